This is an optimization exercise on Yosys and OpenROAD, whose aim is a short achievable clock period and few clock cycles, not a production implementation.
Where RTL was checked, it was by simulation tests only, not by an equivalence proof against the original.
The runs stand in the order in which they began. Some may have run side by side, so a run need not build on the results above it, and the first need not be the original design.
Not every run is shown, and edits may drop behaviour that the tests do not exercise.
No functional check of the RTL was part of runs 2, 4 to 6, 8 to 12, 14, 15, 19 and 20.
No activity file was given, so power comes from the tool's default toggle rates.

==> flow/design.v <==
module MUX #(
    parameter WIDTH = 32
) (
    output wire [WIDTH-1:0] out, 
    input  wire [WIDTH-1:0] in1, in2,
    input  wire             sel
);
assign out = (sel) ? in1 : in2;
endmodule
module MUX4X1 #(
    parameter WIDTH = 32
) (
    output reg  [WIDTH-1:0] out, 
    input  wire [WIDTH-1:0] in1, in2, in3,
    input  wire [1:0]       sel
);
always @(*)
    begin
        case (sel)
            2'b00   : out = in1;
            2'b01   : out = in2;
            2'b10   : out = in3;
            default : out = {(WIDTH){1'b0}};
        endcase
    end
endmodule
module PC_Adder #(
    parameter WIDTH = 32
) (
    output wire  [WIDTH-1:0] pcNewValue,
    input  wire  [WIDTH-1:0] pcCurentValue
);
assign pcNewValue = pcCurentValue + 4; 
endmodule
module pcBranch #(
    parameter WIDTH = 32
) (
    output wire [WIDTH-1:0] pcBranch, 
    input  wire [WIDTH-1:0] shiftedSignImm,
    input  wire [WIDTH-1:0] pcPlusFour
);
assign pcBranch = shiftedSignImm + pcPlusFour; 
endmodule
module equality #(
    parameter WIDTH  = 32   
) ( 
    input     wire  [WIDTH-1:0]            in1, in2,
    output    wire                         equalD
);
assign equalD   =   (in1 == in2);
endmodule
module shiftLeftTwice #(
    parameter WIDTHOut = 32,
    parameter WIDTHIn  = 32
) (
    output wire [WIDTHOut-1:0] out, 
    input  wire [WIDTHIn-1:0] in
);
assign out = in << 2; 
endmodule
module signExtend #(
    parameter OUTPUT_WIDTH = 32,
    parameter INPUT_WIDTH  = 16
) (
    output wire [OUTPUT_WIDTH-1:0] dataOut,
    input  wire [INPUT_WIDTH-1:0]  dataIn
);
assign dataOut = {{(OUTPUT_WIDTH-INPUT_WIDTH) {dataIn[INPUT_WIDTH-1]}}, dataIn};
endmodule
module ALU #(
    parameter DATA_WIDTH = 32,
    parameter OP_WIDTH   = 2
) (
    output reg   [DATA_WIDTH-1:0]  aluOut, 
    input  wire  [OP_WIDTH-1:0]    aluFunc,
    input  wire  [DATA_WIDTH-1:0]  A, B
);
localparam ADD   =  2'b00;
localparam SUB   =  2'b01;
localparam MUL   =  2'b10;
localparam SLT   =  2'b11;
always @ (*)
    begin 
        case (aluFunc)
            ADD: aluOut = A + B; 
            SUB: aluOut = A - B;
            MUL: aluOut = A * B;
            SLT: aluOut = (A < B) ? {{(DATA_WIDTH - 1){1'b0}}, 1'b1} :  {(DATA_WIDTH){1'b0}};  
            default: aluOut = {(DATA_WIDTH){1'b0}};
        endcase
    end
endmodule
module ALU_Decoder (
    input   wire    [1:0]      aluOp,
    input   wire    [5:0]      func,
    output  reg     [1:0]      aluController
);
localparam   add = 6'b10_0000,
             sub = 6'b10_0010,
             slt = 6'b10_1010,
             mul = 6'b01_1100;
always @(*)
    begin
        case (aluOp)
            2'b00   :    aluController = 2'b00;
            2'b01   :    aluController = 2'b01;
            2'b10   :    begin
                            case (func)
                                add     :   aluController = 2'b00;
                                sub     :   aluController = 2'b01;
                                slt     :   aluController = 2'b11;
                                mul     :   aluController = 2'b10;
                                default :   aluController = 2'b00;
                            endcase
                         end 
            default :   aluController = 2'b00;
        endcase
    end
endmodule
module Main_Decoder (
    input    wire     [5:0]     opCode,
    output   reg      [1:0]     aluOp,
    output   reg                memWrite, regWrite, regDest, aluSrc, memtoReg, branch, jump
);
reg     [8:0]     flags;  
localparam loadWord        = 6'b10_0011,
           storeWord       = 6'b10_1011,
           rType           = 6'b00_0000,
           addImmediate    = 6'b00_1000,
           branchIfEqual   = 6'b00_0100,
           jump_inst       = 6'b00_0010; 
always @(*)
    begin
        {jump, aluOp, memWrite, regWrite, regDest, aluSrc, memtoReg, branch} = flags;
    end
always @(*)
    begin
        case (opCode)
            loadWord      : flags = 9'b0_0001_0110;
            storeWord     : flags = 9'b0_0010_0110;
            rType         : flags = 9'b0_1001_1000;
            addImmediate  : flags = 9'b0_0001_0100;
            branchIfEqual : flags = 9'b0_0100_0001;
            jump_inst     : flags = 9'b1_0000_0000;
            default       : flags = 9'b0_0000_0000;
        endcase
    end
endmodule 
module Controller (
    input    wire    [5:0]      opCode, func,
    input    wire               equalD,
    output   wire               memWrite, regWrite, regDest, aluSrc, memtoReg, jump, pcSrcD, clearD, branch,
    output   wire    [1:0]      aluController
);
wire      [1:0]     aluOp;
assign pcSrcD = branch & equalD;
assign clearD = pcSrcD | jump;
Main_Decoder U1_MD1 (
    .opCode(opCode),
    .aluOp(aluOp),
    .memWrite(memWrite),
    .regWrite(regWrite),
    .regDest(regDest),
    .aluSrc(aluSrc),
    .memtoReg(memtoReg),
    .jump(jump),
    .branch(branch)
);
ALU_Decoder  U2_ALUD (
    .aluOp(aluOp),
    .func(func),
    .aluController(aluController)
);
endmodule
module Hazard_Unit (
    input     wire                  regWriteW, regWriteM, memToRegM, regWriteE, memToRegE, jumpD, branchD,
    input     wire      [4:0]       writeRegE, writeRegM, writeRegW, rsE, rsD, rtE, rtD,
    output    wire                  stallD, stallF, flushE,
    output    wire                  forwardAD, forwardBD,
    output    reg       [1:0]       forwardAE, forwardBE
);
wire  lwStall;
wire  branshStall;
assign  lwStall      = (((rsD == rtE) | (rtD == rtE)) & memToRegE);
assign  branshStall  = ((branchD & regWriteE & ((writeRegE == rsD) | (writeRegE == rtD))) | (branchD & memToRegM & ((writeRegM == rsD) | (writeRegM == rtD))));
assign  stallF       = (lwStall | branshStall);
assign  stallD       = (lwStall | branshStall);
assign  flushE       = (lwStall | branshStall | jumpD);
assign  forwardAD    = ((rsD != 0) & (rsD == writeRegM) & regWriteM);
assign  forwardBD    = ((rtD != 0) & (rtD == writeRegM) & regWriteM);
always @(*)
    begin
        if ((rsE != 0) & (rsE == writeRegM) & regWriteM)
                forwardAE = 2'b10;
        else if ((rsE != 0) & (rsE == writeRegW) & regWriteW)
                forwardAE = 2'b01;
        else
                forwardAE = 2'b00;
    end
always @(*)
    begin
        if ((rtE != 0) & (rtE == writeRegM) & regWriteM)
                forwardBE = 2'b10;
        else if ((rtE != 0) & (rtE == writeRegW) & regWriteW)
                forwardBE = 2'b01;
        else
                forwardBE = 2'b00;
    end
endmodule
module Program_Counter #(
    parameter WIDTH = 32
) (
    output reg  [WIDTH-1:0] pcNew, 
    input  wire [WIDTH-1:0] pcOld,
    input  wire             clk,
    input  wire             reset,
    input  wire             enable
);
always @ (posedge clk or negedge reset)
    begin 
        if (!reset)
            begin 
                pcNew <= { (WIDTH) {1'b0} };
            end
        else if(!enable)
            begin
                pcNew <= pcOld; 
            end  
    end 
endmodule
module Register_File #(
    parameter WIDTH  = 32,   
    parameter DEPTH  = 32   
) ( 
    output wire  [WIDTH-1:0]            readData1, readData2,
    input  wire  [WIDTH-1:0]            writeData,
    input  wire  [$clog2 (DEPTH)-1:0]   readAddr1, readAddr2, writeAddr,
    input  wire                         writeEnable, 
    input  wire                         clk, 
    input  wire                         reset
);
reg [WIDTH-1:0] MEM [0:DEPTH-1];
integer i;
always @ (negedge clk or negedge reset)
    begin
        if (!reset)
            begin 
                for (i=0; i<DEPTH; i=i+1)
                    begin
                        MEM [i] <= { (WIDTH) {1'b0} };
                    end
            end
        else if (writeEnable) 
            begin
                MEM[writeAddr] <= writeData;
            end
    end 
assign readData1 = MEM[readAddr1];
assign readData2 = MEM[readAddr2];
endmodule
module Decode_Register (
    input     wire        [31:0]       rd, pcPlus4F,
    input     wire                     clk, en, clear, rst,
    output    reg         [31:0]       instrD, pcPlus4D
);
always @(posedge clk or negedge rst)
        begin
            if(!rst)
                begin
                    instrD   <=    32'b0;
                    pcPlus4D <=    32'b0;
                end
            else if (clear & !en)
                begin
                    instrD   <=    32'b0;
                    pcPlus4D <=    32'b0;
                end
            else if(!en)
                begin
                    instrD   <=    rd;
                    pcPlus4D <=    pcPlus4F;
                end
        end
endmodule 
module Execute_Register (
    output reg              regWriteE, 
    output reg              memToRegE,
    output reg              memWriteE,
    output reg    [1:0]     aluControlE,
    output reg              aluSrcE,
    output reg              regDstE,
    output reg    [31:0]    rd1E,
    output reg    [31:0]    rd2E,
    output reg    [4:0]     rsE, 
    output reg    [4:0]     rtE, 
    output reg    [4:0]     rdE,
    output reg    [31:0]    signImmE, 
    input  wire             regWriteD,
    input  wire             memToRegD,
    input  wire             memWriteD,
    input  wire   [1:0]     aluControlD,
    input  wire             aluSrcD,
    input  wire             regDstD,
    input  wire   [31:0]    rd1D,
    input  wire   [31:0]    rd2D,
    input  wire   [4:0]     rsD, 
    input  wire   [4:0]     rtD, 
    input  wire   [4:0]     rdD,
    input  wire   [31:0]    signImmD, 
    input  wire             clk, 
    input  wire             reset, 
    input  wire             clear
);
always @ (posedge clk or negedge reset)
    begin 
        if (!reset)
            begin
                regWriteE   <=  1'b0;
                memToRegE   <=  1'b0;
                memWriteE   <=  1'b0;
                aluControlE <=  2'b0;
                aluSrcE     <=  1'b0;
                regDstE     <=  1'b0;
                rd1E        <=  32'b0;
                rd2E        <=  32'b0;
                rsE         <=  5'b0;
                rtE         <=  5'b0;
                rdE         <=  5'b0;
                signImmE    <=  32'b0;
            end
        else if (clear)
            begin
                regWriteE   <=  1'b0;
                memToRegE   <=  1'b0;
                memWriteE   <=  1'b0;
                aluControlE <=  2'b0;
                aluSrcE     <=  1'b0;
                regDstE     <=  1'b0;
                rd1E        <=  32'b0;
                rd2E        <=  32'b0;
                rsE         <=  5'b0;
                rtE         <=  5'b0;
                rdE         <=  5'b0;
                signImmE    <=  32'b0;
            end
        else
            begin
                regWriteE   <=  regWriteD;
                memToRegE   <=  memToRegD;
                memWriteE   <=  memWriteD;
                aluControlE <=  aluControlD;
                aluSrcE     <=  aluSrcD;
                regDstE     <=  regDstD;
                rd1E        <=  rd1D;
                rd2E        <=  rd2D;
                rsE         <=  rsD;
                rtE         <=  rtD;
                rdE         <=  rdD;
                signImmE    <=  signImmD;
            end  
    end
endmodule
module Memory_Register (
    input     wire             regWriteE, memToRegE, memWriteE,
    input     wire   [31:0]    aluOutE, writeDataE,
    input     wire   [4:0]     writeRegE,
    input     wire             clk, rst,
    output    reg              regWriteM, memToRegM, memWriteM,
    output    reg    [31:0]    aluOutM, writeDataM,
    output    reg    [4:0]     writeRegM
);
always @(posedge clk or negedge rst)
    begin
        if (!rst)
            begin
                regWriteM    <=    1'b0; 
                memToRegM    <=    1'b0;
                memWriteM    <=    1'b0;
                aluOutM      <=    32'b0; 
                writeDataM   <=    32'b0;
                writeRegM    <=    5'b0;
            end
        else
            begin
                regWriteM    <=   regWriteE; 
                memToRegM    <=   memToRegE;
                memWriteM    <=   memWriteE;
                aluOutM      <=   aluOutE; 
                writeDataM   <=   writeDataE;
                writeRegM    <=   writeRegE;
            end
    end
endmodule 
module WriteBack_Register (
    input    wire            regWriteM, memToRegM,
    input    wire   [31:0]   readDataM, aluOutM,
    input    wire   [4:0]    writeRegM,
    input    wire            clk, rst,
    output   reg             regWriteW, memToRegW,
    output   reg    [31:0]   readDataW, aluOutW,
    output   reg    [4:0]    writeRegW
);
always @(posedge clk or negedge rst)
    begin
        if(!rst)
            begin
                regWriteW      <=      1'b0;
                memToRegW      <=      1'b0;
                readDataW      <=      32'b0;
                aluOutW        <=      32'b0;
                writeRegW      <=      5'b0;
            end
        else
            begin
                regWriteW      <=      regWriteM;
                memToRegW      <=      memToRegM;
                readDataW      <=      readDataM;
                aluOutW        <=      aluOutM;
                writeRegW      <=      writeRegM;
            end
    end
endmodule
module fetchSatge (
    input  wire [31:0] instrIn,
    output wire [31:0] rd, 
    output wire [31:0] pcPlus4F,
    input  wire [31:0] pcF 
);
PC_Adder #(32) pcAdderInstance 
(
    .pcNewValue     (pcPlus4F), 
    .pcCurentValue  (pcF)
);
assign rd = instrIn;
endmodule
module decodeStage (
    input    wire           regWriteW,
    input    wire   [31:0]  instrD, resultW, aluOutM, pcPlus4D,
    input    wire   [4:0]   writeRegW,
    input    wire           forwardAD, forwardBD,
    input    wire           clk, rst,
    output   wire   [5:0]   opCode, func,
    output   wire   [31:0]  rd1D, rd2D, signImmD,
    output   wire   [31:0]  pcBrancD, pcJumpD,
    output   wire   [4:0]   rsD, rtD, rdE,
    output   wire           equalD
);
wire    [31:0]  signImmDTimes4;
wire    [31:0]  equalDIn1, equalDIn2;
assign  opCode    =   instrD[31:26];
assign  func      =   instrD[5:0];
assign  rsD       =   instrD[25:21];
assign  rtD       =   instrD[20:16];
assign  rdE       =   instrD[15:11];
signExtend #(32,16) U1_signExtend (
    .dataOut(signImmD),
    .dataIn(instrD[15:0])
);
shiftLeftTwice #(32) U2_shiftLeftTwice (
    .out(signImmDTimes4),
    .in(signImmD)
);
pcBranch #(32)  U3_pcBranch (
    .pcBranch(pcBrancD),
    .shiftedSignImm(signImmDTimes4),
    .pcPlusFour(pcPlus4D)
);
shiftLeftTwice #(32, 26) U4_shiftLeftTwice (
    .out(pcJumpD),
    .in(instrD[25:0])
);
Register_File #(32,32) U5_Register_File (
    .readData1(rd1D),
    .readData2(rd2D),
    .writeData(resultW),
    .readAddr1(instrD[25:21]),
    .readAddr2(instrD[20:16]),
    .writeAddr(writeRegW),
    .writeEnable(regWriteW),
    .clk(clk),
    .reset(rst)
);
MUX #(32)  U6_MUX (
    .out(equalDIn1),
    .in1(aluOutM),
    .in2(rd1D),
    .sel(forwardAD)
);
MUX #(32)  U7_MUX (
    .out(equalDIn2),
    .in1(aluOutM),
    .in2(rd2D),
    .sel(forwardBD)
);
equality #(32)  U8_equality (
    .in1(equalDIn1),
    .in2(equalDIn2),
    .equalD(equalD)
);
endmodule
module executeStage (
    input     wire              regDstE, aluSrcE,
    input     wire  [1:0]       aluControlE,
    input     wire  [31:0]      rd1D, rd2D,
    input     wire  [4:0]       rsE, rtE, rdE,
    input     wire  [31:0]      signImmE,
    input     wire  [31:0]      aluOutMOut, resultW,
    input     wire  [1:0]       forwardAE, forwardBE,
    output    wire  [4:0]       rsEHazardUnit, rtEHazardUnit,
    output    wire  [4:0]       writeRegE,
    output    wire  [31:0]      writeDataE, aluOutE
);
wire   [31:0]   srcAE, srcBE;
assign rsEHazardUnit = rsE;
assign rtEHazardUnit = rtE;
MUX #(5) U1_MUX (
    .out(writeRegE),
    .in1(rdE),
    .in2(rtE),
    .sel(regDstE)
);
MUX4X1 #(32) U2_MUX (
    .out(srcAE),
    .in1(rd1D),
    .in2(resultW),
    .in3(aluOutMOut),
    .sel(forwardAE)
);
MUX4X1 #(32) U3_MUX (
    .out(writeDataE),
    .in1(rd2D),
    .in2(resultW),
    .in3(aluOutMOut),
    .sel(forwardBE)
);
MUX #(32) U4_MUX (
    .out(srcBE),
    .in1(signImmE),
    .in2(writeDataE),
    .sel(aluSrcE)
);
ALU #(32,2) U5_ALU (
    .aluOut(aluOutE),
    .aluFunc(aluControlE),
    .A(srcAE),
    .B(srcBE)
);
endmodule
module memStage (
    output wire  [4:0]   writeRegMOut,
    output wire  [31:0]  aluOutMOut, 
    output wire  [31:0]  readDataM,
    output wire  [31:0]  aluOutM, 
    output wire  [4:0]   writeRegM,
    output wire  [31:0]  dmem_addr,
    output wire  [31:0]  dmem_wdata,
    output wire          dmem_we,
    input  wire  [31:0]  dmem_rdata,
    input  wire  [4:0]   writeRegMIn, 
    input  wire  [31:0]  aluOutMIn, 
    input  wire  [31:0]  writeDataM, 
    input  wire          memWriteM, 
    input  wire          clk, 
    input  wire          reset 
);
assign writeRegM    = writeRegMIn;
assign writeRegMOut = writeRegMIn; 
assign aluOutM      = aluOutMIn; 
assign aluOutMOut   = aluOutMIn; 
assign dmem_addr    = aluOutMIn;
assign dmem_wdata   = writeDataM;
assign dmem_we      = memWriteM;
assign readDataM    = dmem_rdata;
endmodule
module writeBackStage (
    output wire   [31:0]   resultW, 
    output wire   [4:0]    writeRegWOut,
    input  wire            memToRegW, 
    input  wire   [31:0]   readDataW,
    input  wire   [31:0]   aluOutW,
    input  wire   [4:0]    writeRegWIn    
);
assign writeRegWOut = writeRegWIn; 
MUX #(32) MUX_instance
(
    .out (resultW), 
    .in1 (readDataW), 
    .in2 (aluOutW), 
    .sel (memToRegW)
);
endmodule
module Datapath (
    input      wire               clearD, jump, pcSrcD, 
    input      wire               memWrite, regWrite, regDest, aluSrc, memtoReg, 
    input      wire    [1:0]      aluController,
    input      wire               stallD, stallF, flushE,
    input      wire               forwardAD, forwardBD,
    input      wire    [1:0]      forwardAE, forwardBE,
    input      wire               clk, rst,
    output     wire    [5:0]      opCode, func,
    output     wire               equalD,
    output     wire               regWriteM, memToRegM, regWriteE, memToRegE, regWriteW,
    output     wire    [4:0]      writeRegE, writeRegMOut, writeRegW, rsEHazardUnit, rsD, rtEHazardUnit, rtD,
    output     wire    [31:0]     imem_addr,
    input      wire    [31:0]     imem_rdata,
    output     wire    [31:0]     dmem_addr,
    output     wire    [31:0]     dmem_wdata,
    output     wire               dmem_we,
    input      wire    [31:0]     dmem_rdata
);
wire    [31:0]   pcMux1Out, pcOld, pcPlus4F, pcPlus4D, pcBranchD, pcJumpD;
wire    [31:0]   pcF, rd;
wire    [31:0]   instrD, resultW, aluOutMOut, aluOutMIn, aluOutM, writeDataM;
wire    [4:0]    writeRegWIn, writeRegMIn, writeRegM, rdD;
wire    [31:0]   rd1D, rd2D, signImmD, signImmE;
wire             memWriteE, aluSrcE, regDstE;
wire    [1:0]    aluControlE;
wire    [31:0]   rd1E, rd2E, writeDataE, aluOutE;
wire    [4:0]    rdE, rsE, rtE;
wire             memToRegW, memWriteM;
wire    [31:0]   readDataM, readDataW, aluOutW;
MUX #(32) U1_MUX (
    .out(pcMux1Out),
    .in1(pcBranchD),
    .in2(pcPlus4F),
    .sel(pcSrcD)
);
MUX #(32) U2_MUX (
    .out(pcOld),
    .in1(pcJumpD),
    .in2(pcMux1Out),
    .sel(jump)
);
Program_Counter #(32)  U3_Program_Counter (
    .pcNew(pcF),
    .pcOld(pcOld),
    .clk(clk),
    .reset(rst),
    .enable(stallF)
);
assign imem_addr = pcF;
fetchSatge U4_fetchSatge (
    .instrIn(imem_rdata),
    .rd(rd),
    .pcPlus4F(pcPlus4F),
    .pcF(pcF)
);
Decode_Register U5_Decode_Register(
    .rd(rd),
    .pcPlus4F(pcPlus4F),
    .clk(clk),
    .rst(rst),
    .en(stallD),
    .clear(clearD),
    .instrD(instrD),
    .pcPlus4D(pcPlus4D)
);
decodeStage U6_decodeStage (
    .regWriteW(regWriteW),
    .instrD(instrD),
    .resultW(resultW),
    .aluOutM(aluOutMOut),
    .pcPlus4D(pcPlus4D),
    .writeRegW(writeRegW),
    .forwardAD(forwardAD),
    .forwardBD(forwardBD),
    .clk(clk),
    .rst(rst),
    .opCode(opCode),
    .func(func),
    .rd1D(rd1D),
    .rd2D(rd2D),
    .signImmD(signImmD),
    .pcBrancD(pcBranchD),
    .pcJumpD(pcJumpD),
    .rsD(rsD),
    .rtD(rtD),
    .rdE(rdD),
    .equalD(equalD)
);
Execute_Register U7_Execute_Register (
    .regWriteE(regWriteE),
    .memToRegE(memToRegE),
    .memWriteE(memWriteE),
    .aluControlE(aluControlE),
    .aluSrcE(aluSrcE),
    .regDstE(regDstE),
    .rd1E(rd1E),
    .rd2E(rd2E),
    .rsE(rsE),
    .rtE(rtE),
    .rdE(rdE),
    .signImmE(signImmE),
    .regWriteD(regWrite),
    .memToRegD(memtoReg),
    .memWriteD(memWrite),
    .aluControlD(aluController),
    .aluSrcD(aluSrc),
    .regDstD(regDest),
    .rd1D(rd1D),
    .rd2D(rd2D),
    .rsD(rsD),
    .rtD(rtD),
    .rdD(rdD),
    .signImmD(signImmD),
    .clk(clk),
    .reset(rst),
    .clear(flushE)
);
executeStage U8_executeStage (
    .regDstE(regDstE),
    .aluSrcE(aluSrcE),
    .aluControlE(aluControlE),
    .rd1D(rd1E),
    .rd2D(rd2E),
    .rsE(rsE),
    .rtE(rtE),
    .rdE(rdE),
    .signImmE(signImmE),
    .aluOutMOut(aluOutMOut),
    .resultW(resultW),
    .forwardAE(forwardAE),
    .forwardBE(forwardBE),
    .rsEHazardUnit(rsEHazardUnit),
    .rtEHazardUnit(rtEHazardUnit),
    .writeRegE(writeRegE),
    .writeDataE(writeDataE),
    .aluOutE(aluOutE)
);
Memory_Register U9_Memory_Register (
    .regWriteE(regWriteE),
    .memToRegE(memToRegE),
    .memWriteE(memWriteE),
    .aluOutE(aluOutE),
    .writeRegE(writeRegE),
    .writeDataE(writeDataE),
    .clk(clk),
    .rst(rst),
    .regWriteM(regWriteM),
    .memToRegM(memToRegM),
    .memWriteM(memWriteM),
    .aluOutM(aluOutMIn),
    .writeDataM(writeDataM),
    .writeRegM(writeRegMIn)
);
memStage U10_memStage (
    .writeRegMOut(writeRegMOut),
    .aluOutMOut(aluOutMOut),
    .readDataM(readDataM),
    .aluOutM(aluOutM),
    .writeRegM(writeRegM),
    .dmem_addr(dmem_addr),
    .dmem_wdata(dmem_wdata),
    .dmem_we(dmem_we),
    .dmem_rdata(dmem_rdata),
    .writeRegMIn(writeRegMIn),
    .aluOutMIn(aluOutMIn),
    .writeDataM(writeDataM),
    .memWriteM(memWriteM),
    .clk(clk),
    .reset(rst)
);
WriteBack_Register U11_WriteBack_Register (
    .regWriteM(regWriteM),
    .memToRegM(memToRegM),
    .readDataM(readDataM),
    .aluOutM(aluOutM),
    .writeRegM(writeRegM),
    .clk(clk),
    .rst(rst),
    .regWriteW(regWriteW),
    .memToRegW(memToRegW),
    .readDataW(readDataW),
    .aluOutW(aluOutW),
    .writeRegW(writeRegWIn)
);
writeBackStage U12_writeBackStage (
    .resultW(resultW),
    .writeRegWOut(writeRegW),
    .memToRegW(memToRegW),
    .readDataW(readDataW),
    .aluOutW(aluOutW),
    .writeRegWIn(writeRegWIn)
);
endmodule
module MIPSProcessor (
    input    wire               clk, rst,
    output   wire    [31:0]     imem_addr,
    input    wire    [31:0]     imem_rdata,
    output   wire    [31:0]     dmem_addr,
    output   wire    [31:0]     dmem_wdata,
    output   wire               dmem_we,
    input    wire    [31:0]     dmem_rdata
);
wire               clearD, jump, pcSrcD, branch;
wire               memWrite, regWrite, regDest, aluSrc, memtoReg;
wire    [1:0]      aluController;
wire               stallD, stallF, flushE;
wire               forwardAD, forwardBD;
wire    [1:0]      forwardAE, forwardBE;
wire    [5:0]      opCode, func;
wire               equalD;
wire               regWriteM, memToRegM, regWriteE, memToRegE, regWriteW;
wire    [4:0]      writeRegE, writeRegMOut, writeRegW, rsE, rsD, rtE, rtD;
Datapath U1_Datapath (
    .clearD(clearD),
    .jump(jump),
    .pcSrcD(pcSrcD),
    .memWrite(memWrite), 
    .regWrite(regWrite), 
    .regDest(regDest), 
    .aluSrc(aluSrc), 
    .memtoReg(memtoReg),
    .aluController(aluController),
    .stallD(stallD), 
    .stallF(stallF), 
    .flushE(flushE),
    .forwardAD(forwardAD), 
    .forwardBD(forwardBD),
    .forwardAE(forwardAE), 
    .forwardBE(forwardBE),
    .clk(clk), 
    .rst(rst),
    .opCode(opCode), 
    .func(func),
    .equalD(equalD),
    .regWriteM(regWriteM), 
    .memToRegM(memToRegM), 
    .regWriteE(regWriteE), 
    .memToRegE(memToRegE),
    .writeRegE(writeRegE), 
    .regWriteW(regWriteW),
    .writeRegMOut(writeRegMOut), 
    .writeRegW(writeRegW), 
    .rsEHazardUnit(rsE), 
    .rsD(rsD), 
    .rtEHazardUnit(rtE), 
    .rtD(rtD),
    .imem_addr(imem_addr),
    .imem_rdata(imem_rdata),
    .dmem_addr(dmem_addr),
    .dmem_wdata(dmem_wdata),
    .dmem_we(dmem_we),
    .dmem_rdata(dmem_rdata)
);
Controller U2_Controller (
    .opCode(opCode), 
    .func(func),
    .equalD(equalD),
    .clearD(clearD),
    .jump(jump),
    .pcSrcD(pcSrcD),
    .memWrite(memWrite), 
    .regWrite(regWrite), 
    .regDest(regDest), 
    .aluSrc(aluSrc), 
    .memtoReg(memtoReg),
    .aluController(aluController),
    .branch(branch)
);
Hazard_Unit U3_Hazard_Unit (
    .regWriteW(regWriteW),
    .regWriteM(regWriteM), 
    .memToRegM(memToRegM), 
    .regWriteE(regWriteE), 
    .memToRegE(memToRegE),
    .writeRegE(writeRegE),
    .jumpD(jump), 
    .branchD(branch),
    .writeRegM(writeRegMOut), 
    .writeRegW(writeRegW), 
    .rsE(rsE), 
    .rsD(rsD), 
    .rtE(rtE), 
    .rtD(rtD),
    .stallD(stallD), 
    .stallF(stallF), 
    .flushE(flushE),
    .forwardAD(forwardAD), 
    .forwardBD(forwardBD),
    .forwardAE(forwardAE), 
    .forwardBE(forwardBE)
);
endmodule
==> flow/run.sh <==
#!/bin/bash
# synth_recipe.tcl (not shown) runs the flow's synth.tcl, then flattens the netlist and writes it again
# the make line also repeats each setting of config.mk as NAME=value (left out here)
make -C /OpenROAD-flow-scripts/flow DESIGN_CONFIG=/design/flow/config.mk WORK_HOME=/design/flow/orfs CLKGATE_MAP_FILE= SYNTH_SCRIPT=/design/flow/synth_recipe.tcl finish
==> flow/config.mk <==
export PLATFORM = sky130hd
export DESIGN_NAME = MIPSProcessor
export DESIGN_NICKNAME = MIPSProcessor
export VERILOG_FILES = /design/flow/design.v
export SDC_FILE = /design/flow/constraint.sdc
export NUM_CORES = 8
export LEC_CHECK = 0
export CAP_MARGIN = 20
export CORE_MARGIN = 2
export CORE_UTILIZATION = 40
export SLEW_MARGIN = 20
==> flow/constraint.sdc <==
create_clock -name core_clock -period 12.0 [get_ports {clk}]
set_input_delay 2.4000 -clock core_clock [delete_from_list [all_inputs] [get_ports {clk}]]
set_output_delay 2.4000 -clock core_clock [all_outputs]
set_load 0.01 [all_outputs]
==> results of run 1 <==
-- through the flow --
step / hold WS, ns / utilization (%)
floorplan: 0.3312 / -
finish: 0.3862 / 45.43
detailed placement: 0.3740 / 42.84
global route: 0.4109 / 45.35
global placement: 0.3806 / 42.81
CTS: 0.3879 / 45.28
-- cells in the mapped netlist (48+ instances only) --
cell	instances	area [sq um]
sky130_fd_sc_hd__a2111oi_0	101	884.6
sky130_fd_sc_hd__a21o_1	48	360.4
sky130_fd_sc_hd__a21oi_1	743	3719
sky130_fd_sc_hd__a22o_1	96	840.8
sky130_fd_sc_hd__a22oi_1	346	2597
sky130_fd_sc_hd__and2_1	76	475.5
sky130_fd_sc_hd__and3_1	367	2296
sky130_fd_sc_hd__buf_2	141	705.7
sky130_fd_sc_hd__clkbuf_1	585	2196
sky130_fd_sc_hd__dfrtn_1	1024	25620
sky130_fd_sc_hd__dfrtp_1	336	8408
sky130_fd_sc_hd__fa_1	411	8228
sky130_fd_sc_hd__ha_1	218	2728
sky130_fd_sc_hd__inv_1	550	2064
sky130_fd_sc_hd__mux2i_1	86	860.8
sky130_fd_sc_hd__nand2_1	998	3746
sky130_fd_sc_hd__nand3_1	526	2633
sky130_fd_sc_hd__nand4_1	226	1414
sky130_fd_sc_hd__nor2_1	1138	4272
sky130_fd_sc_hd__nor3_1	102	510.5
sky130_fd_sc_hd__nor4_1	62	387.9
sky130_fd_sc_hd__o21ai_0	645	3228
sky130_fd_sc_hd__xnor2_1	157	1375
sky130_fd_sc_hd__xor2_1	66	578.1
-- sequential cells by signal (all words and copies together) (netlist names), 2 cells and up --
signal / flops
U1_Datapath.U7_Execute_Register.aluControlE: 2
U1_Datapath.U11_WriteBack_Register.writeRegW: 5
U1_Datapath.U11_WriteBack_Register.aluOutW: 32
U1_Datapath.U5_Decode_Register.instrD: 32
U1_Datapath.U3_Program_Counter.pcNew: 32
U1_Datapath.U7_Execute_Register.rdE: 4
U1_Datapath.U9_Memory_Register.writeDataM: 32
U1_Datapath.U11_WriteBack_Register.readDataW: 32
U1_Datapath.U5_Decode_Register.pcPlus4D: 32
U1_Datapath.U9_Memory_Register.writeRegM: 5
U1_Datapath.U7_Execute_Register.rtE: 5
U1_Datapath.U6_decodeStage.U5_Register_File.MEM: 1024
U1_Datapath.U7_Execute_Register.rd2E: 32
U1_Datapath.U7_Execute_Register.rsE: 5
U1_Datapath.U9_Memory_Register.aluOutM: 32
U1_Datapath.U7_Execute_Register.rd1E: 32
U1_Datapath.U7_Execute_Register.signImmE: 12
-- cell type report --
class | count | share of cell area [%]
Inverter | 568 | 2.157
Clock inverter | 65 | 0.9139
Clock buffer | 209 | 4.466
Sequential cell | 1360 | 34.45
Tap cell | 2854 | 3.613
Timing Repair Buffer | 534 | 4.743
Multi-Input combinational cell | 7226 | 49.46
Antenna cell | 78 | 0.1975
-- how the worst max path moves through the flow --
stage	endpoint	slack (ns)	cells after the start
after global routing	U1_Datapath.U9_Memory_Register.aluOutM[30]	0.76	36
after detailed placement	U1_Datapath.U3_Program_Counter.pcNew[17]	1.16	14
after floorplan	U1_Datapath.U3_Program_Counter.pcNew[29]	2.31	16
final	U1_Datapath.U3_Program_Counter.pcNew[29]	1.02	13
after global placement	U1_Datapath.U3_Program_Counter.pcNew[29]	1.21	13
after CTS	U1_Datapath.U3_Program_Counter.pcNew[17]	1.22	14
-- power by group through the flow --
stage          registers [mW]  logic (mW)  clock network, mW
2_1_floorplan            5.28        1.59                  0
3_3_place_gp             5.47        2.85                  0
3_5_place_dp             5.47        2.88                  0
4_1_cts                  5.40        2.90               5.09
5_1_grt                  5.44        3.15               5.28
6_report                 5.42        3.05               5.12
-- metal layers --
| metal | up-vias | wire length, um | global-route usage, % |
|---|---|---|---|
| li1 | 34600 | - | - |
| met1 | 43210 | 167100 | 50.51 |
| met2 | 8086 | 184900 | 56.35 |
| met3 | 2357 | 71670 | 18.12 |
| met4 | 32 | 42370 | 29.09 |
| met5 | - | 560 | 1.233 |
-- logic make-up (layout without fill, tap and decap cells) --
kind of cell | Yosys count | count (layout) | synth area share (%)
AND/OR/NAND/NOR | 3798 | 3798 | 20.59
multiplexers | 117 | 117 | 1.393
buffers and inverters | 1394 | 1376 | 6.670
XOR/XNOR | 224 | 224 | 2.253
AO/OA/AOI/OAI | 2458 | 2458 | 17.78
flip-flops | 1360 | 1360 | 38.82
other | 0 | 78 | 0
adder cells (fa/ha/maj) | 629 | 629 | 12.50
==> out/metrics.cfg, run 1 <==
[sta]
maxSlewViolCount = 0
setup_violations = 0
pin_slew_with_the_least_headroom_to_its_limit_ns = 1.416
setup-tns-final_ns = 0
slew_margin_rel_pct = 5.413
clock_skew_ns = 0.1271
grt_setup_unrepaired = false
report.final.hold_viol_count = 0
worst_slack_ns = 1.024

[route]
totalWireLength_um = 466500
route.detailed.drc = 0
drtIter0Drc = 15770
postRouteAntennaNets = 0
dr_total_vias = 88280
drt_pre_antenna_iters = 17
detail_routed_net_length_per_standard_cell_um = 36.18
post_drt_via_cell_ratio = 6.847

[setup_path]
critical_path.endpoint_type = register
crit_family = simple AND/OR/NAND/NOR gates
ff2ff_setup_slack_ns = 1.02
cp_slowest_stage_delay_ns = 0.73
ff2ff_path_depth = 13
crit_path_cell_trace = and3_1, a2111oi_0, nand4_1, nor4_2, nor2_1, xor2_1, o21ai_0, a21oi_1, or4_1, or3_4, or2_1, a31o_1, o2bb2ai_1
critPathBufInv = 0
crit_fanout = 18
timing.setup.critical_path_class = register to register
worstSetupStartpointType = register
slowest_stage = sky130_fd_sc_hd__nor4_2
critical_path_arrival_ns = 11.64
regToRegEndpoint = U1_Datapath.U3_Program_Counter.pcNew[29]
cp.required_ns = 12.66

[placement]
placement.cell_area_sq_um = 93220
gp_congestion = 1.035
dp_cells = 12540
post-place-ws_ns = 1.162
portBuffers = 162
dp.final_hpwl_um = 310000

[min_path]
min_delay_path_depth = 0
hold_crit_start = U1_Datapath.U7_Execute_Register.regWriteE
min_delay_worst_endpoint = U1_Datapath.U9_Memory_Register.regWriteM
worst_hold_path_type = register to register

[finish]
finish.cell_count_without_fillers = 12890
leading_cell_type_in_the_layout_fill_and_taps_excluded = sky130_fd_sc_hd__nor2_1
final_cell_mix = sky130_fd_sc_hd__nor2_1, sky130_fd_sc_hd__dfrtn_1, sky130_fd_sc_hd__nand2_1, sky130_fd_sc_hd__a21oi_1, sky130_fd_sc_hd__o21ai_0
area_growth_syn_to_layout_pct = 12.74
multiInputGateArea_sq_um = 48890
final_net_count = 10540
final.fill_count = 20840
register_area_sq_um = 34060
post_route_cells_drive_above_1_share_pct = 8.924
final_area_sq_um = 98850

[power]
power_switching_mw = 4.727
share_comb_of_total_power_pct = 22.4
p_per_area_nw_per_um2 = 137.5
clock_power_share_pct = 37.7
relative_contribution_of_sequential_cells_to_total_power_pct = 39.9
power.switching_fraction_pct = 34.78
total_power_mw = 13.59
p_int_mw = 8.864
leakagePower_nw = 44.88
max-vdd-ir-drop_v = 0.0001575

[synthesis]
synth_cells = 9980
syn_area_sq_um = 87680
async_flop_share_pct = 100.0
count_of_warnings_emitted_by_yosys = 12
mean_instance_size_in_the_synthesized_netlist_sq_um = 8.785
synth.distinct_cells = 102
postSynth.topFlopCell = sky130_fd_sc_hd__dfrtn_1
fraction_of_the_yosys_area_taken_by_sequential_cells_pct = 38.82
syn_nets = 10680
synth-edff-count = 0
yosys_register_bits = 1360

[die]
boundaryPins = 163
core.rowCount = 171
die_width_um = 472.2
die_area_sq_um = 222900
initial_utilization_pct = 40.29
core_area_sq_um = 217600
die_h_um = 472.2

[clock_network]
postCtsResizedCells = 0
cts.repair_timing.setup_buffer_count = 0
ctsHoldBuffers = 0
htree_levels = 4
cts_num_sinks = 1360
cts.reportedPaths.clkPinSlew_ns = 0.06
tritoncts = yes
numCtsBuffers = 151
cts.path.max_buffers = 3
clock_latency_ns = 0.86
clockRootBuffer = sky130_fd_sc_hd__clkbuf_16

[grt]
first_global_vias = 83110
grt_first_pass_wirelength_um = 647000
initial_antenna_violation_count = 58
grt.total_usage_pct = 40.89
gr_overflow_total = 0
grt_max_degree = 138

[run_status]
outcome = timing/DRC/antenna clean

[job]
max_cap_violations = 0

Testbench counts, summed over its fixed seeds: cycles 41,405.
==> inputs of run 2 (changes only) <==
==> flow/design.v (replaced) <==
module mul_stage1 (
    input  wire [31:0] a, b,
    output wire [99:0] rows
);
    wire neg0 = b[1];
    wire one0 = b[0] ^ 1'b0;
    wire two0 = (b[1] & ~b[0] & ~1'b0) | (~b[1] & b[0] & 1'b0);
    wire pp0_0 = ((one0 & a[0]) | (two0 & 1'b0)) ^ neg0;
    wire pp0_1 = ((one0 & a[1]) | (two0 & a[0])) ^ neg0;
    wire pp0_2 = ((one0 & a[2]) | (two0 & a[1])) ^ neg0;
    wire pp0_3 = ((one0 & a[3]) | (two0 & a[2])) ^ neg0;
    wire pp0_4 = ((one0 & a[4]) | (two0 & a[3])) ^ neg0;
    wire pp0_5 = ((one0 & a[5]) | (two0 & a[4])) ^ neg0;
    wire pp0_6 = ((one0 & a[6]) | (two0 & a[5])) ^ neg0;
    wire pp0_7 = ((one0 & a[7]) | (two0 & a[6])) ^ neg0;
    wire pp0_8 = ((one0 & a[8]) | (two0 & a[7])) ^ neg0;
    wire pp0_9 = ((one0 & a[9]) | (two0 & a[8])) ^ neg0;
    wire pp0_10 = ((one0 & a[10]) | (two0 & a[9])) ^ neg0;
    wire pp0_11 = ((one0 & a[11]) | (two0 & a[10])) ^ neg0;
    wire pp0_12 = ((one0 & a[12]) | (two0 & a[11])) ^ neg0;
    wire pp0_13 = ((one0 & a[13]) | (two0 & a[12])) ^ neg0;
    wire pp0_14 = ((one0 & a[14]) | (two0 & a[13])) ^ neg0;
    wire pp0_15 = ((one0 & a[15]) | (two0 & a[14])) ^ neg0;
    wire pp0_16 = ((one0 & a[16]) | (two0 & a[15])) ^ neg0;
    wire pp0_17 = ((one0 & a[17]) | (two0 & a[16])) ^ neg0;
    wire pp0_18 = ((one0 & a[18]) | (two0 & a[17])) ^ neg0;
    wire pp0_19 = ((one0 & a[19]) | (two0 & a[18])) ^ neg0;
    wire pp0_20 = ((one0 & a[20]) | (two0 & a[19])) ^ neg0;
    wire pp0_21 = ((one0 & a[21]) | (two0 & a[20])) ^ neg0;
    wire pp0_22 = ((one0 & a[22]) | (two0 & a[21])) ^ neg0;
    wire pp0_23 = ((one0 & a[23]) | (two0 & a[22])) ^ neg0;
    wire pp0_24 = ((one0 & a[24]) | (two0 & a[23])) ^ neg0;
    wire pp0_25 = ((one0 & a[25]) | (two0 & a[24])) ^ neg0;
    wire pp0_26 = ((one0 & a[26]) | (two0 & a[25])) ^ neg0;
    wire pp0_27 = ((one0 & a[27]) | (two0 & a[26])) ^ neg0;
    wire pp0_28 = ((one0 & a[28]) | (two0 & a[27])) ^ neg0;
    wire pp0_29 = ((one0 & a[29]) | (two0 & a[28])) ^ neg0;
    wire pp0_30 = ((one0 & a[30]) | (two0 & a[29])) ^ neg0;
    wire pp0_31 = ((one0 & a[31]) | (two0 & a[30])) ^ neg0;
    wire neg1 = b[3];
    wire one1 = b[2] ^ b[1];
    wire two1 = (b[3] & ~b[2] & ~b[1]) | (~b[3] & b[2] & b[1]);
    wire pp1_0 = ((one1 & a[0]) | (two1 & 1'b0)) ^ neg1;
    wire pp1_1 = ((one1 & a[1]) | (two1 & a[0])) ^ neg1;
    wire pp1_2 = ((one1 & a[2]) | (two1 & a[1])) ^ neg1;
    wire pp1_3 = ((one1 & a[3]) | (two1 & a[2])) ^ neg1;
    wire pp1_4 = ((one1 & a[4]) | (two1 & a[3])) ^ neg1;
    wire pp1_5 = ((one1 & a[5]) | (two1 & a[4])) ^ neg1;
    wire pp1_6 = ((one1 & a[6]) | (two1 & a[5])) ^ neg1;
    wire pp1_7 = ((one1 & a[7]) | (two1 & a[6])) ^ neg1;
    wire pp1_8 = ((one1 & a[8]) | (two1 & a[7])) ^ neg1;
    wire pp1_9 = ((one1 & a[9]) | (two1 & a[8])) ^ neg1;
    wire pp1_10 = ((one1 & a[10]) | (two1 & a[9])) ^ neg1;
    wire pp1_11 = ((one1 & a[11]) | (two1 & a[10])) ^ neg1;
    wire pp1_12 = ((one1 & a[12]) | (two1 & a[11])) ^ neg1;
    wire pp1_13 = ((one1 & a[13]) | (two1 & a[12])) ^ neg1;
    wire pp1_14 = ((one1 & a[14]) | (two1 & a[13])) ^ neg1;
    wire pp1_15 = ((one1 & a[15]) | (two1 & a[14])) ^ neg1;
    wire pp1_16 = ((one1 & a[16]) | (two1 & a[15])) ^ neg1;
    wire pp1_17 = ((one1 & a[17]) | (two1 & a[16])) ^ neg1;
    wire pp1_18 = ((one1 & a[18]) | (two1 & a[17])) ^ neg1;
    wire pp1_19 = ((one1 & a[19]) | (two1 & a[18])) ^ neg1;
    wire pp1_20 = ((one1 & a[20]) | (two1 & a[19])) ^ neg1;
    wire pp1_21 = ((one1 & a[21]) | (two1 & a[20])) ^ neg1;
    wire pp1_22 = ((one1 & a[22]) | (two1 & a[21])) ^ neg1;
    wire pp1_23 = ((one1 & a[23]) | (two1 & a[22])) ^ neg1;
    wire pp1_24 = ((one1 & a[24]) | (two1 & a[23])) ^ neg1;
    wire pp1_25 = ((one1 & a[25]) | (two1 & a[24])) ^ neg1;
    wire pp1_26 = ((one1 & a[26]) | (two1 & a[25])) ^ neg1;
    wire pp1_27 = ((one1 & a[27]) | (two1 & a[26])) ^ neg1;
    wire pp1_28 = ((one1 & a[28]) | (two1 & a[27])) ^ neg1;
    wire pp1_29 = ((one1 & a[29]) | (two1 & a[28])) ^ neg1;
    wire neg2 = b[5];
    wire one2 = b[4] ^ b[3];
    wire two2 = (b[5] & ~b[4] & ~b[3]) | (~b[5] & b[4] & b[3]);
    wire pp2_0 = ((one2 & a[0]) | (two2 & 1'b0)) ^ neg2;
    wire pp2_1 = ((one2 & a[1]) | (two2 & a[0])) ^ neg2;
    wire pp2_2 = ((one2 & a[2]) | (two2 & a[1])) ^ neg2;
    wire pp2_3 = ((one2 & a[3]) | (two2 & a[2])) ^ neg2;
    wire pp2_4 = ((one2 & a[4]) | (two2 & a[3])) ^ neg2;
    wire pp2_5 = ((one2 & a[5]) | (two2 & a[4])) ^ neg2;
    wire pp2_6 = ((one2 & a[6]) | (two2 & a[5])) ^ neg2;
    wire pp2_7 = ((one2 & a[7]) | (two2 & a[6])) ^ neg2;
    wire pp2_8 = ((one2 & a[8]) | (two2 & a[7])) ^ neg2;
    wire pp2_9 = ((one2 & a[9]) | (two2 & a[8])) ^ neg2;
    wire pp2_10 = ((one2 & a[10]) | (two2 & a[9])) ^ neg2;
    wire pp2_11 = ((one2 & a[11]) | (two2 & a[10])) ^ neg2;
    wire pp2_12 = ((one2 & a[12]) | (two2 & a[11])) ^ neg2;
    wire pp2_13 = ((one2 & a[13]) | (two2 & a[12])) ^ neg2;
    wire pp2_14 = ((one2 & a[14]) | (two2 & a[13])) ^ neg2;
    wire pp2_15 = ((one2 & a[15]) | (two2 & a[14])) ^ neg2;
    wire pp2_16 = ((one2 & a[16]) | (two2 & a[15])) ^ neg2;
    wire pp2_17 = ((one2 & a[17]) | (two2 & a[16])) ^ neg2;
    wire pp2_18 = ((one2 & a[18]) | (two2 & a[17])) ^ neg2;
    wire pp2_19 = ((one2 & a[19]) | (two2 & a[18])) ^ neg2;
    wire pp2_20 = ((one2 & a[20]) | (two2 & a[19])) ^ neg2;
    wire pp2_21 = ((one2 & a[21]) | (two2 & a[20])) ^ neg2;
    wire pp2_22 = ((one2 & a[22]) | (two2 & a[21])) ^ neg2;
    wire pp2_23 = ((one2 & a[23]) | (two2 & a[22])) ^ neg2;
    wire pp2_24 = ((one2 & a[24]) | (two2 & a[23])) ^ neg2;
    wire pp2_25 = ((one2 & a[25]) | (two2 & a[24])) ^ neg2;
    wire pp2_26 = ((one2 & a[26]) | (two2 & a[25])) ^ neg2;
    wire pp2_27 = ((one2 & a[27]) | (two2 & a[26])) ^ neg2;
    wire neg3 = b[7];
    wire one3 = b[6] ^ b[5];
    wire two3 = (b[7] & ~b[6] & ~b[5]) | (~b[7] & b[6] & b[5]);
    wire pp3_0 = ((one3 & a[0]) | (two3 & 1'b0)) ^ neg3;
    wire pp3_1 = ((one3 & a[1]) | (two3 & a[0])) ^ neg3;
    wire pp3_2 = ((one3 & a[2]) | (two3 & a[1])) ^ neg3;
    wire pp3_3 = ((one3 & a[3]) | (two3 & a[2])) ^ neg3;
    wire pp3_4 = ((one3 & a[4]) | (two3 & a[3])) ^ neg3;
    wire pp3_5 = ((one3 & a[5]) | (two3 & a[4])) ^ neg3;
    wire pp3_6 = ((one3 & a[6]) | (two3 & a[5])) ^ neg3;
    wire pp3_7 = ((one3 & a[7]) | (two3 & a[6])) ^ neg3;
    wire pp3_8 = ((one3 & a[8]) | (two3 & a[7])) ^ neg3;
    wire pp3_9 = ((one3 & a[9]) | (two3 & a[8])) ^ neg3;
    wire pp3_10 = ((one3 & a[10]) | (two3 & a[9])) ^ neg3;
    wire pp3_11 = ((one3 & a[11]) | (two3 & a[10])) ^ neg3;
    wire pp3_12 = ((one3 & a[12]) | (two3 & a[11])) ^ neg3;
    wire pp3_13 = ((one3 & a[13]) | (two3 & a[12])) ^ neg3;
    wire pp3_14 = ((one3 & a[14]) | (two3 & a[13])) ^ neg3;
    wire pp3_15 = ((one3 & a[15]) | (two3 & a[14])) ^ neg3;
    wire pp3_16 = ((one3 & a[16]) | (two3 & a[15])) ^ neg3;
    wire pp3_17 = ((one3 & a[17]) | (two3 & a[16])) ^ neg3;
    wire pp3_18 = ((one3 & a[18]) | (two3 & a[17])) ^ neg3;
    wire pp3_19 = ((one3 & a[19]) | (two3 & a[18])) ^ neg3;
    wire pp3_20 = ((one3 & a[20]) | (two3 & a[19])) ^ neg3;
    wire pp3_21 = ((one3 & a[21]) | (two3 & a[20])) ^ neg3;
    wire pp3_22 = ((one3 & a[22]) | (two3 & a[21])) ^ neg3;
    wire pp3_23 = ((one3 & a[23]) | (two3 & a[22])) ^ neg3;
    wire pp3_24 = ((one3 & a[24]) | (two3 & a[23])) ^ neg3;
    wire pp3_25 = ((one3 & a[25]) | (two3 & a[24])) ^ neg3;
    wire neg4 = b[9];
    wire one4 = b[8] ^ b[7];
    wire two4 = (b[9] & ~b[8] & ~b[7]) | (~b[9] & b[8] & b[7]);
    wire pp4_0 = ((one4 & a[0]) | (two4 & 1'b0)) ^ neg4;
    wire pp4_1 = ((one4 & a[1]) | (two4 & a[0])) ^ neg4;
    wire pp4_2 = ((one4 & a[2]) | (two4 & a[1])) ^ neg4;
    wire pp4_3 = ((one4 & a[3]) | (two4 & a[2])) ^ neg4;
    wire pp4_4 = ((one4 & a[4]) | (two4 & a[3])) ^ neg4;
    wire pp4_5 = ((one4 & a[5]) | (two4 & a[4])) ^ neg4;
    wire pp4_6 = ((one4 & a[6]) | (two4 & a[5])) ^ neg4;
    wire pp4_7 = ((one4 & a[7]) | (two4 & a[6])) ^ neg4;
    wire pp4_8 = ((one4 & a[8]) | (two4 & a[7])) ^ neg4;
    wire pp4_9 = ((one4 & a[9]) | (two4 & a[8])) ^ neg4;
    wire pp4_10 = ((one4 & a[10]) | (two4 & a[9])) ^ neg4;
    wire pp4_11 = ((one4 & a[11]) | (two4 & a[10])) ^ neg4;
    wire pp4_12 = ((one4 & a[12]) | (two4 & a[11])) ^ neg4;
    wire pp4_13 = ((one4 & a[13]) | (two4 & a[12])) ^ neg4;
    wire pp4_14 = ((one4 & a[14]) | (two4 & a[13])) ^ neg4;
    wire pp4_15 = ((one4 & a[15]) | (two4 & a[14])) ^ neg4;
    wire pp4_16 = ((one4 & a[16]) | (two4 & a[15])) ^ neg4;
    wire pp4_17 = ((one4 & a[17]) | (two4 & a[16])) ^ neg4;
    wire pp4_18 = ((one4 & a[18]) | (two4 & a[17])) ^ neg4;
    wire pp4_19 = ((one4 & a[19]) | (two4 & a[18])) ^ neg4;
    wire pp4_20 = ((one4 & a[20]) | (two4 & a[19])) ^ neg4;
    wire pp4_21 = ((one4 & a[21]) | (two4 & a[20])) ^ neg4;
    wire pp4_22 = ((one4 & a[22]) | (two4 & a[21])) ^ neg4;
    wire pp4_23 = ((one4 & a[23]) | (two4 & a[22])) ^ neg4;
    wire neg5 = b[11];
    wire one5 = b[10] ^ b[9];
    wire two5 = (b[11] & ~b[10] & ~b[9]) | (~b[11] & b[10] & b[9]);
    wire pp5_0 = ((one5 & a[0]) | (two5 & 1'b0)) ^ neg5;
    wire pp5_1 = ((one5 & a[1]) | (two5 & a[0])) ^ neg5;
    wire pp5_2 = ((one5 & a[2]) | (two5 & a[1])) ^ neg5;
    wire pp5_3 = ((one5 & a[3]) | (two5 & a[2])) ^ neg5;
    wire pp5_4 = ((one5 & a[4]) | (two5 & a[3])) ^ neg5;
    wire pp5_5 = ((one5 & a[5]) | (two5 & a[4])) ^ neg5;
    wire pp5_6 = ((one5 & a[6]) | (two5 & a[5])) ^ neg5;
    wire pp5_7 = ((one5 & a[7]) | (two5 & a[6])) ^ neg5;
    wire pp5_8 = ((one5 & a[8]) | (two5 & a[7])) ^ neg5;
    wire pp5_9 = ((one5 & a[9]) | (two5 & a[8])) ^ neg5;
    wire pp5_10 = ((one5 & a[10]) | (two5 & a[9])) ^ neg5;
    wire pp5_11 = ((one5 & a[11]) | (two5 & a[10])) ^ neg5;
    wire pp5_12 = ((one5 & a[12]) | (two5 & a[11])) ^ neg5;
    wire pp5_13 = ((one5 & a[13]) | (two5 & a[12])) ^ neg5;
    wire pp5_14 = ((one5 & a[14]) | (two5 & a[13])) ^ neg5;
    wire pp5_15 = ((one5 & a[15]) | (two5 & a[14])) ^ neg5;
    wire pp5_16 = ((one5 & a[16]) | (two5 & a[15])) ^ neg5;
    wire pp5_17 = ((one5 & a[17]) | (two5 & a[16])) ^ neg5;
    wire pp5_18 = ((one5 & a[18]) | (two5 & a[17])) ^ neg5;
    wire pp5_19 = ((one5 & a[19]) | (two5 & a[18])) ^ neg5;
    wire pp5_20 = ((one5 & a[20]) | (two5 & a[19])) ^ neg5;
    wire pp5_21 = ((one5 & a[21]) | (two5 & a[20])) ^ neg5;
    wire neg6 = b[13];
    wire one6 = b[12] ^ b[11];
    wire two6 = (b[13] & ~b[12] & ~b[11]) | (~b[13] & b[12] & b[11]);
    wire pp6_0 = ((one6 & a[0]) | (two6 & 1'b0)) ^ neg6;
    wire pp6_1 = ((one6 & a[1]) | (two6 & a[0])) ^ neg6;
    wire pp6_2 = ((one6 & a[2]) | (two6 & a[1])) ^ neg6;
    wire pp6_3 = ((one6 & a[3]) | (two6 & a[2])) ^ neg6;
    wire pp6_4 = ((one6 & a[4]) | (two6 & a[3])) ^ neg6;
    wire pp6_5 = ((one6 & a[5]) | (two6 & a[4])) ^ neg6;
    wire pp6_6 = ((one6 & a[6]) | (two6 & a[5])) ^ neg6;
    wire pp6_7 = ((one6 & a[7]) | (two6 & a[6])) ^ neg6;
    wire pp6_8 = ((one6 & a[8]) | (two6 & a[7])) ^ neg6;
    wire pp6_9 = ((one6 & a[9]) | (two6 & a[8])) ^ neg6;
    wire pp6_10 = ((one6 & a[10]) | (two6 & a[9])) ^ neg6;
    wire pp6_11 = ((one6 & a[11]) | (two6 & a[10])) ^ neg6;
    wire pp6_12 = ((one6 & a[12]) | (two6 & a[11])) ^ neg6;
    wire pp6_13 = ((one6 & a[13]) | (two6 & a[12])) ^ neg6;
    wire pp6_14 = ((one6 & a[14]) | (two6 & a[13])) ^ neg6;
    wire pp6_15 = ((one6 & a[15]) | (two6 & a[14])) ^ neg6;
    wire pp6_16 = ((one6 & a[16]) | (two6 & a[15])) ^ neg6;
    wire pp6_17 = ((one6 & a[17]) | (two6 & a[16])) ^ neg6;
    wire pp6_18 = ((one6 & a[18]) | (two6 & a[17])) ^ neg6;
    wire pp6_19 = ((one6 & a[19]) | (two6 & a[18])) ^ neg6;
    wire neg7 = b[15];
    wire one7 = b[14] ^ b[13];
    wire two7 = (b[15] & ~b[14] & ~b[13]) | (~b[15] & b[14] & b[13]);
    wire pp7_0 = ((one7 & a[0]) | (two7 & 1'b0)) ^ neg7;
    wire pp7_1 = ((one7 & a[1]) | (two7 & a[0])) ^ neg7;
    wire pp7_2 = ((one7 & a[2]) | (two7 & a[1])) ^ neg7;
    wire pp7_3 = ((one7 & a[3]) | (two7 & a[2])) ^ neg7;
    wire pp7_4 = ((one7 & a[4]) | (two7 & a[3])) ^ neg7;
    wire pp7_5 = ((one7 & a[5]) | (two7 & a[4])) ^ neg7;
    wire pp7_6 = ((one7 & a[6]) | (two7 & a[5])) ^ neg7;
    wire pp7_7 = ((one7 & a[7]) | (two7 & a[6])) ^ neg7;
    wire pp7_8 = ((one7 & a[8]) | (two7 & a[7])) ^ neg7;
    wire pp7_9 = ((one7 & a[9]) | (two7 & a[8])) ^ neg7;
    wire pp7_10 = ((one7 & a[10]) | (two7 & a[9])) ^ neg7;
    wire pp7_11 = ((one7 & a[11]) | (two7 & a[10])) ^ neg7;
    wire pp7_12 = ((one7 & a[12]) | (two7 & a[11])) ^ neg7;
    wire pp7_13 = ((one7 & a[13]) | (two7 & a[12])) ^ neg7;
    wire pp7_14 = ((one7 & a[14]) | (two7 & a[13])) ^ neg7;
    wire pp7_15 = ((one7 & a[15]) | (two7 & a[14])) ^ neg7;
    wire pp7_16 = ((one7 & a[16]) | (two7 & a[15])) ^ neg7;
    wire pp7_17 = ((one7 & a[17]) | (two7 & a[16])) ^ neg7;
    wire neg8 = b[17];
    wire one8 = b[16] ^ b[15];
    wire two8 = (b[17] & ~b[16] & ~b[15]) | (~b[17] & b[16] & b[15]);
    wire pp8_0 = ((one8 & a[0]) | (two8 & 1'b0)) ^ neg8;
    wire pp8_1 = ((one8 & a[1]) | (two8 & a[0])) ^ neg8;
    wire pp8_2 = ((one8 & a[2]) | (two8 & a[1])) ^ neg8;
    wire pp8_3 = ((one8 & a[3]) | (two8 & a[2])) ^ neg8;
    wire pp8_4 = ((one8 & a[4]) | (two8 & a[3])) ^ neg8;
    wire pp8_5 = ((one8 & a[5]) | (two8 & a[4])) ^ neg8;
    wire pp8_6 = ((one8 & a[6]) | (two8 & a[5])) ^ neg8;
    wire pp8_7 = ((one8 & a[7]) | (two8 & a[6])) ^ neg8;
    wire pp8_8 = ((one8 & a[8]) | (two8 & a[7])) ^ neg8;
    wire pp8_9 = ((one8 & a[9]) | (two8 & a[8])) ^ neg8;
    wire pp8_10 = ((one8 & a[10]) | (two8 & a[9])) ^ neg8;
    wire pp8_11 = ((one8 & a[11]) | (two8 & a[10])) ^ neg8;
    wire pp8_12 = ((one8 & a[12]) | (two8 & a[11])) ^ neg8;
    wire pp8_13 = ((one8 & a[13]) | (two8 & a[12])) ^ neg8;
    wire pp8_14 = ((one8 & a[14]) | (two8 & a[13])) ^ neg8;
    wire pp8_15 = ((one8 & a[15]) | (two8 & a[14])) ^ neg8;
    wire neg9 = b[19];
    wire one9 = b[18] ^ b[17];
    wire two9 = (b[19] & ~b[18] & ~b[17]) | (~b[19] & b[18] & b[17]);
    wire pp9_0 = ((one9 & a[0]) | (two9 & 1'b0)) ^ neg9;
    wire pp9_1 = ((one9 & a[1]) | (two9 & a[0])) ^ neg9;
    wire pp9_2 = ((one9 & a[2]) | (two9 & a[1])) ^ neg9;
    wire pp9_3 = ((one9 & a[3]) | (two9 & a[2])) ^ neg9;
    wire pp9_4 = ((one9 & a[4]) | (two9 & a[3])) ^ neg9;
    wire pp9_5 = ((one9 & a[5]) | (two9 & a[4])) ^ neg9;
    wire pp9_6 = ((one9 & a[6]) | (two9 & a[5])) ^ neg9;
    wire pp9_7 = ((one9 & a[7]) | (two9 & a[6])) ^ neg9;
    wire pp9_8 = ((one9 & a[8]) | (two9 & a[7])) ^ neg9;
    wire pp9_9 = ((one9 & a[9]) | (two9 & a[8])) ^ neg9;
    wire pp9_10 = ((one9 & a[10]) | (two9 & a[9])) ^ neg9;
    wire pp9_11 = ((one9 & a[11]) | (two9 & a[10])) ^ neg9;
    wire pp9_12 = ((one9 & a[12]) | (two9 & a[11])) ^ neg9;
    wire pp9_13 = ((one9 & a[13]) | (two9 & a[12])) ^ neg9;
    wire neg10 = b[21];
    wire one10 = b[20] ^ b[19];
    wire two10 = (b[21] & ~b[20] & ~b[19]) | (~b[21] & b[20] & b[19]);
    wire pp10_0 = ((one10 & a[0]) | (two10 & 1'b0)) ^ neg10;
    wire pp10_1 = ((one10 & a[1]) | (two10 & a[0])) ^ neg10;
    wire pp10_2 = ((one10 & a[2]) | (two10 & a[1])) ^ neg10;
    wire pp10_3 = ((one10 & a[3]) | (two10 & a[2])) ^ neg10;
    wire pp10_4 = ((one10 & a[4]) | (two10 & a[3])) ^ neg10;
    wire pp10_5 = ((one10 & a[5]) | (two10 & a[4])) ^ neg10;
    wire pp10_6 = ((one10 & a[6]) | (two10 & a[5])) ^ neg10;
    wire pp10_7 = ((one10 & a[7]) | (two10 & a[6])) ^ neg10;
    wire pp10_8 = ((one10 & a[8]) | (two10 & a[7])) ^ neg10;
    wire pp10_9 = ((one10 & a[9]) | (two10 & a[8])) ^ neg10;
    wire pp10_10 = ((one10 & a[10]) | (two10 & a[9])) ^ neg10;
    wire pp10_11 = ((one10 & a[11]) | (two10 & a[10])) ^ neg10;
    wire neg11 = b[23];
    wire one11 = b[22] ^ b[21];
    wire two11 = (b[23] & ~b[22] & ~b[21]) | (~b[23] & b[22] & b[21]);
    wire pp11_0 = ((one11 & a[0]) | (two11 & 1'b0)) ^ neg11;
    wire pp11_1 = ((one11 & a[1]) | (two11 & a[0])) ^ neg11;
    wire pp11_2 = ((one11 & a[2]) | (two11 & a[1])) ^ neg11;
    wire pp11_3 = ((one11 & a[3]) | (two11 & a[2])) ^ neg11;
    wire pp11_4 = ((one11 & a[4]) | (two11 & a[3])) ^ neg11;
    wire pp11_5 = ((one11 & a[5]) | (two11 & a[4])) ^ neg11;
    wire pp11_6 = ((one11 & a[6]) | (two11 & a[5])) ^ neg11;
    wire pp11_7 = ((one11 & a[7]) | (two11 & a[6])) ^ neg11;
    wire pp11_8 = ((one11 & a[8]) | (two11 & a[7])) ^ neg11;
    wire pp11_9 = ((one11 & a[9]) | (two11 & a[8])) ^ neg11;
    wire neg12 = b[25];
    wire one12 = b[24] ^ b[23];
    wire two12 = (b[25] & ~b[24] & ~b[23]) | (~b[25] & b[24] & b[23]);
    wire pp12_0 = ((one12 & a[0]) | (two12 & 1'b0)) ^ neg12;
    wire pp12_1 = ((one12 & a[1]) | (two12 & a[0])) ^ neg12;
    wire pp12_2 = ((one12 & a[2]) | (two12 & a[1])) ^ neg12;
    wire pp12_3 = ((one12 & a[3]) | (two12 & a[2])) ^ neg12;
    wire pp12_4 = ((one12 & a[4]) | (two12 & a[3])) ^ neg12;
    wire pp12_5 = ((one12 & a[5]) | (two12 & a[4])) ^ neg12;
    wire pp12_6 = ((one12 & a[6]) | (two12 & a[5])) ^ neg12;
    wire pp12_7 = ((one12 & a[7]) | (two12 & a[6])) ^ neg12;
    wire neg13 = b[27];
    wire one13 = b[26] ^ b[25];
    wire two13 = (b[27] & ~b[26] & ~b[25]) | (~b[27] & b[26] & b[25]);
    wire pp13_0 = ((one13 & a[0]) | (two13 & 1'b0)) ^ neg13;
    wire pp13_1 = ((one13 & a[1]) | (two13 & a[0])) ^ neg13;
    wire pp13_2 = ((one13 & a[2]) | (two13 & a[1])) ^ neg13;
    wire pp13_3 = ((one13 & a[3]) | (two13 & a[2])) ^ neg13;
    wire pp13_4 = ((one13 & a[4]) | (two13 & a[3])) ^ neg13;
    wire pp13_5 = ((one13 & a[5]) | (two13 & a[4])) ^ neg13;
    wire neg14 = b[29];
    wire one14 = b[28] ^ b[27];
    wire two14 = (b[29] & ~b[28] & ~b[27]) | (~b[29] & b[28] & b[27]);
    wire pp14_0 = ((one14 & a[0]) | (two14 & 1'b0)) ^ neg14;
    wire pp14_1 = ((one14 & a[1]) | (two14 & a[0])) ^ neg14;
    wire pp14_2 = ((one14 & a[2]) | (two14 & a[1])) ^ neg14;
    wire pp14_3 = ((one14 & a[3]) | (two14 & a[2])) ^ neg14;
    wire neg15 = b[31];
    wire one15 = b[30] ^ b[29];
    wire two15 = (b[31] & ~b[30] & ~b[29]) | (~b[31] & b[30] & b[29]);
    wire pp15_0 = ((one15 & a[0]) | (two15 & 1'b0)) ^ neg15;
    wire pp15_1 = ((one15 & a[1]) | (two15 & a[0])) ^ neg15;
    wire s1_0 = pp0_2 ^ pp1_0 ^ neg1;
    wire s1_1 = (pp0_2 & pp1_0) | (pp0_2 & neg1) | (pp1_0 & neg1);
    wire s1_2 = pp0_4 ^ pp1_2 ^ pp2_0;
    wire s1_3 = (pp0_4 & pp1_2) | (pp0_4 & pp2_0) | (pp1_2 & pp2_0);
    wire s1_4 = pp0_5 ^ pp1_3 ^ pp2_1;
    wire s1_5 = (pp0_5 & pp1_3) | (pp0_5 & pp2_1) | (pp1_3 & pp2_1);
    wire s1_6 = pp0_6 ^ pp1_4 ^ pp2_2;
    wire s1_7 = (pp0_6 & pp1_4) | (pp0_6 & pp2_2) | (pp1_4 & pp2_2);
    wire s1_8 = pp3_0 ^ neg3;
    wire s1_9 = pp3_0 & neg3;
    wire s1_10 = pp0_7 ^ pp1_5 ^ pp2_3;
    wire s1_11 = (pp0_7 & pp1_5) | (pp0_7 & pp2_3) | (pp1_5 & pp2_3);
    wire s1_12 = pp0_8 ^ pp1_6 ^ pp2_4;
    wire s1_13 = (pp0_8 & pp1_6) | (pp0_8 & pp2_4) | (pp1_6 & pp2_4);
    wire s1_14 = pp3_2 ^ pp4_0 ^ neg4;
    wire s1_15 = (pp3_2 & pp4_0) | (pp3_2 & neg4) | (pp4_0 & neg4);
    wire s1_16 = pp0_9 ^ pp1_7 ^ pp2_5;
    wire s1_17 = (pp0_9 & pp1_7) | (pp0_9 & pp2_5) | (pp1_7 & pp2_5);
    wire s1_18 = pp3_3 ^ pp4_1;
    wire s1_19 = pp3_3 & pp4_1;
    wire s1_20 = pp0_10 ^ pp1_8 ^ pp2_6;
    wire s1_21 = (pp0_10 & pp1_8) | (pp0_10 & pp2_6) | (pp1_8 & pp2_6);
    wire s1_22 = pp3_4 ^ pp4_2 ^ pp5_0;
    wire s1_23 = (pp3_4 & pp4_2) | (pp3_4 & pp5_0) | (pp4_2 & pp5_0);
    wire s1_24 = pp0_11 ^ pp1_9 ^ pp2_7;
    wire s1_25 = (pp0_11 & pp1_9) | (pp0_11 & pp2_7) | (pp1_9 & pp2_7);
    wire s1_26 = pp3_5 ^ pp4_3 ^ pp5_1;
    wire s1_27 = (pp3_5 & pp4_3) | (pp3_5 & pp5_1) | (pp4_3 & pp5_1);
    wire s1_28 = pp0_12 ^ pp1_10 ^ pp2_8;
    wire s1_29 = (pp0_12 & pp1_10) | (pp0_12 & pp2_8) | (pp1_10 & pp2_8);
    wire s1_30 = pp3_6 ^ pp4_4 ^ pp5_2;
    wire s1_31 = (pp3_6 & pp4_4) | (pp3_6 & pp5_2) | (pp4_4 & pp5_2);
    wire s1_32 = pp6_0 ^ neg6;
    wire s1_33 = pp6_0 & neg6;
    wire s1_34 = pp0_13 ^ pp1_11 ^ pp2_9;
    wire s1_35 = (pp0_13 & pp1_11) | (pp0_13 & pp2_9) | (pp1_11 & pp2_9);
    wire s1_36 = pp3_7 ^ pp4_5 ^ pp5_3;
    wire s1_37 = (pp3_7 & pp4_5) | (pp3_7 & pp5_3) | (pp4_5 & pp5_3);
    wire s1_38 = pp0_14 ^ pp1_12 ^ pp2_10;
    wire s1_39 = (pp0_14 & pp1_12) | (pp0_14 & pp2_10) | (pp1_12 & pp2_10);
    wire s1_40 = pp3_8 ^ pp4_6 ^ pp5_4;
    wire s1_41 = (pp3_8 & pp4_6) | (pp3_8 & pp5_4) | (pp4_6 & pp5_4);
    wire s1_42 = pp6_2 ^ pp7_0 ^ neg7;
    wire s1_43 = (pp6_2 & pp7_0) | (pp6_2 & neg7) | (pp7_0 & neg7);
    wire s1_44 = pp0_15 ^ pp1_13 ^ pp2_11;
    wire s1_45 = (pp0_15 & pp1_13) | (pp0_15 & pp2_11) | (pp1_13 & pp2_11);
    wire s1_46 = pp3_9 ^ pp4_7 ^ pp5_5;
    wire s1_47 = (pp3_9 & pp4_7) | (pp3_9 & pp5_5) | (pp4_7 & pp5_5);
    wire s1_48 = pp6_3 ^ pp7_1;
    wire s1_49 = pp6_3 & pp7_1;
    wire s1_50 = pp0_16 ^ pp1_14 ^ pp2_12;
    wire s1_51 = (pp0_16 & pp1_14) | (pp0_16 & pp2_12) | (pp1_14 & pp2_12);
    wire s1_52 = pp3_10 ^ pp4_8 ^ pp5_6;
    wire s1_53 = (pp3_10 & pp4_8) | (pp3_10 & pp5_6) | (pp4_8 & pp5_6);
    wire s1_54 = pp6_4 ^ pp7_2 ^ pp8_0;
    wire s1_55 = (pp6_4 & pp7_2) | (pp6_4 & pp8_0) | (pp7_2 & pp8_0);
    wire s1_56 = pp0_17 ^ pp1_15 ^ pp2_13;
    wire s1_57 = (pp0_17 & pp1_15) | (pp0_17 & pp2_13) | (pp1_15 & pp2_13);
    wire s1_58 = pp3_11 ^ pp4_9 ^ pp5_7;
    wire s1_59 = (pp3_11 & pp4_9) | (pp3_11 & pp5_7) | (pp4_9 & pp5_7);
    wire s1_60 = pp6_5 ^ pp7_3 ^ pp8_1;
    wire s1_61 = (pp6_5 & pp7_3) | (pp6_5 & pp8_1) | (pp7_3 & pp8_1);
    wire s1_62 = pp0_18 ^ pp1_16 ^ pp2_14;
    wire s1_63 = (pp0_18 & pp1_16) | (pp0_18 & pp2_14) | (pp1_16 & pp2_14);
    wire s1_64 = pp3_12 ^ pp4_10 ^ pp5_8;
    wire s1_65 = (pp3_12 & pp4_10) | (pp3_12 & pp5_8) | (pp4_10 & pp5_8);
    wire s1_66 = pp6_6 ^ pp7_4 ^ pp8_2;
    wire s1_67 = (pp6_6 & pp7_4) | (pp6_6 & pp8_2) | (pp7_4 & pp8_2);
    wire s1_68 = pp9_0 ^ neg9;
    wire s1_69 = pp9_0 & neg9;
    wire s1_70 = pp0_19 ^ pp1_17 ^ pp2_15;
    wire s1_71 = (pp0_19 & pp1_17) | (pp0_19 & pp2_15) | (pp1_17 & pp2_15);
    wire s1_72 = pp3_13 ^ pp4_11 ^ pp5_9;
    wire s1_73 = (pp3_13 & pp4_11) | (pp3_13 & pp5_9) | (pp4_11 & pp5_9);
    wire s1_74 = pp6_7 ^ pp7_5 ^ pp8_3;
    wire s1_75 = (pp6_7 & pp7_5) | (pp6_7 & pp8_3) | (pp7_5 & pp8_3);
    wire s1_76 = pp0_20 ^ pp1_18 ^ pp2_16;
    wire s1_77 = (pp0_20 & pp1_18) | (pp0_20 & pp2_16) | (pp1_18 & pp2_16);
    wire s1_78 = pp3_14 ^ pp4_12 ^ pp5_10;
    wire s1_79 = (pp3_14 & pp4_12) | (pp3_14 & pp5_10) | (pp4_12 & pp5_10);
    wire s1_80 = pp6_8 ^ pp7_6 ^ pp8_4;
    wire s1_81 = (pp6_8 & pp7_6) | (pp6_8 & pp8_4) | (pp7_6 & pp8_4);
    wire s1_82 = pp9_2 ^ pp10_0 ^ neg10;
    wire s1_83 = (pp9_2 & pp10_0) | (pp9_2 & neg10) | (pp10_0 & neg10);
    wire s1_84 = pp0_21 ^ pp1_19 ^ pp2_17;
    wire s1_85 = (pp0_21 & pp1_19) | (pp0_21 & pp2_17) | (pp1_19 & pp2_17);
    wire s1_86 = pp3_15 ^ pp4_13 ^ pp5_11;
    wire s1_87 = (pp3_15 & pp4_13) | (pp3_15 & pp5_11) | (pp4_13 & pp5_11);
    wire s1_88 = pp6_9 ^ pp7_7 ^ pp8_5;
    wire s1_89 = (pp6_9 & pp7_7) | (pp6_9 & pp8_5) | (pp7_7 & pp8_5);
    wire s1_90 = pp9_3 ^ pp10_1;
    wire s1_91 = pp9_3 & pp10_1;
    wire s1_92 = pp0_22 ^ pp1_20 ^ pp2_18;
    wire s1_93 = (pp0_22 & pp1_20) | (pp0_22 & pp2_18) | (pp1_20 & pp2_18);
    wire s1_94 = pp3_16 ^ pp4_14 ^ pp5_12;
    wire s1_95 = (pp3_16 & pp4_14) | (pp3_16 & pp5_12) | (pp4_14 & pp5_12);
    wire s1_96 = pp6_10 ^ pp7_8 ^ pp8_6;
    wire s1_97 = (pp6_10 & pp7_8) | (pp6_10 & pp8_6) | (pp7_8 & pp8_6);
    wire s1_98 = pp9_4 ^ pp10_2 ^ pp11_0;
    wire s1_99 = (pp9_4 & pp10_2) | (pp9_4 & pp11_0) | (pp10_2 & pp11_0);
    wire s1_100 = pp0_23 ^ pp1_21 ^ pp2_19;
    wire s1_101 = (pp0_23 & pp1_21) | (pp0_23 & pp2_19) | (pp1_21 & pp2_19);
    wire s1_102 = pp3_17 ^ pp4_15 ^ pp5_13;
    wire s1_103 = (pp3_17 & pp4_15) | (pp3_17 & pp5_13) | (pp4_15 & pp5_13);
    wire s1_104 = pp6_11 ^ pp7_9 ^ pp8_7;
    wire s1_105 = (pp6_11 & pp7_9) | (pp6_11 & pp8_7) | (pp7_9 & pp8_7);
    wire s1_106 = pp9_5 ^ pp10_3 ^ pp11_1;
    wire s1_107 = (pp9_5 & pp10_3) | (pp9_5 & pp11_1) | (pp10_3 & pp11_1);
    wire s1_108 = pp0_24 ^ pp1_22 ^ pp2_20;
    wire s1_109 = (pp0_24 & pp1_22) | (pp0_24 & pp2_20) | (pp1_22 & pp2_20);
    wire s1_110 = pp3_18 ^ pp4_16 ^ pp5_14;
    wire s1_111 = (pp3_18 & pp4_16) | (pp3_18 & pp5_14) | (pp4_16 & pp5_14);
    wire s1_112 = pp6_12 ^ pp7_10 ^ pp8_8;
    wire s1_113 = (pp6_12 & pp7_10) | (pp6_12 & pp8_8) | (pp7_10 & pp8_8);
    wire s1_114 = pp9_6 ^ pp10_4 ^ pp11_2;
    wire s1_115 = (pp9_6 & pp10_4) | (pp9_6 & pp11_2) | (pp10_4 & pp11_2);
    wire s1_116 = pp12_0 ^ neg12;
    wire s1_117 = pp12_0 & neg12;
    wire s1_118 = pp0_25 ^ pp1_23 ^ pp2_21;
    wire s1_119 = (pp0_25 & pp1_23) | (pp0_25 & pp2_21) | (pp1_23 & pp2_21);
    wire s1_120 = pp3_19 ^ pp4_17 ^ pp5_15;
    wire s1_121 = (pp3_19 & pp4_17) | (pp3_19 & pp5_15) | (pp4_17 & pp5_15);
    wire s1_122 = pp6_13 ^ pp7_11 ^ pp8_9;
    wire s1_123 = (pp6_13 & pp7_11) | (pp6_13 & pp8_9) | (pp7_11 & pp8_9);
    wire s1_124 = pp9_7 ^ pp10_5 ^ pp11_3;
    wire s1_125 = (pp9_7 & pp10_5) | (pp9_7 & pp11_3) | (pp10_5 & pp11_3);
    wire s1_126 = pp0_26 ^ pp1_24 ^ pp2_22;
    wire s1_127 = (pp0_26 & pp1_24) | (pp0_26 & pp2_22) | (pp1_24 & pp2_22);
    wire s1_128 = pp3_20 ^ pp4_18 ^ pp5_16;
    wire s1_129 = (pp3_20 & pp4_18) | (pp3_20 & pp5_16) | (pp4_18 & pp5_16);
    wire s1_130 = pp6_14 ^ pp7_12 ^ pp8_10;
    wire s1_131 = (pp6_14 & pp7_12) | (pp6_14 & pp8_10) | (pp7_12 & pp8_10);
    wire s1_132 = pp9_8 ^ pp10_6 ^ pp11_4;
    wire s1_133 = (pp9_8 & pp10_6) | (pp9_8 & pp11_4) | (pp10_6 & pp11_4);
    wire s1_134 = pp12_2 ^ pp13_0 ^ neg13;
    wire s1_135 = (pp12_2 & pp13_0) | (pp12_2 & neg13) | (pp13_0 & neg13);
    wire s1_136 = pp0_27 ^ pp1_25 ^ pp2_23;
    wire s1_137 = (pp0_27 & pp1_25) | (pp0_27 & pp2_23) | (pp1_25 & pp2_23);
    wire s1_138 = pp3_21 ^ pp4_19 ^ pp5_17;
    wire s1_139 = (pp3_21 & pp4_19) | (pp3_21 & pp5_17) | (pp4_19 & pp5_17);
    wire s1_140 = pp6_15 ^ pp7_13 ^ pp8_11;
    wire s1_141 = (pp6_15 & pp7_13) | (pp6_15 & pp8_11) | (pp7_13 & pp8_11);
    wire s1_142 = pp9_9 ^ pp10_7 ^ pp11_5;
    wire s1_143 = (pp9_9 & pp10_7) | (pp9_9 & pp11_5) | (pp10_7 & pp11_5);
    wire s1_144 = pp12_3 ^ pp13_1;
    wire s1_145 = pp12_3 & pp13_1;
    wire s1_146 = pp0_28 ^ pp1_26 ^ pp2_24;
    wire s1_147 = (pp0_28 & pp1_26) | (pp0_28 & pp2_24) | (pp1_26 & pp2_24);
    wire s1_148 = pp3_22 ^ pp4_20 ^ pp5_18;
    wire s1_149 = (pp3_22 & pp4_20) | (pp3_22 & pp5_18) | (pp4_20 & pp5_18);
    wire s1_150 = pp6_16 ^ pp7_14 ^ pp8_12;
    wire s1_151 = (pp6_16 & pp7_14) | (pp6_16 & pp8_12) | (pp7_14 & pp8_12);
    wire s1_152 = pp9_10 ^ pp10_8 ^ pp11_6;
    wire s1_153 = (pp9_10 & pp10_8) | (pp9_10 & pp11_6) | (pp10_8 & pp11_6);
    wire s1_154 = pp12_4 ^ pp13_2 ^ pp14_0;
    wire s1_155 = (pp12_4 & pp13_2) | (pp12_4 & pp14_0) | (pp13_2 & pp14_0);
    wire s1_156 = pp0_29 ^ pp1_27 ^ pp2_25;
    wire s1_157 = (pp0_29 & pp1_27) | (pp0_29 & pp2_25) | (pp1_27 & pp2_25);
    wire s1_158 = pp3_23 ^ pp4_21 ^ pp5_19;
    wire s1_159 = (pp3_23 & pp4_21) | (pp3_23 & pp5_19) | (pp4_21 & pp5_19);
    wire s1_160 = pp6_17 ^ pp7_15 ^ pp8_13;
    wire s1_161 = (pp6_17 & pp7_15) | (pp6_17 & pp8_13) | (pp7_15 & pp8_13);
    wire s1_162 = pp9_11 ^ pp10_9 ^ pp11_7;
    wire s1_163 = (pp9_11 & pp10_9) | (pp9_11 & pp11_7) | (pp10_9 & pp11_7);
    wire s1_164 = pp12_5 ^ pp13_3 ^ pp14_1;
    wire s1_165 = (pp12_5 & pp13_3) | (pp12_5 & pp14_1) | (pp13_3 & pp14_1);
    wire s1_166 = pp0_30 ^ pp1_28 ^ pp2_26;
    wire s1_167 = (pp0_30 & pp1_28) | (pp0_30 & pp2_26) | (pp1_28 & pp2_26);
    wire s1_168 = pp3_24 ^ pp4_22 ^ pp5_20;
    wire s1_169 = (pp3_24 & pp4_22) | (pp3_24 & pp5_20) | (pp4_22 & pp5_20);
    wire s1_170 = pp6_18 ^ pp7_16 ^ pp8_14;
    wire s1_171 = (pp6_18 & pp7_16) | (pp6_18 & pp8_14) | (pp7_16 & pp8_14);
    wire s1_172 = pp9_12 ^ pp10_10 ^ pp11_8;
    wire s1_173 = (pp9_12 & pp10_10) | (pp9_12 & pp11_8) | (pp10_10 & pp11_8);
    wire s1_174 = pp12_6 ^ pp13_4 ^ pp14_2;
    wire s1_175 = (pp12_6 & pp13_4) | (pp12_6 & pp14_2) | (pp13_4 & pp14_2);
    wire s1_176 = pp15_0 ^ neg15;
    wire s1_177 = pp15_0 & neg15;
    wire s1_178 = pp0_31 ^ pp1_29 ^ pp2_27;
    wire s1_179 = pp3_25 ^ pp4_23 ^ pp5_21;
    wire s1_180 = pp6_19 ^ pp7_17 ^ pp8_15;
    wire s1_181 = pp9_13 ^ pp10_11 ^ pp11_9;
    wire s1_182 = pp12_7 ^ pp13_5 ^ pp14_3;
    wire s1_183 = s1_1 ^ pp0_3 ^ pp1_1;
    wire s1_184 = (s1_1 & pp0_3) | (s1_1 & pp1_1) | (pp0_3 & pp1_1);
    wire s1_185 = s1_5 ^ s1_6 ^ s1_8;
    wire s1_186 = (s1_5 & s1_6) | (s1_5 & s1_8) | (s1_6 & s1_8);
    wire s1_187 = s1_7 ^ s1_9 ^ s1_10;
    wire s1_188 = (s1_7 & s1_9) | (s1_7 & s1_10) | (s1_9 & s1_10);
    wire s1_189 = s1_11 ^ s1_12 ^ s1_14;
    wire s1_190 = (s1_11 & s1_12) | (s1_11 & s1_14) | (s1_12 & s1_14);
    wire s1_191 = s1_13 ^ s1_15 ^ s1_16;
    wire s1_192 = (s1_13 & s1_15) | (s1_13 & s1_16) | (s1_15 & s1_16);
    wire s1_193 = s1_17 ^ s1_19 ^ s1_20;
    wire s1_194 = (s1_17 & s1_19) | (s1_17 & s1_20) | (s1_19 & s1_20);
    wire s1_195 = s1_22 ^ neg5;
    wire s1_196 = s1_22 & neg5;
    wire s1_197 = s1_21 ^ s1_23 ^ s1_24;
    wire s1_198 = (s1_21 & s1_23) | (s1_21 & s1_24) | (s1_23 & s1_24);
    wire s1_199 = s1_25 ^ s1_27 ^ s1_28;
    wire s1_200 = (s1_25 & s1_27) | (s1_25 & s1_28) | (s1_27 & s1_28);
    wire s1_201 = s1_30 ^ s1_32;
    wire s1_202 = s1_30 & s1_32;
    wire s1_203 = s1_29 ^ s1_31 ^ s1_33;
    wire s1_204 = (s1_29 & s1_31) | (s1_29 & s1_33) | (s1_31 & s1_33);
    wire s1_205 = s1_34 ^ s1_36 ^ pp6_1;
    wire s1_206 = (s1_34 & s1_36) | (s1_34 & pp6_1) | (s1_36 & pp6_1);
    wire s1_207 = s1_35 ^ s1_37 ^ s1_38;
    wire s1_208 = (s1_35 & s1_37) | (s1_35 & s1_38) | (s1_37 & s1_38);
    wire s1_209 = s1_40 ^ s1_42;
    wire s1_210 = s1_40 & s1_42;
    wire s1_211 = s1_39 ^ s1_41 ^ s1_43;
    wire s1_212 = (s1_39 & s1_41) | (s1_39 & s1_43) | (s1_41 & s1_43);
    wire s1_213 = s1_44 ^ s1_46 ^ s1_48;
    wire s1_214 = (s1_44 & s1_46) | (s1_44 & s1_48) | (s1_46 & s1_48);
    wire s1_215 = s1_45 ^ s1_47 ^ s1_49;
    wire s1_216 = (s1_45 & s1_47) | (s1_45 & s1_49) | (s1_47 & s1_49);
    wire s1_217 = s1_50 ^ s1_52 ^ s1_54;
    wire s1_218 = (s1_50 & s1_52) | (s1_50 & s1_54) | (s1_52 & s1_54);
    wire s1_219 = s1_51 ^ s1_53 ^ s1_55;
    wire s1_220 = (s1_51 & s1_53) | (s1_51 & s1_55) | (s1_53 & s1_55);
    wire s1_221 = s1_56 ^ s1_58 ^ s1_60;
    wire s1_222 = (s1_56 & s1_58) | (s1_56 & s1_60) | (s1_58 & s1_60);
    wire s1_223 = s1_57 ^ s1_59 ^ s1_61;
    wire s1_224 = (s1_57 & s1_59) | (s1_57 & s1_61) | (s1_59 & s1_61);
    wire s1_225 = s1_62 ^ s1_64 ^ s1_66;
    wire s1_226 = (s1_62 & s1_64) | (s1_62 & s1_66) | (s1_64 & s1_66);
    wire s1_227 = s1_63 ^ s1_65 ^ s1_67;
    wire s1_228 = (s1_63 & s1_65) | (s1_63 & s1_67) | (s1_65 & s1_67);
    wire s1_229 = s1_69 ^ s1_70 ^ s1_72;
    wire s1_230 = (s1_69 & s1_70) | (s1_69 & s1_72) | (s1_70 & s1_72);
    wire s1_231 = s1_74 ^ pp9_1;
    wire s1_232 = s1_74 & pp9_1;
    wire s1_233 = s1_71 ^ s1_73 ^ s1_75;
    wire s1_234 = (s1_71 & s1_73) | (s1_71 & s1_75) | (s1_73 & s1_75);
    wire s1_235 = s1_76 ^ s1_78 ^ s1_80;
    wire s1_236 = (s1_76 & s1_78) | (s1_76 & s1_80) | (s1_78 & s1_80);
    wire s1_237 = s1_77 ^ s1_79 ^ s1_81;
    wire s1_238 = (s1_77 & s1_79) | (s1_77 & s1_81) | (s1_79 & s1_81);
    wire s1_239 = s1_83 ^ s1_84 ^ s1_86;
    wire s1_240 = (s1_83 & s1_84) | (s1_83 & s1_86) | (s1_84 & s1_86);
    wire s1_241 = s1_88 ^ s1_90;
    wire s1_242 = s1_88 & s1_90;
    wire s1_243 = s1_85 ^ s1_87 ^ s1_89;
    wire s1_244 = (s1_85 & s1_87) | (s1_85 & s1_89) | (s1_87 & s1_89);
    wire s1_245 = s1_91 ^ s1_92 ^ s1_94;
    wire s1_246 = (s1_91 & s1_92) | (s1_91 & s1_94) | (s1_92 & s1_94);
    wire s1_247 = s1_96 ^ s1_98 ^ neg11;
    wire s1_248 = (s1_96 & s1_98) | (s1_96 & neg11) | (s1_98 & neg11);
    wire s1_249 = s1_93 ^ s1_95 ^ s1_97;
    wire s1_250 = (s1_93 & s1_95) | (s1_93 & s1_97) | (s1_95 & s1_97);
    wire s1_251 = s1_99 ^ s1_100 ^ s1_102;
    wire s1_252 = (s1_99 & s1_100) | (s1_99 & s1_102) | (s1_100 & s1_102);
    wire s1_253 = s1_104 ^ s1_106;
    wire s1_254 = s1_104 & s1_106;
    wire s1_255 = s1_101 ^ s1_103 ^ s1_105;
    wire s1_256 = (s1_101 & s1_103) | (s1_101 & s1_105) | (s1_103 & s1_105);
    wire s1_257 = s1_107 ^ s1_108 ^ s1_110;
    wire s1_258 = (s1_107 & s1_108) | (s1_107 & s1_110) | (s1_108 & s1_110);
    wire s1_259 = s1_112 ^ s1_114 ^ s1_116;
    wire s1_260 = (s1_112 & s1_114) | (s1_112 & s1_116) | (s1_114 & s1_116);
    wire s1_261 = s1_109 ^ s1_111 ^ s1_113;
    wire s1_262 = (s1_109 & s1_111) | (s1_109 & s1_113) | (s1_111 & s1_113);
    wire s1_263 = s1_115 ^ s1_117 ^ s1_118;
    wire s1_264 = (s1_115 & s1_117) | (s1_115 & s1_118) | (s1_117 & s1_118);
    wire s1_265 = s1_120 ^ s1_122 ^ s1_124;
    wire s1_266 = (s1_120 & s1_122) | (s1_120 & s1_124) | (s1_122 & s1_124);
    wire s1_267 = s1_119 ^ s1_121 ^ s1_123;
    wire s1_268 = (s1_119 & s1_121) | (s1_119 & s1_123) | (s1_121 & s1_123);
    wire s1_269 = s1_125 ^ s1_126 ^ s1_128;
    wire s1_270 = (s1_125 & s1_126) | (s1_125 & s1_128) | (s1_126 & s1_128);
    wire s1_271 = s1_130 ^ s1_132 ^ s1_134;
    wire s1_272 = (s1_130 & s1_132) | (s1_130 & s1_134) | (s1_132 & s1_134);
    wire s1_273 = s1_127 ^ s1_129 ^ s1_131;
    wire s1_274 = (s1_127 & s1_129) | (s1_127 & s1_131) | (s1_129 & s1_131);
    wire s1_275 = s1_133 ^ s1_135 ^ s1_136;
    wire s1_276 = (s1_133 & s1_135) | (s1_133 & s1_136) | (s1_135 & s1_136);
    wire s1_277 = s1_138 ^ s1_140 ^ s1_142;
    wire s1_278 = (s1_138 & s1_140) | (s1_138 & s1_142) | (s1_140 & s1_142);
    wire s1_279 = s1_137 ^ s1_139 ^ s1_141;
    wire s1_280 = (s1_137 & s1_139) | (s1_137 & s1_141) | (s1_139 & s1_141);
    wire s1_281 = s1_143 ^ s1_145 ^ s1_146;
    wire s1_282 = (s1_143 & s1_145) | (s1_143 & s1_146) | (s1_145 & s1_146);
    wire s1_283 = s1_148 ^ s1_150 ^ s1_152;
    wire s1_284 = (s1_148 & s1_150) | (s1_148 & s1_152) | (s1_150 & s1_152);
    wire s1_285 = s1_154 ^ neg14;
    wire s1_286 = s1_154 & neg14;
    wire s1_287 = s1_147 ^ s1_149 ^ s1_151;
    wire s1_288 = (s1_147 & s1_149) | (s1_147 & s1_151) | (s1_149 & s1_151);
    wire s1_289 = s1_153 ^ s1_155 ^ s1_156;
    wire s1_290 = (s1_153 & s1_155) | (s1_153 & s1_156) | (s1_155 & s1_156);
    wire s1_291 = s1_158 ^ s1_160 ^ s1_162;
    wire s1_292 = (s1_158 & s1_160) | (s1_158 & s1_162) | (s1_160 & s1_162);
    wire s1_293 = s1_157 ^ s1_159 ^ s1_161;
    wire s1_294 = (s1_157 & s1_159) | (s1_157 & s1_161) | (s1_159 & s1_161);
    wire s1_295 = s1_163 ^ s1_165 ^ s1_166;
    wire s1_296 = (s1_163 & s1_165) | (s1_163 & s1_166) | (s1_165 & s1_166);
    wire s1_297 = s1_168 ^ s1_170 ^ s1_172;
    wire s1_298 = (s1_168 & s1_170) | (s1_168 & s1_172) | (s1_170 & s1_172);
    wire s1_299 = s1_174 ^ s1_176;
    wire s1_300 = s1_174 & s1_176;
    wire s1_301 = s1_167 ^ s1_169 ^ s1_171;
    wire s1_302 = s1_173 ^ s1_175 ^ s1_177;
    wire s1_303 = s1_178 ^ s1_179 ^ s1_180;
    wire s1_304 = s1_181 ^ s1_182 ^ pp15_1;
    wire s1_305 = s1_184 ^ s1_2 ^ neg2;
    wire s1_306 = (s1_184 & s1_2) | (s1_184 & neg2) | (s1_2 & neg2);
    wire s1_307 = s1_186 ^ s1_187 ^ pp3_1;
    wire s1_308 = (s1_186 & s1_187) | (s1_186 & pp3_1) | (s1_187 & pp3_1);
    wire s1_309 = s1_190 ^ s1_191 ^ s1_18;
    wire s1_310 = (s1_190 & s1_191) | (s1_190 & s1_18) | (s1_191 & s1_18);
    wire s1_311 = s1_192 ^ s1_193 ^ s1_195;
    wire s1_312 = (s1_192 & s1_193) | (s1_192 & s1_195) | (s1_193 & s1_195);
    wire s1_313 = s1_194 ^ s1_196 ^ s1_197;
    wire s1_314 = (s1_194 & s1_196) | (s1_194 & s1_197) | (s1_196 & s1_197);
    wire s1_315 = s1_198 ^ s1_199 ^ s1_201;
    wire s1_316 = (s1_198 & s1_199) | (s1_198 & s1_201) | (s1_199 & s1_201);
    wire s1_317 = s1_200 ^ s1_202 ^ s1_203;
    wire s1_318 = (s1_200 & s1_202) | (s1_200 & s1_203) | (s1_202 & s1_203);
    wire s1_319 = s1_204 ^ s1_206 ^ s1_207;
    wire s1_320 = (s1_204 & s1_206) | (s1_204 & s1_207) | (s1_206 & s1_207);
    wire s1_321 = s1_208 ^ s1_210 ^ s1_211;
    wire s1_322 = (s1_208 & s1_210) | (s1_208 & s1_211) | (s1_210 & s1_211);
    wire s1_323 = s1_212 ^ s1_214 ^ s1_215;
    wire s1_324 = (s1_212 & s1_214) | (s1_212 & s1_215) | (s1_214 & s1_215);
    wire s1_325 = s1_217 ^ neg8;
    wire s1_326 = s1_217 & neg8;
    wire s1_327 = s1_216 ^ s1_218 ^ s1_219;
    wire s1_328 = (s1_216 & s1_218) | (s1_216 & s1_219) | (s1_218 & s1_219);
    wire s1_329 = s1_220 ^ s1_222 ^ s1_223;
    wire s1_330 = (s1_220 & s1_222) | (s1_220 & s1_223) | (s1_222 & s1_223);
    wire s1_331 = s1_225 ^ s1_68;
    wire s1_332 = s1_225 & s1_68;
    wire s1_333 = s1_224 ^ s1_226 ^ s1_227;
    wire s1_334 = (s1_224 & s1_226) | (s1_224 & s1_227) | (s1_226 & s1_227);
    wire s1_335 = s1_229 ^ s1_231;
    wire s1_336 = s1_229 & s1_231;
    wire s1_337 = s1_228 ^ s1_230 ^ s1_232;
    wire s1_338 = (s1_228 & s1_230) | (s1_228 & s1_232) | (s1_230 & s1_232);
    wire s1_339 = s1_233 ^ s1_235 ^ s1_82;
    wire s1_340 = (s1_233 & s1_235) | (s1_233 & s1_82) | (s1_235 & s1_82);
    wire s1_341 = s1_234 ^ s1_236 ^ s1_237;
    wire s1_342 = (s1_234 & s1_236) | (s1_234 & s1_237) | (s1_236 & s1_237);
    wire s1_343 = s1_239 ^ s1_241;
    wire s1_344 = s1_239 & s1_241;
    wire s1_345 = s1_238 ^ s1_240 ^ s1_242;
    wire s1_346 = (s1_238 & s1_240) | (s1_238 & s1_242) | (s1_240 & s1_242);
    wire s1_347 = s1_243 ^ s1_245 ^ s1_247;
    wire s1_348 = (s1_243 & s1_245) | (s1_243 & s1_247) | (s1_245 & s1_247);
    wire s1_349 = s1_244 ^ s1_246 ^ s1_248;
    wire s1_350 = (s1_244 & s1_246) | (s1_244 & s1_248) | (s1_246 & s1_248);
    wire s1_351 = s1_249 ^ s1_251 ^ s1_253;
    wire s1_352 = (s1_249 & s1_251) | (s1_249 & s1_253) | (s1_251 & s1_253);
    wire s1_353 = s1_250 ^ s1_252 ^ s1_254;
    wire s1_354 = (s1_250 & s1_252) | (s1_250 & s1_254) | (s1_252 & s1_254);
    wire s1_355 = s1_255 ^ s1_257 ^ s1_259;
    wire s1_356 = (s1_255 & s1_257) | (s1_255 & s1_259) | (s1_257 & s1_259);
    wire s1_357 = s1_256 ^ s1_258 ^ s1_260;
    wire s1_358 = (s1_256 & s1_258) | (s1_256 & s1_260) | (s1_258 & s1_260);
    wire s1_359 = s1_261 ^ s1_263 ^ s1_265;
    wire s1_360 = (s1_261 & s1_263) | (s1_261 & s1_265) | (s1_263 & s1_265);
    wire s1_361 = s1_262 ^ s1_264 ^ s1_266;
    wire s1_362 = (s1_262 & s1_264) | (s1_262 & s1_266) | (s1_264 & s1_266);
    wire s1_363 = s1_267 ^ s1_269 ^ s1_271;
    wire s1_364 = (s1_267 & s1_269) | (s1_267 & s1_271) | (s1_269 & s1_271);
    wire s1_365 = s1_268 ^ s1_270 ^ s1_272;
    wire s1_366 = (s1_268 & s1_270) | (s1_268 & s1_272) | (s1_270 & s1_272);
    wire s1_367 = s1_273 ^ s1_275 ^ s1_277;
    wire s1_368 = (s1_273 & s1_275) | (s1_273 & s1_277) | (s1_275 & s1_277);
    wire s1_369 = s1_274 ^ s1_276 ^ s1_278;
    wire s1_370 = (s1_274 & s1_276) | (s1_274 & s1_278) | (s1_276 & s1_278);
    wire s1_371 = s1_279 ^ s1_281 ^ s1_283;
    wire s1_372 = (s1_279 & s1_281) | (s1_279 & s1_283) | (s1_281 & s1_283);
    wire s1_373 = s1_280 ^ s1_282 ^ s1_284;
    wire s1_374 = (s1_280 & s1_282) | (s1_280 & s1_284) | (s1_282 & s1_284);
    wire s1_375 = s1_286 ^ s1_287 ^ s1_289;
    wire s1_376 = (s1_286 & s1_287) | (s1_286 & s1_289) | (s1_287 & s1_289);
    wire s1_377 = s1_291 ^ s1_164;
    wire s1_378 = s1_291 & s1_164;
    wire s1_379 = s1_288 ^ s1_290 ^ s1_292;
    wire s1_380 = (s1_288 & s1_290) | (s1_288 & s1_292) | (s1_290 & s1_292);
    wire s1_381 = s1_293 ^ s1_295 ^ s1_297;
    wire s1_382 = (s1_293 & s1_295) | (s1_293 & s1_297) | (s1_295 & s1_297);
    wire s1_383 = s1_294 ^ s1_296 ^ s1_298;
    wire s1_384 = s1_300 ^ s1_301 ^ s1_302;
    wire s1_385 = s1_303 ^ s1_304;
    assign rows[0] = pp0_0;
    assign rows[1] = neg0;
    assign rows[2] = pp0_1;
    assign rows[3] = s1_0;
    assign rows[4] = s1_183;
    assign rows[5] = s1_305;
    assign rows[6] = s1_306;
    assign rows[7] = s1_3;
    assign rows[8] = s1_4;
    assign rows[9] = s1_185;
    assign rows[10] = s1_307;
    assign rows[11] = s1_308;
    assign rows[12] = s1_188;
    assign rows[13] = s1_189;
    assign rows[14] = s1_309;
    assign rows[15] = s1_310;
    assign rows[16] = s1_311;
    assign rows[17] = s1_312;
    assign rows[18] = s1_313;
    assign rows[19] = s1_26;
    assign rows[20] = s1_314;
    assign rows[21] = s1_315;
    assign rows[22] = s1_316;
    assign rows[23] = s1_317;
    assign rows[24] = s1_205;
    assign rows[25] = s1_318;
    assign rows[26] = s1_319;
    assign rows[27] = s1_209;
    assign rows[28] = s1_320;
    assign rows[29] = s1_321;
    assign rows[30] = s1_213;
    assign rows[31] = s1_322;
    assign rows[32] = s1_323;
    assign rows[33] = s1_325;
    assign rows[34] = s1_324;
    assign rows[35] = s1_326;
    assign rows[36] = s1_327;
    assign rows[37] = s1_221;
    assign rows[38] = s1_328;
    assign rows[39] = s1_329;
    assign rows[40] = s1_331;
    assign rows[41] = s1_330;
    assign rows[42] = s1_332;
    assign rows[43] = s1_333;
    assign rows[44] = s1_335;
    assign rows[45] = s1_334;
    assign rows[46] = s1_336;
    assign rows[47] = s1_337;
    assign rows[48] = s1_339;
    assign rows[49] = s1_338;
    assign rows[50] = s1_340;
    assign rows[51] = s1_341;
    assign rows[52] = s1_343;
    assign rows[53] = s1_342;
    assign rows[54] = s1_344;
    assign rows[55] = s1_345;
    assign rows[56] = s1_347;
    assign rows[57] = s1_346;
    assign rows[58] = s1_348;
    assign rows[59] = s1_349;
    assign rows[60] = s1_351;
    assign rows[61] = s1_350;
    assign rows[62] = s1_352;
    assign rows[63] = s1_353;
    assign rows[64] = s1_355;
    assign rows[65] = s1_354;
    assign rows[66] = s1_356;
    assign rows[67] = s1_357;
    assign rows[68] = s1_359;
    assign rows[69] = pp12_1;
    assign rows[70] = s1_358;
    assign rows[71] = s1_360;
    assign rows[72] = s1_361;
    assign rows[73] = s1_363;
    assign rows[74] = s1_362;
    assign rows[75] = s1_364;
    assign rows[76] = s1_365;
    assign rows[77] = s1_367;
    assign rows[78] = s1_144;
    assign rows[79] = s1_366;
    assign rows[80] = s1_368;
    assign rows[81] = s1_369;
    assign rows[82] = s1_371;
    assign rows[83] = s1_285;
    assign rows[84] = s1_370;
    assign rows[85] = s1_372;
    assign rows[86] = s1_373;
    assign rows[87] = s1_375;
    assign rows[88] = s1_377;
    assign rows[89] = s1_374;
    assign rows[90] = s1_376;
    assign rows[91] = s1_378;
    assign rows[92] = s1_379;
    assign rows[93] = s1_381;
    assign rows[94] = s1_299;
    assign rows[95] = s1_380;
    assign rows[96] = s1_382;
    assign rows[97] = s1_383;
    assign rows[98] = s1_384;
    assign rows[99] = s1_385;
endmodule
module mul_stage2 (
    input  wire [99:0] rows,
    output wire [31:0] p
);
    wire s2_0 = rows[6] ^ rows[7] ^ rows[8];
    wire s2_1 = (rows[6] & rows[7]) | (rows[6] & rows[8]) | (rows[7] & rows[8]);
    wire s2_2 = rows[11] ^ rows[12] ^ rows[13];
    wire s2_3 = (rows[11] & rows[12]) | (rows[11] & rows[13]) | (rows[12] & rows[13]);
    wire s2_4 = rows[17] ^ rows[18] ^ rows[19];
    wire s2_5 = (rows[17] & rows[18]) | (rows[17] & rows[19]) | (rows[18] & rows[19]);
    wire s2_6 = rows[22] ^ rows[23] ^ rows[24];
    wire s2_7 = (rows[22] & rows[23]) | (rows[22] & rows[24]) | (rows[23] & rows[24]);
    wire s2_8 = rows[25] ^ rows[26] ^ rows[27];
    wire s2_9 = (rows[25] & rows[26]) | (rows[25] & rows[27]) | (rows[26] & rows[27]);
    wire s2_10 = rows[28] ^ rows[29] ^ rows[30];
    wire s2_11 = (rows[28] & rows[29]) | (rows[28] & rows[30]) | (rows[29] & rows[30]);
    wire s2_12 = rows[31] ^ rows[32] ^ rows[33];
    wire s2_13 = (rows[31] & rows[32]) | (rows[31] & rows[33]) | (rows[32] & rows[33]);
    wire s2_14 = rows[34] ^ rows[35] ^ rows[36];
    wire s2_15 = (rows[34] & rows[35]) | (rows[34] & rows[36]) | (rows[35] & rows[36]);
    wire s2_16 = rows[38] ^ rows[39] ^ rows[40];
    wire s2_17 = (rows[38] & rows[39]) | (rows[38] & rows[40]) | (rows[39] & rows[40]);
    wire s2_18 = rows[41] ^ rows[42] ^ rows[43];
    wire s2_19 = (rows[41] & rows[42]) | (rows[41] & rows[43]) | (rows[42] & rows[43]);
    wire s2_20 = rows[45] ^ rows[46] ^ rows[47];
    wire s2_21 = (rows[45] & rows[46]) | (rows[45] & rows[47]) | (rows[46] & rows[47]);
    wire s2_22 = rows[49] ^ rows[50] ^ rows[51];
    wire s2_23 = (rows[49] & rows[50]) | (rows[49] & rows[51]) | (rows[50] & rows[51]);
    wire s2_24 = rows[53] ^ rows[54] ^ rows[55];
    wire s2_25 = (rows[53] & rows[54]) | (rows[53] & rows[55]) | (rows[54] & rows[55]);
    wire s2_26 = rows[57] ^ rows[58] ^ rows[59];
    wire s2_27 = (rows[57] & rows[58]) | (rows[57] & rows[59]) | (rows[58] & rows[59]);
    wire s2_28 = rows[61] ^ rows[62] ^ rows[63];
    wire s2_29 = (rows[61] & rows[62]) | (rows[61] & rows[63]) | (rows[62] & rows[63]);
    wire s2_30 = rows[65] ^ rows[66] ^ rows[67];
    wire s2_31 = (rows[65] & rows[66]) | (rows[65] & rows[67]) | (rows[66] & rows[67]);
    wire s2_32 = rows[68] ^ rows[69];
    wire s2_33 = rows[68] & rows[69];
    wire s2_34 = rows[70] ^ rows[71] ^ rows[72];
    wire s2_35 = (rows[70] & rows[71]) | (rows[70] & rows[72]) | (rows[71] & rows[72]);
    wire s2_36 = rows[74] ^ rows[75] ^ rows[76];
    wire s2_37 = (rows[74] & rows[75]) | (rows[74] & rows[76]) | (rows[75] & rows[76]);
    wire s2_38 = rows[77] ^ rows[78];
    wire s2_39 = rows[77] & rows[78];
    wire s2_40 = rows[79] ^ rows[80] ^ rows[81];
    wire s2_41 = (rows[79] & rows[80]) | (rows[79] & rows[81]) | (rows[80] & rows[81]);
    wire s2_42 = rows[82] ^ rows[83];
    wire s2_43 = rows[82] & rows[83];
    wire s2_44 = rows[84] ^ rows[85] ^ rows[86];
    wire s2_45 = (rows[84] & rows[85]) | (rows[84] & rows[86]) | (rows[85] & rows[86]);
    wire s2_46 = rows[87] ^ rows[88];
    wire s2_47 = rows[87] & rows[88];
    wire s2_48 = rows[89] ^ rows[90] ^ rows[91];
    wire s2_49 = (rows[89] & rows[90]) | (rows[89] & rows[91]) | (rows[90] & rows[91]);
    wire s2_50 = rows[92] ^ rows[93] ^ rows[94];
    wire s2_51 = (rows[92] & rows[93]) | (rows[92] & rows[94]) | (rows[93] & rows[94]);
    wire s2_52 = rows[95] ^ rows[96] ^ rows[97];
    wire s2_53 = rows[98] ^ rows[99];
    wire s2_54 = s2_5 ^ rows[20] ^ rows[21];
    wire s2_55 = (s2_5 & rows[20]) | (s2_5 & rows[21]) | (rows[20] & rows[21]);
    wire s2_56 = s2_13 ^ s2_14 ^ rows[37];
    wire s2_57 = (s2_13 & s2_14) | (s2_13 & rows[37]) | (s2_14 & rows[37]);
    wire s2_58 = s2_17 ^ s2_18 ^ rows[44];
    wire s2_59 = (s2_17 & s2_18) | (s2_17 & rows[44]) | (s2_18 & rows[44]);
    wire s2_60 = s2_19 ^ s2_20 ^ rows[48];
    wire s2_61 = (s2_19 & s2_20) | (s2_19 & rows[48]) | (s2_20 & rows[48]);
    wire s2_62 = s2_21 ^ s2_22 ^ rows[52];
    wire s2_63 = (s2_21 & s2_22) | (s2_21 & rows[52]) | (s2_22 & rows[52]);
    wire s2_64 = s2_23 ^ s2_24 ^ rows[56];
    wire s2_65 = (s2_23 & s2_24) | (s2_23 & rows[56]) | (s2_24 & rows[56]);
    wire s2_66 = s2_25 ^ s2_26 ^ rows[60];
    wire s2_67 = (s2_25 & s2_26) | (s2_25 & rows[60]) | (s2_26 & rows[60]);
    wire s2_68 = s2_27 ^ s2_28 ^ rows[64];
    wire s2_69 = (s2_27 & s2_28) | (s2_27 & rows[64]) | (s2_28 & rows[64]);
    wire s2_70 = s2_29 ^ s2_30 ^ s2_32;
    wire s2_71 = (s2_29 & s2_30) | (s2_29 & s2_32) | (s2_30 & s2_32);
    wire s2_72 = s2_31 ^ s2_33 ^ s2_34;
    wire s2_73 = (s2_31 & s2_33) | (s2_31 & s2_34) | (s2_33 & s2_34);
    wire s2_74 = s2_35 ^ s2_36 ^ s2_38;
    wire s2_75 = (s2_35 & s2_36) | (s2_35 & s2_38) | (s2_36 & s2_38);
    wire s2_76 = s2_37 ^ s2_39 ^ s2_40;
    wire s2_77 = (s2_37 & s2_39) | (s2_37 & s2_40) | (s2_39 & s2_40);
    wire s2_78 = s2_41 ^ s2_43 ^ s2_44;
    wire s2_79 = (s2_41 & s2_43) | (s2_41 & s2_44) | (s2_43 & s2_44);
    wire s2_80 = s2_45 ^ s2_47 ^ s2_48;
    wire s2_81 = (s2_45 & s2_47) | (s2_45 & s2_48) | (s2_47 & s2_48);
    wire s2_82 = s2_49 ^ s2_51 ^ s2_52;
    wire s2_83 = s2_57 ^ s2_15 ^ s2_16;
    wire s2_84 = (s2_57 & s2_15) | (s2_57 & s2_16) | (s2_15 & s2_16);
    wire s2_85 = s2_71 ^ s2_72 ^ rows[73];
    wire s2_86 = (s2_71 & s2_72) | (s2_71 & rows[73]) | (s2_72 & rows[73]);
    wire s2_87 = s2_75 ^ s2_76 ^ s2_42;
    wire s2_88 = (s2_75 & s2_76) | (s2_75 & s2_42) | (s2_76 & s2_42);
    wire s2_89 = s2_77 ^ s2_78 ^ s2_46;
    wire s2_90 = (s2_77 & s2_78) | (s2_77 & s2_46) | (s2_78 & s2_46);
    wire s2_91 = s2_79 ^ s2_80 ^ s2_50;
    wire s2_92 = (s2_79 & s2_80) | (s2_79 & s2_50) | (s2_80 & s2_50);
    wire s2_93 = s2_81 ^ s2_82 ^ s2_53;
    wire s2_94 = s2_86 ^ s2_73 ^ s2_74;
    wire s2_95 = (s2_86 & s2_73) | (s2_86 & s2_74) | (s2_73 & s2_74);
    wire [31:0] x = {s2_92, s2_90, s2_88, s2_95, s2_94, s2_85, s2_69, s2_67, s2_65, s2_63, s2_61, s2_59, s2_84, s2_83, s2_56, s2_11, s2_9, s2_7, s2_55, s2_54, s2_4, rows[15], s2_3, s2_2, rows[10], s2_1, s2_0, rows[5], rows[4], rows[3], rows[2], rows[0]};
    wire [31:0] y = {s2_93, s2_91, s2_89, s2_87, 1'b0, 1'b0, s2_70, s2_68, s2_66, s2_64, s2_62, s2_60, s2_58, 1'b0, 1'b0, s2_12, s2_10, s2_8, s2_6, 1'b0, 1'b0, rows[16], rows[14], 1'b0, 1'b0, rows[9], 1'b0, 1'b0, 1'b0, 1'b0, 1'b0, rows[1]};
    assign p = x + y;
endmodule
module MIPSProcessor (
    input    wire               clk, rst,
    output   wire    [31:0]     imem_addr,
    input    wire    [31:0]     imem_rdata,
    output   wire    [31:0]     dmem_addr,
    output   wire    [31:0]     dmem_wdata,
    output   wire               dmem_we,
    input    wire    [31:0]     dmem_rdata
);
localparam MULW = 100;
localparam OP_R    = 6'b000000,
           OP_ADDI = 6'b001000,
           OP_LW   = 6'b100011,
           OP_SW   = 6'b101011,
           OP_BEQ  = 6'b000100,
           OP_J    = 6'b000010;
reg  [31:0] pcF;
reg         vD;
reg  [31:0] irD;
reg  [31:0] pc4D;
reg         wenE, ldE, mulE, swE, brE;
reg  [4:0]  dstE;
reg  [1:0]  aluE;                
reg  [31:0] opAE, opBE, sdE, tgtE;
reg         fAME, fAWE, fBME, fBWE, fSME, fSWE;
reg         wenM, ldM, mulM, weM;
reg  [4:0]  dstM;
reg  [31:0] resM, sdM;
reg         wenW;
reg  [4:0]  dstW;
reg  [31:0] resW;
reg  [31:0] rf [0:31];
reg  [31:0] rfv;
wire        stallD, redirD, redirE;
wire [31:0] instF = imem_rdata;
wire        jF    = (instF[31:26] == OP_J);
wire [31:0] pc4F  = pcF + 32'd4;
assign imem_addr = pcF;
wire [5:0]  opD  = irD[31:26];
wire [5:0]  fnD  = irD[5:0];
wire [4:0]  rsD  = irD[25:21];
wire [4:0]  rtD  = irD[20:16];
wire [4:0]  rdD  = irD[15:11];
wire [31:0] immD = {{16{irD[15]}}, irD[15:0]};
wire isR   = (opD == OP_R);
wire isAdi = (opD == OP_ADDI);
wire isLw  = (opD == OP_LW);
wire isSw  = (opD == OP_SW);
wire isBeq = (opD == OP_BEQ);
wire [4:0] dstD  = isR ? rdD : rtD;
wire       wenD  = vD & (isR | isAdi | isLw) & (dstD != 5'd0);
wire       useRs = vD & (isR | isAdi | isLw | isSw | isBeq) & (rsD != 5'd0);
wire       useRt = vD & (isR | isSw | isBeq) & (rtD != 5'd0);
wire       useImm = isAdi | isLw | isSw;
wire       beqSame = isBeq & (rsD == rtD);
wire       mulD  = isR & (fnD == 6'b011100);
wire [1:0] aluD  = (isR & (fnD == 6'b100010)) ? 2'd1 :
                   (isR & (fnD == 6'b101010)) ? 2'd2 : 2'd0;
wire [31:0] tgtD = pc4D + {immD[29:0], 2'b00};
wire hazE = wenE & (ldE | mulE);
assign stallD = hazE & ((useRs & (rsD == dstE)) | (useRt & (rtD == dstE)));
assign redirD = vD & beqSame & ~redirE;
wire aME = useRs & wenE & (rsD == dstE);
wire aWE = useRs & wenM & (rsD == dstM) & ~aME;
wire bME = useRt & wenE & (rtD == dstE);
wire bWE = useRt & wenM & (rtD == dstM) & ~bME;
wire [31:0] rfA = (wenW & (dstW == rsD)) ? resW : (rf[rsD] & {32{rfv[rsD]}});
wire [31:0] rfB = (wenW & (dstW == rtD)) ? resW : (rf[rtD] & {32{rfv[rtD]}});
wire [31:0] A  = fAME ? resM : fAWE ? resW : opAE;
wire [31:0] B  = fBME ? resM : fBWE ? resW : opBE;
wire [31:0] SD = fSME ? resM : fSWE ? resW : sdE;
wire [31:0] sumE  = A + B;
wire [32:0] difE  = {1'b0, A} - {1'b0, B};
wire [31:0] aluOut = (aluE == 2'd1) ? difE[31:0] :
                     (aluE == 2'd2) ? {31'd0, difE[32]} : sumE;
assign redirE = brE & (A == SD);
wire [MULW-1:0] mulRowsE;
mul_stage1 U_mul1 (.a(A), .b(B), .rows(mulRowsE));
reg  [MULW-1:0] mulRowsM;
wire [31:0] mulP;
mul_stage2 U_mul2 (.rows(mulRowsM), .p(mulP));
assign dmem_addr  = resM;
assign dmem_wdata = sdM;
assign dmem_we    = weM;
wire [31:0] resMnext = ldM ? dmem_rdata : mulM ? mulP : resM;
always @(posedge clk or negedge rst) begin
    if (!rst) begin
        pcF <= 32'd0;
    end else if (redirE) begin
        pcF <= tgtE;
    end else if (redirD) begin
        pcF <= tgtD;
    end else if (!stallD) begin
        pcF <= jF ? {4'b0000, instF[25:0], 2'b00} : pc4F;
    end
end
always @(posedge clk or negedge rst) begin
    if (!rst) begin
        vD <= 1'b0;
    end else if (redirE | redirD) begin
        vD <= 1'b0;
    end else if (!stallD) begin
        vD <= ~jF;
    end
end
always @(posedge clk) begin
    if (!stallD) begin
        irD  <= instF;
        pc4D <= pc4F;
    end
end
wire killE = stallD | redirE | ~vD;
always @(posedge clk or negedge rst) begin
    if (!rst) begin
        wenE <= 1'b0; ldE <= 1'b0; mulE <= 1'b0; swE <= 1'b0; brE <= 1'b0;
    end else if (killE) begin
        wenE <= 1'b0; ldE <= 1'b0; mulE <= 1'b0; swE <= 1'b0; brE <= 1'b0;
    end else begin
        wenE <= wenD;
        ldE  <= isLw;
        mulE <= mulD & wenD;
        swE  <= isSw;
        brE  <= isBeq & ~beqSame;
    end
end
always @(posedge clk) begin
    dstE <= dstD;
    aluE <= aluD;
    opAE <= rfA;
    opBE <= useImm ? immD : rfB;
    sdE  <= rfB;
    tgtE <= tgtD;
    fAME <= aME;
    fAWE <= aWE;
    fBME <= bME & ~useImm;
    fBWE <= bWE & ~useImm;
    fSME <= bME;
    fSWE <= bWE;
end
always @(posedge clk or negedge rst) begin
    if (!rst) begin
        wenM <= 1'b0; ldM <= 1'b0; mulM <= 1'b0; weM <= 1'b0;
    end else begin
        wenM <= wenE;
        ldM  <= ldE;
        mulM <= mulE;
        weM  <= swE;
    end
end
always @(posedge clk) begin
    dstM     <= dstE;
    resM     <= aluOut;
    sdM      <= SD;
    mulRowsM <= mulRowsE;
end
always @(posedge clk or negedge rst) begin
    if (!rst) begin
        wenW <= 1'b0;
    end else begin
        wenW <= wenM;
    end
end
always @(posedge clk) begin
    dstW <= dstM;
    resW <= resMnext;
end
always @(posedge clk) begin
    if (wenW) rf[dstW] <= resW;
end
always @(posedge clk or negedge rst) begin
    if (!rst) begin
        rfv <= 32'd0;
    end else if (wenW) begin
        rfv[dstW] <= 1'b1;
    end
end
endmodule
--- a/flow/config.mk
+++ b/flow/config.mk
@@ -5,7 +5,9 @@
 export SDC_FILE = /design/flow/constraint.sdc
 export NUM_CORES = 8
 export LEC_CHECK = 0
+export ABC_CLOCK_PERIOD_IN_PS = 3000
 export CAP_MARGIN = 20
 export CORE_MARGIN = 2
 export CORE_UTILIZATION = 40
+export SETUP_SLACK_MARGIN = 5
 export SLEW_MARGIN = 20
==> out/metrics.cfg, run 2 <==
[synthesis]
synth_top_cell_area_share_pct = 38.68
async_flop_share_pct = 4.934
syn_nets = 6754
syn_area_sq_um = 84470
synth_cells = 6341
synth_top_cells_by_area = sky130_fd_sc_hd__edfxtp_1, sky130_fd_sc_hd__mux4_2, sky130_fd_sc_hd__dfxtp_1, sky130_fd_sc_hd__fa_1, sky130_fd_sc_hd__o21ai_0
synth-edff-count = 1088
synth.distinct_cells = 99
count_of_warnings_emitted_by_yosys = 1
most_common_cell_in_the_netlist = sky130_fd_sc_hd__edfxtp_1
fraction_of_the_yosys_area_taken_by_sequential_cells_pct = 49.36
yosys_register_bits = 1520
synth_top_cell_by_area = sky130_fd_sc_hd__edfxtp_1
ys_top_cells_by_count = sky130_fd_sc_hd__edfxtp_1, sky130_fd_sc_hd__mux4_2, sky130_fd_sc_hd__o21ai_0
postSynth.topFlopCell = sky130_fd_sc_hd__edfxtp_1
mean_instance_size_in_the_synthesized_netlist_sq_um = 13.32

[clock_network]
cts_num_sinks = 1520
cts.repair_timing.setup_buffer_count = 0
numCtsBuffers = 163
postCtsResizedCells = 0
tritoncts = yes
cts.path.max_buffers = 3
ctsHoldBuffers = 0
cts.reportedPaths.clkPinSlew_ns = 0.07
htree_levels = 4
clock_latency_ns = 0.84
clockRootBuffer = sky130_fd_sc_hd__clkbuf_16

[route]
post_drt_via_cell_ratio = 6.385
dr_total_vias = 59120
route.detailed.drc = 0
drtIter0Drc = 8745
detail_routed_net_length_per_standard_cell_um = 32.59
totalWireLength_um = 301800
drt_pre_antenna_iters = 9
postRouteAntennaNets = 0

[finish]
leading_cell_type_in_the_layout_fill_and_taps_excluded = sky130_fd_sc_hd__edfxtp_1
area_growth_syn_to_layout_pct = 11.84
biggestRegsByFlops = rf: 1024 flops, mulRowsM: 100 flops
final_net_count = 6728
post_route_cells_drive_above_1_share_pct = 19.59
regMostFlops = rf
final_cell_mix = sky130_fd_sc_hd__edfxtp_1, sky130_fd_sc_hd__mux4_2, sky130_fd_sc_hd__o21ai_0, sky130_fd_sc_hd__nand2_1, sky130_fd_sc_hd__a21oi_1
largest_register_ff_count = 1024

[sta]
clock_skew_ns = 0.04373
finalHoldWorstSlack_ns = 0.3678
setup_violations = 0
setup-tns-final_ns = 0
timing.fmax_mhz = 163.2
layout_worst_path_cycle_share_pct = 51.05
min_period_ns = 6.126
grt_setup_unrepaired = false
report.final.hold_viol_count = 0
slew_margin_rel_pct = 15.04
pin_slew_with_the_least_headroom_to_its_limit_ns = 1.264
maxSlewViolCount = 0

[min_path]
min_delay_path_depth = 0
min_delay_worst_endpoint = weM
hold_crit_start = swE
worst_hold_path_type = register to register

[setup_path]
timing.setup.critical_path_class = register to register
critical_path.reg2reg.startpoint = fBWE
worstSetupStartpointType = register
ff2ff_setup_slack_ns = 5.87
critical_path_arrival_ns = 6.83
ff2ff_path_depth = 17
regToRegEndpoint = resM[0]
critical_path.endpoint_type = register
cp.required_ns = 12.70
crit_fanout = 32

[power]
power.switching_fraction_pct = 31.21
max-vdd-ir-drop_v = 0.0001183
leakagePower_nw = 33.10
share_comb_of_total_power_pct = 23.6
power_switching_mw = 4.641
clock_power_share_pct = 33.7
relative_contribution_of_sequential_cells_to_total_power_pct = 42.8
p_per_area_nw_per_um2 = 157.4
p_int_mw = 10.23

[run_status]
outcome = timing/DRC/antenna clean

[grt]
gr_overflow_total = 0
grt_first_pass_wirelength_um = 430200
first_global_vias = 58140
grt_max_degree = 120
grt.total_usage_pct = 27.63
initial_antenna_violation_count = 4

[placement]
portBuffers = 162
gp_congestion = 0.9811
dp.final_hpwl_um = 192700

[die]
die_area_sq_um = 214900
die_h_um = 463.5
core_area_sq_um = 209800
die_width_um = 463.5
core.rowCount = 168
initial_utilization_pct = 40.27
boundaryPins = 163

[job]
max_cap_violations = 0

## run 2: cell count changes in the layout (fill, tap and decap cells not counted), moves of 340 or more
cell,delta
sky130_fd_sc_hd__a21oi_1,-377
sky130_fd_sc_hd__and3_1,-348
sky130_fd_sc_hd__dfrtn_1,-1024
sky130_fd_sc_hd__dfxtp_1,+340
sky130_fd_sc_hd__edfxtp_1,+1088
sky130_fd_sc_hd__mux4_2,+659
sky130_fd_sc_hd__nand2_1,-600
sky130_fd_sc_hd__nand3_1,-476
sky130_fd_sc_hd__nor2_1,-810
## run 2: how the worst max path moves through the flow
stage,slack (ns),startpoint,end
6_report,5.87,fBWE,resM[0]
5_1_grt,5.57,fBWE,resM[26]
4_1_cts,6.08,fBWE,resM[0]
3_5_place_dp,6.13,fBWE,resM[0]
3_3_place_gp,6.14,fBWE,resM[0]
2_1_floorplan,7.61,resW[2],resM[29]
## run 2: through the flow
stage / utilization (%) / instances / power, mW / instance area, sq um / worst slack (ns)
2_1_floorplan: - / 6341 / 8.549 / 84470 / 7.613
5_1_grt: 45.03 / 9257 / 15.46 / 94470 / 5.566
4_1_cts: 45.00 / 9252 / 14.89 / 94410 / 6.075
6_report: 45.03 / 9260 / 14.87 / 94470 / 5.874
3_3_place_gp: 42.48 / 8950 / 9.853 / 89110 / 6.144
3_5_place_dp: 42.48 / 8951 / 9.890 / 89120 / 6.133
## run 2: layout make-up
| class | count | area (sq um) |
|---|---|---|
| fill | 18670 | 115300 |
| sequential | 1520 | 41740 |
| multi-input combinational | 3995 | 39740 |
| clock buffer | 220 | 4466 |
| tap | 2805 | 3510 |
| timing repair buffer | 349 | 3112 |
| inverter | 286 | 1081 |
| clock inverter | 81 | 819.5 |
| antenna | 4 | 10.01 |
## run 2: metal layers
metal	vias up	wire (um)	global-route usage, %
met5	-	13	0
met4	2	18110	13.88
met2	3824	134300	41.64
met3	752	32680	6.642
met1	30130	116600	37.29
li1	24410	-	-
## run 2: worst max-delay path, stage by stage, from the launching register on
cell and delay, ns:
sky130_fd_sc_hd__dfxtp_2 0.31, sky130_fd_sc_hd__buf_4 0.50, sky130_fd_sc_hd__mux2i_1 0.27, sky130_fd_sc_hd__o21a_1 0.72, sky130_fd_sc_hd__inv_1 0.61, sky130_fd_sc_hd__buf_4 0.42
sky130_fd_sc_hd__ha_1 0.28, sky130_fd_sc_hd__fa_1 0.44, sky130_fd_sc_hd__nor2b_1 0.12, sky130_fd_sc_hd__o21a_1 0.13, sky130_fd_sc_hd__o21ai_0 0.11, sky130_fd_sc_hd__o2bb2ai_1 0.24
sky130_fd_sc_hd__o21ai_2 0.39, sky130_fd_sc_hd__a31oi_2 0.21, sky130_fd_sc_hd__a21oi_1 0.46, sky130_fd_sc_hd__a221o_1 0.27, sky130_fd_sc_hd__a2111oi_0 0.09, sky130_fd_sc_hd__or3_1 0.39
## run 2: cells by family after synthesis
logic type / after synthesis / share of synthesized area [%]
AOI/OAI and AO/OA: 1500 / 11.18
xor gates and xnor gates: 271 / 2.828
adders and majority gates: 348 / 6.974
buffers and inverters: 826 / 3.937
DFF: 1520 / 49.36
muxes: 915 / 20.70
and+or+nand+nor: 961 / 5.024
## run 2: power by group through the flow
stage	clock [mW]	sequential, mW	combinational (mW)
after floorplan	0	6.42	2.13
after global placement	0	6.46	3.40
after detailed placement	0	6.46	3.43
after CTS	5.08	6.36	3.45
after global routing	5.30	6.39	3.78
final	5.01	6.36	3.51
==> inputs of run 3 (changes only) <==
--- a/flow/design.v
+++ b/flow/design.v
@@ -2,326 +2,359 @@
     input  wire [31:0] a, b,
     output wire [99:0] rows
 );
-    wire neg0 = b[1];
-    wire one0 = b[0] ^ 1'b0;
-    wire two0 = (b[1] & ~b[0] & ~1'b0) | (~b[1] & b[0] & 1'b0);
-    wire pp0_0 = ((one0 & a[0]) | (two0 & 1'b0)) ^ neg0;
-    wire pp0_1 = ((one0 & a[1]) | (two0 & a[0])) ^ neg0;
-    wire pp0_2 = ((one0 & a[2]) | (two0 & a[1])) ^ neg0;
-    wire pp0_3 = ((one0 & a[3]) | (two0 & a[2])) ^ neg0;
-    wire pp0_4 = ((one0 & a[4]) | (two0 & a[3])) ^ neg0;
-    wire pp0_5 = ((one0 & a[5]) | (two0 & a[4])) ^ neg0;
-    wire pp0_6 = ((one0 & a[6]) | (two0 & a[5])) ^ neg0;
-    wire pp0_7 = ((one0 & a[7]) | (two0 & a[6])) ^ neg0;
-    wire pp0_8 = ((one0 & a[8]) | (two0 & a[7])) ^ neg0;
-    wire pp0_9 = ((one0 & a[9]) | (two0 & a[8])) ^ neg0;
-    wire pp0_10 = ((one0 & a[10]) | (two0 & a[9])) ^ neg0;
-    wire pp0_11 = ((one0 & a[11]) | (two0 & a[10])) ^ neg0;
-    wire pp0_12 = ((one0 & a[12]) | (two0 & a[11])) ^ neg0;
-    wire pp0_13 = ((one0 & a[13]) | (two0 & a[12])) ^ neg0;
-    wire pp0_14 = ((one0 & a[14]) | (two0 & a[13])) ^ neg0;
-    wire pp0_15 = ((one0 & a[15]) | (two0 & a[14])) ^ neg0;
-    wire pp0_16 = ((one0 & a[16]) | (two0 & a[15])) ^ neg0;
-    wire pp0_17 = ((one0 & a[17]) | (two0 & a[16])) ^ neg0;
-    wire pp0_18 = ((one0 & a[18]) | (two0 & a[17])) ^ neg0;
-    wire pp0_19 = ((one0 & a[19]) | (two0 & a[18])) ^ neg0;
-    wire pp0_20 = ((one0 & a[20]) | (two0 & a[19])) ^ neg0;
-    wire pp0_21 = ((one0 & a[21]) | (two0 & a[20])) ^ neg0;
-    wire pp0_22 = ((one0 & a[22]) | (two0 & a[21])) ^ neg0;
-    wire pp0_23 = ((one0 & a[23]) | (two0 & a[22])) ^ neg0;
-    wire pp0_24 = ((one0 & a[24]) | (two0 & a[23])) ^ neg0;
-    wire pp0_25 = ((one0 & a[25]) | (two0 & a[24])) ^ neg0;
-    wire pp0_26 = ((one0 & a[26]) | (two0 & a[25])) ^ neg0;
-    wire pp0_27 = ((one0 & a[27]) | (two0 & a[26])) ^ neg0;
-    wire pp0_28 = ((one0 & a[28]) | (two0 & a[27])) ^ neg0;
-    wire pp0_29 = ((one0 & a[29]) | (two0 & a[28])) ^ neg0;
-    wire pp0_30 = ((one0 & a[30]) | (two0 & a[29])) ^ neg0;
-    wire pp0_31 = ((one0 & a[31]) | (two0 & a[30])) ^ neg0;
-    wire neg1 = b[3];
-    wire one1 = b[2] ^ b[1];
-    wire two1 = (b[3] & ~b[2] & ~b[1]) | (~b[3] & b[2] & b[1]);
-    wire pp1_0 = ((one1 & a[0]) | (two1 & 1'b0)) ^ neg1;
-    wire pp1_1 = ((one1 & a[1]) | (two1 & a[0])) ^ neg1;
-    wire pp1_2 = ((one1 & a[2]) | (two1 & a[1])) ^ neg1;
-    wire pp1_3 = ((one1 & a[3]) | (two1 & a[2])) ^ neg1;
-    wire pp1_4 = ((one1 & a[4]) | (two1 & a[3])) ^ neg1;
-    wire pp1_5 = ((one1 & a[5]) | (two1 & a[4])) ^ neg1;
-    wire pp1_6 = ((one1 & a[6]) | (two1 & a[5])) ^ neg1;
-    wire pp1_7 = ((one1 & a[7]) | (two1 & a[6])) ^ neg1;
-    wire pp1_8 = ((one1 & a[8]) | (two1 & a[7])) ^ neg1;
-    wire pp1_9 = ((one1 & a[9]) | (two1 & a[8])) ^ neg1;
-    wire pp1_10 = ((one1 & a[10]) | (two1 & a[9])) ^ neg1;
-    wire pp1_11 = ((one1 & a[11]) | (two1 & a[10])) ^ neg1;
-    wire pp1_12 = ((one1 & a[12]) | (two1 & a[11])) ^ neg1;
-    wire pp1_13 = ((one1 & a[13]) | (two1 & a[12])) ^ neg1;
-    wire pp1_14 = ((one1 & a[14]) | (two1 & a[13])) ^ neg1;
-    wire pp1_15 = ((one1 & a[15]) | (two1 & a[14])) ^ neg1;
-    wire pp1_16 = ((one1 & a[16]) | (two1 & a[15])) ^ neg1;
-    wire pp1_17 = ((one1 & a[17]) | (two1 & a[16])) ^ neg1;
-    wire pp1_18 = ((one1 & a[18]) | (two1 & a[17])) ^ neg1;
-    wire pp1_19 = ((one1 & a[19]) | (two1 & a[18])) ^ neg1;
-    wire pp1_20 = ((one1 & a[20]) | (two1 & a[19])) ^ neg1;
-    wire pp1_21 = ((one1 & a[21]) | (two1 & a[20])) ^ neg1;
-    wire pp1_22 = ((one1 & a[22]) | (two1 & a[21])) ^ neg1;
-    wire pp1_23 = ((one1 & a[23]) | (two1 & a[22])) ^ neg1;
-    wire pp1_24 = ((one1 & a[24]) | (two1 & a[23])) ^ neg1;
-    wire pp1_25 = ((one1 & a[25]) | (two1 & a[24])) ^ neg1;
-    wire pp1_26 = ((one1 & a[26]) | (two1 & a[25])) ^ neg1;
-    wire pp1_27 = ((one1 & a[27]) | (two1 & a[26])) ^ neg1;
-    wire pp1_28 = ((one1 & a[28]) | (two1 & a[27])) ^ neg1;
-    wire pp1_29 = ((one1 & a[29]) | (two1 & a[28])) ^ neg1;
-    wire neg2 = b[5];
-    wire one2 = b[4] ^ b[3];
-    wire two2 = (b[5] & ~b[4] & ~b[3]) | (~b[5] & b[4] & b[3]);
-    wire pp2_0 = ((one2 & a[0]) | (two2 & 1'b0)) ^ neg2;
-    wire pp2_1 = ((one2 & a[1]) | (two2 & a[0])) ^ neg2;
-    wire pp2_2 = ((one2 & a[2]) | (two2 & a[1])) ^ neg2;
-    wire pp2_3 = ((one2 & a[3]) | (two2 & a[2])) ^ neg2;
-    wire pp2_4 = ((one2 & a[4]) | (two2 & a[3])) ^ neg2;
-    wire pp2_5 = ((one2 & a[5]) | (two2 & a[4])) ^ neg2;
-    wire pp2_6 = ((one2 & a[6]) | (two2 & a[5])) ^ neg2;
-    wire pp2_7 = ((one2 & a[7]) | (two2 & a[6])) ^ neg2;
-    wire pp2_8 = ((one2 & a[8]) | (two2 & a[7])) ^ neg2;
-    wire pp2_9 = ((one2 & a[9]) | (two2 & a[8])) ^ neg2;
-    wire pp2_10 = ((one2 & a[10]) | (two2 & a[9])) ^ neg2;
-    wire pp2_11 = ((one2 & a[11]) | (two2 & a[10])) ^ neg2;
-    wire pp2_12 = ((one2 & a[12]) | (two2 & a[11])) ^ neg2;
-    wire pp2_13 = ((one2 & a[13]) | (two2 & a[12])) ^ neg2;
-    wire pp2_14 = ((one2 & a[14]) | (two2 & a[13])) ^ neg2;
-    wire pp2_15 = ((one2 & a[15]) | (two2 & a[14])) ^ neg2;
-    wire pp2_16 = ((one2 & a[16]) | (two2 & a[15])) ^ neg2;
-    wire pp2_17 = ((one2 & a[17]) | (two2 & a[16])) ^ neg2;
-    wire pp2_18 = ((one2 & a[18]) | (two2 & a[17])) ^ neg2;
-    wire pp2_19 = ((one2 & a[19]) | (two2 & a[18])) ^ neg2;
-    wire pp2_20 = ((one2 & a[20]) | (two2 & a[19])) ^ neg2;
-    wire pp2_21 = ((one2 & a[21]) | (two2 & a[20])) ^ neg2;
-    wire pp2_22 = ((one2 & a[22]) | (two2 & a[21])) ^ neg2;
-    wire pp2_23 = ((one2 & a[23]) | (two2 & a[22])) ^ neg2;
-    wire pp2_24 = ((one2 & a[24]) | (two2 & a[23])) ^ neg2;
-    wire pp2_25 = ((one2 & a[25]) | (two2 & a[24])) ^ neg2;
-    wire pp2_26 = ((one2 & a[26]) | (two2 & a[25])) ^ neg2;
-    wire pp2_27 = ((one2 & a[27]) | (two2 & a[26])) ^ neg2;
-    wire neg3 = b[7];
-    wire one3 = b[6] ^ b[5];
-    wire two3 = (b[7] & ~b[6] & ~b[5]) | (~b[7] & b[6] & b[5]);
-    wire pp3_0 = ((one3 & a[0]) | (two3 & 1'b0)) ^ neg3;
-    wire pp3_1 = ((one3 & a[1]) | (two3 & a[0])) ^ neg3;
-    wire pp3_2 = ((one3 & a[2]) | (two3 & a[1])) ^ neg3;
-    wire pp3_3 = ((one3 & a[3]) | (two3 & a[2])) ^ neg3;
-    wire pp3_4 = ((one3 & a[4]) | (two3 & a[3])) ^ neg3;
-    wire pp3_5 = ((one3 & a[5]) | (two3 & a[4])) ^ neg3;
-    wire pp3_6 = ((one3 & a[6]) | (two3 & a[5])) ^ neg3;
-    wire pp3_7 = ((one3 & a[7]) | (two3 & a[6])) ^ neg3;
-    wire pp3_8 = ((one3 & a[8]) | (two3 & a[7])) ^ neg3;
-    wire pp3_9 = ((one3 & a[9]) | (two3 & a[8])) ^ neg3;
-    wire pp3_10 = ((one3 & a[10]) | (two3 & a[9])) ^ neg3;
-    wire pp3_11 = ((one3 & a[11]) | (two3 & a[10])) ^ neg3;
-    wire pp3_12 = ((one3 & a[12]) | (two3 & a[11])) ^ neg3;
-    wire pp3_13 = ((one3 & a[13]) | (two3 & a[12])) ^ neg3;
-    wire pp3_14 = ((one3 & a[14]) | (two3 & a[13])) ^ neg3;
-    wire pp3_15 = ((one3 & a[15]) | (two3 & a[14])) ^ neg3;
-    wire pp3_16 = ((one3 & a[16]) | (two3 & a[15])) ^ neg3;
-    wire pp3_17 = ((one3 & a[17]) | (two3 & a[16])) ^ neg3;
-    wire pp3_18 = ((one3 & a[18]) | (two3 & a[17])) ^ neg3;
-    wire pp3_19 = ((one3 & a[19]) | (two3 & a[18])) ^ neg3;
-    wire pp3_20 = ((one3 & a[20]) | (two3 & a[19])) ^ neg3;
-    wire pp3_21 = ((one3 & a[21]) | (two3 & a[20])) ^ neg3;
-    wire pp3_22 = ((one3 & a[22]) | (two3 & a[21])) ^ neg3;
-    wire pp3_23 = ((one3 & a[23]) | (two3 & a[22])) ^ neg3;
-    wire pp3_24 = ((one3 & a[24]) | (two3 & a[23])) ^ neg3;
-    wire pp3_25 = ((one3 & a[25]) | (two3 & a[24])) ^ neg3;
-    wire neg4 = b[9];
-    wire one4 = b[8] ^ b[7];
-    wire two4 = (b[9] & ~b[8] & ~b[7]) | (~b[9] & b[8] & b[7]);
-    wire pp4_0 = ((one4 & a[0]) | (two4 & 1'b0)) ^ neg4;
-    wire pp4_1 = ((one4 & a[1]) | (two4 & a[0])) ^ neg4;
-    wire pp4_2 = ((one4 & a[2]) | (two4 & a[1])) ^ neg4;
-    wire pp4_3 = ((one4 & a[3]) | (two4 & a[2])) ^ neg4;
-    wire pp4_4 = ((one4 & a[4]) | (two4 & a[3])) ^ neg4;
-    wire pp4_5 = ((one4 & a[5]) | (two4 & a[4])) ^ neg4;
-    wire pp4_6 = ((one4 & a[6]) | (two4 & a[5])) ^ neg4;
-    wire pp4_7 = ((one4 & a[7]) | (two4 & a[6])) ^ neg4;
-    wire pp4_8 = ((one4 & a[8]) | (two4 & a[7])) ^ neg4;
-    wire pp4_9 = ((one4 & a[9]) | (two4 & a[8])) ^ neg4;
-    wire pp4_10 = ((one4 & a[10]) | (two4 & a[9])) ^ neg4;
-    wire pp4_11 = ((one4 & a[11]) | (two4 & a[10])) ^ neg4;
-    wire pp4_12 = ((one4 & a[12]) | (two4 & a[11])) ^ neg4;
-    wire pp4_13 = ((one4 & a[13]) | (two4 & a[12])) ^ neg4;
-    wire pp4_14 = ((one4 & a[14]) | (two4 & a[13])) ^ neg4;
-    wire pp4_15 = ((one4 & a[15]) | (two4 & a[14])) ^ neg4;
-    wire pp4_16 = ((one4 & a[16]) | (two4 & a[15])) ^ neg4;
-    wire pp4_17 = ((one4 & a[17]) | (two4 & a[16])) ^ neg4;
-    wire pp4_18 = ((one4 & a[18]) | (two4 & a[17])) ^ neg4;
-    wire pp4_19 = ((one4 & a[19]) | (two4 & a[18])) ^ neg4;
-    wire pp4_20 = ((one4 & a[20]) | (two4 & a[19])) ^ neg4;
-    wire pp4_21 = ((one4 & a[21]) | (two4 & a[20])) ^ neg4;
-    wire pp4_22 = ((one4 & a[22]) | (two4 & a[21])) ^ neg4;
-    wire pp4_23 = ((one4 & a[23]) | (two4 & a[22])) ^ neg4;
-    wire neg5 = b[11];
-    wire one5 = b[10] ^ b[9];
-    wire two5 = (b[11] & ~b[10] & ~b[9]) | (~b[11] & b[10] & b[9]);
-    wire pp5_0 = ((one5 & a[0]) | (two5 & 1'b0)) ^ neg5;
-    wire pp5_1 = ((one5 & a[1]) | (two5 & a[0])) ^ neg5;
-    wire pp5_2 = ((one5 & a[2]) | (two5 & a[1])) ^ neg5;
-    wire pp5_3 = ((one5 & a[3]) | (two5 & a[2])) ^ neg5;
-    wire pp5_4 = ((one5 & a[4]) | (two5 & a[3])) ^ neg5;
-    wire pp5_5 = ((one5 & a[5]) | (two5 & a[4])) ^ neg5;
-    wire pp5_6 = ((one5 & a[6]) | (two5 & a[5])) ^ neg5;
-    wire pp5_7 = ((one5 & a[7]) | (two5 & a[6])) ^ neg5;
-    wire pp5_8 = ((one5 & a[8]) | (two5 & a[7])) ^ neg5;
-    wire pp5_9 = ((one5 & a[9]) | (two5 & a[8])) ^ neg5;
-    wire pp5_10 = ((one5 & a[10]) | (two5 & a[9])) ^ neg5;
-    wire pp5_11 = ((one5 & a[11]) | (two5 & a[10])) ^ neg5;
-    wire pp5_12 = ((one5 & a[12]) | (two5 & a[11])) ^ neg5;
-    wire pp5_13 = ((one5 & a[13]) | (two5 & a[12])) ^ neg5;
-    wire pp5_14 = ((one5 & a[14]) | (two5 & a[13])) ^ neg5;
-    wire pp5_15 = ((one5 & a[15]) | (two5 & a[14])) ^ neg5;
-    wire pp5_16 = ((one5 & a[16]) | (two5 & a[15])) ^ neg5;
-    wire pp5_17 = ((one5 & a[17]) | (two5 & a[16])) ^ neg5;
-    wire pp5_18 = ((one5 & a[18]) | (two5 & a[17])) ^ neg5;
-    wire pp5_19 = ((one5 & a[19]) | (two5 & a[18])) ^ neg5;
-    wire pp5_20 = ((one5 & a[20]) | (two5 & a[19])) ^ neg5;
-    wire pp5_21 = ((one5 & a[21]) | (two5 & a[20])) ^ neg5;
-    wire neg6 = b[13];
-    wire one6 = b[12] ^ b[11];
-    wire two6 = (b[13] & ~b[12] & ~b[11]) | (~b[13] & b[12] & b[11]);
-    wire pp6_0 = ((one6 & a[0]) | (two6 & 1'b0)) ^ neg6;
-    wire pp6_1 = ((one6 & a[1]) | (two6 & a[0])) ^ neg6;
-    wire pp6_2 = ((one6 & a[2]) | (two6 & a[1])) ^ neg6;
-    wire pp6_3 = ((one6 & a[3]) | (two6 & a[2])) ^ neg6;
-    wire pp6_4 = ((one6 & a[4]) | (two6 & a[3])) ^ neg6;
-    wire pp6_5 = ((one6 & a[5]) | (two6 & a[4])) ^ neg6;
-    wire pp6_6 = ((one6 & a[6]) | (two6 & a[5])) ^ neg6;
-    wire pp6_7 = ((one6 & a[7]) | (two6 & a[6])) ^ neg6;
-    wire pp6_8 = ((one6 & a[8]) | (two6 & a[7])) ^ neg6;
-    wire pp6_9 = ((one6 & a[9]) | (two6 & a[8])) ^ neg6;
-    wire pp6_10 = ((one6 & a[10]) | (two6 & a[9])) ^ neg6;
-    wire pp6_11 = ((one6 & a[11]) | (two6 & a[10])) ^ neg6;
-    wire pp6_12 = ((one6 & a[12]) | (two6 & a[11])) ^ neg6;
-    wire pp6_13 = ((one6 & a[13]) | (two6 & a[12])) ^ neg6;
-    wire pp6_14 = ((one6 & a[14]) | (two6 & a[13])) ^ neg6;
-    wire pp6_15 = ((one6 & a[15]) | (two6 & a[14])) ^ neg6;
-    wire pp6_16 = ((one6 & a[16]) | (two6 & a[15])) ^ neg6;
-    wire pp6_17 = ((one6 & a[17]) | (two6 & a[16])) ^ neg6;
-    wire pp6_18 = ((one6 & a[18]) | (two6 & a[17])) ^ neg6;
-    wire pp6_19 = ((one6 & a[19]) | (two6 & a[18])) ^ neg6;
-    wire neg7 = b[15];
-    wire one7 = b[14] ^ b[13];
-    wire two7 = (b[15] & ~b[14] & ~b[13]) | (~b[15] & b[14] & b[13]);
-    wire pp7_0 = ((one7 & a[0]) | (two7 & 1'b0)) ^ neg7;
-    wire pp7_1 = ((one7 & a[1]) | (two7 & a[0])) ^ neg7;
-    wire pp7_2 = ((one7 & a[2]) | (two7 & a[1])) ^ neg7;
-    wire pp7_3 = ((one7 & a[3]) | (two7 & a[2])) ^ neg7;
-    wire pp7_4 = ((one7 & a[4]) | (two7 & a[3])) ^ neg7;
-    wire pp7_5 = ((one7 & a[5]) | (two7 & a[4])) ^ neg7;
-    wire pp7_6 = ((one7 & a[6]) | (two7 & a[5])) ^ neg7;
-    wire pp7_7 = ((one7 & a[7]) | (two7 & a[6])) ^ neg7;
-    wire pp7_8 = ((one7 & a[8]) | (two7 & a[7])) ^ neg7;
-    wire pp7_9 = ((one7 & a[9]) | (two7 & a[8])) ^ neg7;
-    wire pp7_10 = ((one7 & a[10]) | (two7 & a[9])) ^ neg7;
-    wire pp7_11 = ((one7 & a[11]) | (two7 & a[10])) ^ neg7;
-    wire pp7_12 = ((one7 & a[12]) | (two7 & a[11])) ^ neg7;
-    wire pp7_13 = ((one7 & a[13]) | (two7 & a[12])) ^ neg7;
-    wire pp7_14 = ((one7 & a[14]) | (two7 & a[13])) ^ neg7;
-    wire pp7_15 = ((one7 & a[15]) | (two7 & a[14])) ^ neg7;
-    wire pp7_16 = ((one7 & a[16]) | (two7 & a[15])) ^ neg7;
-    wire pp7_17 = ((one7 & a[17]) | (two7 & a[16])) ^ neg7;
-    wire neg8 = b[17];
-    wire one8 = b[16] ^ b[15];
-    wire two8 = (b[17] & ~b[16] & ~b[15]) | (~b[17] & b[16] & b[15]);
-    wire pp8_0 = ((one8 & a[0]) | (two8 & 1'b0)) ^ neg8;
-    wire pp8_1 = ((one8 & a[1]) | (two8 & a[0])) ^ neg8;
-    wire pp8_2 = ((one8 & a[2]) | (two8 & a[1])) ^ neg8;
-    wire pp8_3 = ((one8 & a[3]) | (two8 & a[2])) ^ neg8;
-    wire pp8_4 = ((one8 & a[4]) | (two8 & a[3])) ^ neg8;
-    wire pp8_5 = ((one8 & a[5]) | (two8 & a[4])) ^ neg8;
-    wire pp8_6 = ((one8 & a[6]) | (two8 & a[5])) ^ neg8;
-    wire pp8_7 = ((one8 & a[7]) | (two8 & a[6])) ^ neg8;
-    wire pp8_8 = ((one8 & a[8]) | (two8 & a[7])) ^ neg8;
-    wire pp8_9 = ((one8 & a[9]) | (two8 & a[8])) ^ neg8;
-    wire pp8_10 = ((one8 & a[10]) | (two8 & a[9])) ^ neg8;
-    wire pp8_11 = ((one8 & a[11]) | (two8 & a[10])) ^ neg8;
-    wire pp8_12 = ((one8 & a[12]) | (two8 & a[11])) ^ neg8;
-    wire pp8_13 = ((one8 & a[13]) | (two8 & a[12])) ^ neg8;
-    wire pp8_14 = ((one8 & a[14]) | (two8 & a[13])) ^ neg8;
-    wire pp8_15 = ((one8 & a[15]) | (two8 & a[14])) ^ neg8;
-    wire neg9 = b[19];
-    wire one9 = b[18] ^ b[17];
-    wire two9 = (b[19] & ~b[18] & ~b[17]) | (~b[19] & b[18] & b[17]);
-    wire pp9_0 = ((one9 & a[0]) | (two9 & 1'b0)) ^ neg9;
-    wire pp9_1 = ((one9 & a[1]) | (two9 & a[0])) ^ neg9;
-    wire pp9_2 = ((one9 & a[2]) | (two9 & a[1])) ^ neg9;
-    wire pp9_3 = ((one9 & a[3]) | (two9 & a[2])) ^ neg9;
-    wire pp9_4 = ((one9 & a[4]) | (two9 & a[3])) ^ neg9;
-    wire pp9_5 = ((one9 & a[5]) | (two9 & a[4])) ^ neg9;
-    wire pp9_6 = ((one9 & a[6]) | (two9 & a[5])) ^ neg9;
-    wire pp9_7 = ((one9 & a[7]) | (two9 & a[6])) ^ neg9;
-    wire pp9_8 = ((one9 & a[8]) | (two9 & a[7])) ^ neg9;
-    wire pp9_9 = ((one9 & a[9]) | (two9 & a[8])) ^ neg9;
-    wire pp9_10 = ((one9 & a[10]) | (two9 & a[9])) ^ neg9;
-    wire pp9_11 = ((one9 & a[11]) | (two9 & a[10])) ^ neg9;
-    wire pp9_12 = ((one9 & a[12]) | (two9 & a[11])) ^ neg9;
-    wire pp9_13 = ((one9 & a[13]) | (two9 & a[12])) ^ neg9;
-    wire neg10 = b[21];
-    wire one10 = b[20] ^ b[19];
-    wire two10 = (b[21] & ~b[20] & ~b[19]) | (~b[21] & b[20] & b[19]);
-    wire pp10_0 = ((one10 & a[0]) | (two10 & 1'b0)) ^ neg10;
-    wire pp10_1 = ((one10 & a[1]) | (two10 & a[0])) ^ neg10;
-    wire pp10_2 = ((one10 & a[2]) | (two10 & a[1])) ^ neg10;
-    wire pp10_3 = ((one10 & a[3]) | (two10 & a[2])) ^ neg10;
-    wire pp10_4 = ((one10 & a[4]) | (two10 & a[3])) ^ neg10;
-    wire pp10_5 = ((one10 & a[5]) | (two10 & a[4])) ^ neg10;
-    wire pp10_6 = ((one10 & a[6]) | (two10 & a[5])) ^ neg10;
-    wire pp10_7 = ((one10 & a[7]) | (two10 & a[6])) ^ neg10;
-    wire pp10_8 = ((one10 & a[8]) | (two10 & a[7])) ^ neg10;
-    wire pp10_9 = ((one10 & a[9]) | (two10 & a[8])) ^ neg10;
-    wire pp10_10 = ((one10 & a[10]) | (two10 & a[9])) ^ neg10;
-    wire pp10_11 = ((one10 & a[11]) | (two10 & a[10])) ^ neg10;
-    wire neg11 = b[23];
-    wire one11 = b[22] ^ b[21];
-    wire two11 = (b[23] & ~b[22] & ~b[21]) | (~b[23] & b[22] & b[21]);
-    wire pp11_0 = ((one11 & a[0]) | (two11 & 1'b0)) ^ neg11;
-    wire pp11_1 = ((one11 & a[1]) | (two11 & a[0])) ^ neg11;
-    wire pp11_2 = ((one11 & a[2]) | (two11 & a[1])) ^ neg11;
-    wire pp11_3 = ((one11 & a[3]) | (two11 & a[2])) ^ neg11;
-    wire pp11_4 = ((one11 & a[4]) | (two11 & a[3])) ^ neg11;
-    wire pp11_5 = ((one11 & a[5]) | (two11 & a[4])) ^ neg11;
-    wire pp11_6 = ((one11 & a[6]) | (two11 & a[5])) ^ neg11;
-    wire pp11_7 = ((one11 & a[7]) | (two11 & a[6])) ^ neg11;
-    wire pp11_8 = ((one11 & a[8]) | (two11 & a[7])) ^ neg11;
-    wire pp11_9 = ((one11 & a[9]) | (two11 & a[8])) ^ neg11;
-    wire neg12 = b[25];
-    wire one12 = b[24] ^ b[23];
-    wire two12 = (b[25] & ~b[24] & ~b[23]) | (~b[25] & b[24] & b[23]);
-    wire pp12_0 = ((one12 & a[0]) | (two12 & 1'b0)) ^ neg12;
-    wire pp12_1 = ((one12 & a[1]) | (two12 & a[0])) ^ neg12;
-    wire pp12_2 = ((one12 & a[2]) | (two12 & a[1])) ^ neg12;
-    wire pp12_3 = ((one12 & a[3]) | (two12 & a[2])) ^ neg12;
-    wire pp12_4 = ((one12 & a[4]) | (two12 & a[3])) ^ neg12;
-    wire pp12_5 = ((one12 & a[5]) | (two12 & a[4])) ^ neg12;
-    wire pp12_6 = ((one12 & a[6]) | (two12 & a[5])) ^ neg12;
-    wire pp12_7 = ((one12 & a[7]) | (two12 & a[6])) ^ neg12;
-    wire neg13 = b[27];
-    wire one13 = b[26] ^ b[25];
-    wire two13 = (b[27] & ~b[26] & ~b[25]) | (~b[27] & b[26] & b[25]);
-    wire pp13_0 = ((one13 & a[0]) | (two13 & 1'b0)) ^ neg13;
-    wire pp13_1 = ((one13 & a[1]) | (two13 & a[0])) ^ neg13;
-    wire pp13_2 = ((one13 & a[2]) | (two13 & a[1])) ^ neg13;
-    wire pp13_3 = ((one13 & a[3]) | (two13 & a[2])) ^ neg13;
-    wire pp13_4 = ((one13 & a[4]) | (two13 & a[3])) ^ neg13;
-    wire pp13_5 = ((one13 & a[5]) | (two13 & a[4])) ^ neg13;
-    wire neg14 = b[29];
-    wire one14 = b[28] ^ b[27];
-    wire two14 = (b[29] & ~b[28] & ~b[27]) | (~b[29] & b[28] & b[27]);
-    wire pp14_0 = ((one14 & a[0]) | (two14 & 1'b0)) ^ neg14;
-    wire pp14_1 = ((one14 & a[1]) | (two14 & a[0])) ^ neg14;
-    wire pp14_2 = ((one14 & a[2]) | (two14 & a[1])) ^ neg14;
-    wire pp14_3 = ((one14 & a[3]) | (two14 & a[2])) ^ neg14;
-    wire neg15 = b[31];
-    wire one15 = b[30] ^ b[29];
-    wire two15 = (b[31] & ~b[30] & ~b[29]) | (~b[31] & b[30] & b[29]);
-    wire pp15_0 = ((one15 & a[0]) | (two15 & 1'b0)) ^ neg15;
-    wire pp15_1 = ((one15 & a[1]) | (two15 & a[0])) ^ neg15;
+    wire [31:0] an = ~a;
+    wire p1_0 = ~b[1] & (b[0] ^ 1'b0);
+    wire n1_0 =  b[1] & (b[0] ^ 1'b0);
+    wire p2_0 = ~b[1] &  b[0] &  1'b0;
+    wire n2_0 =  b[1] & ~b[0] & ~1'b0;
+    wire neg0 = n1_0 | n2_0;
+    wire pp0_0 = (p1_0 & a[0]) | (n1_0 & an[0]) | n2_0;
+    wire pp0_1 = (p1_0 & a[1]) | (n1_0 & an[1]) | (p2_0 & a[0]) | (n2_0 & an[0]);
+    wire pp0_2 = (p1_0 & a[2]) | (n1_0 & an[2]) | (p2_0 & a[1]) | (n2_0 & an[1]);
+    wire pp0_3 = (p1_0 & a[3]) | (n1_0 & an[3]) | (p2_0 & a[2]) | (n2_0 & an[2]);
+    wire pp0_4 = (p1_0 & a[4]) | (n1_0 & an[4]) | (p2_0 & a[3]) | (n2_0 & an[3]);
+    wire pp0_5 = (p1_0 & a[5]) | (n1_0 & an[5]) | (p2_0 & a[4]) | (n2_0 & an[4]);
+    wire pp0_6 = (p1_0 & a[6]) | (n1_0 & an[6]) | (p2_0 & a[5]) | (n2_0 & an[5]);
+    wire pp0_7 = (p1_0 & a[7]) | (n1_0 & an[7]) | (p2_0 & a[6]) | (n2_0 & an[6]);
+    wire pp0_8 = (p1_0 & a[8]) | (n1_0 & an[8]) | (p2_0 & a[7]) | (n2_0 & an[7]);
+    wire pp0_9 = (p1_0 & a[9]) | (n1_0 & an[9]) | (p2_0 & a[8]) | (n2_0 & an[8]);
+    wire pp0_10 = (p1_0 & a[10]) | (n1_0 & an[10]) | (p2_0 & a[9]) | (n2_0 & an[9]);
+    wire pp0_11 = (p1_0 & a[11]) | (n1_0 & an[11]) | (p2_0 & a[10]) | (n2_0 & an[10]);
+    wire pp0_12 = (p1_0 & a[12]) | (n1_0 & an[12]) | (p2_0 & a[11]) | (n2_0 & an[11]);
+    wire pp0_13 = (p1_0 & a[13]) | (n1_0 & an[13]) | (p2_0 & a[12]) | (n2_0 & an[12]);
+    wire pp0_14 = (p1_0 & a[14]) | (n1_0 & an[14]) | (p2_0 & a[13]) | (n2_0 & an[13]);
+    wire pp0_15 = (p1_0 & a[15]) | (n1_0 & an[15]) | (p2_0 & a[14]) | (n2_0 & an[14]);
+    wire pp0_16 = (p1_0 & a[16]) | (n1_0 & an[16]) | (p2_0 & a[15]) | (n2_0 & an[15]);
+    wire pp0_17 = (p1_0 & a[17]) | (n1_0 & an[17]) | (p2_0 & a[16]) | (n2_0 & an[16]);
+    wire pp0_18 = (p1_0 & a[18]) | (n1_0 & an[18]) | (p2_0 & a[17]) | (n2_0 & an[17]);
+    wire pp0_19 = (p1_0 & a[19]) | (n1_0 & an[19]) | (p2_0 & a[18]) | (n2_0 & an[18]);
+    wire pp0_20 = (p1_0 & a[20]) | (n1_0 & an[20]) | (p2_0 & a[19]) | (n2_0 & an[19]);
+    wire pp0_21 = (p1_0 & a[21]) | (n1_0 & an[21]) | (p2_0 & a[20]) | (n2_0 & an[20]);
+    wire pp0_22 = (p1_0 & a[22]) | (n1_0 & an[22]) | (p2_0 & a[21]) | (n2_0 & an[21]);
+    wire pp0_23 = (p1_0 & a[23]) | (n1_0 & an[23]) | (p2_0 & a[22]) | (n2_0 & an[22]);
+    wire pp0_24 = (p1_0 & a[24]) | (n1_0 & an[24]) | (p2_0 & a[23]) | (n2_0 & an[23]);
+    wire pp0_25 = (p1_0 & a[25]) | (n1_0 & an[25]) | (p2_0 & a[24]) | (n2_0 & an[24]);
+    wire pp0_26 = (p1_0 & a[26]) | (n1_0 & an[26]) | (p2_0 & a[25]) | (n2_0 & an[25]);
+    wire pp0_27 = (p1_0 & a[27]) | (n1_0 & an[27]) | (p2_0 & a[26]) | (n2_0 & an[26]);
+    wire pp0_28 = (p1_0 & a[28]) | (n1_0 & an[28]) | (p2_0 & a[27]) | (n2_0 & an[27]);
+    wire pp0_29 = (p1_0 & a[29]) | (n1_0 & an[29]) | (p2_0 & a[28]) | (n2_0 & an[28]);
+    wire pp0_30 = (p1_0 & a[30]) | (n1_0 & an[30]) | (p2_0 & a[29]) | (n2_0 & an[29]);
+    wire pp0_31 = (p1_0 & a[31]) | (n1_0 & an[31]) | (p2_0 & a[30]) | (n2_0 & an[30]);
+    wire p1_1 = ~b[3] & (b[2] ^ b[1]);
+    wire n1_1 =  b[3] & (b[2] ^ b[1]);
+    wire p2_1 = ~b[3] &  b[2] &  b[1];
+    wire n2_1 =  b[3] & ~b[2] & ~b[1];
+    wire neg1 = n1_1 | n2_1;
+    wire pp1_0 = (p1_1 & a[0]) | (n1_1 & an[0]) | n2_1;
+    wire pp1_1 = (p1_1 & a[1]) | (n1_1 & an[1]) | (p2_1 & a[0]) | (n2_1 & an[0]);
+    wire pp1_2 = (p1_1 & a[2]) | (n1_1 & an[2]) | (p2_1 & a[1]) | (n2_1 & an[1]);
+    wire pp1_3 = (p1_1 & a[3]) | (n1_1 & an[3]) | (p2_1 & a[2]) | (n2_1 & an[2]);
+    wire pp1_4 = (p1_1 & a[4]) | (n1_1 & an[4]) | (p2_1 & a[3]) | (n2_1 & an[3]);
+    wire pp1_5 = (p1_1 & a[5]) | (n1_1 & an[5]) | (p2_1 & a[4]) | (n2_1 & an[4]);
+    wire pp1_6 = (p1_1 & a[6]) | (n1_1 & an[6]) | (p2_1 & a[5]) | (n2_1 & an[5]);
+    wire pp1_7 = (p1_1 & a[7]) | (n1_1 & an[7]) | (p2_1 & a[6]) | (n2_1 & an[6]);
+    wire pp1_8 = (p1_1 & a[8]) | (n1_1 & an[8]) | (p2_1 & a[7]) | (n2_1 & an[7]);
+    wire pp1_9 = (p1_1 & a[9]) | (n1_1 & an[9]) | (p2_1 & a[8]) | (n2_1 & an[8]);
+    wire pp1_10 = (p1_1 & a[10]) | (n1_1 & an[10]) | (p2_1 & a[9]) | (n2_1 & an[9]);
+    wire pp1_11 = (p1_1 & a[11]) | (n1_1 & an[11]) | (p2_1 & a[10]) | (n2_1 & an[10]);
+    wire pp1_12 = (p1_1 & a[12]) | (n1_1 & an[12]) | (p2_1 & a[11]) | (n2_1 & an[11]);
+    wire pp1_13 = (p1_1 & a[13]) | (n1_1 & an[13]) | (p2_1 & a[12]) | (n2_1 & an[12]);
+    wire pp1_14 = (p1_1 & a[14]) | (n1_1 & an[14]) | (p2_1 & a[13]) | (n2_1 & an[13]);
+    wire pp1_15 = (p1_1 & a[15]) | (n1_1 & an[15]) | (p2_1 & a[14]) | (n2_1 & an[14]);
+    wire pp1_16 = (p1_1 & a[16]) | (n1_1 & an[16]) | (p2_1 & a[15]) | (n2_1 & an[15]);
+    wire pp1_17 = (p1_1 & a[17]) | (n1_1 & an[17]) | (p2_1 & a[16]) | (n2_1 & an[16]);
+    wire pp1_18 = (p1_1 & a[18]) | (n1_1 & an[18]) | (p2_1 & a[17]) | (n2_1 & an[17]);
+    wire pp1_19 = (p1_1 & a[19]) | (n1_1 & an[19]) | (p2_1 & a[18]) | (n2_1 & an[18]);
+    wire pp1_20 = (p1_1 & a[20]) | (n1_1 & an[20]) | (p2_1 & a[19]) | (n2_1 & an[19]);
+    wire pp1_21 = (p1_1 & a[21]) | (n1_1 & an[21]) | (p2_1 & a[20]) | (n2_1 & an[20]);
+    wire pp1_22 = (p1_1 & a[22]) | (n1_1 & an[22]) | (p2_1 & a[21]) | (n2_1 & an[21]);
+    wire pp1_23 = (p1_1 & a[23]) | (n1_1 & an[23]) | (p2_1 & a[22]) | (n2_1 & an[22]);
+    wire pp1_24 = (p1_1 & a[24]) | (n1_1 & an[24]) | (p2_1 & a[23]) | (n2_1 & an[23]);
+    wire pp1_25 = (p1_1 & a[25]) | (n1_1 & an[25]) | (p2_1 & a[24]) | (n2_1 & an[24]);
+    wire pp1_26 = (p1_1 & a[26]) | (n1_1 & an[26]) | (p2_1 & a[25]) | (n2_1 & an[25]);
+    wire pp1_27 = (p1_1 & a[27]) | (n1_1 & an[27]) | (p2_1 & a[26]) | (n2_1 & an[26]);
+    wire pp1_28 = (p1_1 & a[28]) | (n1_1 & an[28]) | (p2_1 & a[27]) | (n2_1 & an[27]);
+    wire pp1_29 = (p1_1 & a[29]) | (n1_1 & an[29]) | (p2_1 & a[28]) | (n2_1 & an[28]);
+    wire p1_2 = ~b[5] & (b[4] ^ b[3]);
+    wire n1_2 =  b[5] & (b[4] ^ b[3]);
+    wire p2_2 = ~b[5] &  b[4] &  b[3];
+    wire n2_2 =  b[5] & ~b[4] & ~b[3];
+    wire neg2 = n1_2 | n2_2;
+    wire pp2_0 = (p1_2 & a[0]) | (n1_2 & an[0]) | n2_2;
+    wire pp2_1 = (p1_2 & a[1]) | (n1_2 & an[1]) | (p2_2 & a[0]) | (n2_2 & an[0]);
+    wire pp2_2 = (p1_2 & a[2]) | (n1_2 & an[2]) | (p2_2 & a[1]) | (n2_2 & an[1]);
+    wire pp2_3 = (p1_2 & a[3]) | (n1_2 & an[3]) | (p2_2 & a[2]) | (n2_2 & an[2]);
+    wire pp2_4 = (p1_2 & a[4]) | (n1_2 & an[4]) | (p2_2 & a[3]) | (n2_2 & an[3]);
+    wire pp2_5 = (p1_2 & a[5]) | (n1_2 & an[5]) | (p2_2 & a[4]) | (n2_2 & an[4]);
+    wire pp2_6 = (p1_2 & a[6]) | (n1_2 & an[6]) | (p2_2 & a[5]) | (n2_2 & an[5]);
+    wire pp2_7 = (p1_2 & a[7]) | (n1_2 & an[7]) | (p2_2 & a[6]) | (n2_2 & an[6]);
+    wire pp2_8 = (p1_2 & a[8]) | (n1_2 & an[8]) | (p2_2 & a[7]) | (n2_2 & an[7]);
+    wire pp2_9 = (p1_2 & a[9]) | (n1_2 & an[9]) | (p2_2 & a[8]) | (n2_2 & an[8]);
+    wire pp2_10 = (p1_2 & a[10]) | (n1_2 & an[10]) | (p2_2 & a[9]) | (n2_2 & an[9]);
+    wire pp2_11 = (p1_2 & a[11]) | (n1_2 & an[11]) | (p2_2 & a[10]) | (n2_2 & an[10]);
+    wire pp2_12 = (p1_2 & a[12]) | (n1_2 & an[12]) | (p2_2 & a[11]) | (n2_2 & an[11]);
+    wire pp2_13 = (p1_2 & a[13]) | (n1_2 & an[13]) | (p2_2 & a[12]) | (n2_2 & an[12]);
+    wire pp2_14 = (p1_2 & a[14]) | (n1_2 & an[14]) | (p2_2 & a[13]) | (n2_2 & an[13]);
+    wire pp2_15 = (p1_2 & a[15]) | (n1_2 & an[15]) | (p2_2 & a[14]) | (n2_2 & an[14]);
+    wire pp2_16 = (p1_2 & a[16]) | (n1_2 & an[16]) | (p2_2 & a[15]) | (n2_2 & an[15]);
+    wire pp2_17 = (p1_2 & a[17]) | (n1_2 & an[17]) | (p2_2 & a[16]) | (n2_2 & an[16]);
+    wire pp2_18 = (p1_2 & a[18]) | (n1_2 & an[18]) | (p2_2 & a[17]) | (n2_2 & an[17]);
+    wire pp2_19 = (p1_2 & a[19]) | (n1_2 & an[19]) | (p2_2 & a[18]) | (n2_2 & an[18]);
+    wire pp2_20 = (p1_2 & a[20]) | (n1_2 & an[20]) | (p2_2 & a[19]) | (n2_2 & an[19]);
+    wire pp2_21 = (p1_2 & a[21]) | (n1_2 & an[21]) | (p2_2 & a[20]) | (n2_2 & an[20]);
+    wire pp2_22 = (p1_2 & a[22]) | (n1_2 & an[22]) | (p2_2 & a[21]) | (n2_2 & an[21]);
+    wire pp2_23 = (p1_2 & a[23]) | (n1_2 & an[23]) | (p2_2 & a[22]) | (n2_2 & an[22]);
+    wire pp2_24 = (p1_2 & a[24]) | (n1_2 & an[24]) | (p2_2 & a[23]) | (n2_2 & an[23]);
+    wire pp2_25 = (p1_2 & a[25]) | (n1_2 & an[25]) | (p2_2 & a[24]) | (n2_2 & an[24]);
+    wire pp2_26 = (p1_2 & a[26]) | (n1_2 & an[26]) | (p2_2 & a[25]) | (n2_2 & an[25]);
+    wire pp2_27 = (p1_2 & a[27]) | (n1_2 & an[27]) | (p2_2 & a[26]) | (n2_2 & an[26]);
+    wire p1_3 = ~b[7] & (b[6] ^ b[5]);
+    wire n1_3 =  b[7] & (b[6] ^ b[5]);
+    wire p2_3 = ~b[7] &  b[6] &  b[5];
+    wire n2_3 =  b[7] & ~b[6] & ~b[5];
+    wire neg3 = n1_3 | n2_3;
+    wire pp3_0 = (p1_3 & a[0]) | (n1_3 & an[0]) | n2_3;
+    wire pp3_1 = (p1_3 & a[1]) | (n1_3 & an[1]) | (p2_3 & a[0]) | (n2_3 & an[0]);
+    wire pp3_2 = (p1_3 & a[2]) | (n1_3 & an[2]) | (p2_3 & a[1]) | (n2_3 & an[1]);
+    wire pp3_3 = (p1_3 & a[3]) | (n1_3 & an[3]) | (p2_3 & a[2]) | (n2_3 & an[2]);
+    wire pp3_4 = (p1_3 & a[4]) | (n1_3 & an[4]) | (p2_3 & a[3]) | (n2_3 & an[3]);
+    wire pp3_5 = (p1_3 & a[5]) | (n1_3 & an[5]) | (p2_3 & a[4]) | (n2_3 & an[4]);
+    wire pp3_6 = (p1_3 & a[6]) | (n1_3 & an[6]) | (p2_3 & a[5]) | (n2_3 & an[5]);
+    wire pp3_7 = (p1_3 & a[7]) | (n1_3 & an[7]) | (p2_3 & a[6]) | (n2_3 & an[6]);
+    wire pp3_8 = (p1_3 & a[8]) | (n1_3 & an[8]) | (p2_3 & a[7]) | (n2_3 & an[7]);
+    wire pp3_9 = (p1_3 & a[9]) | (n1_3 & an[9]) | (p2_3 & a[8]) | (n2_3 & an[8]);
+    wire pp3_10 = (p1_3 & a[10]) | (n1_3 & an[10]) | (p2_3 & a[9]) | (n2_3 & an[9]);
+    wire pp3_11 = (p1_3 & a[11]) | (n1_3 & an[11]) | (p2_3 & a[10]) | (n2_3 & an[10]);
+    wire pp3_12 = (p1_3 & a[12]) | (n1_3 & an[12]) | (p2_3 & a[11]) | (n2_3 & an[11]);
+    wire pp3_13 = (p1_3 & a[13]) | (n1_3 & an[13]) | (p2_3 & a[12]) | (n2_3 & an[12]);
+    wire pp3_14 = (p1_3 & a[14]) | (n1_3 & an[14]) | (p2_3 & a[13]) | (n2_3 & an[13]);
+    wire pp3_15 = (p1_3 & a[15]) | (n1_3 & an[15]) | (p2_3 & a[14]) | (n2_3 & an[14]);
+    wire pp3_16 = (p1_3 & a[16]) | (n1_3 & an[16]) | (p2_3 & a[15]) | (n2_3 & an[15]);
+    wire pp3_17 = (p1_3 & a[17]) | (n1_3 & an[17]) | (p2_3 & a[16]) | (n2_3 & an[16]);
+    wire pp3_18 = (p1_3 & a[18]) | (n1_3 & an[18]) | (p2_3 & a[17]) | (n2_3 & an[17]);
+    wire pp3_19 = (p1_3 & a[19]) | (n1_3 & an[19]) | (p2_3 & a[18]) | (n2_3 & an[18]);
+    wire pp3_20 = (p1_3 & a[20]) | (n1_3 & an[20]) | (p2_3 & a[19]) | (n2_3 & an[19]);
+    wire pp3_21 = (p1_3 & a[21]) | (n1_3 & an[21]) | (p2_3 & a[20]) | (n2_3 & an[20]);
+    wire pp3_22 = (p1_3 & a[22]) | (n1_3 & an[22]) | (p2_3 & a[21]) | (n2_3 & an[21]);
+    wire pp3_23 = (p1_3 & a[23]) | (n1_3 & an[23]) | (p2_3 & a[22]) | (n2_3 & an[22]);
+    wire pp3_24 = (p1_3 & a[24]) | (n1_3 & an[24]) | (p2_3 & a[23]) | (n2_3 & an[23]);
+    wire pp3_25 = (p1_3 & a[25]) | (n1_3 & an[25]) | (p2_3 & a[24]) | (n2_3 & an[24]);
+    wire p1_4 = ~b[9] & (b[8] ^ b[7]);
+    wire n1_4 =  b[9] & (b[8] ^ b[7]);
+    wire p2_4 = ~b[9] &  b[8] &  b[7];
+    wire n2_4 =  b[9] & ~b[8] & ~b[7];
+    wire neg4 = n1_4 | n2_4;
+    wire pp4_0 = (p1_4 & a[0]) | (n1_4 & an[0]) | n2_4;
+    wire pp4_1 = (p1_4 & a[1]) | (n1_4 & an[1]) | (p2_4 & a[0]) | (n2_4 & an[0]);
+    wire pp4_2 = (p1_4 & a[2]) | (n1_4 & an[2]) | (p2_4 & a[1]) | (n2_4 & an[1]);
+    wire pp4_3 = (p1_4 & a[3]) | (n1_4 & an[3]) | (p2_4 & a[2]) | (n2_4 & an[2]);
+    wire pp4_4 = (p1_4 & a[4]) | (n1_4 & an[4]) | (p2_4 & a[3]) | (n2_4 & an[3]);
+    wire pp4_5 = (p1_4 & a[5]) | (n1_4 & an[5]) | (p2_4 & a[4]) | (n2_4 & an[4]);
+    wire pp4_6 = (p1_4 & a[6]) | (n1_4 & an[6]) | (p2_4 & a[5]) | (n2_4 & an[5]);
+    wire pp4_7 = (p1_4 & a[7]) | (n1_4 & an[7]) | (p2_4 & a[6]) | (n2_4 & an[6]);
+    wire pp4_8 = (p1_4 & a[8]) | (n1_4 & an[8]) | (p2_4 & a[7]) | (n2_4 & an[7]);
+    wire pp4_9 = (p1_4 & a[9]) | (n1_4 & an[9]) | (p2_4 & a[8]) | (n2_4 & an[8]);
+    wire pp4_10 = (p1_4 & a[10]) | (n1_4 & an[10]) | (p2_4 & a[9]) | (n2_4 & an[9]);
+    wire pp4_11 = (p1_4 & a[11]) | (n1_4 & an[11]) | (p2_4 & a[10]) | (n2_4 & an[10]);
+    wire pp4_12 = (p1_4 & a[12]) | (n1_4 & an[12]) | (p2_4 & a[11]) | (n2_4 & an[11]);
+    wire pp4_13 = (p1_4 & a[13]) | (n1_4 & an[13]) | (p2_4 & a[12]) | (n2_4 & an[12]);
+    wire pp4_14 = (p1_4 & a[14]) | (n1_4 & an[14]) | (p2_4 & a[13]) | (n2_4 & an[13]);
+    wire pp4_15 = (p1_4 & a[15]) | (n1_4 & an[15]) | (p2_4 & a[14]) | (n2_4 & an[14]);
+    wire pp4_16 = (p1_4 & a[16]) | (n1_4 & an[16]) | (p2_4 & a[15]) | (n2_4 & an[15]);
+    wire pp4_17 = (p1_4 & a[17]) | (n1_4 & an[17]) | (p2_4 & a[16]) | (n2_4 & an[16]);
+    wire pp4_18 = (p1_4 & a[18]) | (n1_4 & an[18]) | (p2_4 & a[17]) | (n2_4 & an[17]);
+    wire pp4_19 = (p1_4 & a[19]) | (n1_4 & an[19]) | (p2_4 & a[18]) | (n2_4 & an[18]);
+    wire pp4_20 = (p1_4 & a[20]) | (n1_4 & an[20]) | (p2_4 & a[19]) | (n2_4 & an[19]);
+    wire pp4_21 = (p1_4 & a[21]) | (n1_4 & an[21]) | (p2_4 & a[20]) | (n2_4 & an[20]);
+    wire pp4_22 = (p1_4 & a[22]) | (n1_4 & an[22]) | (p2_4 & a[21]) | (n2_4 & an[21]);
+    wire pp4_23 = (p1_4 & a[23]) | (n1_4 & an[23]) | (p2_4 & a[22]) | (n2_4 & an[22]);
+    wire p1_5 = ~b[11] & (b[10] ^ b[9]);
+    wire n1_5 =  b[11] & (b[10] ^ b[9]);
+    wire p2_5 = ~b[11] &  b[10] &  b[9];
+    wire n2_5 =  b[11] & ~b[10] & ~b[9];
+    wire neg5 = n1_5 | n2_5;
+    wire pp5_0 = (p1_5 & a[0]) | (n1_5 & an[0]) | n2_5;
+    wire pp5_1 = (p1_5 & a[1]) | (n1_5 & an[1]) | (p2_5 & a[0]) | (n2_5 & an[0]);
+    wire pp5_2 = (p1_5 & a[2]) | (n1_5 & an[2]) | (p2_5 & a[1]) | (n2_5 & an[1]);
+    wire pp5_3 = (p1_5 & a[3]) | (n1_5 & an[3]) | (p2_5 & a[2]) | (n2_5 & an[2]);
+    wire pp5_4 = (p1_5 & a[4]) | (n1_5 & an[4]) | (p2_5 & a[3]) | (n2_5 & an[3]);
+    wire pp5_5 = (p1_5 & a[5]) | (n1_5 & an[5]) | (p2_5 & a[4]) | (n2_5 & an[4]);
+    wire pp5_6 = (p1_5 & a[6]) | (n1_5 & an[6]) | (p2_5 & a[5]) | (n2_5 & an[5]);
+    wire pp5_7 = (p1_5 & a[7]) | (n1_5 & an[7]) | (p2_5 & a[6]) | (n2_5 & an[6]);
+    wire pp5_8 = (p1_5 & a[8]) | (n1_5 & an[8]) | (p2_5 & a[7]) | (n2_5 & an[7]);
+    wire pp5_9 = (p1_5 & a[9]) | (n1_5 & an[9]) | (p2_5 & a[8]) | (n2_5 & an[8]);
+    wire pp5_10 = (p1_5 & a[10]) | (n1_5 & an[10]) | (p2_5 & a[9]) | (n2_5 & an[9]);
+    wire pp5_11 = (p1_5 & a[11]) | (n1_5 & an[11]) | (p2_5 & a[10]) | (n2_5 & an[10]);
+    wire pp5_12 = (p1_5 & a[12]) | (n1_5 & an[12]) | (p2_5 & a[11]) | (n2_5 & an[11]);
+    wire pp5_13 = (p1_5 & a[13]) | (n1_5 & an[13]) | (p2_5 & a[12]) | (n2_5 & an[12]);
+    wire pp5_14 = (p1_5 & a[14]) | (n1_5 & an[14]) | (p2_5 & a[13]) | (n2_5 & an[13]);
+    wire pp5_15 = (p1_5 & a[15]) | (n1_5 & an[15]) | (p2_5 & a[14]) | (n2_5 & an[14]);
+    wire pp5_16 = (p1_5 & a[16]) | (n1_5 & an[16]) | (p2_5 & a[15]) | (n2_5 & an[15]);
+    wire pp5_17 = (p1_5 & a[17]) | (n1_5 & an[17]) | (p2_5 & a[16]) | (n2_5 & an[16]);
+    wire pp5_18 = (p1_5 & a[18]) | (n1_5 & an[18]) | (p2_5 & a[17]) | (n2_5 & an[17]);
+    wire pp5_19 = (p1_5 & a[19]) | (n1_5 & an[19]) | (p2_5 & a[18]) | (n2_5 & an[18]);
+    wire pp5_20 = (p1_5 & a[20]) | (n1_5 & an[20]) | (p2_5 & a[19]) | (n2_5 & an[19]);
+    wire pp5_21 = (p1_5 & a[21]) | (n1_5 & an[21]) | (p2_5 & a[20]) | (n2_5 & an[20]);
+    wire p1_6 = ~b[13] & (b[12] ^ b[11]);
+    wire n1_6 =  b[13] & (b[12] ^ b[11]);
+    wire p2_6 = ~b[13] &  b[12] &  b[11];
+    wire n2_6 =  b[13] & ~b[12] & ~b[11];
+    wire neg6 = n1_6 | n2_6;
+    wire pp6_0 = (p1_6 & a[0]) | (n1_6 & an[0]) | n2_6;
+    wire pp6_1 = (p1_6 & a[1]) | (n1_6 & an[1]) | (p2_6 & a[0]) | (n2_6 & an[0]);
+    wire pp6_2 = (p1_6 & a[2]) | (n1_6 & an[2]) | (p2_6 & a[1]) | (n2_6 & an[1]);
+    wire pp6_3 = (p1_6 & a[3]) | (n1_6 & an[3]) | (p2_6 & a[2]) | (n2_6 & an[2]);
+    wire pp6_4 = (p1_6 & a[4]) | (n1_6 & an[4]) | (p2_6 & a[3]) | (n2_6 & an[3]);
+    wire pp6_5 = (p1_6 & a[5]) | (n1_6 & an[5]) | (p2_6 & a[4]) | (n2_6 & an[4]);
+    wire pp6_6 = (p1_6 & a[6]) | (n1_6 & an[6]) | (p2_6 & a[5]) | (n2_6 & an[5]);
+    wire pp6_7 = (p1_6 & a[7]) | (n1_6 & an[7]) | (p2_6 & a[6]) | (n2_6 & an[6]);
+    wire pp6_8 = (p1_6 & a[8]) | (n1_6 & an[8]) | (p2_6 & a[7]) | (n2_6 & an[7]);
+    wire pp6_9 = (p1_6 & a[9]) | (n1_6 & an[9]) | (p2_6 & a[8]) | (n2_6 & an[8]);
+    wire pp6_10 = (p1_6 & a[10]) | (n1_6 & an[10]) | (p2_6 & a[9]) | (n2_6 & an[9]);
+    wire pp6_11 = (p1_6 & a[11]) | (n1_6 & an[11]) | (p2_6 & a[10]) | (n2_6 & an[10]);
+    wire pp6_12 = (p1_6 & a[12]) | (n1_6 & an[12]) | (p2_6 & a[11]) | (n2_6 & an[11]);
+    wire pp6_13 = (p1_6 & a[13]) | (n1_6 & an[13]) | (p2_6 & a[12]) | (n2_6 & an[12]);
+    wire pp6_14 = (p1_6 & a[14]) | (n1_6 & an[14]) | (p2_6 & a[13]) | (n2_6 & an[13]);
+    wire pp6_15 = (p1_6 & a[15]) | (n1_6 & an[15]) | (p2_6 & a[14]) | (n2_6 & an[14]);
+    wire pp6_16 = (p1_6 & a[16]) | (n1_6 & an[16]) | (p2_6 & a[15]) | (n2_6 & an[15]);
+    wire pp6_17 = (p1_6 & a[17]) | (n1_6 & an[17]) | (p2_6 & a[16]) | (n2_6 & an[16]);
+    wire pp6_18 = (p1_6 & a[18]) | (n1_6 & an[18]) | (p2_6 & a[17]) | (n2_6 & an[17]);
+    wire pp6_19 = (p1_6 & a[19]) | (n1_6 & an[19]) | (p2_6 & a[18]) | (n2_6 & an[18]);
+    wire p1_7 = ~b[15] & (b[14] ^ b[13]);
+    wire n1_7 =  b[15] & (b[14] ^ b[13]);
+    wire p2_7 = ~b[15] &  b[14] &  b[13];
+    wire n2_7 =  b[15] & ~b[14] & ~b[13];
+    wire neg7 = n1_7 | n2_7;
+    wire pp7_0 = (p1_7 & a[0]) | (n1_7 & an[0]) | n2_7;
+    wire pp7_1 = (p1_7 & a[1]) | (n1_7 & an[1]) | (p2_7 & a[0]) | (n2_7 & an[0]);
+    wire pp7_2 = (p1_7 & a[2]) | (n1_7 & an[2]) | (p2_7 & a[1]) | (n2_7 & an[1]);
+    wire pp7_3 = (p1_7 & a[3]) | (n1_7 & an[3]) | (p2_7 & a[2]) | (n2_7 & an[2]);
+    wire pp7_4 = (p1_7 & a[4]) | (n1_7 & an[4]) | (p2_7 & a[3]) | (n2_7 & an[3]);
+    wire pp7_5 = (p1_7 & a[5]) | (n1_7 & an[5]) | (p2_7 & a[4]) | (n2_7 & an[4]);
+    wire pp7_6 = (p1_7 & a[6]) | (n1_7 & an[6]) | (p2_7 & a[5]) | (n2_7 & an[5]);
+    wire pp7_7 = (p1_7 & a[7]) | (n1_7 & an[7]) | (p2_7 & a[6]) | (n2_7 & an[6]);
+    wire pp7_8 = (p1_7 & a[8]) | (n1_7 & an[8]) | (p2_7 & a[7]) | (n2_7 & an[7]);
+    wire pp7_9 = (p1_7 & a[9]) | (n1_7 & an[9]) | (p2_7 & a[8]) | (n2_7 & an[8]);
+    wire pp7_10 = (p1_7 & a[10]) | (n1_7 & an[10]) | (p2_7 & a[9]) | (n2_7 & an[9]);
+    wire pp7_11 = (p1_7 & a[11]) | (n1_7 & an[11]) | (p2_7 & a[10]) | (n2_7 & an[10]);
+    wire pp7_12 = (p1_7 & a[12]) | (n1_7 & an[12]) | (p2_7 & a[11]) | (n2_7 & an[11]);
+    wire pp7_13 = (p1_7 & a[13]) | (n1_7 & an[13]) | (p2_7 & a[12]) | (n2_7 & an[12]);
+    wire pp7_14 = (p1_7 & a[14]) | (n1_7 & an[14]) | (p2_7 & a[13]) | (n2_7 & an[13]);
+    wire pp7_15 = (p1_7 & a[15]) | (n1_7 & an[15]) | (p2_7 & a[14]) | (n2_7 & an[14]);
+    wire pp7_16 = (p1_7 & a[16]) | (n1_7 & an[16]) | (p2_7 & a[15]) | (n2_7 & an[15]);
+    wire pp7_17 = (p1_7 & a[17]) | (n1_7 & an[17]) | (p2_7 & a[16]) | (n2_7 & an[16]);
+    wire p1_8 = ~b[17] & (b[16] ^ b[15]);
+    wire n1_8 =  b[17] & (b[16] ^ b[15]);
+    wire p2_8 = ~b[17] &  b[16] &  b[15];
+    wire n2_8 =  b[17] & ~b[16] & ~b[15];
+    wire neg8 = n1_8 | n2_8;
+    wire pp8_0 = (p1_8 & a[0]) | (n1_8 & an[0]) | n2_8;
+    wire pp8_1 = (p1_8 & a[1]) | (n1_8 & an[1]) | (p2_8 & a[0]) | (n2_8 & an[0]);
+    wire pp8_2 = (p1_8 & a[2]) | (n1_8 & an[2]) | (p2_8 & a[1]) | (n2_8 & an[1]);
+    wire pp8_3 = (p1_8 & a[3]) | (n1_8 & an[3]) | (p2_8 & a[2]) | (n2_8 & an[2]);
+    wire pp8_4 = (p1_8 & a[4]) | (n1_8 & an[4]) | (p2_8 & a[3]) | (n2_8 & an[3]);
+    wire pp8_5 = (p1_8 & a[5]) | (n1_8 & an[5]) | (p2_8 & a[4]) | (n2_8 & an[4]);
+    wire pp8_6 = (p1_8 & a[6]) | (n1_8 & an[6]) | (p2_8 & a[5]) | (n2_8 & an[5]);
+    wire pp8_7 = (p1_8 & a[7]) | (n1_8 & an[7]) | (p2_8 & a[6]) | (n2_8 & an[6]);
+    wire pp8_8 = (p1_8 & a[8]) | (n1_8 & an[8]) | (p2_8 & a[7]) | (n2_8 & an[7]);
+    wire pp8_9 = (p1_8 & a[9]) | (n1_8 & an[9]) | (p2_8 & a[8]) | (n2_8 & an[8]);
+    wire pp8_10 = (p1_8 & a[10]) | (n1_8 & an[10]) | (p2_8 & a[9]) | (n2_8 & an[9]);
+    wire pp8_11 = (p1_8 & a[11]) | (n1_8 & an[11]) | (p2_8 & a[10]) | (n2_8 & an[10]);
+    wire pp8_12 = (p1_8 & a[12]) | (n1_8 & an[12]) | (p2_8 & a[11]) | (n2_8 & an[11]);
+    wire pp8_13 = (p1_8 & a[13]) | (n1_8 & an[13]) | (p2_8 & a[12]) | (n2_8 & an[12]);
+    wire pp8_14 = (p1_8 & a[14]) | (n1_8 & an[14]) | (p2_8 & a[13]) | (n2_8 & an[13]);
+    wire pp8_15 = (p1_8 & a[15]) | (n1_8 & an[15]) | (p2_8 & a[14]) | (n2_8 & an[14]);
+    wire p1_9 = ~b[19] & (b[18] ^ b[17]);
+    wire n1_9 =  b[19] & (b[18] ^ b[17]);
+    wire p2_9 = ~b[19] &  b[18] &  b[17];
+    wire n2_9 =  b[19] & ~b[18] & ~b[17];
+    wire neg9 = n1_9 | n2_9;
+    wire pp9_0 = (p1_9 & a[0]) | (n1_9 & an[0]) | n2_9;
+    wire pp9_1 = (p1_9 & a[1]) | (n1_9 & an[1]) | (p2_9 & a[0]) | (n2_9 & an[0]);
+    wire pp9_2 = (p1_9 & a[2]) | (n1_9 & an[2]) | (p2_9 & a[1]) | (n2_9 & an[1]);
+    wire pp9_3 = (p1_9 & a[3]) | (n1_9 & an[3]) | (p2_9 & a[2]) | (n2_9 & an[2]);
+    wire pp9_4 = (p1_9 & a[4]) | (n1_9 & an[4]) | (p2_9 & a[3]) | (n2_9 & an[3]);
+    wire pp9_5 = (p1_9 & a[5]) | (n1_9 & an[5]) | (p2_9 & a[4]) | (n2_9 & an[4]);
+    wire pp9_6 = (p1_9 & a[6]) | (n1_9 & an[6]) | (p2_9 & a[5]) | (n2_9 & an[5]);
+    wire pp9_7 = (p1_9 & a[7]) | (n1_9 & an[7]) | (p2_9 & a[6]) | (n2_9 & an[6]);
+    wire pp9_8 = (p1_9 & a[8]) | (n1_9 & an[8]) | (p2_9 & a[7]) | (n2_9 & an[7]);
+    wire pp9_9 = (p1_9 & a[9]) | (n1_9 & an[9]) | (p2_9 & a[8]) | (n2_9 & an[8]);
+    wire pp9_10 = (p1_9 & a[10]) | (n1_9 & an[10]) | (p2_9 & a[9]) | (n2_9 & an[9]);
+    wire pp9_11 = (p1_9 & a[11]) | (n1_9 & an[11]) | (p2_9 & a[10]) | (n2_9 & an[10]);
+    wire pp9_12 = (p1_9 & a[12]) | (n1_9 & an[12]) | (p2_9 & a[11]) | (n2_9 & an[11]);
+    wire pp9_13 = (p1_9 & a[13]) | (n1_9 & an[13]) | (p2_9 & a[12]) | (n2_9 & an[12]);
+    wire p1_10 = ~b[21] & (b[20] ^ b[19]);
+    wire n1_10 =  b[21] & (b[20] ^ b[19]);
+    wire p2_10 = ~b[21] &  b[20] &  b[19];
+    wire n2_10 =  b[21] & ~b[20] & ~b[19];
+    wire neg10 = n1_10 | n2_10;
+    wire pp10_0 = (p1_10 & a[0]) | (n1_10 & an[0]) | n2_10;
+    wire pp10_1 = (p1_10 & a[1]) | (n1_10 & an[1]) | (p2_10 & a[0]) | (n2_10 & an[0]);
+    wire pp10_2 = (p1_10 & a[2]) | (n1_10 & an[2]) | (p2_10 & a[1]) | (n2_10 & an[1]);
+    wire pp10_3 = (p1_10 & a[3]) | (n1_10 & an[3]) | (p2_10 & a[2]) | (n2_10 & an[2]);
+    wire pp10_4 = (p1_10 & a[4]) | (n1_10 & an[4]) | (p2_10 & a[3]) | (n2_10 & an[3]);
+    wire pp10_5 = (p1_10 & a[5]) | (n1_10 & an[5]) | (p2_10 & a[4]) | (n2_10 & an[4]);
+    wire pp10_6 = (p1_10 & a[6]) | (n1_10 & an[6]) | (p2_10 & a[5]) | (n2_10 & an[5]);
+    wire pp10_7 = (p1_10 & a[7]) | (n1_10 & an[7]) | (p2_10 & a[6]) | (n2_10 & an[6]);
+    wire pp10_8 = (p1_10 & a[8]) | (n1_10 & an[8]) | (p2_10 & a[7]) | (n2_10 & an[7]);
+    wire pp10_9 = (p1_10 & a[9]) | (n1_10 & an[9]) | (p2_10 & a[8]) | (n2_10 & an[8]);
+    wire pp10_10 = (p1_10 & a[10]) | (n1_10 & an[10]) | (p2_10 & a[9]) | (n2_10 & an[9]);
+    wire pp10_11 = (p1_10 & a[11]) | (n1_10 & an[11]) | (p2_10 & a[10]) | (n2_10 & an[10]);
+    wire p1_11 = ~b[23] & (b[22] ^ b[21]);
+    wire n1_11 =  b[23] & (b[22] ^ b[21]);
+    wire p2_11 = ~b[23] &  b[22] &  b[21];
+    wire n2_11 =  b[23] & ~b[22] & ~b[21];
+    wire neg11 = n1_11 | n2_11;
+    wire pp11_0 = (p1_11 & a[0]) | (n1_11 & an[0]) | n2_11;
+    wire pp11_1 = (p1_11 & a[1]) | (n1_11 & an[1]) | (p2_11 & a[0]) | (n2_11 & an[0]);
+    wire pp11_2 = (p1_11 & a[2]) | (n1_11 & an[2]) | (p2_11 & a[1]) | (n2_11 & an[1]);
+    wire pp11_3 = (p1_11 & a[3]) | (n1_11 & an[3]) | (p2_11 & a[2]) | (n2_11 & an[2]);
+    wire pp11_4 = (p1_11 & a[4]) | (n1_11 & an[4]) | (p2_11 & a[3]) | (n2_11 & an[3]);
+    wire pp11_5 = (p1_11 & a[5]) | (n1_11 & an[5]) | (p2_11 & a[4]) | (n2_11 & an[4]);
+    wire pp11_6 = (p1_11 & a[6]) | (n1_11 & an[6]) | (p2_11 & a[5]) | (n2_11 & an[5]);
+    wire pp11_7 = (p1_11 & a[7]) | (n1_11 & an[7]) | (p2_11 & a[6]) | (n2_11 & an[6]);
+    wire pp11_8 = (p1_11 & a[8]) | (n1_11 & an[8]) | (p2_11 & a[7]) | (n2_11 & an[7]);
+    wire pp11_9 = (p1_11 & a[9]) | (n1_11 & an[9]) | (p2_11 & a[8]) | (n2_11 & an[8]);
+    wire p1_12 = ~b[25] & (b[24] ^ b[23]);
+    wire n1_12 =  b[25] & (b[24] ^ b[23]);
+    wire p2_12 = ~b[25] &  b[24] &  b[23];
+    wire n2_12 =  b[25] & ~b[24] & ~b[23];
+    wire neg12 = n1_12 | n2_12;
+    wire pp12_0 = (p1_12 & a[0]) | (n1_12 & an[0]) | n2_12;
+    wire pp12_1 = (p1_12 & a[1]) | (n1_12 & an[1]) | (p2_12 & a[0]) | (n2_12 & an[0]);
+    wire pp12_2 = (p1_12 & a[2]) | (n1_12 & an[2]) | (p2_12 & a[1]) | (n2_12 & an[1]);
+    wire pp12_3 = (p1_12 & a[3]) | (n1_12 & an[3]) | (p2_12 & a[2]) | (n2_12 & an[2]);
+    wire pp12_4 = (p1_12 & a[4]) | (n1_12 & an[4]) | (p2_12 & a[3]) | (n2_12 & an[3]);
+    wire pp12_5 = (p1_12 & a[5]) | (n1_12 & an[5]) | (p2_12 & a[4]) | (n2_12 & an[4]);
+    wire pp12_6 = (p1_12 & a[6]) | (n1_12 & an[6]) | (p2_12 & a[5]) | (n2_12 & an[5]);
+    wire pp12_7 = (p1_12 & a[7]) | (n1_12 & an[7]) | (p2_12 & a[6]) | (n2_12 & an[6]);
+    wire p1_13 = ~b[27] & (b[26] ^ b[25]);
+    wire n1_13 =  b[27] & (b[26] ^ b[25]);
+    wire p2_13 = ~b[27] &  b[26] &  b[25];
+    wire n2_13 =  b[27] & ~b[26] & ~b[25];
+    wire neg13 = n1_13 | n2_13;
+    wire pp13_0 = (p1_13 & a[0]) | (n1_13 & an[0]) | n2_13;
+    wire pp13_1 = (p1_13 & a[1]) | (n1_13 & an[1]) | (p2_13 & a[0]) | (n2_13 & an[0]);
+    wire pp13_2 = (p1_13 & a[2]) | (n1_13 & an[2]) | (p2_13 & a[1]) | (n2_13 & an[1]);
+    wire pp13_3 = (p1_13 & a[3]) | (n1_13 & an[3]) | (p2_13 & a[2]) | (n2_13 & an[2]);
+    wire pp13_4 = (p1_13 & a[4]) | (n1_13 & an[4]) | (p2_13 & a[3]) | (n2_13 & an[3]);
+    wire pp13_5 = (p1_13 & a[5]) | (n1_13 & an[5]) | (p2_13 & a[4]) | (n2_13 & an[4]);
+    wire p1_14 = ~b[29] & (b[28] ^ b[27]);
+    wire n1_14 =  b[29] & (b[28] ^ b[27]);
+    wire p2_14 = ~b[29] &  b[28] &  b[27];
+    wire n2_14 =  b[29] & ~b[28] & ~b[27];
+    wire neg14 = n1_14 | n2_14;
+    wire pp14_0 = (p1_14 & a[0]) | (n1_14 & an[0]) | n2_14;
+    wire pp14_1 = (p1_14 & a[1]) | (n1_14 & an[1]) | (p2_14 & a[0]) | (n2_14 & an[0]);
+    wire pp14_2 = (p1_14 & a[2]) | (n1_14 & an[2]) | (p2_14 & a[1]) | (n2_14 & an[1]);
+    wire pp14_3 = (p1_14 & a[3]) | (n1_14 & an[3]) | (p2_14 & a[2]) | (n2_14 & an[2]);
+    wire p1_15 = ~b[31] & (b[30] ^ b[29]);
+    wire n1_15 =  b[31] & (b[30] ^ b[29]);
+    wire p2_15 = ~b[31] &  b[30] &  b[29];
+    wire n2_15 =  b[31] & ~b[30] & ~b[29];
+    wire neg15 = n1_15 | n2_15;
+    wire pp15_0 = (p1_15 & a[0]) | (n1_15 & an[0]) | n2_15;
+    wire pp15_1 = (p1_15 & a[1]) | (n1_15 & an[1]) | (p2_15 & a[0]) | (n2_15 & an[0]);
     wire s1_0 = pp0_2 ^ pp1_0 ^ neg1;
     wire s1_1 = (pp0_2 & pp1_0) | (pp0_2 & neg1) | (pp1_0 & neg1);
     wire s1_2 = pp0_4 ^ pp1_2 ^ pp2_0;
@@ -933,14 +966,16 @@
 reg         vD;
 reg  [31:0] irD;
 reg  [31:0] pc4D;
-reg         wenE, ldE, mulE, swE, brE;
+reg         wenE, ldE, eldE, mulE, swE, brE;
 reg  [4:0]  dstE;
 reg  [1:0]  aluE;                
 reg  [31:0] opAE, opBE, sdE, tgtE;
-reg         fAME, fAWE, fBME, fBWE, fSME, fSWE;
+reg         fAME, fAWE, fBME, fBWE, fSME, fSWE, fSXE;
+reg  [31:0] mAE, mBE;
+reg         mfAME, mfAWE, mfBME, mfBWE;
 reg         wenM, ldM, mulM, weM;
 reg  [4:0]  dstM;
-reg  [31:0] resM, sdM;
+reg  [31:0] resM, sdM, addrM;
 reg         wenW;
 reg  [4:0]  dstW;
 reg  [31:0] resW;
@@ -950,6 +985,10 @@
 wire [31:0] instF = imem_rdata;
 wire        jF    = (instF[31:26] == OP_J);
 wire [31:0] pc4F  = pcF + 32'd4;
+wire [8:0]  btLo  = {1'b0, pc4F[9:2]} + {1'b0, instF[7:0]};
+wire        bsF   = (instF[31:26] == OP_BEQ) & (instF[25:21] == instF[20:16]) &
+                    (instF[15:8] == 8'd0) & ~btLo[8];
+wire [31:0] btF   = {pc4F[31:10], btLo[7:0], pc4F[1:0]};
 assign imem_addr = pcF;
 wire [5:0]  opD  = irD[31:26];
 wire [5:0]  fnD  = irD[5:0];
@@ -972,8 +1011,12 @@
 wire [1:0] aluD  = (isR & (fnD == 6'b100010)) ? 2'd1 :
                    (isR & (fnD == 6'b101010)) ? 2'd2 : 2'd0;
 wire [31:0] tgtD = pc4D + {immD[29:0], 2'b00};
-wire hazE = wenE & (ldE | mulE);
-assign stallD = hazE & ((useRs & (rsD == dstE)) | (useRt & (rtD == dstE)));
+wire memE = ldE | swE;
+wire eldD = isLw & (rsD == 5'd0) & ~memE;
+wire hazE   = wenE & (ldE | mulE);
+wire rsHit  = useRs & (rsD == dstE);
+wire rtHit  = useRt & (rtD == dstE);
+assign stallD = hazE & (rsHit | (rtHit & ~isSw));
 assign redirD = vD & beqSame & ~redirE;
 wire aME = useRs & wenE & (rsD == dstE);
 wire aWE = useRs & wenM & (rsD == dstM) & ~aME;
@@ -984,21 +1027,24 @@
 wire [31:0] A  = fAME ? resM : fAWE ? resW : opAE;
 wire [31:0] B  = fBME ? resM : fBWE ? resW : opBE;
 wire [31:0] SD = fSME ? resM : fSWE ? resW : sdE;
+wire [31:0] MA = mfAME ? resM : mfAWE ? resW : mAE;
+wire [31:0] MB = mfBME ? resM : mfBWE ? resW : mBE;
 wire [31:0] sumE  = A + B;
 wire [32:0] difE  = {1'b0, A} - {1'b0, B};
-wire [31:0] aluOut = (aluE == 2'd1) ? difE[31:0] :
+wire [31:0] aluOut = eldE          ? dmem_rdata :
+                     (aluE == 2'd1) ? difE[31:0] :
                      (aluE == 2'd2) ? {31'd0, difE[32]} : sumE;
 assign redirE = brE & (A == SD);
 wire [MULW-1:0] mulRowsE;
-mul_stage1 U_mul1 (.a(A), .b(B), .rows(mulRowsE));
+mul_stage1 U_mul1 (.a(MA), .b(MB), .rows(mulRowsE));
 reg  [MULW-1:0] mulRowsM;
 wire [31:0] mulP;
 mul_stage2 U_mul2 (.rows(mulRowsM), .p(mulP));
-assign dmem_addr  = resM;
+assign dmem_addr  = addrM;
 assign dmem_wdata = sdM;
 assign dmem_we    = weM;
-wire [31:0] resMnext = ldM ? dmem_rdata : mulM ? mulP : resM;
-always @(posedge clk or negedge rst) begin
+wire [31:0] resMnext = mulM ? mulP : ldM ? dmem_rdata : resM;
+always @(posedge clk) begin
     if (!rst) begin
         pcF <= 32'd0;
     end else if (redirE) begin
@@ -1006,7 +1052,8 @@
     end else if (redirD) begin
         pcF <= tgtD;
     end else if (!stallD) begin
-        pcF <= jF ? {4'b0000, instF[25:0], 2'b00} : pc4F;
+        pcF <= jF  ? {4'b0000, instF[25:0], 2'b00} :
+               bsF ? btF : pc4F;
     end
 end
 always @(posedge clk or negedge rst) begin
@@ -1015,7 +1062,7 @@
     end else if (redirE | redirD) begin
         vD <= 1'b0;
     end else if (!stallD) begin
-        vD <= ~jF;
+        vD <= ~(jF | bsF);
     end
 end
 always @(posedge clk) begin
@@ -1027,12 +1074,15 @@
 wire killE = stallD | redirE | ~vD;
 always @(posedge clk or negedge rst) begin
     if (!rst) begin
-        wenE <= 1'b0; ldE <= 1'b0; mulE <= 1'b0; swE <= 1'b0; brE <= 1'b0;
+        wenE <= 1'b0; ldE <= 1'b0; eldE <= 1'b0; mulE <= 1'b0;
+        swE <= 1'b0; brE <= 1'b0;
     end else if (killE) begin
-        wenE <= 1'b0; ldE <= 1'b0; mulE <= 1'b0; swE <= 1'b0; brE <= 1'b0;
+        wenE <= 1'b0; ldE <= 1'b0; eldE <= 1'b0; mulE <= 1'b0;
+        swE <= 1'b0; brE <= 1'b0;
     end else begin
         wenE <= wenD;
-        ldE  <= isLw;
+        ldE  <= isLw & ~eldD;
+        eldE <= eldD;
         mulE <= mulD & wenD;
         swE  <= isSw;
         brE  <= isBeq & ~beqSame;
@@ -1051,6 +1101,15 @@
     fBWE <= bWE & ~useImm;
     fSME <= bME;
     fSWE <= bWE;
+    fSXE <= hazE & rtHit & isSw;
+end
+always @(posedge clk) begin
+    mAE   <= rfA & {32{mulD}};
+    mBE   <= rfB & {32{mulD}};
+    mfAME <= aME & mulD;
+    mfAWE <= aWE & mulD;
+    mfBME <= bME & mulD;
+    mfBWE <= bWE & mulD;
 end
 always @(posedge clk or negedge rst) begin
     if (!rst) begin
@@ -1065,7 +1124,8 @@
 always @(posedge clk) begin
     dstM     <= dstE;
     resM     <= aluOut;
-    sdM      <= SD;
+    sdM      <= fSXE ? resMnext : SD;
+    addrM    <= (vD & eldD) ? immD : sumE;
     mulRowsM <= mulRowsE;
 end
 always @(posedge clk or negedge rst) begin
==> flow/flow/run.sh (new file) <==
#!/bin/bash
# The standard layout, with timing repair aiming past the 12 ns clock:
# repair_timing treats any path with less than SETUP_SLACK_MARGIN of slack
# as failing, so it keeps sizing and buffering the longest paths.
set -euo pipefail
bash standard.sh SETUP_SLACK_MARGIN=8.3 finish > standard_flow.log 2>&1
==> flow/standard.sh (new file) <==
#!/bin/bash
# synth_recipe.tcl (not shown) runs the flow's synth.tcl, then flattens the netlist and writes it again
# the make line also repeats each setting of config.mk as NAME=value (left out here)
make -C /OpenROAD-flow-scripts/flow DESIGN_CONFIG=/design/flow/config.mk WORK_HOME=/design/flow/orfs CLKGATE_MAP_FILE= SYNTH_SCRIPT=/design/flow/synth_recipe.tcl "${@:-finish}"
--- a/flow/config.mk
+++ b/flow/config.mk
@@ -7,7 +7,12 @@
 export LEC_CHECK = 0
 export ABC_CLOCK_PERIOD_IN_PS = 3000
 export CAP_MARGIN = 20
+export CELL_PAD_IN_SITES_DETAIL_PLACEMENT = 1
+export CELL_PAD_IN_SITES_GLOBAL_PLACEMENT = 1
 export CORE_MARGIN = 2
-export CORE_UTILIZATION = 40
+export CORE_UTILIZATION = 50
+export CTS_BUF_LIST = sky130_fd_sc_hd__clkbuf_16
+export CTS_CLUSTER_DIAMETER = 100
+export CTS_CLUSTER_SIZE = 25
 export SETUP_SLACK_MARGIN = 5
 export SLEW_MARGIN = 20
removed: flow/run.sh
==> out/metrics.cfg, run 3 <==
[finish]
leading_cell_type_in_the_layout_fill_and_taps_excluded = sky130_fd_sc_hd__edfxtp_1
final_net_count = 7608
regMostFlops = rf
area_growth_syn_to_layout_pct = 20.26
final.fill_count = 16580
biggestRegsByFlops = rf: 1024 flops, mulRowsM: 100 flops
final_cell_mix = sky130_fd_sc_hd__edfxtp_1, sky130_fd_sc_hd__mux4_2, sky130_fd_sc_hd__nor2_1, sky130_fd_sc_hd__dfxtp_1, sky130_fd_sc_hd__buf_4
largest_register_ff_count = 1024
post_route_cells_drive_above_1_share_pct = 34.27

[sta]
setup-tns-final_ns = 0
report.final.hold_viol_count = 0
min_period_ns = 4.134
maxSlewViolCount = 0
slew_margin_rel_pct = 18.00
pin_slew_with_the_least_headroom_to_its_limit_ns = 1.217
layout_worst_path_cycle_share_pct = 34.45
clock_skew_ns = 0.04299
timing.fmax_mhz = 241.9
setup_violations = 0
grt_setup_unrepaired = true

[grt]
gr_overflow_total = 0
grt.total_usage_pct = 37.28
first_global_vias = 65160
initial_antenna_violation_count = 9
grt_first_pass_wirelength_um = 481300
grt_max_degree = 75

[setup_path]
crit_family = adder cells
worstSetupStartpointType = register
critPathMostFrequentCell = sky130_fd_sc_hd__fa_2
crit_fanout = 13
cp.required_ns = 12.72
critical_path_arrival_ns = 4.85
critical_path.endpoint_type = register
critical_path.reg2reg.startpoint = mfBWE
regToRegEndpoint = mulRowsM[26]
crit_path_cell_trace = buf_12, buf_6, buf_6, mux2i_4, o21a_4, buf_4, buf_4, bufbuf_16, xnor2_1, a21oi_1, fa_2, inv_1, fa_2, inv_2, fa_2
timing.setup.critical_path_class = register to register
slowest_stage = sky130_fd_sc_hd__a21oi_1
ff2ff_path_depth = 15
critPathBufInv = 8
cp_slowest_stage_delay_ns = 0.56
ff2ff_setup_slack_ns = 7.87

[synthesis]
yosys_register_bits = 1622
postSynth.topFlopCell = sky130_fd_sc_hd__edfxtp_1
synth_xor_area_share_pct = 5.061
synth-adder-area-share_pct = 6.859
syn_nets = 7171
synth-compound-area-share_pct = 8.350
synth_top_cells_by_area = sky130_fd_sc_hd__edfxtp_1, sky130_fd_sc_hd__mux4_2, sky130_fd_sc_hd__dfxtp_1, sky130_fd_sc_hd__fa_1, sky130_fd_sc_hd__xnor2_1
synth_top_cell_area_share_pct = 36.73
most_common_cell_in_the_netlist = sky130_fd_sc_hd__edfxtp_1
fraction_of_the_yosys_area_taken_by_sequential_cells_pct = 49.00
async_flop_share_pct = 2.713
ys_top_cells_by_count = sky130_fd_sc_hd__edfxtp_1, sky130_fd_sc_hd__mux4_2, sky130_fd_sc_hd__nor2_1
synth-edff-count = 1088
mean_instance_size_in_the_synthesized_netlist_sq_um = 13.19
synth.distinct_cells = 88
count_of_warnings_emitted_by_yosys = 1
syn_area_sq_um = 88950
synth_mux_area_share_pct = 20.65
basic_gate_share_of_the_synthesized_area_counting_and_or_nand_and_nor_cells_pct = 6.545
synth_top_family_by_area = multiplexers
synth_cells = 6744
synth_top_cell_by_area = sky130_fd_sc_hd__edfxtp_1

[route]
drtIter0Drc = 7850
post_drt_via_cell_ratio = 6.794
postRouteAntennaNets = 0
totalWireLength_um = 356000
dr_total_vias = 65100
route.detailed.drc = 0
detail_routed_net_length_per_standard_cell_um = 37.15
drt_pre_antenna_iters = 8

[placement]
portBuffers = 162
dp.final_hpwl_um = 204500
gp_congestion = 0.9573

[clock_network]
numCtsBuffers = 80
clock_latency_ns = 0.80
clockRootBuffer = sky130_fd_sc_hd__clkbuf_16
cts_num_sinks = 1622
tritoncts = yes
cts.path.max_buffers = 3
cts.reportedPaths.clkPinSlew_ns = 0.11
htree_levels = 3

[min_path]
hold_crit_start = dstM[2]
min_delay_path_depth = 0
worst_hold_path_type = register to register
min_delay_worst_endpoint = dstW[2]

[die]
core_area_sq_um = 176500
initial_utilization_pct = 50.39
die_h_um = 425.8
boundaryPins = 163
die_area_sq_um = 181300
core.rowCount = 154
die_width_um = 425.8

[run_status]
outcome = timing/DRC/antenna clean

[power]
p_int_mw = 8.178
p_per_area_nw_per_um2 = 105.9
total_power_mw = 11.33
share_comb_of_total_power_pct = 15.0
clock_power_share_pct = 28.8
leakagePower_nw = 38.46
relative_contribution_of_sequential_cells_to_total_power_pct = 56.2
power.switching_fraction_pct = 27.83
power_switching_mw = 3.153
max-vdd-ir-drop_v = 0.0001676

[job]
max_cap_violations = 0

## run 3: cell count changes after synthesis, sizes merged, moves of 42 or more
cell,change
a21oi,-52
dfxtp,+133
mux2i,+61
nor2,+197
nor2b,+64
nor3,+42
o21ai,-203
o221ai,-121
o22ai,-60
xnor2,+107
xor2,+136
## run 3: power by group through the flow
stage	combinational (mW)	clock (mW)	sequential, mW
after floorplan	0.859	0	6.43
after global placement	1.37	0	6.52
after detailed placement	1.38	0	6.52
after CTS	1.60	3.31	6.36
after global routing	1.77	3.48	6.37
final	1.69	3.27	6.37
## run 3: what timing repair did
action / 4_1_cts / 5_1_grt
gates resized for setup: 1277 / 491
pin swaps: 163 / 238
endpoints found under the setup margin: 528 / 164
gates cloned: 39 / 16
hold buffers: 0 / 0
buffers inserted: 271 / 192
## run 3: area by class of cell
cell class / instances / area [sq um] / area share [%]
antenna: 6 / 15.01 / 0.01404
clock buffer: 81 / 2027 / 1.895
clock inverter: 56 / 445.4 / 0.4164
inverter: 300 / 1160 / 1.084
multi-input combinational: 4327 / 47050 / 43.98
sequential: 1622 / 43850 / 41.00
tap: 2340 / 2928 / 2.737
timing repair buffer: 849 / 9483 / 8.865
timing repair inverter: 1 / 7.507 / 0.007018
## run 3: logic make-up after synthesis
group,count (synthesis)
xor gates and xnor gates,514
adders and majority gates,361
DFF,1622
muxes,998
buffers and inverters,805
AOI/OAI and AO/OA,1135
and+or+nand+nor,1309
## run 3: worst max path at each step
stage | start | to | slack (ns) | cells past startpoint
floorplan | imem_rdata[0] | pcF[3] | 7.71 | 11
global placement | mfBWE | mulRowsM[93] | 6.48 | 11
detailed placement | mfBWE | mulRowsM[36] | 6.34 | 11
CTS | mulRowsM[36] | sdM[29] | 8.16 | 14
global route | mfBWE | mulRowsM[26] | 7.79 | 15
finish | mfBWE | mulRowsM[26] | 7.87 | 15
## run 3: stage by stage
stage	hold WS, ns	utilization, %	cells	area (sq um)	worst slack, ns
floorplan	0.3479	-	6744	89350	7.714
global placement	0.3495	53.06	8921	93650	6.479
detailed placement	0.3571	53.06	8921	93650	6.340
CTS	0.3827	58.20	9368	102700	8.157
global route	0.3986	60.60	9576	107000	7.789
finish	0.3873	60.60	9582	107000	7.866
## run 3: per-layer routing
layer	share of wire (%)	GRT usage (%)	vias up
li1	-	-	26160
met5	0.013	0	-
met4	6.9	19.33	6
met3	8.2	4.961	1053
met1	38	49.61	34220
met2	47	60.11	3664
## run 3: worst reg2reg max path, stage by stage, from the launching register on
cell and delay, ns:
sky130_fd_sc_hd__dfxtp_4 0.39, sky130_fd_sc_hd__buf_12 0.12, sky130_fd_sc_hd__buf_6 0.10, sky130_fd_sc_hd__buf_6 0.09, sky130_fd_sc_hd__mux2i_4 0.35, sky130_fd_sc_hd__o21a_4 0.19
sky130_fd_sc_hd__buf_4 0.10, sky130_fd_sc_hd__buf_4 0.20, sky130_fd_sc_hd__bufbuf_16 0.35, sky130_fd_sc_hd__xnor2_1 0.10, sky130_fd_sc_hd__a21oi_1 0.56, sky130_fd_sc_hd__fa_2 0.34
sky130_fd_sc_hd__inv_1 0.06, sky130_fd_sc_hd__fa_2 0.56, sky130_fd_sc_hd__inv_2 0.04, sky130_fd_sc_hd__fa_2 0.52
Testbench counts for the RTL of run 3, summed over its fixed seeds: cycles 37,333.
==> run 4: too many edits to list; what changed since run 3 <==
flow/design.v: 1152 -> 1200 lines; modules unchanged: 0
  mul_stage1: edited, 844 -> 778 lines, shown in part
  mul_stage2: edited, 104 -> 220 lines, not shown
  MIPSProcessor: edited, 204 -> 202 lines, not shown
==> module mul_stage1 as of run 4, first 28 of 778 lines <==
module mul_stage1 (
    input  wire [31:0] a, b,
    output wire [166:0] rows
);
    wire [31:0] an = ~a;
    wire p1_0 = ~b[1] & (b[0] ^ 1'b0);
    wire n1_0 =  b[1] & (b[0] ^ 1'b0);
    wire p2_0 = ~b[1] &  b[0] &  1'b0;
    wire n2_0 =  b[1] & ~b[0] & ~1'b0;
    wire neg0 = n1_0 | n2_0;
    wire pp0_0 = (p1_0 & a[0]) | (n1_0 & an[0]) | n2_0;
    wire pp0_1 = (p1_0 & a[1]) | (n1_0 & an[1]) | (p2_0 & a[0]) | (n2_0 & an[0]);
    wire pp0_2 = (p1_0 & a[2]) | (n1_0 & an[2]) | (p2_0 & a[1]) | (n2_0 & an[1]);
    wire pp0_3 = (p1_0 & a[3]) | (n1_0 & an[3]) | (p2_0 & a[2]) | (n2_0 & an[2]);
    wire pp0_4 = (p1_0 & a[4]) | (n1_0 & an[4]) | (p2_0 & a[3]) | (n2_0 & an[3]);
    wire pp0_5 = (p1_0 & a[5]) | (n1_0 & an[5]) | (p2_0 & a[4]) | (n2_0 & an[4]);
    wire pp0_6 = (p1_0 & a[6]) | (n1_0 & an[6]) | (p2_0 & a[5]) | (n2_0 & an[5]);
    wire pp0_7 = (p1_0 & a[7]) | (n1_0 & an[7]) | (p2_0 & a[6]) | (n2_0 & an[6]);
    wire pp0_8 = (p1_0 & a[8]) | (n1_0 & an[8]) | (p2_0 & a[7]) | (n2_0 & an[7]);
    wire pp0_9 = (p1_0 & a[9]) | (n1_0 & an[9]) | (p2_0 & a[8]) | (n2_0 & an[8]);
    wire pp0_10 = (p1_0 & a[10]) | (n1_0 & an[10]) | (p2_0 & a[9]) | (n2_0 & an[9]);
    wire pp0_11 = (p1_0 & a[11]) | (n1_0 & an[11]) | (p2_0 & a[10]) | (n2_0 & an[10]);
    wire pp0_12 = (p1_0 & a[12]) | (n1_0 & an[12]) | (p2_0 & a[11]) | (n2_0 & an[11]);
    wire pp0_13 = (p1_0 & a[13]) | (n1_0 & an[13]) | (p2_0 & a[12]) | (n2_0 & an[12]);
    wire pp0_14 = (p1_0 & a[14]) | (n1_0 & an[14]) | (p2_0 & a[13]) | (n2_0 & an[13]);
    wire pp0_15 = (p1_0 & a[15]) | (n1_0 & an[15]) | (p2_0 & a[14]) | (n2_0 & an[14]);
    wire pp0_16 = (p1_0 & a[16]) | (n1_0 & an[16]) | (p2_0 & a[15]) | (n2_0 & an[15]);
    wire pp0_17 = (p1_0 & a[17]) | (n1_0 & an[17]) | (p2_0 & a[16]) | (n2_0 & an[16]);
==> flow/flow/run.sh (replaced) <==
#!/bin/bash
# The standard layout, with two changes:
# - timing repair aims past the 12 ns clock: repair_timing treats any path
#   with less than SETUP_SLACK_MARGIN of slack as failing, so it keeps
#   sizing and buffering the longest paths;
# - no full/half adder cells (ADDER_MAP_FILE empty): the multiplier's
#   carry-save tree is mapped to plain gates, which are faster here.
# Registers are untouched: synthesis is otherwise the standard flow's own.
set -euo pipefail
bash standard.sh SETUP_SLACK_MARGIN=8.3 ADDER_MAP_FILE= finish > standard_flow.log 2>&1
--- a/flow/config.mk
+++ b/flow/config.mk
@@ -5,7 +5,7 @@
 export SDC_FILE = /design/flow/constraint.sdc
 export NUM_CORES = 8
 export LEC_CHECK = 0
-export ABC_CLOCK_PERIOD_IN_PS = 3000
+export ABC_CLOCK_PERIOD_IN_PS = 1000
 export CAP_MARGIN = 20
 export CELL_PAD_IN_SITES_DETAIL_PLACEMENT = 1
 export CELL_PAD_IN_SITES_GLOBAL_PLACEMENT = 1
==> out/metrics.cfg, run 4 <==
[die]
core.rowCount = 157
die_area_sq_um = 186800
core_area_sq_um = 182700
boundaryPins = 163
initial_utilization_pct = 50.19
die_width_um = 432.3
die_h_um = 432.3

[synthesis]
yosys_register_bits = 1684
syn_area_sq_um = 91700
mean_instance_size_in_the_synthesized_netlist_sq_um = 13.02
async_flop_share_pct = 2.613
synth.distinct_cells = 114
postSynth.topFlopCell = sky130_fd_sc_hd__edfxtp_1
count_of_warnings_emitted_by_yosys = 1
synth_cells = 7041
synth_top_cell_area_share_pct = 35.63
syn_nets = 7107
synth_top_cells_by_area = sky130_fd_sc_hd__edfxtp_1, sky130_fd_sc_hd__mux4_2, sky130_fd_sc_hd__dfxtp_1, sky130_fd_sc_hd__xnor2_1, sky130_fd_sc_hd__xor2_1
fraction_of_the_yosys_area_taken_by_sequential_cells_pct = 48.88
ys_top_cells_by_count = sky130_fd_sc_hd__edfxtp_1, sky130_fd_sc_hd__mux4_2, sky130_fd_sc_hd__nor2_1
synth_top_cell_by_area = sky130_fd_sc_hd__edfxtp_1
most_common_cell_in_the_netlist = sky130_fd_sc_hd__edfxtp_1
synth-edff-count = 1088

[setup_path]
critPathMostFrequentCell = sky130_fd_sc_hd__xor3_2
ff2ff_path_depth = 13
critical_path.endpoint_type = register
worstSetupStartpointType = register
cp_slowest_stage_delay_ns = 0.56
cp_num_cells = 13
crit_fanout = 5
timing.setup.critical_path_class = register to register
regToRegEndpoint = resW[31]
crit_family = simple AND/OR/NAND/NOR gates
crit_path_cell_trace = maj3_2, xor3_2, xor3_2, xor2_2, nand4b_1, or3_4, nand2b_4, a21oi_4, nor3_4, or4b_4, a311oi_2, a311o_2, clkinvlp_4
cp.required_ns = 12.60
slowest_stage = sky130_fd_sc_hd__or4b_4
critical_path_arrival_ns = 5.32
critical_path.reg2reg.startpoint = mulRowsM[68]
critPathBufInv = 1
ff2ff_setup_slack_ns = 7.28

[power]
leakagePower_nw = 36.55
p_int_mw = 8.419
p_per_area_nw_per_um2 = 107.8
power.switching_fraction_pct = 27.34
max-vdd-ir-drop_v = 0.0001569
power_switching_mw = 3.168
share_comb_of_total_power_pct = 13.7
total_power_mw = 11.59
relative_contribution_of_sequential_cells_to_total_power_pct = 57.0
clock_power_share_pct = 29.3

[route]
postRouteAntennaNets = 0
drt_pre_antenna_iters = 6
drtIter0Drc = 6876
dr_total_vias = 66580
detail_routed_net_length_per_standard_cell_um = 35.40
totalWireLength_um = 348200
post_drt_via_cell_ratio = 6.768
route.detailed.drc = 0

[clock_network]
cts.path.max_buffers = 3
cts.reportedPaths.clkPinSlew_ns = 0.11
clock_latency_ns = 0.80
htree_levels = 3
ctsHoldBuffers = 0
clockRootBuffer = sky130_fd_sc_hd__clkbuf_16
cts_num_sinks = 1684
tritoncts = yes
numCtsBuffers = 82

[placement]
portBuffers = 162
dp.final_hpwl_um = 219400
gp_congestion = 0.9239

[finish]
final_net_count = 7450
leading_cell_type_in_the_layout_fill_and_taps_excluded = sky130_fd_sc_hd__edfxtp_1
area_growth_syn_to_layout_pct = 17.20
post_route_cells_drive_above_1_share_pct = 33.10
largest_register_ff_count = 1024
biggestRegsByFlops = rf: 1024 flops, mulRowsM: 167 flops
regMostFlops = rf
final_cell_mix = sky130_fd_sc_hd__edfxtp_1, sky130_fd_sc_hd__mux4_2, sky130_fd_sc_hd__xnor2_1, sky130_fd_sc_hd__nor2_1, sky130_fd_sc_hd__dfxtp_1
final_core_utilization_pct = 58.83

[min_path]
hold_crit_start = pc4D[1]
min_delay_path_depth = 0
min_delay_worst_endpoint = tgtE[1]
worst_hold_path_type = register to register

[grt]
first_global_vias = 66340
grt_first_pass_wirelength_um = 485000
grt_max_degree = 107
initial_antenna_violation_count = 16
grt.total_usage_pct = 36.14
gr_overflow_total = 0

[sta]
pin_slew_with_the_least_headroom_to_its_limit_ns = 1.271
report.final.hold_viol_count = 0
min_period_ns = 4.721
setup-tns-final_ns = 0
grt_setup_unrepaired = true
layout_worst_path_cycle_share_pct = 39.34
clock_skew_ns = 0.05303
maxSlewViolCount = 0
slew_margin_rel_pct = 15.24
setup_violations = 0
timing.fmax_mhz = 211.8

[job]
max_cap_violations = 0

[run_status]
outcome = timing/DRC/antenna clean

[run 4: routing by layer]
metal	part of all wire, %	routed length, um	vias to the layer above	global-route usage, %
met5	0.026	90	-	0
met4	6.1	21120	14	17.81
met3	7.4	25660	789	5.232
met2	49	170400	3022	60.97
met1	38	131000	35110	45.67
li1	-	-	27640	-
[run 4: per-stage QoR]
stage,instance area (sq um),setup WS (ns),hold WS (ns),cells
global route,107500,7.185,0.3942,9837
floorplan,92020,6.891,0.3476,7041
global placement,96750,5.794,0.3549,9263
detailed placement,96810,5.836,0.3654,9269
CTS,104200,7.438,0.3806,9676
finish,107500,7.279,0.3717,9837
[run 4: area by class of cell]
type,instances,area (sq um)
multi-input combinational,4696,48650
antenna,1,2.502
timing repair buffer,780,7567
tap,2385,2984
clock buffer,83,2077
timing repair inverter,1,7.507
clock inverter,68,538.0
inverter,139,565.5
sequential,1684,45080
fill,17380,75220
[run 4: cells by family after synthesis]
family	Yosys count	synth area share, %
simple gates	1332	6.790
flops	1684	48.88
buf+inv	663	2.797
mux	1004	20.18
compound gates	1194	9.199
xor+xnor	940	9.696
fa+ha+maj	224	2.456
[run 4: power by group through the flow]
stage | clock, mW | combinational [mW] | sequential [mW]
after floorplan | 0 | 0.853 | 6.58
after global placement | 0 | 1.26 | 6.72
after detailed placement | 0 | 1.27 | 6.73
after CTS | 3.43 | 1.45 | 6.59
after global routing | 3.60 | 1.66 | 6.61
final | 3.40 | 1.59 | 6.60
[run 4: worst max path at each step]
stage / end / from
2_1_floorplan: pcF[2] / imem_rdata[0]
3_3_place_gp: pcF[4] / imem_rdata[0]
3_5_place_dp: pcF[4] / imem_rdata[0]
4_1_cts: resW[31] / mulRowsM[67]
5_1_grt: resW[31] / mulRowsM[66]
6_report: resW[31] / mulRowsM[68]
[run 4: timing repair]
action                     in CTS  in global routing
setup endpoints to repair     558                291
resized for setup            1098                421
setup buffers                 244                150
pin swaps                     168                224
gates cloned                   12                  8
==> inputs of run 5 (changes only) <==
--- a/flow/config.mk
+++ b/flow/config.mk
@@ -5,7 +5,7 @@
 export SDC_FILE = /design/flow/constraint.sdc
 export NUM_CORES = 8
 export LEC_CHECK = 0
-export ABC_CLOCK_PERIOD_IN_PS = 1000
+export ABC_CLOCK_PERIOD_IN_PS = 2000
 export CAP_MARGIN = 20
 export CELL_PAD_IN_SITES_DETAIL_PLACEMENT = 1
 export CELL_PAD_IN_SITES_GLOBAL_PLACEMENT = 1
==> out/metrics.cfg, run 5 <==
[synthesis]
mean_instance_size_in_the_synthesized_netlist_sq_um = 13.02
async_flop_share_pct = 2.613
syn_area_sq_um = 91700
synth-edff-count = 1088
fraction_of_the_yosys_area_taken_by_sequential_cells_pct = 48.88
postSynth.topFlopCell = sky130_fd_sc_hd__edfxtp_1
synth_cells = 7041
synth_top_cell_area_share_pct = 35.63
synth.distinct_cells = 114
most_common_cell_in_the_netlist = sky130_fd_sc_hd__edfxtp_1
count_of_warnings_emitted_by_yosys = 1
synth_top_cells_by_area = sky130_fd_sc_hd__edfxtp_1, sky130_fd_sc_hd__mux4_2, sky130_fd_sc_hd__dfxtp_1, sky130_fd_sc_hd__xnor2_1, sky130_fd_sc_hd__xor2_1
ys_top_cells_by_count = sky130_fd_sc_hd__edfxtp_1, sky130_fd_sc_hd__mux4_2, sky130_fd_sc_hd__nor2_1
synth_top_cell_by_area = sky130_fd_sc_hd__edfxtp_1
syn_nets = 7107
yosys_register_bits = 1684

[finish]
final_net_count = 7450
register_area_sq_um = 45080
final_core_utilization_pct = 58.83
largest_register_ff_count = 1024
biggestRegsByFlops = rf: 1024 flops, mulRowsM: 167 flops
final_cell_mix = sky130_fd_sc_hd__edfxtp_1, sky130_fd_sc_hd__mux4_2, sky130_fd_sc_hd__xnor2_1, sky130_fd_sc_hd__nor2_1, sky130_fd_sc_hd__dfxtp_1
area_growth_syn_to_layout_pct = 17.20
leading_cell_type_in_the_layout_fill_and_taps_excluded = sky130_fd_sc_hd__edfxtp_1
final.fill_count = 17380
post_route_cells_drive_above_1_share_pct = 33.10
regMostFlops = rf
multiInputGateArea_sq_um = 48650

[die]
die_width_um = 432.3
die_area_sq_um = 186800
boundaryPins = 163
core.rowCount = 157
core_area_sq_um = 182700
initial_utilization_pct = 50.19
die_h_um = 432.3

[route]
totalWireLength_um = 348200
post_drt_via_cell_ratio = 6.768
route.detailed.drc = 0
postRouteAntennaNets = 0
drt_pre_antenna_iters = 6
detail_routed_net_length_per_standard_cell_um = 35.40
dr_total_vias = 66580
drtIter0Drc = 6876

[min_path]
worst_hold_path_type = register to register
hold_crit_start = pc4D[1]
min_delay_worst_endpoint = tgtE[1]
min_delay_path_depth = 0

[setup_path]
cp.required_ns = 12.60
ff2ff_setup_slack_ns = 7.28
ff2ff_path_depth = 13
crit_fanout = 5
critical_path.endpoint_type = register
worstSetupStartpointType = register
timing.setup.critical_path_class = register to register
critical_path.reg2reg.startpoint = mulRowsM[68]
regToRegEndpoint = resW[31]
critical_path_arrival_ns = 5.32

[job]
max_cap_violations = 0

[run_status]
outcome = timing/DRC/antenna clean

[grt]
grt.total_usage_pct = 36.14
grt_first_pass_wirelength_um = 485000
initial_antenna_violation_count = 16
first_global_vias = 66340
gr_overflow_total = 0
grt_max_degree = 107

[clock_network]
numCtsBuffers = 82
htree_levels = 3
cts_num_sinks = 1684
clock_latency_ns = 0.80
cts.reportedPaths.clkPinSlew_ns = 0.11
cts.path.max_buffers = 3
tritoncts = yes
clockRootBuffer = sky130_fd_sc_hd__clkbuf_16

[power]
leakagePower_nw = 36.55
p_per_area_nw_per_um2 = 107.8
max-vdd-ir-drop_v = 0.0001569

[placement]
dp.final_hpwl_um = 219400
gp_congestion = 0.9239
portBuffers = 162

[sta]
maxSlewViolCount = 0
layout_worst_path_cycle_share_pct = 39.34
setup_violations = 0
min_period_ns = 4.721
pin_slew_with_the_least_headroom_to_its_limit_ns = 1.271
slew_margin_rel_pct = 15.24
setup-tns-final_ns = 0
grt_setup_unrepaired = true
clock_skew_ns = 0.05303
timing.fmax_mhz = 211.8
report.final.hold_viol_count = 0

-- run 5: how the worst max path moves through the flow --
stage                              from        to
final                      mulRowsM[68]  resW[31]
after global routing       mulRowsM[66]  resW[31]
after CTS                  mulRowsM[67]  resW[31]
after detailed placement  imem_rdata[0]    pcF[4]
after global placement    imem_rdata[0]    pcF[4]
after floorplan           imem_rdata[0]    pcF[2]
-- run 5: cell families (layout without fill, tap and decap cells) --
family / count (synthesis) / in the layout / share of synthesized area [%]
buffers and inverters: 663 / 1071 / 2.797
and+or+nand+nor: 1332 / 1333 / 6.790
adders and majority gates: 224 / 224 / 2.456
other: 0 / 1 / 0
xor gates and xnor gates: 940 / 941 / 9.696
DFF: 1684 / 1684 / 48.88
muxes: 1004 / 1004 / 20.18
AOI/OAI and AO/OA: 1194 / 1194 / 9.199
-- run 5: area by class of cell --
type                            instances  share of cell area [%]
Multi-Input combinational cell       4696                   45.27
Sequential cell                      1684                   41.95
Timing Repair Buffer                  780                   7.041
Tap cell                             2385                   2.777
Clock buffer                           83                   1.933
Inverter                              139                  0.5262
Clock inverter                         68                  0.5006
Timing Repair inverter                  1                0.006986
Antenna cell                            1                0.002329
-- run 5: per-layer routing --
layer | part of all wire [%] | vias to the layer above | wire length [um] | GRT usage, %
li1 | - | 27640 | - | -
met5 | 0.026 | - | 90 | 0
met1 | 38 | 35110 | 131000 | 45.67
met4 | 6.1 | 14 | 21120 | 17.81
met2 | 49 | 3022 | 170400 | 60.97
met3 | 7.4 | 789 | 25660 | 5.232
-- run 5: repair_timing --
action | CTS | global route
gates resized for setup | 1098 | 421
gates cloned | 12 | 8
pin swaps | 168 | 224
hold buffers | 0 | 0
setup endpoints to repair | 558 | 291
setup buffers | 244 | 150
-- run 5: where the power goes --
part | internal [mW] | switching, mW | leakage [nW] | total (mW)
Combinational | 0.736 | 0.853 | 19.7 | 1.59
Clock | 1.35 | 2.05 | 1.43 | 3.40
Sequential | 6.33 | 0.268 | 15.4 | 6.60
-- run 5: per-stage QoR --
| stage | setup slack [ns] | std cells | hold slack (ns) | power [mW] | cell area (sq um) |
|---|---|---|---|---|---|
| after floorplan | 6.891 | 7041 | 0.3476 | 7.432 | 92020 |
| after global placement | 5.794 | 9263 | 0.3549 | 7.978 | 96750 |
| after detailed placement | 5.836 | 9269 | 0.3654 | 8.002 | 96810 |
| after CTS | 7.438 | 9676 | 0.3806 | 11.47 | 104200 |
| after global routing | 7.185 | 9837 | 0.3942 | 11.87 | 107500 |
| final | 7.279 | 9837 | 0.3717 | 11.59 | 107500 |
-- run 5: worst max-delay path: stages (launching register included) --
cell	delay [ns]
sky130_fd_sc_hd__dfxtp_1	0.35
sky130_fd_sc_hd__maj3_2	0.33
sky130_fd_sc_hd__xor3_2	0.42
sky130_fd_sc_hd__xor3_2	0.54
sky130_fd_sc_hd__xor2_2	0.28
sky130_fd_sc_hd__nand4b_1	0.19
sky130_fd_sc_hd__or3_4	0.44
sky130_fd_sc_hd__nand2b_4	0.17
sky130_fd_sc_hd__a21oi_4	0.28
sky130_fd_sc_hd__nor3_4	0.10
sky130_fd_sc_hd__or4b_4	0.56
sky130_fd_sc_hd__a311oi_2	0.25
sky130_fd_sc_hd__a311o_2	0.29
sky130_fd_sc_hd__clkinvlp_4	0.31
==> inputs of run 6 (changes only) <==
==> flow/flow/run.sh (replaced) <==
#!/bin/bash
# The standard layout, with timing repair aiming past the 12 ns clock:
# repair_timing treats any path with less than SETUP_SLACK_MARGIN of slack
# as failing, so it keeps sizing and buffering the longest paths.
set -euo pipefail
bash standard.sh SETUP_SLACK_MARGIN=8.3 finish > standard_flow.log 2>&1
--- a/flow/config.mk
+++ b/flow/config.mk
@@ -5,7 +5,7 @@
 export SDC_FILE = /design/flow/constraint.sdc
 export NUM_CORES = 8
 export LEC_CHECK = 0
-export ABC_CLOCK_PERIOD_IN_PS = 2000
+export ABC_CLOCK_PERIOD_IN_PS = 3000
 export CAP_MARGIN = 20
 export CELL_PAD_IN_SITES_DETAIL_PLACEMENT = 1
 export CELL_PAD_IN_SITES_GLOBAL_PLACEMENT = 1
==> out/metrics.cfg, run 6 <==
[run_status]
outcome = timing/DRC/antenna clean

[finish]
biggestRegsByFlops = rf: 1024 flops, mulRowsM: 167 flops
final_net_count = 7362
final.fill_count = 16800
area_growth_syn_to_layout_pct = 16.53
largest_register_ff_count = 1024
final_cell_mix = sky130_fd_sc_hd__edfxtp_1, sky130_fd_sc_hd__mux4_2, sky130_fd_sc_hd__dfxtp_1, sky130_fd_sc_hd__buf_4, sky130_fd_sc_hd__inv_1
post_route_cells_drive_above_1_share_pct = 32.42
multiInputGateArea_sq_um = 45850
register_area_sq_um = 45090
final_area_sq_um = 105000
regMostFlops = rf
leading_cell_type_in_the_layout_fill_and_taps_excluded = sky130_fd_sc_hd__edfxtp_1

[sta]
pin_slew_with_the_least_headroom_to_its_limit_ns = 1.200
finalHoldWorstSlack_ns = 0.3831
slew_margin_rel_pct = 19.17
maxSlewViolCount = 0
grt_setup_unrepaired = true
report.final.hold_viol_count = 0
layout_worst_path_cycle_share_pct = 37.92
timing.fmax_mhz = 219.8
min_period_ns = 4.550
setup_violations = 0
clock_skew_ns = 0.05328
setup-tns-final_ns = 0
worst_slack_ns = 7.450

[synthesis]
mean_instance_size_in_the_synthesized_netlist_sq_um = 13.56
synth_cells = 6645
synth.distinct_cells = 97
synth_xor_area_share_pct = 4.735
fraction_of_the_yosys_area_taken_by_sequential_cells_pct = 49.76
synth_top_cell_by_area = sky130_fd_sc_hd__edfxtp_1
synth-compound-area-share_pct = 9.385
basic_gate_share_of_the_synthesized_area_counting_and_or_nand_and_nor_cells_pct = 5.077
postSynth.topFlopCell = sky130_fd_sc_hd__edfxtp_1
synth-adder-area-share_pct = 6.736
synth_top_cells_by_area = sky130_fd_sc_hd__edfxtp_1, sky130_fd_sc_hd__mux4_2, sky130_fd_sc_hd__dfxtp_1, sky130_fd_sc_hd__fa_1, sky130_fd_sc_hd__xnor2_1
syn_area_sq_um = 90080
async_flop_share_pct = 2.613
ys_top_cells_by_count = sky130_fd_sc_hd__edfxtp_1, sky130_fd_sc_hd__mux4_2, sky130_fd_sc_hd__dfxtp_1
synth_top_cell_area_share_pct = 36.27
synth_top_family_by_area = multiplexers
count_of_warnings_emitted_by_yosys = 1
synth_mux_area_share_pct = 20.37
synth-edff-count = 1088
yosys_register_bits = 1684
most_common_cell_in_the_netlist = sky130_fd_sc_hd__edfxtp_1
syn_nets = 7076

[setup_path]
crit_fanout = 10
cp.required_ns = 12.64
crit_path_cell_trace = inv_1, fa_1, fa_1, inv_1, fa_2, ha_4, a21o_1, a21o_1, a21o_1, a31oi_1, o21ai_1, or3_1, a31oi_2, a21oi_4, buf_4, a21oi_4
ff2ff_path_depth = 16
critPathMostFrequentCell = sky130_fd_sc_hd__a21o_1
worstSetupStartpointType = register
critical_path_arrival_ns = 5.19
timing.setup.critical_path_class = register to register
cp_slowest_stage_delay_ns = 0.58
critical_path.endpoint_type = register
critical_path.reg2reg.startpoint = mulRowsM[121]
ff2ff_setup_slack_ns = 7.45
critPathBufInv = 3
slowest_stage = sky130_fd_sc_hd__fa_2
crit_family = adder cells
regToRegEndpoint = sdM[31]

[route]
drt_pre_antenna_iters = 5
totalWireLength_um = 346800
detail_routed_net_length_per_standard_cell_um = 37.06
route.detailed.drc = 0
drtIter0Drc = 6647
post_drt_via_cell_ratio = 6.756
postRouteAntennaNets = 0
dr_total_vias = 63220

[clock_network]
cts.path.max_buffers = 3
tritoncts = yes
clock_latency_ns = 0.79
ctsHoldBuffers = 0
cts_num_sinks = 1684
cts.reportedPaths.clkPinSlew_ns = 0.10
htree_levels = 3
clockRootBuffer = sky130_fd_sc_hd__clkbuf_16
numCtsBuffers = 82

[placement]
post-place-ws_ns = 6.682
gp_congestion = 0.9239
placement.cell_area_sq_um = 95080
dp.final_hpwl_um = 215700
portBuffers = 162

[power]
leakagePower_nw = 37.96
max-vdd-ir-drop_v = 0.0001505
p_per_area_nw_per_um2 = 111.3
total_power_mw = 11.68

[min_path]
hold_crit_start = pc4D[1]
min_delay_path_depth = 0
min_delay_worst_endpoint = tgtE[1]
worst_hold_path_type = register to register

[grt]
grt_max_degree = 77
grt.total_usage_pct = 36.92
first_global_vias = 65060
gr_overflow_total = 0
initial_antenna_violation_count = 10
grt_first_pass_wirelength_um = 486700

[die]
core.rowCount = 155
initial_utilization_pct = 50.38
core_area_sq_um = 178800
die_width_um = 428.5
boundaryPins = 163
die_h_um = 428.5
die_area_sq_um = 183600

[job]
max_cap_violations = 0

[run 6: layout make-up]
type / instances / share of cell area, %
Antenna cell: 6 / 0.01430
Clock buffer: 84 / 2.002
Tap cell: 2355 / 2.807
Multi-Input combinational cell: 4084 / 43.68
Clock inverter: 65 / 0.4172
Timing Repair Buffer: 713 / 6.779
Sequential cell: 1684 / 42.95
Inverter: 366 / 1.349
[run 6: worst register-to-register path: cells and delay by family (launching register included)]
kind,cells,cell delay (ns)
AOI/OAI and AO/OA,8,1.59
adders and majority gates,4,1.86
DFF,1,0.33
buffers and inverters,3,0.30
and+or+nand+nor,1,0.37
[run 6: cell families after synthesis]
kind of cell / count (synthesis)
compound gates: 1242
xor+xnor: 487
fa+ha+maj: 365
buf+inv: 880
flops: 1684
mux: 991
simple gates: 996
[run 6: stage by stage]
stage          util, %  cells
3_3_place_gp     53.16   8837
3_5_place_dp     53.17   8837
2_1_floorplan        -   6645
6_report         58.71   9357
4_1_cts          57.12   9201
5_1_grt          58.70   9353
[run 6: per-layer routing]
metal  GRT usage [%]  vias to the layer above  wire (um)
li1                -                    25800          -
met1           46.86                    33550     129800
met2           60.20                     2994     167200
met3           6.792                      868      27730
met4           20.21                        6      22080
met5               0                        -         34
[run 6: power by group]
group | switching [mW] | internal [mW] | leakage (nW)
sequential | 0.291 | 6.36 | 15.3
combinational | 0.909 | 0.761 | 21.3
clock | 2.02 | 1.34 | 1.39
total | 3.22 | 8.47 | 38.0
[run 6: worst max-delay path by stage]
stage                              start        to  slack (ns)  cells after the start
after floorplan            imem_rdata[0]    pcF[5]        7.58                     12
final                      mulRowsM[121]   sdM[31]        7.45                     16
after CTS                   mulRowsM[24]  opBE[31]        7.47                     15
after global routing       mulRowsM[121]   sdM[31]        7.35                     16
after global placement    imem_rdata[16]    pcF[2]        6.60                     10
after detailed placement  imem_rdata[16]    pcF[3]        6.68                      9
[run 6: repair_timing]
| item | CTS | global route |
|---|---|---|
| buffers inserted | 195 | 141 |
| gates resized for setup | 1078 | 360 |
| endpoints found under the setup margin | 569 | 273 |
| pin swaps | 128 | 154 |
| gates cloned | 20 | 9 |
--- run 7: outline of the changes from run 6 ---
flow/design.v: 1200 -> 1150 lines; modules unchanged: 0
  mul_stage1: edited, 778 -> 844 lines, shown in part
  mul_stage2: edited, 220 -> 104 lines, not shown
  MIPSProcessor: edited, 202 -> 202 lines
==> module mul_stage1 as of run 7, first 28 of 844 lines <==
module mul_stage1 (
    input  wire [31:0] a, b,
    output wire [99:0] rows
);
    wire [31:0] an = ~a;
    wire p1_0 = ~b[1] & (b[0] ^ 1'b0);
    wire n1_0 =  b[1] & (b[0] ^ 1'b0);
    wire p2_0 = ~b[1] &  b[0] &  1'b0;
    wire n2_0 =  b[1] & ~b[0] & ~1'b0;
    wire neg0 = n1_0 | n2_0;
    wire pp0_0 = (p1_0 & a[0]) | (n1_0 & an[0]) | n2_0;
    wire pp0_1 = (p1_0 & a[1]) | (n1_0 & an[1]) | (p2_0 & a[0]) | (n2_0 & an[0]);
    wire pp0_2 = (p1_0 & a[2]) | (n1_0 & an[2]) | (p2_0 & a[1]) | (n2_0 & an[1]);
    wire pp0_3 = (p1_0 & a[3]) | (n1_0 & an[3]) | (p2_0 & a[2]) | (n2_0 & an[2]);
    wire pp0_4 = (p1_0 & a[4]) | (n1_0 & an[4]) | (p2_0 & a[3]) | (n2_0 & an[3]);
    wire pp0_5 = (p1_0 & a[5]) | (n1_0 & an[5]) | (p2_0 & a[4]) | (n2_0 & an[4]);
    wire pp0_6 = (p1_0 & a[6]) | (n1_0 & an[6]) | (p2_0 & a[5]) | (n2_0 & an[5]);
    wire pp0_7 = (p1_0 & a[7]) | (n1_0 & an[7]) | (p2_0 & a[6]) | (n2_0 & an[6]);
    wire pp0_8 = (p1_0 & a[8]) | (n1_0 & an[8]) | (p2_0 & a[7]) | (n2_0 & an[7]);
    wire pp0_9 = (p1_0 & a[9]) | (n1_0 & an[9]) | (p2_0 & a[8]) | (n2_0 & an[8]);
    wire pp0_10 = (p1_0 & a[10]) | (n1_0 & an[10]) | (p2_0 & a[9]) | (n2_0 & an[9]);
    wire pp0_11 = (p1_0 & a[11]) | (n1_0 & an[11]) | (p2_0 & a[10]) | (n2_0 & an[10]);
    wire pp0_12 = (p1_0 & a[12]) | (n1_0 & an[12]) | (p2_0 & a[11]) | (n2_0 & an[11]);
    wire pp0_13 = (p1_0 & a[13]) | (n1_0 & an[13]) | (p2_0 & a[12]) | (n2_0 & an[12]);
    wire pp0_14 = (p1_0 & a[14]) | (n1_0 & an[14]) | (p2_0 & a[13]) | (n2_0 & an[13]);
    wire pp0_15 = (p1_0 & a[15]) | (n1_0 & an[15]) | (p2_0 & a[14]) | (n2_0 & an[14]);
    wire pp0_16 = (p1_0 & a[16]) | (n1_0 & an[16]) | (p2_0 & a[15]) | (n2_0 & an[15]);
    wire pp0_17 = (p1_0 & a[17]) | (n1_0 & an[17]) | (p2_0 & a[16]) | (n2_0 & an[16]);
==> module MIPSProcessor, changes in run 7 <==
@@ -7,7 +7,7 @@
     output   wire               dmem_we,
     input    wire    [31:0]     dmem_rdata
 );
-localparam MULW = 167;
+localparam MULW = 100;
 localparam OP_R    = 6'b000000,
            OP_ADDI = 6'b001000,
            OP_LW   = 6'b100011,
==> out/metrics.cfg, run 7 <==
[grt]
grt_max_degree = 68
gr_overflow_total = 0
initial_antenna_violation_count = 9
grt.total_usage_pct = 35.85
grt_first_pass_wirelength_um = 465700
first_global_vias = 63130

[setup_path]
cp.required_ns = 12.62
slowest_stage = sky130_fd_sc_hd__fa_2
crit_fanout = 3
critical_path_arrival_ns = 4.51
critical_path.endpoint_type = register
crit_path_cell_trace = inv_2, fa_1, fa_1, fa_2, fa_2, nor2_4, and3_4, a21boi_4, or3_4, a31oi_4, inv_2, a21oi_4, o21ai_1
cp_slowest_stage_delay_ns = 0.62
critPathBufInv = 2
worstSetupStartpointType = register
timing.setup.critical_path_class = register to register
crit_family = adder cells

[route]
drt_pre_antenna_iters = 7
route.detailed.drc = 0
postRouteAntennaNets = 0
detail_routed_net_length_per_standard_cell_um = 36.04
dr_total_vias = 62950
drtIter0Drc = 7277
totalWireLength_um = 335300
post_drt_via_cell_ratio = 6.765

[synthesis]
postSynth.topFlopCell = sky130_fd_sc_hd__edfxtp_1
count_of_warnings_emitted_by_yosys = 1
mean_instance_size_in_the_synthesized_netlist_sq_um = 13.38
synth_top_cell_area_share_pct = 36.82
async_flop_share_pct = 2.721
synth_top_cells_by_area = sky130_fd_sc_hd__edfxtp_1, sky130_fd_sc_hd__mux4_2, sky130_fd_sc_hd__dfxtp_1, sky130_fd_sc_hd__fa_1, sky130_fd_sc_hd__xnor2_1
fraction_of_the_yosys_area_taken_by_sequential_cells_pct = 49.00
ys_top_cells_by_count = sky130_fd_sc_hd__edfxtp_1, sky130_fd_sc_hd__mux4_2, sky130_fd_sc_hd__dfxtp_1
most_common_cell_in_the_netlist = sky130_fd_sc_hd__edfxtp_1
synth-edff-count = 1088
syn_area_sq_um = 88730
synth.distinct_cells = 95
yosys_register_bits = 1617
synth_top_cell_by_area = sky130_fd_sc_hd__edfxtp_1
synth_cells = 6631
syn_nets = 7058

[power]
p_per_area_nw_per_um2 = 108.0
leakagePower_nw = 37.11
total_power_mw = 11.16
max-vdd-ir-drop_v = 0.0001821

[sta]
slew_margin_rel_pct = 23.63
pin_slew_with_the_least_headroom_to_its_limit_ns = 1.144
maxSlewViolCount = 0
grt_setup_unrepaired = true
setup_violations = 0
min_period_ns = 3.897
timing.fmax_mhz = 256.6
setup-tns-final_ns = 0
finalHoldWorstSlack_ns = 0.3840
report.final.hold_viol_count = 0
clock_skew_ns = 0.06041
worst_slack_ns = 8.103
layout_worst_path_cycle_share_pct = 32.47

[placement]
post-place-ws_ns = 6.449
placement.cell_area_sq_um = 93350
gp_congestion = 0.9199
portBuffers = 162
dp.final_hpwl_um = 204600
dp_cells = 8810

[finish]
final_area_sq_um = 103300
final_core_utilization_pct = 58.60
post_route_cells_drive_above_1_share_pct = 31.05
leading_cell_type_in_the_layout_fill_and_taps_excluded = sky130_fd_sc_hd__edfxtp_1
largest_register_ff_count = 1024
regMostFlops = rf
final.fill_count = 16730
biggestRegsByFlops = rf: 1024 flops, mulRowsM: 100 flops
final_cell_mix = sky130_fd_sc_hd__edfxtp_1, sky130_fd_sc_hd__mux4_2, sky130_fd_sc_hd__nor2_1, sky130_fd_sc_hd__dfxtp_1, sky130_fd_sc_hd__buf_4
finish.cell_count_without_fillers = 9305
area_growth_syn_to_layout_pct = 16.44
final_net_count = 7335

[die]
core_area_sq_um = 176300
die_width_um = 425.3
boundaryPins = 163
initial_utilization_pct = 50.33
die_h_um = 425.3
core.rowCount = 154
die_area_sq_um = 180900

[clock_network]
tritoncts = yes
numCtsBuffers = 79
cts.reportedPaths.clkPinSlew_ns = 0.11
clock_latency_ns = 0.77
ctsHoldBuffers = 0
clockRootBuffer = sky130_fd_sc_hd__clkbuf_16
htree_levels = 3
cts.path.max_buffers = 3
cts_num_sinks = 1617

[run_status]
outcome = timing/DRC/antenna clean

[job]
max_cap_violations = 0

[min_path]
worst_hold_path_type = register to register

==> run 7: cell count changes in the layout (fill, tap and decap cells not counted), moves of 30 or more <==
cell                       change
sky130_fd_sc_hd__a22oi_1      -30
sky130_fd_sc_hd__dfxtp_1      -55
sky130_fd_sc_hd__inv_1        -33
sky130_fd_sc_hd__mux2_2       -45
sky130_fd_sc_hd__mux2i_1      +61
sky130_fd_sc_hd__nor2_1      +155
sky130_fd_sc_hd__o221ai_1     -44
==> run 7: path summary, 6_finish.rpt <==
path | start | endpoint | slack (ns) | cells after the start
max in group asynchronous | rst | ldM | 9.24 | 2
max reg2reg | mulRowsM[72] | opBE[30] | 8.10 | 13
max | mulRowsM[72] | opBE[30] | 8.10 | 13
min reg2reg | pc4D[0] | tgtE[0] | 0.38 | 0
min | pc4D[0] | tgtE[0] | 0.38 | 0
min in group asynchronous | rst | vD | 1.57 | 1
==> run 7: final cells by class <==
type | instances | area, sq um | area share [%]
Clock inverter | 54 | 341.6 | 0.3306
Inverter | 328 | 1252 | 1.212
Clock buffer | 81 | 2027 | 1.962
Antenna cell | 3 | 7.507 | 0.007266
Sequential cell | 1617 | 43730 | 42.32
Tap cell | 2340 | 2928 | 2.834
Timing Repair Buffer | 689 | 7226 | 6.994
Multi-Input combinational cell | 4193 | 45810 | 44.34
==> run 7: cells by family after synthesis <==
group,Yosys count,synth area share [%]
multiplexers,993,20.61
adder cells (fa/ha/maj),361,6.875
XOR/XNOR,499,4.925
buffers and inverters,826,3.752
AND/OR/NAND/NOR,1123,5.639
AO/OA/AOI/OAI,1212,9.192
flip-flops,1617,49.00
==> run 7: report_power, final <==
part,switching (mW),total (mW),internal (mW)
Clock,1.92,3.18,1.27
Combinational,0.891,1.58,0.685
Sequential,0.264,6.40,6.14
Total,3.07,11.2,8.09
==> run 7: what timing repair did <==
item | CTS | global route
gates cloned | 20 | 22
pin swaps | 100 | 174
resized for setup | 1079 | 430
buffers inserted | 158 | 157
setup endpoints to repair | 581 | 254
==> run 7: layer usage <==
layer,GRT usage (%),part of all wire [%]
met5,0,0.0039
met4,13.66,4.7
met3,5.420,8.6
met2,57.30,47
met1,49.76,40
Testbench counts for the RTL of run 7, summed over its fixed seeds: cycles 37,333.
==> inputs of run 8 (changes only) <==
--- a/flow/design.v
+++ b/flow/design.v
@@ -1095,7 +1095,7 @@
     dstE <= dstD;
     aluE <= aluD;
     opAE <= opA;
-    opBE <= useImm ? immD : opB;
+    opBE <= (bWE & ~useImm) ? resMnext : (useImm ? immD : rfB);
     sdE  <= opB;
     tgtE <= tgtD;
     fAME <= aME;
@@ -1104,8 +1104,8 @@
     fSXE <= hazE & rtHit & isSw;
 end
 always @(posedge clk) begin
-    mAE   <= opA & {32{mulD}};
-    mBE   <= opB & {32{mulD}};
+    mAE   <= (aWE & mulD) ? resMnext : (rfA & {32{mulD}});
+    mBE   <= (bWE & mulD) ? resMnext : (rfB & {32{mulD}});
     mfAME <= aME & mulD;
     mfBME <= bME & mulD;
 end
==> out/metrics.cfg, run 8 <==
[run_status]
outcome = timing/DRC/antenna clean

[grt]
grt_max_degree = 68
gr_overflow_total = 0
initial_antenna_violation_count = 17
grt_first_pass_wirelength_um = 492600
grt.total_usage_pct = 38.60
first_global_vias = 64310

[synthesis]
postSynth.topFlopCell = sky130_fd_sc_hd__edfxtp_1
most_common_cell_in_the_netlist = sky130_fd_sc_hd__edfxtp_1
synth_top_cell_by_area = sky130_fd_sc_hd__edfxtp_1
fraction_of_the_yosys_area_taken_by_sequential_cells_pct = 49.15
synth.distinct_cells = 95
synth_cells = 6598
syn_area_sq_um = 88460
syn_nets = 7025
ys_top_cells_by_count = sky130_fd_sc_hd__edfxtp_1, sky130_fd_sc_hd__mux4_2, sky130_fd_sc_hd__dfxtp_1
count_of_warnings_emitted_by_yosys = 1
async_flop_share_pct = 2.721
synth_top_cells_by_area = sky130_fd_sc_hd__edfxtp_1, sky130_fd_sc_hd__mux4_2, sky130_fd_sc_hd__dfxtp_1, sky130_fd_sc_hd__fa_1, sky130_fd_sc_hd__xnor2_1
synth_top_cell_area_share_pct = 36.93
mean_instance_size_in_the_synthesized_netlist_sq_um = 13.41
yosys_register_bits = 1617
synth-edff-count = 1088

[die]
boundaryPins = 163
die_area_sq_um = 180300
die_width_um = 424.6
core.rowCount = 154
initial_utilization_pct = 50.28
die_h_um = 424.6
core_area_sq_um = 175900

[finish]
leading_cell_type_in_the_layout_fill_and_taps_excluded = sky130_fd_sc_hd__edfxtp_1
final_area_sq_um = 105100
largest_register_ff_count = 1024
regMostFlops = rf
area_growth_syn_to_layout_pct = 18.84
final_cell_mix = sky130_fd_sc_hd__edfxtp_1, sky130_fd_sc_hd__mux4_2, sky130_fd_sc_hd__dfxtp_1, sky130_fd_sc_hd__nor2_1, sky130_fd_sc_hd__buf_4
biggestRegsByFlops = rf: 1024 flops, mulRowsM: 100 flops
final_net_count = 7401
post_route_cells_drive_above_1_share_pct = 32.56

[clock_network]
clock_latency_ns = 0.80
cts.path.max_buffers = 3
tritoncts = yes
clockRootBuffer = sky130_fd_sc_hd__clkbuf_16
numCtsBuffers = 80
htree_levels = 3
cts_num_sinks = 1617
cts.reportedPaths.clkPinSlew_ns = 0.11
ctsHoldBuffers = 0

[setup_path]
crit_path_cell_trace = fa_1, fa_2, fa_2, ha_4, and4_1, a221o_1, a311o_1, o31ai_2, mux2i_2, a311oi_4, buf_12, a21oi_4, buf_12, nor2_4
crit_fanout = 4
critical_path_arrival_ns = 4.80
critPathBufInv = 2
critical_path.endpoint_type = register
worstSetupStartpointType = register
crit_family = adder cells
cp.required_ns = 12.62
timing.setup.critical_path_class = register to register
cp_slowest_stage_delay_ns = 0.50
slowest_stage = sky130_fd_sc_hd__fa_1

[route]
dr_total_vias = 65530
post_drt_via_cell_ratio = 6.981
postRouteAntennaNets = 0
drt_pre_antenna_iters = 7
detail_routed_net_length_per_standard_cell_um = 38.87
drtIter0Drc = 9023
totalWireLength_um = 364900
route.detailed.drc = 0

[power]
p_per_area_nw_per_um2 = 107.6
max-vdd-ir-drop_v = 0.0001111
leakagePower_nw = 38.21
total_power_mw = 11.31

[sta]
timing.fmax_mhz = 239.4
setup_violations = 0
report.final.hold_viol_count = 0
min_period_ns = 4.177
pin_slew_with_the_least_headroom_to_its_limit_ns = 1.133
setup-tns-final_ns = 0
slew_margin_rel_pct = 24.35
maxSlewViolCount = 0
clock_skew_ns = 0.06150
layout_worst_path_cycle_share_pct = 34.81
grt_setup_unrepaired = true

[placement]
dp.final_hpwl_um = 215600
portBuffers = 162
gp_congestion = 0.9259
placement.cell_area_sq_um = 93420

[job]
max_cap_violations = 0

[min_path]
worst_hold_path_type = register to register

==> run 8: changes by cell type after synthesis, sizes merged, moves of 8 or more <==
cell / delta
buf: +15
a21oi: +30
nor4: +12
or2: +9
clkbuf: -23
nor2b: +8
nor2: -35
xor2: -11
and3: -13
o21ai: -12
or3: +8
==> run 8: cell families (layout without fill, tap and decap cells) <==
| logic type | after synthesis | in the layout | synth area share (%) |
|---|---|---|---|
| AO/OA/AOI/OAI | 1212 | 1212 | 9.154 |
| multiplexers | 986 | 986 | 20.58 |
| buffers and inverters | 823 | 1252 | 3.669 |
| other | 0 | 16 | 0 |
| adder cells (fa/ha/maj) | 361 | 361 | 6.897 |
| AND/OR/NAND/NOR | 1110 | 1114 | 5.703 |
| flip-flops | 1617 | 1617 | 49.15 |
| XOR/XNOR | 489 | 489 | 4.842 |
==> run 8: final timing paths <==
kind	cells past startpoint	startpoint	endpoint	slack [ns]
worst max-delay path	14	mulRowsM[34]	mBE[30]	7.82
worst min register to register	0	pc4D[0]	tgtE[0]	0.38
worst max register to register	14	mulRowsM[34]	mBE[30]	7.82
min in group asynchronous	2	rst	vD	1.72
worst min-delay path	0	pc4D[0]	tgtE[0]	0.38
max in group asynchronous	2	rst	eldE	9.76
==> run 8: worst register-to-register path: cells and delay by family, from the launching register on <==
| kind | cells | cell delay (ns) |
|---|---|---|
| multiplexers | 1 | 0.32 |
| flip-flops | 1 | 0.33 |
| AND/OR/NAND/NOR | 2 | 0.19 |
| AO/OA/AOI/OAI | 5 | 1.27 |
| adder cells (fa/ha/maj) | 4 | 1.52 |
| buffers and inverters | 2 | 0.38 |
==> run 8: area by class of cell <==
cell class	instances	area, sq um
fillers	16480	70800
inverters	333	1279
clock inverters	57	417.9
well taps	2340	2928
clock buffers	82	2052
repair inverters	2	15.01
diodes	16	40.04
repair buffers	778	8707
multi-input cells	4162	45980
flip-flops and latches	1617	43710
==> run 8: power breakdown <==
group          internal, mW  switching, mW  total [mW]
Combinational         0.705          0.919        1.62
Clock                  1.30           1.99        3.29
Sequential             6.13          0.268        6.40
==> run 8: through the flow <==
step / cells / worst slack, ns / utilization [%] / hold slack, ns
3_3_place_gp: 8800 / 6.498 / 53.07 / 0.3599
3_5_place_dp: 8802 / 6.501 / 53.10 / 0.3661
5_1_grt: 9372 / 7.768 / 59.74 / 0.4001
4_1_cts: 9202 / 7.955 / 57.59 / 0.3841
6_report: 9387 / 7.823 / 59.76 / 0.3826
2_1_floorplan: 6598 / 7.359 / - / 0.3479
==> run 8: repair_timing <==
item,4_1_cts,5_1_grt
pin swaps,114,186
hold endpoints to repair,0,0
cloned,37,25
setup endpoints to repair,460,262
resized for setup,1058,476
setup buffers,224,143
==> run 8: per-layer routing <==
layer	track usage [%]	wire length, um	vias to the layer above
met5	0	272	-
met4	16.09	19530	24
met3	8.709	41020	875
met2	58.25	162800	4101
met1	54.12	141200	34680
li1	-	-	25850
==> inputs of run 9 (changes only) <==
--- a/flow/design.v
+++ b/flow/design.v
@@ -846,104 +846,98 @@
     input  wire [99:0] rows,
     output wire [31:0] p
 );
-    wire s2_0 = rows[6] ^ rows[7] ^ rows[8];
-    wire s2_1 = (rows[6] & rows[7]) | (rows[6] & rows[8]) | (rows[7] & rows[8]);
-    wire s2_2 = rows[11] ^ rows[12] ^ rows[13];
-    wire s2_3 = (rows[11] & rows[12]) | (rows[11] & rows[13]) | (rows[12] & rows[13]);
-    wire s2_4 = rows[17] ^ rows[18] ^ rows[19];
-    wire s2_5 = (rows[17] & rows[18]) | (rows[17] & rows[19]) | (rows[18] & rows[19]);
-    wire s2_6 = rows[22] ^ rows[23] ^ rows[24];
-    wire s2_7 = (rows[22] & rows[23]) | (rows[22] & rows[24]) | (rows[23] & rows[24]);
-    wire s2_8 = rows[25] ^ rows[26] ^ rows[27];
-    wire s2_9 = (rows[25] & rows[26]) | (rows[25] & rows[27]) | (rows[26] & rows[27]);
-    wire s2_10 = rows[28] ^ rows[29] ^ rows[30];
-    wire s2_11 = (rows[28] & rows[29]) | (rows[28] & rows[30]) | (rows[29] & rows[30]);
-    wire s2_12 = rows[31] ^ rows[32] ^ rows[33];
-    wire s2_13 = (rows[31] & rows[32]) | (rows[31] & rows[33]) | (rows[32] & rows[33]);
-    wire s2_14 = rows[34] ^ rows[35] ^ rows[36];
-    wire s2_15 = (rows[34] & rows[35]) | (rows[34] & rows[36]) | (rows[35] & rows[36]);
-    wire s2_16 = rows[38] ^ rows[39] ^ rows[40];
-    wire s2_17 = (rows[38] & rows[39]) | (rows[38] & rows[40]) | (rows[39] & rows[40]);
-    wire s2_18 = rows[41] ^ rows[42] ^ rows[43];
-    wire s2_19 = (rows[41] & rows[42]) | (rows[41] & rows[43]) | (rows[42] & rows[43]);
-    wire s2_20 = rows[45] ^ rows[46] ^ rows[47];
-    wire s2_21 = (rows[45] & rows[46]) | (rows[45] & rows[47]) | (rows[46] & rows[47]);
-    wire s2_22 = rows[49] ^ rows[50] ^ rows[51];
-    wire s2_23 = (rows[49] & rows[50]) | (rows[49] & rows[51]) | (rows[50] & rows[51]);
-    wire s2_24 = rows[53] ^ rows[54] ^ rows[55];
-    wire s2_25 = (rows[53] & rows[54]) | (rows[53] & rows[55]) | (rows[54] & rows[55]);
-    wire s2_26 = rows[57] ^ rows[58] ^ rows[59];
-    wire s2_27 = (rows[57] & rows[58]) | (rows[57] & rows[59]) | (rows[58] & rows[59]);
-    wire s2_28 = rows[61] ^ rows[62] ^ rows[63];
-    wire s2_29 = (rows[61] & rows[62]) | (rows[61] & rows[63]) | (rows[62] & rows[63]);
-    wire s2_30 = rows[65] ^ rows[66] ^ rows[67];
-    wire s2_31 = (rows[65] & rows[66]) | (rows[65] & rows[67]) | (rows[66] & rows[67]);
-    wire s2_32 = rows[68] ^ rows[69];
-    wire s2_33 = rows[68] & rows[69];
-    wire s2_34 = rows[70] ^ rows[71] ^ rows[72];
-    wire s2_35 = (rows[70] & rows[71]) | (rows[70] & rows[72]) | (rows[71] & rows[72]);
-    wire s2_36 = rows[74] ^ rows[75] ^ rows[76];
-    wire s2_37 = (rows[74] & rows[75]) | (rows[74] & rows[76]) | (rows[75] & rows[76]);
-    wire s2_38 = rows[77] ^ rows[78];
-    wire s2_39 = rows[77] & rows[78];
-    wire s2_40 = rows[79] ^ rows[80] ^ rows[81];
-    wire s2_41 = (rows[79] & rows[80]) | (rows[79] & rows[81]) | (rows[80] & rows[81]);
-    wire s2_42 = rows[82] ^ rows[83];
-    wire s2_43 = rows[82] & rows[83];
-    wire s2_44 = rows[84] ^ rows[85] ^ rows[86];
-    wire s2_45 = (rows[84] & rows[85]) | (rows[84] & rows[86]) | (rows[85] & rows[86]);
-    wire s2_46 = rows[87] ^ rows[88];
-    wire s2_47 = rows[87] & rows[88];
-    wire s2_48 = rows[89] ^ rows[90] ^ rows[91];
-    wire s2_49 = (rows[89] & rows[90]) | (rows[89] & rows[91]) | (rows[90] & rows[91]);
-    wire s2_50 = rows[92] ^ rows[93] ^ rows[94];
-    wire s2_51 = (rows[92] & rows[93]) | (rows[92] & rows[94]) | (rows[93] & rows[94]);
-    wire s2_52 = rows[95] ^ rows[96] ^ rows[97];
-    wire s2_53 = rows[98] ^ rows[99];
-    wire s2_54 = s2_5 ^ rows[20] ^ rows[21];
-    wire s2_55 = (s2_5 & rows[20]) | (s2_5 & rows[21]) | (rows[20] & rows[21]);
-    wire s2_56 = s2_13 ^ s2_14 ^ rows[37];
-    wire s2_57 = (s2_13 & s2_14) | (s2_13 & rows[37]) | (s2_14 & rows[37]);
-    wire s2_58 = s2_17 ^ s2_18 ^ rows[44];
-    wire s2_59 = (s2_17 & s2_18) | (s2_17 & rows[44]) | (s2_18 & rows[44]);
-    wire s2_60 = s2_19 ^ s2_20 ^ rows[48];
-    wire s2_61 = (s2_19 & s2_20) | (s2_19 & rows[48]) | (s2_20 & rows[48]);
-    wire s2_62 = s2_21 ^ s2_22 ^ rows[52];
-    wire s2_63 = (s2_21 & s2_22) | (s2_21 & rows[52]) | (s2_22 & rows[52]);
-    wire s2_64 = s2_23 ^ s2_24 ^ rows[56];
-    wire s2_65 = (s2_23 & s2_24) | (s2_23 & rows[56]) | (s2_24 & rows[56]);
-    wire s2_66 = s2_25 ^ s2_26 ^ rows[60];
-    wire s2_67 = (s2_25 & s2_26) | (s2_25 & rows[60]) | (s2_26 & rows[60]);
-    wire s2_68 = s2_27 ^ s2_28 ^ rows[64];
-    wire s2_69 = (s2_27 & s2_28) | (s2_27 & rows[64]) | (s2_28 & rows[64]);
-    wire s2_70 = s2_29 ^ s2_30 ^ s2_32;
-    wire s2_71 = (s2_29 & s2_30) | (s2_29 & s2_32) | (s2_30 & s2_32);
-    wire s2_72 = s2_31 ^ s2_33 ^ s2_34;
-    wire s2_73 = (s2_31 & s2_33) | (s2_31 & s2_34) | (s2_33 & s2_34);
-    wire s2_74 = s2_35 ^ s2_36 ^ s2_38;
-    wire s2_75 = (s2_35 & s2_36) | (s2_35 & s2_38) | (s2_36 & s2_38);
-    wire s2_76 = s2_37 ^ s2_39 ^ s2_40;
-    wire s2_77 = (s2_37 & s2_39) | (s2_37 & s2_40) | (s2_39 & s2_40);
-    wire s2_78 = s2_41 ^ s2_43 ^ s2_44;
-    wire s2_79 = (s2_41 & s2_43) | (s2_41 & s2_44) | (s2_43 & s2_44);
-    wire s2_80 = s2_45 ^ s2_47 ^ s2_48;
-    wire s2_81 = (s2_45 & s2_47) | (s2_45 & s2_48) | (s2_47 & s2_48);
-    wire s2_82 = s2_49 ^ s2_51 ^ s2_52;
-    wire s2_83 = s2_57 ^ s2_15 ^ s2_16;
-    wire s2_84 = (s2_57 & s2_15) | (s2_57 & s2_16) | (s2_15 & s2_16);
-    wire s2_85 = s2_71 ^ s2_72 ^ rows[73];
-    wire s2_86 = (s2_71 & s2_72) | (s2_71 & rows[73]) | (s2_72 & rows[73]);
-    wire s2_87 = s2_75 ^ s2_76 ^ s2_42;
-    wire s2_88 = (s2_75 & s2_76) | (s2_75 & s2_42) | (s2_76 & s2_42);
-    wire s2_89 = s2_77 ^ s2_78 ^ s2_46;
-    wire s2_90 = (s2_77 & s2_78) | (s2_77 & s2_46) | (s2_78 & s2_46);
-    wire s2_91 = s2_79 ^ s2_80 ^ s2_50;
-    wire s2_92 = (s2_79 & s2_80) | (s2_79 & s2_50) | (s2_80 & s2_50);
-    wire s2_93 = s2_81 ^ s2_82 ^ s2_53;
-    wire s2_94 = s2_86 ^ s2_73 ^ s2_74;
-    wire s2_95 = (s2_86 & s2_73) | (s2_86 & s2_74) | (s2_73 & s2_74);
-    wire [31:0] x = {s2_92, s2_90, s2_88, s2_95, s2_94, s2_85, s2_69, s2_67, s2_65, s2_63, s2_61, s2_59, s2_84, s2_83, s2_56, s2_11, s2_9, s2_7, s2_55, s2_54, s2_4, rows[15], s2_3, s2_2, rows[10], s2_1, s2_0, rows[5], rows[4], rows[3], rows[2], rows[0]};
-    wire [31:0] y = {s2_93, s2_91, s2_89, s2_87, 1'b0, 1'b0, s2_70, s2_68, s2_66, s2_64, s2_62, s2_60, s2_58, 1'b0, 1'b0, s2_12, s2_10, s2_8, s2_6, 1'b0, 1'b0, rows[16], rows[14], 1'b0, 1'b0, rows[9], 1'b0, 1'b0, 1'b0, 1'b0, 1'b0, rows[1]};
+    wire s2_0 = rows[65] ^ rows[66];
+    wire s2_1 = rows[65] & rows[66];
+    wire s2_2 = rows[70] ^ rows[71];
+    wire s2_3 = rows[70] & rows[71];
+    wire s2_4 = rows[74] ^ rows[75] ^ rows[76];
+    wire s2_5 = (rows[74] & rows[75]) | (rows[74] & rows[76]) | (rows[75] & rows[76]);
+    wire s2_6 = rows[79] ^ rows[80] ^ rows[81];
+    wire s2_7 = (rows[79] & rows[80]) | (rows[79] & rows[81]) | (rows[80] & rows[81]);
+    wire s2_8 = rows[84] ^ rows[85] ^ rows[86];
+    wire s2_9 = (rows[84] & rows[85]) | (rows[84] & rows[86]) | (rows[85] & rows[86]);
+    wire s2_10 = rows[89] ^ rows[90] ^ rows[91];
+    wire s2_11 = (rows[89] & rows[90]) | (rows[89] & rows[91]) | (rows[90] & rows[91]);
+    wire s2_12 = rows[92] ^ rows[93];
+    wire s2_13 = rows[92] & rows[93];
+    wire s2_14 = rows[95] ^ rows[96] ^ rows[97];
+    wire s2_15 = rows[98] ^ rows[99];
+    wire s2_16 = rows[34] ^ rows[35];
+    wire s2_17 = rows[34] & rows[35];
+    wire s2_18 = rows[38] ^ rows[39];
+    wire s2_19 = rows[38] & rows[39];
+    wire s2_20 = rows[41] ^ rows[42] ^ rows[43];
+    wire s2_21 = (rows[41] & rows[42]) | (rows[41] & rows[43]) | (rows[42] & rows[43]);
+    wire s2_22 = rows[45] ^ rows[46] ^ rows[47];
+    wire s2_23 = (rows[45] & rows[46]) | (rows[45] & rows[47]) | (rows[46] & rows[47]);
+    wire s2_24 = rows[49] ^ rows[50] ^ rows[51];
+    wire s2_25 = (rows[49] & rows[50]) | (rows[49] & rows[51]) | (rows[50] & rows[51]);
+    wire s2_26 = rows[53] ^ rows[54] ^ rows[55];
+    wire s2_27 = (rows[53] & rows[54]) | (rows[53] & rows[55]) | (rows[54] & rows[55]);
+    wire s2_28 = rows[57] ^ rows[58] ^ rows[59];
+    wire s2_29 = (rows[57] & rows[58]) | (rows[57] & rows[59]) | (rows[58] & rows[59]);
+    wire s2_30 = rows[61] ^ rows[62] ^ rows[63];
+    wire s2_31 = (rows[61] & rows[62]) | (rows[61] & rows[63]) | (rows[62] & rows[63]);
+    wire s2_32 = s2_0 ^ rows[67] ^ rows[68];
+    wire s2_33 = (s2_0 & rows[67]) | (s2_0 & rows[68]) | (rows[67] & rows[68]);
+    wire s2_34 = s2_1 ^ s2_2 ^ rows[72];
+    wire s2_35 = (s2_1 & s2_2) | (s2_1 & rows[72]) | (s2_2 & rows[72]);
+    wire s2_36 = s2_3 ^ s2_4 ^ rows[77];
+    wire s2_37 = (s2_3 & s2_4) | (s2_3 & rows[77]) | (s2_4 & rows[77]);
+    wire s2_38 = s2_5 ^ s2_6 ^ rows[82];
+    wire s2_39 = (s2_5 & s2_6) | (s2_5 & rows[82]) | (s2_6 & rows[82]);
+    wire s2_40 = s2_7 ^ s2_8 ^ rows[87];
+    wire s2_41 = (s2_7 & s2_8) | (s2_7 & rows[87]) | (s2_8 & rows[87]);
+    wire s2_42 = s2_9 ^ s2_10 ^ s2_12;
+    wire s2_43 = (s2_9 & s2_10) | (s2_9 & s2_12) | (s2_10 & s2_12);
+    wire s2_44 = s2_11 ^ s2_13 ^ s2_14;
+    wire s2_45 = rows[6] ^ rows[7];
+    wire s2_46 = rows[6] & rows[7];
+    wire s2_47 = rows[11] ^ rows[12];
+    wire s2_48 = rows[11] & rows[12];
+    wire s2_49 = rows[17] ^ rows[18];
+    wire s2_50 = rows[17] & rows[18];
+    wire s2_51 = rows[20] ^ rows[21];
+    wire s2_52 = rows[20] & rows[21];
+    wire s2_53 = rows[22] ^ rows[23] ^ rows[24];
+    wire s2_54 = (rows[22] & rows[23]) | (rows[22] & rows[24]) | (rows[23] & rows[24]);
+    wire s2_55 = rows[25] ^ rows[26] ^ rows[27];
+    wire s2_56 = (rows[25] & rows[26]) | (rows[25] & rows[27]) | (rows[26] & rows[27]);
+    wire s2_57 = rows[28] ^ rows[29] ^ rows[30];
+    wire s2_58 = (rows[28] & rows[29]) | (rows[28] & rows[30]) | (rows[29] & rows[30]);
+    wire s2_59 = rows[31] ^ rows[32] ^ rows[33];
+    wire s2_60 = (rows[31] & rows[32]) | (rows[31] & rows[33]) | (rows[32] & rows[33]);
+    wire s2_61 = s2_16 ^ rows[36] ^ rows[37];
+    wire s2_62 = (s2_16 & rows[36]) | (s2_16 & rows[37]) | (rows[36] & rows[37]);
+    wire s2_63 = s2_17 ^ s2_18 ^ rows[40];
+    wire s2_64 = (s2_17 & s2_18) | (s2_17 & rows[40]) | (s2_18 & rows[40]);
+    wire s2_65 = s2_19 ^ s2_20 ^ rows[44];
+    wire s2_66 = (s2_19 & s2_20) | (s2_19 & rows[44]) | (s2_20 & rows[44]);
+    wire s2_67 = s2_21 ^ s2_22 ^ rows[48];
+    wire s2_68 = (s2_21 & s2_22) | (s2_21 & rows[48]) | (s2_22 & rows[48]);
+    wire s2_69 = s2_23 ^ s2_24 ^ rows[52];
+    wire s2_70 = (s2_23 & s2_24) | (s2_23 & rows[52]) | (s2_24 & rows[52]);
+    wire s2_71 = s2_25 ^ s2_26 ^ rows[56];
+    wire s2_72 = (s2_25 & s2_26) | (s2_25 & rows[56]) | (s2_26 & rows[56]);
+    wire s2_73 = s2_27 ^ s2_28 ^ rows[60];
+    wire s2_74 = (s2_27 & s2_28) | (s2_27 & rows[60]) | (s2_28 & rows[60]);
+    wire s2_75 = s2_29 ^ s2_30 ^ rows[64];
+    wire s2_76 = (s2_29 & s2_30) | (s2_29 & rows[64]) | (s2_30 & rows[64]);
+    wire s2_77 = s2_31 ^ s2_32 ^ rows[69];
+    wire s2_78 = (s2_31 & s2_32) | (s2_31 & rows[69]) | (s2_32 & rows[69]);
+    wire s2_79 = s2_33 ^ s2_34 ^ rows[73];
+    wire s2_80 = (s2_33 & s2_34) | (s2_33 & rows[73]) | (s2_34 & rows[73]);
+    wire s2_81 = s2_35 ^ s2_36 ^ rows[78];
+    wire s2_82 = (s2_35 & s2_36) | (s2_35 & rows[78]) | (s2_36 & rows[78]);
+    wire s2_83 = s2_37 ^ s2_38 ^ rows[83];
+    wire s2_84 = (s2_37 & s2_38) | (s2_37 & rows[83]) | (s2_38 & rows[83]);
+    wire s2_85 = s2_39 ^ s2_40 ^ rows[88];
+    wire s2_86 = (s2_39 & s2_40) | (s2_39 & rows[88]) | (s2_40 & rows[88]);
+    wire s2_87 = s2_41 ^ s2_42 ^ rows[94];
+    wire s2_88 = (s2_41 & s2_42) | (s2_41 & rows[94]) | (s2_42 & rows[94]);
+    wire s2_89 = s2_43 ^ s2_44 ^ s2_15;
+    wire [31:0] x = {s2_88, s2_86, s2_84, s2_82, s2_80, s2_78, s2_76, s2_74, s2_72, s2_70, s2_68, s2_66, s2_64, s2_62, s2_60, s2_58, s2_56, s2_54, s2_52, s2_50, s2_49, rows[15], s2_48, s2_47, rows[10], s2_46, s2_45, rows[5], rows[4], rows[3], rows[2], rows[0]};
+    wire [31:0] y = {s2_89, s2_87, s2_85, s2_83, s2_81, s2_79, s2_77, s2_75, s2_73, s2_71, s2_69, s2_67, s2_65, s2_63, s2_61, s2_59, s2_57, s2_55, s2_53, s2_51, rows[19], rows[16], rows[14], rows[13], 1'b0, rows[9], rows[8], 1'b0, 1'b0, 1'b0, 1'b0, rows[1]};
     assign p = x + y;
 endmodule
 module MIPSProcessor (
@@ -1095,7 +1089,7 @@
     dstE <= dstD;
     aluE <= aluD;
     opAE <= opA;
-    opBE <= (bWE & ~useImm) ? resMnext : (useImm ? immD : rfB);
+    opBE <= useImm ? immD : opB;
     sdE  <= opB;
     tgtE <= tgtD;
     fAME <= aME;
@@ -1104,8 +1098,8 @@
     fSXE <= hazE & rtHit & isSw;
 end
 always @(posedge clk) begin
-    mAE   <= (aWE & mulD) ? resMnext : (rfA & {32{mulD}});
-    mBE   <= (bWE & mulD) ? resMnext : (rfB & {32{mulD}});
+    mAE   <= opA & {32{mulD}};
+    mBE   <= opB & {32{mulD}};
     mfAME <= aME & mulD;
     mfBME <= bME & mulD;
 end
==> out/metrics.cfg, run 9 <==
[synthesis]
count_of_warnings_emitted_by_yosys = 1
postSynth.topFlopCell = sky130_fd_sc_hd__edfxtp_1
syn_nets = 6942
synth.distinct_cells = 88
ys_top_cells_by_count = sky130_fd_sc_hd__edfxtp_1, sky130_fd_sc_hd__mux4_2, sky130_fd_sc_hd__dfxtp_1
mean_instance_size_in_the_synthesized_netlist_sq_um = 13.54
yosys_register_bits = 1617
async_flop_share_pct = 2.721
syn_area_sq_um = 88160
most_common_cell_in_the_netlist = sky130_fd_sc_hd__edfxtp_1
synth_top_cells_by_area = sky130_fd_sc_hd__edfxtp_1, sky130_fd_sc_hd__mux4_2, sky130_fd_sc_hd__dfxtp_1, sky130_fd_sc_hd__fa_1, sky130_fd_sc_hd__xnor2_1
synth_top_cell_area_share_pct = 37.06
synth-edff-count = 1088
fraction_of_the_yosys_area_taken_by_sequential_cells_pct = 49.32
synth_top_cell_by_area = sky130_fd_sc_hd__edfxtp_1
synth_cells = 6510

[route]
drtIter0Drc = 7678
route.detailed.drc = 0
dr_total_vias = 63940
postRouteAntennaNets = 0
post_drt_via_cell_ratio = 6.834
totalWireLength_um = 355000
detail_routed_net_length_per_standard_cell_um = 37.95
drt_pre_antenna_iters = 8

[sta]
pin_slew_with_the_least_headroom_to_its_limit_ns = 1.175
report.final.hold_viol_count = 0
slew_margin_rel_pct = 21.17
layout_worst_path_cycle_share_pct = 34.62
timing.fmax_mhz = 240.7
setup-tns-final_ns = 0
maxSlewViolCount = 0
min_period_ns = 4.154
grt_setup_unrepaired = true
worst_slack_ns = 7.846
clock_skew_ns = 0.04626
setup_violations = 0

[clock_network]
cts_num_sinks = 1617
clock_latency_ns = 0.80
cts.reportedPaths.clkPinSlew_ns = 0.11
clockRootBuffer = sky130_fd_sc_hd__clkbuf_16
numCtsBuffers = 80
htree_levels = 3
ctsHoldBuffers = 0
tritoncts = yes
cts.path.max_buffers = 3

[setup_path]
crit_family = compound AO/OA/AOI/OAI gates
crit_path_cell_trace = clkdlybuf4s50_1, xnor2_1, nand4_1, a311oi_4, buf_6, buf_12, o21ai_1, a21oi_1, a22o_1, nand2_1, a21oi_1
regToRegEndpoint = mAE[26]
critical_path.reg2reg.startpoint = mulRowsM[43]
timing.setup.critical_path_class = input pin to register
slowest_stage = sky130_fd_sc_hd__clkdlybuf4s50_1
critPathMostFrequentCell = sky130_fd_sc_hd__a21oi_1
critical_path.endpoint_type = register
cp_slowest_stage_delay_ns = 0.53
ff2ff_setup_slack_ns = 7.99
ff2ff_path_depth = 16
critPathBufInv = 3
worstSetupStartpointType = input pin
cp.required_ns = 12.71
crit_fanout = 7
critical_path_arrival_ns = 4.87

[power]
p_per_area_nw_per_um2 = 106.8
power_switching_mw = 3.196
p_int_mw = 8.163
clock_power_share_pct = 28.8
share_comb_of_total_power_pct = 14.1
leakagePower_nw = 38.41
power.switching_fraction_pct = 28.14
relative_contribution_of_sequential_cells_to_total_power_pct = 57.2
max-vdd-ir-drop_v = 0.0001201

[finish]
biggestRegsByFlops = rf: 1024 flops, mulRowsM: 100 flops
area_growth_syn_to_layout_pct = 20.64
regMostFlops = rf
final_cell_mix = sky130_fd_sc_hd__edfxtp_1, sky130_fd_sc_hd__mux4_2, sky130_fd_sc_hd__buf_4, sky130_fd_sc_hd__dfxtp_1, sky130_fd_sc_hd__inv_1
post_route_cells_drive_above_1_share_pct = 36.08
final_net_count = 7378
largest_register_ff_count = 1024
final.fill_count = 16300
final_area_sq_um = 106400
leading_cell_type_in_the_layout_fill_and_taps_excluded = sky130_fd_sc_hd__edfxtp_1

[grt]
first_global_vias = 63970
grt_max_degree = 82
grt.total_usage_pct = 37.64
initial_antenna_violation_count = 19
gr_overflow_total = 0
grt_first_pass_wirelength_um = 481600

[min_path]
hold_crit_start = swE
min_delay_worst_endpoint = weM
worst_hold_path_type = register to register
min_delay_path_depth = 0

[placement]
gp_congestion = 0.9109
dp.final_hpwl_um = 212500
post-place-ws_ns = 6.153
placement.cell_area_sq_um = 93140
portBuffers = 162

[die]
boundaryPins = 163
die_h_um = 423.9
core_area_sq_um = 175700
die_width_um = 423.9
initial_utilization_pct = 50.17
core.rowCount = 154
die_area_sq_um = 179700

[run_status]
outcome = timing/DRC/antenna clean

[job]
max_cap_violations = 0

-- run 9: cell types whose count changed after synthesis, sizes merged, moves of 13 or more --
cell	delta
inv	+31
clkbuf	+84
mux2	+87
buf	-78
nand2	-41
a211oi	-46
mux2i	-67
ha	+13
a221oi	+34
nor2	-101
nor4	-19
a21oi	+24
-- run 9: cell families after synthesis --
kind of cell	synth area share, %
DFF	49.32
AOI/OAI and AO/OA	9.158
muxes	20.99
and+or+nand+nor	4.956
buffers and inverters	3.715
xor gates and xnor gates	4.937
adders and majority gates	6.923
-- run 9: power groups by stage --
| stage | clock [mW] | combinational [mW] | sequential, mW |
|---|---|---|---|
| final | 3.27 | 1.60 | 6.49 |
| after detailed placement | 0 | 1.29 | 6.61 |
| after global placement | 0 | 1.28 | 6.60 |
| after global routing | 3.47 | 1.66 | 6.51 |
| after floorplan | 0 | 0.809 | 6.43 |
| after CTS | 3.29 | 1.46 | 6.47 |
-- run 9: repair_timing --
| action | 4_1_cts | 5_1_grt |
|---|---|---|
| pin swaps | 148 | 254 |
| buffers inserted | 250 | 202 |
| gates cloned | 30 | 17 |
| endpoints found under the setup margin | 554 | 292 |
| hold endpoints to repair | 0 | 0 |
| resized for setup | 1178 | 584 |
-- run 9: cell type report --
class / instances / area (sq um) / area share [%]
clock inverter: 68 / 474.2 / 0.4458
multi-input combinational: 4036 / 46550 / 43.77
timing repair buffer: 846 / 9244 / 8.691
tap: 2340 / 2928 / 2.753
sequential: 1617 / 43730 / 41.11
inverter: 365 / 1401 / 1.318
antenna: 3 / 7.507 / 0.007058
clock buffer: 81 / 2027 / 1.906
-- run 9: worst max-delay path by stage --
| stage | end | start | cells after the start | slack, ns |
|---|---|---|---|---|
| after floorplan | pcF[7] | imem_rdata[0] | 13 | 7.38 |
| after CTS | mAE[26] | mulRowsM[43] | 16 | 8.01 |
| after global routing | pcF[6] | imem_rdata[0] | 14 | 7.77 |
| final | pcF[6] | imem_rdata[19] | 11 | 7.85 |
| after detailed placement | pcF[7] | imem_rdata[0] | 14 | 6.15 |
| after global placement | pcF[7] | imem_rdata[0] | 14 | 6.10 |
-- run 9: worst register-to-register path, delay by kind of cell (launching register included) --
family	cells	cell delay (ns)
xor+xnor	1	0.23
mux	1	0.36
simple gates	5	0.85
buf+inv	2	0.09
fa+ha+maj	3	1.20
flops	1	0.34
compound gates	4	0.84
-- run 9: per-layer routing --
| layer | GRT usage, % | wire, um |
|---|---|---|
| met1 | 48.93 | 132100 |
| met2 | 61.21 | 166900 |
| met3 | 7.151 | 31990 |
| met4 | 17.70 | 23870 |
| met5 | 0 | 157 |
-- run 9: per-stage QoR --
| stage | util (%) | total power, mW | cells | hold WS [ns] |
|---|---|---|---|---|
| after CTS | 57.89 | 11.22 | 9134 | 0.3922 |
| after floorplan | - | 7.238 | 6510 | 0.3486 |
| final | 60.53 | 11.36 | 9356 | 0.3914 |
| after global routing | 60.52 | 11.63 | 9353 | 0.3986 |
| after detailed placement | 53.00 | 7.905 | 8705 | 0.3650 |
| after global placement | 52.99 | 7.888 | 8704 | 0.3576 |
==> inputs of run 10 (changes only) <==
--- a/flow/design.v
+++ b/flow/design.v
@@ -1041,16 +1041,14 @@
 assign dmem_wdata = sdM;
 assign dmem_we    = weM;
 assign resMnext = mulM ? mulP : ldM ? dmem_rdata : resM;
+wire [31:0] pcSlow = redirE ? tgtE : redirD ? tgtD : stallD ? pcF : pc4F;
+wire        useF   = (jF | bsF) & ~redirE & ~redirD & ~stallD;
+wire [31:0] tgtF   = jF ? {4'b0000, instF[25:0], 2'b00} : btF;
 always @(posedge clk) begin
     if (!rst) begin
         pcF <= 32'd0;
-    end else if (redirE) begin
-        pcF <= tgtE;
-    end else if (redirD) begin
-        pcF <= tgtD;
-    end else if (!stallD) begin
-        pcF <= jF  ? {4'b0000, instF[25:0], 2'b00} :
-               bsF ? btF : pc4F;
+    end else begin
+        pcF <= useF ? tgtF : pcSlow;
     end
 end
 always @(posedge clk or negedge rst) begin
==> out/metrics.cfg, run 10 <==
[power]
share_comb_of_total_power_pct = 14.9
relative_contribution_of_sequential_cells_to_total_power_pct = 56.4
clock_power_share_pct = 28.7
p_int_mw = 8.218
leakagePower_nw = 38.25
p_per_area_nw_per_um2 = 108.7
max-vdd-ir-drop_v = 0.0001630
power_switching_mw = 3.201
power.switching_fraction_pct = 28.03

[finish]
final_cell_mix = sky130_fd_sc_hd__edfxtp_1, sky130_fd_sc_hd__mux4_2, sky130_fd_sc_hd__dfxtp_1, sky130_fd_sc_hd__inv_1, sky130_fd_sc_hd__buf_4
area_growth_syn_to_layout_pct = 18.25
leading_cell_type_in_the_layout_fill_and_taps_excluded = sky130_fd_sc_hd__edfxtp_1
multiInputGateArea_sq_um = 46210
post_route_cells_drive_above_1_share_pct = 33.72
final_net_count = 7329
finish.cell_count_without_fillers = 9308
largest_register_ff_count = 1024
final.fill_count = 16440
register_area_sq_um = 43720
biggestRegsByFlops = rf: 1024 flops, mulRowsM: 100 flops
regMostFlops = rf

[clock_network]
cts.reportedPaths.clkPinSlew_ns = 0.10
numCtsBuffers = 80
cts.path.max_buffers = 3
tritoncts = yes
clockRootBuffer = sky130_fd_sc_hd__clkbuf_16
htree_levels = 3
clock_latency_ns = 0.79
cts_num_sinks = 1617

[setup_path]
timing.setup.critical_path_class = input pin to register
crit_family = simple AND/OR/NAND/NOR gates
critical_path_arrival_ns = 4.93
slowest_stage = sky130_fd_sc_hd__clkdlybuf4s50_1
crit_path_cell_trace = clkdlybuf4s50_1, xnor2_1, nand3b_1, nor4_4, a21boi_4, or3_4, buf_12, nor2_8, buf_12, buf_12, o211ai_1, a31oi_1
critical_path.reg2reg.startpoint = mulRowsM[76]
critPathBufInv = 4
ff2ff_setup_slack_ns = 8.08
critical_path.endpoint_type = register
crit_fanout = 5
regToRegEndpoint = sdM[31]
cp.required_ns = 12.69
critPathMostFrequentCell = sky130_fd_sc_hd__buf_12
worstSetupStartpointType = input pin
cp_slowest_stage_delay_ns = 0.51
ff2ff_path_depth = 14

[synthesis]
syn_area_sq_um = 88830
fraction_of_the_yosys_area_taken_by_sequential_cells_pct = 48.95
yosys_register_bits = 1617
postSynth.topFlopCell = sky130_fd_sc_hd__edfxtp_1
ys_top_cells_by_count = sky130_fd_sc_hd__edfxtp_1, sky130_fd_sc_hd__mux4_2, sky130_fd_sc_hd__dfxtp_1
synth_top_cell_by_area = sky130_fd_sc_hd__edfxtp_1
synth_top_cell_area_share_pct = 36.78
synth_top_cells_by_area = sky130_fd_sc_hd__edfxtp_1, sky130_fd_sc_hd__mux4_2, sky130_fd_sc_hd__dfxtp_1, sky130_fd_sc_hd__fa_1, sky130_fd_sc_hd__xnor2_1
synth-edff-count = 1088
count_of_warnings_emitted_by_yosys = 1
syn_nets = 6982
synth.distinct_cells = 97
mean_instance_size_in_the_synthesized_netlist_sq_um = 13.56
synth_cells = 6550
async_flop_share_pct = 2.721
most_common_cell_in_the_netlist = sky130_fd_sc_hd__edfxtp_1

[sta]
min_period_ns = 4.238
clock_skew_ns = 0.07884
report.final.hold_viol_count = 0
maxSlewViolCount = 0
grt_setup_unrepaired = true
timing.fmax_mhz = 236.0
pin_slew_with_the_least_headroom_to_its_limit_ns = 1.246
setup_violations = 0
slew_margin_rel_pct = 16.82
layout_worst_path_cycle_share_pct = 35.32
setup-tns-final_ns = 0

[grt]
initial_antenna_violation_count = 14
gr_overflow_total = 0
first_global_vias = 63480
grt.total_usage_pct = 37.15
grt_max_degree = 68
grt_first_pass_wirelength_um = 478400

[die]
die_width_um = 425.5
core.rowCount = 154
die_area_sq_um = 181000
core_area_sq_um = 176300
initial_utilization_pct = 50.38
die_h_um = 425.5
boundaryPins = 163

[placement]
gp_congestion = 0.9098
dp.final_hpwl_um = 210400
portBuffers = 162
dp_cells = 8752

[min_path]
hold_crit_start = pc4D[0]
min_delay_path_depth = 0
min_delay_worst_endpoint = tgtE[0]
worst_hold_path_type = register to register

[route]
postRouteAntennaNets = 0
drtIter0Drc = 7344
route.detailed.drc = 0
drt_pre_antenna_iters = 6
detail_routed_net_length_per_standard_cell_um = 37.26
post_drt_via_cell_ratio = 6.801
totalWireLength_um = 346800
dr_total_vias = 63310

[run_status]
outcome = timing/DRC/antenna clean

[job]
max_cap_violations = 0

-- run 10: changes by cell type in the layout (fill, tap and decap cells not counted), sizes merged, moves of 17 or more --
cell / change
buf: -92
a21oi: -34
xor2: +33
nand2: -25
o22ai: -24
a31oi: +19
xnor2: -19
o21ai: +18
nor2: +17
o221ai: -17
-- run 10: logic make-up (layout without fill, tap and decap cells) --
logic type / count (synthesis) / in the layout / share of synthesized area (%)
flops: 1617 / 1617 / 48.95
compound gates: 1210 / 1211 / 9.149
mux: 1007 / 1008 / 20.89
simple gates: 977 / 981 / 5.215
buf+inv: 862 / 1270 / 3.890
xor+xnor: 511 / 511 / 5.038
fa+ha+maj: 366 / 366 / 6.871
other cells: 0 / 4 / 0
-- run 10: final cells by class --
class	count	area share [%]
Inverter	368	1.334
Clock inverter	67	0.4348
Tap cell	2340	2.787
Antenna cell	4	0.009530
Multi-Input combinational cell	4077	44.00
Timing Repair Buffer	753	7.861
Sequential cell	1617	41.62
Clock buffer	82	1.954
-- run 10: routing by layer --
layer / routed length [um] / GRT usage [%] / part of all wire (%)
met5: 49 / 0 / 0.014
met4: 21450 / 17.20 / 6.2
met3: 28710 / 6.706 / 8.3
met2: 165900 / 60.96 / 48
met1: 130700 / 48.12 / 38
-- run 10: worst max path at each step --
stage                         from      end  slack [ns]  cells past startpoint
finish              imem_rdata[16]  pcF[17]        7.76                     12
global route        imem_rdata[10]  pcF[17]        7.70                     12
CTS                  imem_rdata[0]  pcF[17]        7.90                     14
detailed placement   imem_rdata[0]  pcF[26]        6.15                     12
global placement     imem_rdata[0]  pcF[26]        6.21                     12
floorplan            imem_rdata[0]  pcF[15]        7.33                     13
-- run 10: power by group through the flow --
| stage | Sequential, mW | Clock [mW] | Combinational, mW |
|---|---|---|---|
| global route | 6.45 | 3.49 | 1.78 |
| CTS | 6.42 | 3.31 | 1.56 |
| global placement | 6.55 | 0 | 1.41 |
| floorplan | 6.40 | 0 | 0.923 |
| detailed placement | 6.56 | 0 | 1.42 |
| finish | 6.44 | 3.28 | 1.70 |
-- run 10: metrics by stage --
stage | hold slack, ns | power, mW | area, sq um | setup WS (ns) | util [%]
finish | 0.3835 | 11.42 | 105000 | 7.762 | 59.58
CTS | 0.3826 | 11.30 | 101600 | 7.899 | 57.65
global route | 0.3939 | 11.72 | 105000 | 7.697 | 59.57
global placement | 0.3540 | 7.959 | 93610 | 6.206 | 53.09
detailed placement | 0.3602 | 7.980 | 93660 | 6.148 | 53.12
floorplan | 0.3479 | 7.325 | 89060 | 7.334 | -
-- run 10: timing repair --
action / in CTS / in global routing
hold buffers: 0 / 0
setup buffers: 206 / 147
gates resized for setup: 1113 / 456
endpoints found under the setup margin: 463 / 231
gates cloned: 34 / 16
pin swaps: 157 / 222
==> inputs of run 11 (changes only) <==
--- a/flow/design.v
+++ b/flow/design.v
@@ -846,98 +846,104 @@
     input  wire [99:0] rows,
     output wire [31:0] p
 );
-    wire s2_0 = rows[65] ^ rows[66];
-    wire s2_1 = rows[65] & rows[66];
-    wire s2_2 = rows[70] ^ rows[71];
-    wire s2_3 = rows[70] & rows[71];
-    wire s2_4 = rows[74] ^ rows[75] ^ rows[76];
-    wire s2_5 = (rows[74] & rows[75]) | (rows[74] & rows[76]) | (rows[75] & rows[76]);
-    wire s2_6 = rows[79] ^ rows[80] ^ rows[81];
-    wire s2_7 = (rows[79] & rows[80]) | (rows[79] & rows[81]) | (rows[80] & rows[81]);
-    wire s2_8 = rows[84] ^ rows[85] ^ rows[86];
-    wire s2_9 = (rows[84] & rows[85]) | (rows[84] & rows[86]) | (rows[85] & rows[86]);
-    wire s2_10 = rows[89] ^ rows[90] ^ rows[91];
-    wire s2_11 = (rows[89] & rows[90]) | (rows[89] & rows[91]) | (rows[90] & rows[91]);
-    wire s2_12 = rows[92] ^ rows[93];
-    wire s2_13 = rows[92] & rows[93];
-    wire s2_14 = rows[95] ^ rows[96] ^ rows[97];
-    wire s2_15 = rows[98] ^ rows[99];
-    wire s2_16 = rows[34] ^ rows[35];
-    wire s2_17 = rows[34] & rows[35];
-    wire s2_18 = rows[38] ^ rows[39];
-    wire s2_19 = rows[38] & rows[39];
-    wire s2_20 = rows[41] ^ rows[42] ^ rows[43];
-    wire s2_21 = (rows[41] & rows[42]) | (rows[41] & rows[43]) | (rows[42] & rows[43]);
-    wire s2_22 = rows[45] ^ rows[46] ^ rows[47];
-    wire s2_23 = (rows[45] & rows[46]) | (rows[45] & rows[47]) | (rows[46] & rows[47]);
-    wire s2_24 = rows[49] ^ rows[50] ^ rows[51];
-    wire s2_25 = (rows[49] & rows[50]) | (rows[49] & rows[51]) | (rows[50] & rows[51]);
-    wire s2_26 = rows[53] ^ rows[54] ^ rows[55];
-    wire s2_27 = (rows[53] & rows[54]) | (rows[53] & rows[55]) | (rows[54] & rows[55]);
-    wire s2_28 = rows[57] ^ rows[58] ^ rows[59];
-    wire s2_29 = (rows[57] & rows[58]) | (rows[57] & rows[59]) | (rows[58] & rows[59]);
-    wire s2_30 = rows[61] ^ rows[62] ^ rows[63];
-    wire s2_31 = (rows[61] & rows[62]) | (rows[61] & rows[63]) | (rows[62] & rows[63]);
-    wire s2_32 = s2_0 ^ rows[67] ^ rows[68];
-    wire s2_33 = (s2_0 & rows[67]) | (s2_0 & rows[68]) | (rows[67] & rows[68]);
-    wire s2_34 = s2_1 ^ s2_2 ^ rows[72];
-    wire s2_35 = (s2_1 & s2_2) | (s2_1 & rows[72]) | (s2_2 & rows[72]);
-    wire s2_36 = s2_3 ^ s2_4 ^ rows[77];
-    wire s2_37 = (s2_3 & s2_4) | (s2_3 & rows[77]) | (s2_4 & rows[77]);
-    wire s2_38 = s2_5 ^ s2_6 ^ rows[82];
-    wire s2_39 = (s2_5 & s2_6) | (s2_5 & rows[82]) | (s2_6 & rows[82]);
-    wire s2_40 = s2_7 ^ s2_8 ^ rows[87];
-    wire s2_41 = (s2_7 & s2_8) | (s2_7 & rows[87]) | (s2_8 & rows[87]);
-    wire s2_42 = s2_9 ^ s2_10 ^ s2_12;
-    wire s2_43 = (s2_9 & s2_10) | (s2_9 & s2_12) | (s2_10 & s2_12);
-    wire s2_44 = s2_11 ^ s2_13 ^ s2_14;
-    wire s2_45 = rows[6] ^ rows[7];
-    wire s2_46 = rows[6] & rows[7];
-    wire s2_47 = rows[11] ^ rows[12];
-    wire s2_48 = rows[11] & rows[12];
-    wire s2_49 = rows[17] ^ rows[18];
-    wire s2_50 = rows[17] & rows[18];
-    wire s2_51 = rows[20] ^ rows[21];
-    wire s2_52 = rows[20] & rows[21];
-    wire s2_53 = rows[22] ^ rows[23] ^ rows[24];
-    wire s2_54 = (rows[22] & rows[23]) | (rows[22] & rows[24]) | (rows[23] & rows[24]);
-    wire s2_55 = rows[25] ^ rows[26] ^ rows[27];
-    wire s2_56 = (rows[25] & rows[26]) | (rows[25] & rows[27]) | (rows[26] & rows[27]);
-    wire s2_57 = rows[28] ^ rows[29] ^ rows[30];
-    wire s2_58 = (rows[28] & rows[29]) | (rows[28] & rows[30]) | (rows[29] & rows[30]);
-    wire s2_59 = rows[31] ^ rows[32] ^ rows[33];
-    wire s2_60 = (rows[31] & rows[32]) | (rows[31] & rows[33]) | (rows[32] & rows[33]);
-    wire s2_61 = s2_16 ^ rows[36] ^ rows[37];
-    wire s2_62 = (s2_16 & rows[36]) | (s2_16 & rows[37]) | (rows[36] & rows[37]);
-    wire s2_63 = s2_17 ^ s2_18 ^ rows[40];
-    wire s2_64 = (s2_17 & s2_18) | (s2_17 & rows[40]) | (s2_18 & rows[40]);
-    wire s2_65 = s2_19 ^ s2_20 ^ rows[44];
-    wire s2_66 = (s2_19 & s2_20) | (s2_19 & rows[44]) | (s2_20 & rows[44]);
-    wire s2_67 = s2_21 ^ s2_22 ^ rows[48];
-    wire s2_68 = (s2_21 & s2_22) | (s2_21 & rows[48]) | (s2_22 & rows[48]);
-    wire s2_69 = s2_23 ^ s2_24 ^ rows[52];
-    wire s2_70 = (s2_23 & s2_24) | (s2_23 & rows[52]) | (s2_24 & rows[52]);
-    wire s2_71 = s2_25 ^ s2_26 ^ rows[56];
-    wire s2_72 = (s2_25 & s2_26) | (s2_25 & rows[56]) | (s2_26 & rows[56]);
-    wire s2_73 = s2_27 ^ s2_28 ^ rows[60];
-    wire s2_74 = (s2_27 & s2_28) | (s2_27 & rows[60]) | (s2_28 & rows[60]);
-    wire s2_75 = s2_29 ^ s2_30 ^ rows[64];
-    wire s2_76 = (s2_29 & s2_30) | (s2_29 & rows[64]) | (s2_30 & rows[64]);
-    wire s2_77 = s2_31 ^ s2_32 ^ rows[69];
-    wire s2_78 = (s2_31 & s2_32) | (s2_31 & rows[69]) | (s2_32 & rows[69]);
-    wire s2_79 = s2_33 ^ s2_34 ^ rows[73];
-    wire s2_80 = (s2_33 & s2_34) | (s2_33 & rows[73]) | (s2_34 & rows[73]);
-    wire s2_81 = s2_35 ^ s2_36 ^ rows[78];
-    wire s2_82 = (s2_35 & s2_36) | (s2_35 & rows[78]) | (s2_36 & rows[78]);
-    wire s2_83 = s2_37 ^ s2_38 ^ rows[83];
-    wire s2_84 = (s2_37 & s2_38) | (s2_37 & rows[83]) | (s2_38 & rows[83]);
-    wire s2_85 = s2_39 ^ s2_40 ^ rows[88];
-    wire s2_86 = (s2_39 & s2_40) | (s2_39 & rows[88]) | (s2_40 & rows[88]);
-    wire s2_87 = s2_41 ^ s2_42 ^ rows[94];
-    wire s2_88 = (s2_41 & s2_42) | (s2_41 & rows[94]) | (s2_42 & rows[94]);
-    wire s2_89 = s2_43 ^ s2_44 ^ s2_15;
-    wire [31:0] x = {s2_88, s2_86, s2_84, s2_82, s2_80, s2_78, s2_76, s2_74, s2_72, s2_70, s2_68, s2_66, s2_64, s2_62, s2_60, s2_58, s2_56, s2_54, s2_52, s2_50, s2_49, rows[15], s2_48, s2_47, rows[10], s2_46, s2_45, rows[5], rows[4], rows[3], rows[2], rows[0]};
-    wire [31:0] y = {s2_89, s2_87, s2_85, s2_83, s2_81, s2_79, s2_77, s2_75, s2_73, s2_71, s2_69, s2_67, s2_65, s2_63, s2_61, s2_59, s2_57, s2_55, s2_53, s2_51, rows[19], rows[16], rows[14], rows[13], 1'b0, rows[9], rows[8], 1'b0, 1'b0, 1'b0, 1'b0, rows[1]};
+    wire s2_0 = rows[6] ^ rows[7] ^ rows[8];
+    wire s2_1 = (rows[6] & rows[7]) | (rows[6] & rows[8]) | (rows[7] & rows[8]);
+    wire s2_2 = rows[11] ^ rows[12] ^ rows[13];
+    wire s2_3 = (rows[11] & rows[12]) | (rows[11] & rows[13]) | (rows[12] & rows[13]);
+    wire s2_4 = rows[17] ^ rows[18] ^ rows[19];
+    wire s2_5 = (rows[17] & rows[18]) | (rows[17] & rows[19]) | (rows[18] & rows[19]);
+    wire s2_6 = rows[22] ^ rows[23] ^ rows[24];
+    wire s2_7 = (rows[22] & rows[23]) | (rows[22] & rows[24]) | (rows[23] & rows[24]);
+    wire s2_8 = rows[25] ^ rows[26] ^ rows[27];
+    wire s2_9 = (rows[25] & rows[26]) | (rows[25] & rows[27]) | (rows[26] & rows[27]);
+    wire s2_10 = rows[28] ^ rows[29] ^ rows[30];
+    wire s2_11 = (rows[28] & rows[29]) | (rows[28] & rows[30]) | (rows[29] & rows[30]);
+    wire s2_12 = rows[31] ^ rows[32] ^ rows[33];
+    wire s2_13 = (rows[31] & rows[32]) | (rows[31] & rows[33]) | (rows[32] & rows[33]);
+    wire s2_14 = rows[34] ^ rows[35] ^ rows[36];
+    wire s2_15 = (rows[34] & rows[35]) | (rows[34] & rows[36]) | (rows[35] & rows[36]);
+    wire s2_16 = rows[38] ^ rows[39] ^ rows[40];
+    wire s2_17 = (rows[38] & rows[39]) | (rows[38] & rows[40]) | (rows[39] & rows[40]);
+    wire s2_18 = rows[41] ^ rows[42] ^ rows[43];
+    wire s2_19 = (rows[41] & rows[42]) | (rows[41] & rows[43]) | (rows[42] & rows[43]);
+    wire s2_20 = rows[45] ^ rows[46] ^ rows[47];
+    wire s2_21 = (rows[45] & rows[46]) | (rows[45] & rows[47]) | (rows[46] & rows[47]);
+    wire s2_22 = rows[49] ^ rows[50] ^ rows[51];
+    wire s2_23 = (rows[49] & rows[50]) | (rows[49] & rows[51]) | (rows[50] & rows[51]);
+    wire s2_24 = rows[53] ^ rows[54] ^ rows[55];
+    wire s2_25 = (rows[53] & rows[54]) | (rows[53] & rows[55]) | (rows[54] & rows[55]);
+    wire s2_26 = rows[57] ^ rows[58] ^ rows[59];
+    wire s2_27 = (rows[57] & rows[58]) | (rows[57] & rows[59]) | (rows[58] & rows[59]);
+    wire s2_28 = rows[61] ^ rows[62] ^ rows[63];
+    wire s2_29 = (rows[61] & rows[62]) | (rows[61] & rows[63]) | (rows[62] & rows[63]);
+    wire s2_30 = rows[65] ^ rows[66] ^ rows[67];
+    wire s2_31 = (rows[65] & rows[66]) | (rows[65] & rows[67]) | (rows[66] & rows[67]);
+    wire s2_32 = rows[68] ^ rows[69];
+    wire s2_33 = rows[68] & rows[69];
+    wire s2_34 = rows[70] ^ rows[71] ^ rows[72];
+    wire s2_35 = (rows[70] & rows[71]) | (rows[70] & rows[72]) | (rows[71] & rows[72]);
+    wire s2_36 = rows[74] ^ rows[75] ^ rows[76];
+    wire s2_37 = (rows[74] & rows[75]) | (rows[74] & rows[76]) | (rows[75] & rows[76]);
+    wire s2_38 = rows[77] ^ rows[78];
+    wire s2_39 = rows[77] & rows[78];
+    wire s2_40 = rows[79] ^ rows[80] ^ rows[81];
+    wire s2_41 = (rows[79] & rows[80]) | (rows[79] & rows[81]) | (rows[80] & rows[81]);
+    wire s2_42 = rows[82] ^ rows[83];
+    wire s2_43 = rows[82] & rows[83];
+    wire s2_44 = rows[84] ^ rows[85] ^ rows[86];
+    wire s2_45 = (rows[84] & rows[85]) | (rows[84] & rows[86]) | (rows[85] & rows[86]);
+    wire s2_46 = rows[87] ^ rows[88];
+    wire s2_47 = rows[87] & rows[88];
+    wire s2_48 = rows[89] ^ rows[90] ^ rows[91];
+    wire s2_49 = (rows[89] & rows[90]) | (rows[89] & rows[91]) | (rows[90] & rows[91]);
+    wire s2_50 = rows[92] ^ rows[93] ^ rows[94];
+    wire s2_51 = (rows[92] & rows[93]) | (rows[92] & rows[94]) | (rows[93] & rows[94]);
+    wire s2_52 = rows[95] ^ rows[96] ^ rows[97];
+    wire s2_53 = rows[98] ^ rows[99];
+    wire s2_54 = s2_5 ^ rows[20] ^ rows[21];
+    wire s2_55 = (s2_5 & rows[20]) | (s2_5 & rows[21]) | (rows[20] & rows[21]);
+    wire s2_56 = s2_13 ^ s2_14 ^ rows[37];
+    wire s2_57 = (s2_13 & s2_14) | (s2_13 & rows[37]) | (s2_14 & rows[37]);
+    wire s2_58 = s2_17 ^ s2_18 ^ rows[44];
+    wire s2_59 = (s2_17 & s2_18) | (s2_17 & rows[44]) | (s2_18 & rows[44]);
+    wire s2_60 = s2_19 ^ s2_20 ^ rows[48];
+    wire s2_61 = (s2_19 & s2_20) | (s2_19 & rows[48]) | (s2_20 & rows[48]);
+    wire s2_62 = s2_21 ^ s2_22 ^ rows[52];
+    wire s2_63 = (s2_21 & s2_22) | (s2_21 & rows[52]) | (s2_22 & rows[52]);
+    wire s2_64 = s2_23 ^ s2_24 ^ rows[56];
+    wire s2_65 = (s2_23 & s2_24) | (s2_23 & rows[56]) | (s2_24 & rows[56]);
+    wire s2_66 = s2_25 ^ s2_26 ^ rows[60];
+    wire s2_67 = (s2_25 & s2_26) | (s2_25 & rows[60]) | (s2_26 & rows[60]);
+    wire s2_68 = s2_27 ^ s2_28 ^ rows[64];
+    wire s2_69 = (s2_27 & s2_28) | (s2_27 & rows[64]) | (s2_28 & rows[64]);
+    wire s2_70 = s2_29 ^ s2_30 ^ s2_32;
+    wire s2_71 = (s2_29 & s2_30) | (s2_29 & s2_32) | (s2_30 & s2_32);
+    wire s2_72 = s2_31 ^ s2_33 ^ s2_34;
+    wire s2_73 = (s2_31 & s2_33) | (s2_31 & s2_34) | (s2_33 & s2_34);
+    wire s2_74 = s2_35 ^ s2_36 ^ s2_38;
+    wire s2_75 = (s2_35 & s2_36) | (s2_35 & s2_38) | (s2_36 & s2_38);
+    wire s2_76 = s2_37 ^ s2_39 ^ s2_40;
+    wire s2_77 = (s2_37 & s2_39) | (s2_37 & s2_40) | (s2_39 & s2_40);
+    wire s2_78 = s2_41 ^ s2_43 ^ s2_44;
+    wire s2_79 = (s2_41 & s2_43) | (s2_41 & s2_44) | (s2_43 & s2_44);
+    wire s2_80 = s2_45 ^ s2_47 ^ s2_48;
+    wire s2_81 = (s2_45 & s2_47) | (s2_45 & s2_48) | (s2_47 & s2_48);
+    wire s2_82 = s2_49 ^ s2_51 ^ s2_52;
+    wire s2_83 = s2_57 ^ s2_15 ^ s2_16;
+    wire s2_84 = (s2_57 & s2_15) | (s2_57 & s2_16) | (s2_15 & s2_16);
+    wire s2_85 = s2_71 ^ s2_72 ^ rows[73];
+    wire s2_86 = (s2_71 & s2_72) | (s2_71 & rows[73]) | (s2_72 & rows[73]);
+    wire s2_87 = s2_75 ^ s2_76 ^ s2_42;
+    wire s2_88 = (s2_75 & s2_76) | (s2_75 & s2_42) | (s2_76 & s2_42);
+    wire s2_89 = s2_77 ^ s2_78 ^ s2_46;
+    wire s2_90 = (s2_77 & s2_78) | (s2_77 & s2_46) | (s2_78 & s2_46);
+    wire s2_91 = s2_79 ^ s2_80 ^ s2_50;
+    wire s2_92 = (s2_79 & s2_80) | (s2_79 & s2_50) | (s2_80 & s2_50);
+    wire s2_93 = s2_81 ^ s2_82 ^ s2_53;
+    wire s2_94 = s2_86 ^ s2_73 ^ s2_74;
+    wire s2_95 = (s2_86 & s2_73) | (s2_86 & s2_74) | (s2_73 & s2_74);
+    wire [31:0] x = {s2_92, s2_90, s2_88, s2_95, s2_94, s2_85, s2_69, s2_67, s2_65, s2_63, s2_61, s2_59, s2_84, s2_83, s2_56, s2_11, s2_9, s2_7, s2_55, s2_54, s2_4, rows[15], s2_3, s2_2, rows[10], s2_1, s2_0, rows[5], rows[4], rows[3], rows[2], rows[0]};
+    wire [31:0] y = {s2_93, s2_91, s2_89, s2_87, 1'b0, 1'b0, s2_70, s2_68, s2_66, s2_64, s2_62, s2_60, s2_58, 1'b0, 1'b0, s2_12, s2_10, s2_8, s2_6, 1'b0, 1'b0, rows[16], rows[14], 1'b0, 1'b0, rows[9], 1'b0, 1'b0, 1'b0, 1'b0, 1'b0, rows[1]};
     assign p = x + y;
 endmodule
 module MIPSProcessor (
@@ -979,10 +985,11 @@
 wire [31:0] instF = imem_rdata;
 wire        jF    = (instF[31:26] == OP_J);
 wire [31:0] pc4F  = pcF + 32'd4;
-wire [8:0]  btLo  = {1'b0, pc4F[9:2]} + {1'b0, instF[7:0]};
+wire [4:0]  btLo  = {1'b0, pc4F[5:2]} + {1'b0, instF[3:0]};
+wire [25:0] btHiP = pc4F[31:6] + 26'd1;
 wire        bsF   = (instF[31:26] == OP_BEQ) & (instF[25:21] == instF[20:16]) &
-                    (instF[15:8] == 8'd0) & ~btLo[8];
-wire [31:0] btF   = {pc4F[31:10], btLo[7:0], pc4F[1:0]};
+                    (instF[15:4] == 12'd0);
+wire [31:0] btF   = {(btLo[4] ? btHiP : pc4F[31:6]), btLo[3:0], pc4F[1:0]};
 assign imem_addr = pcF;
 wire [31:0] resMnext;
 wire [5:0]  opD  = irD[31:26];
@@ -1041,14 +1048,16 @@
 assign dmem_wdata = sdM;
 assign dmem_we    = weM;
 assign resMnext = mulM ? mulP : ldM ? dmem_rdata : resM;
-wire [31:0] pcSlow = redirE ? tgtE : redirD ? tgtD : stallD ? pcF : pc4F;
-wire        useF   = (jF | bsF) & ~redirE & ~redirD & ~stallD;
-wire [31:0] tgtF   = jF ? {4'b0000, instF[25:0], 2'b00} : btF;
 always @(posedge clk) begin
     if (!rst) begin
         pcF <= 32'd0;
-    end else begin
-        pcF <= useF ? tgtF : pcSlow;
+    end else if (redirE) begin
+        pcF <= tgtE;
+    end else if (redirD) begin
+        pcF <= tgtD;
+    end else if (!stallD) begin
+        pcF <= jF  ? {4'b0000, instF[25:0], 2'b00} :
+               bsF ? btF : pc4F;
     end
 end
 always @(posedge clk or negedge rst) begin
==> out/metrics.cfg, run 11 <==
[run_status]
outcome = timing/DRC/antenna clean

[synthesis]
synth_top_cells_by_area = sky130_fd_sc_hd__edfxtp_1, sky130_fd_sc_hd__mux4_2, sky130_fd_sc_hd__dfxtp_1, sky130_fd_sc_hd__fa_1, sky130_fd_sc_hd__xnor2_1
async_flop_share_pct = 2.721
ys_top_cells_by_count = sky130_fd_sc_hd__edfxtp_1, sky130_fd_sc_hd__mux4_2, sky130_fd_sc_hd__dfxtp_1
syn_area_sq_um = 88760
postSynth.topFlopCell = sky130_fd_sc_hd__edfxtp_1
synth.distinct_cells = 103
synth_top_cell_area_share_pct = 36.81
synth_cells = 6564
synth_top_cell_by_area = sky130_fd_sc_hd__edfxtp_1
count_of_warnings_emitted_by_yosys = 1
yosys_register_bits = 1617
synth-edff-count = 1088
mean_instance_size_in_the_synthesized_netlist_sq_um = 13.52
syn_nets = 6988
most_common_cell_in_the_netlist = sky130_fd_sc_hd__edfxtp_1
fraction_of_the_yosys_area_taken_by_sequential_cells_pct = 48.99

[clock_network]
numCtsBuffers = 81
ctsHoldBuffers = 0
htree_levels = 3
cts.path.max_buffers = 3
clockRootBuffer = sky130_fd_sc_hd__clkbuf_16
tritoncts = yes
clock_latency_ns = 0.79
cts_num_sinks = 1617
cts.reportedPaths.clkPinSlew_ns = 0.10

[setup_path]
crit_fanout = 4
critical_path.endpoint_type = register
worstSetupStartpointType = input pin
timing.setup.critical_path_class = input pin to register
cp.required_ns = 12.71
critical_path_arrival_ns = 4.82

[finish]
leading_cell_type_in_the_layout_fill_and_taps_excluded = sky130_fd_sc_hd__edfxtp_1
final_cell_mix = sky130_fd_sc_hd__edfxtp_1, sky130_fd_sc_hd__mux4_2, sky130_fd_sc_hd__dfxtp_1, sky130_fd_sc_hd__buf_4, sky130_fd_sc_hd__inv_1
regMostFlops = rf
biggestRegsByFlops = rf: 1024 flops, mulRowsM: 100 flops
final_net_count = 7387
final_area_sq_um = 105700
largest_register_ff_count = 1024
area_growth_syn_to_layout_pct = 19.07
post_route_cells_drive_above_1_share_pct = 34.63

[route]
drt_pre_antenna_iters = 6
detail_routed_net_length_per_standard_cell_um = 38.21
post_drt_via_cell_ratio = 6.915
drtIter0Drc = 7963
totalWireLength_um = 358300
postRouteAntennaNets = 0
dr_total_vias = 64850
route.detailed.drc = 0

[sta]
finalHoldWorstSlack_ns = 0.3895
layout_worst_path_cycle_share_pct = 34.25
clock_skew_ns = 0.04178
min_period_ns = 4.110
setup_violations = 0
timing.fmax_mhz = 243.3
slew_margin_rel_pct = 17.74
setup-tns-final_ns = 0
maxSlewViolCount = 0
report.final.hold_viol_count = 0
pin_slew_with_the_least_headroom_to_its_limit_ns = 1.229
grt_setup_unrepaired = true

[placement]
dp.final_hpwl_um = 210100
portBuffers = 162
placement.cell_area_sq_um = 93740
gp_congestion = 0.9399

[job]
max_cap_violations = 0

[grt]
initial_antenna_violation_count = 17
grt_first_pass_wirelength_um = 478300
gr_overflow_total = 0
grt.total_usage_pct = 37.08
first_global_vias = 64170
grt_max_degree = 102

[die]
boundaryPins = 163
die_area_sq_um = 180900
die_h_um = 425.3
core.rowCount = 154
die_width_um = 425.3
core_area_sq_um = 176300
initial_utilization_pct = 50.34

[power]
max-vdd-ir-drop_v = 0.0001239
leakagePower_nw = 38.23
p_per_area_nw_per_um2 = 108.8
total_power_mw = 11.50

[min_path]
worst_hold_path_type = register to register

==> run 11: cell types whose count changed in the layout (fill, tap and decap cells not counted), sizes merged, moves of 44 or more <==
cell   change
xor2      -47
nand2     +69
inv       -58
buf       +44
o22ai     +48
xnor2     +48
==> run 11: critical path: stages <==
cell and delay [ns]:
sky130_fd_sc_hd__buf_8 0.10, sky130_fd_sc_hd__nor4b_4 0.32, sky130_fd_sc_hd__nand4_1 0.22, sky130_fd_sc_hd__nor4_4 0.30, sky130_fd_sc_hd__buf_4 0.19, sky130_fd_sc_hd__and3_4 0.21
sky130_fd_sc_hd__nand4_4 0.16, sky130_fd_sc_hd__buf_4 0.22, sky130_fd_sc_hd__buf_6 0.11, sky130_fd_sc_hd__nor2b_1 0.13, sky130_fd_sc_hd__xnor2_1 0.09, sky130_fd_sc_hd__nor2_1 0.12
sky130_fd_sc_hd__a21oi_1 0.05, sky130_fd_sc_hd__a211oi_1 0.20
==> run 11: cell families (layout without fill, tap and decap cells) <==
logic type	count (synthesis)	count (layout)	synth area share (%)
adders and majority gates	358	358	6.831
muxes	991	991	20.73
buffers and inverters	823	1273	3.714
DFF	1617	1617	48.99
other	0	14	0
xor gates and xnor gates	510	512	5.058
and+or+nand+nor	1060	1067	5.632
AOI/OAI and AO/OA	1205	1205	9.047
==> run 11: metal layers <==
metal  part of all wire (%)  global-route usage [%]  routed length, um  vias to the layer above
li1                       -                       -                  -                    25850
met3                    9.5                   6.635              34150                     1185
met4                    7.1                   18.83              25440                       10
met1                     37                   48.29             133100                    33870
met5                  0.019                       0                 69                        -
met2                     46                   59.83             165500                     3927
==> run 11: cell type report <==
cell class	count	area, sq um
repair inverters	1	7.507
clock inverters	59	489.2
multi-input cells	4133	46410
clock buffers	84	2102
flip-flops and latches	1617	43690
fillers	16470	70620
repair buffers	800	8775
inverters	329	1256
diodes	14	35.03
well taps	2340	2928
==> run 11: worst paths after layout <==
check | start | end | slack [ns] | cells after the start
setup / recovery | imem_rdata[10] | pcF[20] | 7.89 | 14
setup reg to reg | mulRowsM[89] | opBE[31] | 7.91 | 12
hold reg to reg | pc4D[1] | tgtE[1] | 0.39 | 0
max in group asynchronous | rst | rfv[0] | 9.28 | 2
min in group asynchronous | rst | wenE | 1.66 | 1
hold / removal | pc4D[1] | tgtE[1] | 0.39 | 0
==> run 11: power by group <==
part / internal (mW) / switching, mW
Sequential: 6.15 / 0.279
Clock: 1.35 / 1.99
Combinational: 0.754 / 0.971
==> run 11: timing repair <==
action                     4_1_cts  5_1_grt
cloned                          29       30
resized for setup             1124      487
setup endpoints to repair      438      224
pin swaps                      153      246
setup buffers                  226      170
==> run 11: metrics by stage <==
step | utilization (%) | instances | setup WS, ns
after floorplan | - | 6564 | 7.396
after global placement | 53.08 | 8760 | 6.155
after detailed placement | 53.17 | 8765 | 6.032
after CTS | 57.65 | 9163 | 7.991
after global routing | 59.93 | 9364 | 7.817
final | 59.95 | 9377 | 7.890
==> inputs of run 12 (changes only) <==
--- a/flow/design.v
+++ b/flow/design.v
@@ -1048,16 +1048,14 @@
 assign dmem_wdata = sdM;
 assign dmem_we    = weM;
 assign resMnext = mulM ? mulP : ldM ? dmem_rdata : resM;
+wire [31:0] pcSlow = redirE ? tgtE : redirD ? tgtD : stallD ? pcF : pc4F;
+wire        useF   = (jF | bsF) & ~redirE & ~redirD & ~stallD;
+wire [31:0] tgtF   = jF ? {4'b0000, instF[25:0], 2'b00} : btF;
 always @(posedge clk) begin
     if (!rst) begin
         pcF <= 32'd0;
-    end else if (redirE) begin
-        pcF <= tgtE;
-    end else if (redirD) begin
-        pcF <= tgtD;
-    end else if (!stallD) begin
-        pcF <= jF  ? {4'b0000, instF[25:0], 2'b00} :
-               bsF ? btF : pc4F;
+    end else begin
+        pcF <= useF ? tgtF : pcSlow;
     end
 end
 always @(posedge clk or negedge rst) begin
==> out/metrics.cfg, run 12 <==
[synthesis]
postSynth.topFlopCell = sky130_fd_sc_hd__edfxtp_1
synth_top_cells_by_area = sky130_fd_sc_hd__edfxtp_1, sky130_fd_sc_hd__mux4_2, sky130_fd_sc_hd__dfxtp_1, sky130_fd_sc_hd__fa_1, sky130_fd_sc_hd__xnor2_1
syn_area_sq_um = 89150
yosys_register_bits = 1617
most_common_cell_in_the_netlist = sky130_fd_sc_hd__edfxtp_1
synth_top_cell_area_share_pct = 36.65
async_flop_share_pct = 2.721
mean_instance_size_in_the_synthesized_netlist_sq_um = 13.31
synth-edff-count = 1088
fraction_of_the_yosys_area_taken_by_sequential_cells_pct = 48.77
synth_cells = 6698
synth.distinct_cells = 101
syn_nets = 7122
count_of_warnings_emitted_by_yosys = 1
synth_top_cell_by_area = sky130_fd_sc_hd__edfxtp_1
ys_top_cells_by_count = sky130_fd_sc_hd__edfxtp_1, sky130_fd_sc_hd__mux4_2, sky130_fd_sc_hd__dfxtp_1

[finish]
leading_cell_type_in_the_layout_fill_and_taps_excluded = sky130_fd_sc_hd__edfxtp_1
post_route_cells_drive_above_1_share_pct = 32.89
largest_register_ff_count = 1024
final_net_count = 7482
regMostFlops = rf
biggestRegsByFlops = rf: 1024 flops, mulRowsM: 100 flops
final_cell_mix = sky130_fd_sc_hd__edfxtp_1, sky130_fd_sc_hd__mux4_2, sky130_fd_sc_hd__buf_4, sky130_fd_sc_hd__dfxtp_1, sky130_fd_sc_hd__nor2_1
area_growth_syn_to_layout_pct = 18.79
finish.cell_count_without_fillers = 9457

[die]
die_width_um = 426.3
die_h_um = 426.3
core.rowCount = 154
die_area_sq_um = 181700
initial_utilization_pct = 50.46
core_area_sq_um = 176700
boundaryPins = 163

[sta]
report.final.hold_viol_count = 0
maxSlewViolCount = 0
clock_skew_ns = 0.05370
min_period_ns = 4.239
setup-tns-final_ns = 0
pin_slew_with_the_least_headroom_to_its_limit_ns = 1.204
grt_setup_unrepaired = true
timing.fmax_mhz = 235.9
setup_violations = 0
layout_worst_path_cycle_share_pct = 35.33
slew_margin_rel_pct = 19.60

[power]
leakagePower_nw = 38.39
p_per_area_nw_per_um2 = 108.8
max-vdd-ir-drop_v = 0.0001476

[setup_path]
cp_slowest_stage_delay_ns = 0.52
crit_family = simple AND/OR/NAND/NOR gates
timing.setup.critical_path_class = input pin to register
ff2ff_setup_slack_ns = 7.98
ff2ff_path_depth = 15
regToRegEndpoint = opBE[31]
slowest_stage = sky130_fd_sc_hd__or4_4
critical_path.reg2reg.startpoint = mulRowsM[72]
critPathBufInv = 2
critical_path.endpoint_type = register
critical_path_arrival_ns = 4.94
cp.required_ns = 12.71
worstSetupStartpointType = input pin
crit_fanout = 5
crit_path_cell_trace = buf_8, ha_4, fa_2, a21o_1, a21o_4, buf_6, o211ai_1, or4_4, nor3_4, nand3_2, xor2_1, nor2_1, a211oi_1, o32ai_1

[clock_network]
tritoncts = yes
cts_num_sinks = 1617
clockRootBuffer = sky130_fd_sc_hd__clkbuf_16
htree_levels = 3
ctsHoldBuffers = 0
clock_latency_ns = 0.80
cts.path.max_buffers = 3
numCtsBuffers = 81
cts.reportedPaths.clkPinSlew_ns = 0.10

[grt]
first_global_vias = 65220
gr_overflow_total = 0
grt.total_usage_pct = 37.35
grt_first_pass_wirelength_um = 483900
initial_antenna_violation_count = 11
grt_max_degree = 78

[route]
postRouteAntennaNets = 0
post_drt_via_cell_ratio = 6.795
dr_total_vias = 64260
drt_pre_antenna_iters = 6
detail_routed_net_length_per_standard_cell_um = 37.30
drtIter0Drc = 7739
totalWireLength_um = 352800
route.detailed.drc = 0

[min_path]
min_delay_worst_endpoint = tgtE[0]
hold_crit_start = pc4D[0]
worst_hold_path_type = register to register
min_delay_path_depth = 0

[run_status]
outcome = timing/DRC/antenna clean

[placement]
portBuffers = 162
dp.final_hpwl_um = 215400
dp_cells = 8873
gp_congestion = 0.9442

[job]
max_cap_violations = 0

## run 12: cell types whose count changed in the layout (fill, tap and decap cells not counted), sizes merged, moves of 18 or more
| cell | change |
|---|---|
| nor2 | +60 |
| mux2 | -46 |
| mux2i | +45 |
| xor2 | +31 |
| and3 | -22 |
| a211oi | +21 |
| o221ai | -20 |
| a221o | -18 |
## run 12: through the flow
stage                     worst slack [ns]  util [%]  hold slack [ns]  cell area, sq um  power [mW]
after floorplan                      7.190         -           0.3479             89550       7.334
after global placement               6.235     53.21           0.3530             94010       7.966
after detailed placement             6.218     53.21           0.3588             94020       7.986
after CTS                            7.758     57.71           0.3833            102000       11.35
after global routing                 7.677     59.93           0.3949            105900       11.82
final                                7.761     59.94           0.3860            105900       11.52
## run 12: worst max path at each step
stage                       start  slack [ns]  cells past startpoint  endpoint
finish              imem_rdata[0]        7.76                     14   pcF[24]
global route        imem_rdata[0]        7.68                     14   pcF[24]
CTS                 imem_rdata[0]        7.76                     13   pcF[25]
detailed placement  imem_rdata[0]        6.22                     13   pcF[25]
global placement    imem_rdata[0]        6.23                     13   pcF[25]
floorplan           imem_rdata[0]        7.19                     13   pcF[25]
## run 12: cell type report
class,instances,area [sq um]
diodes,3,7.507
clock buffers,81,2027
clock inverters,58,535.5
fillers,16620,70790
inverters,333,1266
multi-input cells,4243,46800
flip-flops and latches,1617,43720
well taps,2340,2928
repair buffers,782,8621
## run 12: layer usage
metal / vias up / wire length [um] / share of wire, % / GRT usage [%]
li1: 26080 / - / - / -
met1: 33570 / 132000 / 37 / 48.51
met2: 3522 / 163300 / 46 / 59.44
met3: 1081 / 30960 / 8.8 / 6.905
met4: 12 / 26450 / 7.5 / 20.70
met5: - / 94 / 0.027 / 0
## run 12: power by group
part	internal, mW	leakage [nW]	switching, mW
Clock	1.34	1.36	2.00
Sequential	6.14	14.8	0.260
Combinational	0.776	22.3	1.00
## run 12: cells by family after synthesis
group           Yosys count  share of synthesized area [%]
fa+ha+maj               358                          6.801
compound gates         1224                          9.047
simple gates           1131                          5.861
mux                     990                          20.55
buf+inv                 847                          3.749
flops                  1617                          48.77
xor+xnor                531                          5.225
## run 12: worst reg2reg max path, stage by stage (launching register included)
cell	delay, ns
sky130_fd_sc_hd__dfxtp_2	0.33
sky130_fd_sc_hd__inv_2	0.03
sky130_fd_sc_hd__fa_1	0.54
sky130_fd_sc_hd__fa_1	0.43
sky130_fd_sc_hd__fa_2	0.37
sky130_fd_sc_hd__fa_2	0.64
sky130_fd_sc_hd__nor2_4	0.07
sky130_fd_sc_hd__and2_4	0.18
sky130_fd_sc_hd__o21ai_4	0.15
sky130_fd_sc_hd__a31oi_4	0.06
sky130_fd_sc_hd__a21o_1	0.24
sky130_fd_sc_hd__a21oi_4	0.21
sky130_fd_sc_hd__xnor2_2	0.14
sky130_fd_sc_hd__buf_6	0.16
sky130_fd_sc_hd__a31o_4	0.22
sky130_fd_sc_hd__o21ai_1	0.08
## run 12: timing repair
| action | CTS | global route |
|---|---|---|
| setup buffers | 201 | 192 |
| hold endpoints to repair | 0 | 0 |
| resized for setup | 1148 | 471 |
| pin swaps | 123 | 209 |
| endpoints found under the setup margin | 474 | 328 |
| cloned | 31 | 18 |
==> inputs of run 13 (changes only) <==
--- a/flow/design.v
+++ b/flow/design.v
@@ -981,15 +981,14 @@
 reg  [31:0] resW;
 reg  [31:0] rf [0:31];
 reg  [31:0] rfv;
-wire        stallD, redirD, redirE;
+wire        stallD, redirE;
 wire [31:0] instF = imem_rdata;
 wire        jF    = (instF[31:26] == OP_J);
 wire [31:0] pc4F  = pcF + 32'd4;
-wire [4:0]  btLo  = {1'b0, pc4F[5:2]} + {1'b0, instF[3:0]};
-wire [25:0] btHiP = pc4F[31:6] + 26'd1;
+wire [8:0]  btLo  = {1'b0, pc4F[9:2]} + {1'b0, instF[7:0]};
 wire        bsF   = (instF[31:26] == OP_BEQ) & (instF[25:21] == instF[20:16]) &
-                    (instF[15:4] == 12'd0);
-wire [31:0] btF   = {(btLo[4] ? btHiP : pc4F[31:6]), btLo[3:0], pc4F[1:0]};
+                    (instF[15:8] == 8'd0) & ~btLo[8];
+wire [31:0] btF   = {pc4F[31:10], btLo[7:0], pc4F[1:0]};
 assign imem_addr = pcF;
 wire [31:0] resMnext;
 wire [5:0]  opD  = irD[31:26];
@@ -1008,18 +1007,19 @@
 wire       useRs = vD & (isR | isAdi | isLw | isSw | isBeq) & (rsD != 5'd0);
 wire       useRt = vD & (isR | isSw | isBeq) & (rtD != 5'd0);
 wire       useImm = isAdi | isLw | isSw;
-wire       beqSame = isBeq & (rsD == rtD);
 wire       mulD  = isR & (fnD == 6'b011100);
 wire [1:0] aluD  = (isR & (fnD == 6'b100010)) ? 2'd1 :
                    (isR & (fnD == 6'b101010)) ? 2'd2 : 2'd0;
 wire [31:0] tgtD = pc4D + {immD[29:0], 2'b00};
 wire memE = ldE | swE;
 wire eldD = isLw & (rsD == 5'd0) & ~memE;
+wire esD  = vD & isSw & (rsD == 5'd0) & ~memE &
+            ~(useRt & ((wenE & (rtD == dstE)) | (wenM & (rtD == dstM))));
+wire esGo = esD & ~redirE;
 wire hazE   = wenE & (ldE | mulE);
 wire rsHit  = useRs & (rsD == dstE);
 wire rtHit  = useRt & (rtD == dstE);
 assign stallD = hazE & (rsHit | (rtHit & ~isSw));
-assign redirD = vD & beqSame & ~redirE;
 wire aME = useRs & wenE & (rsD == dstE);
 wire aWE = useRs & wenM & (rsD == dstM) & ~aME;
 wire bME = useRt & wenE & (rtD == dstE);
@@ -1048,20 +1048,20 @@
 assign dmem_wdata = sdM;
 assign dmem_we    = weM;
 assign resMnext = mulM ? mulP : ldM ? dmem_rdata : resM;
-wire [31:0] pcSlow = redirE ? tgtE : redirD ? tgtD : stallD ? pcF : pc4F;
-wire        useF   = (jF | bsF) & ~redirE & ~redirD & ~stallD;
-wire [31:0] tgtF   = jF ? {4'b0000, instF[25:0], 2'b00} : btF;
 always @(posedge clk) begin
     if (!rst) begin
         pcF <= 32'd0;
-    end else begin
-        pcF <= useF ? tgtF : pcSlow;
+    end else if (redirE) begin
+        pcF <= tgtE;
+    end else if (!stallD) begin
+        pcF <= jF  ? {4'b0000, instF[25:0], 2'b00} :
+               bsF ? btF : pc4F;
     end
 end
 always @(posedge clk or negedge rst) begin
     if (!rst) begin
         vD <= 1'b0;
-    end else if (redirE | redirD) begin
+    end else if (redirE) begin
         vD <= 1'b0;
     end else if (!stallD) begin
         vD <= ~(jF | bsF);
@@ -1086,8 +1086,8 @@
         ldE  <= isLw & ~eldD;
         eldE <= eldD;
         mulE <= mulD & wenD;
-        swE  <= isSw;
-        brE  <= isBeq & ~beqSame;
+        swE  <= isSw & ~esD;
+        brE  <= isBeq;
     end
 end
 always @(posedge clk) begin
@@ -1115,14 +1115,14 @@
         wenM <= wenE;
         ldM  <= ldE;
         mulM <= mulE;
-        weM  <= swE;
+        weM  <= swE | esGo;
     end
 end
 always @(posedge clk) begin
     dstM     <= dstE;
     resM     <= aluOut;
-    sdM      <= fSXE ? resMnext : SD;
-    addrM    <= (vD & eldD) ? immD : sumE;
+    sdM      <= esD ? rfB : fSXE ? resMnext : SD;
+    addrM    <= ((vD & eldD) | esD) ? immD : sumE;
     mulRowsM <= mulRowsE;
 end
 always @(posedge clk or negedge rst) begin
==> out/metrics.cfg, run 13 <==
[route]
post_drt_via_cell_ratio = 6.743
totalWireLength_um = 342500
route.detailed.drc = 0
detail_routed_net_length_per_standard_cell_um = 36.31
drtIter0Drc = 7368
dr_total_vias = 63600
postRouteAntennaNets = 0
drt_pre_antenna_iters = 6

[finish]
regMostFlops = rf
area_growth_syn_to_layout_pct = 16.61
final_net_count = 7457
final_cell_mix = sky130_fd_sc_hd__edfxtp_1, sky130_fd_sc_hd__mux4_2, sky130_fd_sc_hd__buf_4, sky130_fd_sc_hd__dfxtp_1, sky130_fd_sc_hd__nor2_1
largest_register_ff_count = 1024
final.fill_count = 16740
leading_cell_type_in_the_layout_fill_and_taps_excluded = sky130_fd_sc_hd__edfxtp_1
post_route_cells_drive_above_1_share_pct = 29.91
biggestRegsByFlops = rf: 1024 flops, mulRowsM: 100 flops
final_core_utilization_pct = 58.82

[setup_path]
critical_path.endpoint_type = register
ff2ff_path_depth = 15
timing.setup.critical_path_class = input pin to register
ff2ff_setup_slack_ns = 8.08
worstSetupStartpointType = input pin
regToRegEndpoint = opBE[29]
critical_path_arrival_ns = 4.66
crit_fanout = 3
cp.required_ns = 12.64
critical_path.reg2reg.startpoint = mulRowsM[70]
crit_path_start = dmem_rdata[30]
endpoint = mAE[30]

[die]
die_h_um = 426.2
die_width_um = 426.2
core_area_sq_um = 176700
boundaryPins = 163
initial_utilization_pct = 50.44
die_area_sq_um = 181600
core.rowCount = 154

[power]
p_int_mw = 8.150
max-vdd-ir-drop_v = 0.0001669
relative_contribution_of_sequential_cells_to_total_power_pct = 56.3
power_switching_mw = 3.175
total_power_mw = 11.32
leakagePower_nw = 38.04
p_per_area_nw_per_um2 = 109.0
share_comb_of_total_power_pct = 14.9
power.switching_fraction_pct = 28.03
clock_power_share_pct = 28.8

[sta]
setup_violations = 0
setup-tns-final_ns = 0
timing.fmax_mhz = 248.8
min_period_ns = 4.019
layout_worst_path_cycle_share_pct = 33.50
slew_margin_rel_pct = 23.67
pin_slew_with_the_least_headroom_to_its_limit_ns = 1.145
maxSlewViolCount = 0
grt_setup_unrepaired = true
clock_skew_ns = 0.04436
report.final.hold_viol_count = 0

[synthesis]
syn_nets = 7175
synth_mux_area_share_pct = 20.66
synth-adder-area-share_pct = 6.846
count_of_warnings_emitted_by_yosys = 1
synth_top_cell_area_share_pct = 36.66
synth-edff-count = 1088
synth_xor_area_share_pct = 4.756
postSynth.topFlopCell = sky130_fd_sc_hd__edfxtp_1
most_common_cell_in_the_netlist = sky130_fd_sc_hd__edfxtp_1
async_flop_share_pct = 2.721
ys_top_cells_by_count = sky130_fd_sc_hd__edfxtp_1, sky130_fd_sc_hd__mux4_2, sky130_fd_sc_hd__dfxtp_1
fraction_of_the_yosys_area_taken_by_sequential_cells_pct = 48.79
synth_top_cell_by_area = sky130_fd_sc_hd__edfxtp_1
syn_area_sq_um = 89120
synth_cells = 6748
synth_top_cells_by_area = sky130_fd_sc_hd__edfxtp_1, sky130_fd_sc_hd__mux4_2, sky130_fd_sc_hd__dfxtp_1, sky130_fd_sc_hd__fa_1, sky130_fd_sc_hd__mux2i_1
synth_top_family_by_area = multiplexers
basic_gate_share_of_the_synthesized_area_counting_and_or_nand_and_nor_cells_pct = 5.780
mean_instance_size_in_the_synthesized_netlist_sq_um = 13.21
synth.distinct_cells = 85
yosys_register_bits = 1617
synth-compound-area-share_pct = 9.312

[grt]
grt_first_pass_wirelength_um = 472400
first_global_vias = 63520
grt_max_degree = 97
grt.total_usage_pct = 36.33
gr_overflow_total = 0
initial_antenna_violation_count = 8

[clock_network]
tritoncts = yes
cts.path.max_buffers = 3
clock_latency_ns = 0.79
clockRootBuffer = sky130_fd_sc_hd__clkbuf_16
cts.reportedPaths.clkPinSlew_ns = 0.11
numCtsBuffers = 79
htree_levels = 3
cts_num_sinks = 1617

[run_status]
outcome = timing/DRC/antenna clean

[placement]
portBuffers = 162
dp.final_hpwl_um = 216000
gp_congestion = 0.9290

[min_path]
worst_hold_path_type = register to register

[job]
max_cap_violations = 0

run 13: changes by cell type after synthesis, sizes merged, moves of 15 or more:
cell    previous run  this run
a211oi            52        75
nor2             420       437
nor2b             70        98
buf              165       194
nand4             40        18
xnor2            344       308
mux4             660       629
o21ai            229       204
a22oi             25        50
a21o              62        79
clkbuf           349       329
and2              21         6
mux2i            220       306
run 13: cell type report:
type                       instances  area (sq um)  share of cell area [%]
sequential                      1617         43710                   42.06
antenna                            5         12.51                 0.01204
inverter                         331          1267                   1.220
tap                             2340          2928                   2.817
clock inverter                    57         442.9                  0.4262
timing repair buffer             718          7510                   7.226
clock buffer                      81          2027                   1.950
multi-input combinational       4283         46030                   44.29
run 13: kinds of logic (layout without fill, tap and decap cells):
kind of cell             count (synthesis)  in the layout
buffers and inverters                  854           1187
adder cells (fa/ha/maj)                361            361
other                                    0              5
AO/OA/AOI/OAI                         1257           1257
XOR/XNOR                               484            484
flip-flops                            1617           1617
multiplexers                          1040           1040
AND/OR/NAND/NOR                       1135           1141
run 13: timing repair:
item                                   4_1_cts  5_1_grt
hold buffers                                 0        0
gates resized for setup                   1055      377
buffers inserted                           140      192
setup endpoints to repair                  520      242
cloned                                      16       26
endpoints found under the hold margin        0        0
pin swaps                                   90      128
run 13: stage by stage:
stage                     setup WS (ns)  cell area, sq um  hold slack, ns  std cells
final                             7.981            103900          0.3603       9432
after global routing              8.025            103900          0.3786       9428
after CTS                         8.077            100100          0.3571       9209
after detailed placement          6.850             93720          0.3285       8915
after global placement            6.818             93710          0.3234       8915
after floorplan                   7.667             89280          0.3233       6748
run 13: worst min-delay path by stage:
stage,end,from,depth (start not counted),slack [ns]
floorplan,tgtE[0],pc4D[0],0,0.32
global placement,tgtE[0],pc4D[0],0,0.32
detailed placement,tgtE[0],pc4D[0],0,0.33
CTS,tgtE[0],pc4D[0],0,0.36
global route,tgtE[0],pc4D[0],0,0.38
finish,tgtE[0],pc4D[0],0,0.36
run 13: worst max-delay path, stage by stage:
cell and delay [ns]:
sky130_fd_sc_hd__clkdlybuf4s50_1 0.57, sky130_fd_sc_hd__mux2i_1 0.76, sky130_fd_sc_hd__nor2_1 0.17, sky130_fd_sc_hd__a31oi_4 0.35, sky130_fd_sc_hd__buf_6 0.15, sky130_fd_sc_hd__a21oi_2 0.06
sky130_fd_sc_hd__nor2b_2 0.19
run 13: layer usage:
metal / vias to the layer above / global-route usage, % / wire length [um]
li1: 26080 / - / -
met1: 33540 / 48.47 / 132000
met2: 3140 / 59.12 / 162800
met3: 843 / 5.417 / 26730
met4: 0 / 16.43 / 21020
met5: - / 0 / 0
run 13: power groups by stage:
| stage | Sequential (mW) | Combinational, mW | Clock (mW) |
|---|---|---|---|
| 6_report | 6.38 | 1.69 | 3.26 |
| 5_1_grt | 6.39 | 1.76 | 3.47 |
| 4_1_cts | 6.37 | 1.55 | 3.30 |
| 3_5_place_dp | 6.51 | 1.43 | 0 |
| 3_3_place_gp | 6.50 | 1.41 | 0 |
| 2_1_floorplan | 6.39 | 0.885 | 0 |
Testbench counts for the RTL of run 13, summed over its fixed seeds: cycles 37,178.
==> inputs of run 14 (changes only) <==
--- a/flow/design.v
+++ b/flow/design.v
@@ -1048,14 +1048,14 @@
 assign dmem_wdata = sdM;
 assign dmem_we    = weM;
 assign resMnext = mulM ? mulP : ldM ? dmem_rdata : resM;
+wire [31:0] pcSlow = redirE ? tgtE : stallD ? pcF : pc4F;
+wire        useF   = (jF | bsF) & ~redirE & ~stallD;
+wire [31:0] tgtF   = jF ? {4'b0000, instF[25:0], 2'b00} : btF;
 always @(posedge clk) begin
     if (!rst) begin
         pcF <= 32'd0;
-    end else if (redirE) begin
-        pcF <= tgtE;
-    end else if (!stallD) begin
-        pcF <= jF  ? {4'b0000, instF[25:0], 2'b00} :
-               bsF ? btF : pc4F;
+    end else begin
+        pcF <= useF ? tgtF : pcSlow;
     end
 end
 always @(posedge clk or negedge rst) begin
==> out/metrics.cfg, run 14 <==
[finish]
final_core_utilization_pct = 59.54
final.fill_count = 16560
biggestRegsByFlops = rf: 1024 flops, mulRowsM: 100 flops
area_growth_syn_to_layout_pct = 18.62
largest_register_ff_count = 1024
final_cell_mix = sky130_fd_sc_hd__edfxtp_1, sky130_fd_sc_hd__mux4_2, sky130_fd_sc_hd__nor2_1, sky130_fd_sc_hd__buf_4, sky130_fd_sc_hd__dfxtp_1
regMostFlops = rf
post_route_cells_drive_above_1_share_pct = 32.15
final_net_count = 7441
leading_cell_type_in_the_layout_fill_and_taps_excluded = sky130_fd_sc_hd__edfxtp_1

[setup_path]
worstSetupStartpointType = input pin
ff2ff_path_depth = 16
crit_fanout = 3
cp.required_ns = 12.65
critical_path_arrival_ns = 5.15
timing.setup.critical_path_class = input pin to register
critical_path.endpoint_type = register
critical_path.reg2reg.startpoint = mulRowsM[72]
regToRegEndpoint = opBE[30]
ff2ff_setup_slack_ns = 7.83

[die]
initial_utilization_pct = 50.20
die_area_sq_um = 179800
core.rowCount = 154
boundaryPins = 163
die_h_um = 424.0
core_area_sq_um = 175700
die_width_um = 424.0

[sta]
grt_setup_unrepaired = true
slew_margin_rel_pct = -5.982
min_period_ns = 4.494
clock_skew_ns = 0.03893
worst_slack_ns = 7.506
layout_worst_path_cycle_share_pct = 37.45
pin_slew_with_the_least_headroom_to_its_limit_ns = 1.580
timing.fmax_mhz = 222.5
setup_violations = 0
maxSlewViolCount = 2
report.final.hold_viol_count = 0
setup-tns-final_ns = 0

[run_status]
outcome = complete, but fails checks
check.faults = max-capacitance violations, max-slew violations

[synthesis]
synth_cells = 6645
mean_instance_size_in_the_synthesized_netlist_sq_um = 13.28
synth_top_cells_by_area = sky130_fd_sc_hd__edfxtp_1, sky130_fd_sc_hd__mux4_2, sky130_fd_sc_hd__dfxtp_1, sky130_fd_sc_hd__fa_1, sky130_fd_sc_hd__xnor2_1
synth-edff-count = 1088
syn_area_sq_um = 88210
fraction_of_the_yosys_area_taken_by_sequential_cells_pct = 49.29
synth_top_cell_area_share_pct = 37.04
postSynth.topFlopCell = sky130_fd_sc_hd__edfxtp_1
syn_nets = 7072
ys_top_cells_by_count = sky130_fd_sc_hd__edfxtp_1, sky130_fd_sc_hd__mux4_2, sky130_fd_sc_hd__nor2_1
synth_top_cell_by_area = sky130_fd_sc_hd__edfxtp_1
async_flop_share_pct = 2.721
count_of_warnings_emitted_by_yosys = 1
most_common_cell_in_the_netlist = sky130_fd_sc_hd__edfxtp_1
synth.distinct_cells = 97
yosys_register_bits = 1617

[route]
post_drt_via_cell_ratio = 6.772
drtIter0Drc = 7627
dr_total_vias = 63700
totalWireLength_um = 349300
postRouteAntennaNets = 0
detail_routed_net_length_per_standard_cell_um = 37.14
drt_pre_antenna_iters = 8
route.detailed.drc = 0

[grt]
initial_antenna_violation_count = 14
grt.total_usage_pct = 36.93
gr_overflow_total = 0
first_global_vias = 63380
grt_max_degree = 62
grt_first_pass_wirelength_um = 473700

[clock_network]
ctsHoldBuffers = 0
clock_latency_ns = 0.77
cts_num_sinks = 1617
numCtsBuffers = 79
cts.path.max_buffers = 3
htree_levels = 3
clockRootBuffer = sky130_fd_sc_hd__clkbuf_16
cts.reportedPaths.clkPinSlew_ns = 0.10
tritoncts = yes

[placement]
portBuffers = 162
dp.final_hpwl_um = 214000
post-place-ws_ns = 6.454
gp_congestion = 0.9219

[min_path]
hold_crit_start = pc4D[1]
worst_hold_path_type = register to register
min_delay_path_depth = 0
min_delay_worst_endpoint = tgtE[1]

[power]
p_per_area_nw_per_um2 = 108.6
total_power_mw = 11.36
leakagePower_nw = 38.35
max-vdd-ir-drop_v = 0.0001724

[job]
max_cap_violations = 1

## run 14: cell types whose count changed in the layout (fill, tap and decap cells not counted), moves of 26 or more
| cell | delta |
|---|---|
| sky130_fd_sc_hd__a21oi_1 | -35 |
| sky130_fd_sc_hd__and2_1 | +38 |
| sky130_fd_sc_hd__buf_6 | +35 |
| sky130_fd_sc_hd__nand2_1 | +30 |
| sky130_fd_sc_hd__o22ai_1 | -31 |
| sky130_fd_sc_hd__mux2i_1 | -32 |
| sky130_fd_sc_hd__nor2_1 | +49 |
| sky130_fd_sc_hd__inv_1 | -26 |
| sky130_fd_sc_hd__nor2b_1 | -51 |
## run 14: layer usage
layer | routed length, um | GRT usage [%] | part of all wire [%]
met2 | 162100 | 59.17 | 46
met5 | 39 | 0 | 0.011
met1 | 131700 | 48.85 | 38
met3 | 31060 | 5.839 | 8.9
met4 | 24330 | 19.02 | 7.0
## run 14: worst max path at each step
| stage | startpoint | endpoint |
|---|---|---|
| final | dmem_rdata[29] | opBE[29] |
| after global routing | dmem_rdata[29] | opBE[29] |
| after CTS | mulRowsM[72] | opBE[30] |
| after detailed placement | imem_rdata[0] | pcF[5] |
| after global placement | imem_rdata[17] | pcF[5] |
| after floorplan | imem_rdata[0] | pcF[4] |
## run 14: kinds of logic (layout without fill, tap and decap cells)
| family | Yosys count | in the layout | synth area share [%] |
|---|---|---|---|
| compound gates | 1139 | 1139 | 8.489 |
| xor+xnor | 502 | 502 | 4.984 |
| fa+ha+maj | 361 | 361 | 6.916 |
| buf+inv | 816 | 1224 | 3.783 |
| flops | 1617 | 1617 | 49.29 |
| mux | 991 | 992 | 20.33 |
| other cells | 0 | 3 | 0 |
| simple gates | 1219 | 1228 | 6.210 |
## run 14: what timing repair did
| item | 4_1_cts | 5_1_grt |
|---|---|---|
| endpoints found under the hold margin | 0 | 0 |
| endpoints found under the setup margin | 516 | 273 |
| resized for setup | 1094 | 496 |
| gates cloned | 38 | 22 |
| buffers inserted | 189 | 169 |
| pin swaps | 120 | 200 |
## run 14: layout make-up
type	count	area [sq um]	share of cell area, %
timing repair buffer	771	8504	8.128
inverter	323	1229	1.174
tap	2340	2928	2.798
multi-input combinational	4222	45850	43.81
clock buffer	81	2027	1.937
antenna	3	7.507	0.007175
sequential	1617	43730	41.80
clock inverter	49	360.3	0.3444
## run 14: critical path, stage by stage
cell                              delay [ns]
sky130_fd_sc_hd__clkdlybuf4s50_1        0.53
sky130_fd_sc_hd__a211oi_1               1.32
sky130_fd_sc_hd__a21oi_1                0.23
sky130_fd_sc_hd__buf_4                  0.28
sky130_fd_sc_hd__buf_6                  0.13
sky130_fd_sc_hd__o21ai_4                0.15
sky130_fd_sc_hd__o21ai_1                0.10
## run 14: stage by stage
step                      hold slack (ns)  cell area [sq um]  cells
after CTS                          0.3572             100500   9211
after global placement             0.3249              92990   8853
after floorplan                    0.3233              88430   6645
after global routing               0.3596             104600   9403
after detailed placement           0.3390              93020   8854
final                              0.3551             104600   9406
## run 14: power breakdown
group / internal [mW] / switching (mW) / leakage, nW
logic: 0.739 / 1.03 / 22.3
clock network: 1.30 / 1.91 / 1.28
registers: 6.15 / 0.237 / 14.8
==> inputs of run 15 (changes only) <==
--- a/flow/design.v
+++ b/flow/design.v
@@ -846,104 +846,98 @@
     input  wire [99:0] rows,
     output wire [31:0] p
 );
-    wire s2_0 = rows[6] ^ rows[7] ^ rows[8];
-    wire s2_1 = (rows[6] & rows[7]) | (rows[6] & rows[8]) | (rows[7] & rows[8]);
-    wire s2_2 = rows[11] ^ rows[12] ^ rows[13];
-    wire s2_3 = (rows[11] & rows[12]) | (rows[11] & rows[13]) | (rows[12] & rows[13]);
-    wire s2_4 = rows[17] ^ rows[18] ^ rows[19];
-    wire s2_5 = (rows[17] & rows[18]) | (rows[17] & rows[19]) | (rows[18] & rows[19]);
-    wire s2_6 = rows[22] ^ rows[23] ^ rows[24];
-    wire s2_7 = (rows[22] & rows[23]) | (rows[22] & rows[24]) | (rows[23] & rows[24]);
-    wire s2_8 = rows[25] ^ rows[26] ^ rows[27];
-    wire s2_9 = (rows[25] & rows[26]) | (rows[25] & rows[27]) | (rows[26] & rows[27]);
-    wire s2_10 = rows[28] ^ rows[29] ^ rows[30];
-    wire s2_11 = (rows[28] & rows[29]) | (rows[28] & rows[30]) | (rows[29] & rows[30]);
-    wire s2_12 = rows[31] ^ rows[32] ^ rows[33];
-    wire s2_13 = (rows[31] & rows[32]) | (rows[31] & rows[33]) | (rows[32] & rows[33]);
-    wire s2_14 = rows[34] ^ rows[35] ^ rows[36];
-    wire s2_15 = (rows[34] & rows[35]) | (rows[34] & rows[36]) | (rows[35] & rows[36]);
-    wire s2_16 = rows[38] ^ rows[39] ^ rows[40];
-    wire s2_17 = (rows[38] & rows[39]) | (rows[38] & rows[40]) | (rows[39] & rows[40]);
-    wire s2_18 = rows[41] ^ rows[42] ^ rows[43];
-    wire s2_19 = (rows[41] & rows[42]) | (rows[41] & rows[43]) | (rows[42] & rows[43]);
-    wire s2_20 = rows[45] ^ rows[46] ^ rows[47];
-    wire s2_21 = (rows[45] & rows[46]) | (rows[45] & rows[47]) | (rows[46] & rows[47]);
-    wire s2_22 = rows[49] ^ rows[50] ^ rows[51];
-    wire s2_23 = (rows[49] & rows[50]) | (rows[49] & rows[51]) | (rows[50] & rows[51]);
-    wire s2_24 = rows[53] ^ rows[54] ^ rows[55];
-    wire s2_25 = (rows[53] & rows[54]) | (rows[53] & rows[55]) | (rows[54] & rows[55]);
-    wire s2_26 = rows[57] ^ rows[58] ^ rows[59];
-    wire s2_27 = (rows[57] & rows[58]) | (rows[57] & rows[59]) | (rows[58] & rows[59]);
-    wire s2_28 = rows[61] ^ rows[62] ^ rows[63];
-    wire s2_29 = (rows[61] & rows[62]) | (rows[61] & rows[63]) | (rows[62] & rows[63]);
-    wire s2_30 = rows[65] ^ rows[66] ^ rows[67];
-    wire s2_31 = (rows[65] & rows[66]) | (rows[65] & rows[67]) | (rows[66] & rows[67]);
-    wire s2_32 = rows[68] ^ rows[69];
-    wire s2_33 = rows[68] & rows[69];
-    wire s2_34 = rows[70] ^ rows[71] ^ rows[72];
-    wire s2_35 = (rows[70] & rows[71]) | (rows[70] & rows[72]) | (rows[71] & rows[72]);
-    wire s2_36 = rows[74] ^ rows[75] ^ rows[76];
-    wire s2_37 = (rows[74] & rows[75]) | (rows[74] & rows[76]) | (rows[75] & rows[76]);
-    wire s2_38 = rows[77] ^ rows[78];
-    wire s2_39 = rows[77] & rows[78];
-    wire s2_40 = rows[79] ^ rows[80] ^ rows[81];
-    wire s2_41 = (rows[79] & rows[80]) | (rows[79] & rows[81]) | (rows[80] & rows[81]);
-    wire s2_42 = rows[82] ^ rows[83];
-    wire s2_43 = rows[82] & rows[83];
-    wire s2_44 = rows[84] ^ rows[85] ^ rows[86];
-    wire s2_45 = (rows[84] & rows[85]) | (rows[84] & rows[86]) | (rows[85] & rows[86]);
-    wire s2_46 = rows[87] ^ rows[88];
-    wire s2_47 = rows[87] & rows[88];
-    wire s2_48 = rows[89] ^ rows[90] ^ rows[91];
-    wire s2_49 = (rows[89] & rows[90]) | (rows[89] & rows[91]) | (rows[90] & rows[91]);
-    wire s2_50 = rows[92] ^ rows[93] ^ rows[94];
-    wire s2_51 = (rows[92] & rows[93]) | (rows[92] & rows[94]) | (rows[93] & rows[94]);
-    wire s2_52 = rows[95] ^ rows[96] ^ rows[97];
-    wire s2_53 = rows[98] ^ rows[99];
-    wire s2_54 = s2_5 ^ rows[20] ^ rows[21];
-    wire s2_55 = (s2_5 & rows[20]) | (s2_5 & rows[21]) | (rows[20] & rows[21]);
-    wire s2_56 = s2_13 ^ s2_14 ^ rows[37];
-    wire s2_57 = (s2_13 & s2_14) | (s2_13 & rows[37]) | (s2_14 & rows[37]);
-    wire s2_58 = s2_17 ^ s2_18 ^ rows[44];
-    wire s2_59 = (s2_17 & s2_18) | (s2_17 & rows[44]) | (s2_18 & rows[44]);
-    wire s2_60 = s2_19 ^ s2_20 ^ rows[48];
-    wire s2_61 = (s2_19 & s2_20) | (s2_19 & rows[48]) | (s2_20 & rows[48]);
-    wire s2_62 = s2_21 ^ s2_22 ^ rows[52];
-    wire s2_63 = (s2_21 & s2_22) | (s2_21 & rows[52]) | (s2_22 & rows[52]);
-    wire s2_64 = s2_23 ^ s2_24 ^ rows[56];
-    wire s2_65 = (s2_23 & s2_24) | (s2_23 & rows[56]) | (s2_24 & rows[56]);
-    wire s2_66 = s2_25 ^ s2_26 ^ rows[60];
-    wire s2_67 = (s2_25 & s2_26) | (s2_25 & rows[60]) | (s2_26 & rows[60]);
-    wire s2_68 = s2_27 ^ s2_28 ^ rows[64];
-    wire s2_69 = (s2_27 & s2_28) | (s2_27 & rows[64]) | (s2_28 & rows[64]);
-    wire s2_70 = s2_29 ^ s2_30 ^ s2_32;
-    wire s2_71 = (s2_29 & s2_30) | (s2_29 & s2_32) | (s2_30 & s2_32);
-    wire s2_72 = s2_31 ^ s2_33 ^ s2_34;
-    wire s2_73 = (s2_31 & s2_33) | (s2_31 & s2_34) | (s2_33 & s2_34);
-    wire s2_74 = s2_35 ^ s2_36 ^ s2_38;
-    wire s2_75 = (s2_35 & s2_36) | (s2_35 & s2_38) | (s2_36 & s2_38);
-    wire s2_76 = s2_37 ^ s2_39 ^ s2_40;
-    wire s2_77 = (s2_37 & s2_39) | (s2_37 & s2_40) | (s2_39 & s2_40);
-    wire s2_78 = s2_41 ^ s2_43 ^ s2_44;
-    wire s2_79 = (s2_41 & s2_43) | (s2_41 & s2_44) | (s2_43 & s2_44);
-    wire s2_80 = s2_45 ^ s2_47 ^ s2_48;
-    wire s2_81 = (s2_45 & s2_47) | (s2_45 & s2_48) | (s2_47 & s2_48);
-    wire s2_82 = s2_49 ^ s2_51 ^ s2_52;
-    wire s2_83 = s2_57 ^ s2_15 ^ s2_16;
-    wire s2_84 = (s2_57 & s2_15) | (s2_57 & s2_16) | (s2_15 & s2_16);
-    wire s2_85 = s2_71 ^ s2_72 ^ rows[73];
-    wire s2_86 = (s2_71 & s2_72) | (s2_71 & rows[73]) | (s2_72 & rows[73]);
-    wire s2_87 = s2_75 ^ s2_76 ^ s2_42;
-    wire s2_88 = (s2_75 & s2_76) | (s2_75 & s2_42) | (s2_76 & s2_42);
-    wire s2_89 = s2_77 ^ s2_78 ^ s2_46;
-    wire s2_90 = (s2_77 & s2_78) | (s2_77 & s2_46) | (s2_78 & s2_46);
-    wire s2_91 = s2_79 ^ s2_80 ^ s2_50;
-    wire s2_92 = (s2_79 & s2_80) | (s2_79 & s2_50) | (s2_80 & s2_50);
-    wire s2_93 = s2_81 ^ s2_82 ^ s2_53;
-    wire s2_94 = s2_86 ^ s2_73 ^ s2_74;
-    wire s2_95 = (s2_86 & s2_73) | (s2_86 & s2_74) | (s2_73 & s2_74);
-    wire [31:0] x = {s2_92, s2_90, s2_88, s2_95, s2_94, s2_85, s2_69, s2_67, s2_65, s2_63, s2_61, s2_59, s2_84, s2_83, s2_56, s2_11, s2_9, s2_7, s2_55, s2_54, s2_4, rows[15], s2_3, s2_2, rows[10], s2_1, s2_0, rows[5], rows[4], rows[3], rows[2], rows[0]};
-    wire [31:0] y = {s2_93, s2_91, s2_89, s2_87, 1'b0, 1'b0, s2_70, s2_68, s2_66, s2_64, s2_62, s2_60, s2_58, 1'b0, 1'b0, s2_12, s2_10, s2_8, s2_6, 1'b0, 1'b0, rows[16], rows[14], 1'b0, 1'b0, rows[9], 1'b0, 1'b0, 1'b0, 1'b0, 1'b0, rows[1]};
+    wire s2_0 = rows[65] ^ rows[66];
+    wire s2_1 = rows[65] & rows[66];
+    wire s2_2 = rows[70] ^ rows[71];
+    wire s2_3 = rows[70] & rows[71];
+    wire s2_4 = rows[74] ^ rows[75] ^ rows[76];
+    wire s2_5 = (rows[74] & rows[75]) | (rows[74] & rows[76]) | (rows[75] & rows[76]);
+    wire s2_6 = rows[79] ^ rows[80] ^ rows[81];
+    wire s2_7 = (rows[79] & rows[80]) | (rows[79] & rows[81]) | (rows[80] & rows[81]);
+    wire s2_8 = rows[84] ^ rows[85] ^ rows[86];
+    wire s2_9 = (rows[84] & rows[85]) | (rows[84] & rows[86]) | (rows[85] & rows[86]);
+    wire s2_10 = rows[89] ^ rows[90] ^ rows[91];
+    wire s2_11 = (rows[89] & rows[90]) | (rows[89] & rows[91]) | (rows[90] & rows[91]);
+    wire s2_12 = rows[92] ^ rows[93];
+    wire s2_13 = rows[92] & rows[93];
+    wire s2_14 = rows[95] ^ rows[96] ^ rows[97];
+    wire s2_15 = rows[98] ^ rows[99];
+    wire s2_16 = rows[34] ^ rows[35];
+    wire s2_17 = rows[34] & rows[35];
+    wire s2_18 = rows[38] ^ rows[39];
+    wire s2_19 = rows[38] & rows[39];
+    wire s2_20 = rows[41] ^ rows[42] ^ rows[43];
+    wire s2_21 = (rows[41] & rows[42]) | (rows[41] & rows[43]) | (rows[42] & rows[43]);
+    wire s2_22 = rows[45] ^ rows[46] ^ rows[47];
+    wire s2_23 = (rows[45] & rows[46]) | (rows[45] & rows[47]) | (rows[46] & rows[47]);
+    wire s2_24 = rows[49] ^ rows[50] ^ rows[51];
+    wire s2_25 = (rows[49] & rows[50]) | (rows[49] & rows[51]) | (rows[50] & rows[51]);
+    wire s2_26 = rows[53] ^ rows[54] ^ rows[55];
+    wire s2_27 = (rows[53] & rows[54]) | (rows[53] & rows[55]) | (rows[54] & rows[55]);
+    wire s2_28 = rows[57] ^ rows[58] ^ rows[59];
+    wire s2_29 = (rows[57] & rows[58]) | (rows[57] & rows[59]) | (rows[58] & rows[59]);
+    wire s2_30 = rows[61] ^ rows[62] ^ rows[63];
+    wire s2_31 = (rows[61] & rows[62]) | (rows[61] & rows[63]) | (rows[62] & rows[63]);
+    wire s2_32 = s2_0 ^ rows[67] ^ rows[68];
+    wire s2_33 = (s2_0 & rows[67]) | (s2_0 & rows[68]) | (rows[67] & rows[68]);
+    wire s2_34 = s2_1 ^ s2_2 ^ rows[72];
+    wire s2_35 = (s2_1 & s2_2) | (s2_1 & rows[72]) | (s2_2 & rows[72]);
+    wire s2_36 = s2_3 ^ s2_4 ^ rows[77];
+    wire s2_37 = (s2_3 & s2_4) | (s2_3 & rows[77]) | (s2_4 & rows[77]);
+    wire s2_38 = s2_5 ^ s2_6 ^ rows[82];
+    wire s2_39 = (s2_5 & s2_6) | (s2_5 & rows[82]) | (s2_6 & rows[82]);
+    wire s2_40 = s2_7 ^ s2_8 ^ rows[87];
+    wire s2_41 = (s2_7 & s2_8) | (s2_7 & rows[87]) | (s2_8 & rows[87]);
+    wire s2_42 = s2_9 ^ s2_10 ^ s2_12;
+    wire s2_43 = (s2_9 & s2_10) | (s2_9 & s2_12) | (s2_10 & s2_12);
+    wire s2_44 = s2_11 ^ s2_13 ^ s2_14;
+    wire s2_45 = rows[6] ^ rows[7];
+    wire s2_46 = rows[6] & rows[7];
+    wire s2_47 = rows[11] ^ rows[12];
+    wire s2_48 = rows[11] & rows[12];
+    wire s2_49 = rows[17] ^ rows[18];
+    wire s2_50 = rows[17] & rows[18];
+    wire s2_51 = rows[20] ^ rows[21];
+    wire s2_52 = rows[20] & rows[21];
+    wire s2_53 = rows[22] ^ rows[23] ^ rows[24];
+    wire s2_54 = (rows[22] & rows[23]) | (rows[22] & rows[24]) | (rows[23] & rows[24]);
+    wire s2_55 = rows[25] ^ rows[26] ^ rows[27];
+    wire s2_56 = (rows[25] & rows[26]) | (rows[25] & rows[27]) | (rows[26] & rows[27]);
+    wire s2_57 = rows[28] ^ rows[29] ^ rows[30];
+    wire s2_58 = (rows[28] & rows[29]) | (rows[28] & rows[30]) | (rows[29] & rows[30]);
+    wire s2_59 = rows[31] ^ rows[32] ^ rows[33];
+    wire s2_60 = (rows[31] & rows[32]) | (rows[31] & rows[33]) | (rows[32] & rows[33]);
+    wire s2_61 = s2_16 ^ rows[36] ^ rows[37];
+    wire s2_62 = (s2_16 & rows[36]) | (s2_16 & rows[37]) | (rows[36] & rows[37]);
+    wire s2_63 = s2_17 ^ s2_18 ^ rows[40];
+    wire s2_64 = (s2_17 & s2_18) | (s2_17 & rows[40]) | (s2_18 & rows[40]);
+    wire s2_65 = s2_19 ^ s2_20 ^ rows[44];
+    wire s2_66 = (s2_19 & s2_20) | (s2_19 & rows[44]) | (s2_20 & rows[44]);
+    wire s2_67 = s2_21 ^ s2_22 ^ rows[48];
+    wire s2_68 = (s2_21 & s2_22) | (s2_21 & rows[48]) | (s2_22 & rows[48]);
+    wire s2_69 = s2_23 ^ s2_24 ^ rows[52];
+    wire s2_70 = (s2_23 & s2_24) | (s2_23 & rows[52]) | (s2_24 & rows[52]);
+    wire s2_71 = s2_25 ^ s2_26 ^ rows[56];
+    wire s2_72 = (s2_25 & s2_26) | (s2_25 & rows[56]) | (s2_26 & rows[56]);
+    wire s2_73 = s2_27 ^ s2_28 ^ rows[60];
+    wire s2_74 = (s2_27 & s2_28) | (s2_27 & rows[60]) | (s2_28 & rows[60]);
+    wire s2_75 = s2_29 ^ s2_30 ^ rows[64];
+    wire s2_76 = (s2_29 & s2_30) | (s2_29 & rows[64]) | (s2_30 & rows[64]);
+    wire s2_77 = s2_31 ^ s2_32 ^ rows[69];
+    wire s2_78 = (s2_31 & s2_32) | (s2_31 & rows[69]) | (s2_32 & rows[69]);
+    wire s2_79 = s2_33 ^ s2_34 ^ rows[73];
+    wire s2_80 = (s2_33 & s2_34) | (s2_33 & rows[73]) | (s2_34 & rows[73]);
+    wire s2_81 = s2_35 ^ s2_36 ^ rows[78];
+    wire s2_82 = (s2_35 & s2_36) | (s2_35 & rows[78]) | (s2_36 & rows[78]);
+    wire s2_83 = s2_37 ^ s2_38 ^ rows[83];
+    wire s2_84 = (s2_37 & s2_38) | (s2_37 & rows[83]) | (s2_38 & rows[83]);
+    wire s2_85 = s2_39 ^ s2_40 ^ rows[88];
+    wire s2_86 = (s2_39 & s2_40) | (s2_39 & rows[88]) | (s2_40 & rows[88]);
+    wire s2_87 = s2_41 ^ s2_42 ^ rows[94];
+    wire s2_88 = (s2_41 & s2_42) | (s2_41 & rows[94]) | (s2_42 & rows[94]);
+    wire s2_89 = s2_43 ^ s2_44 ^ s2_15;
+    wire [31:0] x = {s2_88, s2_86, s2_84, s2_82, s2_80, s2_78, s2_76, s2_74, s2_72, s2_70, s2_68, s2_66, s2_64, s2_62, s2_60, s2_58, s2_56, s2_54, s2_52, s2_50, s2_49, rows[15], s2_48, s2_47, rows[10], s2_46, s2_45, rows[5], rows[4], rows[3], rows[2], rows[0]};
+    wire [31:0] y = {s2_89, s2_87, s2_85, s2_83, s2_81, s2_79, s2_77, s2_75, s2_73, s2_71, s2_69, s2_67, s2_65, s2_63, s2_61, s2_59, s2_57, s2_55, s2_53, s2_51, rows[19], rows[16], rows[14], rows[13], 1'b0, rows[9], rows[8], 1'b0, 1'b0, 1'b0, 1'b0, rows[1]};
     assign p = x + y;
 endmodule
 module MIPSProcessor (
@@ -1048,14 +1042,14 @@
 assign dmem_wdata = sdM;
 assign dmem_we    = weM;
 assign resMnext = mulM ? mulP : ldM ? dmem_rdata : resM;
-wire [31:0] pcSlow = redirE ? tgtE : stallD ? pcF : pc4F;
-wire        useF   = (jF | bsF) & ~redirE & ~stallD;
-wire [31:0] tgtF   = jF ? {4'b0000, instF[25:0], 2'b00} : btF;
 always @(posedge clk) begin
     if (!rst) begin
         pcF <= 32'd0;
-    end else begin
-        pcF <= useF ? tgtF : pcSlow;
+    end else if (redirE) begin
+        pcF <= tgtE;
+    end else if (!stallD) begin
+        pcF <= jF  ? {4'b0000, instF[25:0], 2'b00} :
+               bsF ? btF : pc4F;
     end
 end
 always @(posedge clk or negedge rst) begin
==> out/metrics.cfg, run 15 <==
[run_status]
outcome = timing/DRC/antenna clean

[sta]
slew_margin_rel_pct = 24.98
timing.fmax_mhz = 231.7
layout_worst_path_cycle_share_pct = 35.97
clock_skew_ns = 0.05178
report.final.hold_viol_count = 0
pin_slew_with_the_least_headroom_to_its_limit_ns = 1.124
worst_slack_ns = 7.684
grt_setup_unrepaired = true
min_period_ns = 4.316
setup_violations = 0
setup-tns-final_ns = 0
maxSlewViolCount = 0

[synthesis]
synth_top_cell_by_area = sky130_fd_sc_hd__edfxtp_1
synth_top_cell_area_share_pct = 36.54
mean_instance_size_in_the_synthesized_netlist_sq_um = 13.13
synth_top_cells_by_area = sky130_fd_sc_hd__edfxtp_1, sky130_fd_sc_hd__mux4_2, sky130_fd_sc_hd__dfxtp_1, sky130_fd_sc_hd__fa_1, sky130_fd_sc_hd__mux2i_1
synth_cells = 6810
postSynth.topFlopCell = sky130_fd_sc_hd__edfxtp_1
syn_nets = 7242
synth.distinct_cells = 102
most_common_cell_in_the_netlist = sky130_fd_sc_hd__edfxtp_1
synth-edff-count = 1088
fraction_of_the_yosys_area_taken_by_sequential_cells_pct = 48.63
yosys_register_bits = 1617
async_flop_share_pct = 2.721
count_of_warnings_emitted_by_yosys = 1
ys_top_cells_by_count = sky130_fd_sc_hd__edfxtp_1, sky130_fd_sc_hd__mux4_2, sky130_fd_sc_hd__dfxtp_1
syn_area_sq_um = 89420

[die]
core.rowCount = 155
die_width_um = 426.9
die_h_um = 426.9
core_area_sq_um = 178000
initial_utilization_pct = 50.22
boundaryPins = 163
die_area_sq_um = 182200

[route]
totalWireLength_um = 350200
post_drt_via_cell_ratio = 6.777
wire_length_the_detailed_router_placed_on_met1_um = 131400
postRouteAntennaNets = 0
met2WireLength_um = 164200
route.met3.wl_um = 30310
dr_total_vias = 64830
detail_routed_net_length_per_standard_cell_um = 36.61
drtIter0Drc = 7742
top_layer = met5
route.detailed.drc = 0
drt_pre_antenna_iters = 8

[finish]
largest_register_ff_count = 1024
final_area_sq_um = 105300
finish.cell_count_without_fillers = 9565
final_cell_mix = sky130_fd_sc_hd__edfxtp_1, sky130_fd_sc_hd__mux4_2, sky130_fd_sc_hd__inv_1, sky130_fd_sc_hd__buf_4, sky130_fd_sc_hd__dfxtp_1
register_area_sq_um = 43720
area_growth_syn_to_layout_pct = 17.78
biggestRegsByFlops = rf: 1024 flops, mulRowsM: 100 flops
final.fill_count = 16810
final_net_count = 7579
post_route_cells_drive_above_1_share_pct = 31.37
leading_cell_type_in_the_layout_fill_and_taps_excluded = sky130_fd_sc_hd__edfxtp_1
multiInputGateArea_sq_um = 46470
regMostFlops = rf
final_core_utilization_pct = 59.15

[grt]
first_global_vias = 64890
grt_first_pass_wirelength_um = 482600
gr_overflow_total = 0
initial_antenna_violation_count = 23
grt.total_usage_pct = 37.16
grt_max_degree = 83

[setup_path]
ff2ff_setup_slack_ns = 7.68
critical_path_arrival_ns = 4.96
worstSetupStartpointType = register
cp.required_ns = 12.65
timing.setup.critical_path_class = register to register
critical_path.endpoint_type = register
regToRegEndpoint = opBE[30]
critical_path.reg2reg.startpoint = mulRowsM[81]
crit_fanout = 4
ff2ff_path_depth = 15

[clock_network]
ctsHoldBuffers = 0
clockRootBuffer = sky130_fd_sc_hd__clkbuf_16
cts.reportedPaths.clkPinSlew_ns = 0.11
cts.path.max_buffers = 3
tritoncts = yes
clock_latency_ns = 0.79
numCtsBuffers = 80
cts_num_sinks = 1617
htree_levels = 3

[power]
share_comb_of_total_power_pct = 15.2
p_per_area_nw_per_um2 = 108.4
max-vdd-ir-drop_v = 0.0001248
leakagePower_nw = 38.61
relative_contribution_of_sequential_cells_to_total_power_pct = 56.1
power.switching_fraction_pct = 28.47
clock_power_share_pct = 28.7
power_switching_mw = 3.252
p_int_mw = 8.169

[min_path]
min_delay_worst_endpoint = tgtE[0]
hold_crit_start = pc4D[0]
min_delay_path_depth = 0
worst_hold_path_type = register to register

[placement]
placement.cell_area_sq_um = 94160
portBuffers = 162
dp.final_hpwl_um = 213400
gp_congestion = 0.9407
post-place-ws_ns = 6.585
dp_cells = 8999

[job]
max_cap_violations = 0

-- run 15: cell count changes in the layout (fill, tap and decap cells not counted), sizes merged, moves of 32 or more --
cell and change:
a21oi +42, and2 -39, inv +80, mux2 +32, nor2b +45, o21ai +39
nor2 -100
-- run 15: cells by family after synthesis --
group	Yosys count	synth area share (%)
buf+inv	913	4.082
xor+xnor	482	4.721
simple gates	1139	5.864
mux	1026	20.50
compound gates	1267	9.382
flops	1617	48.63
fa+ha+maj	366	6.826
-- run 15: per-layer routing --
| layer | vias up | track usage (%) |
|---|---|---|
| met1 | 34110 | 48.02 |
| li1 | 26380 | - |
| met2 | 3376 | 59.75 |
| met5 | - | 0 |
| met4 | 22 | 19.78 |
| met3 | 938 | 6.930 |
-- run 15: timing repair --
action                                 in CTS  in global routing
gates cloned                               28                 16
endpoints found under the hold margin       0                  0
setup endpoints to repair                 527                254
buffers inserted                          219                158
pin swaps                                 124                181
gates resized for setup                  1129                435
-- run 15: worst max path at each step --
stage	slack [ns]	startpoint	cells past startpoint	endpoint
finish	7.68	mulRowsM[81]	15	opBE[30]
global route	7.66	mulRowsM[81]	15	opBE[30]
detailed placement	6.58	imem_rdata[0]	11	pcF[9]
floorplan	7.62	imem_rdata[0]	12	pcF[8]
CTS	7.83	mulRowsM[76]	16	mBE[30]
global placement	6.54	mfBME	11	mulRowsM[87]
-- run 15: metrics by stage --
| step | power [mW] | hold WS (ns) |
|---|---|---|
| after floorplan | 7.336 | 0.3233 |
| after global placement | 7.994 | 0.3257 |
| after detailed placement | 8.011 | 0.3357 |
| after CTS | 11.32 | 0.3560 |
| after global routing | 11.70 | 0.3652 |
| final | 11.42 | 0.3524 |
-- run 15: worst max-delay path: stages (launching register included) --
cell,delay (ns)
sky130_fd_sc_hd__dfxtp_2,0.33
sky130_fd_sc_hd__inv_2,0.03
sky130_fd_sc_hd__fa_1,0.56
sky130_fd_sc_hd__fa_1,0.47
sky130_fd_sc_hd__fa_2,0.73
sky130_fd_sc_hd__inv_2,0.10
sky130_fd_sc_hd__ha_4,0.24
sky130_fd_sc_hd__buf_4,0.13
sky130_fd_sc_hd__nand4_1,0.14
sky130_fd_sc_hd__nor3_2,0.09
sky130_fd_sc_hd__or4_4,0.52
sky130_fd_sc_hd__a31oi_4,0.34
sky130_fd_sc_hd__inv_4,0.09
sky130_fd_sc_hd__mux2i_4,0.20
sky130_fd_sc_hd__buf_12,0.16
sky130_fd_sc_hd__o21ai_1,0.05
-- run 15: cell type report --
cell class              instances  share of cell area, %
well taps                    2355                  2.798
clock buffers                  80                  1.901
repair buffers                763                  7.751
diodes                          6                0.01426
clock inverters                59                 0.4717
multi-input cells            4291                  44.12
flip-flops and latches       1617                  41.51
inverters                     394                  1.427
-- run 15: power by group through the flow --
stage | logic (mW) | registers [mW] | clock network (mW)
2_1_floorplan | 0.929 | 6.41 | 0
3_3_place_gp | 1.47 | 6.52 | 0
3_5_place_dp | 1.48 | 6.53 | 0
5_1_grt | 1.82 | 6.42 | 3.46
6_report | 1.74 | 6.41 | 3.28
4_1_cts | 1.62 | 6.40 | 3.31
==> inputs of run 16 (changes only) <==
==> flow/design.v: back to that of run 13 <==
--- a/flow/config.mk
+++ b/flow/config.mk
@@ -10,7 +10,7 @@
 export CELL_PAD_IN_SITES_DETAIL_PLACEMENT = 1
 export CELL_PAD_IN_SITES_GLOBAL_PLACEMENT = 1
 export CORE_MARGIN = 2
-export CORE_UTILIZATION = 50
+export CORE_UTILIZATION = 60
 export CTS_BUF_LIST = sky130_fd_sc_hd__clkbuf_16
 export CTS_CLUSTER_DIAMETER = 100
 export CTS_CLUSTER_SIZE = 25
==> out/metrics.cfg, run 16 <==
[run_status]
outcome = timing/DRC/antenna clean

[synthesis]
syn_area_sq_um = 89120
synth_top_cell_by_area = sky130_fd_sc_hd__edfxtp_1
most_common_cell_in_the_netlist = sky130_fd_sc_hd__edfxtp_1
ys_top_cells_by_count = sky130_fd_sc_hd__edfxtp_1, sky130_fd_sc_hd__mux4_2, sky130_fd_sc_hd__dfxtp_1
synth.distinct_cells = 85
synth-edff-count = 1088
mean_instance_size_in_the_synthesized_netlist_sq_um = 13.21
synth_cells = 6748
yosys_register_bits = 1617
async_flop_share_pct = 2.721
fraction_of_the_yosys_area_taken_by_sequential_cells_pct = 48.79
postSynth.topFlopCell = sky130_fd_sc_hd__edfxtp_1
count_of_warnings_emitted_by_yosys = 1
synth_top_cells_by_area = sky130_fd_sc_hd__edfxtp_1, sky130_fd_sc_hd__mux4_2, sky130_fd_sc_hd__dfxtp_1, sky130_fd_sc_hd__fa_1, sky130_fd_sc_hd__mux2i_1
syn_nets = 7175
synth_top_cell_area_share_pct = 36.66

[sta]
layout_worst_path_cycle_share_pct = 32.81
slew_margin_rel_pct = 22.05
clock_skew_ns = 0.05806
min_period_ns = 3.937
report.final.hold_viol_count = 0
grt_setup_unrepaired = true
maxSlewViolCount = 0
setup_violations = 0
timing.fmax_mhz = 254.0
pin_slew_with_the_least_headroom_to_its_limit_ns = 1.168
setup-tns-final_ns = 0
finalHoldWorstSlack_ns = 0.3503

[clock_network]
clockRootBuffer = sky130_fd_sc_hd__clkbuf_16
htree_levels = 3
clock_latency_ns = 0.78
cts_num_sinks = 1617
cts.reportedPaths.clkPinSlew_ns = 0.11
cts.path.max_buffers = 3
ctsHoldBuffers = 0
numCtsBuffers = 77
tritoncts = yes

[grt]
grt_max_degree = 82
first_global_vias = 67150
gr_overflow_total = 0
initial_antenna_violation_count = 17
grt_first_pass_wirelength_um = 475100
grt.total_usage_pct = 43.55

[power]
leakagePower_nw = 37.70
p_per_area_nw_per_um2 = 108.9
max-vdd-ir-drop_v = 0.0001619

[route]
route.detailed.drc = 0
detail_routed_net_length_per_standard_cell_um = 39.70
totalWireLength_um = 356100
dr_total_vias = 67660
drtIter0Drc = 9613
drt_pre_antenna_iters = 10
postRouteAntennaNets = 0
post_drt_via_cell_ratio = 7.544

[setup_path]
worstSetupStartpointType = register
cp.required_ns = 12.67
crit_fanout = 4
critical_path_arrival_ns = 4.60
timing.setup.critical_path_class = register to register
critical_path.endpoint_type = register

[die]
initial_utilization_pct = 60.35
die_area_sq_um = 151600
boundaryPins = 163
core_area_sq_um = 147700
die_width_um = 389.4
core.rowCount = 141
die_h_um = 389.4

[finish]
final_cell_mix = sky130_fd_sc_hd__edfxtp_1, sky130_fd_sc_hd__mux4_2, sky130_fd_sc_hd__dfxtp_1, sky130_fd_sc_hd__nor2_1, sky130_fd_sc_hd__buf_4
final.fill_count = 13240
post_route_cells_drive_above_1_share_pct = 29.70
biggestRegsByFlops = rf: 1024 flops, mulRowsM: 100 flops
final_net_count = 7420
area_growth_syn_to_layout_pct = 15.26
leading_cell_type_in_the_layout_fill_and_taps_excluded = sky130_fd_sc_hd__edfxtp_1
regMostFlops = rf
largest_register_ff_count = 1024

[placement]
portBuffers = 162
dp.final_hpwl_um = 206000
gp_congestion = 0.9726

[job]
max_cap_violations = 0

[min_path]
worst_hold_path_type = register to register

run 16: worst paths after layout:
kind	startpoint	to	slack (ns)	cells after the start
worst min-delay path	pc4D[0]	tgtE[0]	0.35	0
min in group asynchronous	rst	weM	1.79	2
max in group asynchronous	rst	rfv[16]	9.66	2
worst max register to register	mulRowsM[72]	opBE[29]	8.06	14
worst max-delay path	mulRowsM[72]	opBE[29]	8.06	14
worst min register to register	pc4D[0]	tgtE[0]	0.35	0
run 16: layer usage:
| layer | GRT usage (%) | vias to the layer above | share of wire, % |
|---|---|---|---|
| met5 | 0 | - | 0.042 |
| met4 | 25.18 | 20 | 8.9 |
| met3 | 9.439 | 1732 | 12 |
| met2 | 68.98 | 5487 | 45 |
| met1 | 55.91 | 34470 | 33 |
| li1 | - | 25960 | - |
run 16: what timing repair did:
item / in CTS / in global routing
hold endpoints to repair: 0 / 0
setup endpoints to repair: 531 / 250
pin swaps: 83 / 148
resized for setup: 1000 / 421
setup buffers: 150 / 167
cloned: 21 / 22
run 16: cell type report:
cell class	instances	area [sq um]	share of cell area [%]
Antenna cell	2	5.005	0.004872
Clock buffer	78	1952	1.900
Clock inverter	45	362.8	0.3532
Inverter	331	1270	1.236
Multi-Input combinational cell	4286	46050	44.83
Sequential cell	1617	43700	42.54
Tap cell	1930	2415	2.351
Timing Repair Buffer	680	6969	6.785
run 16: cells by family after synthesis:
group,synth area share (%)
muxes,20.66
xor gates and xnor gates,4.756
and+or+nand+nor,5.780
AOI/OAI and AO/OA,9.312
buffers and inverters,3.854
adders and majority gates,6.846
DFF,48.79
run 16: per-stage QoR:
step	util [%]	instances	total power, mW	area (sq um)	worst slack [ns]
finish	69.56	8969	11.19	102700	8.063
global route	69.56	8967	11.40	102700	7.985
CTS	67.15	8778	10.98	99150	8.174
detailed placement	63.04	8484	7.894	93090	6.520
global placement	63.01	8483	7.849	93050	6.553
floorplan	-	6748	7.276	89280	7.667
run 16: power by group:
group / leakage, nW / total [mW] / internal [mW] / switching (mW)
logic: 21.7 / 1.65 / 0.698 / 0.951
registers: 14.8 / 6.41 / 6.14 / 0.274
clock network: 1.23 / 3.13 / 1.22 / 1.90
total: 37.7 / 11.2 / 8.06 / 3.13
run 16: critical path: stages (launching register included):
cell	delay [ns]
sky130_fd_sc_hd__dfxtp_2	0.34
sky130_fd_sc_hd__inv_2	0.04
sky130_fd_sc_hd__fa_1	0.56
sky130_fd_sc_hd__fa_1	0.44
sky130_fd_sc_hd__fa_2	0.39
sky130_fd_sc_hd__fa_2	0.47
sky130_fd_sc_hd__nor2_4	0.18
sky130_fd_sc_hd__nand2_8	0.10
sky130_fd_sc_hd__o21bai_4	0.17
sky130_fd_sc_hd__inv_2	0.09
sky130_fd_sc_hd__o31ai_4	0.07
sky130_fd_sc_hd__xor2_2	0.26
sky130_fd_sc_hd__a21oi_4	0.14
sky130_fd_sc_hd__mux2_4	0.41
sky130_fd_sc_hd__o21ai_1	0.16
Testbench counts for the RTL of run 16, summed over its fixed seeds: cycles 37,178.
==> inputs of run 17 (changes only) <==
--- a/flow/config.mk
+++ b/flow/config.mk
@@ -10,7 +10,7 @@
 export CELL_PAD_IN_SITES_DETAIL_PLACEMENT = 1
 export CELL_PAD_IN_SITES_GLOBAL_PLACEMENT = 1
 export CORE_MARGIN = 2
-export CORE_UTILIZATION = 60
+export CORE_UTILIZATION = 55
 export CTS_BUF_LIST = sky130_fd_sc_hd__clkbuf_16
 export CTS_CLUSTER_DIAMETER = 100
 export CTS_CLUSTER_SIZE = 25
==> out/metrics.cfg, run 17 <==
[power]
power_switching_mw = 3.146
p_per_area_nw_per_um2 = 108.6
clock_power_share_pct = 28.4
p_int_mw = 8.099
max-vdd-ir-drop_v = 0.0001752
leakagePower_nw = 37.86
power.switching_fraction_pct = 27.98
share_comb_of_total_power_pct = 14.7
relative_contribution_of_sequential_cells_to_total_power_pct = 56.9

[sta]
setup-tns-final_ns = 0
slew_margin_rel_pct = 25.19
grt_setup_unrepaired = true
pin_slew_with_the_least_headroom_to_its_limit_ns = 1.113
min_period_ns = 3.867
report.final.hold_viol_count = 0
clock_skew_ns = 0.06949
layout_worst_path_cycle_share_pct = 32.22
maxSlewViolCount = 0
setup_violations = 0
timing.fmax_mhz = 258.6

[finish]
final.fill_count = 14950
post_route_cells_drive_above_1_share_pct = 30.42
final_net_count = 7434
largest_register_ff_count = 1024
final_area_sq_um = 103500
biggestRegsByFlops = rf: 1024 flops, mulRowsM: 100 flops
finish.cell_count_without_fillers = 9229
leading_cell_type_in_the_layout_fill_and_taps_excluded = sky130_fd_sc_hd__edfxtp_1
area_growth_syn_to_layout_pct = 16.14
final_cell_mix = sky130_fd_sc_hd__edfxtp_1, sky130_fd_sc_hd__mux4_2, sky130_fd_sc_hd__dfxtp_1, sky130_fd_sc_hd__buf_4, sky130_fd_sc_hd__nor2_1
regMostFlops = rf

[synthesis]
fraction_of_the_yosys_area_taken_by_sequential_cells_pct = 48.79
synth_top_family_by_area = multiplexers
synth_top_cell_area_share_pct = 36.66
synth-edff-count = 1088
async_flop_share_pct = 2.721
yosys_register_bits = 1617
syn_area_sq_um = 89120
synth_cells = 6748
most_common_cell_in_the_netlist = sky130_fd_sc_hd__edfxtp_1
synth-adder-area-share_pct = 6.846
synth_mux_area_share_pct = 20.66
synth_top_cell_by_area = sky130_fd_sc_hd__edfxtp_1
mean_instance_size_in_the_synthesized_netlist_sq_um = 13.21
ys_top_cells_by_count = sky130_fd_sc_hd__edfxtp_1, sky130_fd_sc_hd__mux4_2, sky130_fd_sc_hd__dfxtp_1
synth_xor_area_share_pct = 4.756
synth.distinct_cells = 85
postSynth.topFlopCell = sky130_fd_sc_hd__edfxtp_1
count_of_warnings_emitted_by_yosys = 1
basic_gate_share_of_the_synthesized_area_counting_and_or_nand_and_nor_cells_pct = 5.780
synth-compound-area-share_pct = 9.312
syn_nets = 7175
synth_top_cells_by_area = sky130_fd_sc_hd__edfxtp_1, sky130_fd_sc_hd__mux4_2, sky130_fd_sc_hd__dfxtp_1, sky130_fd_sc_hd__fa_1, sky130_fd_sc_hd__mux2i_1

[grt]
first_global_vias = 65310
grt_max_degree = 84
grt.total_usage_pct = 40.16
gr_overflow_total = 0
initial_antenna_violation_count = 19
grt_first_pass_wirelength_um = 473300

[setup_path]
critPathMostFrequentCell = sky130_fd_sc_hd__fa_1
critical_path.endpoint_type = register
cp_slowest_stage_delay_ns = 0.52
slowest_stage = sky130_fd_sc_hd__fa_1
crit_fanout = 7
timing.setup.critical_path_class = register to register
worstSetupStartpointType = register
cp.required_ns = 12.60
crit_path_cell_trace = buf_12, buf_8, mux2i_4, buf_6, buf_6, nand2_4, nor2_4, buf_12, buf_16, a22oi_1, o21ai_0, fa_1, fa_1, fa_1
crit_family = adder cells
critical_path_arrival_ns = 4.46
critPathBufInv = 6

[route]
route.detailed.drc = 0
drt_pre_antenna_iters = 6
detail_routed_net_length_per_standard_cell_um = 37.60
dr_total_vias = 65490
post_drt_via_cell_ratio = 7.096
postRouteAntennaNets = 0
totalWireLength_um = 347000
drtIter0Drc = 8269

[placement]
dp.final_hpwl_um = 207600
placement.cell_area_sq_um = 93470
dp_cells = 8723
portBuffers = 162
gp_congestion = 0.9455

[clock_network]
cts.reportedPaths.clkPinSlew_ns = 0.11
clock_latency_ns = 0.79
tritoncts = yes
cts_num_sinks = 1617
numCtsBuffers = 79
cts.path.max_buffers = 3
htree_levels = 3
ctsHoldBuffers = 0
clockRootBuffer = sky130_fd_sc_hd__clkbuf_16

[min_path]
worst_hold_path_type = register to register

[die]
die_h_um = 406.5
die_width_um = 406.5
core.rowCount = 147
core_area_sq_um = 160800
boundaryPins = 163
die_area_sq_um = 165300
initial_utilization_pct = 55.44

[job]
max_cap_violations = 0

[run_status]
outcome = timing/DRC/antenna clean

==> run 17: area by class of cell <==
cell class              instances  area, sq um  area share (%)
diodes                          9        22.52         0.02176
clock buffers                  79         1977           1.910
clock inverters                55        446.7          0.4315
inverters                     331         1260           1.217
multi-input cells            4282        46150           44.59
flip-flops and latches       1617        43710           42.23
well taps                    2160         2703           2.611
repair buffers                696         7236           6.991
==> run 17: worst paths after layout <==
kind                       slack, ns      endpoint  depth (start not counted)    start
min                             0.35       tgtE[1]                          0  pc4D[1]
max in group asynchronous       9.69          mulM                          2      rst
min in group asynchronous       1.78          eldE                          2      rst
max                             8.13  mulRowsM[26]                         14    mfBME
max reg2reg                     8.13  mulRowsM[26]                         14    mfBME
min reg2reg                     0.35       tgtE[1]                          0  pc4D[1]
==> run 17: power by group through the flow <==
stage / combinational [mW] / sequential (mW) / clock, mW
floorplan: 0.885 / 6.39 / 0
detailed placement: 1.39 / 6.52 / 0
global placement: 1.37 / 6.51 / 0
CTS: 1.51 / 6.39 / 3.20
finish: 1.66 / 6.40 / 3.19
global route: 1.74 / 6.41 / 3.37
==> run 17: timing repair <==
item                                   in CTS  in global routing
gates cloned                               24                 25
buffers inserted                          160                153
setup endpoints to repair                 524                265
pin swaps                                  86                172
resized for setup                         990                431
endpoints found under the hold margin       0                  0
==> run 17: stage by stage <==
| step | util, % | hold WS (ns) | setup slack, ns | power, mW |
|---|---|---|---|---|
| floorplan | - | 0.3233 | 7.667 | 7.276 |
| global placement | 58.14 | 0.3243 | 6.877 | 7.879 |
| detailed placement | 58.15 | 0.3383 | 6.823 | 7.910 |
| CTS | 62.15 | 0.3589 | 8.161 | 11.10 |
| global route | 64.38 | 0.3709 | 8.117 | 11.51 |
| finish | 64.39 | 0.3537 | 8.133 | 11.25 |
==> run 17: layer usage <==
metal,global-route usage [%],share of wire [%],vias to the layer above
li1,-,-,26040
met1,51.99,36,33810
met2,64.10,46,4321
met3,8.152,11,1301
met4,21.49,7.4,14
met5,0,0.031,-
==> run 17: kinds of logic after synthesis <==
family,Yosys count
multiplexers,1040
buffers and inverters,854
flip-flops,1617
AND/OR/NAND/NOR,1135
AO/OA/AOI/OAI,1257
adder cells (fa/ha/maj),361
XOR/XNOR,484
==> inputs of run 18 (changes only) <==
--- a/flow/config.mk
+++ b/flow/config.mk
@@ -7,8 +7,8 @@
 export LEC_CHECK = 0
 export ABC_CLOCK_PERIOD_IN_PS = 3000
 export CAP_MARGIN = 20
-export CELL_PAD_IN_SITES_DETAIL_PLACEMENT = 1
-export CELL_PAD_IN_SITES_GLOBAL_PLACEMENT = 1
+export CELL_PAD_IN_SITES_DETAIL_PLACEMENT = 0
+export CELL_PAD_IN_SITES_GLOBAL_PLACEMENT = 0
 export CORE_MARGIN = 2
 export CORE_UTILIZATION = 55
 export CTS_BUF_LIST = sky130_fd_sc_hd__clkbuf_16
==> out/metrics.cfg, run 18 <==
[sta]
min_period_ns = 3.881
report.final.hold_viol_count = 0
timing.fmax_mhz = 257.7
maxSlewViolCount = 0
setup-tns-final_ns = 0
setup_violations = 0
layout_worst_path_cycle_share_pct = 32.34
pin_slew_with_the_least_headroom_to_its_limit_ns = 1.117
grt_setup_unrepaired = true
clock_skew_ns = 0.05145
slew_margin_rel_pct = 25.46

[setup_path]
regToRegEndpoint = opBE[28]
endpoint = opBE[28]
critical_path.endpoint_type = register
ff2ff_path_depth = 12
critical_path_arrival_ns = 4.41
ff2ff_setup_slack_ns = 8.12
cp.required_ns = 12.53
worstSetupStartpointType = register
crit_path_start = mulRowsM[71]
crit_fanout = 3
critical_path.reg2reg.startpoint = mulRowsM[71]
timing.setup.critical_path_class = register to register

[finish]
register_area_sq_um = 43700
leading_cell_type_in_the_layout_fill_and_taps_excluded = sky130_fd_sc_hd__edfxtp_1
final.fill_count = 12310
biggestRegsByFlops = rf: 1024 flops, mulRowsM: 100 flops
largest_register_ff_count = 1024
finish.cell_count_without_fillers = 9138
regMostFlops = rf
area_growth_syn_to_layout_pct = 13.91
multiInputGateArea_sq_um = 45280
post_route_cells_drive_above_1_share_pct = 27.52
final_cell_mix = sky130_fd_sc_hd__edfxtp_1, sky130_fd_sc_hd__mux4_2, sky130_fd_sc_hd__dfxtp_1, sky130_fd_sc_hd__nor2_1, sky130_fd_sc_hd__inv_1
final_net_count = 7349

[synthesis]
synth_xor_area_share_pct = 4.756
yosys_register_bits = 1617
synth_top_family_by_area = multiplexers
synth-compound-area-share_pct = 9.312
synth_top_cell_area_share_pct = 36.66
ys_top_cells_by_count = sky130_fd_sc_hd__edfxtp_1, sky130_fd_sc_hd__mux4_2, sky130_fd_sc_hd__dfxtp_1
syn_area_sq_um = 89120
fraction_of_the_yosys_area_taken_by_sequential_cells_pct = 48.79
syn_nets = 7175
mean_instance_size_in_the_synthesized_netlist_sq_um = 13.21
synth.distinct_cells = 85
async_flop_share_pct = 2.721
basic_gate_share_of_the_synthesized_area_counting_and_or_nand_and_nor_cells_pct = 5.780
synth-edff-count = 1088
count_of_warnings_emitted_by_yosys = 1
synth-adder-area-share_pct = 6.846
most_common_cell_in_the_netlist = sky130_fd_sc_hd__edfxtp_1
synth_mux_area_share_pct = 20.66
synth_cells = 6748
synth_top_cell_by_area = sky130_fd_sc_hd__edfxtp_1
synth_top_cells_by_area = sky130_fd_sc_hd__edfxtp_1, sky130_fd_sc_hd__mux4_2, sky130_fd_sc_hd__dfxtp_1, sky130_fd_sc_hd__fa_1, sky130_fd_sc_hd__mux2i_1
postSynth.topFlopCell = sky130_fd_sc_hd__edfxtp_1

[placement]
dp.final_hpwl_um = 196500
dp_cells = 8722
gp_congestion = 0.9798
portBuffers = 162

[route]
top_layer = met5
drtIter0Drc = 8373
dr_total_vias = 62470
post_drt_via_cell_ratio = 6.836
route.detailed.drc = 0
detail_routed_net_length_per_standard_cell_um = 34.59
wire_length_the_detailed_router_placed_on_met1_um = 119700
drt_pre_antenna_iters = 6
postRouteAntennaNets = 0
totalWireLength_um = 316100
met2WireLength_um = 146100
route.met3.wl_um = 31490

[clock_network]
numCtsBuffers = 78
htree_levels = 3
ctsHoldBuffers = 0
cts_num_sinks = 1617
clock_latency_ns = 0.74
cts.reportedPaths.clkPinSlew_ns = 0.11
tritoncts = yes
clockRootBuffer = sky130_fd_sc_hd__clkbuf_16
cts.path.max_buffers = 3

[power]
leakagePower_nw = 37.22
p_per_area_nw_per_um2 = 109.9
total_power_mw = 11.16
max-vdd-ir-drop_v = 0.0001548

[die]
die_h_um = 406.5
die_area_sq_um = 165300
initial_utilization_pct = 55.44
boundaryPins = 163
die_width_um = 406.5
core_area_sq_um = 160800
core.rowCount = 147

[grt]
gr_overflow_total = 0
first_global_vias = 60100
grt_first_pass_wirelength_um = 438500
grt_max_degree = 85
grt.total_usage_pct = 37.32
initial_antenna_violation_count = 10

[min_path]
worst_hold_path_type = register to register

[run_status]
outcome = timing/DRC/antenna clean

[job]
max_cap_violations = 0

==> run 18: worst min path at each step <==
stage            start       to  cells after the start
6_report       pc4D[1]  tgtE[1]                      0
4_1_cts        pc4D[1]  tgtE[1]                      0
2_1_floorplan  pc4D[0]  tgtE[0]                      0
3_5_place_dp   pc4D[0]  tgtE[0]                      0
3_3_place_gp   pc4D[0]  tgtE[0]                      0
5_1_grt        pc4D[1]  tgtE[1]                      0
==> run 18: logic make-up after synthesis <==
logic type | count (synthesis)
AO/OA/AOI/OAI | 1257
XOR/XNOR | 484
adder cells (fa/ha/maj) | 361
buffers and inverters | 854
flip-flops | 1617
multiplexers | 1040
AND/OR/NAND/NOR | 1135
==> run 18: timing repair <==
item / CTS / global route
pin swaps: 83 / 98
setup buffers: 132 / 111
resized for setup: 928 / 240
cloned: 20 / 17
setup endpoints to repair: 519 / 234
==> run 18: power by group <==
part	internal, mW	leakage, nW	switching, mW
clock	1.28	1.30	1.88
sequential	6.14	14.8	0.249
combinational	0.698	21.1	0.912
total	8.11	37.2	3.04
==> run 18: worst max-delay path, cell delays in order (launching register included) <==
cell and delay (ns):
sky130_fd_sc_hd__dfxtp_1 0.32, sky130_fd_sc_hd__inv_2 0.04, sky130_fd_sc_hd__fa_2 0.59, sky130_fd_sc_hd__fa_1 0.45
sky130_fd_sc_hd__fa_2 0.38, sky130_fd_sc_hd__fa_2 0.66, sky130_fd_sc_hd__nor2_4 0.07, sky130_fd_sc_hd__buf_4 0.14
sky130_fd_sc_hd__nand3b_1 0.06, sky130_fd_sc_hd__o21ai_0 0.10, sky130_fd_sc_hd__o31a_2 0.41, sky130_fd_sc_hd__mux2i_4 0.26
sky130_fd_sc_hd__o21ai_0 0.20
==> run 18: area by class of cell <==
| class | count | area share (%) |
|---|---|---|
| flip-flops and latches | 1617 | 43.05 |
| clock inverters | 54 | 0.3389 |
| multi-input cells | 4283 | 44.61 |
| repair buffers | 611 | 6.091 |
| diodes | 1 | 0.002465 |
| well taps | 2160 | 2.662 |
| clock buffers | 81 | 1.997 |
| inverters | 331 | 1.257 |
==> run 18: layer usage <==
metal	track usage (%)	up-vias
li1	-	25840
met1	50.58	31980
met2	58.39	3801
met3	6.948	840
met4	18.10	6
met5	0	-
==> run 18: per-stage QoR <==
stage	util (%)	area [sq um]	setup WS (ns)	hold slack, ns
detailed placement	58.14	93460	6.871	0.3400
CTS	61.72	99220	8.152	0.3590
floorplan	-	89280	7.667	0.3233
global route	63.15	101500	8.074	0.3734
finish	63.15	101500	8.119	0.3532
global placement	58.13	93450	6.882	0.3244
==> inputs of run 19 (changes only) <==
--- a/flow/design.v
+++ b/flow/design.v
@@ -981,7 +981,7 @@
 reg  [31:0] resW;
 reg  [31:0] rf [0:31];
 reg  [31:0] rfv;
-wire        stallD, redirE;
+wire        stallD, redirD, redirE;
 wire [31:0] instF = imem_rdata;
 wire        jF    = (instF[31:26] == OP_J);
 wire [31:0] pc4F  = pcF + 32'd4;
@@ -1024,8 +1024,12 @@
 wire aWE = useRs & wenM & (rsD == dstM) & ~aME;
 wire bME = useRt & wenE & (rtD == dstE);
 wire bWE = useRt & wenM & (rtD == dstM) & ~bME;
+wire rfOnlyD = ~((useRs & ((wenE & (rsD == dstE)) | (wenM & (rsD == dstM)))) |
+                 (useRt & ((wenE & (rtD == dstE)) | (wenM & (rtD == dstM)))));
 wire [31:0] rfA = (wenW & (dstW == rsD)) ? resW : (rf[rsD] & {32{rfv[rsD]}});
 wire [31:0] rfB = (wenW & (dstW == rtD)) ? resW : (rf[rtD] & {32{rfv[rtD]}});
+wire brD    = vD & isBeq & rfOnlyD;
+assign redirD = brD & (rfA == rfB) & ~redirE;
 wire [31:0] opA = aWE ? resMnext : rfA;
 wire [31:0] opB = bWE ? resMnext : rfB;
 wire [31:0] A  = fAME ? resM : opAE;
@@ -1053,6 +1057,8 @@
         pcF <= 32'd0;
     end else if (redirE) begin
         pcF <= tgtE;
+    end else if (redirD) begin
+        pcF <= tgtD;
     end else if (!stallD) begin
         pcF <= jF  ? {4'b0000, instF[25:0], 2'b00} :
                bsF ? btF : pc4F;
@@ -1061,7 +1067,7 @@
 always @(posedge clk or negedge rst) begin
     if (!rst) begin
         vD <= 1'b0;
-    end else if (redirE) begin
+    end else if (redirE | redirD) begin
         vD <= 1'b0;
     end else if (!stallD) begin
         vD <= ~(jF | bsF);
@@ -1087,7 +1093,7 @@
         eldE <= eldD;
         mulE <= mulD & wenD;
         swE  <= isSw & ~esD;
-        brE  <= isBeq;
+        brE  <= isBeq & ~rfOnlyD;
     end
 end
 always @(posedge clk) begin
--- a/flow/config.mk
+++ b/flow/config.mk
@@ -10,7 +10,7 @@
 export CELL_PAD_IN_SITES_DETAIL_PLACEMENT = 0
 export CELL_PAD_IN_SITES_GLOBAL_PLACEMENT = 0
 export CORE_MARGIN = 2
-export CORE_UTILIZATION = 55
+export CORE_UTILIZATION = 50
 export CTS_BUF_LIST = sky130_fd_sc_hd__clkbuf_16
 export CTS_CLUSTER_DIAMETER = 100
 export CTS_CLUSTER_SIZE = 25
==> out/metrics.cfg, run 19 <==
[run_status]
outcome = timing/DRC/antenna clean

[power]
leakagePower_nw = 38.81
p_per_area_nw_per_um2 = 107.0
max-vdd-ir-drop_v = 0.0001060
total_power_mw = 11.29

[placement]
gp_congestion = 0.9468
post-place-ws_ns = 5.469
dp.final_hpwl_um = 196600
portBuffers = 162

[setup_path]
crit_fanout = 16
crit_path_cell_trace = buf_12, buf_6, mux4_2, mux2i_1, mux4_2, buf_4, or2_4, o31ai_4, xnor2_1, nand4_1, nor4_4, nand4_4, buf_12, buf_12, buf_12, a31o_4, a21oi_2
worstSetupStartpointType = register
cp_num_cells = 17
cp_slowest_stage_delay_ns = 0.57
critPathMostFrequentCell = sky130_fd_sc_hd__buf_12
ff2ff_path_depth = 17
critPathBufInv = 6
critical_path_arrival_ns = 5.24
critical_path.endpoint_type = register
slowest_stage = sky130_fd_sc_hd__nor4_4
crit_family = simple AND/OR/NAND/NOR gates
cp.required_ns = 12.67
timing.setup.critical_path_class = register to register

[synthesis]
synth.distinct_cells = 88
async_flop_share_pct = 2.721
synth_top_cells_by_area = sky130_fd_sc_hd__edfxtp_1, sky130_fd_sc_hd__mux4_2, sky130_fd_sc_hd__dfxtp_1, sky130_fd_sc_hd__fa_1, sky130_fd_sc_hd__mux2i_1
syn_nets = 7045
synth_top_family_by_area = multiplexers
synth-compound-area-share_pct = 8.345
yosys_register_bits = 1617
most_common_cell_in_the_netlist = sky130_fd_sc_hd__edfxtp_1
basic_gate_share_of_the_synthesized_area_counting_and_or_nand_and_nor_cells_pct = 5.665
ys_top_cells_by_count = sky130_fd_sc_hd__edfxtp_1, sky130_fd_sc_hd__mux4_2, sky130_fd_sc_hd__dfxtp_1
synth_cells = 6618
count_of_warnings_emitted_by_yosys = 1
synth_top_cell_by_area = sky130_fd_sc_hd__edfxtp_1
mean_instance_size_in_the_synthesized_netlist_sq_um = 13.32
synth-adder-area-share_pct = 6.920
synth_top_cell_area_share_pct = 37.06
syn_area_sq_um = 88160
synth-edff-count = 1088
fraction_of_the_yosys_area_taken_by_sequential_cells_pct = 49.32
synth_mux_area_share_pct = 20.99
postSynth.topFlopCell = sky130_fd_sc_hd__edfxtp_1
synth_xor_area_share_pct = 5.136

[sta]
finalHoldWorstSlack_ns = 0.3823
min_period_ns = 4.570
setup-tns-final_ns = 0
worst_slack_ns = 7.430
slew_margin_rel_pct = 22.70
pin_slew_with_the_least_headroom_to_its_limit_ns = 1.158
maxSlewViolCount = 0
clock_skew_ns = 0.04286
timing.fmax_mhz = 218.8
grt_setup_unrepaired = true
layout_worst_path_cycle_share_pct = 38.09
setup_violations = 0
report.final.hold_viol_count = 0

[clock_network]
numCtsBuffers = 78
htree_levels = 3
tritoncts = yes
clockRootBuffer = sky130_fd_sc_hd__clkbuf_16
clock_latency_ns = 0.76
cts_num_sinks = 1617
cts.reportedPaths.clkPinSlew_ns = 0.11
ctsHoldBuffers = 0
cts.path.max_buffers = 3

[finish]
regMostFlops = rf
area_growth_syn_to_layout_pct = 19.72
largest_register_ff_count = 1024
post_route_cells_drive_above_1_share_pct = 33.66
leading_cell_type_in_the_layout_fill_and_taps_excluded = sky130_fd_sc_hd__edfxtp_1
final_cell_mix = sky130_fd_sc_hd__edfxtp_1, sky130_fd_sc_hd__mux4_2, sky130_fd_sc_hd__dfxtp_1, sky130_fd_sc_hd__buf_4, sky130_fd_sc_hd__nand2_1
final_net_count = 7444
biggestRegsByFlops = rf: 1024 flops, mulRowsM: 100 flops

[die]
die_area_sq_um = 179700
core.rowCount = 154
boundaryPins = 163
die_h_um = 423.9
die_width_um = 423.9
core_area_sq_um = 175700
initial_utilization_pct = 50.17

[grt]
grt.total_usage_pct = 36.41
first_global_vias = 61200
grt_first_pass_wirelength_um = 463500
initial_antenna_violation_count = 10
grt_max_degree = 81
gr_overflow_total = 0

[job]
max_cap_violations = 0

[route]
post_drt_via_cell_ratio = 6.819
postRouteAntennaNets = 0
drtIter0Drc = 9608
detail_routed_net_length_per_standard_cell_um = 35.80
dr_total_vias = 64210
drt_pre_antenna_iters = 5
totalWireLength_um = 337100
route.detailed.drc = 0

[min_path]
min_delay_path_depth = 0
worst_hold_path_type = register to register

## run 19: cell count changes after synthesis, moves of 30 or more
cell / change
sky130_fd_sc_hd__nor2b_1: -30
sky130_fd_sc_hd__a211oi_1: -39
sky130_fd_sc_hd__a21oi_1: -47
sky130_fd_sc_hd__nand2_1: +34
sky130_fd_sc_hd__buf_2: -47
sky130_fd_sc_hd__o21ai_0: +89
## run 19: what timing repair did
item                                    in CTS  in global routing
resized for setup                         1137                523
pin swaps                                  167                234
endpoints found under the setup margin     529                326
buffers inserted                           274                141
gates cloned                                50                 13
## run 19: where the power goes
part | leakage [nW] | total (mW) | switching, mW | internal, mW
clock network | 1.28 | 3.12 | 1.88 | 1.24
registers | 14.8 | 6.41 | 0.259 | 6.15
logic | 22.8 | 1.76 | 0.966 | 0.798
total | 38.8 | 11.3 | 3.10 | 8.19
## run 19: path summary, 6_finish.rpt
path | start | end | slack [ns]
setup / recovery | irD[16] | pcF[9] | 7.43
hold / removal | pc4D[1] | tgtE[1] | 0.38
setup reg to reg | irD[16] | pcF[9] | 7.43
hold reg to reg | pc4D[1] | tgtE[1] | 0.38
max in group asynchronous | rst | mulM | 9.74
min in group asynchronous | rst | vD | 1.71
## run 19: cells by family (layout without fill, tap and decap cells)
logic type | count (synthesis) | after routing
simple gates | 1115 | 1120
mux | 1058 | 1061
fa+ha+maj | 361 | 361
other cells | 0 | 4
compound gates | 1147 | 1147
buf+inv | 803 | 1250
flops | 1617 | 1617
xor+xnor | 517 | 517
## run 19: final cells by class
| class | count | area [sq um] |
|---|---|---|
| antenna | 4 | 10.01 |
| timing repair buffer | 794 | 9076 |
| clock buffer | 80 | 2002 |
| inverter | 320 | 1241 |
| fill | 13600 | 70180 |
| sequential | 1617 | 43690 |
| multi-input combinational | 4206 | 46280 |
| clock inverter | 56 | 310.3 |
| tap | 2340 | 2928 |
## run 19: metrics by stage
step / utilization (%) / std cells / area (sq um)
finish: 60.06 / 9417 / 105500
global route: 60.06 / 9413 / 105500
CTS: 57.93 / 9258 / 101800
detailed placement: 52.84 / 8798 / 92860
global placement: 52.83 / 8796 / 92830
floorplan: - / 6618 / 88470
## run 19: metal layers
metal	GRT usage [%]	part of all wire, %
met1	48.22	37
met4	18.00	6.8
met5	0.4032	0.048
met3	7.803	11
met2	57.07	46
==> inputs of run 20 (changes only) <==
--- a/flow/design.v
+++ b/flow/design.v
@@ -981,7 +981,7 @@
 reg  [31:0] resW;
 reg  [31:0] rf [0:31];
 reg  [31:0] rfv;
-wire        stallD, redirD, redirE;
+wire        stallD, redirE;
 wire [31:0] instF = imem_rdata;
 wire        jF    = (instF[31:26] == OP_J);
 wire [31:0] pc4F  = pcF + 32'd4;
@@ -1012,7 +1012,8 @@
                    (isR & (fnD == 6'b101010)) ? 2'd2 : 2'd0;
 wire [31:0] tgtD = pc4D + {immD[29:0], 2'b00};
 wire memE = ldE | swE;
-wire eldD = isLw & (rsD == 5'd0) & ~memE;
+wire rsRF = ~(useRs & ((wenE & (rsD == dstE)) | (wenM & (rsD == dstM))));
+wire eldD = isLw & rsRF & ~memE;
 wire esD  = vD & isSw & (rsD == 5'd0) & ~memE &
             ~(useRt & ((wenE & (rtD == dstE)) | (wenM & (rtD == dstM))));
 wire esGo = esD & ~redirE;
@@ -1024,12 +1025,9 @@
 wire aWE = useRs & wenM & (rsD == dstM) & ~aME;
 wire bME = useRt & wenE & (rtD == dstE);
 wire bWE = useRt & wenM & (rtD == dstM) & ~bME;
-wire rfOnlyD = ~((useRs & ((wenE & (rsD == dstE)) | (wenM & (rsD == dstM)))) |
-                 (useRt & ((wenE & (rtD == dstE)) | (wenM & (rtD == dstM)))));
 wire [31:0] rfA = (wenW & (dstW == rsD)) ? resW : (rf[rsD] & {32{rfv[rsD]}});
 wire [31:0] rfB = (wenW & (dstW == rtD)) ? resW : (rf[rtD] & {32{rfv[rtD]}});
-wire brD    = vD & isBeq & rfOnlyD;
-assign redirD = brD & (rfA == rfB) & ~redirE;
+wire [31:0] eaD = rfA + immD;
 wire [31:0] opA = aWE ? resMnext : rfA;
 wire [31:0] opB = bWE ? resMnext : rfB;
 wire [31:0] A  = fAME ? resM : opAE;
@@ -1057,8 +1055,6 @@
         pcF <= 32'd0;
     end else if (redirE) begin
         pcF <= tgtE;
-    end else if (redirD) begin
-        pcF <= tgtD;
     end else if (!stallD) begin
         pcF <= jF  ? {4'b0000, instF[25:0], 2'b00} :
                bsF ? btF : pc4F;
@@ -1067,7 +1063,7 @@
 always @(posedge clk or negedge rst) begin
     if (!rst) begin
         vD <= 1'b0;
-    end else if (redirE | redirD) begin
+    end else if (redirE) begin
         vD <= 1'b0;
     end else if (!stallD) begin
         vD <= ~(jF | bsF);
@@ -1093,7 +1089,7 @@
         eldE <= eldD;
         mulE <= mulD & wenD;
         swE  <= isSw & ~esD;
-        brE  <= isBeq & ~rfOnlyD;
+        brE  <= isBeq;
     end
 end
 always @(posedge clk) begin
@@ -1128,7 +1124,7 @@
     dstM     <= dstE;
     resM     <= aluOut;
     sdM      <= esD ? rfB : fSXE ? resMnext : SD;
-    addrM    <= ((vD & eldD) | esD) ? immD : sumE;
+    addrM    <= (vD & eldD) ? eaD : esD ? immD : sumE;
     mulRowsM <= mulRowsE;
 end
 always @(posedge clk or negedge rst) begin
==> out/metrics.cfg, run 20 <==
[run_status]
outcome = timing/DRC/antenna clean

[min_path]
min_delay_path_depth = 0
min_delay_worst_endpoint = tgtE[1]
hold_crit_start = pc4D[1]
worst_hold_path_type = register to register

[synthesis]
syn_area_sq_um = 89380
fraction_of_the_yosys_area_taken_by_sequential_cells_pct = 48.65
synth_xor_area_share_pct = 5.056
synth_top_family_by_area = multiplexers
count_of_warnings_emitted_by_yosys = 1
synth_mux_area_share_pct = 20.85
synth-edff-count = 1088
async_flop_share_pct = 2.721
most_common_cell_in_the_netlist = sky130_fd_sc_hd__edfxtp_1
synth_cells = 6719
synth_top_cells_by_area = sky130_fd_sc_hd__edfxtp_1, sky130_fd_sc_hd__mux4_2, sky130_fd_sc_hd__dfxtp_1, sky130_fd_sc_hd__fa_1, sky130_fd_sc_hd__xnor2_1
mean_instance_size_in_the_synthesized_netlist_sq_um = 13.30
basic_gate_share_of_the_synthesized_area_counting_and_or_nand_and_nor_cells_pct = 5.965
syn_nets = 7178
synth-adder-area-share_pct = 7.282
synth.distinct_cells = 93
synth_top_cell_area_share_pct = 36.55
synth_top_cell_by_area = sky130_fd_sc_hd__edfxtp_1
yosys_register_bits = 1617
synth-compound-area-share_pct = 8.563
ys_top_cells_by_count = sky130_fd_sc_hd__edfxtp_1, sky130_fd_sc_hd__mux4_2, sky130_fd_sc_hd__dfxtp_1
postSynth.topFlopCell = sky130_fd_sc_hd__edfxtp_1

[clock_network]
clockRootBuffer = sky130_fd_sc_hd__clkbuf_16
ctsHoldBuffers = 0
cts_num_sinks = 1617
cts.reportedPaths.clkPinSlew_ns = 0.10
numCtsBuffers = 80
htree_levels = 3
cts.path.max_buffers = 3
clock_latency_ns = 0.79
tritoncts = yes

[grt]
grt_first_pass_wirelength_um = 454400
gr_overflow_total = 0
first_global_vias = 61670
grt.total_usage_pct = 35.13
grt_max_degree = 74
initial_antenna_violation_count = 13

[finish]
biggestRegsByFlops = rf: 1024 flops, mulRowsM: 100 flops
largest_register_ff_count = 1024
final_net_count = 7584
leading_cell_type_in_the_layout_fill_and_taps_excluded = sky130_fd_sc_hd__edfxtp_1
post_route_cells_drive_above_1_share_pct = 35.09
final_cell_mix = sky130_fd_sc_hd__edfxtp_1, sky130_fd_sc_hd__mux4_2, sky130_fd_sc_hd__dfxtp_1, sky130_fd_sc_hd__nor2_1, sky130_fd_sc_hd__buf_4
area_growth_syn_to_layout_pct = 20.68
finish.cell_count_without_fillers = 9537
regMostFlops = rf

[power]
total_power_mw = 11.40
leakagePower_nw = 39.44
max-vdd-ir-drop_v = 0.0001354
p_per_area_nw_per_um2 = 105.7

[die]
die_width_um = 426.8
initial_utilization_pct = 50.20
boundaryPins = 163
die_h_um = 426.8
core_area_sq_um = 178000
die_area_sq_um = 182200
core.rowCount = 155

[sta]
pin_slew_with_the_least_headroom_to_its_limit_ns = 1.333
clock_skew_ns = 0.07112
maxSlewViolCount = 0
min_period_ns = 4.870
grt_setup_unrepaired = true
setup-tns-final_ns = 0
setup_violations = 0
timing.fmax_mhz = 205.3
report.final.hold_viol_count = 0
layout_worst_path_cycle_share_pct = 40.59
slew_margin_rel_pct = 11.05

[route]
totalWireLength_um = 329600
route.detailed.drc = 0
post_drt_via_cell_ratio = 6.667
dr_total_vias = 63580
drt_pre_antenna_iters = 8
drtIter0Drc = 8773
postRouteAntennaNets = 0
detail_routed_net_length_per_standard_cell_um = 34.56

[setup_path]
critical_path_arrival_ns = 5.57
crit_path_cell_trace = buf_12, buf_4, buf_16, mux4_2, mux4_2, mux2i_4, o21ai_4, ha_4, a211oi_4, o211ai_1, a221oi_4, o211ai_1, buf_4, o21ba_4, o21a_4, a31oi_1, a2bb2oi_1, o311ai_2, nor3_2
crit_fanout = 6
regToRegEndpoint = addrM[31]
slowest_stage = sky130_fd_sc_hd__mux4_2
crit_family = compound AO/OA/AOI/OAI gates
cp.required_ns = 12.70
critical_path.endpoint_type = register
ff2ff_setup_slack_ns = 7.13
critPathBufInv = 4
timing.setup.critical_path_class = register to register
cp_slowest_stage_delay_ns = 0.54
ff2ff_path_depth = 19
worstSetupStartpointType = register

[placement]
dp.final_hpwl_um = 195300
portBuffers = 162
dp_cells = 8918
gp_congestion = 0.9725

[job]
max_cap_violations = 0

## run 20: routing by layer
layer / up-vias / GRT usage [%] / part of all wire (%)
li1: 26180 / - / -
met1: 32770 / 47.40 / 38
met2: 3716 / 55.40 / 46
met3: 912 / 6.991 / 9.8
met4: 4 / 15.48 / 6.0
met5: - / 0 / 0.0079
## run 20: cell families (layout without fill, tap and decap cells)
kind of cell             count (synthesis)  after routing
flip-flops                            1617           1617
multiplexers                          1021           1022
buffers and inverters                  807           1250
AO/OA/AOI/OAI                         1193           1194
adder cells (fa/ha/maj)                393            393
other                                    0             10
AND/OR/NAND/NOR                       1172           1179
XOR/XNOR                               516            517
## run 20: cell type report
class	count	area (sq um)
Inverter	328	1236
Clock buffer	80	2002
Sequential cell	1617	43780
Multi-Input combinational cell	4305	48130
Antenna cell	10	25.02
Fill cell	13570	70170
Clock inverter	49	415.4
Tap cell	2355	2947
Timing Repair Buffer	793	9329
## run 20: what timing repair did
| action | 4_1_cts | 5_1_grt |
|---|---|---|
| gates cloned | 52 | 16 |
| setup buffers | 252 | 160 |
| pin swaps | 182 | 222 |
| gates resized for setup | 1362 | 545 |
| setup endpoints to repair | 509 | 349 |
## run 20: per-stage QoR
stage / utilization [%] / cell area (sq um) / setup WS (ns) / hold slack, ns
final: 60.59 / 107900 / 7.130 / 0.3518
after global placement: 52.82 / 94050 / 5.377 / 0.3257
after CTS: 58.34 / 103900 / 7.180 / 0.3539
after detailed placement: 52.83 / 94050 / 5.376 / 0.3301
after floorplan: - / 89910 / 7.601 / 0.3233
after global routing: 60.58 / 107900 / 7.041 / 0.3665
## run 20: power by group
| part | internal, mW | switching (mW) | leakage, nW | total [mW] |
|---|---|---|---|---|
| Sequential | 6.15 | 0.265 | 14.8 | 6.41 |
| Combinational | 0.815 | 0.980 | 23.4 | 1.80 |
| Clock | 1.28 | 1.92 | 1.27 | 3.20 |
## run 20: how the worst max path moves through the flow
stage                     cells past startpoint         to  slack, ns     startpoint
final                                        19  addrM[31]       7.13       register
after global routing                         20  addrM[29]       7.04       register
after CTS                                    19  addrM[31]       7.18       register
after detailed placement                     17  addrM[31]       5.38       register
after global placement                       17  addrM[31]       5.38       register
after floorplan                              11     pcF[9]       7.60  imem_rdata[0]
==> inputs of run 21 (changes only) <==
--- a/flow/design.v
+++ b/flow/design.v
@@ -1012,8 +1012,7 @@
                    (isR & (fnD == 6'b101010)) ? 2'd2 : 2'd0;
 wire [31:0] tgtD = pc4D + {immD[29:0], 2'b00};
 wire memE = ldE | swE;
-wire rsRF = ~(useRs & ((wenE & (rsD == dstE)) | (wenM & (rsD == dstM))));
-wire eldD = isLw & rsRF & ~memE;
+wire eldD = isLw & (rsD == 5'd0) & ~memE;
 wire esD  = vD & isSw & (rsD == 5'd0) & ~memE &
             ~(useRt & ((wenE & (rtD == dstE)) | (wenM & (rtD == dstM))));
 wire esGo = esD & ~redirE;
@@ -1027,7 +1026,6 @@
 wire bWE = useRt & wenM & (rtD == dstM) & ~bME;
 wire [31:0] rfA = (wenW & (dstW == rsD)) ? resW : (rf[rsD] & {32{rfv[rsD]}});
 wire [31:0] rfB = (wenW & (dstW == rtD)) ? resW : (rf[rtD] & {32{rfv[rtD]}});
-wire [31:0] eaD = rfA + immD;
 wire [31:0] opA = aWE ? resMnext : rfA;
 wire [31:0] opB = bWE ? resMnext : rfB;
 wire [31:0] A  = fAME ? resM : opAE;
@@ -1124,7 +1122,7 @@
     dstM     <= dstE;
     resM     <= aluOut;
     sdM      <= esD ? rfB : fSXE ? resMnext : SD;
-    addrM    <= (vD & eldD) ? eaD : esD ? immD : sumE;
+    addrM    <= ((vD & eldD) | esD) ? immD : sumE;
     mulRowsM <= mulRowsE;
 end
 always @(posedge clk or negedge rst) begin
==> flow/flow/run.sh (replaced) <==
#!/bin/bash
# The standard layout, with timing repair aiming past the 12 ns clock:
# repair_timing treats any path with less than SETUP_SLACK_MARGIN of slack
# as failing, so it keeps sizing and buffering the longest paths.
set -euo pipefail
bash standard.sh SETUP_SLACK_MARGIN=8.6 finish > standard_flow.log 2>&1
==> out/metrics.cfg, run 21 <==
[clock_network]
tritoncts = yes
htree_levels = 3
clock_latency_ns = 0.77
ctsHoldBuffers = 0
cts_num_sinks = 1617
clockRootBuffer = sky130_fd_sc_hd__clkbuf_16
cts.reportedPaths.clkPinSlew_ns = 0.11
numCtsBuffers = 78
cts.path.max_buffers = 3

[route]
detail_routed_net_length_per_standard_cell_um = 34.91
totalWireLength_um = 333900
drt_pre_antenna_iters = 12
wire_length_the_detailed_router_placed_on_met1_um = 122000
post_drt_via_cell_ratio = 6.816
postRouteAntennaNets = 0
top_layer = met5
dr_total_vias = 65190
met2WireLength_um = 153600
route.met3.wl_um = 36580
drtIter0Drc = 8975
route.detailed.drc = 0

[synthesis]
count_of_warnings_emitted_by_yosys = 1
mean_instance_size_in_the_synthesized_netlist_sq_um = 13.21
synth_cells = 6748
postSynth.topFlopCell = sky130_fd_sc_hd__edfxtp_1
syn_nets = 7175
async_flop_share_pct = 2.721
synth_top_cells_by_area = sky130_fd_sc_hd__edfxtp_1, sky130_fd_sc_hd__mux4_2, sky130_fd_sc_hd__dfxtp_1, sky130_fd_sc_hd__fa_1, sky130_fd_sc_hd__mux2i_1
most_common_cell_in_the_netlist = sky130_fd_sc_hd__edfxtp_1
yosys_register_bits = 1617
synth-edff-count = 1088
synth_top_cell_by_area = sky130_fd_sc_hd__edfxtp_1
synth_top_cell_area_share_pct = 36.66
synth.distinct_cells = 85
fraction_of_the_yosys_area_taken_by_sequential_cells_pct = 48.79
ys_top_cells_by_count = sky130_fd_sc_hd__edfxtp_1, sky130_fd_sc_hd__mux4_2, sky130_fd_sc_hd__dfxtp_1
syn_area_sq_um = 89120

[grt]
grt_first_pass_wirelength_um = 458600
grt_max_degree = 83
initial_antenna_violation_count = 19
first_global_vias = 63070
grt.total_usage_pct = 35.22
gr_overflow_total = 0

[finish]
largest_register_ff_count = 1024
regMostFlops = rf
register_area_sq_um = 43780
multiInputGateArea_sq_um = 48770
area_growth_syn_to_layout_pct = 22.84
final_core_utilization_pct = 61.96
leading_cell_type_in_the_layout_fill_and_taps_excluded = sky130_fd_sc_hd__edfxtp_1
final_net_count = 7609
post_route_cells_drive_above_1_share_pct = 37.81
final_cell_mix = sky130_fd_sc_hd__edfxtp_1, sky130_fd_sc_hd__mux4_2, sky130_fd_sc_hd__buf_4, sky130_fd_sc_hd__nor2_1, sky130_fd_sc_hd__dfxtp_1
final.fill_count = 13020
biggestRegsByFlops = rf: 1024 flops, mulRowsM: 100 flops

[die]
boundaryPins = 163
core_area_sq_um = 176700
initial_utilization_pct = 50.44
core.rowCount = 154
die_area_sq_um = 181600
die_width_um = 426.2
die_h_um = 426.2

[sta]
pin_slew_with_the_least_headroom_to_its_limit_ns = 1.179
slew_margin_rel_pct = 21.39
grt_setup_unrepaired = true
layout_worst_path_cycle_share_pct = 34.16
report.final.hold_viol_count = 0
maxSlewViolCount = 0
min_period_ns = 4.099
timing.fmax_mhz = 243.9
worst_slack_ns = 7.901
clock_skew_ns = 0.03986
setup_violations = 0
setup-tns-final_ns = 0

[power]
p_per_area_nw_per_um2 = 102.9
leakagePower_nw = 39.52
max-vdd-ir-drop_v = 0.0001249

[setup_path]
slowest_stage = sky130_fd_sc_hd__fa_2
crit_family = adder cells
crit_fanout = 3
cp_slowest_stage_delay_ns = 0.58
worstSetupStartpointType = register
cp.required_ns = 12.69
critical_path.endpoint_type = register
crit_path_cell_trace = inv_2, fa_1, fa_1, fa_2, fa_2, nor2_4, nand2_4, buf_6, nor2_2, nand2_1, o21a_1, nand2_1, o211ai_1, buf_4, mux2_4, o21ai_1
critPathBufInv = 3
timing.setup.critical_path_class = register to register
critical_path_arrival_ns = 4.79

[job]
max_cap_violations = 0

[min_path]
worst_hold_path_type = register to register

[run_status]
outcome = timing/DRC/antenna clean

[placement]
portBuffers = 162
dp.final_hpwl_um = 189000
gp_congestion = 0.9323
post-place-ws_ns = 6.763

==> run 21: cell count changes in the layout (fill, tap and decap cells not counted), moves of 26 or more <==
| cell | before | now |
|---|---|---|
| sky130_fd_sc_hd__mux4_2 | 656 | 629 |
| sky130_fd_sc_hd__ha_1 | 129 | 93 |
| sky130_fd_sc_hd__fa_1 | 154 | 109 |
| sky130_fd_sc_hd__nor2b_1 | 67 | 94 |
| sky130_fd_sc_hd__o21ai_1 | 65 | 39 |
| sky130_fd_sc_hd__o21ai_0 | 182 | 130 |
| sky130_fd_sc_hd__inv_1 | 307 | 256 |
| sky130_fd_sc_hd__nand2_1 | 332 | 302 |
| sky130_fd_sc_hd__mux2i_1 | 156 | 200 |
| sky130_fd_sc_hd__inv_2 | 46 | 82 |
| sky130_fd_sc_hd__dfxtp_2 | 50 | 89 |
| sky130_fd_sc_hd__buf_6 | 156 | 189 |
| sky130_fd_sc_hd__buf_4 | 339 | 370 |
| sky130_fd_sc_hd__fa_2 | 58 | 102 |
==> run 21: final cells by class <==
| class | count | area share, % |
|---|---|---|
| multi-input cells | 4292 | 44.54 |
| flip-flops and latches | 1617 | 39.99 |
| repair buffers | 860 | 9.498 |
| well taps | 2340 | 2.674 |
| clock buffers | 79 | 1.806 |
| inverters | 331 | 1.201 |
| clock inverters | 37 | 0.2549 |
| repair inverters | 2 | 0.01943 |
| diodes | 7 | 0.01600 |
==> run 21: routing by layer <==
metal | global-route usage, % | up-vias
met2 | 55.70 | 4203
met3 | 8.600 | 1175
li1 | - | 26410
met5 | 0 | -
met1 | 45.53 | 33400
met4 | 17.48 | 10
==> run 21: repair_timing <==
action                                  4_1_cts  5_1_grt
cloned                                       60       16
buffers inserted                            369      115
endpoints found under the setup margin      587      488
gates resized for setup                    1766      472
pin swaps                                   264      246
==> run 21: cell families after synthesis <==
kind of cell / Yosys count / share of synthesized area [%]
adder cells (fa/ha/maj): 361 / 6.846
AND/OR/NAND/NOR: 1135 / 5.780
buffers and inverters: 854 / 3.854
AO/OA/AOI/OAI: 1257 / 9.312
XOR/XNOR: 484 / 4.756
flip-flops: 1617 / 48.79
multiplexers: 1040 / 20.66
==> run 21: power by group <==
| group | internal, mW | switching (mW) | total (mW) |
|---|---|---|---|
| Clock | 1.23 | 1.89 | 3.12 |
| Sequential | 6.14 | 0.296 | 6.43 |
| Combinational | 0.796 | 0.916 | 1.71 |
==> run 21: path summary, 6_finish.rpt <==
path	startpoint	to	slack (ns)	cells after the start
worst max-delay path	mulRowsM[70]	opBE[31]	7.90	16
worst min-delay path	pc4D[0]	tgtE[0]	0.36	0
worst max register to register	mulRowsM[70]	opBE[31]	7.90	16
worst min register to register	pc4D[0]	tgtE[0]	0.36	0
max in group asynchronous	rst	rfv[4]	9.71	2
min in group asynchronous	rst	vD	1.72	2
==> run 21: through the flow <==
step	hold WS, ns	power (mW)	instances	instance area [sq um]
6_report	0.3553	11.26	9565	109500
5_1_grt	0.3636	11.56	9563	109500
4_1_cts	0.3569	11.12	9427	106000
3_5_place_dp	0.3390	7.857	8882	93690
3_3_place_gp	0.3295	7.845	8882	93680
2_1_floorplan	0.3233	7.286	6748	89970
Testbench counts for the RTL of run 21, summed over its fixed seeds: cycles 37,178.
==> inputs of run 22 (changes only) <==
==> flow/flow/run.sh (replaced) <==
#!/bin/bash
# The standard layout, with timing repair aiming past the 12 ns clock:
# repair_timing treats any path with less than SETUP_SLACK_MARGIN of slack
# as failing, so it keeps sizing and buffering the longest paths.
set -euo pipefail
bash standard.sh SETUP_SLACK_MARGIN=8.3 finish > standard_flow.log 2>&1
==> out/metrics.cfg, run 22 <==
[run_status]
outcome = timing/DRC/antenna clean

[sta]
layout_worst_path_cycle_share_pct = 31.90
maxSlewViolCount = 0
slew_margin_rel_pct = 19.38
min_period_ns = 3.828
setup_violations = 0
setup-tns-final_ns = 0
report.final.hold_viol_count = 0
timing.fmax_mhz = 261.3
pin_slew_with_the_least_headroom_to_its_limit_ns = 1.199
grt_setup_unrepaired = true
clock_skew_ns = 0.03976

[synthesis]
synth_top_cells_by_area = sky130_fd_sc_hd__edfxtp_1, sky130_fd_sc_hd__mux4_2, sky130_fd_sc_hd__dfxtp_1, sky130_fd_sc_hd__fa_1, sky130_fd_sc_hd__mux2i_1
postSynth.topFlopCell = sky130_fd_sc_hd__edfxtp_1
ys_top_cells_by_count = sky130_fd_sc_hd__edfxtp_1, sky130_fd_sc_hd__mux4_2, sky130_fd_sc_hd__dfxtp_1
async_flop_share_pct = 2.721
synth_top_cell_by_area = sky130_fd_sc_hd__edfxtp_1
fraction_of_the_yosys_area_taken_by_sequential_cells_pct = 48.79
yosys_register_bits = 1617
syn_nets = 7175
count_of_warnings_emitted_by_yosys = 1
synth_cells = 6748
synth_top_cell_area_share_pct = 36.66
most_common_cell_in_the_netlist = sky130_fd_sc_hd__edfxtp_1
synth-edff-count = 1088
mean_instance_size_in_the_synthesized_netlist_sq_um = 13.21
synth.distinct_cells = 85
syn_area_sq_um = 89120

[finish]
multiInputGateArea_sq_um = 45370
area_growth_syn_to_layout_pct = 14.53
post_route_cells_drive_above_1_share_pct = 27.77
final_cell_mix = sky130_fd_sc_hd__edfxtp_1, sky130_fd_sc_hd__mux4_2, sky130_fd_sc_hd__nor2_1, sky130_fd_sc_hd__dfxtp_1, sky130_fd_sc_hd__inv_1
leading_cell_type_in_the_layout_fill_and_taps_excluded = sky130_fd_sc_hd__edfxtp_1
final_area_sq_um = 102100
largest_register_ff_count = 1024
finish.cell_count_without_fillers = 9310
final_net_count = 7344
register_area_sq_um = 43750
regMostFlops = rf
biggestRegsByFlops = rf: 1024 flops, mulRowsM: 100 flops
final.fill_count = 13920
final_core_utilization_pct = 57.77

[clock_network]
cts.path.max_buffers = 3
tritoncts = yes
htree_levels = 3
clockRootBuffer = sky130_fd_sc_hd__clkbuf_16
numCtsBuffers = 79
clock_latency_ns = 0.75
cts_num_sinks = 1617
ctsHoldBuffers = 0
cts.reportedPaths.clkPinSlew_ns = 0.10

[die]
core_area_sq_um = 176700
initial_utilization_pct = 50.44
die_h_um = 426.2
die_width_um = 426.2
core.rowCount = 154
die_area_sq_um = 181600
boundaryPins = 163

[power]
total_power_mw = 11.05
max-vdd-ir-drop_v = 0.0001346
leakagePower_nw = 37.21
p_per_area_nw_per_um2 = 108.3

[route]
dr_total_vias = 62080
totalWireLength_um = 307900
drt_pre_antenna_iters = 6
drtIter0Drc = 8160
detail_routed_net_length_per_standard_cell_um = 33.08
postRouteAntennaNets = 0
post_drt_via_cell_ratio = 6.668
route.detailed.drc = 0

[setup_path]
worstSetupStartpointType = input pin
slowest_stage = sky130_fd_sc_hd__clkdlybuf4s50_1
crit_path_cell_trace = clkdlybuf4s50_1, a211oi_1, a311oi_1, o211ai_1, buf_4, mux2_4, o21ai_2
cp.required_ns = 12.65
critical_path.reg2reg.startpoint = mulRowsM[89]
crit_path_start = dmem_rdata[31]
critical_path_arrival_ns = 4.48
timing.setup.critical_path_class = input pin to register
regToRegEndpoint = opBE[31]
crit_fanout = 3
critical_path.endpoint_type = register
ff2ff_setup_slack_ns = 8.20
ff2ff_path_depth = 13
cp_slowest_stage_delay_ns = 0.64

[min_path]
worst_hold_path_type = register to register
hold_crit_start = pc4D[0]
min_delay_worst_endpoint = tgtE[0]
min_delay_path_depth = 0

[grt]
grt_max_degree = 77
initial_antenna_violation_count = 11
grt_first_pass_wirelength_um = 432300
grt.total_usage_pct = 33.09
first_global_vias = 59470
gr_overflow_total = 0

[job]
max_cap_violations = 0

[placement]
placement.cell_area_sq_um = 93570
dp_cells = 8890
portBuffers = 162
gp_congestion = 0.9575
dp.final_hpwl_um = 191100

run 22: cells by family after synthesis:
group | after synthesis | synth area share [%]
fa+ha+maj | 361 | 6.846
flops | 1617 | 48.79
compound gates | 1257 | 9.312
buf+inv | 854 | 3.854
mux | 1040 | 20.66
xor+xnor | 484 | 4.756
simple gates | 1135 | 5.780
run 22: power by group:
group          leakage (nW)  internal [mW]  switching, mW
combinational          21.2          0.663          0.820
clock                  1.26           1.27           1.88
sequential             14.8           6.14          0.289
run 22: area by class of cell:
class / count / area share, %
Timing Repair inverter: 1 / 0.007355
Clock inverter: 48 / 0.3481
Sequential cell: 1617 / 42.86
Multi-Input combinational cell: 4284 / 44.45
Antenna cell: 6 / 0.01471
Inverter: 331 / 1.234
Tap cell: 2340 / 2.868
Clock buffer: 80 / 1.961
Timing Repair Buffer: 603 / 6.252
run 22: how the worst max path moves through the flow:
stage                    end  slack (ns)  depth (start not counted)
global route        opBE[31]        8.07                         13
detailed placement  opBE[20]        6.73                          8
global placement    opBE[20]        6.74                          8
floorplan             pcF[8]        7.67                         11
finish              opBE[31]        8.17                          7
CTS                 opBE[29]        8.15                         14
run 22: layer usage:
layer	track usage, %	share of wire [%]
met4	14.49	5.7
met3	5.417	9.6
met5	0	0.0042
met2	52.13	46
met1	45.58	39
run 22: per-stage QoR:
step	hold slack, ns	worst slack, ns
finish	0.3639	8.172
global route	0.3707	8.069
CTS	0.3663	8.152
detailed placement	0.3340	6.732
global placement	0.3258	6.738
floorplan	0.3233	7.667
run 22: critical path, delay by kind of cell:
family                 cells  cell delay, ns
buffers and inverters      2            0.83
AO/OA/AOI/OAI              4            0.93
multiplexers               1            0.32
run 22: timing repair:
action / in CTS / in global routing
gates cloned: 18 / 16
resized for setup: 950 / 317
setup buffers: 128 / 123
pin swaps: 58 / 94
endpoints found under the setup margin: 518 / 264
==> inputs of run 23 (changes only) <==
--- a/flow/config.mk
+++ b/flow/config.mk
@@ -10,7 +10,7 @@
 export CELL_PAD_IN_SITES_DETAIL_PLACEMENT = 0
 export CELL_PAD_IN_SITES_GLOBAL_PLACEMENT = 0
 export CORE_MARGIN = 2
-export CORE_UTILIZATION = 50
+export CORE_UTILIZATION = 45
 export CTS_BUF_LIST = sky130_fd_sc_hd__clkbuf_16
 export CTS_CLUSTER_DIAMETER = 100
 export CTS_CLUSTER_SIZE = 25
==> out/metrics.cfg, run 23 <==
[run_status]
outcome = timing/DRC/antenna clean

[synthesis]
ys_top_cells_by_count = sky130_fd_sc_hd__edfxtp_1, sky130_fd_sc_hd__mux4_2, sky130_fd_sc_hd__dfxtp_1
mean_instance_size_in_the_synthesized_netlist_sq_um = 13.21
syn_nets = 7175
synth_top_cell_by_area = sky130_fd_sc_hd__edfxtp_1
most_common_cell_in_the_netlist = sky130_fd_sc_hd__edfxtp_1
synth.distinct_cells = 85
synth_cells = 6748
syn_area_sq_um = 89120
postSynth.topFlopCell = sky130_fd_sc_hd__edfxtp_1
fraction_of_the_yosys_area_taken_by_sequential_cells_pct = 48.79
synth-edff-count = 1088
yosys_register_bits = 1617
count_of_warnings_emitted_by_yosys = 1
synth_top_cell_area_share_pct = 36.66
synth_top_cells_by_area = sky130_fd_sc_hd__edfxtp_1, sky130_fd_sc_hd__mux4_2, sky130_fd_sc_hd__dfxtp_1, sky130_fd_sc_hd__fa_1, sky130_fd_sc_hd__mux2i_1
async_flop_share_pct = 2.721

[finish]
regMostFlops = rf
finish.cell_count_without_fillers = 9605
leading_cell_type_in_the_layout_fill_and_taps_excluded = sky130_fd_sc_hd__edfxtp_1
final_net_count = 7345
area_growth_syn_to_layout_pct = 14.96
final.fill_count = 16480
post_route_cells_drive_above_1_share_pct = 28.05
biggestRegsByFlops = rf: 1024 flops, mulRowsM: 100 flops
final_cell_mix = sky130_fd_sc_hd__edfxtp_1, sky130_fd_sc_hd__mux4_2, sky130_fd_sc_hd__nor2_1, sky130_fd_sc_hd__dfxtp_1, sky130_fd_sc_hd__inv_1
largest_register_ff_count = 1024
multiInputGateArea_sq_um = 45300
final_area_sq_um = 102500
register_area_sq_um = 43740

[sta]
slew_margin_rel_pct = 11.85
report.final.hold_viol_count = 0
timing.fmax_mhz = 242.7
maxSlewViolCount = 0
grt_setup_unrepaired = true
setup-tns-final_ns = 0
pin_slew_with_the_least_headroom_to_its_limit_ns = 1.297
min_period_ns = 4.121
setup_violations = 0
clock_skew_ns = 0.06756
layout_worst_path_cycle_share_pct = 34.34

[die]
boundaryPins = 163
initial_utilization_pct = 45.24
core.rowCount = 163
die_width_um = 449.0
die_area_sq_um = 201600
core_area_sq_um = 197000
die_h_um = 449.0

[grt]
grt_max_degree = 68
grt.total_usage_pct = 29.61
grt_first_pass_wirelength_um = 435300
initial_antenna_violation_count = 11
gr_overflow_total = 0
first_global_vias = 60320

[placement]
gp_congestion = 0.9329
portBuffers = 162
placement.cell_area_sq_um = 93950
dp.final_hpwl_um = 189500
dp_cells = 9188

[clock_network]
ctsHoldBuffers = 0
numCtsBuffers = 79
cts.reportedPaths.clkPinSlew_ns = 0.10
cts_num_sinks = 1617
clockRootBuffer = sky130_fd_sc_hd__clkbuf_16
htree_levels = 3
clock_latency_ns = 0.79
tritoncts = yes
cts.path.max_buffers = 3

[route]
totalWireLength_um = 310100
detail_routed_net_length_per_standard_cell_um = 32.28
drtIter0Drc = 8247
drt_pre_antenna_iters = 7
postRouteAntennaNets = 0
post_drt_via_cell_ratio = 6.481
route.detailed.drc = 0
dr_total_vias = 62250

[setup_path]
cp.required_ns = 12.61
crit_fanout = 3
timing.setup.critical_path_class = input pin to register
worstSetupStartpointType = input pin
critical_path.endpoint_type = register
slowest_stage = sky130_fd_sc_hd__a211oi_1
cp_slowest_stage_delay_ns = 1.07
critical_path_arrival_ns = 4.73
crit_path_cell_trace = clkdlybuf4s50_1, a211oi_1, a311oi_1, o211ai_1, buf_4, mux2_4, o21ai_4

[min_path]
worst_hold_path_type = register to register

[power]
p_per_area_nw_per_um2 = 108.1
leakagePower_nw = 37.21
max-vdd-ir-drop_v = 0.0001118
total_power_mw = 11.07

[job]
max_cap_violations = 0

## run 23: changes by cell type in the layout (fill, tap and decap cells not counted), sizes merged, moves of 2 or more
cell	change
bufbuf	+4
diode	+3
clkinvlp	-2
clkbuf	-3
inv	-7
dlygate4sd2	+7
buf	-5
## run 23: stage by stage
stage | hold slack, ns | utilization (%) | setup slack, ns
3_5_place_dp | 0.3306 | 47.69 | 6.870
5_1_grt | 0.3601 | 52.00 | 7.920
2_1_floorplan | 0.3233 | - | 7.667
3_3_place_gp | 0.3287 | 47.67 | 6.893
4_1_cts | 0.3556 | 50.53 | 8.128
6_report | 0.3530 | 52.01 | 7.879
## run 23: logic make-up (layout without fill, tap and decap cells)
| group | after synthesis | after routing | share of synthesized area (%) |
|---|---|---|---|
| XOR/XNOR | 484 | 484 | 4.756 |
| buffers and inverters | 854 | 1057 | 3.854 |
| AO/OA/AOI/OAI | 1257 | 1257 | 9.312 |
| AND/OR/NAND/NOR | 1135 | 1139 | 5.780 |
| flip-flops | 1617 | 1617 | 48.79 |
| other | 0 | 9 | 0 |
| adder cells (fa/ha/maj) | 361 | 361 | 6.846 |
| multiplexers | 1040 | 1041 | 20.66 |
## run 23: final timing paths
| check | cells after the start | startpoint | slack (ns) | endpoint |
|---|---|---|---|---|
| max | 7 | dmem_rdata[31] | 7.88 | opBE[31] |
| min | 0 | pc4D[1] | 0.35 | tgtE[1] |
| max reg2reg | 15 | mulRowsM[70] | 8.19 | mAE[29] |
| min reg2reg | 0 | pc4D[1] | 0.35 | tgtE[1] |
| max in group asynchronous | 2 | rst | 9.68 | ldM |
| min in group asynchronous | 2 | rst | 1.74 | rfv[21] |
## run 23: power by group
| part | internal, mW | leakage, nW | switching (mW) | total (mW) |
|---|---|---|---|---|
| Combinational | 0.660 | 21.2 | 0.803 | 1.46 |
| Clock | 1.27 | 1.23 | 1.90 | 3.17 |
| Sequential | 6.14 | 14.8 | 0.299 | 6.44 |
| Total | 8.07 | 37.2 | 3.00 | 11.1 |
## run 23: repair_timing
action	in CTS	in global routing
resized for setup	923	316
hold endpoints to repair	0	0
endpoints found under the setup margin	499	211
buffers inserted	131	118
gates cloned	20	19
pin swaps	61	108
## run 23: metal layers
layer	global-route usage, %	share of wire [%]	vias to the layer above
li1	-	-	25830
met5	0	0	-
met3	4.670	9.0	820
met4	14.73	6.3	0
met1	39.78	39	32060
met2	46.92	46	3548
## run 23: cell type report
class                      instances  share of cell area (%)
tap                             2640                   3.224
timing repair buffer             607                   6.316
sequential                      1617                   42.69
clock inverter                    40                  0.3688
multi-input combinational       4282                   44.21
inverter                         331                   1.238
antenna                            9                 0.02198
clock buffer                      79                   1.930
## run 23: worst max-delay path, delay by kind of cell
kind                   cells  cell delay [ns]
AO/OA/AOI/OAI              4             1.40
buffers and inverters      2             0.72
multiplexers               1             0.21
==> inputs of run 24 (changes only) <==
--- a/flow/config.mk
+++ b/flow/config.mk
@@ -10,9 +10,9 @@
 export CELL_PAD_IN_SITES_DETAIL_PLACEMENT = 0
 export CELL_PAD_IN_SITES_GLOBAL_PLACEMENT = 0
 export CORE_MARGIN = 2
-export CORE_UTILIZATION = 45
+export CORE_UTILIZATION = 50
 export CTS_BUF_LIST = sky130_fd_sc_hd__clkbuf_16
-export CTS_CLUSTER_DIAMETER = 100
-export CTS_CLUSTER_SIZE = 25
+export CTS_CLUSTER_DIAMETER = 120
+export CTS_CLUSTER_SIZE = 20
 export SETUP_SLACK_MARGIN = 5
 export SLEW_MARGIN = 20
==> out/metrics.cfg, run 24 <==
[clock_network]
cts.path.max_buffers = 3
numCtsBuffers = 91
clockRootBuffer = sky130_fd_sc_hd__clkbuf_16
cts_num_sinks = 1617
cts.reportedPaths.clkPinSlew_ns = 0.09
ctsHoldBuffers = 0
clock_latency_ns = 0.79
tritoncts = yes
htree_levels = 3

[setup_path]
cp_slowest_stage_delay_ns = 0.82
crit_family = compound AO/OA/AOI/OAI gates
worstSetupStartpointType = input pin
cp.required_ns = 12.59
crit_fanout = 3
critPathMostFrequentCell = sky130_fd_sc_hd__o21ai_2
crit_path_cell_trace = clkdlybuf4s50_1, a211oi_1, a311oi_1, o211ai_1, buf_4, inv_2, o21ai_2, o21ai_2
critPathBufInv = 3
critical_path_arrival_ns = 4.55
slowest_stage = sky130_fd_sc_hd__a211oi_1
timing.setup.critical_path_class = input pin to register
critical_path.endpoint_type = register

[finish]
largest_register_ff_count = 1024
regMostFlops = rf
final_net_count = 7377
leading_cell_type_in_the_layout_fill_and_taps_excluded = sky130_fd_sc_hd__edfxtp_1
final.fill_count = 13820
biggestRegsByFlops = rf: 1024 flops, mulRowsM: 100 flops
final_cell_mix = sky130_fd_sc_hd__edfxtp_1, sky130_fd_sc_hd__mux4_2, sky130_fd_sc_hd__nor2_1, sky130_fd_sc_hd__dfxtp_1, sky130_fd_sc_hd__inv_1
post_route_cells_drive_above_1_share_pct = 28.22
area_growth_syn_to_layout_pct = 15.44

[route]
route.detailed.drc = 0
drt_pre_antenna_iters = 6
postRouteAntennaNets = 0
detail_routed_net_length_per_standard_cell_um = 33.07
met2WireLength_um = 142900
wire_length_the_detailed_router_placed_on_met1_um = 121100
post_drt_via_cell_ratio = 6.659
dr_total_vias = 62250
drtIter0Drc = 8265
totalWireLength_um = 309100
top_layer = met5
route.met3.wl_um = 28410

[synthesis]
synth-edff-count = 1088
ys_top_cells_by_count = sky130_fd_sc_hd__edfxtp_1, sky130_fd_sc_hd__mux4_2, sky130_fd_sc_hd__dfxtp_1
synth.distinct_cells = 85
count_of_warnings_emitted_by_yosys = 1
synth_cells = 6748
postSynth.topFlopCell = sky130_fd_sc_hd__edfxtp_1
synth_top_cell_by_area = sky130_fd_sc_hd__edfxtp_1
synth_top_cell_area_share_pct = 36.66
mean_instance_size_in_the_synthesized_netlist_sq_um = 13.21
async_flop_share_pct = 2.721
synth_top_cells_by_area = sky130_fd_sc_hd__edfxtp_1, sky130_fd_sc_hd__mux4_2, sky130_fd_sc_hd__dfxtp_1, sky130_fd_sc_hd__fa_1, sky130_fd_sc_hd__mux2i_1
syn_nets = 7175
fraction_of_the_yosys_area_taken_by_sequential_cells_pct = 48.79
syn_area_sq_um = 89120
most_common_cell_in_the_netlist = sky130_fd_sc_hd__edfxtp_1
yosys_register_bits = 1617

[power]
leakagePower_nw = 37.68
max-vdd-ir-drop_v = 0.0001370
p_per_area_nw_per_um2 = 109.2

[die]
boundaryPins = 163
initial_utilization_pct = 50.44
die_area_sq_um = 181600
die_width_um = 426.2
core.rowCount = 154
die_h_um = 426.2
core_area_sq_um = 176700

[sta]
finalHoldWorstSlack_ns = 0.3603
layout_worst_path_cycle_share_pct = 33.00
report.final.hold_viol_count = 0
min_period_ns = 3.961
setup-tns-final_ns = 0
pin_slew_with_the_least_headroom_to_its_limit_ns = 1.174
setup_violations = 0
slew_margin_rel_pct = 21.10
timing.fmax_mhz = 252.5
maxSlewViolCount = 0
grt_setup_unrepaired = true
clock_skew_ns = 0.05141

[placement]
dp.final_hpwl_um = 191100
portBuffers = 162
gp_congestion = 0.9575

[grt]
initial_antenna_violation_count = 11
gr_overflow_total = 0
grt_first_pass_wirelength_um = 435100
grt_max_degree = 77
first_global_vias = 59810
grt.total_usage_pct = 33.28

[job]
max_cap_violations = 0

[run_status]
outcome = timing/DRC/antenna clean

[min_path]
worst_hold_path_type = register to register

run 24: cell type report:
type / instances / area [sq um] / share of cell area, %
multi-input cells: 4284 / 45420 / 44.15
flip-flops and latches: 1617 / 43760 / 42.53
repair buffers: 624 / 6825 / 6.634
well taps: 2340 / 2928 / 2.846
clock buffers: 92 / 2302 / 2.238
inverters: 331 / 1261 / 1.226
clock inverters: 53 / 360.3 / 0.3502
diodes: 7 / 17.52 / 0.01703
repair inverters: 1 / 7.507 / 0.007297
run 24: cell families (layout without fill, tap and decap cells):
kind of cell    count (synthesis)  after routing  synth area share, %
compound gates               1257           1257                9.312
xor+xnor                      484            484                4.756
fa+ha+maj                     361            361                6.846
buf+inv                       854           1101                3.854
flops                        1617           1617                48.79
mux                          1040           1041                20.66
other cells                     0              7                    0
simple gates                 1135           1141                5.780
run 24: path summary, 6_finish.rpt:
path | from | slack (ns) | end | cells past startpoint
min in group asynchronous | rst | 1.72 | vD | 2
min reg2reg | pc4D[1] | 0.36 | tgtE[1] | 0
max | dmem_rdata[31] | 8.04 | sdM[31] | 8
max in group asynchronous | rst | 9.75 | rfv[26] | 2
min | pc4D[1] | 0.36 | tgtE[1] | 0
max reg2reg | mulRowsM[72] | 8.23 | opBE[29] | 14
run 24: report_power, final:
part,internal [mW],switching (mW)
combinational,0.658,0.818
clock,1.41,1.93
sequential,6.13,0.290
total,8.20,3.03
run 24: metrics by stage:
stage                     setup WS [ns]  area, sq um  std cells  power, mW  util, %
after floorplan                   7.667        89280       6748      7.276        -
after global placement            6.738        93530       8889      7.834    52.93
after detailed placement          6.732        93570       8890      7.844    52.95
after CTS                         8.131       100100       9210      11.19    56.68
after global routing              8.086       102900       9348      11.57    58.23
final                             8.039       102900       9349      11.24    58.23
run 24: routing by layer:
metal  up-vias  track usage, %
li1      25920               -
met1     32020           45.70
met2      3601           52.30
met3       713           5.588
met4         2           14.96
met5         -               0
run 24: repair_timing:
action                      CTS  global route
setup endpoints to repair   521           236
cloned                       22            12
pin swaps                    65            85
gates resized for setup    1008           317
buffers inserted            153           119
==> inputs of run 25 (changes only) <==
--- a/flow/config.mk
+++ b/flow/config.mk
@@ -10,9 +10,9 @@
 export CELL_PAD_IN_SITES_DETAIL_PLACEMENT = 0
 export CELL_PAD_IN_SITES_GLOBAL_PLACEMENT = 0
 export CORE_MARGIN = 2
-export CORE_UTILIZATION = 50
+export CORE_UTILIZATION = 52
 export CTS_BUF_LIST = sky130_fd_sc_hd__clkbuf_16
-export CTS_CLUSTER_DIAMETER = 120
-export CTS_CLUSTER_SIZE = 20
+export CTS_CLUSTER_DIAMETER = 100
+export CTS_CLUSTER_SIZE = 25
 export SETUP_SLACK_MARGIN = 5
 export SLEW_MARGIN = 20
==> out/metrics.cfg, run 25 <==
[finish]
final_net_count = 7370
leading_cell_type_in_the_layout_fill_and_taps_excluded = sky130_fd_sc_hd__edfxtp_1
area_growth_syn_to_layout_pct = 15.24
final.fill_count = 13150
post_route_cells_drive_above_1_share_pct = 28.90
final_cell_mix = sky130_fd_sc_hd__edfxtp_1, sky130_fd_sc_hd__mux4_2, sky130_fd_sc_hd__nor2_1, sky130_fd_sc_hd__dfxtp_1, sky130_fd_sc_hd__inv_1
biggestRegsByFlops = rf: 1024 flops, mulRowsM: 100 flops
largest_register_ff_count = 1024
regMostFlops = rf

[grt]
initial_antenna_violation_count = 10
grt.total_usage_pct = 34.11
grt_max_degree = 90
gr_overflow_total = 0
first_global_vias = 59650
grt_first_pass_wirelength_um = 430000

[route]
totalWireLength_um = 308500
drt_pre_antenna_iters = 7
post_drt_via_cell_ratio = 6.771
route.detailed.drc = 0
detail_routed_net_length_per_standard_cell_um = 33.52
dr_total_vias = 62320
postRouteAntennaNets = 0
drtIter0Drc = 7580

[min_path]
worst_hold_path_type = register to register
hold_crit_start = pc4D[1]

[setup_path]
cp_slowest_stage_delay_ns = 0.58
critical_path_arrival_ns = 4.53
slowest_stage = sky130_fd_sc_hd__fa_1
crit_path_cell_trace = inv_2, fa_1, fa_1, fa_2, fa_2, nor2_4, nand2_4, buf_6, buf_6, a21oi_4, nand3_2, a31oi_4, buf_12, nand2_1, a22o_1
crit_fanout = 4
crit_path_start = mulRowsM[72]
critical_path.endpoint_type = register
cp.required_ns = 12.63
critical_path.reg2reg.startpoint = mulRowsM[72]
worstSetupStartpointType = register
timing.setup.critical_path_class = register to register

[sta]
finalHoldWorstSlack_ns = 0.3554
layout_worst_path_cycle_share_pct = 32.49
report.final.hold_viol_count = 0
grt_setup_unrepaired = true
min_period_ns = 3.899
setup_violations = 0
setup-tns-final_ns = 0
slew_margin_rel_pct = 26.49
maxSlewViolCount = 0
clock_skew_ns = 0.03377
timing.fmax_mhz = 256.5
pin_slew_with_the_least_headroom_to_its_limit_ns = 1.094

[synthesis]
syn_nets = 7175
syn_area_sq_um = 89120
yosys_register_bits = 1617
ys_top_cells_by_count = sky130_fd_sc_hd__edfxtp_1, sky130_fd_sc_hd__mux4_2, sky130_fd_sc_hd__dfxtp_1
postSynth.topFlopCell = sky130_fd_sc_hd__edfxtp_1
most_common_cell_in_the_netlist = sky130_fd_sc_hd__edfxtp_1
synth.distinct_cells = 85
synth_top_cell_area_share_pct = 36.66
synth-edff-count = 1088
synth_top_cells_by_area = sky130_fd_sc_hd__edfxtp_1, sky130_fd_sc_hd__mux4_2, sky130_fd_sc_hd__dfxtp_1, sky130_fd_sc_hd__fa_1, sky130_fd_sc_hd__mux2i_1
synth_top_cell_by_area = sky130_fd_sc_hd__edfxtp_1
count_of_warnings_emitted_by_yosys = 1
mean_instance_size_in_the_synthesized_netlist_sq_um = 13.21
async_flop_share_pct = 2.721
fraction_of_the_yosys_area_taken_by_sequential_cells_pct = 48.79
synth_cells = 6748

[clock_network]
cts_num_sinks = 1617
htree_levels = 3
clock_latency_ns = 0.77
tritoncts = yes
cts.reportedPaths.clkPinSlew_ns = 0.10
numCtsBuffers = 79
cts.path.max_buffers = 3
clockRootBuffer = sky130_fd_sc_hd__clkbuf_16

[power]
max-vdd-ir-drop_v = 0.0001209
leakagePower_nw = 37.41
p_per_area_nw_per_um2 = 107.8

[die]
die_width_um = 418.0
die_area_sq_um = 174700
boundaryPins = 163
die_h_um = 418.0
core.rowCount = 151
core_area_sq_um = 169800
initial_utilization_pct = 52.47

[run_status]
outcome = timing/DRC/antenna clean

[placement]
dp.final_hpwl_um = 186800
portBuffers = 162
gp_congestion = 0.9457

[job]
max_cap_violations = 0

[run 25: cell count changes in the layout (fill, tap and decap cells not counted), moves of 8 or more]
cell,change
sky130_fd_sc_hd__buf_6,-10
sky130_fd_sc_hd__dfxtp_4,-12
sky130_fd_sc_hd__buf_12,-17
sky130_fd_sc_hd__fa_2,+8
sky130_fd_sc_hd__fa_1,-8
sky130_fd_sc_hd__clkbuf_16,-10
sky130_fd_sc_hd__inv_1,-30
sky130_fd_sc_hd__buf_4,+10
sky130_fd_sc_hd__buf_2,+12
sky130_fd_sc_hd__dfxtp_2,+15
[run 25: worst max-delay path, delay by kind of cell (launching register included)]
family	cells	cell delay, ns
compound gates	3	0.69
simple gates	4	0.41
flops	1	0.33
buf+inv	4	0.42
fa+ha+maj	4	1.90
[run 25: metal layers]
metal / global-route usage (%) / wire (um)
met5: 0 / 12
met4: 14.03 / 16540
met3: 5.351 / 28510
met2: 54.72 / 144500
met1: 46.67 / 118900
[run 25: cell type report]
| class | instances | area [sq um] | share of cell area (%) |
|---|---|---|---|
| inverters | 331 | 1264 | 1.230 |
| diodes | 6 | 15.01 | 0.01462 |
| clock buffers | 79 | 1977 | 1.925 |
| flip-flops and latches | 1617 | 43730 | 42.58 |
| clock inverters | 39 | 336.6 | 0.3277 |
| multi-input cells | 4287 | 45810 | 44.61 |
| repair buffers | 627 | 6789 | 6.610 |
| well taps | 2218 | 2775 | 2.702 |
[run 25: path summary, 6_finish.rpt]
| kind | cells past startpoint | slack (ns) | end |
|---|---|---|---|
| max | 15 | 8.10 | sdM[30] |
| min | 0 | 0.36 | tgtE[1] |
| max reg2reg | 15 | 8.10 | sdM[30] |
| min reg2reg | 0 | 0.36 | tgtE[1] |
| max in group asynchronous | 2 | 9.76 | mulM |
| min in group asynchronous | 2 | 1.72 | vD |
[run 25: timing repair]
item | in CTS | in global routing
setup buffers | 110 | 155
pin swaps | 71 | 141
gates resized for setup | 1012 | 364
setup endpoints to repair | 519 | 224
hold buffers | 0 | 0
endpoints found under the hold margin | 0 | 0
gates cloned | 26 | 20
[run 25: through the flow]
step	power, mW	setup WS, ns	instance area [sq um]	instances	util [%]
detailed placement	7.847	6.805	93430	8769	55.01
floorplan	7.276	7.667	89280	6748	-
global placement	7.836	6.837	93420	8769	55.00
CTS	10.99	8.097	99340	9023	58.49
global route	11.39	7.946	102700	9203	60.46
finish	11.07	8.101	102700	9204	60.47
[run 25: power by group]
part | internal (mW) | switching (mW)
sequential | 6.14 | 0.287
combinational | 0.682 | 0.827
clock | 1.24 | 1.89
total | 8.06 | 3.01
[run 25: logic make-up after synthesis]
family	synth area share, %
flip-flops	48.79
AO/OA/AOI/OAI	9.312
AND/OR/NAND/NOR	5.780
multiplexers	20.66
buffers and inverters	3.854
XOR/XNOR	4.756
adder cells (fa/ha/maj)	6.846
==> inputs of run 26 (changes only) <==
--- a/flow/config.mk
+++ b/flow/config.mk
@@ -10,9 +10,10 @@
 export CELL_PAD_IN_SITES_DETAIL_PLACEMENT = 0
 export CELL_PAD_IN_SITES_GLOBAL_PLACEMENT = 0
 export CORE_MARGIN = 2
-export CORE_UTILIZATION = 52
+export CORE_UTILIZATION = 50
 export CTS_BUF_LIST = sky130_fd_sc_hd__clkbuf_16
 export CTS_CLUSTER_DIAMETER = 100
 export CTS_CLUSTER_SIZE = 25
+export GPL_ROUTABILITY_DRIVEN = 0
 export SETUP_SLACK_MARGIN = 5
 export SLEW_MARGIN = 20
==> out/metrics.cfg, run 26 <==
[setup_path]
crit_fanout = 6
ff2ff_path_depth = 14
worstSetupStartpointType = register
endpoint = mulRowsM[73]
timing.setup.critical_path_class = register to register
ff2ff_setup_slack_ns = 8.18
crit_path_start = mfBME
cp.required_ns = 12.60
regToRegEndpoint = mulRowsM[73]
critical_path_arrival_ns = 4.43
critical_path.endpoint_type = register
critical_path.reg2reg.startpoint = mfBME

[synthesis]
ys_top_cells_by_count = sky130_fd_sc_hd__edfxtp_1, sky130_fd_sc_hd__mux4_2, sky130_fd_sc_hd__dfxtp_1
synth_top_cell_by_area = sky130_fd_sc_hd__edfxtp_1
synth-edff-count = 1088
synth_top_cell_area_share_pct = 36.66
synth_top_cells_by_area = sky130_fd_sc_hd__edfxtp_1, sky130_fd_sc_hd__mux4_2, sky130_fd_sc_hd__dfxtp_1, sky130_fd_sc_hd__fa_1, sky130_fd_sc_hd__mux2i_1
mean_instance_size_in_the_synthesized_netlist_sq_um = 13.21
most_common_cell_in_the_netlist = sky130_fd_sc_hd__edfxtp_1
async_flop_share_pct = 2.721
synth_cells = 6748
count_of_warnings_emitted_by_yosys = 1
yosys_register_bits = 1617
synth.distinct_cells = 85
fraction_of_the_yosys_area_taken_by_sequential_cells_pct = 48.79
syn_area_sq_um = 89120
syn_nets = 7175
postSynth.topFlopCell = sky130_fd_sc_hd__edfxtp_1

[job]
max_cap_violations = 0

[die]
core.rowCount = 154
die_area_sq_um = 181600
boundaryPins = 163
die_h_um = 426.2
core_area_sq_um = 176700
initial_utilization_pct = 50.44
die_width_um = 426.2

[clock_network]
numCtsBuffers = 78
cts.reportedPaths.clkPinSlew_ns = 0.11
tritoncts = yes
htree_levels = 3
cts_num_sinks = 1617
clockRootBuffer = sky130_fd_sc_hd__clkbuf_16
cts.path.max_buffers = 3
clock_latency_ns = 0.78

[route]
dr_total_vias = 62830
post_drt_via_cell_ratio = 6.724
postRouteAntennaNets = 0
detail_routed_net_length_per_standard_cell_um = 33.34
drt_pre_antenna_iters = 7
totalWireLength_um = 311500
route.detailed.drc = 0
drtIter0Drc = 8707

[sta]
timing.fmax_mhz = 261.8
setup-tns-final_ns = 0
setup_violations = 0
grt_setup_unrepaired = true
layout_worst_path_cycle_share_pct = 31.84
maxSlewViolCount = 0
finalHoldWorstSlack_ns = 0.3485
slew_margin_rel_pct = 12.53
clock_skew_ns = 0.06162
min_period_ns = 3.820
pin_slew_with_the_least_headroom_to_its_limit_ns = 1.287
report.final.hold_viol_count = 0

[finish]
biggestRegsByFlops = rf: 1024 flops, mulRowsM: 100 flops
largest_register_ff_count = 1024
final_cell_mix = sky130_fd_sc_hd__edfxtp_1, sky130_fd_sc_hd__mux4_2, sky130_fd_sc_hd__dfxtp_1, sky130_fd_sc_hd__nor2_1, sky130_fd_sc_hd__inv_1
area_growth_syn_to_layout_pct = 15.75
post_route_cells_drive_above_1_share_pct = 29.63
final_net_count = 7387
regMostFlops = rf
leading_cell_type_in_the_layout_fill_and_taps_excluded = sky130_fd_sc_hd__edfxtp_1

[grt]
gr_overflow_total = 0
initial_antenna_violation_count = 9
first_global_vias = 60480
grt_max_degree = 91
grt_first_pass_wirelength_um = 435000
grt.total_usage_pct = 33.18

[min_path]
worst_hold_path_type = register to register
min_delay_path_depth = 0

[run_status]
outcome = timing/DRC/antenna clean

[placement]
portBuffers = 162
dp.final_hpwl_um = 185700

[power]
leakagePower_nw = 37.54
p_per_area_nw_per_um2 = 107.6
max-vdd-ir-drop_v = 0.0001143
total_power_mw = 11.10

## run 26: critical path, stage by stage (launching register included)
cell                      delay [ns]
sky130_fd_sc_hd__dfxtp_4        0.41
sky130_fd_sc_hd__buf_6          0.14
sky130_fd_sc_hd__buf_16         0.14
sky130_fd_sc_hd__buf_6          0.12
sky130_fd_sc_hd__mux2i_4        0.18
sky130_fd_sc_hd__buf_12         0.19
sky130_fd_sc_hd__buf_12         0.15
sky130_fd_sc_hd__or3_4          0.45
sky130_fd_sc_hd__buf_6          0.16
sky130_fd_sc_hd__o22ai_2        0.16
sky130_fd_sc_hd__a21oi_2        0.05
sky130_fd_sc_hd__fa_1           0.49
sky130_fd_sc_hd__fa_1           0.51
sky130_fd_sc_hd__inv_1          0.05
sky130_fd_sc_hd__fa_1           0.43
## run 26: power breakdown
group          total, mW  switching, mW  internal, mW  leakage (nW)
Combinational       1.53          0.833         0.693          21.5
Clock               3.14           1.89          1.25          1.21
Sequential          6.44          0.301          6.14          14.8
Total               11.1           3.02          8.08          37.5
## run 26: worst min-delay path by stage
stage	start	to	slack, ns
6_report	pc4D[1]	tgtE[1]	0.35
3_3_place_gp	pc4D[0]	tgtE[0]	0.33
3_5_place_dp	pc4D[0]	tgtE[0]	0.33
2_1_floorplan	pc4D[0]	tgtE[0]	0.32
4_1_cts	pc4D[1]	tgtE[1]	0.35
5_1_grt	pc4D[1]	tgtE[1]	0.37
## run 26: timing repair
| item | 4_1_cts | 5_1_grt |
|---|---|---|
| hold buffers | 0 | 0 |
| pin swaps | 93 | 156 |
| resized for setup | 1010 | 397 |
| buffers inserted | 160 | 133 |
| gates cloned | 30 | 17 |
| endpoints found under the setup margin | 528 | 242 |
## run 26: logic make-up (layout without fill, tap and decap cells)
family	Yosys count	count (layout)	share of synthesized area [%]
AO/OA/AOI/OAI	1257	1257	9.312
XOR/XNOR	484	485	4.756
adder cells (fa/ha/maj)	361	361	6.846
buffers and inverters	854	1093	3.854
flip-flops	1617	1617	48.79
multiplexers	1040	1041	20.66
other	0	4	0
AND/OR/NAND/NOR	1135	1145	5.780
## run 26: metrics by stage
step	util, %	area (sq um)	worst slack, ns	std cells
floorplan	-	89280	7.667	6748
global placement	52.89	93460	6.620	8879
detailed placement	52.90	93480	6.574	8879
CTS	56.60	100000	8.165	9188
global route	58.38	103200	8.118	9341
finish	58.38	103200	8.180	9343
## run 26: cell type report
cell class                      instances  area, sq um
Fill cell                           13800        73530
Multi-Input combinational cell       4289        46010
Sequential cell                      1617        43750
Timing Repair Buffer                  643         6870
Tap cell                             2340         2928
Clock buffer                           79         1977
Inverter                              331         1267
Clock inverter                         40        342.8
Antenna cell                            4        10.01
## run 26: per-layer routing
layer,GRT usage (%),up-vias,part of all wire [%]
li1,-,25940,-
met1,44.89,32140,38
met2,51.85,3818,46
met3,6.752,926,10
met4,15.18,4,6.0
met5,0,-,0.022
==> inputs of run 27 (changes only) <==
--- a/flow/config.mk
+++ b/flow/config.mk
@@ -14,6 +14,6 @@
 export CTS_BUF_LIST = sky130_fd_sc_hd__clkbuf_16
 export CTS_CLUSTER_DIAMETER = 100
 export CTS_CLUSTER_SIZE = 25
-export GPL_ROUTABILITY_DRIVEN = 0
+export PLACE_DENSITY = 0.7
 export SETUP_SLACK_MARGIN = 5
 export SLEW_MARGIN = 20
==> out/metrics.cfg, run 27 <==
[run_status]
outcome = timing/DRC/antenna clean

[route]
detail_routed_net_length_per_standard_cell_um = 32.55
route.detailed.drc = 0
drt_pre_antenna_iters = 12
drtIter0Drc = 9879
post_drt_via_cell_ratio = 6.852
dr_total_vias = 63820
totalWireLength_um = 303200
postRouteAntennaNets = 0

[min_path]
min_delay_path_depth = 0
min_delay_worst_endpoint = tgtE[1]
worst_hold_path_type = register to register
hold_crit_start = pc4D[1]

[job]
max_cap_violations = 0

[sta]
grt_setup_unrepaired = true
worst_slack_ns = 8.141
maxSlewViolCount = 0
setup_violations = 0
min_period_ns = 3.859
clock_skew_ns = 0.04592
layout_worst_path_cycle_share_pct = 32.16
pin_slew_with_the_least_headroom_to_its_limit_ns = 1.169
slew_margin_rel_pct = 19.83
setup-tns-final_ns = 0
report.final.hold_viol_count = 0
timing.fmax_mhz = 259.2

[grt]
grt.total_usage_pct = 32.45
gr_overflow_total = 0
grt_max_degree = 83
initial_antenna_violation_count = 18
first_global_vias = 61380
grt_first_pass_wirelength_um = 429700

[synthesis]
synth_top_cells_by_area = sky130_fd_sc_hd__edfxtp_1, sky130_fd_sc_hd__mux4_2, sky130_fd_sc_hd__dfxtp_1, sky130_fd_sc_hd__fa_1, sky130_fd_sc_hd__mux2i_1
synth_cells = 6748
syn_area_sq_um = 89120
most_common_cell_in_the_netlist = sky130_fd_sc_hd__edfxtp_1
yosys_register_bits = 1617
ys_top_cells_by_count = sky130_fd_sc_hd__edfxtp_1, sky130_fd_sc_hd__mux4_2, sky130_fd_sc_hd__dfxtp_1
synth.distinct_cells = 85
mean_instance_size_in_the_synthesized_netlist_sq_um = 13.21
async_flop_share_pct = 2.721
synth-edff-count = 1088
synth_top_cell_by_area = sky130_fd_sc_hd__edfxtp_1
fraction_of_the_yosys_area_taken_by_sequential_cells_pct = 48.79
synth_top_cell_area_share_pct = 36.66
syn_nets = 7175
count_of_warnings_emitted_by_yosys = 1
postSynth.topFlopCell = sky130_fd_sc_hd__edfxtp_1

[power]
max-vdd-ir-drop_v = 0.0001001
p_per_area_nw_per_um2 = 108.4
leakagePower_nw = 37.30
total_power_mw = 11.09

[finish]
area_growth_syn_to_layout_pct = 14.78
final_net_count = 7347
post_route_cells_drive_above_1_share_pct = 27.89
biggestRegsByFlops = rf: 1024 flops, mulRowsM: 100 flops
largest_register_ff_count = 1024
regMostFlops = rf
final_cell_mix = sky130_fd_sc_hd__edfxtp_1, sky130_fd_sc_hd__mux4_2, sky130_fd_sc_hd__nor2_1, sky130_fd_sc_hd__dfxtp_1, sky130_fd_sc_hd__inv_1
leading_cell_type_in_the_layout_fill_and_taps_excluded = sky130_fd_sc_hd__edfxtp_1

[setup_path]
crit_fanout = 3
critical_path.reg2reg.startpoint = mulRowsM[72]
worstSetupStartpointType = input pin
timing.setup.critical_path_class = input pin to register
cp_slowest_stage_delay_ns = 0.63
ff2ff_setup_slack_ns = 8.19
crit_family = buffers and inverters
crit_path_cell_trace = clkdlybuf4s50_1, mux2i_1, nor2_1, a31oi_4, buf_4, a21oi_2, nor2b_1
slowest_stage = sky130_fd_sc_hd__mux2i_1
cp.required_ns = 12.61
critPathBufInv = 2
crit_path_start = dmem_rdata[30]
regToRegEndpoint = opBE[31]
critical_path_arrival_ns = 4.47
ff2ff_path_depth = 14
critical_path.endpoint_type = register

[clock_network]
htree_levels = 3
cts.path.max_buffers = 3
numCtsBuffers = 80
tritoncts = yes
clockRootBuffer = sky130_fd_sc_hd__clkbuf_16
ctsHoldBuffers = 0
cts.reportedPaths.clkPinSlew_ns = 0.10
cts_num_sinks = 1617
clock_latency_ns = 0.77

[placement]
gp_congestion = 0.9793
portBuffers = 162
dp.final_hpwl_um = 188100
post-place-ws_ns = 6.929

[die]
die_area_sq_um = 181600
core_area_sq_um = 176700
die_h_um = 426.2
boundaryPins = 163
die_width_um = 426.2
initial_utilization_pct = 50.44
core.rowCount = 154

-- run 27: cell counts after synthesis --
Identical to the previous run, type by type.
-- run 27: logic make-up after synthesis --
kind of cell	Yosys count	synth area share [%]
AO/OA/AOI/OAI	1257	9.312
adder cells (fa/ha/maj)	361	6.846
buffers and inverters	854	3.854
AND/OR/NAND/NOR	1135	5.780
flip-flops	1617	48.79
XOR/XNOR	484	4.756
multiplexers	1040	20.66
-- run 27: how the worst max path moves through the flow --
stage	cells past startpoint	endpoint
global route	11	mulRowsM[18]
finish	7	mAE[30]
floorplan	11	pcF[8]
CTS	15	opBE[31]
detailed placement	9	mAE[17]
global placement	9	mAE[17]
-- run 27: cell type report --
cell class                      instances  area, sq um
Antenna cell                           10        25.02
Clock buffer                           81         2027
Clock inverter                         45        346.6
Fill cell                           13550        74400
Inverter                              331         1262
Multi-Input combinational cell       4282        45430
Sequential cell                      1617        43740
Tap cell                             2340         2928
Timing Repair Buffer                  607         6520
Timing Repair inverter                  1        7.507
-- run 27: metal layers --
metal / track usage [%] / share of wire [%]
met2: 50.15 / 45
met1: 42.99 / 36
met5: 0 / 0.035
met4: 17.31 / 7.1
met3: 7.215 / 12
-- run 27: power breakdown --
group          internal, mW  switching [mW]  leakage (nW)
logic                 0.662           0.810          21.3
clock network          1.27            1.91          1.25
registers              6.14           0.307          14.8
-- run 27: through the flow --
stage	cells	util, %	hold slack (ns)	instance area, sq um
finish	9314	57.89	0.3483	102300
global route	9309	57.89	0.3609	102300
CTS	9188	56.39	0.3509	99630
detailed placement	8882	52.91	0.3350	93480
global placement	8882	52.90	0.3281	93460
floorplan	6748	-	0.3233	89280
-- run 27: repair_timing --
action                     CTS  global route
resized for setup          955           304
setup endpoints to repair  498           251
pin swaps                   71            96
buffers inserted           154           103
gates cloned                26            12
==> inputs of run 28 (changes only) <==
--- a/flow/config.mk
+++ b/flow/config.mk
@@ -10,10 +10,9 @@
 export CELL_PAD_IN_SITES_DETAIL_PLACEMENT = 0
 export CELL_PAD_IN_SITES_GLOBAL_PLACEMENT = 0
 export CORE_MARGIN = 2
-export CORE_UTILIZATION = 50
+export CORE_UTILIZATION = 60
 export CTS_BUF_LIST = sky130_fd_sc_hd__clkbuf_16
-export CTS_CLUSTER_DIAMETER = 100
-export CTS_CLUSTER_SIZE = 25
-export PLACE_DENSITY = 0.7
+export CTS_CLUSTER_DIAMETER = 120
+export CTS_CLUSTER_SIZE = 20
 export SETUP_SLACK_MARGIN = 5
 export SLEW_MARGIN = 20
==> out/metrics.cfg, run 28 <==
[die]
initial_utilization_pct = 60.35
boundaryPins = 163
core_area_sq_um = 147700
die_area_sq_um = 151600
core.rowCount = 141
die_width_um = 389.4
die_h_um = 389.4

[sta]
pin_slew_with_the_least_headroom_to_its_limit_ns = 1.098
maxSlewViolCount = 0
slew_margin_rel_pct = 25.35
clock_skew_ns = 0.02932
grt_setup_unrepaired = true
timing.fmax_mhz = 247.9
worst_slack_ns = 7.967
setup-tns-final_ns = 0
finalHoldWorstSlack_ns = 0.3439
min_period_ns = 4.033
report.final.hold_viol_count = 0
layout_worst_path_cycle_share_pct = 33.61
setup_violations = 0

[clock_network]
htree_levels = 3
cts.path.max_buffers = 3
cts.reportedPaths.clkPinSlew_ns = 0.10
numCtsBuffers = 90
clock_latency_ns = 0.77
cts_num_sinks = 1617
clockRootBuffer = sky130_fd_sc_hd__clkbuf_16
ctsHoldBuffers = 0
tritoncts = yes

[setup_path]
regToRegEndpoint = opBE[29]
timing.setup.critical_path_class = register to register
critical_path.endpoint_type = register
cp.required_ns = 12.68
ff2ff_path_depth = 14
critical_path.reg2reg.startpoint = mulRowsM[72]
ff2ff_setup_slack_ns = 7.97
crit_path_cell_trace = inv_2, fa_1, fa_1, fa_2, fa_2, nor2_4, nand2_4, o21bai_1, inv_1, o31ai_2, xor2_1, a21oi_2, mux2_4, o21ai_4
slowest_stage = sky130_fd_sc_hd__fa_1
cp_slowest_stage_delay_ns = 0.55
critical_path_arrival_ns = 4.71
crit_fanout = 4
worstSetupStartpointType = register

[synthesis]
synth_top_cells_by_area = sky130_fd_sc_hd__edfxtp_1, sky130_fd_sc_hd__mux4_2, sky130_fd_sc_hd__dfxtp_1, sky130_fd_sc_hd__fa_1, sky130_fd_sc_hd__mux2i_1
count_of_warnings_emitted_by_yosys = 1
synth_cells = 6748
mean_instance_size_in_the_synthesized_netlist_sq_um = 13.21
yosys_register_bits = 1617
synth-edff-count = 1088
most_common_cell_in_the_netlist = sky130_fd_sc_hd__edfxtp_1
async_flop_share_pct = 2.721
synth_top_cell_area_share_pct = 36.66
syn_nets = 7175
synth_top_cell_by_area = sky130_fd_sc_hd__edfxtp_1
ys_top_cells_by_count = sky130_fd_sc_hd__edfxtp_1, sky130_fd_sc_hd__mux4_2, sky130_fd_sc_hd__dfxtp_1
synth.distinct_cells = 85
syn_area_sq_um = 89120
fraction_of_the_yosys_area_taken_by_sequential_cells_pct = 48.79
postSynth.topFlopCell = sky130_fd_sc_hd__edfxtp_1

[min_path]
min_delay_path_depth = 0
min_delay_worst_endpoint = tgtE[1]
hold_crit_start = pc4D[1]
worst_hold_path_type = register to register

[power]
p_per_area_nw_per_um2 = 110.1
total_power_mw = 11.21
share_comb_of_total_power_pct = 13.6
power_switching_mw = 3.012
relative_contribution_of_sequential_cells_to_total_power_pct = 57.1
power.switching_fraction_pct = 26.86
p_int_mw = 8.200
leakagePower_nw = 37.56
max-vdd-ir-drop_v = 0.0001479
clock_power_share_pct = 29.3

[finish]
largest_register_ff_count = 1024
regMostFlops = rf
final_cell_mix = sky130_fd_sc_hd__edfxtp_1, sky130_fd_sc_hd__mux4_2, sky130_fd_sc_hd__dfxtp_1, sky130_fd_sc_hd__nor2_1, sky130_fd_sc_hd__inv_1
leading_cell_type_in_the_layout_fill_and_taps_excluded = sky130_fd_sc_hd__edfxtp_1
final_net_count = 7386
area_growth_syn_to_layout_pct = 14.30
post_route_cells_drive_above_1_share_pct = 27.82
biggestRegsByFlops = rf: 1024 flops, mulRowsM: 100 flops

[grt]
grt_first_pass_wirelength_um = 434100
first_global_vias = 60970
gr_overflow_total = 0
grt.total_usage_pct = 39.94
initial_antenna_violation_count = 11
grt_max_degree = 113

[route]
top_layer = met5
postRouteAntennaNets = 0
route.detailed.drc = 0
totalWireLength_um = 312400
route.met3.wl_um = 35450
detail_routed_net_length_per_standard_cell_um = 34.93
drt_pre_antenna_iters = 10
drtIter0Drc = 8901
met2WireLength_um = 142900
wire_length_the_detailed_router_placed_on_met1_um = 112500
post_drt_via_cell_ratio = 7.133
dr_total_vias = 63800

[run_status]
outcome = timing/DRC/antenna clean

[placement]
portBuffers = 162
gp_congestion = 0.9961
dp.final_hpwl_um = 189000
post-place-ws_ns = 6.785

[job]
max_cap_violations = 0

-- run 28: cell counts after synthesis --
Identical to the previous run, type by type.
-- run 28: layout make-up --
class / count / area (sq um)
repair buffers: 634 / 6571
multi-input cells: 4285 / 45260
fillers: 10300 / 45800
inverters: 331 / 1262
diodes: 2 / 5.005
clock buffers: 92 / 2302
well taps: 1930 / 2415
flip-flops and latches: 1617 / 43720
clock inverters: 53 / 330.3
-- run 28: routing by layer --
| metal | track usage [%] | vias to the layer above |
|---|---|---|
| li1 | - | 25930 |
| met1 | 53.50 | 32330 |
| met2 | 62.90 | 4450 |
| met3 | 7.933 | 1085 |
| met4 | 19.74 | 8 |
| met5 | 0 | - |
-- run 28: critical path: cells and delay by family (launching register included) --
| kind | cells | cell delay [ns] |
|---|---|---|
| xor gates and xnor gates | 1 | 0.35 |
| adders and majority gates | 4 | 1.93 |
| buffers and inverters | 2 | 0.11 |
| AOI/OAI and AO/OA | 4 | 0.58 |
| and+or+nand+nor | 2 | 0.26 |
| DFF | 1 | 0.33 |
| muxes | 1 | 0.39 |
-- run 28: cell families after synthesis --
kind of cell,after synthesis,share of synthesized area (%)
flops,1617,48.79
compound gates,1257,9.312
simple gates,1135,5.780
mux,1040,20.66
buf+inv,854,3.854
xor+xnor,484,4.756
fa+ha+maj,361,6.846
-- run 28: timing repair --
action | 4_1_cts | 5_1_grt
buffers inserted | 131 | 132
setup endpoints to repair | 538 | 248
pin swaps | 63 | 94
resized for setup | 940 | 331
cloned | 20 | 21
endpoints found under the hold margin | 0 | 0
-- run 28: worst max path at each step --
| stage | start | endpoint | slack [ns] |
|---|---|---|---|
| 4_1_cts | mulRowsM[72] | opBE[29] | 8.03 |
| 5_1_grt | mulRowsM[72] | sdM[31] | 7.97 |
| 2_1_floorplan | imem_rdata[0] | pcF[8] | 7.67 |
| 3_3_place_gp | imem_rdata[0] | pcF[2] | 6.85 |
| 3_5_place_dp | imem_rdata[0] | pcF[2] | 6.79 |
| 6_report | mulRowsM[72] | opBE[29] | 7.97 |
-- run 28: metrics by stage --
stage          instances  instance area, sq um  utilization (%)
2_1_floorplan       6748                 89280                -
3_3_place_gp        8491                 93100            63.05
3_5_place_dp        8491                 93110            63.06
4_1_cts             8787                 98980            67.03
5_1_grt             8942                101900            68.98
6_report            8944                101900            68.98
-- run 28: power groups by stage --
| stage | Combinational, mW | Clock [mW] | Sequential (mW) |
|---|---|---|---|
| 3_3_place_gp | 1.33 | 0 | 6.52 |
| 4_1_cts | 1.43 | 3.32 | 6.39 |
| 3_5_place_dp | 1.34 | 0 | 6.52 |
| 6_report | 1.52 | 3.29 | 6.41 |
| 2_1_floorplan | 0.885 | 0 | 6.39 |
| 5_1_grt | 1.59 | 3.50 | 6.41 |
==> inputs of run 29 (changes only) <==
--- a/flow/config.mk
+++ b/flow/config.mk
@@ -10,7 +10,7 @@
 export CELL_PAD_IN_SITES_DETAIL_PLACEMENT = 0
 export CELL_PAD_IN_SITES_GLOBAL_PLACEMENT = 0
 export CORE_MARGIN = 2
-export CORE_UTILIZATION = 60
+export CORE_UTILIZATION = 55
 export CTS_BUF_LIST = sky130_fd_sc_hd__clkbuf_16
 export CTS_CLUSTER_DIAMETER = 120
 export CTS_CLUSTER_SIZE = 20
==> out/metrics.cfg, run 29 <==
[setup_path]
critPathBufInv = 2
cp.required_ns = 12.70
cp_slowest_stage_delay_ns = 0.59
worstSetupStartpointType = register
crit_family = adder cells
critPathMostFrequentCell = sky130_fd_sc_hd__fa_2
critical_path_arrival_ns = 4.56
ff2ff_setup_slack_ns = 8.13
regToRegEndpoint = opBE[29]
crit_path_cell_trace = inv_2, fa_2, fa_1, fa_2, fa_2, nor2_4, nand2_4, buf_4, o31ai_4, xor2_2, a21oi_4, mux2_4, o21ai_2
critical_path.reg2reg.startpoint = mulRowsM[70]
critical_path.endpoint_type = register
crit_fanout = 4
slowest_stage = sky130_fd_sc_hd__fa_2
timing.setup.critical_path_class = register to register
ff2ff_path_depth = 13

[synthesis]
syn_area_sq_um = 89120
postSynth.topFlopCell = sky130_fd_sc_hd__edfxtp_1
synth-edff-count = 1088
yosys_register_bits = 1617
basic_gate_share_of_the_synthesized_area_counting_and_or_nand_and_nor_cells_pct = 5.780
synth.distinct_cells = 85
count_of_warnings_emitted_by_yosys = 1
synth_top_cells_by_area = sky130_fd_sc_hd__edfxtp_1, sky130_fd_sc_hd__mux4_2, sky130_fd_sc_hd__dfxtp_1, sky130_fd_sc_hd__fa_1, sky130_fd_sc_hd__mux2i_1
mean_instance_size_in_the_synthesized_netlist_sq_um = 13.21
fraction_of_the_yosys_area_taken_by_sequential_cells_pct = 48.79
synth_top_cell_area_share_pct = 36.66
synth-compound-area-share_pct = 9.312
synth_top_family_by_area = multiplexers
syn_nets = 7175
synth-adder-area-share_pct = 6.846
synth_cells = 6748
synth_top_cell_by_area = sky130_fd_sc_hd__edfxtp_1
synth_xor_area_share_pct = 4.756
async_flop_share_pct = 2.721
synth_mux_area_share_pct = 20.66
ys_top_cells_by_count = sky130_fd_sc_hd__edfxtp_1, sky130_fd_sc_hd__mux4_2, sky130_fd_sc_hd__dfxtp_1
most_common_cell_in_the_netlist = sky130_fd_sc_hd__edfxtp_1

[sta]
min_period_ns = 3.867
slew_margin_rel_pct = 25.34
setup_violations = 0
worst_slack_ns = 8.133
setup-tns-final_ns = 0
finalHoldWorstSlack_ns = 0.3432
layout_worst_path_cycle_share_pct = 32.23
timing.fmax_mhz = 258.6
maxSlewViolCount = 0
pin_slew_with_the_least_headroom_to_its_limit_ns = 1.118
clock_skew_ns = 0.04711
report.final.hold_viol_count = 0
grt_setup_unrepaired = true

[finish]
final_net_count = 7377
regMostFlops = rf
area_growth_syn_to_layout_pct = 14.61
biggestRegsByFlops = rf: 1024 flops, mulRowsM: 100 flops
largest_register_ff_count = 1024
final_cell_mix = sky130_fd_sc_hd__edfxtp_1, sky130_fd_sc_hd__mux4_2, sky130_fd_sc_hd__dfxtp_1, sky130_fd_sc_hd__nor2_1, sky130_fd_sc_hd__inv_1
final.fill_count = 12300
leading_cell_type_in_the_layout_fill_and_taps_excluded = sky130_fd_sc_hd__edfxtp_1
post_route_cells_drive_above_1_share_pct = 28.16

[route]
drtIter0Drc = 8547
totalWireLength_um = 317700
postRouteAntennaNets = 0
post_drt_via_cell_ratio = 6.857
dr_total_vias = 62920
detail_routed_net_length_per_standard_cell_um = 34.62
route.detailed.drc = 0
drt_pre_antenna_iters = 8

[min_path]
worst_hold_path_type = register to register
hold_crit_start = pc4D[0]
min_delay_path_depth = 0
min_delay_worst_endpoint = tgtE[0]

[die]
boundaryPins = 163
die_width_um = 406.5
core_area_sq_um = 160800
core.rowCount = 147
initial_utilization_pct = 55.44
die_area_sq_um = 165300
die_h_um = 406.5

[grt]
gr_overflow_total = 0
grt_max_degree = 85
first_global_vias = 60440
grt.busiest_layer = met2
grtUsageMet1_pct = 50.57
grt_first_pass_wirelength_um = 439100
globalRouteMet3Util_pct = 6.783
grt.total_usage_pct = 37.40
grtUsageMet2_pct = 58.46
initial_antenna_violation_count = 12

[clock_network]
htree_levels = 3
ctsHoldBuffers = 0
tritoncts = yes
clockRootBuffer = sky130_fd_sc_hd__clkbuf_16
numCtsBuffers = 91
clock_latency_ns = 0.77
cts_num_sinks = 1617
cts.path.max_buffers = 3
cts.reportedPaths.clkPinSlew_ns = 0.10

[placement]
post-place-ws_ns = 6.871
portBuffers = 162
dp.final_hpwl_um = 196500
gp_congestion = 0.9798

[power]
p_per_area_nw_per_um2 = 111.0
leakagePower_nw = 37.54
max-vdd-ir-drop_v = 0.0001360

[job]
max_cap_violations = 0

[run_status]
outcome = timing/DRC/antenna clean

==> run 29: area by class of cell <==
cell class / instances / area, sq um / area share (%)
Inverter: 331 / 1274 / 1.247
Multi-Input combinational cell: 4287 / 45540 / 44.58
Sequential cell: 1617 / 43710 / 42.79
Timing Repair Buffer: 622 / 6233 / 6.103
Clock inverter: 65 / 377.9 / 0.3699
Antenna cell: 3 / 7.507 / 0.007350
Clock buffer: 92 / 2302 / 2.254
Tap cell: 2160 / 2703 / 2.646
==> run 29: kinds of logic after synthesis <==
logic type      after synthesis
fa+ha+maj                   361
simple gates               1135
flops                      1617
compound gates             1257
buf+inv                     854
xor+xnor                    484
mux                        1040
==> run 29: metrics by stage <==
step	instance area [sq um]	util (%)	cells	power, mW
6_report	102100	63.54	9177	11.34
5_1_grt	102100	63.54	9176	11.64
4_1_cts	99650	61.99	9043	11.25
3_5_place_dp	93460	58.14	8722	7.890
3_3_place_gp	93450	58.13	8721	7.885
2_1_floorplan	89280	-	6748	7.276
==> run 29: what timing repair did <==
item / CTS / global route
pin swaps: 83 / 108
cloned: 21 / 19
buffers inserted: 143 / 111
gates resized for setup: 969 / 295
setup endpoints to repair: 520 / 226
hold endpoints to repair: 0 / 0
==> run 29: metal layers <==
layer  routed length, um  vias up
li1                    -    25910
met1              119100    32160
met2              145400     3955
met3               32250      899
met4               20940        2
met5                   9        -
==> run 29: worst reg2reg max path, delay by kind of cell (launching register included) <==
| family | cells | cell delay, ns |
|---|---|---|
| simple gates | 2 | 0.28 |
| compound gates | 3 | 0.51 |
| fa+ha+maj | 4 | 1.95 |
| mux | 1 | 0.37 |
| flops | 1 | 0.33 |
| xor+xnor | 1 | 0.21 |
| buf+inv | 2 | 0.19 |
==> run 29: power by group <==
part / switching (mW) / leakage (nW) / total [mW] / internal [mW]
Combinational: 0.909 / 21.3 / 1.60 / 0.694
Clock: 1.94 / 1.50 / 3.35 / 1.41
Sequential: 0.248 / 14.8 / 6.38 / 6.13
==> run 29: worst max-delay path by stage <==
stage                             start       end  cells after the start
after floorplan           imem_rdata[0]    pcF[8]                     11
after global placement    imem_rdata[0]    pcF[2]                     12
after detailed placement  imem_rdata[0]    pcF[2]                     12
final                      mulRowsM[70]  opBE[29]                     13
after global routing       mulRowsM[70]   sdM[31]                     17
after CTS                  mulRowsM[72]  opBE[31]                     15

static timing again, ports no longer ideal:
How much do the figures lean on ideal ports? The routed layouts below were timed once more, with nothing changed but the port constraints. Step 1, drivers: a clkbuf_16 drives clk and a buf_2 each remaining input, both assumed. Step 2 also shifts input and output timing later by t, the mid clock arrival at the registers, as if the neighbouring blocks saw the same clock. Three values: ideal ports, drivers, drivers and shift; two values: the first two.
run | t, ns | setup slack, ns | worst hold slack (ns)
run 2 | 0.912 | 5.874 / 5.874 / 5.874 | 0.368 / 0.368 / 0.368
run 3 | 0.862 | 7.866 / 7.866 / 7.310 | 0.387 / 0.387 / 0.387
run 4 | 0.863 | 7.279 / 7.279 / 6.596 | 0.372 / 0.372 / 0.372
run 5 | 0.863 | 7.279 / 7.279 / 6.596 | 0.372 / 0.372 / 0.372
run 6 | 0.859 | 7.450 / 7.450 / 7.211 | 0.383 / 0.383 / 0.383
run 7 | 0.832 | 8.103 / 8.103 / 7.368 | 0.384 / 0.384 / 0.384
run 8 | 0.861 | 7.823 / 7.823 / 7.093 | 0.383 / 0.383 / 0.383
run 9 | 0.875 | 7.846 / 7.925 / 7.050 | 0.391 / 0.391 / 0.391
run 10 | 0.840 | 7.762 / 7.831 / 6.991 | 0.383 / 0.383 / 0.383
run 11 | 0.862 | 7.890 / 7.913 / 7.079 | 0.390 / 0.390 / 0.390
run 12 | 0.873 | 7.761 / 7.798 / 6.925 | 0.386 / 0.386 / 0.386
run 13 | 0.863 | 7.981 / 8.045 / 7.182 | 0.360 / 0.360 / 0.360
run 14 | 0.845 | 7.506 / 7.564 / 6.720 | 0.355 / 0.355 / 0.355
run 15 | 0.859 | 7.684 / 7.684 / 7.198 | 0.352 / 0.352 / 0.352
run 16 | 0.843 | 8.063 / 8.063 / 7.317 | 0.350 / 0.350 / 0.350
run 17 | 0.843 | 8.133 / 8.133 / 7.373 | 0.354 / 0.354 / 0.354
run 18 | 0.801 | 8.119 / 8.119 / 7.400 | 0.353 / 0.353 / 0.353
run 19 | 0.826 | 7.430 / 7.430 / 6.814 | 0.382 / 0.382 / 0.382
run 20 | 0.841 | 7.130 / 7.130 / 7.130 | 0.352 / 0.352 / 0.352
run 21 | 0.832 | 7.901 / 7.901 / 7.343 | 0.355 / 0.355 / 0.355
run 22 | 0.818 | 8.172 / 8.196 / 7.396 | 0.364 / 0.364 / 0.364
run 23 | 0.853 | 7.879 / 7.934 / 7.082 | 0.353 / 0.353 / 0.353
run 24 | 0.846 | 8.039 / 8.097 / 7.251 | 0.360 / 0.360 / 0.360
run 25 | 0.852 | 8.101 / 8.101 / 7.421 | 0.355 / 0.355 / 0.355
run 26 | 0.835 | 8.180 / 8.155 / 7.376 | 0.348 / 0.348 / 0.348
run 27 | 0.817 | 8.141 / 8.180 / 7.379 | 0.348 / 0.348 / 0.348
run 28 | 0.835 | 7.967 / 7.967 / 7.349 | 0.344 / 0.344 / 0.344
run 29 | 0.843 | 8.133 / 8.133 / 7.391 | 0.343 / 0.343 / 0.343
For run 12, which loses most, drivers alone change the setup slack by +0.037 ns; drivers and shift together by -0.836 ns.
